This is an optimization exercise on Yosys and OpenROAD, whose aim is small area, a short achievable clock period and few clock cycles, not a production implementation.
At most, simulation tests tie the RTL to the original design; equivalence was not proved.
Order is by start time. A run may have started before the one above it ended, and the first run may already hold edits.
Some runs may be left out. An edit can pass the tests and still lose a function that they never use.
No functional check of the RTL was part of runs 7 to 10, 14, 19, 20, 24, 31 to 33, 39, 43, 56, 57, 61, 62, 64, 65, 73 and 76 to 78.

--- flow/design.v ---
module qrcode_decoder(
    input clk,
    input srst_n,             
    input start,                         
    input sram_rdata,       
    output reg [11:0] sram_raddr,
    output reg [5:0] loc_y,
    output reg [5:0] loc_x,
    output reg [7:0] decode_text,
    output reg valid,
    output reg finish         
);
reg [11:0] n_sram_raddr;
reg [7:0] n_decode_text;
reg [5:0] n_loc_y;
reg [5:0] n_loc_x;
reg n_finish;
reg n_valid;
localparam IDLE = 3'b000, LOC = 3'b001, ROTAT = 3'b010, MASK = 3'b011, READ = 3'b100, WRITE = 3'b101;
reg [2:0]state, n_state;
reg [8:0]cnt, n_cnt;
reg [2:0]rot, n_rot;
reg rot_done, n_rot_done;
reg rot_pause, n_rot_pause;
reg [2:0] mask_ID, n_mask_ID;
reg [152-1:0] codeword;
reg [152-1:0] n_codeword;
reg [8-1:0] length;
reg [5:0] i_index, n_i_index; 
reg [5:0] j_index, n_j_index;
integer i, j;
always @* begin
    case (state)  
        IDLE: begin
            n_state = IDLE;
            n_sram_raddr = 0;
            n_rot = rot;
            n_loc_x = 0;
            n_loc_y = 0;
            n_i_index = 0;
            n_j_index = 0;
            n_rot_done = 0;
            n_rot_pause = 0; 
            if(start) begin
                n_state = LOC;
            end
        end 
        LOC : begin
            n_state = LOC;
            n_sram_raddr = sram_raddr + 1;
            n_rot = rot;
            n_loc_x = loc_x;
            n_loc_y = loc_y;
            n_i_index = 0;
            n_j_index = 0;
            n_rot_done = 0;
            n_rot_pause = 0;     
            if(sram_rdata) begin
                n_state = ROTAT;
                n_loc_x = sram_raddr%64;
                n_loc_y = sram_raddr/64;
                n_sram_raddr = sram_raddr;
            end
        end
        ROTAT: begin
            n_state = ROTAT;
            n_sram_raddr = sram_raddr + 1;
            n_rot = rot;
            n_loc_x = loc_x;
            n_loc_y = loc_y;
            n_i_index = i_index;
            n_j_index = j_index;
            n_rot_done = rot_done;
            n_rot_pause = rot_pause;
            if(rot_done) begin
                n_state = MASK;
                n_rot_done = 0;
                n_i_index = 2;
                n_j_index = 8;
                case (rot)
                    3'b111: begin  
                        n_loc_x = loc_x;
                        n_loc_y = loc_y;
                        n_sram_raddr = loc_x + 64*loc_y + 514;
                    end
                    3'b101: begin  
                        n_loc_x = loc_x;
                        n_loc_y = loc_y + 20;
                        n_sram_raddr = loc_x + 64*loc_y + 1160;
                    end
                    3'b110: begin  
                        n_loc_x = loc_x + 20;
                        n_loc_y = loc_y + 20;
                        n_sram_raddr = loc_x + 64*loc_y + 786; 
                    end
                    3'b011: begin  
                        n_loc_x = loc_x + 20;
                        n_loc_y = loc_y;
                        n_sram_raddr = loc_x + 64*loc_y + 140; 
                    end
                    3'b000: begin  
                        n_loc_x = loc_x + 20; 
                        n_loc_y = loc_y + 20;
                        n_sram_raddr = loc_x + 64*loc_y + 786; 
                    end
                    default: begin
                        n_loc_x = loc_x;
                        n_loc_y = loc_y;
                        n_sram_raddr = loc_x + 64*loc_y + 514;
                    end
                endcase
            end
            else if(sram_raddr/64 == loc_y) begin
                n_rot_done = 0;
                n_rot_pause = 0;
                if(sram_raddr%64 < loc_x+7) begin
                    if(~sram_rdata) begin
                        n_rot[0] = 0;
                        n_sram_raddr = loc_x+(64*loc_y)+14;
                        n_rot_pause = 1;
                    end
                    else if(sram_raddr%64 == loc_x+6) begin
                        n_rot[0] = 1;
                        n_sram_raddr = loc_x+(64*loc_y)+14;
                    end
                end
                else if(rot_pause & (sram_raddr == loc_x+(64*loc_y)+14)) begin
                    n_rot = rot;
                    n_rot_pause = 0;
                    n_sram_raddr = sram_raddr;
                end
                else begin
                    if(~sram_rdata) begin
                        n_rot[1] = 0;
                        n_sram_raddr = loc_x+64*(loc_y+14);
                        if(~n_rot[0]) begin
                            n_loc_x = ((sram_raddr- 21)%64);
                        end 
                    end
                    else if(sram_raddr%64 == loc_x+20) begin
                        n_rot[1] = 1;
                        n_sram_raddr = loc_x+64*(loc_y+14);
                    end      
                end
            end
            else begin
                n_rot_done = 0;
                n_sram_raddr = sram_raddr + 64;
                if(~sram_rdata) begin
                    n_rot[2] = 0;
                    n_rot_done = 1;
                end
                else if(sram_raddr/64 == loc_y+20)begin
                    n_rot[2] = 1;
                    n_rot_done = 1;
                end
            end
        end
        MASK: begin
            n_state = MASK;
            n_rot = rot;
            n_loc_x = loc_x;
            n_loc_y = loc_y;
            n_i_index = i_index + 1;
            n_j_index = 8;
            n_rot_done = rot_done;
            n_rot_pause = rot_pause;
            n_sram_raddr = (loc_x + n_i_index) + 64*(loc_y + n_j_index);
            case (rot)
                3'b111: begin  
                    n_sram_raddr = (loc_x + n_i_index) + 64*(loc_y + n_j_index);
                end
                3'b101: begin  
                    n_sram_raddr = (loc_x + n_j_index) + 64*(loc_y - n_i_index);
                end
                3'b110: begin  
                    n_sram_raddr = (loc_x - n_i_index) + 64*(loc_y - n_j_index);
                end
                3'b011: begin  
                    n_sram_raddr = (loc_x - n_j_index) + 64*(loc_y + n_i_index);
                end
                3'b000: begin  
                    n_sram_raddr = (loc_x - n_i_index) + 64*(loc_y - n_j_index);
                end
                default: begin
                    n_sram_raddr = (loc_x + n_i_index) + 64*(loc_y + n_j_index);
                end
            endcase
            if(i_index == 4) begin
                n_state = READ;
                n_i_index = 20;
                n_j_index = 20;
            end
        end
        READ: begin
            n_state = READ;
            n_rot = rot;
            n_loc_x = loc_x;
            n_loc_y = loc_y;
            n_rot_done = rot_done;
            n_rot_pause = rot_pause;
            n_i_index = i_index - 1;
            n_j_index = j_index;
            if(j_index > 8) begin
                if(i_index == 11) begin
                    n_j_index = j_index - 1;
                    if(j_index == 9)
                        n_i_index = 12;
                    else
                        n_i_index = 20;
                end
            end
            else begin
                if(i_index == 9) begin
                    n_i_index = 12;
                    if(j_index == 7)
                        n_j_index = j_index - 2;
                    else if(j_index == 0) begin
                        n_i_index = 0;
                        n_j_index = 0;
                        n_state = WRITE;
                    end
                    else
                        n_j_index = j_index - 1;
                end
            end
            n_sram_raddr = (loc_x + n_i_index) + 64*(loc_y + n_j_index);
            case (rot)
                3'b111: begin  
                    n_sram_raddr = (loc_x + n_i_index) + 64*(loc_y + n_j_index);
                end
                3'b101: begin  
                    n_sram_raddr = (loc_x + n_j_index) + 64*(loc_y - n_i_index);
                end
                3'b110: begin  
                    n_sram_raddr = (loc_x - n_i_index) + 64*(loc_y - n_j_index);
                end
                3'b011: begin  
                    n_sram_raddr = (loc_x - n_j_index) + 64*(loc_y + n_i_index);
                end
                3'b000: begin  
                    n_sram_raddr = (loc_x - n_i_index) + 64*(loc_y - n_j_index);
                end
                default: begin
                    n_sram_raddr = (loc_x + n_i_index) + 64*(loc_y + n_j_index);
                end
            endcase
        end
        WRITE: begin
            n_state = WRITE;
            n_sram_raddr = sram_raddr;
            n_rot = rot;
            n_loc_x = loc_x;
            n_loc_y = loc_y;
            n_i_index = i_index;
            n_j_index = j_index;
            n_rot_done = rot_done;
            n_rot_pause = rot_pause;
            if(n_finish) n_state = IDLE;
        end
        default: begin
            n_state = IDLE;
            n_sram_raddr = sram_raddr;
            n_rot = rot;
            n_loc_x = loc_x;
            n_loc_y = loc_y;
            n_i_index = i_index;
            n_j_index = j_index;
            n_rot_done = rot_done;
            n_rot_pause = rot_pause;
        end 
    endcase
end
always @* begin
    n_mask_ID = mask_ID;
    if(state == MASK) begin
    case (i_index)  
        2: n_mask_ID[2] = sram_rdata^1'b1;
        3: n_mask_ID[1] = sram_rdata^1'b0;
        4: n_mask_ID[0] = sram_rdata^1'b1;
        default: n_mask_ID = 3'b0;
    endcase
    end
end
reg [31:0] cw_idx;
reg cw_we;
reg cw_bit;
always @* begin
    for(i=0; i<152; i=i+1)
        n_codeword[i] = codeword[i];
    case (mask_ID) 
    3'b000: cw_bit = sram_rdata^(((j_index)+(i_index))%2 == 0)?1:0;
    3'b001: cw_bit = sram_rdata^((j_index)%2 == 0)?1:0;
    3'b010: cw_bit = sram_rdata^((i_index)%3 == 0)?1:0;
    3'b011: cw_bit = sram_rdata^(((j_index)+(i_index))%3 == 0)?1:0;
    3'b100: cw_bit = sram_rdata^((((j_index)/2)+((i_index)/3))%2 == 0)?1:0;
    3'b101: cw_bit = sram_rdata^((((j_index)*(i_index))%2)+(((j_index)*(i_index))%3) == 0)?1:0;
    3'b110: cw_bit = sram_rdata^(((((j_index)*(i_index))%2)+(((j_index)*(i_index))%3))%2 == 0)?1:0;
    default: cw_bit = sram_rdata^(((((j_index)*(i_index))%3)+(((j_index)+(i_index))%2))%2 == 0)?1:0;
    endcase
    cw_we = 0;
    cw_idx = 0;
    if(state == READ) begin
        if(j_index > 8) begin
            if((i_index-1)%4 > 1) begin
                if((i_index-1)/4 == 4) begin
                    cw_we = 1;
                    cw_idx = 23-2*(j_index-9)-(i_index-19);
                end
                else if((i_index-1)/4 == 3) begin
                    cw_we = 1;
                    cw_idx = 71-2*(j_index-9)-(i_index-15);
                end
                else if((i_index-1)/4 == 2) begin
                    cw_we = 1;
                    cw_idx = 119-2*(j_index-9)-(i_index-11);
                end
            end
            else begin
                if((i_index-1)/4 == 4) begin
                    cw_we = 1;
                    cw_idx = 25+2*(j_index-9)-(i_index-17);
                end
                else if((i_index-1)/4 == 3) begin
                    cw_we = 1;
                    cw_idx = 73+2*(j_index-9)-(i_index-13);
                end
            end 
        end
        else begin
            if((i_index-1)%4 > 1) begin
                if((j_index) > 6) begin
                    cw_we = 1;
                    cw_idx = 123-2*(j_index-7)-(i_index-11);
                end
                else begin
                    cw_we = 1;
                    cw_idx = 135-2*(j_index)-(i_index-11);
                end
            end
            else begin
                if((j_index) > 6) begin
                    cw_we = 1;
                    cw_idx = 149+2*(j_index-7)-(i_index-9);
                end
                else begin
                    cw_we = 1;
                    cw_idx = 137+2*(j_index)-(i_index-9);
                end
            end
        end
        if(cw_we) n_codeword[cw_idx] = cw_bit;
    end
end
always @* begin
    for(i=0; i<8; i=i+1)
        length[i] = codeword[11-i];
end
always @* begin
    n_cnt = cnt;
    n_valid = 0;
    n_finish = 0;
    n_decode_text = decode_text;
    if(state == WRITE) begin
        n_cnt = cnt + 1;
        n_valid = 1;
        n_finish = 0;
        n_decode_text[0] = codeword[19+cnt*8];
        n_decode_text[1] = codeword[18+cnt*8];
        n_decode_text[2] = codeword[17+cnt*8];
        n_decode_text[3] = codeword[16+cnt*8];
        n_decode_text[4] = codeword[15+cnt*8];
        n_decode_text[5] = codeword[14+cnt*8];
        n_decode_text[6] = codeword[13+cnt*8];
        n_decode_text[7] = codeword[12+cnt*8];
        if(cnt == length-1) begin
            n_finish = 1;
        end
    end
end
always @(posedge clk) begin
    if(!srst_n) begin
        sram_raddr <= 0;
        decode_text <= 0;
        mask_ID <= 0;
        loc_y <= 0;
        loc_x <= 0;
        finish <= 0;
        valid <= 0;
        state <= 0;
        cnt <= 0;
        rot <= 0;
        rot_done <= 0;
        rot_pause <= 0;
        for(i=0; i<152; i=i+1)
            codeword[i] <= 0;
        i_index <= 0;
        j_index <= 0;
    end
    else begin
        sram_raddr <= n_sram_raddr;
        decode_text <= n_decode_text;
        mask_ID <= n_mask_ID;
        loc_y <= n_loc_y;
        loc_x <= n_loc_x;
        finish <= n_finish;
        valid <= n_valid;
        state <= n_state;
        cnt <= n_cnt;
        rot <= n_rot;
        rot_done <= n_rot_done;
        rot_pause <= n_rot_pause;
        for(i=0; i<152; i=i+1)
            codeword[i] <= n_codeword[i];
        i_index <= n_i_index;
        j_index <= n_j_index;
    end
end
endmodule
--- flow/run.sh ---
#!/bin/bash
# synth_recipe.tcl (not shown) runs the flow's synth.tcl, then flattens the netlist and writes it again
# the make line also repeats each setting of config.mk as NAME=value (left out here)
make -C /OpenROAD-flow-scripts/flow DESIGN_CONFIG=/design/flow/config.mk WORK_HOME=/design/flow/orfs CLKGATE_MAP_FILE= SYNTH_SCRIPT=/design/flow/synth_recipe.tcl finish
--- flow/config.mk ---
export PLATFORM = sky130hd
export DESIGN_NAME = qrcode_decoder
export DESIGN_NICKNAME = qrcode_decoder
export VERILOG_FILES = /design/flow/design.v
export SDC_FILE = /design/flow/constraint.sdc
export NUM_CORES = 8
export LEC_CHECK = 0
export CAP_MARGIN = 20
export CORE_MARGIN = 2
export CORE_UTILIZATION = 40
export SLEW_MARGIN = 20
--- flow/constraint.sdc ---
create_clock -name core_clock -period 16.0 [get_ports {clk}]
set_input_delay 3.2000 -clock core_clock [delete_from_list [all_inputs] [get_ports {clk}]]
set_output_delay 3.2000 -clock core_clock [all_outputs]
set_load 0.01 [all_outputs]
==> results of run 1 <==
-- through the flow --
stage / hold slack [ps] / area (um2)
finish: 508 / 31200
global route: 542 / 31200
CTS: 520 / 31200
detailed placement: 504 / 30300
global placement: 499 / 30300
floorplan: 471 / 29300
-- layout make-up --
type	count	area (um2)	share of cell area, %
multi-input cells	3041	23200	74.3
flip-flops and latches	214	4290	13.8
well taps	959	1200	3.85
inverters	242	916	2.94
repair buffers	88	753	2.42
clock buffers	34	709	2.28
clock inverters	9	139	0.445
-- cell usage after synthesis, drive strengths merged (12+ instances only) --
cell type,n
a31oi,46
o21ai,173
and3,23
nand2b,34
a22o,12
a21oi,208
mux4,41
or3,22
nor3,70
buf,39
nor3b,13
o211ai,30
nor4,33
o221ai,23
xor2,96
a22oi,33
o22ai,36
o21bai,25
ha,326
clkbuf,189
nor2b,34
a21o,58
nand4,32
o21a,12
nor2,463
nand2,265
a211oi,210
o31ai,19
mux2i,168
and2,45
inv,238
xnor2,183
nand3,61
a221oi,16
fa,42
dfxtp,214
-- cells by family (layout without fill, tap and decap cells) --
group | after synthesis | count (layout) | share of synthesized area [%]
AND/OR/NAND/NOR | 1144 | 1144 | 18.2
buffers and inverters | 470 | 373 | 6.43
XOR/XNOR | 279 | 279 | 8.39
multiplexers | 215 | 215 | 9.13
flip-flops | 214 | 214 | 14.6
adder cells (fa/ha/maj) | 368 | 368 | 16.8
AO/OA/AOI/OAI | 1035 | 1035 | 26.4
-- cell usage in the layout (no fill, tap or decap), types with 69 or more instances in the layout --
cell	n
nor2_1	461
a21oi_1	206
ha_1	326
mux2i_1	168
nand2_1	264
inv_1	237
a211oi_1	87
xor2_1	95
dfxtp_1	211
a211oi_2	123
o21ai_0	166
xnor2_1	182
nor3_1	69
-- tightest hold or removal path, cell delays in order, from the launching register on --
cell and delay [ps]:
dfxtp_1 320, a22oi_1 80, nor2_1 80
-- worst max path at each step --
stage / endpoint / slack [ps] / cells after the start
CTS: codeword[32]$_SDFFE_PN0P_ / 2400 / 40
global placement: codeword[110]$_SDFFE_PN0P_ / 2710 / 41
global route: codeword[128]$_SDFFE_PN0P_ / 1270 / 41
finish: codeword[126]$_SDFFE_PN0P_ / 2330 / 42
detailed placement: codeword[126]$_SDFFE_PN0P_ / 2460 / 41
floorplan: codeword[48]$_SDFFE_PN0P_ / 4730 / 47
-- state kept, by name, indices dropped and copies added, names as in the netlist, 3 cells and up --
signal / cells
cnt: 9
codeword: 148
decode_text: 8
i_index: 6
j_index: 6
loc_x: 6
loc_y: 6
mask_ID: 3
rot: 3
sram_raddr: 12
state: 3
-- per-layer routing --
layer	up-vias	GRT usage (%)	wire, um
li1	13300	-	-
met2	992	36.5	39600
met3	129	2.85	6490
met1	13200	34.4	43400
met4	0	5.42	2000
met5	-	0	0
==> flow_metrics.env, run 1 <==
export IMPL_die_w_um=275
export IMPL_maxSlewHeadroom_pct=24.3
export IMPL_holdPathStages=2
export IMPL_r2r_cells=42
export IMPL_worstMarginPinSlew_ps=1130
export IMPL_netlist_area_mm2=0.0293
export IMPL_syn_area_per_cell_um2=7.87
export IMPL_cp_arrival_ps=14100
export IMPL_dr_total_vias=27600
export IMPL_whs_endpoint="decode_text[7]$_SDFFE_PN0P_"
export IMPL_portBuffers=37
export IMPL_routed_via_density=6.02
export IMPL_critical_path_most_common_cell="ha_1"
export IMPL_holdCritPathClass="reg2reg"
export IMPL_reg2reg_slack_ps=2330
export IMPL_status="timing/DRC/antenna clean"
export IMPL_critPathMaxFanout=121
export IMPL_synth_seq_cells=214
export IMPL_cts_max_level=1
export IMPL_hold_start="decode_text[7]$_SDFFE_PN0P_"
export IMPL_drtPass1Iterations=6
export IMPL_fin_nets=3984
export IMPL_antennaDiodeCount=0
export IMPL_setup_viol=0
export IMPL_period_needed_ps=13670
export IMPL_grt_pass1_vias=25400
export IMPL_reg2reg_from="i_index[0]$_SDFFE_PN0P_"
export IMPL_seq_area_frac_synth_pct=14.6
export IMPL_die_y_um=275
export IMPL_postCtsSetupBuffers=0
export IMPL_fin_util_pct=42.9
export IMPL_cp_top_family="compound AO/OA/AOI/OAI gates"
export IMPL_grt_pass1_wl_um=144000
export IMPL_grtUsageTotal_pct=23.5
export IMPL_startpoint="i_index[0]$_SDFFE_PN0P_"
export IMPL_dpl_hpwl_um=66000
export IMPL_drtIter0Drc=2438
export IMPL_die_area_mm2=0.0755
export IMPL_syn_nets=4097
export IMPL_fin_worst_skew_ps=22.8
export IMPL_rows=99
export IMPL_routed_wirelength_um=91400
export IMPL_async_flop_share_pct=0
export IMPL_drv_slew=0
export IMPL_cts_path_max_buffers=3
export IMPL_cts_resized=0
export IMPL_yosysTopAreaCellShare_pct=14.6
export IMPL_slowest_delay_ps=920
export IMPL_post_synth_inst_count=3725
export IMPL_worst_path_buf_inv=6
export IMPL_grt_max_degree=122
export IMPL_min_period_over_period_pct=85.5
export IMPL_rsz0062_at_grt="false"
export IMPL_layout_drive_gt1_share_pct=8.71
export IMPL_tns_ps=0
export IMPL_overflow=0
export IMPL_maxCapViolCount=0
export IMPL_pre_cts_ws_ps=2460
export IMPL_crit_type="reg2reg"
export IMPL_remaining_drc_errors=0
export IMPL_postRouteAntennaNets=0
export IMPL_cts_sinks=214
export IMPL_end_kind="flop"
export IMPL_cts_inserted_buffers=25
export IMPL_core_area_mm2=0.0727
export IMPL_wire_per_inst_um=19.9
export IMPL_synth_area_leader_cell="dfxtp_1"
export IMPL_cts_root_buffer="clkbuf_16"
export IMPL_reg2reg_to="codeword[126]$_SDFFE_PN0P_"
export IMPL_max_freq_ghz=0.0731
export IMPL_synth_edf_count=0
export IMPL_worst_ep_required_time_ps=16430
export IMPL_dp_cells=4544
export IMPL_globalplace_congestion=0.933
export IMPL_hold_buffers=0
export IMPL_fin_cells=4587
export IMPL_clk_transition_reported_paths_ps=60
export IMPL_synth_ff_type="dfxtp_1"
export IMPL_hold_violations=0
export IMPL_area_delta_synth_final_pct=6.36
export IMPL_critPathSlowestCell="mux2_8"
export IMPL_layout_setup_ws_ps=2330
export IMPL_fillerInstances=7319
export IMPL_start_kind="flop"
export IMPL_pin_count=38
export IMPL_clk_latency_ps=580
export IMPL_antenna_found_initial=0
export IMPL_start_util_pct=40.3
export IMPL_ys_warn_count=1
export IMPL_yosysUniqueCellTypes=108
export IMPL_cts_tree="done"
export IMPL_synth_area_leaders="dfxtp_1 (15%), ha_1 (14%), nor2_1 (5.9%)"
Testbench counts, summed over its fixed seeds: cycles 309,800.
Power of run 1 is not shown: the default activity estimate is doubtful for this run.
==> inputs of run 2 (changes only) <==
==> flow/design.v (replaced) <==
module qrcode_decoder(
    input clk,
    input srst_n,
    input start,
    input sram_rdata,
    output [11:0] sram_raddr,
    output reg [5:0] loc_y,
    output reg [5:0] loc_x,
    output reg [7:0] decode_text,
    output reg valid,
    output reg finish
);
localparam S_A = 3'd0, S_P = 3'd1, S_Y = 3'd2, S_X = 3'd3, S_V = 3'd4,
           S_M = 3'd5, S_D = 3'd6, S_E = 3'd7;
reg [2:0] st;
reg [5:0] y, x;           
reg       pv;             
reg       started;
assign sram_raddr = {y, x};
wire dark = sram_rdata & pv;
reg [4:0] t;              
reg [3:0] k;              
reg [4:0] o;              
reg [5:0] ylo, yhi, xlo, xhi;
reg       grp;            
reg [1:0] cidx;           
reg [1:0] rot;
reg [2:0] mask;
reg [4:0] i, j;
reg       up;
reg [2:0] bc;
reg       inlen;
reg [4:0] rem;
function [11:0] rotd;     
    input [1:0] r;
    input [5:0] di, dj;
    begin
        case (r)
            2'd0: rotd = {di, dj};
            2'd1: rotd = {dj, -di};
            2'd2: rotd = {-di, -dj};
            default: rotd = {-dj, di};
        endcase
    end
endfunction
function maskbit;
    input [2:0] m;
    input [4:0] a, b;     
    reg [9:0] p;
    begin
        p = a * b;
        case (m)
            3'd0: maskbit = ((a + b) % 2) == 0;
            3'd1: maskbit = (a % 2) == 0;
            3'd2: maskbit = (b % 3) == 0;
            3'd3: maskbit = ((a + b) % 3) == 0;
            3'd4: maskbit = ((a / 2 + b / 3) % 2) == 0;
            3'd5: maskbit = ((p % 2) + (p % 3)) == 0;
            3'd6: maskbit = (((p % 2) + (p % 3)) % 2) == 0;
            default: maskbit = ((((a + b) % 2) + (p % 3)) % 2) == 0;
        endcase
    end
endfunction
function [11:0] apoint;   
    input [4:0] tt;
    input [3:0] kk;
    reg [5:0] c, h, l;
    begin
        c = {1'b0, tt} + 6'd20; h = {1'b0, tt} + 6'd41; l = {1'b0, tt} + 6'd63;
        case (kk)
            4'd0: apoint = {c, c};
            4'd1: apoint = {c, h};
            4'd2: apoint = {h, c};
            4'd3: apoint = {h, h};
            4'd4: apoint = {c, l};
            4'd5: apoint = {h, l};
            4'd6: apoint = {l, c};
            4'd7: apoint = {l, h};
            default: apoint = {l, l};
        endcase
    end
endfunction
function [11:0] poff;     
    input [4:0] oo;
    begin
        case (oo)
            5'd0:  poff = {6'd0,  6'd14};
            5'd1:  poff = {6'd0,  6'd50};
            5'd2:  poff = {6'd14, 6'd0};
            5'd3:  poff = {6'd50, 6'd0};
            5'd4:  poff = {6'd14, 6'd14};
            5'd5:  poff = {6'd50, 6'd50};
            5'd6:  poff = {6'd14, 6'd50};
            5'd7:  poff = {6'd50, 6'd14};
            5'd8:  poff = {6'd0,  6'd7};
            5'd9:  poff = {6'd0,  6'd57};
            5'd10: poff = {6'd7,  6'd0};
            5'd11: poff = {6'd57, 6'd0};
            5'd12: poff = {6'd7,  6'd7};
            5'd13: poff = {6'd57, 6'd57};
            5'd14: poff = {6'd7,  6'd57};
            5'd15: poff = {6'd57, 6'd7};
            5'd16: poff = {6'd0,  6'd17};
            5'd17: poff = {6'd0,  6'd47};
            5'd18: poff = {6'd17, 6'd0};
            5'd19: poff = {6'd47, 6'd0};
            5'd20: poff = {6'd0,  6'd10};
            5'd21: poff = {6'd0,  6'd54};
            5'd22: poff = {6'd10, 6'd0};
            5'd23: poff = {6'd54, 6'd0};
            5'd24: poff = {6'd3,  6'd14};
            5'd25: poff = {6'd61, 6'd50};
            5'd26: poff = {6'd14, 6'd3};
            default: poff = {6'd50, 6'd61};
        endcase
    end
endfunction
localparam [4:0] P_LAST = 5'd27;
function [6:0] ring;      
    input [3:0] kk;
    begin
        case (kk)
            4'd0: ring = {3'd3, 3'd3, 1'b1};
            4'd1: ring = {3'd1, 3'd1, 1'b0};
            4'd2: ring = {3'd2, 3'd2, 1'b1};
            4'd3: ring = {3'd1, 3'd3, 1'b0};
            4'd4: ring = {3'd3, 3'd1, 1'b0};
            4'd5: ring = {3'd1, 3'd5, 1'b0};
            4'd6: ring = {3'd5, 3'd1, 1'b0};
            4'd7: ring = {3'd4, 3'd4, 1'b1};
            4'd8: ring = {3'd1, 3'd2, 1'b0};
            4'd9: ring = {3'd2, 3'd1, 1'b0};
            4'd10: ring = {3'd5, 3'd5, 1'b0};
            4'd11: ring = {3'd2, 3'd4, 1'b1};
            4'd12: ring = {3'd4, 3'd2, 1'b1};
            4'd13: ring = {3'd1, 3'd4, 1'b0};
            4'd14: ring = {3'd4, 3'd1, 1'b0};
            default: ring = {3'd3, 3'd2, 1'b1};
        endcase
    end
endfunction
wire [4:0] o1 = o + 5'd1;
wire [11:0] po = poff(o1);
wire [6:0] pny = {1'b0, loc_y} + {po[11], po[11:6]};
wire [6:0] pnx = {1'b0, loc_x} + {po[5], po[5:0]};
wire [5:0] ym20 = y - 6'd20, xm20 = x - 6'd20;
wire [5:0] u_ylo = (y >= 6'd20 && ym20 > ylo) ? ym20 : ylo;
wire [5:0] u_yhi = (y < yhi) ? y : yhi;
wire [5:0] u_xlo = (x >= 6'd20 && xm20 > xlo) ? xm20 : xlo;
wire [5:0] u_xhi = (x < xhi) ? x : xhi;
wire [5:0] c_ylo = dark ? u_ylo : ylo;
wire [5:0] c_yhi = dark ? u_yhi : yhi;
wire [5:0] c_xlo = dark ? u_xlo : xlo;
wire [5:0] c_xhi = dark ? u_xhi : xhi;
wire c_small = ((c_yhi - c_ylo) <= 6'd6) && ((c_xhi - c_xlo) <= 6'd6);
wire [4:0] top = (j >= 5'd13) ? 5'd9 : 5'd0;
wire lowj = (j <= 5'd12);
reg [5:0] w_di, w_dj;
reg [4:0] w_i, w_j;
reg       w_up;
always @* begin
    w_up = up;
    if (!j[0]) begin
        w_di = 0; w_dj = 6'h3f; w_i = i; w_j = j - 5'd1;
    end else if (up) begin
        if (i == top) begin
            w_di = 0; w_dj = 6'h3f; w_i = i; w_j = j - 5'd1; w_up = 1'b0;
        end else if (lowj && i == 5'd7) begin
            w_di = 6'h3e; w_dj = 6'd1; w_i = 5'd5; w_j = j + 5'd1;
        end else begin
            w_di = 6'h3f; w_dj = 6'd1; w_i = i - 5'd1; w_j = j + 5'd1;
        end
    end else begin
        if (i == 5'd20) begin
            w_di = 0; w_dj = 6'h3f; w_i = i; w_j = j - 5'd1; w_up = 1'b1;
        end else if (lowj && i == 5'd5) begin
            w_di = 6'd2; w_dj = 6'd1; w_i = 5'd7; w_j = j + 5'd1;
        end else begin
            w_di = 6'd1; w_dj = 6'd1; w_i = i + 5'd1; w_j = j + 5'd1;
        end
    end
end
wire [11:0] w_d = rotd(rot, w_di, w_dj);
wire dbit = sram_rdata ^ maskbit(mask, i, j);
reg [1:0] m_rot;
reg [5:0] m_oy, m_ox;
always @* begin
    case (cidx)
        2'd0: begin m_rot = 2'd2; m_oy = ylo + 6'd20; m_ox = xlo + 6'd20; end
        2'd1: begin m_rot = 2'd3; m_oy = ylo + 6'd20; m_ox = xlo; end
        2'd2: begin m_rot = 2'd1; m_oy = ylo; m_ox = xlo + 6'd20; end
        default: begin m_rot = 2'd0; m_oy = ylo; m_ox = xlo; end
    endcase
end
wire [11:0] m_d0 = rotd(m_rot, 6'd8, 6'd2);
wire [11:0] m_dn = rotd(rot, 6'd0, 6'd1);
wire [11:0] m_dd = rotd(rot, 6'd9, 6'd15);    
wire [1:0] cn = cidx + 2'd1;
wire [5:0] cy0 = ylo, cy1 = ylo + 6'd20, cx0 = xlo, cx1 = xlo + 6'd20;
wire [6:0] rg = ring(k);
wire [6:0] rgn = ring(k + 4'd1);
wire [6:0] rg0 = ring(4'd0);
function [11:0] raddr;    
    input [1:0] c;
    input [2:0] a, b;
    input [5:0] yl, xl;
    begin
        raddr = {c[1] ? yl + 6'd20 - a : yl + a, c[0] ? xl + 6'd20 - b : xl + b};
    end
endfunction
always @(posedge clk) begin
    if (!srst_n) begin
        st <= S_A; y <= 6'd20; x <= 6'd20; pv <= 1'b1; started <= 1'b0;
        t <= 0; k <= 0; o <= 0; ylo <= 0; yhi <= 0; xlo <= 0; xhi <= 0;
        grp <= 0; cidx <= 0; rot <= 0; mask <= 0; i <= 0; j <= 0; up <= 0;
        bc <= 0; inlen <= 0; rem <= 0;
        loc_y <= 0; loc_x <= 0; decode_text <= 0; valid <= 0; finish <= 0;
    end else begin
        if (start) started <= 1'b1;
        valid <= 1'b0;
        finish <= 1'b0;
        case (st)
        S_A: begin
            if (dark) begin
                loc_y <= y; loc_x <= x;
                ylo <= (y >= 6'd20) ? y - 6'd20 : 6'd0;
                yhi <= (y > 6'd43) ? 6'd43 : y;
                xlo <= (x >= 6'd20) ? x - 6'd20 : 6'd0;
                xhi <= (x > 6'd43) ? 6'd43 : x;
                o <= 5'd0;
                st <= S_P;
                y <= y; x <= x + 6'd14; pv <= (x <= 6'd49);
            end else begin
                if (k == 4'd8) begin
                    k <= 4'd0;
                    t <= (t == 5'd20) ? 5'd0 : t + 5'd1;
                    {y, x} <= apoint((t == 5'd20) ? 5'd0 : t + 5'd1, 4'd0);
                end else begin
                    k <= k + 4'd1;
                    {y, x} <= apoint(t, k + 4'd1);
                end
                pv <= 1'b1;
            end
        end
        S_P: begin
            ylo <= c_ylo; yhi <= c_yhi; xlo <= c_xlo; xhi <= c_xhi;
            if (c_small || o == P_LAST) begin
                st <= S_Y; grp <= 1'b0;
                y <= c_ylo; x <= c_xhi; pv <= 1'b1;
            end else begin
                o <= o1;
                y <= pny[5:0]; x <= pnx[5:0];
                pv <= (pny[6] == 1'b0) && (pnx[6] == 1'b0);
            end
        end
        S_Y: begin
            pv <= 1'b1;
            if (dark) begin
                ylo <= y;
                st <= S_X; grp <= 1'b0;
                y <= y; x <= xlo;
            end else if (!grp) begin
                if (x >= xlo + 6'd7) x <= x - 6'd7;
                else begin grp <= 1'b1; x <= xlo + 6'd20; end
            end else begin
                if (x + 6'd7 <= xhi + 6'd20 && x <= 6'd56) x <= x + 6'd7;
                else begin grp <= 1'b0; y <= y + 6'd1; x <= xhi; end
            end
        end
        S_X: begin
            pv <= 1'b1;
            if (dark) begin
                xlo <= x;
                st <= S_V;
                if (grp) begin
                    cidx <= 2'd0; st <= S_M;
                    rot <= 2'd2; loc_y <= ylo + 6'd20; loc_x <= x + 6'd20;
                    {y, x} <= {ylo + 6'd20 - 6'd8, x + 6'd20 - 6'd2};
                    k <= 4'd0;
                end else begin
                    cidx <= 2'd1; grp <= 1'b0;
                    y <= ylo; x <= x + 6'd20;
                end
            end else if (!grp) begin
                grp <= 1'b1; y <= ylo + 6'd20;
            end else begin
                grp <= 1'b0; y <= ylo; x <= x + 6'd1;
            end
        end
        S_V: begin
            if ((!grp && !dark) || (grp && (dark != rg[0]))) begin
                st <= S_M; rot <= m_rot; loc_y <= m_oy; loc_x <= m_ox;
                y <= m_oy + m_d0[11:6]; x <= m_ox + m_d0[5:0];
                k <= 4'd0;
            end else if (!grp) begin
                if (cidx == 2'd3) begin
                    grp <= 1'b1; cidx <= 2'd0; k <= 4'd0;
                    {y, x} <= raddr(2'd0, rg0[6:4], rg0[3:1], ylo, xlo);
                end else begin
                    cidx <= cn;
                    y <= cn[1] ? cy1 : cy0; x <= cn[0] ? cx1 : cx0;
                end
            end else begin
                cidx <= cn;
                if (cidx == 2'd3 && k == 4'd15) begin
                    st <= S_M; rot <= m_rot; loc_y <= m_oy; loc_x <= m_ox;
                    y <= m_oy + m_d0[11:6]; x <= m_ox + m_d0[5:0];
                    k <= 4'd0;
                end else if (cidx == 2'd3) begin
                    k <= k + 4'd1;
                    {y, x} <= raddr(2'd0, rgn[6:4], rgn[3:1], ylo, xlo);
                end else begin
                    {y, x} <= raddr(cn, rg[6:4], rg[3:1], ylo, xlo);
                end
            end
        end
        S_M: begin
            if (k == 4'd0 && !started) begin
            end else begin
                mask <= {mask[1:0], sram_rdata ^ ~k[0]};
                if (k == 4'd2) begin
                    st <= S_D; i <= 5'd17; j <= 5'd19; up <= 1'b1;
                    inlen <= 1'b1; bc <= 3'd0; rem <= 5'd0;
                    y <= y + m_dd[11:6]; x <= x + m_dd[5:0];
                end else begin
                    k <= k + 4'd1;
                    y <= y + m_dn[11:6]; x <= x + m_dn[5:0];
                end
            end
        end
        S_D: begin
            i <= w_i; j <= w_j; up <= w_up;
            y <= y + w_d[11:6]; x <= x + w_d[5:0];
            if (inlen) begin
                rem <= {rem[3:0], dbit};
                bc <= (bc == 3'd4) ? 3'd0 : bc + 3'd1;
                if (bc == 3'd4) inlen <= 1'b0;
            end else begin
                decode_text <= {decode_text[6:0], dbit};
                bc <= bc + 3'd1;
                if (bc == 3'd7) begin
                    valid <= 1'b1;
                    rem <= rem - 5'd1;
                    if (rem == 5'd1) begin
                        finish <= 1'b1;
                        st <= S_E;
                    end
                end
            end
        end
        default: ;
        endcase
    end
end
endmodule
==> flow_metrics.env, run 2 <==
export IMPL_status="timing/DRC/antenna clean"
export IMPL_top_layer="met4"
export IMPL_routed_wirelength_um=59400
export IMPL_postRouteAntennaNets=0
export IMPL_layout_drive_gt1_share_pct=4.34
export IMPL_yosys_area_share_simple_pct=21.6
export IMPL_reg2reg_slack_ps=4960
export IMPL_antenna_found_initial=0
export IMPL_placed_area_mm2=0.0182
export IMPL_cts_resized=0
export IMPL_synth_seq_cells=112
export IMPL_clk_latency_ps=400
export IMPL_area_delta_synth_final_pct=6.61
export IMPL_largest_register_ff_count=8
export IMPL_ys_warn_count=1
export IMPL_holdCritPathClass="reg2reg"
export IMPL_cts_inserted_buffers=9
export IMPL_busiest_layer="met2"
export IMPL_end_kind="flop"
export IMPL_met1_usage_pct=34.4
export IMPL_die_y_um=212
export IMPL_grtUsageMet2_pct=42.6
export IMPL_post_synth_inst_count=2499
export IMPL_nonClockBufferCount=79
export IMPL_worst_ep_required_time_ps=16270
export IMPL_portBuffers=37
export IMPL_period_needed_ps=11040
export IMPL_dpl_hpwl_um=44800
export IMPL_syn_area_per_cell_um2=6.95
export IMPL_r2r_cells=42
export IMPL_fin_worst_skew_ps=18.4
export IMPL_pin_count=38
export IMPL_holdPathStages=2
export IMPL_yosysUniqueCellTypes=96
export IMPL_fin_util_pct=43.1
export IMPL_cp_arrival_ps=11310
export IMPL_grt_pass1_wl_um=94600
export IMPL_critPathMaxFanout=18
export IMPL_cts_tree="done"
export IMPL_reg2reg_to="rem[0]$_SDFFE_PN0P_"
export IMPL_dp_cells=3014
export IMPL_synth_fa_ha_area_share_pct=17.9
export IMPL_worstMarginPinSlew_ps=1070
export IMPL_core_area_mm2=0.0430
export IMPL_dr_wl_met2_um=27000
export IMPL_fin_cells=3030
export IMPL_seq_area_frac_synth_pct=12.9
export IMPL_tns_ps=0
export IMPL_synth_area_leaders="ha_1 (15%), dfxtp_1 (13%), a21oi_1 (7.4%)"
-- run 2: changes by cell type after synthesis, moves of 23 or more --
cell	previous run	this run
a211oi_1	87	40
a211oi_2	123	2
a21oi_1	207	257
clkbuf_1	189	137
dfxtp_1	214	112
ha_1	326	208
inv_1	237	158
mux2i_1	168	45
mux4_2	41	2
nor2_1	461	278
nor4_1	33	10
xnor2_1	182	111
xor2_1	95	40
-- run 2: worst max path at each step --
stage | startpoint | end | slack (ps) | cells past startpoint
finish | j[2]$_SDFFE_PN0P_ | rem[0]$_SDFFE_PN0P_ | 4960 | 42
CTS | j[2]$_SDFFE_PN0P_ | rem[0]$_SDFFE_PN0P_ | 5000 | 42
global route | j[2]$_SDFFE_PN0P_ | rem[0]$_SDFFE_PN0P_ | 4070 | 42
global placement | j[2]$_SDFFE_PN0P_ | rem[0]$_SDFFE_PN0P_ | 5270 | 42
floorplan | j[3]$_SDFFE_PN0P_ | rem[0]$_SDFFE_PN0P_ | 6590 | 42
detailed placement | j[2]$_SDFFE_PN0P_ | rem[0]$_SDFFE_PN0P_ | 5090 | 42
Testbench counts for the RTL of run 2, summed over its fixed seeds: cycles 22,667.
Power of run 2 is not shown: the default activity estimate is doubtful for this run.
==> inputs of run 3 (changes only) <==
==> flow/design.v (replaced) <==
module qrcode_decoder(
    input clk,
    input srst_n,
    input start,
    input sram_rdata,
    output [11:0] sram_raddr,
    output reg [5:0] loc_y,
    output reg [5:0] loc_x,
    output reg [7:0] decode_text,
    output reg valid,
    output reg finish
);
localparam S_A = 3'd0, S_P = 3'd1, S_Y = 3'd2, S_X = 3'd3, S_V = 3'd4,
           S_M = 3'd5, S_D = 3'd6, S_E = 3'd7;
reg [2:0] st, pst;        
reg [5:0] y, x;           
reg       pv;             
reg [5:0] py, px;         
reg       pix;            
reg       started;
assign sram_raddr = {y, x};
reg [5:0] k;              
reg [5:0] ya, yb, xa, xb; 
reg       tight, wide;    
reg       grp;            
reg [1:0] cidx, pcidx;    
reg       pf;             
reg [1:0] rot;
reg [2:0] mask;
reg [1:0] pk;             
reg [4:0] i, j;           
reg       up;
reg [2:0] mv;             
reg [1:0] i3, j3;         
reg       jq;             
reg       mbit;           
reg [2:0] bc;
reg       inlen;
reg [4:0] rem;
function [11:0] rotd;     
    input [1:0] r;
    input [5:0] di, dj;
    begin
        case (r)
            2'd0: rotd = {di, dj};
            2'd1: rotd = {dj, -di};
            2'd2: rotd = {-di, -dj};
            default: rotd = {-dj, di};
        endcase
    end
endfunction
function maskbit;        
    input [2:0] m;
    input a0, a1, b0;     
    input [1:0] a3, b3;   
    input q;              
    reg [1:0] p3, s3;
    reg p2, s2;
    begin
        p3 = (a3 == 2'd0 || b3 == 2'd0) ? 2'd0 : (a3 == b3) ? 2'd1 : 2'd2;
        s3 = (a3 == 2'd0) ? b3 : (b3 == 2'd0) ? a3 : (a3 != b3) ? 2'd0 : (a3 == 2'd1) ? 2'd2 : 2'd1;
        p2 = a0 & b0;
        s2 = a0 ^ b0;
        case (m)
            3'd0: maskbit = ~s2;
            3'd1: maskbit = ~a0;
            3'd2: maskbit = (b3 == 2'd0);
            3'd3: maskbit = (s3 == 2'd0);
            3'd4: maskbit = ~(a1 ^ q);
            3'd5: maskbit = ~p2 & (p3 == 2'd0);
            3'd6: maskbit = ~(p2 ^ p3[0]);
            default: maskbit = ~(s2 ^ p3[0]);
        endcase
    end
endfunction
function [11:0] astep;    
    input [3:0] kk;
    begin
        astep =
    (kk == 4'd0) ? {6'd0, 6'd21} :
    (kk == 4'd1) ? {6'd21, 6'd43} :
    (kk == 4'd2) ? {6'd0, 6'd21} :
    (kk == 4'd3) ? {6'd43, 6'd22} :
    (kk == 4'd4) ? {6'd21, 6'd0} :
    (kk == 4'd5) ? {6'd22, 6'd21} :
    (kk == 4'd6) ? {6'd0, 6'd21} :
    (kk == 4'd7) ? {6'd0, 6'd22} :
    {6'd22, 6'd22};
    end
endfunction
function [11:0] poff;     
    input [4:0] kk;
    begin
        poff =
    (kk == 5'd0) ? {6'd0, 6'd14} :
    (kk == 5'd1) ? {6'd0, 6'd50} :
    (kk == 5'd2) ? {6'd14, 6'd0} :
    (kk == 5'd3) ? {6'd50, 6'd0} :
    (kk == 5'd4) ? {6'd14, 6'd14} :
    (kk == 5'd5) ? {6'd50, 6'd50} :
    (kk == 5'd6) ? {6'd14, 6'd50} :
    (kk == 5'd7) ? {6'd50, 6'd14} :
    (kk == 5'd8) ? {6'd0, 6'd7} :
    (kk == 5'd9) ? {6'd0, 6'd57} :
    (kk == 5'd10) ? {6'd7, 6'd0} :
    (kk == 5'd11) ? {6'd57, 6'd0} :
    (kk == 5'd12) ? {6'd7, 6'd7} :
    (kk == 5'd13) ? {6'd57, 6'd57} :
    (kk == 5'd14) ? {6'd7, 6'd57} :
    (kk == 5'd15) ? {6'd57, 6'd7} :
    (kk == 5'd16) ? {6'd0, 6'd17} :
    (kk == 5'd17) ? {6'd0, 6'd47} :
    (kk == 5'd18) ? {6'd17, 6'd0} :
    (kk == 5'd19) ? {6'd47, 6'd0} :
    (kk == 5'd20) ? {6'd0, 6'd10} :
    (kk == 5'd21) ? {6'd0, 6'd54} :
    (kk == 5'd22) ? {6'd10, 6'd0} :
    (kk == 5'd23) ? {6'd54, 6'd0} :
    (kk == 5'd24) ? {6'd3, 6'd14} :
    (kk == 5'd25) ? {6'd61, 6'd50} :
    (kk == 5'd26) ? {6'd14, 6'd3} :
    {6'd50, 6'd61};
    end
endfunction
localparam [5:0] P_N = 6'd28;
function [5:0] roff;      
    input s;
    input [2:0] a;
    begin
        roff = s ? 6'd20 - {3'd0, a} : {3'd0, a};
    end
endfunction
function [2:0] wmove;     
    input [4:0] a, b;
    input u;
    begin
        if (!b[0]) wmove = 3'd0;                                    
        else if (u) begin
            if (a == ((b >= 5'd13) ? 5'd9 : 5'd0)) wmove = 3'd0;    
            else if (b <= 5'd12 && a == 5'd7) wmove = 3'd2;         
            else wmove = 3'd1;
        end else begin
            if (a == 5'd20) wmove = 3'd0;
            else if (b <= 5'd12 && a == 5'd5) wmove = 3'd4;
            else wmove = 3'd3;
        end
    end
endfunction
wire [1:0] cn = cidx + 2'd1;
wire [5:0] kn = (cidx == 2'd3) ? k + 6'd1 : k;
wire ring_f = (k[5:3] != 3'd7) && (k[2:0] != 3'd7) &&
              !(((k[5:3] == 3'd1) || (k[5:3] == 3'd5)) && (k[2:0] >= 3'd1) && (k[2:0] <= 3'd5)) &&
              !(((k[2:0] == 3'd1) || (k[2:0] == 3'd5)) && (k[5:3] >= 3'd1) && (k[5:3] <= 3'd5));
wire v_miss = (pst == S_V) && (pix != pf);
wire v_end = v_miss || (cidx == 2'd3 && k == 6'd63);
wire [1:0] mc = (st == S_X) ? 2'd0 : v_miss ? pcidx : 2'd3;
reg [1:0] m_rot;
reg [5:0] m_my, m_mx;     
always @* begin
    case (mc)
        2'd0: begin m_rot = 2'd2; m_my = 6'd12; m_mx = 6'd18; end
        2'd1: begin m_rot = 2'd3; m_my = 6'd18; m_mx = 6'd8;  end
        2'd2: begin m_rot = 2'd1; m_my = 6'd2;  m_mx = 6'd12; end
        default: begin m_rot = 2'd0; m_my = 6'd8; m_mx = 6'd2; end
    endcase
end
reg [2:0] n_mask;
always @* begin
    n_mask = mask;
    if (pst == S_M) begin
        case (pk)
            2'd0: n_mask[2] = ~pix;
            2'd1: n_mask[1] = pix;
            default: n_mask[0] = ~pix;
        endcase
    end
end
wire dbit = pix ^ mbit;
reg [5:0] mdi, mdj;
always @* begin
    case (mv)
        3'd0: begin mdi = 6'd0;  mdj = 6'h3f; end
        3'd1: begin mdi = 6'h3f; mdj = 6'd1; end
        3'd2: begin mdi = 6'h3e; mdj = 6'd1; end
        3'd3: begin mdi = 6'd1;  mdj = 6'd1; end
        default: begin mdi = 6'd2; mdj = 6'd1; end
    endcase
end
wire [4:0] ni = i + mdi[4:0];
wire [4:0] nj = j + mdj[4:0];
wire nup = (mv == 3'd0 && j[0]) ? ~up : up;
reg [1:0] ni3, nj3;
reg nq;
always @* begin
    case (mv)
        3'd1: ni3 = (i3 == 2'd0) ? 2'd2 : i3 - 2'd1;
        3'd2: ni3 = (i3 == 2'd2) ? 2'd0 : i3 + 2'd1;
        3'd3: ni3 = (i3 == 2'd2) ? 2'd0 : i3 + 2'd1;
        3'd4: ni3 = (i3 == 2'd0) ? 2'd2 : i3 - 2'd1;
        default: ni3 = i3;
    endcase
    if (mv == 3'd0) begin
        nj3 = (j3 == 2'd0) ? 2'd2 : j3 - 2'd1;
        nq = (j3 == 2'd0) ? ~jq : jq;
    end else begin
        nj3 = (j3 == 2'd2) ? 2'd0 : j3 + 2'd1;
        nq = (j3 == 2'd2) ? ~jq : jq;
    end
end
wire [11:0] a_st = astep(k[3:0]);
wire [11:0] p_of = poff(k[4:0]);
wire [11:0] r_dd = rotd(rot, 6'd9, 6'd15);    
wire [11:0] r_dn = rotd(rot, 6'd0, 6'd1);     
wire [11:0] r_dw = rotd(rot, mdi, mdj);       
reg [5:0] ay, by, ax, bx;
wire [6:0] sy = {1'b0, ay} + {by[5], by};
wire [6:0] sx = {1'b0, ax} + {bx[5], bx};
wire hit = pix && (pst == st);
always @* begin
    ay = y; by = 6'd0; ax = x; bx = 6'd0;
    case (st)
        S_A: if (hit) begin ay = py; ax = px; bx = 6'd14; end
             else begin by = a_st[11:6]; bx = a_st[5:0]; end
        S_P: if (tight || k == P_N) begin ay = yb; by = 6'd44; ax = xa; end
             else begin ay = loc_y; by = p_of[11:6]; ax = loc_x; bx = p_of[5:0]; end
        S_Y: if (hit) begin ay = py; ax = xb; bx = 6'd44; end
             else case (k[2:0])
                 3'd0, 3'd2, 3'd4: bx = 6'd14;
                 3'd1, 3'd3: if (wide) bx = 6'd43; else begin by = 6'd1; bx = 6'd50; end
                 default: by = 6'd1;
             endcase
        S_X: if (hit) begin
                 ay = ya; ax = px;
                 if (py != ya) begin by = m_my; bx = m_mx; end
                 else bx = 6'd20;
             end else if (!grp) by = 6'd20;
             else begin by = 6'd44; bx = 6'd1; end
        S_V: if (v_end) begin ay = ya; by = m_my; ax = xb; bx = m_mx; end
             else begin ay = ya; by = roff(cn[1], kn[5:3]); ax = xb; bx = roff(cn[0], kn[2:0]); end
        S_M: if (k == 6'd2) begin by = r_dd[11:6]; bx = r_dd[5:0]; end
             else if (k != 6'd0 || started) begin by = r_dn[11:6]; bx = r_dn[5:0]; end
        S_D: begin by = r_dw[11:6]; bx = r_dw[5:0]; end
        default: ;
    endcase
end
always @(posedge clk) begin
    begin
        if (start) started <= 1'b1;
        py <= y; px <= x; pix <= sram_rdata & pv; pst <= st;
        pcidx <= cidx; pf <= ring_f; pk <= k[1:0];
        mask <= n_mask;
        mbit <= maskbit(n_mask, i[0], i[1], j[0], i3, j3, jq);
        y <= sy[5:0]; x <= sx[5:0]; pv <= 1'b1;
        valid <= 1'b0;
        finish <= 1'b0;
        case (st)
        S_A: begin
            if (hit) begin
                loc_y <= py; loc_x <= px;
                ya <= py; yb <= py;
                xa <= (px > 6'd43) ? 6'd43 : px; xb <= px;
                tight <= 1'b0;
                st <= S_P; k <= 6'd1;
                pv <= !sx[6];
            end else begin
                k <= (k == 6'd8) ? 6'd0 : k + 6'd1;
            end
        end
        S_P: begin
            if (hit) begin
                if (py < ya) ya <= py;
                if (py > yb) yb <= py;
                if (px < xa) xa <= px;
                if (px > xb) xb <= px;
            end
            tight <= ((yb - ya >= 6'd14) || (ya <= 6'd6) || (yb >= 6'd57)) &&
                     ((xb - xa >= 6'd14) || (xa <= 6'd6) || (xb >= 6'd57));
            wide <= !((xb - xa >= 6'd14) || (xa <= 6'd6) || (xb >= 6'd57));
            if (tight || k == P_N) begin
                st <= S_Y; k <= 6'd0;
                if (sy[6]) y <= 6'd0;
            end else begin
                k <= k + 6'd1;
                pv <= !sy[6] && !sx[6];
            end
        end
        S_Y: begin
            if (hit) begin
                ya <= py;                       
                st <= S_X; grp <= 1'b0;
                if (sx[6]) x <= 6'd0;           
            end else begin
                if (k[2:0] == (wide ? 3'd5 : 3'd1)) k <= 6'd0;
                else k <= k + 6'd1;
            end
        end
        S_X: begin
            if (hit) begin
                xb <= px;                       
                if (py != ya) begin
                    rot <= 2'd2; loc_y <= ya + 6'd20; loc_x <= px + 6'd20;
                    st <= S_M; k <= 6'd0;
                end else begin
                    st <= S_V; cidx <= 2'd1; k <= 6'd0;
                end
            end else grp <= ~grp;
        end
        S_V: begin
            if (v_end) begin
                rot <= m_rot;
                loc_y <= mc[1] ? ya : ya + 6'd20;
                loc_x <= mc[0] ? xb : xb + 6'd20;
                st <= S_M; k <= 6'd0;
            end else begin
                cidx <= cn; k <= kn;
            end
        end
        S_M: begin
            if (k == 6'd2) begin
                st <= S_D; i <= 5'd17; j <= 5'd19; up <= 1'b1; mv <= 3'd1;
                i3 <= 2'd2; j3 <= 2'd1; jq <= 1'b0;
                inlen <= 1'b1; bc <= 3'd0; rem <= 5'd0;
            end else if (k != 6'd0 || started) k <= k + 6'd1;
        end
        S_D: begin
            i <= ni; j <= nj; up <= nup; mv <= wmove(ni, nj, nup);
            i3 <= ni3; j3 <= nj3; jq <= nq;
            if (pst == S_D) begin
                if (inlen) begin
                    rem <= {rem[3:0], dbit};
                    bc <= (bc == 3'd4) ? 3'd0 : bc + 3'd1;
                    if (bc == 3'd4) inlen <= 1'b0;
                end else begin
                    decode_text <= {decode_text[6:0], dbit};
                    bc <= bc + 3'd1;
                    if (bc == 3'd7) begin
                        valid <= 1'b1;
                        rem <= rem - 5'd1;
                        if (rem == 5'd1) begin
                            finish <= 1'b1;
                            st <= S_E;
                        end
                    end
                end
            end
        end
        default: ;
        endcase
    end
    if (!srst_n) begin
        st <= S_A; pst <= S_E; y <= 6'd20; x <= 6'd20; pv <= 1'b1;
        started <= 1'b0; k <= 6'd0; valid <= 1'b0; finish <= 1'b0;
    end
end
endmodule
--- a/flow/config.mk
+++ b/flow/config.mk
@@ -7,2 +7,3 @@
 export LEC_CHECK = 0
+export ABC_AREA = 1
 export CAP_MARGIN = 20
==> flow_metrics.env, run 3 <==
export IMPL_status="timing/DRC/antenna clean"
export IMPL_fin_util_pct=45.8
export IMPL_multi_input_cells=967
export IMPL_layout_drive_gt1_share_pct=6.91
export IMPL_final_clk_cell_share_pct=5.10
export IMPL_hold_buffers=0
export IMPL_maxCapViolCount=0
export IMPL_largest_register_ff_count=8
export IMPL_syn_area_per_cell_um2=7.49
export IMPL_largest_cell_class="multi-input combinational cells"
export IMPL_yosysTopAreaCellShare_pct=23.5
export IMPL_cts_inserted_buffers=17
export IMPL_die_w_um=163
export IMPL_busiest_layer="met2"
export IMPL_synth_area_leader_cell="edfxtp_1"
export IMPL_synth_seq_cells=129
export IMPL_routed_via_density=5.40
export IMPL_reg2reg_to="y[2]$_SDFF_PN1_"
export IMPL_dr_total_vias=9350
export IMPL_slowest_delay_ps=1030
export IMPL_grt_pass1_wl_um=47000
export IMPL_synth_ff_type="edfxtp_1"
export IMPL_regMostFlops="decode_text"
export IMPL_start_kind="primary input"
export IMPL_worst_ep_required_time_ps=16310
export IMPL_seq_area_frac_synth_pct=33.4
export IMPL_drtIter0Drc=767
export IMPL_layout_commonest_cell="nand2_1"
export IMPL_tns_ps=0
export IMPL_clk_latency_ps=430
export IMPL_cts_path_max_buffers=2
export IMPL_fin_cells=1733
export IMPL_synth_area_leaders="edfxtp_1 (23%), ha_1 (12%), dfxtp_1 (9.9%)"
export IMPL_routed_wirelength_um=29100
export IMPL_r2r_cells=21
export IMPL_wl_met3_um=1800
export IMPL_sh_seq_area_pct=29.5
export IMPL_area_delta_synth_final_pct=13.0
export IMPL_cp_arrival_ps=5180
export IMPL_cp_top_family="buffers and inverters"
export IMPL_nonClockBufferCount=45
export IMPL_antennaDiodeCount=0
export IMPL_grtUsageMet2_pct=36.1
export IMPL_wl_met1_um=13600
export IMPL_taps=330
export IMPL_critPathMaxFanout=17
export IMPL_grt_max_degree=22
export IMPL_async_flop_share_pct=0
export IMPL_globalplace_congestion=0.952
run 3: cell types whose count changed after synthesis, sizes merged, moves of 79 or more:
cell    delta
nor2     -107
ha       -112
clkbuf   -128
edfxtp    +79
xnor2    -101
a21oi    -174
run 3: per-stage QoR:
step	area, um2	setup WS, ps
floorplan	10100	12160
global placement	10800	10810
detailed placement	10800	10740
CTS	11400	11160
global route	11400	10650
finish	11400	11130
run 3: kinds of logic after synthesis:
| logic type | count (synthesis) | share of synthesized area, % |
|---|---|---|
| compound gates | 304 | 18.3 |
| buf+inv | 253 | 9.73 |
| fa+ha+maj | 102 | 13.1 |
| xor+xnor | 32 | 2.77 |
| simple gates | 528 | 22.7 |
| mux | 1 | 0.0990 |
| flops | 129 | 33.4 |
run 3: worst max path at each step:
| stage | startpoint | end | depth (start not counted) |
|---|---|---|---|
| floorplan | srst_n | y[3]$_SDFF_PN0_ | 4 |
| global placement | srst_n | k[3]$_SDFFE_PN0P_ | 3 |
| detailed placement | srst_n | k[3]$_SDFFE_PN0P_ | 3 |
| CTS | srst_n | k[5]$_SDFFE_PN0P_ | 3 |
| global route | k[0]$_SDFFE_PN0P_ | y[2]$_SDFF_PN1_ | 21 |
| finish | srst_n | k[3]$_SDFFE_PN0P_ | 3 |
Testbench counts for the RTL of run 3, summed over its fixed seeds: cycles 23,910.
Power of run 3 is not shown: the default activity estimate is doubtful for this run.
==> inputs of run 4 (changes only) <==
==> flow/flow/run.sh (new file) <==
#!/bin/bash
# The standard layout, with one change: the buffers that the flow puts on every
# input and output port are sky130_fd_sc_hd__buf_4 cells instead of the delay
# buffers buffer_ports picks by default. Each tool's output is in standard.log.
export BUFFER_PORTS_ARGS="-buffer_cell sky130_fd_sc_hd__buf_4"
bash standard.sh > standard.log 2>&1
==> flow/standard.sh (new file) <==
#!/bin/bash
# synth_recipe.tcl (not shown) runs the flow's synth.tcl, then flattens the netlist and writes it again
# the make line also repeats each setting of config.mk as NAME=value (left out here)
make -C /OpenROAD-flow-scripts/flow DESIGN_CONFIG=/design/flow/config.mk WORK_HOME=/design/flow/orfs CLKGATE_MAP_FILE= SYNTH_SCRIPT=/design/flow/synth_recipe.tcl "${@:-finish}"
removed: flow/run.sh
==> flow_metrics.env, run 4 <==
export IMPL_dp_cells=1698
export IMPL_antennaDiodeCount=0
export IMPL_busiest_layer="met2"
export IMPL_cp_top_family="compound AO/OA/AOI/OAI gates"
export IMPL_synth_area_leaders="edfxtp_1 (23%), ha_1 (12%), dfxtp_1 (9.9%)"
export IMPL_portBuffers=37
export IMPL_synth_top_family_by_area="simple AND/OR/NAND/NOR gates"
export IMPL_yosysMostFrequentCell="nand2_1"
export IMPL_synthTopCellsByCount="nand2_1 (239), inv_1 (209), nor2_1 (155), ha_1 (96), o21ai_0 (92)"
export IMPL_worst_path_buf_inv=2
export IMPL_critPathSlowestCell="fa_1"
export IMPL_cts_max_level=4
export IMPL_hold_buffers=0
export IMPL_cts_resized=0
export IMPL_fin_util_pct=45.2
export IMPL_critPathMaxFanout=15
export IMPL_drtIter0Drc=783
export IMPL_wl_met3_um=1690
export IMPL_grt_pass1_wl_um=47800
export IMPL_rsz0062_at_grt="false"
export IMPL_drtPass1Iterations=5
export IMPL_synth_area_leader_cell="edfxtp_1"
export IMPL_status="timing/DRC/antenna clean"
export IMPL_netlist_area_mm2=0.0101
export IMPL_met3_usage_pct=3.62
export IMPL_cts_tree="done"
export IMPL_syn_nets=1455
export IMPL_mostFrequentLayoutCells="nand2_1 (239), inv_1 (209), nor2_1 (155), ha_1 (96), o21ai_0 (92)"
export IMPL_async_flop_share_pct=0
export IMPL_grt_max_degree=23
export IMPL_whs_ps=381
export IMPL_synth_edf_count=79
export IMPL_remaining_drc_errors=0
export IMPL_synthMuxAreaShare_pct=0.0990
export IMPL_hold_violations=0
export IMPL_fin_nets=1493
export IMPL_fin_cells=1730
export IMPL_worstMarginPinSlew_ps=1060
export IMPL_area_delta_synth_final_pct=11.7
export IMPL_yosysUniqueCellTypes=60
export IMPL_drv_slew=0
export IMPL_largest_cell_class="multi-input combinational cells"
export IMPL_synth_compound_area_share_pct=18.3
export IMPL_layout_setup_ws_ps=11100
export IMPL_yosysTopAreaCellShare_pct=23.5
export IMPL_grt_pass1_vias=9082
export IMPL_layout_drive_gt1_share_pct=9.29
export IMPL_dpl_hpwl_um=23300
export IMPL_stdcell_area_mm2=0.0113
-- run 4: cell counts after synthesis --
Identical to the previous run, type by type.
-- run 4: final timing paths --
path	from	endpoint	slack, ps	cells past startpoint
setup / recovery	st[0]$_SDFFE_PN0P_	y[4]$_SDFF_PN1_	11100	18
hold reg to reg	x[0]$_SDFF_PN0_	px[0]$_DFF_P_	380	0
setup reg to reg	st[0]$_SDFFE_PN0P_	y[4]$_SDFF_PN1_	11100	18
hold / removal	x[0]$_SDFF_PN0_	px[0]$_DFF_P_	380	0
-- run 4: worst reg2reg max path: stages, from the launching register on --
cell,delay [ps]
dfxtp_1,520
nand2_1,180
nor2_1,210
inv_1,290
o21ai_1,520
ha_1,390
inv_1,140
a21oi_1,110
a221oi_1,400
o311ai_0,440
fa_1,560
a21oi_1,140
o21ai_0,140
a21oi_1,170
nor2_1,70
o21ai_1,190
nand3_2,150
nand2_1,100
nand2_1,50
-- run 4: cells by family (layout without fill, tap and decap cells) --
logic type | Yosys count | in the layout
xor gates and xnor gates | 32 | 32
DFF | 129 | 129
buffers and inverters | 253 | 304
and+or+nand+nor | 528 | 528
muxes | 1 | 1
adders and majority gates | 102 | 102
AOI/OAI and AO/OA | 304 | 304
Power of run 4 is not shown: the default activity estimate is doubtful for this run.
==> inputs of run 5 (changes only) <==
==> flow/flow/run.sh (replaced) <==
#!/bin/bash
# The standard layout (standard.sh, unchanged), with two changes made through
# its environment:
#  - the buffers that the flow puts on every input and output port are
#    sky130_fd_sc_hd__buf_4 cells instead of the slow delay cells that
#    buffer_ports picks by default;
#  - repair_timing aims for a setup slack of 12 ns, i.e. it sizes the cells of
#    paths slower than about 4 ns. The clock, its period and the I/O
#    constraints are the design's, unchanged.
# Each tool's full output is in standard.log in this folder.
export BUFFER_PORTS_ARGS="-buffer_cell sky130_fd_sc_hd__buf_4"
export SETUP_SLACK_MARGIN=12
bash standard.sh > standard.log 2>&1
==> flow_metrics.env, run 5 <==
export IMPL_synth_ff_type="edfxtp_1"
export IMPL_period_needed_ps=4180
export IMPL_whs_endpoint="py[0]$_DFF_P_"
export IMPL_antenna_found_initial=0
export IMPL_cp_top_family="flip-flops"
export IMPL_cts_resized=74
export IMPL_dr_wl_met2_um=14200
export IMPL_cts_root_buffer="clkbuf_16"
export IMPL_reg2reg_slack_ps=12170
export IMPL_worst_ep_required_time_ps=12800
export IMPL_path_depth=1
export IMPL_worst_path_buf_inv=1
export IMPL_post_synth_inst_count=1349
export IMPL_ys_warn_count=1
export IMPL_die_area_mm2=0.0266
export IMPL_maxCapViolCount=0
export IMPL_async_flop_share_pct=0
export IMPL_postRouteAntennaNets=0
export IMPL_end_kind="output pin"
export IMPL_yosysUniqueCellTypes=60
export IMPL_slowest_delay_ps=420
export IMPL_setup_viol=0
export IMPL_cts_path_max_buffers=2
export IMPL_critical_path_endpoint="loc_y[5]"
export IMPL_overflow=0
export IMPL_pin_count=38
export IMPL_die_y_um=163
export IMPL_dpl_hpwl_um=23300
export IMPL_start_util_pct=40.5
export IMPL_portBuffers=37
export IMPL_worstMarginPinSlew_ps=1050
export IMPL_drv_slew=0
export IMPL_min_period_over_period_pct=26.1
export IMPL_tns_ps=0
export IMPL_globalplace_congestion=0.984
export IMPL_holdPathStages=0
export IMPL_maxSlewHeadroom_pct=27.9
export IMPL_holdCritPathClass="reg2reg"
export IMPL_drtIter0Drc=825
export IMPL_met1_usage_pct=31.8
export IMPL_routed_wirelength_um=31100
export IMPL_grtUsageTotal_pct=23.6
export IMPL_fillerInstances=2442
export IMPL_status="timing/DRC/antenna clean"
export IMPL_synth_area_leader_cell="edfxtp_1"
export IMPL_grt_pass1_wl_um=48700
export IMPL_fin_worst_skew_ps=12.3
export IMPL_antennaDiodeCount=0
export IMPL_clk_latency_ps=430
## run 5: cell counts after synthesis
Identical to the previous run, type by type.
## run 5: kinds of logic after synthesis
family	share of synthesized area, %
flip-flops	33.4
multiplexers	0.0990
buffers and inverters	9.73
AO/OA/AOI/OAI	18.3
AND/OR/NAND/NOR	22.7
XOR/XNOR	2.77
adder cells (fa/ha/maj)	13.1
## run 5: per-stage QoR
step                      worst slack (ps)  hold WS (ps)  utilization [%]  area (um2)  cells
final                                11820           397             48.8       12200   1787
after global routing                 11770           405             48.8       12200   1787
after CTS                            11800           400             47.0       11700   1755
after detailed placement             11260           372             43.0       10700   1698
after global placement               11420           379             43.0       10700   1698
after floorplan                      12160           352                -       10100   1349
## run 5: final cells by class
type | instances | area, um2 | area share (%)
multi-input combinational | 967 | 6030 | 49.4
timing repair buffer | 99 | 867 | 7.11
tap | 330 | 413 | 3.39
clock inverter | 13 | 125 | 1.03
inverter | 230 | 887 | 7.28
sequential | 129 | 3430 | 28.1
clock buffer | 19 | 443 | 3.63
Power of run 5 is not shown: the default activity estimate is doubtful for this run.
==> inputs of run 6 (changes only) <==
--- a/flow/design.v
+++ b/flow/design.v
@@ -14,3 +14,4 @@
            S_M = 3'd5, S_D = 3'd6, S_E = 3'd7;
-reg [2:0] st, pst;        
+reg [2:0] st;             
+reg       cont;           
 reg [5:0] y, x;           
@@ -29,3 +30,2 @@
 reg [2:0] mask;
-reg [1:0] pk;             
 reg [4:0] i, j;           
@@ -35,3 +35,2 @@
 reg       jq;             
-reg       mbit;           
 reg [2:0] bc;
@@ -153,3 +152,3 @@
               !(((k[2:0] == 3'd1) || (k[2:0] == 3'd5)) && (k[5:3] >= 3'd1) && (k[5:3] <= 3'd5));
-wire v_miss = (pst == S_V) && (pix != pf);
+wire v_miss = cont && (pix != pf);
 wire v_end = v_miss || (cidx == 2'd3 && k == 6'd63);
@@ -166,14 +165,3 @@
 end
-reg [2:0] n_mask;
-always @* begin
-    n_mask = mask;
-    if (pst == S_M) begin
-        case (pk)
-            2'd0: n_mask[2] = ~pix;
-            2'd1: n_mask[1] = pix;
-            default: n_mask[0] = ~pix;
-        endcase
-    end
-end
-wire dbit = pix ^ mbit;
+wire dbit = sram_rdata ^ maskbit(mask, i[0], i[1], j[0], i3, j3, jq);
 reg [5:0] mdi, mdj;
@@ -217,3 +205,3 @@
 wire [6:0] sx = {1'b0, ax} + {bx[5], bx};
-wire hit = pix && (pst == st);
+wire hit = pix && cont;
 always @* begin
@@ -248,6 +236,4 @@
         if (start) started <= 1'b1;
-        py <= y; px <= x; pix <= sram_rdata & pv; pst <= st;
-        pcidx <= cidx; pf <= ring_f; pk <= k[1:0];
-        mask <= n_mask;
-        mbit <= maskbit(n_mask, i[0], i[1], j[0], i3, j3, jq);
+        py <= y; px <= x; pix <= sram_rdata & pv; cont <= 1'b1;
+        pcidx <= cidx; pf <= ring_f;
         y <= sy[5:0]; x <= sx[5:0]; pv <= 1'b1;
@@ -262,3 +248,3 @@
                 tight <= 1'b0;
-                st <= S_P; k <= 6'd1;
+                st <= S_P; cont <= 1'b0; k <= 6'd1;
                 pv <= !sx[6];
@@ -279,3 +265,3 @@
             if (tight || k == P_N) begin
-                st <= S_Y; k <= 6'd0;
+                st <= S_Y; cont <= 1'b0; k <= 6'd0;
                 if (sy[6]) y <= 6'd0;
@@ -289,3 +275,3 @@
                 ya <= py;                       
-                st <= S_X; grp <= 1'b0;
+                st <= S_X; cont <= 1'b0; grp <= 1'b0;
                 if (sx[6]) x <= 6'd0;           
@@ -301,5 +287,5 @@
                     rot <= 2'd2; loc_y <= ya + 6'd20; loc_x <= px + 6'd20;
-                    st <= S_M; k <= 6'd0;
+                    st <= S_M; cont <= 1'b0; k <= 6'd0;
                 end else begin
-                    st <= S_V; cidx <= 2'd1; k <= 6'd0;
+                    st <= S_V; cont <= 1'b0; cidx <= 2'd1; k <= 6'd0;
                 end
@@ -312,3 +298,3 @@
                 loc_x <= mc[0] ? xb : xb + 6'd20;
-                st <= S_M; k <= 6'd0;
+                st <= S_M; cont <= 1'b0; k <= 6'd0;
             end else begin
@@ -318,4 +304,9 @@
         S_M: begin
+            case (k[1:0])
+                2'd0: mask[2] <= ~sram_rdata;
+                2'd1: mask[1] <= sram_rdata;
+                default: mask[0] <= ~sram_rdata;
+            endcase
             if (k == 6'd2) begin
-                st <= S_D; i <= 5'd17; j <= 5'd19; up <= 1'b1; mv <= 3'd1;
+                st <= S_D; cont <= 1'b0; i <= 5'd17; j <= 5'd19; up <= 1'b1; mv <= 3'd1;
                 i3 <= 2'd2; j3 <= 2'd1; jq <= 1'b0;
@@ -327,3 +318,3 @@
             i3 <= ni3; j3 <= nj3; jq <= nq;
-            if (pst == S_D) begin
+            begin
                 if (inlen) begin
@@ -340,3 +331,3 @@
                             finish <= 1'b1;
-                            st <= S_E;
+                            st <= S_E; cont <= 1'b0;
                         end
@@ -350,3 +341,3 @@
     if (!srst_n) begin
-        st <= S_A; pst <= S_E; y <= 6'd20; x <= 6'd20; pv <= 1'b1;
+        st <= S_A; cont <= 1'b0; y <= 6'd20; x <= 6'd20; pv <= 1'b1;
         started <= 1'b0; k <= 6'd0; valid <= 1'b0; finish <= 1'b0;
==> flow_metrics.env, run 6 <==
export IMPL_status="timing/DRC/antenna clean"
export IMPL_drtPass1Iterations=6
export IMPL_end_kind="output pin"
export IMPL_multi_input_comb_area_mm2=0.00600
export IMPL_reg2reg_from="k[0]$_SDFFE_PN0P_"
export IMPL_reg2reg_to="y[5]$_SDFF_PN0_"
export IMPL_cts_path_max_buffers=2
export IMPL_cts_resized=79
export IMPL_portBuffers=37
export IMPL_dr_wl_met2_um=14800
export IMPL_synth_area_leaders="edfxtp_1 (25%), ha_1 (12%), dfxtp_1 (8.4%)"
export IMPL_largest_register_ff_count=8
export IMPL_post_synth_inst_count=1334
export IMPL_clk_latency_ps=430
export IMPL_regMostFlops="decode_text"
export IMPL_r2r_cells=22
export IMPL_synth_ff_type="edfxtp_1"
export IMPL_synthTopCellsByCount="inv_1 (220), nand2_1 (220), nor2_1 (162), ha_1 (96), o21ai_0 (88)"
export IMPL_synth_seq_cells=124
export IMPL_min_period_over_period_pct=26.5
export IMPL_met1_usage_pct=33.4
export IMPL_cts_tree="done"
export IMPL_antenna_found_initial=0
export IMPL_postRouteAntennaNets=0
export IMPL_seq_area_frac_synth_pct=33.0
export IMPL_tns_ps=0
export IMPL_hold_buffers=0
export IMPL_taps=324
export IMPL_n_all_inverters=237
export IMPL_routed_via_density=5.47
export IMPL_grt_pass1_vias=9159
export IMPL_start_kind="flop"
export IMPL_fillerInstances=2372
export IMPL_met3_usage_pct=4.16
export IMPL_maxCapViolCount=0
export IMPL_area_delta_synth_final_pct=23.3
export IMPL_grtUsageMet2_pct=38.4
export IMPL_fin_nets=1553
export IMPL_die_area_mm2=0.0263
export IMPL_synth_edf_count=82
export IMPL_clock_buffers=18
export IMPL_dpl_hpwl_um=23800
export IMPL_startpoint="loc_x[2]$_DFFE_PP_"
export IMPL_crit_type="reg2out"
export IMPL_antennaDiodeCount=0
export IMPL_routed_wirelength_um=31900
export IMPL_die_w_um=162
export IMPL_postCtsSetupBuffers=31
export IMPL_layout_drive_gt1_share_pct=19.2
-- run 6: cell types whose count changed in the layout (fill, tap and decap cells not counted), sizes merged, moves of 8 or more --
cell	previous run	this run
nor2	172	181
buf	99	115
nand3	50	65
a211oi	17	8
nand2	248	231
o21ai	104	94
dfxtp	50	42
-- run 6: per-stage QoR --
stage               area [um2]  hold WS, ps  util, %  setup WS, ps  cells
finish                   12300          405     50.4         11760   1784
global route             12300          408     50.4         11740   1784
detailed placement       10600          384     43.5         11370   1680
floorplan                10000          352        -         12120   1334
CTS                      11700          399     48.0         11760   1743
global placement         10600          383     43.4         11460   1680
-- run 6: worst min-delay path by stage --
stage	startpoint	endpoint	slack, ps	cells after the start
CTS	y[5]$_SDFF_PN0_	py[5]$_DFF_P_	400	0
global placement	x[0]$_SDFF_PN0_	px[0]$_DFF_P_	380	0
floorplan	cidx[1]$_SDFFCE_PN0P_	pcidx[1]$_DFF_P_	350	0
detailed placement	x[0]$_SDFF_PN0_	px[0]$_DFF_P_	380	0
global route	x[2]$_SDFF_PN1_	px[2]$_DFF_P_	410	0
finish	x[2]$_SDFF_PN1_	px[2]$_DFF_P_	410	0
Testbench counts for the RTL of run 6, summed over its fixed seeds: cycles 23,718.
Power of run 6 is not shown: the default activity estimate is doubtful for this run.
==> inputs of run 7 (changes only) <==
==> flow/design.v (replaced) <==
module qrcode_decoder(
    input clk,
    input srst_n,
    input start,
    input sram_rdata,
    output [11:0] sram_raddr,
    output reg [5:0] loc_y,
    output reg [5:0] loc_x,
    output reg [7:0] decode_text,    
    output reg valid,
    output reg finish
);
localparam S_A = 3'd0, S_P = 3'd1, S_Y = 3'd2, S_X = 3'd3, S_V = 3'd4,
           S_M = 3'd5, S_D = 3'd6, S_E = 3'd7;
reg [2:0] st;             
reg       cont;           
reg [5:0] y, x;           
reg       pv;             
reg [5:0] py, px;         
reg       pix;            
reg       started;
assign sram_raddr = {y, x};
reg [5:0] k;              
reg [5:0] s0;             
reg [5:0] s1;             
reg [5:0] s2;             
reg [5:0] s3;             
reg [1:0] cidx, pcidx;    
reg [1:0] rot;
reg [2:0] mask;
wire signed [2:0] cy_lo = s0[5:3], cy_hi = s0[2:0];
wire signed [2:0] cx_lo = s1[5:3], cx_hi = s1[2:0];
wire signed [2:0] pcy = s2[5:3], pcx = s2[2:0];
wire tight = s3[5], wide = s3[4], grp = s3[0];
wire [4:0] i = s0[4:0];   
wire       up = s0[5];
wire [4:0] j = s1[4:0];
wire       inlen = s1[5]; 
wire [4:0] rem = s2[4:0]; 
wire       jq = s2[5];    
wire [2:0] mv = s3[2:0];  
wire [2:0] bc = s3[5:3];  
wire [1:0] i3 = cidx, j3 = pcidx;
always @* decode_text = {px[1:0], py};
function [11:0] rotd;     
    input [1:0] r;
    input [5:0] di, dj;
    begin
        case (r)
            2'd0: rotd = {di, dj};
            2'd1: rotd = {dj, -di};
            2'd2: rotd = {-di, -dj};
            default: rotd = {-dj, di};
        endcase
    end
endfunction
function maskbit;         
    input [2:0] m;
    input a0, a1, b0;     
    input [1:0] a3, b3;   
    input q;              
    reg [1:0] p3, s3;
    reg p2, s2;
    begin
        p3 = (a3 == 2'd0 || b3 == 2'd0) ? 2'd0 : (a3 == b3) ? 2'd1 : 2'd2;
        s3 = (a3 == 2'd0) ? b3 : (b3 == 2'd0) ? a3 : (a3 != b3) ? 2'd0 : (a3 == 2'd1) ? 2'd2 : 2'd1;
        p2 = a0 & b0;
        s2 = a0 ^ b0;
        case (m)
            3'd0: maskbit = ~s2;
            3'd1: maskbit = ~a0;
            3'd2: maskbit = (b3 == 2'd0);
            3'd3: maskbit = (s3 == 2'd0);
            3'd4: maskbit = ~(a1 ^ q);
            3'd5: maskbit = ~p2 & (p3 == 2'd0);
            3'd6: maskbit = ~(p2 ^ p3[0]);
            default: maskbit = ~(s2 ^ p3[0]);
        endcase
    end
endfunction
function [3:0] astep;     
    input [3:0] kk;       
    begin
        astep =
            (kk == 4'd0) ? {2'd0, 2'd1} :
            (kk == 4'd1) ? {2'd1, 2'd3} :
            (kk == 4'd2) ? {2'd0, 2'd1} :
            (kk == 4'd3) ? {2'd3, 2'd2} :
            (kk == 4'd4) ? {2'd1, 2'd0} :
            (kk == 4'd5) ? {2'd2, 2'd1} :
            (kk == 4'd6) ? {2'd0, 2'd1} :
            (kk == 4'd7) ? {2'd0, 2'd2} :
                           {2'd2, 2'd2};
    end
endfunction
function [5:0] astepv;    
    input [1:0] c;
    begin
        case (c)
            2'd0: astepv = 6'd0;
            2'd1: astepv = 6'd21;
            2'd2: astepv = 6'd22;
            default: astepv = 6'd43;
        endcase
    end
endfunction
function [5:0] poff;      
    input [3:0] kk;
    begin
        poff =
            (kk == 4'd0) ? {3'sd0, 3'sd2} :
            (kk == 4'd1) ? {3'sd0, -3'sd2} :
            (kk == 4'd2) ? {3'sd2, 3'sd0} :
            (kk == 4'd3) ? {-3'sd2, 3'sd0} :
            (kk == 4'd4) ? {3'sd2, 3'sd2} :
            (kk == 4'd5) ? {-3'sd2, -3'sd2} :
            (kk == 4'd6) ? {3'sd2, -3'sd2} :
            (kk == 4'd7) ? {-3'sd2, 3'sd2} :
            (kk == 4'd8) ? {3'sd0, 3'sd1} :
            (kk == 4'd9) ? {3'sd0, -3'sd1} :
            (kk == 4'd10) ? {3'sd1, 3'sd0} :
            (kk == 4'd11) ? {-3'sd1, 3'sd0} :
            (kk == 4'd12) ? {3'sd1, 3'sd1} :
            (kk == 4'd13) ? {-3'sd1, -3'sd1} :
            (kk == 4'd14) ? {3'sd1, -3'sd1} :
                           {-3'sd1, 3'sd1};
    end
endfunction
localparam [5:0] P_N = 6'd16;     
function [5:0] x7;        
    input [2:0] c;
    begin
        case (c)
            3'b001: x7 = 6'd7;
            3'b010: x7 = 6'd14;
            3'b111: x7 = 6'd57;
            3'b110: x7 = 6'd50;
            default: x7 = 6'd0;
        endcase
    end
endfunction
function [5:0] x7m20;     
    input [2:0] c;
    begin
        case (c)
            3'b001: x7m20 = 6'd51;
            3'b010: x7m20 = 6'd58;
            3'b111: x7m20 = 6'd37;
            3'b110: x7m20 = 6'd30;
            default: x7m20 = 6'd44;
        endcase
    end
endfunction
function span2;           
    input signed [2:0] lo, hi;
    begin
        span2 = (hi - lo) >= 2;
    end
endfunction
function [5:0] roff;      
    input s;
    input [2:0] c;
    begin
        case (c)
            3'd0: roff = s ? 6'd17 : 6'd3;
            3'd1: roff = s ? 6'd18 : 6'd2;
            3'd2: roff = s ? 6'd16 : 6'd4;
            3'd3: roff = s ? 6'd20 : 6'd0;
            default: roff = s ? 6'd14 : 6'd6;
        endcase
    end
endfunction
function [2:0] wmove;     
    input [4:0] a, b;
    input u;
    begin
        if (!b[0]) wmove = 3'd0;                                    
        else if (u) begin
            if (a == ((b >= 5'd13) ? 5'd9 : 5'd0)) wmove = 3'd0;    
            else if (b <= 5'd12 && a == 5'd7) wmove = 3'd2;         
            else wmove = 3'd1;
        end else begin
            if (a == 5'd20) wmove = 3'd0;
            else if (b <= 5'd12 && a == 5'd5) wmove = 3'd4;
            else wmove = 3'd3;
        end
    end
endfunction
wire [5:0] p_c = poff(k[3:0]);           
wire [5:0] p_n = poff(k[3:0] + 4'd1);     
wire y_ok = span2(cy_lo, cy_hi), x_ok = span2(cx_lo, cx_hi);
wire [5:0] xhi_c = 6'd43;
wire [1:0] cn = cidx + 2'd1;
wire [5:0] kn = (cidx != 2'd3) ? k : (k[2:0] == 3'd4) ? {k[5:3] + 3'd1, 3'd0} : k + 6'd1;
wire v_miss = cont && !pix;
wire v_end = v_miss || (cidx == 2'd3 && k == 6'o44);
wire [1:0] mc = (st == S_X) ? 2'd0 : v_miss ? pcidx : 2'd3;
reg [1:0] m_rot;
reg [5:0] m_my, m_mx;     
always @* begin
    case (mc)
        2'd0: begin m_rot = 2'd2; m_my = 6'd12; m_mx = 6'd18; end
        2'd1: begin m_rot = 2'd3; m_my = 6'd18; m_mx = 6'd8;  end
        2'd2: begin m_rot = 2'd1; m_my = 6'd2;  m_mx = 6'd12; end
        default: begin m_rot = 2'd0; m_my = 6'd8; m_mx = 6'd2; end
    endcase
end
wire dbit = sram_rdata ^ maskbit(mask, i[0], i[1], j[0], i3, j3, jq);
reg [2:0] mdi, mdj;       
always @* begin
    case (mv)
        3'd0: begin mdi = 3'd0; mdj = 3'd7; end
        3'd1: begin mdi = 3'd7; mdj = 3'd1; end
        3'd2: begin mdi = 3'd6; mdj = 3'd1; end
        3'd3: begin mdi = 3'd1; mdj = 3'd1; end
        default: begin mdi = 3'd2; mdj = 3'd1; end
    endcase
end
reg [2:0] wdy, wdx;       
always @* begin
    case (rot)
        2'd0: begin wdy = mdi; wdx = mdj; end
        2'd1: begin wdy = mdj; wdx = -mdi; end
        2'd2: begin wdy = -mdi; wdx = -mdj; end
        default: begin wdy = -mdj; wdx = mdi; end
    endcase
end
wire [4:0] ni = i + {{2{mdi[2]}}, mdi};
wire [4:0] nj = j + {{2{mdj[2]}}, mdj};
wire nup = (mv == 3'd0 && j[0]) ? ~up : up;
reg [1:0] ni3, nj3;
reg nq;
always @* begin
    case (mv)
        3'd1: ni3 = (i3 == 2'd0) ? 2'd2 : i3 - 2'd1;
        3'd2: ni3 = (i3 == 2'd2) ? 2'd0 : i3 + 2'd1;
        3'd3: ni3 = (i3 == 2'd2) ? 2'd0 : i3 + 2'd1;
        3'd4: ni3 = (i3 == 2'd0) ? 2'd2 : i3 - 2'd1;
        default: ni3 = i3;
    endcase
    if (mv == 3'd0) begin
        nj3 = (j3 == 2'd0) ? 2'd2 : j3 - 2'd1;
        nq = (j3 == 2'd0) ? ~jq : jq;
    end else begin
        nj3 = (j3 == 2'd2) ? 2'd0 : j3 + 2'd1;
        nq = (j3 == 2'd2) ? ~jq : jq;
    end
end
wire [3:0] a_st = astep(k[3:0]);
wire [11:0] r_dd = rotd(rot, 6'd9, 6'd15);    
wire [11:0] r_dn = rotd(rot, 6'd0, 6'd1);     
wire p_end = tight || k == P_N;
reg [5:0] ay, by, ax, bx;
wire [6:0] sy = {1'b0, ay} + {by[5], by};
wire [6:0] sx = {1'b0, ax} + {bx[5], bx};
wire hit = pix && cont;
always @* begin
    ay = y; by = 6'd0; ax = x; bx = 6'd0;
    case (st)
        S_A: if (hit) begin ay = py; ax = px; bx = 6'd14; end
             else begin by = astepv(a_st[3:2]); bx = astepv(a_st[1:0]); end
        S_P: begin
                 ay = loc_y; ax = loc_x;
                 if (p_end) begin by = x7m20(cy_hi); bx = x7(cx_lo); end
                 else begin by = x7(p_n[5:3]); bx = x7(p_n[2:0]); end
             end
        S_Y: if (hit) begin ay = py; ax = loc_x; bx = x7m20(cx_hi); end
             else case (k[2:0])
                 3'd0, 3'd2, 3'd4: bx = 6'd14;
                 3'd1, 3'd3: if (wide) bx = 6'd43; else begin by = 6'd1; bx = 6'd50; end
                 default: by = 6'd1;
             endcase
        S_X: if (hit) begin
                 ay = loc_y; ax = px;
                 if (py != loc_y) begin by = m_my; bx = m_mx; end
                 else bx = 6'd20;
             end else if (!grp) by = 6'd20;
             else begin by = 6'd44; bx = 6'd1; end
        S_V: if (v_end) begin ay = loc_y; by = m_my; ax = loc_x; bx = m_mx; end
             else begin ay = loc_y; by = roff(cn[1], kn[5:3]); ax = loc_x; bx = roff(cn[0], kn[2:0]); end
        S_M: if (k == 6'd2) begin by = r_dd[11:6]; bx = r_dd[5:0]; end
             else if (k != 6'd0 || started) begin by = r_dn[11:6]; bx = r_dn[5:0]; end
        S_D: begin by = {{3{wdy[2]}}, wdy}; bx = {{3{wdx[2]}}, wdx}; end
        default: ;
    endcase
end
always @(posedge clk) begin
    if (start) started <= 1'b1;
    if (st != S_D) begin py <= y; px <= x; pcidx <= cidx; end
    pix <= sram_rdata & pv; cont <= 1'b1;
    y <= sy[5:0]; x <= sx[5:0]; pv <= 1'b1;
    valid <= 1'b0;
    finish <= 1'b0;
    case (st)
    S_A: begin
        if (hit) begin
            loc_y <= py; loc_x <= px;
            s0 <= 6'd0; s1 <= 6'd0; s3 <= 6'd0;
            st <= S_P; cont <= 1'b0; k <= 6'd0;
            pv <= !sx[6];
        end else begin
            k <= (k == 6'd8) ? 6'd0 : k + 6'd1;
        end
    end
    S_P: begin
        if (hit) begin
            if (pcy < cy_lo) s0[5:3] <= pcy;
            if (pcy > cy_hi) s0[2:0] <= pcy;
            if (pcx < cx_lo) s1[5:3] <= pcx;
            if (pcx > cx_hi) s1[2:0] <= pcx;
        end
        s3[5] <= y_ok && x_ok;
        s3[4] <= !x_ok;
        if (p_end) begin
            st <= S_Y; cont <= 1'b0; k <= 6'd0;
            if (sy[6]) y <= 6'd0;
            if (sx[5:0] > 6'd43) x <= xhi_c;
        end else begin
            k <= k + 6'd1;
            pv <= !sy[6] && !sx[6] && (k != P_N - 6'd1);
        end
        s2 <= p_c;                          
    end
    S_Y: begin
        if (hit) begin
            loc_y <= py;                        
            st <= S_X; cont <= 1'b0; s3[0] <= 1'b0;
            if (sx[6]) x <= 6'd0;               
        end else begin
            if (k[2:0] == (wide ? 3'd5 : 3'd1)) k <= 6'd0;
            else k <= k + 6'd1;
        end
    end
    S_X: begin
        if (hit) begin
            loc_x <= px;                        
            if (py != loc_y) begin
                rot <= 2'd2; loc_y <= loc_y + 6'd20; loc_x <= px + 6'd20;
                st <= S_M; cont <= 1'b0; k <= 6'd0;
            end else begin
                st <= S_V; cont <= 1'b0; cidx <= 2'd1; k <= 6'd0;
            end
        end else s3[0] <= ~grp;
    end
    S_V: begin
        if (v_end) begin
            rot <= m_rot;
            if (!mc[1]) loc_y <= loc_y + 6'd20;
            if (!mc[0]) loc_x <= loc_x + 6'd20;
            st <= S_M; cont <= 1'b0; k <= 6'd0;
        end else begin
            cidx <= cn; k <= kn;
        end
    end
    S_M: begin
        case (k[1:0])
            2'd0: mask[2] <= ~sram_rdata;
            2'd1: mask[1] <= sram_rdata;
            default: mask[0] <= ~sram_rdata;
        endcase
        if (k == 6'd2) begin
            st <= S_D; cont <= 1'b0;
            s0 <= {1'b1, 5'd17};            
            s1 <= {1'b1, 5'd19};            
            s2 <= {1'b0, 5'd0};             
            s3 <= {3'd0, 3'd1};             
            cidx <= 2'd2; pcidx <= 2'd1;    
        end else if (k != 6'd0 || started) k <= k + 6'd1;
    end
    S_D: begin
        s0 <= {nup, ni}; s1[4:0] <= nj; s3[2:0] <= wmove(ni, nj, nup);
        cidx <= ni3; pcidx <= nj3; s2[5] <= nq;
        if (inlen) begin
            s2[4:0] <= {rem[3:0], dbit};
            s3[5:3] <= (bc == 3'd4) ? 3'd0 : bc + 3'd1;
            if (bc == 3'd4) s1[5] <= 1'b0;
        end else begin
            {px[1:0], py} <= {px[0], py, dbit};
            s3[5:3] <= bc + 3'd1;
            if (bc == 3'd7) begin
                valid <= 1'b1;
                s2[4:0] <= rem - 5'd1;
                if (rem == 5'd1) begin
                    finish <= 1'b1;
                    st <= S_E; cont <= 1'b0;
                end
            end
        end
    end
    default: ;
    endcase
    if (!srst_n) begin
        st <= S_A; cont <= 1'b0; y <= 6'd20; x <= 6'd20; pv <= 1'b1;
        started <= 1'b0; k <= 6'd0; valid <= 1'b0; finish <= 1'b0;
    end
end
endmodule
--- a/flow/flow/run.sh
+++ b/flow/flow/run.sh
@@ -11,3 +11,3 @@
 export BUFFER_PORTS_ARGS="-buffer_cell sky130_fd_sc_hd__buf_4"
-export SETUP_SLACK_MARGIN=12
+export SETUP_SLACK_MARGIN=11.5
 bash standard.sh > standard.log 2>&1
==> flow_metrics.env, run 7 <==
export IMPL_status="timing/DRC/antenna clean"
export IMPL_clock_buffers=10
export IMPL_worst_path_buf_inv=4
export IMPL_grt_max_degree=28
export IMPL_setup_viol=0
export IMPL_synthMuxAreaShare_pct=0
export IMPL_whs_endpoint="pix$_DFF_P_"
export IMPL_wire_per_inst_um=19.3
export IMPL_post_synth_inst_count=1176
export IMPL_overflow=0
export IMPL_cts_sinks=84
export IMPL_synth_area_leader_cell="edfxtp_1"
export IMPL_holdPathStages=2
export IMPL_routed_via_density=5.67
export IMPL_n_all_inverters=190
export IMPL_cp_top_family="simple AND/OR/NAND/NOR gates"
export IMPL_fillerInstances=2154
export IMPL_synth_top_family_by_area="simple AND/OR/NAND/NOR gates"
export IMPL_rsz0062_at_grt="true"
export IMPL_drtPass1Iterations=7
export IMPL_die_w_um=149
export IMPL_fin_util_pct=46.5
export IMPL_pin_count=38
export IMPL_synth_edf_count=47
export IMPL_netlist_area_mm2=0.00844
export IMPL_dpl_hpwl_um=23000
export IMPL_remaining_drc_errors=0
export IMPL_synth_area_leaders="edfxtp_1 (17%), ha_1 (12%), nand2_1 (9.7%)"
export IMPL_top_layer="met4"
export IMPL_final_seq_area_mm2=0.00217
export IMPL_layout_setup_ws_ps=11680
export IMPL_cts_resized=19
export IMPL_reg2reg_slack_ps=11680
export IMPL_critical_path_most_common_cell="nand2_1"
export IMPL_drtIter0Drc=839
export IMPL_whs_ps=449
export IMPL_sh_seq_area_pct=22.3
export IMPL_period_needed_ps=4320
export IMPL_ys_warn_count=1
export IMPL_clk_transition_reported_paths_ps=70
export IMPL_nFlopsAndLatches=84
export IMPL_taps=275
export IMPL_start_util_pct=40.4
export IMPL_yosysTopAreaCellShare_pct=16.7
export IMPL_maxCapViolCount=0
export IMPL_min_period_over_period_pct=27.0
export IMPL_multi_input_cells=882
export IMPL_antenna_found_initial=0
export IMPL_seq_area_frac_synth_pct=25.5
[run 7: changes by cell type in the layout (fill, tap and decap cells not counted), sizes merged, moves of 12 or more]
cell	before	now
o21ai	94	118
a21oi	87	58
ha	96	84
buf	115	65
edfxtp	82	47
inv	233	187
nor2	181	137
[run 7: how the worst max path moves through the flow]
stage / startpoint / end / slack, ps
2_1_floorplan: k[0]$_SDFFE_PN0P_ / x[2]$_SDFF_PN1_ / 11770
3_3_place_gp: k[1]$_SDFFE_PN0P_ / x[4]$_SDFF_PN1_ / 11210
3_5_place_dp: k[1]$_SDFFE_PN0P_ / x[2]$_SDFF_PN1_ / 11150
4_1_cts: k[0]$_SDFFE_PN0P_ / x[2]$_SDFF_PN1_ / 11520
5_1_grt: k[0]$_SDFFE_PN0P_ / x[2]$_SDFF_PN1_ / 11460
6_report: k[0]$_SDFFE_PN0P_ / y[2]$_SDFF_PN1_ / 11680
[run 7: logic make-up after synthesis]
kind of cell	after synthesis
buffers and inverters	210
AO/OA/AOI/OAI	274
adder cells (fa/ha/maj)	90
AND/OR/NAND/NOR	489
flip-flops	84
XOR/XNOR	29
[run 7: worst min-delay path, cell delays in order, from the launching register on]
cell	delay (ps)
dfxtp_1	320
nand2_1	60
inv_1	30
Power of run 7 is not shown: the default activity estimate is doubtful for this run.
==> inputs of run 8 (changes only) <==
--- a/flow/flow/run.sh
+++ b/flow/flow/run.sh
@@ -11,3 +11,3 @@
 export BUFFER_PORTS_ARGS="-buffer_cell sky130_fd_sc_hd__buf_4"
-export SETUP_SLACK_MARGIN=11.5
+export SETUP_SLACK_MARGIN=12.5
 bash standard.sh > standard.log 2>&1
==> flow_metrics.env, run 8 <==
export IMPL_fin_util_pct=54.3
export IMPL_stdcell_area_mm2=0.0113
export IMPL_layout_drive_gt1_share_pct=31.5
export IMPL_routed_wirelength_um=31700
export IMPL_fin_cells=1617
export IMPL_hold_buffers=0
export IMPL_placed_area_mm2=0.00917
export IMPL_status="timing/DRC/antenna clean"
export IMPL_cp_arrival_ps=950
export IMPL_largest_cell_class="multi-input combinational cells"
export IMPL_antennaDiodeCount=1
export IMPL_dp_cells=1473
export IMPL_portBuffers=37
export IMPL_synth_xor_area_share_pct=3.01
export IMPL_fillerInstances=1975
export IMPL_dr_total_vias=9166
export IMPL_multi_input_comb_area_mm2=0.00624
export IMPL_final_seq_area_mm2=0.00222
export IMPL_overflow=0
export IMPL_layout_setup_ws_ps=11850
export IMPL_synth_compound_area_share_pct=19.7
export IMPL_remaining_drc_errors=0
export IMPL_critPathMaxFanout=2
export IMPL_clk_latency_ps=360
export IMPL_critPathSlowestCell="edfxtp_1"
export IMPL_yosysUniqueCellTypes=55
export IMPL_sh_seq_area_pct=19.6
export IMPL_grtUsageTotal_pct=28.3
export IMPL_synth_ff_type="edfxtp_1"
export IMPL_synthTopCellsByCount="nand2_1 (217), inv_1 (167), nor2_1 (121), o21ai_0 (114), ha_1 (84)"
export IMPL_cts_path_max_buffers=2
export IMPL_holdCritPathClass="reg2reg"
export IMPL_multi_input_area_share_pct=55.1
export IMPL_taps=275
export IMPL_routed_via_density=5.67
export IMPL_pin_count=38
export IMPL_grt_pass1_vias=8655
export IMPL_crit_type="reg2out"
export IMPL_nonClockBufferCount=168
export IMPL_synth_seq_cells=84
export IMPL_rows=53
export IMPL_fin_worst_skew_ps=11.0
export IMPL_n_all_inverters=190
export IMPL_worst_path_buf_inv=1
export IMPL_pre_cts_ws_ps=11450
export IMPL_maxSlewHeadroom_pct=48.8
export IMPL_yosys_area_share_simple_pct=28.1
export IMPL_drtIter0Drc=907
export IMPL_antenna_found_initial=1
## run 8: cell counts after synthesis
No cell type changed its count.
## run 8: how the worst min path moves through the flow
stage / start / endpoint / slack (ps) / cells past startpoint
2_1_floorplan: pv$_SDFF_PN1_ / pix$_DFF_P_ / 390 / 2
3_3_place_gp: x[5]$_SDFF_PN0_ / px[5]$_DFFE_PN_ / 440 / 0
3_5_place_dp: x[3]$_SDFF_PN0_ / px[3]$_DFFE_PN_ / 440 / 0
4_1_cts: pv$_SDFF_PN1_ / pix$_DFF_P_ / 440 / 2
5_1_grt: pv$_SDFF_PN1_ / pix$_DFF_P_ / 470 / 2
6_report: pv$_SDFF_PN1_ / pix$_DFF_P_ / 450 / 2
## run 8: timing repair
action	CTS	global route
resized for setup	196	36
endpoints found under the setup margin	51	50
buffers inserted	107	19
pin swaps	67	41
gates cloned	1	0
## run 8: metal layers
metal	vias up	GRT usage, %	routed length (um)	share of wire, %
met1	4314	38.4	13500	43
met5	-	0.227	0	0
met3	86	6.39	3050	9.6
met2	434	41.9	13500	43
met4	0	14.6	1600	5.0
li1	4332	-	-	-
Power of run 8 is not shown: the default activity estimate is doubtful for this run.
==> inputs of run 9 (changes only) <==
--- a/flow/design.v
+++ b/flow/design.v
@@ -190,3 +190,7 @@
 wire [5:0] p_n = poff(k[3:0] + 4'd1);     
-wire y_ok = span2(cy_lo, cy_hi), x_ok = span2(cx_lo, cx_hi);
+wire signed [2:0] u_ylo = (hit && pcy < cy_lo) ? pcy : cy_lo;
+wire signed [2:0] u_yhi = (hit && pcy > cy_hi) ? pcy : cy_hi;
+wire signed [2:0] u_xlo = (hit && pcx < cx_lo) ? pcx : cx_lo;
+wire signed [2:0] u_xhi = (hit && pcx > cx_hi) ? pcx : cx_hi;
+wire y_ok = span2(u_ylo, u_yhi), x_ok = span2(u_xlo, u_xhi);
 wire [5:0] xhi_c = 6'd43;
@@ -305,8 +309,3 @@
     S_P: begin
-        if (hit) begin
-            if (pcy < cy_lo) s0[5:3] <= pcy;
-            if (pcy > cy_hi) s0[2:0] <= pcy;
-            if (pcx < cx_lo) s1[5:3] <= pcx;
-            if (pcx > cx_hi) s1[2:0] <= pcx;
-        end
+        s0 <= {u_ylo, u_yhi}; s1 <= {u_xlo, u_xhi};
         s3[5] <= y_ok && x_ok;
--- a/flow/flow/run.sh
+++ b/flow/flow/run.sh
@@ -11,3 +11,3 @@
 export BUFFER_PORTS_ARGS="-buffer_cell sky130_fd_sc_hd__buf_4"
-export SETUP_SLACK_MARGIN=12.5
+export SETUP_SLACK_MARGIN=11.0
 bash standard.sh > standard.log 2>&1
==> flow_metrics.env, run 9 <==
export IMPL_status="timing/DRC/antenna clean"
export IMPL_synth_area_leader_cell="edfxtp_1"
export IMPL_cts_tree="done"
export IMPL_syn_area_per_cell_um2=7.05
export IMPL_r2r_cells=21
export IMPL_clk_latency_ps=360
export IMPL_multi_input_cells=863
export IMPL_period_needed_ps=4620
export IMPL_maxSlewHeadroom_pct=42.8
export IMPL_yosys_area_share_simple_pct=25.5
export IMPL_cp_arrival_ps=4870
export IMPL_crit_type="reg2reg"
export IMPL_rsz0062_at_grt="false"
export IMPL_synth_xor_area_share_pct=2.88
export IMPL_pre_cts_ws_ps=11200
export IMPL_wire_per_inst_um=19.6
export IMPL_taps=270
export IMPL_multi_input_area_share_pct=57.5
export IMPL_synth_area_leaders="edfxtp_1 (17%), ha_1 (12%), nand2_1 (10%)"
export IMPL_fin_worst_skew_ps=8.74
export IMPL_stdcell_area_mm2=0.00909
export IMPL_end_kind="flop"
export IMPL_portBuffers=37
export IMPL_yosysMostFrequentCell="nand2_1"
export IMPL_hold_buffers=0
export IMPL_rows=52
export IMPL_cts_path_max_buffers=2
export IMPL_start_util_pct=40.6
export IMPL_worst_ep_required_time_ps=16250
export IMPL_fillerInstances=2122
export IMPL_dpl_hpwl_um=23000
export IMPL_startpoint="st[2]$_SDFFE_PN0P_"
export IMPL_netlist_area_mm2=0.00820
export IMPL_whs_ps=439
export IMPL_critPathMaxFanout=12
export IMPL_seq_area_frac_synth_pct=26.3
export IMPL_globalplace_congestion=1.03
export IMPL_grtUsageTotal_pct=26.5
export IMPL_reg2reg_from="st[2]$_SDFFE_PN0P_"
export IMPL_start_kind="flop"
export IMPL_synth_top_family_by_area="simple AND/OR/NAND/NOR gates"
export IMPL_layout_commonest_cell="nand2_1"
export IMPL_nonClockBufferCount=41
export IMPL_drtIter0Drc=888
export IMPL_drv_slew=0
export IMPL_yosysTopAreaCellShare_pct=17.2
export IMPL_fin_nets=1284
export IMPL_sh_seq_area_pct=23.7
export IMPL_die_y_um=147
-- run 9: cell count changes after synthesis, moves of 5 or more --
| cell | change |
|---|---|
| a22oi_1 | -6 |
| o21ai_1 | +5 |
| nand3_2 | -6 |
| inv_2 | -11 |
| o21ai_0 | -13 |
| nor2_4 | -6 |
| nor2_1 | -11 |
| o211ai_1 | +5 |
| nand2_4 | -8 |
| inv_1 | +14 |
| nand2_1 | +8 |
| a21oi_1 | +9 |
| o221ai_1 | +10 |
| nand2_2 | -10 |
-- run 9: metal layers --
metal / GRT usage, % / wire length (um) / up-vias
li1: - / - / 4032
met1: 39.7 / 13400 / 3821
met2: 38.6 / 12000 / 395
met3: 4.97 / 2600 / 47
met4: 7.98 / 742 / 0
met5: 0 / 0 / -
-- run 9: worst max-delay path: stages, from the launching register on --
cell and delay [ps]:
dfxtp_1 730, inv_1 300, nor2_2 550, inv_1 360, nor2_2 400, nand4_1 190, nand2_1 110, nor4_1 50
nand2_1 110, ha_1 180, inv_1 60, fa_1 390, o21ai_0 280, nand2_1 90, nand2_1 70, a21oi_1 70
nand4_1 140, nand3_2 130, nand2_1 120, nand2_1 60, nand2_1 50, nand2_1 50
Power of run 9 is not shown: the default activity estimate is doubtful for this run.
==> inputs of run 10 (changes only) <==
--- a/flow/flow/run.sh
+++ b/flow/flow/run.sh
@@ -11,3 +11,3 @@
 export BUFFER_PORTS_ARGS="-buffer_cell sky130_fd_sc_hd__buf_4"
-export SETUP_SLACK_MARGIN=11.0
+export SETUP_SLACK_MARGIN=10.5
 bash standard.sh > standard.log 2>&1
==> flow_metrics.env, run 10 <==
export IMPL_pre_cts_ws_ps=11200
export IMPL_start_kind="flop"
export IMPL_seq_area_frac_synth_pct=26.3
export IMPL_drtPass1Iterations=5
export IMPL_area_delta_synth_final_pct=10.6
export IMPL_fin_nets=1284
export IMPL_die_w_um=147
export IMPL_globalplace_congestion=1.03
export IMPL_synth_seq_cells=84
export IMPL_sh_seq_area_pct=23.7
export IMPL_dp_cells=1452
export IMPL_holdPathStages=2
export IMPL_path_cells="inv_1 -> nor2_1 -> inv_1 -> nor2_2 -> nand4_1 -> nand2_1 -> nor4_1 -> nand2_1 -> ha_1 -> inv_1 -> fa_1 -> o21ai_0 -> nand2_1 -> nand2_1 -> a21oi_1 -> nand4_1 -> nand3_2 -> nand2_1 -> nand2_1 -> nand2_1 -> nand2_1"
export IMPL_layout_drive_gt1_share_pct=8.68
export IMPL_post_synth_inst_count=1163
export IMPL_fin_worst_skew_ps=9.17
export IMPL_drv_slew=0
export IMPL_start_util_pct=40.6
export IMPL_crit_type="reg2reg"
export IMPL_cts_inserted_buffers=9
export IMPL_r2r_cells=21
export IMPL_syn_area_per_cell_um2=7.05
export IMPL_dpl_hpwl_um=23000
export IMPL_clk_transition_reported_paths_ps=70
export IMPL_multi_input_cells=863
export IMPL_synth_edf_count=47
export IMPL_maxCapViolCount=0
export IMPL_postRouteAntennaNets=0
export IMPL_cts_root_buffer="clkbuf_16"
export IMPL_hold_buffers=0
export IMPL_die_y_um=147
export IMPL_synth_ff_type="edfxtp_1"
export IMPL_postCtsSetupBuffers=0
export IMPL_worstMarginPinSlew_ps=905
export IMPL_cts_tree="done"
export IMPL_max_freq_ghz=0.203
export IMPL_async_flop_share_pct=0
export IMPL_fillerInstances=2126
export IMPL_critPathMaxFanout=12
export IMPL_dr_total_vias=8341
export IMPL_netlist_area_mm2=0.00820
export IMPL_cts_resized=0
export IMPL_hold_violations=0
export IMPL_status="timing/DRC/antenna clean"
export IMPL_yosysUniqueCellTypes=60
export IMPL_path_depth=21
export IMPL_mostFrequentLayoutCells="nand2_1 (225), inv_1 (181), nor2_1 (110), o21ai_0 (101), ha_1 (81)"
export IMPL_rows=52
export IMPL_reg2reg_to="x[2]$_SDFF_PN1_"
[run 10: cell counts after synthesis]
Identical to the previous run, type by type.
[run 10: cell families (layout without fill, tap and decap cells)]
group	Yosys count	after routing	share of synthesized area, %
buffers and inverters	216	251	10.2
adder cells (fa/ha/maj)	87	87	13.8
flip-flops	84	84	26.3
AO/OA/AOI/OAI	285	285	21.3
XOR/XNOR	27	27	2.88
AND/OR/NAND/NOR	464	464	25.5
[run 10: worst max path at each step]
stage / start / to / slack (ps)
after floorplan: k[0]$_SDFFE_PN0P_ / x[2]$_SDFF_PN1_ / 12090
after global placement: k[0]$_SDFFE_PN0P_ / x[3]$_SDFF_PN0_ / 11150
after detailed placement: st[2]$_SDFFE_PN0P_ / x[2]$_SDFF_PN1_ / 11200
after CTS: st[2]$_SDFFE_PN0P_ / x[2]$_SDFF_PN1_ / 11190
after global routing: k[0]$_SDFFE_PN0P_ / x[5]$_SDFF_PN0_ / 10560
final: st[2]$_SDFFE_PN0P_ / x[2]$_SDFF_PN1_ / 11080
[run 10: layer usage]
metal	global-route usage (%)	vias to the layer above	wire length [um]
met1	39.7	3854	13500
met4	7.98	0	715
li1	-	4029	-
met3	4.97	46	2630
met2	38.6	412	12000
met5	0	-	0
Power of run 10 is not shown: the default activity estimate is doubtful for this run.
==> inputs of run 11 (changes only) <==
--- a/flow/design.v
+++ b/flow/design.v
@@ -61,9 +61,9 @@
     input q;              
-    reg [1:0] p3, s3;
-    reg p2, s2;
+    reg s2, p2, p1, p0, s0;
     begin
-        p3 = (a3 == 2'd0 || b3 == 2'd0) ? 2'd0 : (a3 == b3) ? 2'd1 : 2'd2;
-        s3 = (a3 == 2'd0) ? b3 : (b3 == 2'd0) ? a3 : (a3 != b3) ? 2'd0 : (a3 == 2'd1) ? 2'd2 : 2'd1;
-        p2 = a0 & b0;
-        s2 = a0 ^ b0;
+        s2 = a0 ^ b0;                                   
+        p2 = a0 & b0;                                   
+        p1 = (a3 == b3) && (a3 != 2'd0);                
+        p0 = (a3 == 2'd0) || (b3 == 2'd0);              
+        s0 = (a3 == 2'd0) ? (b3 == 2'd0) : (a3 == 2'd1) ? (b3 == 2'd2) : (b3 == 2'd1);  
         case (m)
@@ -72,7 +72,7 @@
             3'd2: maskbit = (b3 == 2'd0);
-            3'd3: maskbit = (s3 == 2'd0);
+            3'd3: maskbit = s0;
             3'd4: maskbit = ~(a1 ^ q);
-            3'd5: maskbit = ~p2 & (p3 == 2'd0);
-            3'd6: maskbit = ~(p2 ^ p3[0]);
-            default: maskbit = ~(s2 ^ p3[0]);
+            3'd5: maskbit = ~p2 & p0;
+            3'd6: maskbit = ~(p2 ^ p1);
+            default: maskbit = ~(s2 ^ p1);
         endcase
@@ -222,11 +222,6 @@
 end
-reg [2:0] wdy, wdx;       
-always @* begin
-    case (rot)
-        2'd0: begin wdy = mdi; wdx = mdj; end
-        2'd1: begin wdy = mdj; wdx = -mdi; end
-        2'd2: begin wdy = -mdi; wdx = -mdj; end
-        default: begin wdy = -mdj; wdx = mdi; end
-    endcase
-end
+wire [2:0] ei = (rot[0] == rot[1]) ? mdi : -mdi;
+wire [2:0] ej = rot[1] ? -mdj : mdj;
+wire [2:0] wdy = rot[0] ? ej : ei;
+wire [2:0] wdx = rot[0] ? ei : ej;
 wire [4:0] ni = i + {{2{mdi[2]}}, mdi};
--- a/flow/flow/run.sh
+++ b/flow/flow/run.sh
@@ -11,3 +11,3 @@
 export BUFFER_PORTS_ARGS="-buffer_cell sky130_fd_sc_hd__buf_4"
-export SETUP_SLACK_MARGIN=10.5
+export SETUP_SLACK_MARGIN=11.5
 bash standard.sh > standard.log 2>&1
==> flow_metrics.env, run 11 <==
export IMPL_antennaDiodeCount=0
export IMPL_post_synth_inst_count=1174
export IMPL_rows=52
export IMPL_maxCapViolCount=0
export IMPL_setup_viol=0
export IMPL_clk_transition_reported_paths_ps=80
export IMPL_cp_arrival_ps=1050
export IMPL_cts_root_buffer="clkbuf_16"
export IMPL_hold_buffers=0
export IMPL_critical_path_endpoint="loc_y[2]"
export IMPL_synth_area_leaders="edfxtp_1 (17%), ha_1 (12%), nand2_1 (10%)"
export IMPL_synth_edf_count=47
export IMPL_period_needed_ps=4250
export IMPL_drv_slew=0
export IMPL_synthTopCellsByCount="nand2_1 (230), inv_1 (179), nor2_1 (110), o21ai_0 (100), a21oi_1 (80)"
export IMPL_mostFrequentLayoutCells="nand2_1 (229), inv_1 (177), nor2_1 (106), o21ai_0 (99)"
export IMPL_seq_area_frac_synth_pct=26.1
export IMPL_r2r_cells=18
export IMPL_n_all_inverters=198
export IMPL_min_period_over_period_pct=26.6
export IMPL_synth_ff_type="edfxtp_1"
export IMPL_postRouteAntennaNets=0
export IMPL_area_delta_synth_final_pct=11.0
export IMPL_drtIter0Drc=824
export IMPL_reg2reg_to="pv$_SDFF_PN1_"
export IMPL_yosysUniqueCellTypes=57
export IMPL_routed_via_density=5.66
export IMPL_final_seq_area_mm2=0.00216
export IMPL_globalplace_congestion=1.05
export IMPL_start_kind="flop"
export IMPL_sh_seq_area_pct=23.5
export IMPL_worstMarginPinSlew_ps=1060
export IMPL_multi_input_area_share_pct=57.5
export IMPL_netlist_area_mm2=0.00826
export IMPL_status="timing/DRC/antenna clean"
export IMPL_cts_max_level=3
export IMPL_yosysMostFrequentCell="nand2_1"
export IMPL_holdCritPathClass="reg2reg"
export IMPL_largest_cell_class="multi-input combinational cells"
export IMPL_grtUsageTotal_pct=27.1
export IMPL_reg2reg_slack_ps=11860
export IMPL_synth_seq_cells=84
export IMPL_multi_input_cells=872
export IMPL_hold_start="pv$_SDFF_PN1_"
export IMPL_crit_type="reg2out"
export IMPL_clk_latency_ps=370
export IMPL_pre_cts_ws_ps=11630
export IMPL_die_y_um=148
export IMPL_nonClockBufferCount=47
[run 11: cell types whose count changed after synthesis, moves of 5 or more]
cell      previous run  this run
nand3_1             51        58
a31oi_1             12         5
inv_2                9        15
nand2_1            225       230
a21oi_1             65        80
o221ai_1            21        15
o22ai_1             14         9
o21ai_1              8         0
[run 11: what timing repair did]
item,4_1_cts,5_1_grt
setup endpoints to repair,0,13
resized for setup,0,15
buffers inserted,0,4
[run 11: layer usage]
layer	GRT usage (%)	wire length, um	vias up
li1	-	-	4064
met1	40.0	13500	3954
met2	41.0	12800	358
met3	3.89	2350	42
met4	8.32	745	0
met5	0	0	-
[run 11: cells by family (layout without fill, tap and decap cells)]
group	Yosys count	in the layout	share of synthesized area, %
xor+xnor	25	25	2.65
compound gates	283	283	21.2
fa+ha+maj	85	85	13.4
flops	84	84	26.1
simple gates	479	479	26.3
buf+inv	218	261	10.3
[run 11: stage by stage]
step	area, um2	instances
floorplan	8260	1174
global placement	8810	1467
detailed placement	8810	1467
CTS	9100	1483
global route	9170	1487
finish	9170	1487
Testbench counts for the RTL of run 11, summed over its fixed seeds: cycles 24,384.
Power of run 11 is not shown: the default activity estimate is doubtful for this run.
==> inputs of run 12 (changes only) <==
--- a/flow/flow/run.sh
+++ b/flow/flow/run.sh
@@ -11,3 +11,3 @@
 export BUFFER_PORTS_ARGS="-buffer_cell sky130_fd_sc_hd__buf_4"
-export SETUP_SLACK_MARGIN=11.5
+export SETUP_SLACK_MARGIN=12.0
 bash standard.sh > standard.log 2>&1
==> flow_metrics.env, run 12 <==
export IMPL_cp_arrival_ps=950
export IMPL_crit_type="reg2out"
export IMPL_yosysTopAreaCellShare_pct=17.1
export IMPL_hold_violations=0
export IMPL_final_seq_area_mm2=0.00220
export IMPL_wl_met3_um=2170
export IMPL_tns_ps=0
export IMPL_drv_slew=0
export IMPL_start_kind="flop"
export IMPL_placed_area_mm2=0.00881
export IMPL_reg2reg_slack_ps=12100
export IMPL_drtPass1Iterations=5
export IMPL_die_w_um=148
export IMPL_whs_endpoint="pix$_DFF_P_"
export IMPL_min_period_over_period_pct=26.0
export IMPL_worst_ep_required_time_ps=12800
export IMPL_multi_input_comb_area_mm2=0.00554
export IMPL_period_needed_ps=4150
export IMPL_critical_path_endpoint="loc_y[5]"
export IMPL_overflow=0
export IMPL_wire_per_inst_um=19.7
export IMPL_startpoint="loc_y[5]$_DFFE_PP_"
export IMPL_cts_root_buffer="clkbuf_16"
export IMPL_holdCritPathClass="reg2reg"
export IMPL_synth_ff_type="edfxtp_1"
export IMPL_fillerInstances=2048
export IMPL_cp_top_family="flip-flops"
export IMPL_layout_commonest_cell="nand2_1"
export IMPL_top_layer="met4"
export IMPL_clk_latency_ps=370
export IMPL_cts_max_level=3
export IMPL_hold_start="pv$_SDFF_PN1_"
export IMPL_reg2reg_from="k[1]$_SDFFE_PN0P_"
export IMPL_rows=52
export IMPL_path_cells="buf_6"
export IMPL_seq_area_frac_synth_pct=26.1
export IMPL_hold_buffers=0
export IMPL_maxSlewHeadroom_pct=47.4
export IMPL_yosys_area_share_simple_pct=26.3
export IMPL_max_freq_ghz=0.241
export IMPL_synthMuxAreaShare_pct=0
export IMPL_layout_drive_gt1_share_pct=21.2
export IMPL_worstMarginPinSlew_ps=784
export IMPL_grt_pass1_vias=8023
export IMPL_globalplace_congestion=1.05
export IMPL_fin_nets=1355
export IMPL_fin_worst_skew_ps=10.1
export IMPL_grt_pass1_wl_um=45800
export IMPL_status="timing/DRC/antenna clean"
==> run 12: cell counts after synthesis <==
No cell type changed its count.
==> run 12: logic make-up after synthesis <==
kind of cell / Yosys count
buf+inv: 218
xor+xnor: 25
fa+ha+maj: 85
compound gates: 283
simple gates: 479
flops: 84
==> run 12: routing by layer <==
layer	up-vias	track usage (%)
li1	4189	-
met1	4123	40.1
met2	361	41.9
met3	44	4.35
met4	0	8.80
met5	-	0
==> run 12: final cells by class <==
type / count / area share (%)
Tap cell: 270 / 3.37
Inverter: 198 / 7.64
Clock inverter: 7 / 0.711
Clock buffer: 9 / 2.25
Multi-Input combinational cell: 872 / 55.2
Antenna cell: 1 / 0.0250
Sequential cell: 84 / 22.0
Timing Repair Buffer: 101 / 8.80
==> run 12: timing repair <==
action,4_1_cts,5_1_grt
pin swaps,2,28
setup buffers,30,28
endpoints found under the setup margin,47,47
gates resized for setup,78,77
==> run 12: per-stage QoR <==
stage	setup slack, ps	cells	hold WS (ps)
3_5_place_dp	11630	1467	436
5_1_grt	11830	1541	454
3_3_place_gp	11750	1467	438
6_report	11850	1542	452
4_1_cts	11840	1513	448
2_1_floorplan	12240	1174	390
Power of run 12 is not shown: the default activity estimate is doubtful for this run.
==> inputs of run 13 (changes only) <==
--- a/flow/flow/run.sh
+++ b/flow/flow/run.sh
@@ -7,3 +7,3 @@
 #  - repair_timing aims for a setup slack of 12 ns, i.e. it sizes the cells of
-#    paths slower than about 4 ns. The clock, its period and the I/O
+#    paths slower than about 4.5 ns. The clock, its period and the I/O
 #    constraints are the design's, unchanged.
@@ -11,3 +11,3 @@
 export BUFFER_PORTS_ARGS="-buffer_cell sky130_fd_sc_hd__buf_4"
-export SETUP_SLACK_MARGIN=12.0
+export SETUP_SLACK_MARGIN=11.5
 bash standard.sh > standard.log 2>&1
==> flow_metrics.env, run 13 <==
export IMPL_layout_commonest_cell="nand2_1"
export IMPL_clk_transition_reported_paths_ps=80
export IMPL_layout_setup_ws_ps=11750
export IMPL_met3_usage_pct=3.89
export IMPL_grt_max_degree=22
export IMPL_largest_cell_class="multi-input combinational cells"
export IMPL_cp_top_family="flip-flops"
export IMPL_setup_viol=0
export IMPL_nFlopsAndLatches=84
export IMPL_cts_max_level=3
export IMPL_worstMarginPinSlew_ps=1060
export IMPL_crit_type="reg2out"
export IMPL_synth_area_leaders="edfxtp_1 (17%), ha_1 (12%), nand2_1 (10%)"
export IMPL_drtIter0Drc=824
export IMPL_grtUsageMet2_pct=41.0
export IMPL_fin_nets=1301
export IMPL_portBuffers=37
export IMPL_die_area_mm2=0.0218
export IMPL_clk_latency_ps=370
export IMPL_die_w_um=148
export IMPL_globalplace_congestion=1.05
export IMPL_dr_wl_met2_um=12800
export IMPL_final_seq_area_mm2=0.00216
export IMPL_met1_usage_pct=40.0
export IMPL_rows=52
export IMPL_taps=270
export IMPL_synth_edf_count=47
export IMPL_hold_violations=0
export IMPL_yosysMostFrequentCell="nand2_1"
export IMPL_postCtsSetupBuffers=0
export IMPL_path_cells="buf_4"
export IMPL_die_y_um=148
export IMPL_end_kind="output pin"
export IMPL_grt_pass1_vias=7805
export IMPL_syn_area_per_cell_um2=7.03
export IMPL_synth_ff_type="edfxtp_1"
export IMPL_yosysUniqueCellTypes=57
export IMPL_antennaDiodeCount=0
export IMPL_yosysTopAreaCellShare_pct=17.1
export IMPL_cp_arrival_ps=1050
export IMPL_start_kind="flop"
export IMPL_worst_ep_required_time_ps=12800
export IMPL_async_flop_share_pct=0
export IMPL_layout_nonclk_buf_share_pct=3.85
export IMPL_cts_inserted_buffers=9
export IMPL_status="timing/DRC/antenna clean"
export IMPL_maxCapViolCount=0
export IMPL_pre_cts_ws_ps=11630
export IMPL_cts_resized=0
[run 13: kinds of logic after synthesis]
family / Yosys count / share of synthesized area, %
AOI/OAI and AO/OA: 283 / 21.2
xor gates and xnor gates: 25 / 2.65
adders and majority gates: 85 / 13.4
buffers and inverters: 218 / 10.3
DFF: 84 / 26.1
and+or+nand+nor: 479 / 26.3
[run 13: final timing paths]
check / from / end / slack (ps) / cells past startpoint
worst max-delay path: loc_y[2]$_DFFE_PP_ / loc_y[2] / 11750 / 1
worst min-delay path: pv$_SDFF_PN1_ / pix$_DFF_P_ / 450 / 2
worst max register to register: st[0]$_SDFFE_PN0P_ / pv$_SDFF_PN1_ / 11860 / 18
worst min register to register: pv$_SDFF_PN1_ / pix$_DFF_P_ / 450 / 2
[run 13: stage by stage]
| stage | hold WS, ps | instance area [um2] | util [%] |
|---|---|---|---|
| floorplan | 390 | 8260 | - |
| global placement | 438 | 8810 | 43.5 |
| detailed placement | 436 | 8810 | 43.5 |
| CTS | 448 | 9100 | 45.0 |
| global route | 452 | 9170 | 45.3 |
| finish | 452 | 9170 | 45.3 |
Power of run 13 is not shown: the default activity estimate is doubtful for this run.
==> inputs of run 14 (changes only) <==
--- a/flow/design.v
+++ b/flow/design.v
@@ -12,5 +12,6 @@
 );
-localparam S_A = 3'd0, S_P = 3'd1, S_Y = 3'd2, S_X = 3'd3, S_V = 3'd4,
-           S_M = 3'd5, S_D = 3'd6, S_E = 3'd7;
-reg [2:0] st;             
+localparam S_A = 8'h01, S_P = 8'h02, S_Y = 8'h04, S_X = 8'h08, S_V = 8'h10,
+           S_M = 8'h20, S_D = 8'h40, S_E = 8'h80;
+localparam A = 0, P = 1, Y = 2, X = 3, V = 4, M = 5, D = 6;
+reg [7:0] st;             
 reg       cont;           
@@ -22,2 +23,3 @@
 assign sram_raddr = {y, x};
+wire hit = pix && cont;   
 reg [5:0] k;              
@@ -200,3 +202,3 @@
 wire v_end = v_miss || (cidx == 2'd3 && k == 6'o44);
-wire [1:0] mc = (st == S_X) ? 2'd0 : v_miss ? pcidx : 2'd3;
+wire [1:0] mc = st[X] ? 2'd0 : v_miss ? pcidx : 2'd3;
 reg [1:0] m_rot;
@@ -251,39 +253,46 @@
 wire p_end = tight || k == P_N;
-reg [5:0] ay, by, ax, bx;
-wire [6:0] sy = {1'b0, ay} + {by[5], by};
-wire [6:0] sx = {1'b0, ax} + {bx[5], bx};
-wire hit = pix && cont;
+reg [5:0] ayA, byA, axA, bxA, ayP, byP, axP, bxP, ayY, byY, axY, bxY;
+reg [5:0] ayX, byX, axX, bxX, ayV, byV, axV, bxV, byM, bxM, byD, bxD;
 always @* begin
-    ay = y; by = 6'd0; ax = x; bx = 6'd0;
-    case (st)
-        S_A: if (hit) begin ay = py; ax = px; bx = 6'd14; end
-             else begin by = astepv(a_st[3:2]); bx = astepv(a_st[1:0]); end
-        S_P: begin
-                 ay = loc_y; ax = loc_x;
-                 if (p_end) begin by = x7m20(cy_hi); bx = x7(cx_lo); end
-                 else begin by = x7(p_n[5:3]); bx = x7(p_n[2:0]); end
-             end
-        S_Y: if (hit) begin ay = py; ax = loc_x; bx = x7m20(cx_hi); end
-             else case (k[2:0])
-                 3'd0, 3'd2, 3'd4: bx = 6'd14;
-                 3'd1, 3'd3: if (wide) bx = 6'd43; else begin by = 6'd1; bx = 6'd50; end
-                 default: by = 6'd1;
-             endcase
-        S_X: if (hit) begin
-                 ay = loc_y; ax = px;
-                 if (py != loc_y) begin by = m_my; bx = m_mx; end
-                 else bx = 6'd20;
-             end else if (!grp) by = 6'd20;
-             else begin by = 6'd44; bx = 6'd1; end
-        S_V: if (v_end) begin ay = loc_y; by = m_my; ax = loc_x; bx = m_mx; end
-             else begin ay = loc_y; by = roff(cn[1], kn[5:3]); ax = loc_x; bx = roff(cn[0], kn[2:0]); end
-        S_M: if (k == 6'd2) begin by = r_dd[11:6]; bx = r_dd[5:0]; end
-             else if (k != 6'd0 || started) begin by = r_dn[11:6]; bx = r_dn[5:0]; end
-        S_D: begin by = {{3{wdy[2]}}, wdy}; bx = {{3{wdx[2]}}, wdx}; end
-        default: ;
+    ayA = hit ? py : y;  byA = hit ? 6'd0 : astepv(a_st[3:2]);
+    axA = hit ? px : x;  bxA = hit ? 6'd14 : astepv(a_st[1:0]);
+    ayP = loc_y; byP = p_end ? x7m20(cy_hi) : x7(p_n[5:3]);
+    axP = loc_x; bxP = p_end ? x7(cx_lo) : x7(p_n[2:0]);
+    ayY = hit ? py : y;
+    axY = hit ? loc_x : x;
+    byY = 6'd0; bxY = 6'd0;
+    if (hit) bxY = x7m20(cx_hi);
+    else case (k[2:0])
+        3'd0, 3'd2, 3'd4: bxY = 6'd14;
+        3'd1, 3'd3: if (wide) bxY = 6'd43; else begin byY = 6'd1; bxY = 6'd50; end
+        default: byY = 6'd1;
     endcase
+    ayX = hit ? loc_y : y;
+    axX = hit ? px : x;
+    if (hit) begin
+        if (py != loc_y) begin byX = m_my; bxX = m_mx; end
+        else begin byX = 6'd0; bxX = 6'd20; end
+    end else if (!grp) begin byX = 6'd20; bxX = 6'd0; end
+    else begin byX = 6'd44; bxX = 6'd1; end
+    ayV = loc_y; axV = loc_x;
+    byV = v_end ? m_my : roff(cn[1], kn[5:3]);
+    bxV = v_end ? m_mx : roff(cn[0], kn[2:0]);
+    if (k == 6'd2) begin byM = r_dd[11:6]; bxM = r_dd[5:0]; end
+    else if (k != 6'd0 || started) begin byM = r_dn[11:6]; bxM = r_dn[5:0]; end
+    else begin byM = 6'd0; bxM = 6'd0; end
+    byD = {{3{wdy[2]}}, wdy}; bxD = {{3{wdx[2]}}, wdx};
 end
+wire [5:0] ay = ({6{st[A]}} & ayA) | ({6{st[P]}} & ayP) | ({6{st[Y]}} & ayY) |
+                ({6{st[X]}} & ayX) | ({6{st[V]}} & ayV) | ({6{st[M] | st[D] | st[7]}} & y);
+wire [5:0] ax = ({6{st[A]}} & axA) | ({6{st[P]}} & axP) | ({6{st[Y]}} & axY) |
+                ({6{st[X]}} & axX) | ({6{st[V]}} & axV) | ({6{st[M] | st[D] | st[7]}} & x);
+wire [5:0] by = ({6{st[A]}} & byA) | ({6{st[P]}} & byP) | ({6{st[Y]}} & byY) |
+                ({6{st[X]}} & byX) | ({6{st[V]}} & byV) | ({6{st[M]}} & byM) | ({6{st[D]}} & byD);
+wire [5:0] bx = ({6{st[A]}} & bxA) | ({6{st[P]}} & bxP) | ({6{st[Y]}} & bxY) |
+                ({6{st[X]}} & bxX) | ({6{st[V]}} & bxV) | ({6{st[M]}} & bxM) | ({6{st[D]}} & bxD);
+wire [6:0] sy = {1'b0, ay} + {by[5], by};
+wire [6:0] sx = {1'b0, ax} + {bx[5], bx};
 always @(posedge clk) begin
     if (start) started <= 1'b1;
-    if (st != S_D) begin py <= y; px <= x; pcidx <= cidx; end
+    if (!st[D]) begin py <= y; px <= x; pcidx <= cidx; end
     pix <= sram_rdata & pv; cont <= 1'b1;
@@ -292,4 +301,3 @@
     finish <= 1'b0;
-    case (st)
-    S_A: begin
+    if (st[A]) begin
         if (hit) begin
@@ -303,3 +311,3 @@
     end
-    S_P: begin
+    if (st[P]) begin
         s0 <= {u_ylo, u_yhi}; s1 <= {u_xlo, u_xhi};
@@ -317,3 +325,3 @@
     end
-    S_Y: begin
+    if (st[Y]) begin
         if (hit) begin
@@ -327,3 +335,3 @@
     end
-    S_X: begin
+    if (st[X]) begin
         if (hit) begin
@@ -338,3 +346,3 @@
     end
-    S_V: begin
+    if (st[V]) begin
         if (v_end) begin
@@ -348,3 +356,3 @@
     end
-    S_M: begin
+    if (st[M]) begin
         case (k[1:0])
@@ -363,3 +371,3 @@
     end
-    S_D: begin
+    if (st[D]) begin
         s0 <= {nup, ni}; s1[4:0] <= nj; s3[2:0] <= wmove(ni, nj, nup);
@@ -383,4 +391,2 @@
     end
-    default: ;
-    endcase
     if (!srst_n) begin
--- a/flow/flow/run.sh
+++ b/flow/flow/run.sh
@@ -7,3 +7,3 @@
 #  - repair_timing aims for a setup slack of 12 ns, i.e. it sizes the cells of
-#    paths slower than about 4.5 ns. The clock, its period and the I/O
+#    paths slower than about 4 ns. The clock, its period and the I/O
 #    constraints are the design's, unchanged.
==> flow_metrics.env, run 14 <==
export IMPL_hold_start="pv$_SDFF_PN1_"
export IMPL_critPathMaxFanout=8
export IMPL_area_delta_synth_final_pct=10.9
export IMPL_die_area_mm2=0.0221
export IMPL_overflow=0
export IMPL_clk_transition_reported_paths_ps=70
export IMPL_grtUsageMet2_pct=42.1
export IMPL_rows=52
export IMPL_met1_usage_pct=40.7
export IMPL_critPathSlowestCell="dfxtp_2"
export IMPL_reg2reg_from="k[0]$_SDFF_PN0_"
export IMPL_synthTopCellsByCount="nand2_1 (228), inv_1 (193), nor2_1 (106), o21ai_0 (92), a21oi_1 (81)"
export IMPL_routed_wirelength_um=30700
export IMPL_core_area_mm2=0.0204
export IMPL_die_y_um=149
export IMPL_yosysTopAreaCellShare_pct=17.9
export IMPL_top_layer="met4"
export IMPL_fin_nets=1370
export IMPL_busiest_layer="met2"
export IMPL_portBuffers=37
export IMPL_layout_setup_ws_ps=11760
export IMPL_mostFrequentLayoutCells="nand2_1 (228), inv_1 (192), nor2_1 (106), o21ai_0 (90), a21oi_1 (80)"
export IMPL_cts_max_level=3
export IMPL_die_w_um=149
export IMPL_yosysUniqueCellTypes=62
export IMPL_regMostFlops="st"
export IMPL_post_synth_inst_count=1256
export IMPL_layout_drive_gt1_share_pct=12.6
export IMPL_largest_register_ff_count=8
export IMPL_ys_warn_count=1
export IMPL_placed_area_mm2=0.00895
export IMPL_antennaDiodeCount=0
export IMPL_cts_tree="done"
export IMPL_cp_arrival_ps=4500
export IMPL_r2r_cells=22
export IMPL_syn_area_per_cell_um2=6.68
export IMPL_cts_inserted_buffers=9
export IMPL_dpl_hpwl_um=24400
export IMPL_whs_ps=472
export IMPL_fin_worst_skew_ps=7.73
export IMPL_synth_ff_type="dfxtp_1"
export IMPL_min_period_over_period_pct=26.5
export IMPL_drv_slew=0
export IMPL_crit_type="reg2reg"
export IMPL_status="timing/DRC/antenna clean"
export IMPL_remaining_drc_errors=0
export IMPL_grtUsageTotal_pct=27.9
export IMPL_dr_wl_met2_um=13100
export IMPL_maxSlewHeadroom_pct=44.8
## run 14: changes by cell type after synthesis, moves of 8 or more
cell / delta
edfxtp_1: -33
o21ai_1: +11
nor2_2: +12
nand2_2: +11
o21ai_0: -8
nand3_1: +9
inv_1: +14
dfxtp_1: +38
o22ai_1: +11
## run 14: what timing repair did
action,4_1_cts,5_1_grt
cloned,0,0
buffers inserted,0,1
pin swaps,0,1
setup endpoints to repair,10,13
resized for setup,2,17
hold buffers,0,0
## run 14: final cells by class
cell class	instances	share of cell area [%]
clock buffer	10	2.46
clock inverter	6	0.578
inverter	218	8.86
multi-input combinational	921	59.9
sequential	89	20.7
tap	270	3.63
timing repair buffer	48	3.87
## run 14: cells by family after synthesis
logic type	count (synthesis)	share of synthesized area (%)
AOI/OAI and AO/OA	308	22.6
xor gates and xnor gates	30	3.31
adders and majority gates	79	12.3
buffers and inverters	246	11.4
DFF	89	22.9
muxes	1	0.134
and+or+nand+nor	503	27.3
## run 14: critical path, delay by kind of cell, from the launching register on
family	cells	cell delay (ps)
XOR/XNOR	1	150
AND/OR/NAND/NOR	8	1140
AO/OA/AOI/OAI	5	940
flip-flops	1	360
adder cells (fa/ha/maj)	3	750
buffers and inverters	5	810
Power of run 14 is not shown: the default activity estimate is doubtful for this run.
==> inputs of run 15 (changes only) <==
==> flow/design.v: back to that of run 11 <==
--- a/flow/config.mk
+++ b/flow/config.mk
@@ -10,3 +10,3 @@
 export CORE_MARGIN = 2
-export CORE_UTILIZATION = 40
+export CORE_UTILIZATION = 55
 export SLEW_MARGIN = 20
==> flow_metrics.env, run 15 <==
export IMPL_wire_per_inst_um=19.9
export IMPL_syn_area_per_cell_um2=7.03
export IMPL_synthMuxAreaShare_pct=0
export IMPL_sh_seq_area_pct=23.9
export IMPL_grt_pass1_vias=7862
export IMPL_pre_cts_ws_ps=11720
export IMPL_mostFrequentLayoutCells="nand2_1 (230), inv_1 (177), nor2_1 (108), o21ai_0 (99)"
export IMPL_portBuffers=37
export IMPL_globalplace_congestion=1.06
export IMPL_cts_path_max_buffers=2
export IMPL_remaining_drc_errors=0
export IMPL_reg2reg_from="cont$_SDFF_PN0_"
export IMPL_ys_warn_count=1
export IMPL_status="timing/DRC/antenna clean"
export IMPL_slowest_delay_ps=500
export IMPL_holdPathStages=0
export IMPL_nFlopsAndLatches=84
export IMPL_grtUsageTotal_pct=35.2
export IMPL_maxCapViolCount=0
export IMPL_fin_worst_skew_ps=13.2
export IMPL_drv_slew=0
export IMPL_end_kind="output pin"
export IMPL_pin_count=38
export IMPL_tns_ps=0
export IMPL_die_y_um=127
export IMPL_worst_path_buf_inv=1
export IMPL_placed_area_mm2=0.00870
export IMPL_max_freq_ghz=0.235
export IMPL_drtPass1Iterations=5
export IMPL_multi_input_comb_area_mm2=0.00527
export IMPL_netlist_area_mm2=0.00826
export IMPL_synth_xor_area_share_pct=2.65
export IMPL_grt_max_degree=28
export IMPL_synth_seq_cells=84
export IMPL_fin_cells=1398
export IMPL_die_w_um=127
export IMPL_overflow=0
export IMPL_synth_ff_type="edfxtp_1"
export IMPL_multi_input_area_share_pct=58.4
export IMPL_start_util_pct=56.6
export IMPL_yosysTopAreaCellShare_pct=17.1
export IMPL_start_kind="flop"
export IMPL_cp_arrival_ps=1050
export IMPL_area_delta_synth_final_pct=9.33
export IMPL_largest_cell_class="multi-input combinational cells"
export IMPL_routed_wirelength_um=27800
export IMPL_cts_max_level=3
export IMPL_die_area_mm2=0.0160
export IMPL_cts_sinks=84
## run 15: cell count changes after synthesis, sizes merged, moves of 8 or more
cell    before  now
dfxtp       75   37
inv        215  194
edfxtp      14   47
nand2      248  240
o22ai       20    9
## run 15: routing by layer
metal	share of wire (%)	global-route usage [%]	wire length (um)	up-vias
met2	43	52.5	11900	441
met3	12	10.1	3300	65
li1	-	-	-	4062
met5	0	0	0	-
met1	42	48.0	11600	3845
met4	3.7	14.5	1020	0
## run 15: logic make-up after synthesis
family | Yosys count
flops | 84
compound gates | 283
fa+ha+maj | 85
buf+inv | 218
xor+xnor | 25
simple gates | 479
## run 15: how the worst max path moves through the flow
stage | end | from | cells after the start
after floorplan | x[0]$_SDFF_PN0_ | k[0]$_SDFFE_PN0P_ | 27
after CTS | x[3]$_SDFF_PN0_ | k[0]$_SDFFE_PN0P_ | 26
after detailed placement | x[3]$_SDFF_PN0_ | k[0]$_SDFFE_PN0P_ | 26
after global placement | x[3]$_SDFF_PN0_ | k[0]$_SDFFE_PN0P_ | 25
final | loc_y[4] | loc_y[4]$_DFFE_PP_ | 1
after global routing | x[3]$_SDFF_PN0_ | k[1]$_SDFFE_PN0P_ | 24
Testbench counts for the RTL of run 15, summed over its fixed seeds: cycles 24,384.
Power of run 15 is not shown: the default activity estimate is doubtful for this run.
==> inputs of run 16 (changes only) <==
--- a/flow/flow/run.sh
+++ b/flow/flow/run.sh
@@ -11,3 +11,3 @@
 export BUFFER_PORTS_ARGS="-buffer_cell sky130_fd_sc_hd__buf_4"
-export SETUP_SLACK_MARGIN=11.5
+export SETUP_SLACK_MARGIN=11.75
 bash standard.sh > standard.log 2>&1
--- a/flow/config.mk
+++ b/flow/config.mk
@@ -10,3 +10,3 @@
 export CORE_MARGIN = 2
-export CORE_UTILIZATION = 55
+export CORE_UTILIZATION = 40
 export SLEW_MARGIN = 20
==> flow_metrics.env, run 16 <==
export IMPL_cp_arrival_ps=1020
export IMPL_seq_area_frac_synth_pct=26.1
export IMPL_cts_max_level=3
export IMPL_end_kind="output pin"
export IMPL_layout_drive_gt1_share_pct=14.4
export IMPL_dr_total_vias=8462
export IMPL_wl_met3_um=1990
export IMPL_busiest_layer="met2"
export IMPL_clk_latency_ps=370
export IMPL_dp_cells=1467
export IMPL_reg2reg_slack_ps=11970
export IMPL_synth_ff_type="edfxtp_1"
export IMPL_layout_nonclk_buf_share_pct=4.65
export IMPL_max_freq_ghz=0.237
export IMPL_synth_top_family_by_area="simple AND/OR/NAND/NOR gates"
export IMPL_synth_seq_cells=84
export IMPL_yosysTopAreaCellShare_pct=17.1
export IMPL_maxCapViolCount=0
export IMPL_reg2reg_to="x[0]$_SDFF_PN0_"
export IMPL_pin_count=38
export IMPL_cts_inserted_buffers=9
export IMPL_taps=270
export IMPL_tns_ps=0
export IMPL_antennaDiodeCount=0
export IMPL_drtPass1Iterations=6
export IMPL_hold_violations=0
export IMPL_clock_buffers=9
export IMPL_layout_commonest_cell="nand2_1"
export IMPL_synth_compound_area_share_pct=21.2
export IMPL_drtIter0Drc=839
export IMPL_grt_pass1_vias=7807
export IMPL_status="timing/DRC/antenna clean"
export IMPL_clk_transition_reported_paths_ps=80
export IMPL_multi_input_area_share_pct=57.5
export IMPL_met1_usage_pct=40.0
export IMPL_ys_warn_count=1
export IMPL_critPathMaxFanout=5
export IMPL_synth_area_leader_cell="edfxtp_1"
export IMPL_rsz0062_at_grt="true"
export IMPL_min_period_over_period_pct=26.4
export IMPL_cp_top_family="flip-flops"
export IMPL_synthTopCellsByCount="nand2_1 (230), inv_1 (179), nor2_1 (110), o21ai_0 (100), a21oi_1 (80)"
export IMPL_worstMarginPinSlew_ps=1050
export IMPL_antenna_found_initial=0
export IMPL_fillerInstances=2122
export IMPL_globalplace_congestion=1.05
export IMPL_async_flop_share_pct=0
export IMPL_start_kind="flop"
export IMPL_grt_max_degree=22
[run 16: worst max-delay path by stage]
stage	to	slack, ps	cells past startpoint	from
after detailed placement	x[0]$_SDFF_PN0_	11630	26	k[0]$_SDFFE_PN0P_
after global routing	x[0]$_SDFF_PN0_	11720	26	k[0]$_SDFFE_PN0P_
final	loc_x[2]	11780	1	loc_x[2]$_DFFE_PP_
after global placement	x[0]$_SDFF_PN0_	11750	26	k[0]$_SDFFE_PN0P_
after floorplan	x[0]$_SDFF_PN0_	12240	27	k[0]$_SDFFE_PN0P_
after CTS	x[0]$_SDFF_PN0_	11750	24	k[2]$_SDFFE_PN0P_
[run 16: what timing repair did]
action / in CTS / in global routing
setup buffers: 1 / 14
resized for setup: 3 / 46
endpoints found under the hold margin: 0 / 0
pin swaps: 0 / 9
endpoints found under the setup margin: 7 / 14
[run 16: worst register-to-register path, delay by kind of cell, from the launching register on]
kind / cells / cell delay [ps]
simple gates: 12 / 1240
compound gates: 8 / 1110
fa+ha+maj: 3 / 840
flops: 1 / 400
buf+inv: 3 / 300
Power of run 16 is not shown: the default activity estimate is doubtful for this run.
==> inputs of run 17 (changes only) <==
==> flow/design.v (replaced) <==
module qrcode_decoder(
    input clk,
    input srst_n,
    input start,
    input sram_rdata,
    output [11:0] sram_raddr,
    output reg [5:0] loc_y,
    output reg [5:0] loc_x,
    output reg [7:0] decode_text,    
    output reg valid,
    output reg finish
);
localparam S_A = 3'd0, S_P = 3'd1, S_Y = 3'd2, S_X = 3'd3, S_V = 3'd4,
           S_M = 3'd5, S_D = 3'd6, S_E = 3'd7;
reg [2:0] st;             
reg       cont;           
reg [5:0] y, x;           
reg       pv;             
reg       pix;            
reg       started;
assign sram_raddr = {y, x};
wire hit = pix && cont;   
reg [5:0] k;              
reg       lx6;            
reg [5:0] s0;             
reg [5:0] s1;             
reg [5:0] s2;             
reg [5:0] s3;             
reg [1:0] cidx, pcidx;    
reg [1:0] rot;
reg [2:0] mask;
wire signed [2:0] cy_lo = s0[5:3], cy_hi = s0[2:0];
wire signed [2:0] cx_lo = s1[5:3], cx_hi = s1[2:0];
wire signed [2:0] pcy = s2[5:3], pcx = s2[2:0];
wire tight = s3[5], wide = s3[4], tlm = s3[1], grp = s3[0];
wire [4:0] i = s0[4:0];   
wire [4:0] j = s1[4:0];
wire       inlen = s1[5]; 
wire [4:0] rem = s2[4:0]; 
wire [2:0] mv = s3[2:0];  
wire [2:0] bc = s3[5:3];  
always @* decode_text = {cidx, k};
wire [7:0] sa = 8'd1 << st;    
function maskbit;         
    input [2:0] m;
    input a0, a1, b0;     
    input [1:0] a3, b3;   
    input q;              
    reg s2, p2, p1, p0, s0;
    begin
        s2 = a0 ^ b0;                                   
        p2 = a0 & b0;                                   
        p1 = (a3 == b3) && (a3 != 2'd0);                
        p0 = (a3 == 2'd0) || (b3 == 2'd0);              
        s0 = (a3 == 2'd0) ? (b3 == 2'd0) : (a3 == 2'd1) ? (b3 == 2'd2) : (b3 == 2'd1);  
        case (m)
            3'd0: maskbit = ~s2;
            3'd1: maskbit = ~a0;
            3'd2: maskbit = (b3 == 2'd0);
            3'd3: maskbit = s0;
            3'd4: maskbit = ~(a1 ^ q);
            3'd5: maskbit = ~p2 & p0;
            3'd6: maskbit = ~(p2 ^ p1);
            default: maskbit = ~(s2 ^ p1);
        endcase
    end
endfunction
function [1:0] mod3;
    input [4:0] v;
    begin
        mod3 = v % 3;
    end
endfunction
function [3:0] astep;     
    input [3:0] kk;       
    begin
        astep =
            (kk == 4'd0) ? {2'd0, 2'd1} :
            (kk == 4'd1) ? {2'd1, 2'd3} :
            (kk == 4'd2) ? {2'd0, 2'd1} :
            (kk == 4'd3) ? {2'd3, 2'd2} :
            (kk == 4'd4) ? {2'd1, 2'd0} :
            (kk == 4'd5) ? {2'd2, 2'd1} :
            (kk == 4'd6) ? {2'd0, 2'd1} :
            (kk == 4'd7) ? {2'd0, 2'd2} :
                           {2'd2, 2'd2};
    end
endfunction
function [5:0] astepv;    
    input [1:0] c;
    begin
        case (c)
            2'd0: astepv = 6'd0;
            2'd1: astepv = 6'd21;
            2'd2: astepv = 6'd22;
            default: astepv = 6'd43;
        endcase
    end
endfunction
function [3:0] bstep;     
    input [3:0] kk;       
    begin
        bstep =
            (kk == 4'd1) ? {2'd0, 2'd1} :
            (kk == 4'd2) ? {2'd1, 2'd3} :
            (kk == 4'd3) ? {2'd0, 2'd1} :
            (kk == 4'd4) ? {2'd3, 2'd2} :
            (kk == 4'd5) ? {2'd1, 2'd0} :
            (kk == 4'd6) ? {2'd2, 2'd1} :
            (kk == 4'd7) ? {2'd0, 2'd1} :
            (kk == 4'd8) ? {2'd0, 2'd2} :
                           {2'd2, 2'd2};
    end
endfunction
function [5:0] bstepy;    
    input [1:0] c;
    begin
        case (c)
            2'd0: bstepy = 6'd0;
            2'd1: bstepy = 6'd43;
            2'd2: bstepy = 6'd42;
            default: bstepy = 6'd21;
        endcase
    end
endfunction
function [6:0] bstepx14;  
    input [1:0] c;
    begin
        case (c)
            2'd0: bstepx14 = 7'd14;
            2'd1: bstepx14 = 7'd121;      
            2'd2: bstepx14 = 7'd120;      
            default: bstepx14 = 7'd99;    
        endcase
    end
endfunction
function [5:0] poff;      
    input [3:0] kk;
    begin
        poff =
            (kk == 4'd0)  ? {3'sd0, 3'sd2} :
            (kk == 4'd1)  ? {3'sd0, -3'sd2} :
            (kk == 4'd2)  ? {3'sd2, 3'sd0} :
            (kk == 4'd3)  ? {-3'sd2, 3'sd0} :
            (kk == 4'd4)  ? {3'sd2, 3'sd2} :
            (kk == 4'd5)  ? {-3'sd2, -3'sd2} :
            (kk == 4'd6)  ? {3'sd2, -3'sd2} :
            (kk == 4'd7)  ? {-3'sd2, 3'sd2} :
            (kk == 4'd8)  ? {3'sd0, 3'sd1} :
            (kk == 4'd9)  ? {3'sd0, -3'sd1} :
            (kk == 4'd10) ? {3'sd1, 3'sd0} :
            (kk == 4'd11) ? {-3'sd1, 3'sd0} :
            (kk == 4'd12) ? {3'sd1, 3'sd1} :
            (kk == 4'd13) ? {-3'sd1, -3'sd1} :
            (kk == 4'd14) ? {3'sd1, -3'sd1} :
                            {-3'sd1, 3'sd1};
    end
endfunction
localparam [5:0] P_N = 6'd16;     
function [5:0] x7;        
    input [2:0] c;
    begin
        case (c)
            3'b001: x7 = 6'd7;
            3'b010: x7 = 6'd14;
            3'b111: x7 = 6'd57;
            3'b110: x7 = 6'd50;
            default: x7 = 6'd0;
        endcase
    end
endfunction
function [6:0] x7m14;     
    input [2:0] c;
    begin
        case (c)
            3'b001: x7m14 = 7'd121;
            3'b010: x7m14 = 7'd0;
            3'b111: x7m14 = 7'd107;
            3'b110: x7m14 = 7'd100;
            default: x7m14 = 7'd114;
        endcase
    end
endfunction
function [5:0] x7m20;     
    input [2:0] c;
    begin
        case (c)
            3'b001: x7m20 = 6'd51;
            3'b010: x7m20 = 6'd58;
            3'b111: x7m20 = 6'd37;
            3'b110: x7m20 = 6'd30;
            default: x7m20 = 6'd44;
        endcase
    end
endfunction
function [6:0] x7m34;     
    input [2:0] c;
    begin
        case (c)
            3'b001: x7m34 = 7'd101;
            3'b010: x7m34 = 7'd108;
            3'b111: x7m34 = 7'd87;
            3'b110: x7m34 = 7'd80;
            default: x7m34 = 7'd94;
        endcase
    end
endfunction
function span2;           
    input signed [2:0] lo, hi;
    begin
        span2 = (hi - lo) >= 2;
    end
endfunction
function [5:0] roffy;     
    input s;
    input [2:0] c;
    begin
        case (c)
            3'd0: roffy = s ? 6'd17 : 6'd3;
            3'd1: roffy = s ? 6'd18 : 6'd2;
            3'd2: roffy = s ? 6'd16 : 6'd4;
            3'd3: roffy = s ? 6'd20 : 6'd0;
            default: roffy = s ? 6'd14 : 6'd6;
        endcase
    end
endfunction
function [5:0] roffx;     
    input s;
    input [2:0] c;
    begin
        case (c)
            3'd0: roffx = s ? 6'd61 : 6'd47;
            3'd1: roffx = s ? 6'd62 : 6'd46;
            3'd2: roffx = s ? 6'd60 : 6'd48;
            3'd3: roffx = s ? 6'd0 : 6'd44;
            default: roffx = s ? 6'd58 : 6'd50;
        endcase
    end
endfunction
function [2:0] wmove;     
    input [4:0] a, b;
    reg u;
    begin
        u = (b == 5'd20) || (b == 5'd19) || (b == 5'd16) || (b == 5'd15) ||
            (b == 5'd12) || (b == 5'd11);
        if (!b[0]) wmove = 3'd0;                                    
        else if (u) begin
            if (a == ((b >= 5'd13) ? 5'd9 : 5'd0)) wmove = 3'd0;    
            else if (b <= 5'd12 && a == 5'd7) wmove = 3'd2;         
            else wmove = 3'd1;
        end else begin
            if (a == 5'd20) wmove = 3'd0;
            else if (b <= 5'd12 && a == 5'd5) wmove = 3'd4;
            else wmove = 3'd3;
        end
    end
endfunction
wire [5:0] p_c = poff(k[3:0]);           
wire [5:0] p_n = poff(k[3:0] + 4'd1);    
wire signed [2:0] u_ylo = (hit && pcy < cy_lo) ? pcy : cy_lo;
wire signed [2:0] u_yhi = (hit && pcy > cy_hi) ? pcy : cy_hi;
wire signed [2:0] u_xlo = (hit && pcx < cx_lo) ? pcx : cx_lo;
wire signed [2:0] u_xhi = (hit && pcx > cx_hi) ? pcx : cx_hi;
wire y_ok = span2(u_ylo, u_yhi), x_ok = span2(u_xlo, u_xhi);
wire p_end = tight || k == P_N;
wire [1:0] cn = cidx + 2'd1;
wire [5:0] kn = (cidx != 2'd3) ? k : (k[2:0] == 3'd4) ? {k[5:3] + 3'd1, 3'd0} : k + 6'd1;
wire v_miss = cont && !pix;
wire v_end = tlm || v_miss || (cidx == 2'd3 && k == 6'o44);
wire [1:0] mc = tlm ? 2'd0 : v_miss ? pcidx : 2'd3;    
reg [1:0] m_rot;
reg [5:0] m_my, m_mx;     
always @* begin
    case (mc)
        2'd0: begin m_rot = 2'd2; m_my = 6'd12; m_mx = 6'd62; end
        2'd1: begin m_rot = 2'd3; m_my = 6'd18; m_mx = 6'd52; end
        2'd2: begin m_rot = 2'd1; m_my = 6'd2;  m_mx = 6'd56; end
        default: begin m_rot = 2'd0; m_my = 6'd8; m_mx = 6'd46; end
    endcase
end
wire [1:0] i3 = mod3(i), j3 = mod3(j);
wire jq = ((j / 3) % 2) == 1;
wire dbit = sram_rdata ^ maskbit(mask, i[0], i[1], j[0], i3, j3, jq);
reg [2:0] mdi, mdj;       
always @* begin
    case (mv)
        3'd0: begin mdi = 3'd0; mdj = 3'd7; end
        3'd1: begin mdi = 3'd7; mdj = 3'd1; end
        3'd2: begin mdi = 3'd6; mdj = 3'd1; end
        3'd3: begin mdi = 3'd1; mdj = 3'd1; end
        default: begin mdi = 3'd2; mdj = 3'd1; end
    endcase
end
wire [2:0] ei = (rot[0] == rot[1]) ? mdi : -mdi;
wire [2:0] ej = rot[1] ? -mdj : mdj;
wire [2:0] wdy = rot[0] ? ej : ei;
wire [2:0] wdx = rot[0] ? ei : ej;
wire [4:0] ni = i + {{2{mdi[2]}}, mdi};
wire [4:0] nj = j + {{2{mdj[2]}}, mdj};
reg [5:0] r_ddy, r_ddx, r_dny, r_dnx;    
always @* begin
    case (rot)
        2'd0: begin r_ddy = 6'd9;  r_ddx = 6'd15; r_dny = 6'd0;  r_dnx = 6'd1;  end
        2'd1: begin r_ddy = 6'd15; r_ddx = 6'd55; r_dny = 6'd1;  r_dnx = 6'd0;  end
        2'd2: begin r_ddy = 6'd55; r_ddx = 6'd49; r_dny = 6'd0;  r_dnx = 6'd63; end
        default: begin r_ddy = 6'd49; r_ddx = 6'd9; r_dny = 6'd63; r_dnx = 6'd0; end
    endcase
end
wire [3:0] a_st = astep(k[3:0]);
wire [3:0] b_st = bstep(k[3:0]);
reg [5:0] ayA, byA, ayP, byP, ayY, byY, ayX, byX, ayV, byV, byM, byD;
reg [6:0] axA, bxA, axP, bxP, axY, bxY, axX, bxX, axV, bxV, bxM, bxD;
always @* begin
    ayA = y; byA = hit ? bstepy(b_st[3:2]) : astepv(a_st[3:2]);
    axA = {1'b0, x};
    bxA = hit ? bstepx14(b_st[1:0]) : {1'b0, astepv(a_st[1:0])};
    ayP = loc_y; byP = p_end ? x7m20(cy_hi) : x7(p_n[5:3]);
    axP = {lx6, loc_x}; bxP = x7m14(p_end ? cx_lo : p_n[2:0]);
    ayY = y; axY = hit ? {lx6, loc_x} : {1'b0, x};
    byY = 6'd0; bxY = 7'd0;
    if (hit) begin
        byY = (k[2:0] == 3'd0) ? 6'd63 : 6'd0;
        bxY = x7m34(cx_hi);
    end else case (k[2:0])
        3'd0, 3'd2, 3'd4: bxY = 7'd14;
        3'd1, 3'd3: if (wide) bxY = 7'd107; else begin byY = 6'd1; bxY = 7'd114; end
        default: byY = 6'd1;
    endcase
    ayX = y; axX = {1'b0, x};
    if (hit) begin
        byX = grp ? 6'd44 : 6'd0; bxX = grp ? 7'd20 : 7'd19;
    end else if (!grp) begin byX = 6'd20; bxX = 7'd0; end
    else begin byX = 6'd44; bxX = 7'd1; end
    ayV = loc_y; axV = {1'b0, loc_x};
    byV = v_end ? m_my : roffy(cn[1], kn[5:3]);
    bxV = {1'b0, v_end ? m_mx : roffx(cn[0], kn[2:0])};
    if (k == 6'd2) begin byM = r_ddy; bxM = {1'b0, r_ddx}; end
    else if (k != 6'd0 || started) begin byM = r_dny; bxM = {1'b0, r_dnx}; end
    else begin byM = 6'd0; bxM = 7'd0; end
    byD = {{3{wdy[2]}}, wdy}; bxD = {1'b0, {3{wdx[2]}}, wdx};
end
wire [5:0] ay = ({6{sa[0]}} & ayA) | ({6{sa[1]}} & ayP) | ({6{sa[2]}} & ayY) |
                ({6{sa[3]}} & ayX) | ({6{sa[4]}} & ayV) | ({6{sa[5] | sa[6] | sa[7]}} & y);
wire [6:0] ax = ({7{sa[0]}} & axA) | ({7{sa[1]}} & axP) | ({7{sa[2]}} & axY) |
                ({7{sa[3]}} & axX) | ({7{sa[4]}} & axV) | ({7{sa[5] | sa[6] | sa[7]}} & {1'b0, x});
wire [5:0] by = ({6{sa[0]}} & byA) | ({6{sa[1]}} & byP) | ({6{sa[2]}} & byY) |
                ({6{sa[3]}} & byX) | ({6{sa[4]}} & byV) | ({6{sa[5]}} & byM) | ({6{sa[6]}} & byD);
wire [6:0] bx = ({7{sa[0]}} & bxA) | ({7{sa[1]}} & bxP) | ({7{sa[2]}} & bxY) |
                ({7{sa[3]}} & bxX) | ({7{sa[4]}} & bxV) | ({7{sa[5]}} & bxM) | ({7{sa[6]}} & bxD);
wire [6:0] sy = {1'b0, ay} + {by[5], by};
wire [6:0] sx = ax + bx;
always @(posedge clk) begin
    if (start) started <= 1'b1;
    if (!sa[6]) pcidx <= cidx;
    pix <= sram_rdata & pv; cont <= 1'b1;
    y <= sy[5:0]; x <= sx[5:0]; pv <= 1'b1;
    valid <= 1'b0;
    finish <= 1'b0;
    if (sa[0]) begin
        if (hit) begin
            loc_y <= sy[5:0]; loc_x <= sx[5:0]; lx6 <= (sx[5:0] < 6'd14);
            s0 <= 6'd0; s1 <= 6'd0; s3 <= 6'd0;
            st <= S_P; cont <= 1'b0; k <= 6'd0;
            pv <= (sx[5:0] >= 6'd14);
        end else begin
            k <= (k == 6'd8) ? 6'd0 : k + 6'd1;
        end
    end
    if (sa[1]) begin
        s0 <= {u_ylo, u_yhi}; s1 <= {u_xlo, u_xhi};
        s3[5] <= y_ok && x_ok;
        s3[4] <= !x_ok;
        if (p_end) begin
            st <= S_Y; cont <= 1'b0; k <= 6'd0;
            if (sy[6]) y <= 6'd0;
            if (sx[5:0] > 6'd43) x <= 6'd43;
        end else begin
            k <= k + 6'd1;
            pv <= !sy[6] && !sx[6] && (k != P_N - 6'd1);
        end
        s2 <= p_c;                          
    end
    if (sa[2]) begin
        if (hit) begin
            loc_y <= sy[5:0];                   
            st <= S_X; cont <= 1'b0; s3[1:0] <= 2'b00;
            if (sx[6]) x <= 6'd0;               
        end else begin
            if (k[2:0] == (wide ? 3'd5 : 3'd1)) k <= 6'd0;
            else k <= k + 6'd1;
        end
    end
    if (sa[3]) begin
        if (hit) begin
            loc_x <= sx[5:0];                   
            s3[1] <= !grp;
            st <= S_V; cont <= 1'b0; cidx <= 2'd1; k <= 6'd0;
        end else s3[0] <= ~grp;
    end
    if (sa[4]) begin
        if (v_end) begin
            rot <= m_rot;
            if (!mc[1]) loc_y <= loc_y + 6'd20;
            if (mc[0]) loc_x <= loc_x - 6'd20;
            st <= S_M; cont <= 1'b0; k <= 6'd0;
        end else begin
            cidx <= cn; k <= kn;
        end
    end
    if (sa[5]) begin
        case (k[1:0])
            2'd0: mask[2] <= ~sram_rdata;
            2'd1: mask[1] <= sram_rdata;
            default: mask[0] <= ~sram_rdata;
        endcase
        if (k == 6'd2) begin
            st <= S_D; cont <= 1'b0;
            s0 <= {1'b0, 5'd17};            
            s1 <= {1'b1, 5'd19};            
            s2 <= {1'b0, 5'd0};             
            s3 <= {3'd0, 3'd1};             
        end else if (k != 6'd0 || started) k <= k + 6'd1;
    end
    if (sa[6]) begin
        s0[4:0] <= ni; s1[4:0] <= nj; s3[2:0] <= wmove(ni, nj);
        if (inlen) begin
            s2[4:0] <= {rem[3:0], dbit};
            s3[5:3] <= (bc == 3'd4) ? 3'd0 : bc + 3'd1;
            if (bc == 3'd4) s1[5] <= 1'b0;
        end else begin
            {cidx, k} <= {cidx[0], k, dbit};
            s3[5:3] <= bc + 3'd1;
            if (bc == 3'd7) begin
                valid <= 1'b1;
                s2[4:0] <= rem - 5'd1;
                if (rem == 5'd1) begin
                    finish <= 1'b1;
                    st <= S_E; cont <= 1'b0;
                end
            end
        end
    end
    if (!srst_n) begin
        st <= S_A; cont <= 1'b0; y <= 6'd20; x <= 6'd20; pv <= 1'b1;
        started <= 1'b0; k <= 6'd0; valid <= 1'b0; finish <= 1'b0;
    end
end
endmodule
==> flow/flow/run.sh (replaced) <==
#!/bin/bash
export BUFFER_PORTS_ARGS="-buffer_cell sky130_fd_sc_hd__buf_2"
export SETUP_SLACK_MARGIN=11.5

bash standard.sh > standard.log 2>&1
==> flow_metrics.env, run 17 <==
export IMPL_fin_worst_skew_ps=17.0
export IMPL_placed_area_mm2=0.00847
export IMPL_cts_inserted_buffers=9
export IMPL_netlist_area_mm2=0.00803
export IMPL_pin_count=38
export IMPL_dr_total_vias=8522
export IMPL_worst_path_buf_inv=1
export IMPL_synth_area_leaders="dfxtp_1 (15%), ha_1 (13%), nand2_1 (11%)"
export IMPL_wire_per_inst_um=17.8
export IMPL_die_y_um=146
export IMPL_end_kind="output pin"
export IMPL_ys_warn_count=1
export IMPL_dpl_hpwl_um=21800
export IMPL_rows=51
export IMPL_max_freq_ghz=0.228
export IMPL_wl_met3_um=1560
export IMPL_cts_root_buffer="clkbuf_16"
export IMPL_die_w_um=146
export IMPL_async_flop_share_pct=0
export IMPL_final_seq_area_mm2=0.00159
export IMPL_cp_arrival_ps=1190
export IMPL_clk_transition_reported_paths_ps=70
export IMPL_layout_drive_gt1_share_pct=12.2
export IMPL_clk_latency_ps=360
export IMPL_routed_via_density=5.51
export IMPL_hold_start="pv$_SDFF_PN1_"
export IMPL_synth_seq_cells=73
export IMPL_cts_sinks=73
export IMPL_synthTopCellsByCount="nand2_1 (240), inv_1 (181), nor2_1 (145), o21ai_0 (98), ha_1 (84)"
export IMPL_synth_edf_count=12
export IMPL_status="timing/DRC/antenna clean"
export IMPL_startpoint="k[4]$_SDFF_PN0_"
export IMPL_globalplace_congestion=0.999
export IMPL_area_delta_synth_final_pct=11.4
export IMPL_drv_slew=0
export IMPL_fin_util_pct=45.7
export IMPL_reg2reg_from="k[1]$_SDFF_PN0_"
export IMPL_drtIter0Drc=741
export IMPL_hold_buffers=0
export IMPL_synth_ff_type="dfxtp_1"
export IMPL_dp_cells=1530
export IMPL_worst_ep_required_time_ps=12800
export IMPL_fin_cells=1548
export IMPL_grt_max_degree=33
export IMPL_overflow=0
export IMPL_grtUsageTotal_pct=25.6
export IMPL_reg2reg_slack_ps=11810
export IMPL_path_cells="buf_2"
export IMPL_antennaDiodeCount=0
## run 17: cell types whose count changed after synthesis, sizes merged, moves of 12 or more
cell / change
o211ai: -14
nor2: +33
nor3: +13
dfxtp: +24
edfxtp: -35
o221ai: -12
## run 17: layer usage
layer | global-route usage (%) | vias up
li1 | - | 4248
met1 | 35.4 | 3985
met2 | 42.3 | 252
met3 | 3.29 | 37
met4 | 6.18 | 0
met5 | 0 | -
## run 17: cell type report
class | instances | area share, %
Clock buffer | 10 | 2.80
Clock inverter | 6 | 0.574
Inverter | 205 | 8.67
Multi-Input combinational cell | 945 | 63.8
Sequential cell | 73 | 17.8
Tap cell | 265 | 3.71
Timing Repair Buffer | 44 | 2.66
## run 17: timing repair
action | in CTS | in global routing
gates cloned | 0 | 0
endpoints found under the hold margin | 0 | 0
buffers inserted | 1 | 1
gates resized for setup | 11 | 38
pin swaps | 1 | 3
endpoints found under the setup margin | 19 | 16
## run 17: cell families (layout without fill, tap and decap cells)
logic type      after synthesis  count (layout)  share of synthesized area (%)
simple gates                544             544                           29.5
compound gates              275             275                           20.7
buf+inv                     230             265                           11.1
fa+ha+maj                    90              90                           14.6
flops                        73              73                           19.7
xor+xnor                     30              30                           3.60
mux                           6               6                          0.841
Testbench counts for the RTL of run 17, summed over its fixed seeds: cycles 24,414.
Power of run 17 is not shown: the default activity estimate is doubtful for this run.
==> inputs of run 18 (changes only) <==
--- a/flow/flow/run.sh
+++ b/flow/flow/run.sh
@@ -3,3 +3,3 @@
 export SETUP_SLACK_MARGIN=11.5
-
+export CTS_ARGS="-sink_clustering_enable -repair_clock_nets -dont_use_dummy_load"
 bash standard.sh > standard.log 2>&1
==> flow_metrics.env, run 18 <==
export IMPL_grtUsageMet2_pct=42.1
export IMPL_die_area_mm2=0.0212
export IMPL_cp_arrival_ps=1170
export IMPL_grt_pass1_vias=7845
export IMPL_antenna_found_initial=0
export IMPL_async_flop_share_pct=0
export IMPL_grt_max_degree=33
export IMPL_whs_endpoint="pix$_DFF_P_"
export IMPL_rows=51
export IMPL_postRouteAntennaNets=0
export IMPL_stdcell_area_mm2=0.00886
export IMPL_post_synth_inst_count=1248
export IMPL_period_needed_ps=4370
export IMPL_layout_setup_ws_ps=11630
export IMPL_holdCritPathClass="reg2reg"
export IMPL_drtPass1Iterations=6
export IMPL_synth_top_family_by_area="simple AND/OR/NAND/NOR gates"
export IMPL_pin_count=38
export IMPL_clk_latency_ps=350
export IMPL_placed_area_mm2=0.00847
export IMPL_status="timing/DRC/antenna clean"
export IMPL_seq_area_frac_synth_pct=19.7
export IMPL_syn_area_per_cell_um2=6.43
export IMPL_dr_wl_met2_um=12700
export IMPL_die_w_um=146
export IMPL_globalplace_congestion=0.999
export IMPL_crit_type="reg2out"
export IMPL_worst_path_buf_inv=1
export IMPL_synth_ff_type="dfxtp_1"
export IMPL_startpoint="k[4]$_SDFF_PN0_"
export IMPL_die_y_um=146
export IMPL_worstMarginPinSlew_ps=730
export IMPL_worst_ep_required_time_ps=12800
export IMPL_pre_cts_ws_ps=10990
export IMPL_clk_transition_reported_paths_ps=60
export IMPL_portBuffers=37
export IMPL_routed_wirelength_um=27500
export IMPL_synth_xor_area_share_pct=3.60
export IMPL_hold_start="pv$_SDFF_PN1_"
export IMPL_hold_violations=0
export IMPL_synthMuxAreaShare_pct=0.842
export IMPL_dpl_hpwl_um=21800
export IMPL_fin_nets=1376
export IMPL_top_layer="met4"
export IMPL_mostFrequentLayoutCells="nand2_1 (239), inv_1 (179), nor2_1 (137), o21ai_0 (95), ha_1 (80)"
export IMPL_tns_ps=0
export IMPL_fin_worst_skew_ps=20.6
export IMPL_cts_path_max_buffers=2
export IMPL_reg2reg_to="x[5]$_SDFF_PN0_"
-- run 18: layout make-up --
cell class	instances	area, um2
Inverter	205	772
Sequential cell	73	1590
Tap cell	265	332
Fill cell	2147	10700
Timing Repair Buffer	48	268
Clock buffer	9	225
Multi-Input combinational cell	945	5670
-- run 18: cell families after synthesis --
family                     Yosys count
buffers and inverters              230
and+or+nand+nor                    544
muxes                                6
DFF                                 73
adders and majority gates           90
xor gates and xnor gates            30
AOI/OAI and AO/OA                  275
-- run 18: repair_timing --
| action | in CTS | in global routing |
|---|---|---|
| cloned | 0 | 0 |
| hold buffers | 0 | 0 |
| pin swaps | 1 | 3 |
| endpoints found under the hold margin | 0 | 0 |
| resized for setup | 10 | 32 |
| endpoints found under the setup margin | 19 | 16 |
| buffers inserted | 1 | 5 |
-- run 18: worst reg2reg max path, delay by kind of cell (launching register included) --
kind	cells	cell delay, ps
compound gates	5	1180
xor+xnor	1	170
fa+ha+maj	1	390
buf+inv	2	520
flops	1	630
simple gates	10	1200
-- run 18: metrics by stage --
step           utilization [%]  hold slack, ps
2_1_floorplan                -             390
6_report                  45.2             437
3_5_place_dp              43.2             427
3_3_place_gp              43.2             417
4_1_cts                   44.5             446
5_1_grt                   45.2             463
Power of run 18 is not shown: the default activity estimate is doubtful for this run.
==> inputs of run 19 (changes only) <==
--- a/flow/design.v
+++ b/flow/design.v
@@ -38,6 +38,6 @@
 wire       inlen = s1[5]; 
-wire [4:0] rem = s2[4:0]; 
+wire [4:0] rem = k[4:0];  
 wire [2:0] mv = s3[2:0];  
 wire [2:0] bc = s3[5:3];  
-always @* decode_text = {cidx, k};
+always @* decode_text = {pcidx, s2};
 wire [7:0] sa = 8'd1 << st;    
@@ -419,3 +419,3 @@
             s1 <= {1'b1, 5'd19};            
-            s2 <= {1'b0, 5'd0};             
+            k <= 6'd0;                      
             s3 <= {3'd0, 3'd1};             
@@ -426,3 +426,3 @@
         if (inlen) begin
-            s2[4:0] <= {rem[3:0], dbit};
+            k[4:0] <= {rem[3:0], dbit};
             s3[5:3] <= (bc == 3'd4) ? 3'd0 : bc + 3'd1;
@@ -430,3 +430,3 @@
         end else begin
-            {cidx, k} <= {cidx[0], k, dbit};
+            {pcidx, s2} <= {pcidx[0], s2, dbit};
             s3[5:3] <= bc + 3'd1;
@@ -434,3 +434,3 @@
                 valid <= 1'b1;
-                s2[4:0] <= rem - 5'd1;
+                k[4:0] <= rem - 5'd1;
                 if (rem == 5'd1) begin
==> flow/flow/run.sh (replaced) <==
#!/bin/bash
export BUFFER_PORTS_ARGS="-buffer_cell sky130_fd_sc_hd__buf_4"
export SETUP_SLACK_MARGIN=11.5
export CTS_ARGS="-sink_clustering_enable -repair_clock_nets -dont_use_dummy_load"
bash standard.sh > standard.log 2>&1
==> flow_metrics.env, run 19 <==
export IMPL_cts_max_level=3
export IMPL_status="timing/DRC/antenna clean"
export IMPL_setup_viol=0
export IMPL_layout_nonclk_buf_share_pct=4.30
export IMPL_postRouteAntennaNets=0
export IMPL_critPathMaxFanout=7
export IMPL_drv_slew=0
export IMPL_hold_buffers=0
export IMPL_max_freq_ghz=0.234
export IMPL_cts_sinks=73
export IMPL_dp_cells=1535
export IMPL_holdCritPathClass="reg2reg"
export IMPL_ys_warn_count=1
export IMPL_dr_wl_met2_um=12600
export IMPL_slowest_delay_ps=530
export IMPL_n_all_inverters=204
export IMPL_postCtsSetupBuffers=2
export IMPL_fin_util_pct=45.8
export IMPL_whs_ps=478
export IMPL_rows=52
export IMPL_mostFrequentLayoutCells="nand2_1 (235), inv_1 (170), nor2_1 (121), o21ai_0 (103), ha_1 (82)"
export IMPL_met3_usage_pct=4.13
export IMPL_routed_wirelength_um=28000
export IMPL_die_y_um=147
export IMPL_synth_fa_ha_area_share_pct=14.6
export IMPL_synth_ff_type="dfxtp_1"
export IMPL_overflow=0
export IMPL_fin_cells=1556
export IMPL_routed_via_density=5.61
export IMPL_synth_area_leader_cell="dfxtp_1"
export IMPL_busiest_layer="met2"
export IMPL_rsz0062_at_grt="false"
export IMPL_grt_max_degree=31
export IMPL_die_w_um=147
export IMPL_cp_top_family="flip-flops"
export IMPL_core_area_mm2=0.0202
export IMPL_async_flop_share_pct=0
export IMPL_synthMuxAreaShare_pct=0.827
export IMPL_clk_latency_ps=350
export IMPL_synth_seq_cells=73
export IMPL_remaining_drc_errors=0
export IMPL_netlist_area_mm2=0.00817
export IMPL_cp_arrival_ps=1070
export IMPL_synth_xor_area_share_pct=3.23
export IMPL_largest_cell_class="multi-input combinational cells"
export IMPL_die_area_mm2=0.0216
export IMPL_synth_area_leaders="dfxtp_1 (15%), ha_1 (13%), nand2_1 (11%)"
export IMPL_dr_total_vias=8727
export IMPL_multi_input_comb_area_mm2=0.00591
==> run 19: changes by cell type after synthesis, moves of 6 or more <==
cell,change
o21ai_1,-6
o21ai_0,+10
o211ai_1,+6
nor2_1,-16
==> run 19: cell families (layout without fill, tap and decap cells) <==
logic type / count (synthesis) / count (layout)
AND/OR/NAND/NOR: 519 / 519
AO/OA/AOI/OAI: 302 / 302
buffers and inverters: 226 / 266
adder cells (fa/ha/maj): 92 / 92
flip-flops: 73 / 73
XOR/XNOR: 28 / 28
multiplexers: 6 / 6
==> run 19: worst paths after layout <==
path,start,end,slack (ps),depth (start not counted)
worst max register to register,k[1]$_SDFF_PN0_,x[2]$_SDFF_PN1_,11740,24
worst max-delay path,s2[4]$_DFF_P_,decode_text[4],11730,1
worst min-delay path,pv$_SDFF_PN1_,pix$_DFF_P_,480,2
worst min register to register,pv$_SDFF_PN1_,pix$_DFF_P_,480,2
==> run 19: metrics by stage <==
| step | instance area, um2 | worst slack (ps) |
|---|---|---|
| finish | 9240 | 11730 |
| global route | 9240 | 11480 |
| CTS | 9000 | 11500 |
| detailed placement | 8710 | 10580 |
| global placement | 8710 | 10770 |
| floorplan | 8170 | 11670 |
Power of run 19 is not shown: the default activity estimate is doubtful for this run.
==> inputs of run 20 (changes only) <==
==> flow/flow/run.sh (replaced) <==
#!/bin/bash
export BUFFER_PORTS_ARGS="-buffer_cell sky130_fd_sc_hd__buf_2"
export SETUP_SLACK_MARGIN=11.5
export CTS_ARGS="-sink_clustering_enable -repair_clock_nets -dont_use_dummy_load"
bash standard.sh > standard.log 2>&1
==> flow_metrics.env, run 20 <==
export IMPL_status="timing/DRC/antenna clean"
export IMPL_yosysTopAreaCellShare_pct=15.4
export IMPL_synth_xor_area_share_pct=3.23
export IMPL_synth_fa_ha_area_share_pct=14.6
export IMPL_syn_area_per_cell_um2=6.56
export IMPL_path_cells="buf_2"
export IMPL_grt_pass1_wl_um=43700
export IMPL_period_needed_ps=4300
export IMPL_rows=52
export IMPL_layout_commonest_cell="nand2_1"
export IMPL_cts_max_level=3
export IMPL_worstMarginPinSlew_ps=906
export IMPL_cts_root_buffer="clkbuf_16"
export IMPL_maxSlewHeadroom_pct=38.9
export IMPL_cp_arrival_ps=1100
export IMPL_remaining_drc_errors=0
export IMPL_overflow=0
export IMPL_critPathMaxFanout=7
export IMPL_holdCritPathClass="reg2reg"
export IMPL_yosys_area_share_simple_pct=28.6
export IMPL_dr_total_vias=8699
export IMPL_slowest_delay_ps=540
export IMPL_hold_buffers=0
export IMPL_synth_seq_cells=73
export IMPL_portBuffers=37
export IMPL_synth_top_family_by_area="simple AND/OR/NAND/NOR gates"
export IMPL_dpl_hpwl_um=22300
export IMPL_die_y_um=147
export IMPL_core_area_mm2=0.0202
export IMPL_synth_compound_area_share_pct=22.8
export IMPL_hold_violations=0
export IMPL_netlist_area_mm2=0.00817
export IMPL_drtIter0Drc=953
export IMPL_tns_ps=0
export IMPL_routed_via_density=5.60
export IMPL_reg2reg_from="k[1]$_SDFF_PN0_"
export IMPL_critPathSlowestCell="dfxtp_1"
export IMPL_wire_per_inst_um=18.3
export IMPL_cts_tree="done"
export IMPL_die_area_mm2=0.0216
export IMPL_grtUsageMet2_pct=39.9
export IMPL_worst_path_buf_inv=1
export IMPL_synth_edf_count=10
export IMPL_syn_nets=1342
export IMPL_startpoint="s2[4]$_DFF_P_"
export IMPL_async_flop_share_pct=0
export IMPL_postRouteAntennaNets=0
export IMPL_crit_type="reg2out"
export IMPL_cts_path_max_buffers=2
-- run 20: cell counts after synthesis --
Identical to the previous run, type by type.
-- run 20: metrics by stage --
stage / std cells / hold slack, ps / cell area (um2) / worst slack, ps / util, %
detailed placement: 1535 / 460 / 8610 / 10740 / 42.7
CTS: 1548 / 467 / 8920 / 11500 / 44.2
global placement: 1535 / 455 / 8610 / 10880 / 42.7
floorplan: 1246 / 390 / 8170 / 11670 / -
finish: 1553 / 476 / 9120 / 11700 / 45.2
global route: 1553 / 492 / 9120 / 11510 / 45.2
-- run 20: what timing repair did --
item                                    4_1_cts  5_1_grt
endpoints found under the setup margin       17       17
pin swaps                                     3        6
buffers inserted                              4        5
resized for setup                            18       50
-- run 20: path summary, 6_finish.rpt --
kind,endpoint,slack (ps),cells past startpoint
max,decode_text[4],11700,1
min reg2reg,pix$_DFF_P_,480,2
max reg2reg,x[4]$_SDFF_PN1_,11720,25
min,pix$_DFF_P_,480,2
-- run 20: cell type report --
class                           count  area, um2
Fill cell                        2150      11000
Multi-Input combinational cell    947       5900
Sequential cell                    73       1580
Inverter                          204        797
Tap cell                          270        338
Timing Repair Buffer               50        283
Clock buffer                        9        225
Power of run 20 is not shown: the default activity estimate is doubtful for this run.
==> inputs of run 21 (changes only) <==
--- a/flow/design.v
+++ b/flow/design.v
@@ -38,6 +38,6 @@
 wire       inlen = s1[5]; 
-wire [4:0] rem = k[4:0];  
+wire [4:0] rem = s2[4:0]; 
 wire [2:0] mv = s3[2:0];  
 wire [2:0] bc = s3[5:3];  
-always @* decode_text = {pcidx, s2};
+always @* decode_text = {cidx, k};
 wire [7:0] sa = 8'd1 << st;    
@@ -419,3 +419,3 @@
             s1 <= {1'b1, 5'd19};            
-            k <= 6'd0;                      
+            s2 <= {1'b0, 5'd0};             
             s3 <= {3'd0, 3'd1};             
@@ -426,3 +426,3 @@
         if (inlen) begin
-            k[4:0] <= {rem[3:0], dbit};
+            s2[4:0] <= {rem[3:0], dbit};
             s3[5:3] <= (bc == 3'd4) ? 3'd0 : bc + 3'd1;
@@ -430,3 +430,3 @@
         end else begin
-            {pcidx, s2} <= {pcidx[0], s2, dbit};
+            {cidx, k} <= {cidx[0], k, dbit};
             s3[5:3] <= bc + 3'd1;
@@ -434,3 +434,3 @@
                 valid <= 1'b1;
-                k[4:0] <= rem - 5'd1;
+                s2[4:0] <= rem - 5'd1;
                 if (rem == 5'd1) begin
--- a/flow/flow/run.sh
+++ b/flow/flow/run.sh
@@ -1,2 +1,12 @@
 #!/bin/bash
+# The standard layout (standard.sh, unchanged), with three changes made through
+# its environment:
+#  - the buffers that the flow puts on every input and output port are
+#    sky130_fd_sc_hd__buf_2 cells instead of the slower delay cells that
+#    buffer_ports picks by default;
+#  - repair_timing aims for a setup slack of 11.5 ns, i.e. it sizes the cells
+#    of paths slower than about 4.5 ns;
+#  - clock tree synthesis runs without dummy loads.
+# The clock, its period and the I/O constraints are the design's, unchanged.
+# Each tool's full output is in standard.log in this folder.
 export BUFFER_PORTS_ARGS="-buffer_cell sky130_fd_sc_hd__buf_2"
==> flow_metrics.env, run 21 <==
export IMPL_grtUsageTotal_pct=25.5
export IMPL_synth_top_family_by_area="simple AND/OR/NAND/NOR gates"
export IMPL_clk_latency_ps=350
export IMPL_seq_area_frac_synth_pct=19.7
export IMPL_synth_edf_count=12
export IMPL_whs_ps=437
export IMPL_dr_total_vias=8556
export IMPL_fin_cells=1545
export IMPL_synthMuxAreaShare_pct=0.842
export IMPL_globalplace_congestion=0.999
export IMPL_max_freq_ghz=0.229
export IMPL_routed_wirelength_um=27500
export IMPL_synth_ff_type="dfxtp_1"
export IMPL_synth_area_leaders="dfxtp_1 (15%), ha_1 (13%), nand2_1 (11%)"
export IMPL_postRouteAntennaNets=0
export IMPL_antennaDiodeCount=0
export IMPL_top_layer="met4"
export IMPL_die_y_um=146
export IMPL_layout_setup_ws_ps=11630
export IMPL_cts_path_max_buffers=2
export IMPL_area_delta_synth_final_pct=10.4
export IMPL_met1_usage_pct=35.2
export IMPL_post_synth_inst_count=1248
export IMPL_yosysMostFrequentCell="nand2_1"
export IMPL_yosysUniqueCellTypes=61
export IMPL_layout_drive_gt1_share_pct=11.7
export IMPL_layout_commonest_cell="nand2_1"
export IMPL_dr_wl_met2_um=12700
export IMPL_cts_max_level=3
export IMPL_cts_inserted_buffers=9
export IMPL_drtIter0Drc=777
export IMPL_pin_count=38
export IMPL_wl_met1_um=12400
export IMPL_period_needed_ps=4370
export IMPL_end_kind="output pin"
export IMPL_status="timing/DRC/antenna clean"
export IMPL_dp_cells=1530
export IMPL_crit_type="reg2out"
export IMPL_clk_transition_reported_paths_ps=60
export IMPL_synth_area_leader_cell="dfxtp_1"
export IMPL_fin_util_pct=45.2
export IMPL_mostFrequentLayoutCells="nand2_1 (239), inv_1 (179), nor2_1 (137), o21ai_0 (95), ha_1 (80)"
export IMPL_setup_viol=0
export IMPL_yosysTopAreaCellShare_pct=15.2
export IMPL_async_flop_share_pct=0
export IMPL_cts_tree="done"
export IMPL_cp_arrival_ps=1170
export IMPL_rows=51
export IMPL_grt_pass1_vias=7845
-- run 21: repair_timing --
action	4_1_cts	5_1_grt
buffers inserted	1	5
hold buffers	0	0
setup endpoints to repair	19	16
gates resized for setup	10	32
pin swaps	1	3
-- run 21: logic make-up (layout without fill, tap and decap cells) --
family | count (synthesis) | after routing
xor gates and xnor gates | 30 | 30
adders and majority gates | 90 | 90
muxes | 6 | 6
DFF | 73 | 73
and+or+nand+nor | 544 | 544
buffers and inverters | 230 | 262
AOI/OAI and AO/OA | 275 | 275
-- run 21: worst paths after layout --
check                  startpoint         endpoint  slack [ps]  cells after the start
setup / recovery  k[4]$_SDFF_PN0_   decode_text[4]       11630                      1
hold / removal      pv$_SDFF_PN1_      pix$_DFF_P_         440                      2
setup reg to reg    s1[0]$_DFF_P_  x[5]$_SDFF_PN0_       11810                     19
hold reg to reg     pv$_SDFF_PN1_      pix$_DFF_P_         440                      2
-- run 21: cell type report --
class / count / area, um2 / share of cell area [%]
flip-flops and latches: 73 / 1590 / 18.0
repair buffers: 48 / 268 / 3.02
clock buffers: 9 / 225 / 2.54
well taps: 265 / 332 / 3.74
multi-input cells: 945 / 5670 / 64.0
inverters: 205 / 772 / 8.71
Testbench counts for the RTL of run 21, summed over its fixed seeds: cycles 24,414.
Power of run 21 is not shown: the default activity estimate is doubtful for this run.
==> inputs of run 22 (changes only) <==
--- a/flow/flow/run.sh
+++ b/flow/flow/run.sh
@@ -13,3 +13,3 @@
 export SETUP_SLACK_MARGIN=11.5
-export CTS_ARGS="-sink_clustering_enable -repair_clock_nets -dont_use_dummy_load"
+export CTS_ARGS="-sink_clustering_enable -repair_clock_nets -dont_use_dummy_load -buf_list sky130_fd_sc_hd__clkbuf_8"
 bash standard.sh > standard.log 2>&1
==> flow_metrics.env, run 22 <==
export IMPL_reg2reg_from="k[1]$_SDFF_PN0_"
export IMPL_antenna_found_initial=0
export IMPL_cp_top_family="flip-flops"
export IMPL_die_area_mm2=0.0212
export IMPL_wire_per_inst_um=17.8
export IMPL_cts_max_level=3
export IMPL_dpl_hpwl_um=21800
export IMPL_fin_worst_skew_ps=29.3
export IMPL_cts_resized=10
export IMPL_yosysMostFrequentCell="nand2_1"
export IMPL_layout_setup_ws_ps=11600
export IMPL_synth_edf_count=12
export IMPL_dr_total_vias=8526
export IMPL_cts_sinks=73
export IMPL_mostFrequentLayoutCells="nand2_1 (239), inv_1 (179), nor2_1 (137), o21ai_0 (95), ha_1 (80)"
export IMPL_syn_area_per_cell_um2=6.43
export IMPL_syn_nets=1342
export IMPL_r2r_cells=26
export IMPL_status="timing/DRC/antenna clean"
export IMPL_synth_top_family_by_area="simple AND/OR/NAND/NOR gates"
export IMPL_drtIter0Drc=810
export IMPL_die_y_um=146
export IMPL_worst_ep_required_time_ps=12800
export IMPL_fin_util_pct=44.5
export IMPL_synthTopCellsByCount="nand2_1 (240), inv_1 (181), nor2_1 (145), o21ai_0 (98), ha_1 (84)"
export IMPL_maxSlewHeadroom_pct=48.8
export IMPL_min_period_over_period_pct=27.5
export IMPL_hold_start="pv$_SDFF_PN1_"
export IMPL_tns_ps=0
export IMPL_fin_nets=1371
export IMPL_path_depth=1
export IMPL_end_kind="output pin"
export IMPL_yosys_area_share_simple_pct=29.5
export IMPL_routed_via_density=5.54
export IMPL_globalplace_congestion=0.999
export IMPL_layout_commonest_cell="nand2_1"
export IMPL_synth_area_leader_cell="dfxtp_1"
export IMPL_drtPass1Iterations=6
export IMPL_die_w_um=146
export IMPL_maxCapViolCount=0
export IMPL_synth_seq_cells=73
export IMPL_yosysUniqueCellTypes=61
export IMPL_post_synth_inst_count=1248
export IMPL_path_cells="buf_2"
export IMPL_overflow=0
export IMPL_area_delta_synth_final_pct=8.54
export IMPL_grt_pass1_wl_um=43200
export IMPL_ys_warn_count=1
export IMPL_postRouteAntennaNets=0
[run 22: cell counts after synthesis]
No cell type changed its count.
[run 22: layer usage]
metal / vias to the layer above / GRT usage, % / share of wire [%]
met3: 45 / 3.39 / 6.0
met5: - / 0 / 0
met4: 0 / 6.08 / 2.0
met1: 3951 / 35.5 / 46
met2: 298 / 42.1 / 46
li1: 4232 / - / -
[run 22: final timing paths]
| path | slack, ps | endpoint |
|---|---|---|
| setup / recovery | 11600 | decode_text[4] |
| hold / removal | 440 | pix$_DFF_P_ |
| setup reg to reg | 11740 | x[5]$_SDFF_PN0_ |
| hold reg to reg | 440 | pix$_DFF_P_ |
[run 22: per-stage QoR]
| step | std cells | instance area (um2) |
|---|---|---|
| detailed placement | 1530 | 8470 |
| finish | 1540 | 8710 |
| global placement | 1530 | 8470 |
| floorplan | 1248 | 8030 |
| global route | 1540 | 8710 |
| CTS | 1540 | 8620 |
[run 22: cell type report]
class	count	area, um2
fill	2165	10900
multi-input combinational	945	5660
sequential	73	1590
inverter	205	772
tap	265	332
timing repair buffer	43	230
clock buffer	9	124
Power of run 22 is not shown: the default activity estimate is doubtful for this run.
==> inputs of run 23 (changes only) <==
--- a/flow/config.mk
+++ b/flow/config.mk
@@ -10,3 +10,3 @@
 export CORE_MARGIN = 2
-export CORE_UTILIZATION = 40
+export CORE_UTILIZATION = 60
 export SLEW_MARGIN = 20
==> flow_metrics.env, run 23 <==
export IMPL_fin_nets=1374
export IMPL_core_area_mm2=0.0131
export IMPL_yosys_area_share_simple_pct=29.5
export IMPL_routed_via_density=6.03
export IMPL_reg2reg_slack_ps=11730
export IMPL_synth_compound_area_share_pct=20.7
export IMPL_synth_edf_count=12
export IMPL_synth_ff_type="dfxtp_1"
export IMPL_path_depth=1
export IMPL_rsz0062_at_grt="false"
export IMPL_cts_tree="done"
export IMPL_post_synth_inst_count=1248
export IMPL_mostFrequentLayoutCells="nand2_1 (239), inv_1 (180), nor2_1 (141), o21ai_0 (96), ha_1 (81)"
export IMPL_grtUsageTotal_pct=37.0
export IMPL_cts_sinks=73
export IMPL_maxSlewHeadroom_pct=46.6
export IMPL_rows=42
export IMPL_cp_top_family="flip-flops"
export IMPL_cts_max_level=3
export IMPL_cts_path_max_buffers=2
export IMPL_path_cells="buf_2"
export IMPL_crit_type="reg2out"
export IMPL_setup_viol=0
export IMPL_cts_resized=8
export IMPL_async_flop_share_pct=0
export IMPL_start_util_pct=61.1
export IMPL_die_area_mm2=0.0143
export IMPL_status="timing/DRC/antenna clean"
export IMPL_dr_total_vias=8765
export IMPL_overflow=0
export IMPL_dpl_hpwl_um=20500
export IMPL_remaining_drc_errors=0
export IMPL_period_needed_ps=4370
export IMPL_worst_ep_required_time_ps=12800
export IMPL_grt_max_degree=32
export IMPL_reg2reg_from="k[1]$_SDFF_PN0_"
export IMPL_start_kind="flop"
export IMPL_yosysUniqueCellTypes=61
export IMPL_worstMarginPinSlew_ps=798
export IMPL_portBuffers=37
export IMPL_syn_area_per_cell_um2=6.43
export IMPL_die_y_um=120
export IMPL_fin_cells=1454
export IMPL_clk_latency_ps=390
export IMPL_synthMuxAreaShare_pct=0.842
export IMPL_wire_per_inst_um=18.0
export IMPL_synthTopCellsByCount="nand2_1 (240), inv_1 (181), nor2_1 (145), o21ai_0 (98), ha_1 (84)"
export IMPL_yosysTopAreaCellShare_pct=15.2
export IMPL_yosysMostFrequentCell="nand2_1"
## run 23: cell counts after synthesis
Identical to the previous run, type by type.
## run 23: through the flow
stage	setup slack (ps)	instance area, um2
4_1_cts	11560	8510
2_1_floorplan	11780	8030
6_report	11630	8630
5_1_grt	11460	8630
3_5_place_dp	11040	8370
3_3_place_gp	11270	8370
## run 23: layer usage
layer / routed length [um] / track usage [%] / up-vias
met5: 0 / 0 / -
met3: 2200 / 6.04 / 69
met1: 11200 / 49.5 / 4028
li1: - / - / 4251
met2: 11700 / 59.3 / 417
met4: 1040 / 15.0 / 0
## run 23: cell type report
class                   instances  area, um2  share of cell area, %
well taps                     176        220                   2.55
multi-input cells             945       5660                   65.6
repair buffers                 46        253                   2.93
clock buffers                   9        124                   1.44
inverters                     205        776                   8.99
flip-flops and latches         73       1600                   18.5
## run 23: cells by family after synthesis
family,Yosys count
adder cells (fa/ha/maj),90
multiplexers,6
AND/OR/NAND/NOR,544
flip-flops,73
AO/OA/AOI/OAI,275
buffers and inverters,230
XOR/XNOR,30
Power of run 23 is not shown: the default activity estimate is doubtful for this run.
==> inputs of run 24 (changes only) <==
--- a/flow/design.v
+++ b/flow/design.v
@@ -140,18 +140,18 @@
         poff =
-            (kk == 4'd0)  ? {3'sd0, 3'sd2} :
-            (kk == 4'd1)  ? {3'sd0, -3'sd2} :
-            (kk == 4'd2)  ? {3'sd2, 3'sd0} :
-            (kk == 4'd3)  ? {-3'sd2, 3'sd0} :
-            (kk == 4'd4)  ? {3'sd2, 3'sd2} :
-            (kk == 4'd5)  ? {-3'sd2, -3'sd2} :
-            (kk == 4'd6)  ? {3'sd2, -3'sd2} :
-            (kk == 4'd7)  ? {-3'sd2, 3'sd2} :
-            (kk == 4'd8)  ? {3'sd0, 3'sd1} :
-            (kk == 4'd9)  ? {3'sd0, -3'sd1} :
-            (kk == 4'd10) ? {3'sd1, 3'sd0} :
-            (kk == 4'd11) ? {-3'sd1, 3'sd0} :
-            (kk == 4'd12) ? {3'sd1, 3'sd1} :
-            (kk == 4'd13) ? {-3'sd1, -3'sd1} :
-            (kk == 4'd14) ? {3'sd1, -3'sd1} :
-                            {-3'sd1, 3'sd1};
+            (kk == 4'd0) ? {3'sd0, 3'sd2} :
+            (kk == 4'd1) ? {3'sd2, 3'sd2} :
+            (kk == 4'd2) ? {-3'sd2, -3'sd2} :
+            (kk == 4'd3) ? {3'sd2, -3'sd2} :
+            (kk == 4'd4) ? {-3'sd2, 3'sd2} :
+            (kk == 4'd5) ? {3'sd0, -3'sd2} :
+            (kk == 4'd6) ? {3'sd2, 3'sd0} :
+            (kk == 4'd7) ? {-3'sd2, 3'sd0} :
+            (kk == 4'd8) ? {3'sd1, 3'sd1} :
+            (kk == 4'd9) ? {-3'sd1, -3'sd1} :
+            (kk == 4'd10) ? {3'sd1, -3'sd1} :
+            (kk == 4'd11) ? {-3'sd1, 3'sd1} :
+            (kk == 4'd12) ? {3'sd0, 3'sd1} :
+            (kk == 4'd13) ? {3'sd0, -3'sd1} :
+            (kk == 4'd14) ? {3'sd1, 3'sd0} :
+                            {-3'sd1, 3'sd0};
     end
@@ -219,5 +219,5 @@
             3'd0: roffy = s ? 6'd17 : 6'd3;
-            3'd1: roffy = s ? 6'd18 : 6'd2;
-            3'd2: roffy = s ? 6'd16 : 6'd4;
-            3'd3: roffy = s ? 6'd20 : 6'd0;
+            3'd1: roffy = s ? 6'd20 : 6'd0;
+            3'd2: roffy = s ? 6'd18 : 6'd2;
+            3'd3: roffy = s ? 6'd16 : 6'd4;
             default: roffy = s ? 6'd14 : 6'd6;
@@ -232,5 +232,5 @@
             3'd0: roffx = s ? 6'd61 : 6'd47;
-            3'd1: roffx = s ? 6'd62 : 6'd46;
-            3'd2: roffx = s ? 6'd60 : 6'd48;
-            3'd3: roffx = s ? 6'd0 : 6'd44;
+            3'd1: roffx = s ? 6'd0 : 6'd44;
+            3'd2: roffx = s ? 6'd62 : 6'd46;
+            3'd3: roffx = s ? 6'd60 : 6'd48;
             default: roffx = s ? 6'd58 : 6'd50;
@@ -264,3 +264,3 @@
 wire y_ok = span2(u_ylo, u_yhi), x_ok = span2(u_xlo, u_xhi);
-wire p_end = tight || k == P_N;
+wire p_end = (y_ok && x_ok) || k == P_N;    
 wire [1:0] cn = cidx + 2'd1;
@@ -316,4 +316,4 @@
     bxA = hit ? bstepx14(b_st[1:0]) : {1'b0, astepv(a_st[1:0])};
-    ayP = loc_y; byP = p_end ? x7m20(cy_hi) : x7(p_n[5:3]);
-    axP = {lx6, loc_x}; bxP = x7m14(p_end ? cx_lo : p_n[2:0]);
+    ayP = loc_y; byP = p_end ? x7m20(u_yhi) : x7(p_n[5:3]);
+    axP = {lx6, loc_x}; bxP = x7m14(p_end ? u_xlo : p_n[2:0]);
     ayY = y; axY = hit ? {lx6, loc_x} : {1'b0, x};
--- a/flow/config.mk
+++ b/flow/config.mk
@@ -10,3 +10,3 @@
 export CORE_MARGIN = 2
-export CORE_UTILIZATION = 60
+export CORE_UTILIZATION = 40
 export SLEW_MARGIN = 20
==> flow_metrics.env, run 24 <==
export IMPL_status="timing/DRC/antenna clean"
export IMPL_remaining_drc_errors=0
export IMPL_synth_ff_type="dfxtp_1"
export IMPL_path_depth=37
export IMPL_ys_warn_count=1
export IMPL_drtIter0Drc=698
export IMPL_portBuffers=37
export IMPL_grt_pass1_vias=8691
export IMPL_cts_inserted_buffers=9
export IMPL_cp_arrival_ps=5120
export IMPL_holdPathStages=2
export IMPL_tns_ps=0
export IMPL_critical_path_most_common_cell="nand2_4"
export IMPL_critPathSlowestCell="dfxtp_2"
export IMPL_hold_violations=0
export IMPL_fin_nets=1519
export IMPL_synthMuxAreaShare_pct=1.03
export IMPL_netlist_area_mm2=0.00854
export IMPL_multi_input_comb_area_mm2=0.00650
export IMPL_crit_type="reg2reg"
export IMPL_sh_seq_area_pct=16.2
export IMPL_cts_sinks=73
export IMPL_n_all_inverters=235
export IMPL_yosysUniqueCellTypes=64
export IMPL_syn_area_per_cell_um2=6.26
export IMPL_worst_path_buf_inv=3
export IMPL_hold_buffers=0
export IMPL_wl_met1_um=13000
export IMPL_rows=53
export IMPL_cts_max_level=3
export IMPL_multi_input_cells=1030
export IMPL_final_clk_cell_share_pct=1.24
export IMPL_multi_input_area_share_pct=64.9
export IMPL_r2r_cells=37
export IMPL_nonClockBufferCount=79
export IMPL_fillerInstances=2193
export IMPL_yosysTopAreaCellShare_pct=14.3
export IMPL_grt_max_degree=30
export IMPL_yosys_area_share_simple_pct=30.5
export IMPL_worstMarginPinSlew_ps=1060
export IMPL_cts_tree="done"
export IMPL_antennaDiodeCount=0
export IMPL_synth_xor_area_share_pct=3.16
export IMPL_grtUsageMet2_pct=42.3
export IMPL_final_seq_area_mm2=0.00163
export IMPL_dpl_hpwl_um=21900
export IMPL_routed_via_density=5.48
export IMPL_critPathMaxFanout=7
export IMPL_rsz0062_at_grt="true"
run 24: cell types whose count changed after synthesis, sizes merged, moves of 5 or more:
cell	before	now
a21oi	74	110
a211oi	11	5
o211ai	8	14
o21ai	107	132
clkbuf	13	18
inv	198	229
o31ai	8	3
o32ai	10	4
nor2	160	152
nand2	249	298
nand3	75	67
run 24: path summary, 6_finish.rpt:
| check | startpoint | to | slack, ps |
|---|---|---|---|
| setup / recovery | s1[5]$_DFF_P_ | x[5]$_SDFF_PN0_ | 11170 |
| hold / removal | pv$_SDFF_PN1_ | pix$_DFF_P_ | 450 |
| setup reg to reg | s1[5]$_DFF_P_ | x[5]$_SDFF_PN0_ | 11170 |
| hold reg to reg | pv$_SDFF_PN1_ | pix$_DFF_P_ | 450 |
run 24: stage by stage:
step           util, %  instances  hold WS (ps)  setup slack, ps
2_1_floorplan        -       1365           390            11510
3_3_place_gp      43.0       1654           437            10760
3_5_place_dp      43.0       1654           436            10660
4_1_cts           45.5       1685           467            11240
5_1_grt           47.7       1701           480            10880
6_report          47.7       1701           453            11170
run 24: timing repair:
item                       CTS  global route
pin swaps                   25            35
setup buffers               22            16
resized for setup           74            81
hold endpoints to repair     0             0
setup endpoints to repair   23            26
Power of run 24 is left out: the tool's default activity adds up to more than one toggle a clock period on the data nets, which glitch-free logic cannot reach.
==> inputs of run 25 (changes only) <==
--- a/flow/design.v
+++ b/flow/design.v
@@ -264,3 +264,3 @@
 wire y_ok = span2(u_ylo, u_yhi), x_ok = span2(u_xlo, u_xhi);
-wire p_end = (y_ok && x_ok) || k == P_N;    
+wire p_end = tight || k == P_N;
 wire [1:0] cn = cidx + 2'd1;
@@ -316,4 +316,4 @@
     bxA = hit ? bstepx14(b_st[1:0]) : {1'b0, astepv(a_st[1:0])};
-    ayP = loc_y; byP = p_end ? x7m20(u_yhi) : x7(p_n[5:3]);
-    axP = {lx6, loc_x}; bxP = x7m14(p_end ? u_xlo : p_n[2:0]);
+    ayP = loc_y; byP = p_end ? x7m20(cy_hi) : x7(p_n[5:3]);
+    axP = {lx6, loc_x}; bxP = x7m14(p_end ? cx_lo : p_n[2:0]);
     ayY = y; axY = hit ? {lx6, loc_x} : {1'b0, x};
==> flow_metrics.env, run 25 <==
export IMPL_status="timing/DRC/antenna clean"
export IMPL_fin_cells=1547
export IMPL_maxCapViolCount=0
export IMPL_yosysMostFrequentCell="nand2_1"
export IMPL_start_util_pct=40.7
export IMPL_synth_seq_cells=73
export IMPL_whs_endpoint="pix$_DFF_P_"
export IMPL_grt_max_degree=28
export IMPL_area_delta_synth_final_pct=10.7
export IMPL_cts_inserted_buffers=9
export IMPL_r2r_cells=22
export IMPL_startpoint="s3[0]$_DFF_P_"
export IMPL_clk_latency_ps=380
export IMPL_crit_type="reg2reg"
export IMPL_cts_tree="done"
export IMPL_stdcell_area_mm2=0.00878
export IMPL_reg2reg_to="pv$_SDFF_PN1_"
export IMPL_drtPass1Iterations=5
export IMPL_maxSlewHeadroom_pct=44.8
export IMPL_tns_ps=0
export IMPL_worstMarginPinSlew_ps=825
export IMPL_reg2reg_slack_ps=11730
export IMPL_pin_count=38
export IMPL_synth_edf_count=12
export IMPL_cp_arrival_ps=4530
export IMPL_synth_area_leaders="dfxtp_1 (15%), ha_1 (13%), nand2_1 (11%)"
export IMPL_dpl_hpwl_um=21300
export IMPL_fin_worst_skew_ps=28.6
export IMPL_dp_cells=1527
export IMPL_holdCritPathClass="reg2reg"
export IMPL_die_area_mm2=0.0210
export IMPL_hold_buffers=0
export IMPL_yosysTopAreaCellShare_pct=15.4
export IMPL_rows=51
export IMPL_synthTopCellsByCount="nand2_1 (232), inv_1 (200), nor2_1 (141), o21ai_0 (114), ha_1 (83)"
export IMPL_cts_resized=21
export IMPL_fillerInstances=2113
export IMPL_layout_commonest_cell="nand2_1"
export IMPL_ys_warn_count=1
export IMPL_cts_path_max_buffers=2
export IMPL_overflow=0
export IMPL_clk_transition_reported_paths_ps=70
export IMPL_reg2reg_from="s3[0]$_DFF_P_"
export IMPL_fin_util_pct=45.1
export IMPL_wire_per_inst_um=17.6
export IMPL_multi_input_comb_area_mm2=0.00560
export IMPL_final_seq_area_mm2=0.00160
export IMPL_syn_nets=1334
export IMPL_placed_area_mm2=0.00839
[run 25: cell type report]
class                   count  area share, %
inverters                 218           9.45
well taps                 265           3.78
multi-input cells         929           63.7
repair buffers             53           3.48
flip-flops and latches     73           18.2
clock buffers               9           1.41
[run 25: worst max-delay path: stages, from the launching register on]
cell and delay, ps:
dfxtp_2 410, inv_1 170, nand2_1 100, nand3_1 200, nand2_1 150, inv_1 100
ha_1 210, nor2_1 140, xor2_1 230, a21oi_1 200, nor4_2 420, o311ai_2 170
ha_1 390, a21oi_1 160, nand2_1 100, a21oi_1 140, o21ai_0 120, xor2_1 200
buf_4 150, nor2_1 140, nand2_1 80, a21oi_1 130, nand2_1 70
[run 25: kinds of logic after synthesis]
logic type                 synth area share [%]
AOI/OAI and AO/OA                          21.8
xor gates and xnor gates                   3.19
adders and majority gates                  14.6
buffers and inverters                      11.6
DFF                                        19.9
muxes                                     0.978
and+or+nand+nor                            27.8
[run 25: layer usage]
layer | routed length, um | track usage [%]
met5 | 0 | 0
met4 | 822 | 9.50
met3 | 1950 | 3.65
met2 | 12100 | 41.8
met1 | 12300 | 35.7
Testbench counts for the RTL of run 25, summed over its fixed seeds: cycles 24,336.
Power of run 25 is not shown: the default activity estimate is doubtful for this run.
==> inputs of run 26 (changes only) <==
--- a/flow/flow/run.sh
+++ b/flow/flow/run.sh
@@ -8,3 +8,4 @@
 #    of paths slower than about 4.5 ns;
-#  - clock tree synthesis runs without dummy loads.
+#  - clock tree synthesis uses sky130_fd_sc_hd__clkbuf_8 buffers and no dummy
+#    loads.
 # The clock, its period and the I/O constraints are the design's, unchanged.
==> flow_metrics.env, run 26 <==
export IMPL_syn_nets=1334
export IMPL_antennaDiodeCount=0
export IMPL_remaining_drc_errors=0
export IMPL_clk_transition_reported_paths_ps=70
export IMPL_cp_top_family="simple AND/OR/NAND/NOR gates"
export IMPL_end_kind="flop"
export IMPL_grtUsageTotal_pct=26.1
export IMPL_worst_path_buf_inv=3
export IMPL_rsz0062_at_grt="false"
export IMPL_die_y_um=145
export IMPL_cts_path_max_buffers=2
export IMPL_fin_worst_skew_ps=28.6
export IMPL_synth_area_leaders="dfxtp_1 (15%), ha_1 (13%), nand2_1 (11%)"
export IMPL_grt_max_degree=28
export IMPL_holdCritPathClass="reg2reg"
export IMPL_path_cells="inv_1 -> nand2_1 -> nand3_1 -> nand2_1 -> inv_1 -> ha_1 -> nor2_1 -> xor2_1 -> a21oi_1 -> nor4_2 -> o311ai_2 -> ha_1 -> a21oi_1 -> nand2_1 -> a21oi_1 -> o21ai_0 -> xor2_1 -> buf_4 -> nor2_1 -> nand2_1 -> a21oi_1 -> nand2_1"
export IMPL_die_area_mm2=0.0210
export IMPL_cts_max_level=3
export IMPL_worstMarginPinSlew_ps=825
export IMPL_grtUsageMet2_pct=41.8
export IMPL_maxSlewHeadroom_pct=44.8
export IMPL_drtIter0Drc=804
export IMPL_syn_area_per_cell_um2=6.39
export IMPL_async_flop_share_pct=0
export IMPL_synth_ff_type="dfxtp_1"
export IMPL_max_freq_ghz=0.234
export IMPL_yosysTopAreaCellShare_pct=15.4
export IMPL_status="timing/DRC/antenna clean"
export IMPL_grt_pass1_vias=7896
export IMPL_busiest_layer="met2"
export IMPL_critical_path_most_common_cell="nand2_1"
export IMPL_dr_wl_met2_um=12100
export IMPL_tns_ps=0
export IMPL_layout_drive_gt1_share_pct=11.2
export IMPL_post_synth_inst_count=1241
export IMPL_routed_via_density=5.57
export IMPL_synth_compound_area_share_pct=21.8
export IMPL_crit_type="reg2reg"
export IMPL_start_kind="flop"
export IMPL_slowest_delay_ps=420
export IMPL_dr_total_vias=8620
export IMPL_synthTopCellsByCount="nand2_1 (232), inv_1 (200), nor2_1 (141), o21ai_0 (114), ha_1 (83)"
export IMPL_dpl_hpwl_um=21300
export IMPL_ys_warn_count=1
export IMPL_top_layer="met4"
export IMPL_hold_buffers=0
export IMPL_synth_top_family_by_area="simple AND/OR/NAND/NOR gates"
export IMPL_synth_xor_area_share_pct=3.19
export IMPL_synth_edf_count=12
## run 26: cell counts in the layout (fill, tap and decap cells not counted)
No cell type changed its count.
## run 26: layout make-up
type                       instances  area [um2]
clock buffer                       9         124
fill                            2113       10700
tap                              265         332
inverter                         218         830
multi-input combinational        929        5600
timing repair buffer              53         305
sequential                        73        1600
## run 26: final timing paths
kind | startpoint | to | cells after the start
setup / recovery | s3[0]$_DFF_P_ | pv$_SDFF_PN1_ | 22
hold / removal | pv$_SDFF_PN1_ | pix$_DFF_P_ | 2
setup reg to reg | s3[0]$_DFF_P_ | pv$_SDFF_PN1_ | 22
hold reg to reg | pv$_SDFF_PN1_ | pix$_DFF_P_ | 2
## run 26: per-stage QoR
step	setup slack [ps]	hold slack [ps]	util, %	instances	instance area [um2]
final	11730	422	45.1	1547	8780
after global routing	11510	445	45.1	1547	8780
after CTS	11500	428	44.2	1539	8600
after detailed placement	10700	413	43.1	1527	8390
after global placement	10840	397	43.1	1527	8390
after floorplan	11910	390	-	1241	7930
## run 26: what timing repair did
item                                    in CTS  in global routing
buffers inserted                             3                  8
gates cloned                                 0                  0
resized for setup                           21                 40
pin swaps                                    4                  8
endpoints found under the setup margin      20                 16
Power of run 26 is not shown: the default activity estimate is doubtful for this run.
==> inputs of run 27 (changes only) <==
--- a/flow/flow/run.sh
+++ b/flow/flow/run.sh
@@ -13,3 +13,3 @@
 export BUFFER_PORTS_ARGS="-buffer_cell sky130_fd_sc_hd__buf_2"
-export SETUP_SLACK_MARGIN=11.5
+export SETUP_SLACK_MARGIN=11.3
 export CTS_ARGS="-sink_clustering_enable -repair_clock_nets -dont_use_dummy_load -buf_list sky130_fd_sc_hd__clkbuf_8"
==> flow_metrics.env, run 27 <==
export IMPL_drtPass1Iterations=6
export IMPL_maxSlewHeadroom_pct=42.3
export IMPL_startpoint="k[1]$_SDFF_PN0_"
export IMPL_r2r_cells=24
export IMPL_layout_drive_gt1_share_pct=9.74
export IMPL_busiest_layer="met2"
export IMPL_synth_compound_area_share_pct=21.8
export IMPL_antennaDiodeCount=0
export IMPL_hold_start="pv$_SDFF_PN1_"
export IMPL_yosysMostFrequentCell="nand2_1"
export IMPL_netlist_area_mm2=0.00793
export IMPL_critPathMaxFanout=9
export IMPL_syn_nets=1334
export IMPL_cts_inserted_buffers=9
export IMPL_layout_commonest_cell="nand2_1"
export IMPL_synth_ff_type="dfxtp_1"
export IMPL_hold_buffers=0
export IMPL_seq_area_frac_synth_pct=19.9
export IMPL_synth_top_family_by_area="simple AND/OR/NAND/NOR gates"
export IMPL_routed_via_density=5.61
export IMPL_die_w_um=145
export IMPL_synthMuxAreaShare_pct=0.978
export IMPL_end_kind="flop"
export IMPL_clk_latency_ps=380
export IMPL_holdPathStages=2
export IMPL_grtUsageMet2_pct=41.6
export IMPL_area_delta_synth_final_pct=9.32
export IMPL_reg2reg_from="k[1]$_SDFF_PN0_"
export IMPL_maxCapViolCount=0
export IMPL_start_kind="flop"
export IMPL_drtIter0Drc=758
export IMPL_portBuffers=37
export IMPL_grt_pass1_wl_um=42200
export IMPL_max_freq_ghz=0.224
export IMPL_worst_ep_required_time_ps=16260
export IMPL_status="timing/DRC/antenna clean"
export IMPL_cp_arrival_ps=4720
export IMPL_synthTopCellsByCount="nand2_1 (232), inv_1 (200), nor2_1 (141), o21ai_0 (114), ha_1 (83)"
export IMPL_rsz0062_at_grt="false"
export IMPL_ys_warn_count=1
export IMPL_dr_wl_met2_um=12100
export IMPL_yosysTopAreaCellShare_pct=15.4
export IMPL_postRouteAntennaNets=0
export IMPL_placed_area_mm2=0.00839
export IMPL_met1_usage_pct=35.7
export IMPL_cts_path_max_buffers=2
export IMPL_dpl_hpwl_um=21300
export IMPL_grt_max_degree=28
export IMPL_crit_type="reg2reg"
==> run 27: cell counts after synthesis <==
No cell type changed its count.
==> run 27: cell type report <==
cell class / count / area, um2
repair buffers: 44 / 238
well taps: 265 / 332
multi-input cells: 929 / 5560
inverters: 218 / 830
fillers: 2120 / 10800
flip-flops and latches: 73 / 1590
clock buffers: 9 / 124
==> run 27: worst max-delay path: stages, from the launching register on <==
cell and delay [ps]:
dfxtp_2 410, inv_1 130, ha_1 270, inv_4 150
nor2_2 80, nor2_1 190, inv_1 90, a21oi_2 190
inv_1 70, ha_1 290, o21ai_0 240, o2bb2ai_1 90
nor4_1 290, o311ai_1 190, ha_1 420, a21oi_1 160
nand2_1 100, a21oi_1 140, o21ai_0 100, xor2_1 180
buf_4 150, nor2_1 140, nand2_1 80, a21oi_1 130
nand2_1 70
==> run 27: through the flow <==
step                      worst slack [ps]  instances  hold WS, ps
after detailed placement             10700       1527          413
after CTS                            11310       1537          428
after global routing                 11290       1538          445
final                                11540       1538          422
after global placement               10840       1527          397
after floorplan                      11910       1241          390
==> run 27: what timing repair did <==
action,CTS,global route
gates resized for setup,13,32
setup buffers,1,1
pin swaps,3,2
gates cloned,0,0
endpoints found under the setup margin,16,16
hold endpoints to repair,0,0
Power of run 27 is not shown: the default activity estimate is doubtful for this run.
==> inputs of run 28 (changes only) <==
--- a/flow/flow/run.sh
+++ b/flow/flow/run.sh
@@ -13,3 +13,3 @@
 export BUFFER_PORTS_ARGS="-buffer_cell sky130_fd_sc_hd__buf_2"
-export SETUP_SLACK_MARGIN=11.3
+export SETUP_SLACK_MARGIN=11.7
 export CTS_ARGS="-sink_clustering_enable -repair_clock_nets -dont_use_dummy_load -buf_list sky130_fd_sc_hd__clkbuf_8"
==> flow_metrics.env, run 28 <==
export IMPL_end_kind="output pin"
export IMPL_setup_viol=0
export IMPL_yosysMostFrequentCell="nand2_1"
export IMPL_wire_per_inst_um=17.6
export IMPL_overflow=0
export IMPL_reg2reg_slack_ps=11870
export IMPL_remaining_drc_errors=0
export IMPL_grt_pass1_vias=7920
export IMPL_startpoint="k[0]$_SDFF_PN0_"
export IMPL_worstMarginPinSlew_ps=822
export IMPL_die_area_mm2=0.0210
export IMPL_die_w_um=145
export IMPL_syn_area_per_cell_um2=6.39
export IMPL_fin_worst_skew_ps=27.9
export IMPL_hold_buffers=0
export IMPL_status="timing/DRC/antenna clean"
export IMPL_fin_nets=1388
export IMPL_routed_via_density=5.60
export IMPL_netlist_area_mm2=0.00793
export IMPL_whs_endpoint="pix$_DFF_P_"
export IMPL_worst_ep_required_time_ps=12800
export IMPL_hold_start="pv$_SDFF_PN1_"
export IMPL_cts_resized=43
export IMPL_rsz0062_at_grt="true"
export IMPL_async_flop_share_pct=0
export IMPL_reg2reg_from="s3[0]$_DFF_P_"
export IMPL_cts_inserted_buffers=9
export IMPL_maxSlewHeadroom_pct=44.7
export IMPL_layout_drive_gt1_share_pct=14.4
export IMPL_synth_area_leaders="dfxtp_1 (15%), ha_1 (13%), nand2_1 (11%)"
export IMPL_synthTopCellsByCount="nand2_1 (232), inv_1 (200), nor2_1 (141), o21ai_0 (114), ha_1 (83)"
export IMPL_cp_top_family="flip-flops"
export IMPL_holdCritPathClass="reg2reg"
export IMPL_drtIter0Drc=792
export IMPL_drv_slew=0
export IMPL_min_period_over_period_pct=26.4
export IMPL_postRouteAntennaNets=0
export IMPL_final_seq_area_mm2=0.00160
export IMPL_synth_seq_cells=73
export IMPL_cts_root_buffer="clkbuf_8"
export IMPL_die_y_um=145
export IMPL_cts_tree="done"
export IMPL_multi_input_comb_area_mm2=0.00574
export IMPL_dpl_hpwl_um=21300
export IMPL_yosysTopAreaCellShare_pct=15.4
export IMPL_holdPathStages=2
export IMPL_tns_ps=0
export IMPL_grt_max_degree=28
export IMPL_clk_transition_reported_paths_ps=70
-- run 28: cell counts after synthesis --
Identical to the previous run, type by type.
-- run 28: stage by stage --
| step | hold WS (ps) | cells |
|---|---|---|
| 2_1_floorplan | 390 | 1241 |
| 3_3_place_gp | 397 | 1527 |
| 3_5_place_dp | 413 | 1527 |
| 4_1_cts | 428 | 1539 |
| 5_1_grt | 445 | 1558 |
| 6_report | 422 | 1558 |
-- run 28: final cells by class --
| cell class | instances | area share (%) |
|---|---|---|
| clock buffers | 9 | 1.37 |
| flip-flops and latches | 73 | 17.7 |
| repair buffers | 64 | 4.42 |
| inverters | 218 | 9.35 |
| multi-input cells | 929 | 63.5 |
| well taps | 265 | 3.66 |
-- run 28: layer usage --
layer | track usage [%] | wire, um | vias up
met5 | 0 | 0 | -
met4 | 9.91 | 898 | 0
met3 | 3.92 | 1980 | 64
met2 | 41.7 | 12300 | 373
met1 | 35.7 | 12300 | 4020
li1 | - | - | 4265
-- run 28: cells by family after synthesis --
kind of cell | synth area share, %
flops | 19.9
compound gates | 21.8
mux | 0.978
buf+inv | 11.6
fa+ha+maj | 14.6
xor+xnor | 3.19
simple gates | 27.8
Power of run 28 is not shown: the default activity estimate is doubtful for this run.
==> inputs of run 29 (changes only) <==
--- a/flow/flow/run.sh
+++ b/flow/flow/run.sh
@@ -13,3 +13,3 @@
 export BUFFER_PORTS_ARGS="-buffer_cell sky130_fd_sc_hd__buf_2"
-export SETUP_SLACK_MARGIN=11.7
+export SETUP_SLACK_MARGIN=11.9
 export CTS_ARGS="-sink_clustering_enable -repair_clock_nets -dont_use_dummy_load -buf_list sky130_fd_sc_hd__clkbuf_8"
==> flow_metrics.env, run 29 <==
export IMPL_status="timing/DRC/antenna clean"
export IMPL_sh_seq_area_pct=17.0
export IMPL_core_area_mm2=0.0195
export IMPL_cts_path_max_buffers=2
export IMPL_synth_edf_count=12
export IMPL_end_kind="output pin"
export IMPL_postRouteAntennaNets=0
export IMPL_yosysTopAreaCellShare_pct=15.4
export IMPL_cp_arrival_ps=990
export IMPL_grt_pass1_vias=8107
export IMPL_layout_nonclk_buf_share_pct=7.22
export IMPL_wire_per_inst_um=17.8
export IMPL_overflow=0
export IMPL_period_needed_ps=4190
export IMPL_fillerInstances=2012
export IMPL_ys_warn_count=1
export IMPL_worstMarginPinSlew_ps=1010
export IMPL_layout_setup_ws_ps=11810
export IMPL_path_cells="buf_6 -> buf_6"
export IMPL_remaining_drc_errors=0
export IMPL_antenna_found_initial=0
export IMPL_critical_path_endpoint="decode_text[0]"
export IMPL_final_seq_area_mm2=0.00165
export IMPL_async_flop_share_pct=0
export IMPL_synth_fa_ha_area_share_pct=14.6
export IMPL_synthMuxAreaShare_pct=0.978
export IMPL_r2r_cells=24
export IMPL_cts_root_buffer="clkbuf_8"
export IMPL_drtPass1Iterations=6
export IMPL_clk_latency_ps=380
export IMPL_startpoint="k[0]$_SDFF_PN0_"
export IMPL_grt_pass1_wl_um=43100
export IMPL_reg2reg_to="y[1]$_SDFF_PN0_"
export IMPL_layout_drive_gt1_share_pct=22.9
export IMPL_yosysUniqueCellTypes=62
export IMPL_hold_violations=0
export IMPL_die_area_mm2=0.0210
export IMPL_post_synth_inst_count=1241
export IMPL_slowest_delay_ps=420
export IMPL_holdPathStages=2
export IMPL_cts_sinks=73
export IMPL_path_depth=2
export IMPL_setup_viol=0
export IMPL_yosysMostFrequentCell="nand2_1"
export IMPL_maxCapViolCount=0
export IMPL_synth_xor_area_share_pct=3.19
export IMPL_hold_buffers=0
export IMPL_multi_input_comb_area_mm2=0.00605
export IMPL_grtUsageTotal_pct=26.5
==> run 29: changes by cell type in the layout (fill, tap and decap cells not counted), moves of 6 or more <==
cell,delta
dfxtp_2,+12
dfxtp_4,+9
nand2_1,-11
inv_2,+6
dfxtp_1,-21
nor2_1,-12
nor2_4,+9
buf_4,+34
inv_1,-11
nand2_2,+7
a21oi_2,+9
a21oi_1,-9
buf_6,+6
==> run 29: worst register-to-register path, stage by stage, from the launching register on <==
cell	delay, ps
dfxtp_4	420
buf_6	120
ha_4	190
inv_2	60
nor2_4	140
inv_2	80
a21oi_2	150
o21a_1	200
ha_4	220
o21ai_4	130
nor2_2	50
a2111o_1	410
a311oi_2	270
o31ai_2	130
ha_1	340
a21oi_2	160
o21ai_2	80
a21oi_1	170
inv_1	70
a21oi_2	170
inv_1	70
nand2_2	80
nand3_4	110
nand2_4	110
nor2_1	50
==> run 29: metal layers <==
metal	track usage, %	wire (um)	vias up
met2	42.9	13000	424
met1	35.9	12400	4140
met5	0	0	-
met4	9.91	919	0
li1	-	-	4330
met3	3.72	2090	68
==> run 29: timing repair <==
item                       4_1_cts  5_1_grt
pin swaps                       13       49
buffers inserted                27       31
resized for setup               87      148
setup endpoints to repair       48       37
Power of run 29 is not shown: the default activity estimate is doubtful for this run.
==> inputs of run 30 (changes only) <==
--- a/flow/flow/run.sh
+++ b/flow/flow/run.sh
@@ -13,3 +13,3 @@
 export BUFFER_PORTS_ARGS="-buffer_cell sky130_fd_sc_hd__buf_2"
-export SETUP_SLACK_MARGIN=11.9
+export SETUP_SLACK_MARGIN=11.8
 export CTS_ARGS="-sink_clustering_enable -repair_clock_nets -dont_use_dummy_load -buf_list sky130_fd_sc_hd__clkbuf_8"
==> flow_metrics.env, run 30 <==
export IMPL_status="timing/DRC/antenna clean"
export IMPL_area_delta_synth_final_pct=18.1
export IMPL_cts_inserted_buffers=9
export IMPL_tns_ps=0
export IMPL_post_synth_inst_count=1241
export IMPL_clk_latency_ps=380
export IMPL_cts_path_max_buffers=2
export IMPL_hold_violations=0
export IMPL_die_y_um=145
export IMPL_start_util_pct=40.7
export IMPL_holdCritPathClass="reg2reg"
export IMPL_antenna_found_initial=0
export IMPL_placed_area_mm2=0.00839
export IMPL_grt_pass1_wl_um=42500
export IMPL_hold_buffers=0
export IMPL_path_cells="buf_6 -> buf_6"
export IMPL_busiest_layer="met2"
export IMPL_grt_pass1_vias=7941
export IMPL_start_kind="flop"
export IMPL_cp_arrival_ps=1010
export IMPL_top_layer="met4"
export IMPL_async_flop_share_pct=0
export IMPL_clk_transition_reported_paths_ps=70
export IMPL_overflow=0
export IMPL_rsz0062_at_grt="true"
export IMPL_ys_warn_count=1
export IMPL_fin_cells=1570
export IMPL_postCtsSetupBuffers=7
export IMPL_wl_met3_um=1900
export IMPL_min_period_over_period_pct=26.3
export IMPL_synth_ff_type="dfxtp_1"
export IMPL_crit_type="reg2out"
export IMPL_cts_max_level=3
export IMPL_whs_ps=422
export IMPL_dp_cells=1527
export IMPL_cts_resized=55
export IMPL_syn_area_per_cell_um2=6.39
export IMPL_slowest_delay_ps=440
export IMPL_critical_path_most_common_cell="buf_6"
export IMPL_antennaDiodeCount=0
export IMPL_synth_area_leaders="dfxtp_1 (15%), ha_1 (13%), nand2_1 (11%)"
export IMPL_core_area_mm2=0.0195
export IMPL_syn_nets=1334
export IMPL_drtIter0Drc=798
export IMPL_maxSlewHeadroom_pct=44.5
export IMPL_met3_usage_pct=3.88
export IMPL_max_freq_ghz=0.237
export IMPL_maxCapViolCount=0
export IMPL_fin_worst_skew_ps=28.9
run 30: cell counts after synthesis:
No cell type changed its count.
run 30: worst max-delay path, delay by kind of cell (launching register included):
family | cells | cell delay (ps)
buf+inv | 2 | 220
flops | 1 | 440
run 30: cells by family (layout without fill, tap and decap cells):
logic type / count (synthesis) / after routing / share of synthesized area, %
AND/OR/NAND/NOR: 517 / 517 / 27.8
adder cells (fa/ha/maj): 89 / 89 / 14.6
AO/OA/AOI/OAI: 288 / 288 / 21.8
buffers and inverters: 239 / 303 / 11.6
multiplexers: 7 / 7 / 0.978
flip-flops: 73 / 73 / 19.9
XOR/XNOR: 28 / 28 / 3.19
run 30: area by class of cell:
cell class                      instances  area [um2]  share of cell area, %
Clock buffer                            9         124                   1.32
Inverter                              218         862                   9.21
Multi-Input combinational cell        929        5920                   63.2
Sequential cell                        73        1620                   17.3
Tap cell                              265         332                   3.54
Timing Repair Buffer                   76         508                   5.42
run 30: path summary, 6_finish.rpt:
path | to | slack [ps] | cells after the start
worst max register to register | y[1]$_SDFF_PN0_ | 11930 | 25
worst max-delay path | decode_text[0] | 11790 | 2
worst min register to register | pix$_DFF_P_ | 420 | 2
worst min-delay path | pix$_DFF_P_ | 420 | 2
Power of run 30 is not shown: the default activity estimate is doubtful for this run.
==> inputs of run 31 (changes only) <==
--- a/flow/design.v
+++ b/flow/design.v
@@ -34,3 +34,3 @@
 wire signed [2:0] pcy = s2[5:3], pcx = s2[2:0];
-wire tight = s3[5], wide = s3[4], tlm = s3[1], grp = s3[0];
+wire tight = s3[5], wide = s3[4], mid = s3[3], tlm = s3[1], grp = s3[0];
 wire [4:0] i = s0[4:0];   
@@ -325,3 +325,4 @@
         3'd0, 3'd2, 3'd4: bxY = 7'd14;
-        3'd1, 3'd3: if (wide) bxY = 7'd107; else begin byY = 6'd1; bxY = 7'd114; end
+        3'd1: if (wide || mid) bxY = 7'd107; else begin byY = 6'd1; bxY = 7'd114; end
+        3'd3: if (wide) bxY = 7'd107; else begin byY = 6'd1; bxY = 7'd121; end
         default: byY = 6'd1;
@@ -371,3 +372,4 @@
         s3[5] <= y_ok && x_ok;
-        s3[4] <= !x_ok;
+        s3[4] <= !x_ok && !(u_xhi != u_xlo);
+        s3[3] <= !x_ok && (u_xhi != u_xlo);
         if (p_end) begin
@@ -388,3 +390,3 @@
         end else begin
-            if (k[2:0] == (wide ? 3'd5 : 3'd1)) k <= 6'd0;
+            if (k[2:0] == (wide ? 3'd5 : mid ? 3'd3 : 3'd1)) k <= 6'd0;
             else k <= k + 6'd1;
--- a/flow/flow/run.sh
+++ b/flow/flow/run.sh
@@ -13,3 +13,3 @@
 export BUFFER_PORTS_ARGS="-buffer_cell sky130_fd_sc_hd__buf_2"
-export SETUP_SLACK_MARGIN=11.8
+export SETUP_SLACK_MARGIN=11.5
 export CTS_ARGS="-sink_clustering_enable -repair_clock_nets -dont_use_dummy_load -buf_list sky130_fd_sc_hd__clkbuf_8"
==> flow_metrics.env, run 31 <==
export IMPL_status="timing/DRC/antenna clean"
export IMPL_layout_commonest_cell="nand2_1"
export IMPL_reg2reg_from="k[0]$_SDFF_PN0_"
export IMPL_drtIter0Drc=833
export IMPL_hold_start="pv$_SDFF_PN1_"
export IMPL_synth_edf_count=12
export IMPL_critPathSlowestCell="dfxtp_1"
export IMPL_yosysMostFrequentCell="nand2_1"
export IMPL_post_synth_inst_count=1263
export IMPL_die_area_mm2=0.0219
export IMPL_cp_arrival_ps=1170
export IMPL_async_flop_share_pct=0
export IMPL_placed_area_mm2=0.00875
export IMPL_fillerInstances=2151
export IMPL_drtPass1Iterations=6
export IMPL_seq_area_frac_synth_pct=19.0
export IMPL_rsz0062_at_grt="false"
export IMPL_fin_nets=1396
export IMPL_die_y_um=148
export IMPL_rows=52
export IMPL_die_w_um=148
export IMPL_cts_max_level=3
export IMPL_syn_area_per_cell_um2=6.58
export IMPL_portBuffers=37
export IMPL_synth_area_leaders="dfxtp_1 (15%), ha_1 (13%), nand2_1 (9.8%)"
export IMPL_critical_path_endpoint="decode_text[4]"
export IMPL_multi_input_comb_area_mm2=0.00593
export IMPL_fin_worst_skew_ps=39.1
export IMPL_yosysUniqueCellTypes=66
export IMPL_dpl_hpwl_um=22300
export IMPL_postRouteAntennaNets=0
export IMPL_cts_tree="done"
export IMPL_path_depth=1
export IMPL_clk_latency_ps=390
export IMPL_worst_path_buf_inv=1
export IMPL_pin_count=38
export IMPL_area_delta_synth_final_pct=8.96
export IMPL_critPathMaxFanout=8
export IMPL_syn_nets=1360
export IMPL_min_period_over_period_pct=27.3
export IMPL_antenna_found_initial=0
export IMPL_worst_ep_required_time_ps=12800
export IMPL_start_kind="flop"
export IMPL_grt_pass1_wl_um=44600
export IMPL_grt_pass1_vias=8125
export IMPL_reg2reg_to="y[1]$_SDFF_PN0_"
export IMPL_routed_wirelength_um=28300
export IMPL_crit_type="reg2out"
export IMPL_startpoint="k[4]$_SDFF_PN0_"
## run 31: final cells by class
cell class | count | share of cell area (%)
repair buffers | 47 | 2.88
flip-flops and latches | 73 | 17.7
inverters | 211 | 8.81
clock buffers | 9 | 1.37
well taps | 270 | 3.73
multi-input cells | 957 | 65.5
## run 31: per-layer routing
layer  routed length [um]  global-route usage, %
met2                12600                   41.4
met3                 2040                   3.59
met1                12900                   36.8
met5                    0                      0
met4                  654                   7.33
## run 31: through the flow
stage	instances	util, %	setup WS, ps
floorplan	1263	-	11760
global placement	1553	43.1	11230
detailed placement	1553	43.1	11090
CTS	1563	43.8	11520
global route	1567	44.6	11500
finish	1567	44.6	11630
## run 31: what timing repair did
action	in CTS	in global routing
pin swaps	1	4
gates resized for setup	11	38
buffers inserted	1	4
setup endpoints to repair	15	19
cloned	0	0
## run 31: cell families after synthesis
group	synth area share (%)
and+or+nand+nor	29.0
AOI/OAI and AO/OA	22.3
buffers and inverters	11.0
adders and majority gates	14.6
DFF	19.0
xor gates and xnor gates	3.25
muxes	0.934
## run 31: tightest hold or removal path: stages, from the launching register on
cell and delay [ps]:
dfxtp_1 320, nand2_1 50, inv_1 40
Power of run 31 is not shown: the default activity estimate is doubtful for this run.
==> inputs of run 32 (changes only) <==
--- a/flow/flow/run.sh
+++ b/flow/flow/run.sh
@@ -13,3 +13,3 @@
 export BUFFER_PORTS_ARGS="-buffer_cell sky130_fd_sc_hd__buf_2"
-export SETUP_SLACK_MARGIN=11.5
+export SETUP_SLACK_MARGIN=11.3
 export CTS_ARGS="-sink_clustering_enable -repair_clock_nets -dont_use_dummy_load -buf_list sky130_fd_sc_hd__clkbuf_8"
==> flow_metrics.env, run 32 <==
export IMPL_critical_path_most_common_cell="nand2_1"
export IMPL_start_util_pct=40.9
export IMPL_cp_top_family="simple AND/OR/NAND/NOR gates"
export IMPL_top_layer="met4"
export IMPL_synth_seq_cells=73
export IMPL_antennaDiodeCount=0
export IMPL_pre_cts_ws_ps=11090
export IMPL_drv_slew=0
export IMPL_wl_met1_um=13100
export IMPL_status="timing/DRC/antenna clean"
export IMPL_cts_tree="done"
export IMPL_layout_drive_gt1_share_pct=13.4
export IMPL_r2r_cells=27
export IMPL_cts_path_max_buffers=2
export IMPL_fin_worst_skew_ps=39.3
export IMPL_remaining_drc_errors=0
export IMPL_cp_arrival_ps=4680
export IMPL_cts_root_buffer="clkbuf_8"
export IMPL_setup_viol=0
export IMPL_drtIter0Drc=928
export IMPL_grt_pass1_wl_um=44600
export IMPL_cts_sinks=73
export IMPL_hold_violations=0
export IMPL_mostFrequentLayoutCells="nand2_1 (215), inv_1 (174), nor2_1 (142), o21ai_0 (109), ha_1 (85)"
export IMPL_synthTopCellsByCount="nand2_1 (216), inv_1 (177), nor2_1 (143), o21ai_0 (111), ha_1 (87)"
export IMPL_globalplace_congestion=1.06
export IMPL_async_flop_share_pct=0
export IMPL_crit_type="reg2reg"
export IMPL_slowest_delay_ps=430
export IMPL_critPathSlowestCell="nor2_1"
export IMPL_rsz0062_at_grt="true"
export IMPL_clk_transition_reported_paths_ps=90
export IMPL_dr_total_vias=8822
export IMPL_whs_endpoint="pix$_DFF_P_"
export IMPL_holdPathStages=2
export IMPL_end_kind="flop"
export IMPL_tns_ps=0
export IMPL_synth_edf_count=12
export IMPL_antenna_found_initial=0
export IMPL_worst_ep_required_time_ps=16260
export IMPL_grt_pass1_vias=8128
export IMPL_overflow=0
export IMPL_netlist_area_mm2=0.00831
export IMPL_layout_setup_ws_ps=11580
export IMPL_dpl_hpwl_um=22300
export IMPL_busiest_layer="met2"
export IMPL_synth_area_leaders="dfxtp_1 (15%), ha_1 (13%), nand2_1 (9.8%)"
export IMPL_grt_max_degree=30
export IMPL_yosysUniqueCellTypes=66
-- run 32: changes by cell type in the layout (fill, tap and decap cells not counted), moves of 3 or more --
cell / delta
buf_4: -3
nor2_2: -6
nor2_1: +6
ha_1: +4
-- run 32: layout make-up --
| type | instances | area (um2) |
|---|---|---|
| Clock buffer | 9 | 124 |
| Fill cell | 2159 | 11300 |
| Inverter | 211 | 797 |
| Multi-Input combinational cell | 957 | 5870 |
| Sequential cell | 73 | 1590 |
| Tap cell | 270 | 338 |
| Timing Repair Buffer | 44 | 238 |
-- run 32: cells by family after synthesis --
kind of cell	count (synthesis)	synth area share, %
adder cells (fa/ha/maj)	93	14.6
multiplexers	7	0.934
XOR/XNOR	30	3.25
flip-flops	73	19.0
AO/OA/AOI/OAI	304	22.3
buffers and inverters	233	11.0
AND/OR/NAND/NOR	523	29.0
-- run 32: per-stage QoR --
step                      utilization (%)  hold slack (ps)  std cells  area [um2]
after CTS                            43.8              426       1563        8880
after global routing                 44.1              444       1564        8960
after detailed placement             43.1              403       1553        8750
after floorplan                         -              390       1263        8310
final                                44.1              421       1564        8960
after global placement               43.1              401       1553        8750
Power of run 32 is not shown: the default activity estimate is doubtful for this run.
==> inputs of run 33 (changes only) <==
--- a/flow/flow/run.sh
+++ b/flow/flow/run.sh
@@ -13,3 +13,3 @@
 export BUFFER_PORTS_ARGS="-buffer_cell sky130_fd_sc_hd__buf_2"
-export SETUP_SLACK_MARGIN=11.3
+export SETUP_SLACK_MARGIN=11.7
 export CTS_ARGS="-sink_clustering_enable -repair_clock_nets -dont_use_dummy_load -buf_list sky130_fd_sc_hd__clkbuf_8"
==> flow_metrics.env, run 33 <==
export IMPL_synth_ff_type="dfxtp_1"
export IMPL_antenna_found_initial=0
export IMPL_cp_top_family="flip-flops"
export IMPL_reg2reg_to="pv$_SDFF_PN1_"
export IMPL_ys_warn_count=1
export IMPL_clk_latency_ps=390
export IMPL_status="timing/DRC/antenna clean"
export IMPL_yosysMostFrequentCell="nand2_1"
export IMPL_pin_count=38
export IMPL_worstMarginPinSlew_ps=745
export IMPL_maxCapViolCount=0
export IMPL_drtIter0Drc=833
export IMPL_mostFrequentLayoutCells="nand2_1 (208), inv_1 (170), nor2_1 (132), o21ai_0 (105), ha_1 (79)"
export IMPL_cts_tree="done"
export IMPL_min_period_over_period_pct=26.6
export IMPL_synth_fa_ha_area_share_pct=14.6
export IMPL_start_kind="flop"
export IMPL_slowest_delay_ps=420
export IMPL_post_synth_inst_count=1263
export IMPL_cts_sinks=73
export IMPL_crit_type="reg2out"
export IMPL_hold_violations=0
export IMPL_postRouteAntennaNets=0
export IMPL_startpoint="k[1]$_SDFF_PN0_"
export IMPL_syn_nets=1360
export IMPL_fin_nets=1411
export IMPL_end_kind="output pin"
export IMPL_die_w_um=148
export IMPL_antennaDiodeCount=0
export IMPL_rows=52
export IMPL_dpl_hpwl_um=22300
export IMPL_remaining_drc_errors=0
export IMPL_globalplace_congestion=1.06
export IMPL_maxSlewHeadroom_pct=50.0
export IMPL_routed_wirelength_um=28700
export IMPL_cts_inserted_buffers=9
export IMPL_reg2reg_slack_ps=11950
export IMPL_hold_buffers=0
export IMPL_cts_root_buffer="clkbuf_8"
export IMPL_synth_xor_area_share_pct=3.25
export IMPL_path_cells="buf_4 -> buf_2"
export IMPL_grt_pass1_wl_um=44700
export IMPL_holdCritPathClass="reg2reg"
export IMPL_synth_top_family_by_area="simple AND/OR/NAND/NOR gates"
export IMPL_grtUsageTotal_pct=26.0
export IMPL_fin_util_pct=46.0
export IMPL_area_delta_synth_final_pct=12.4
export IMPL_cts_path_max_buffers=2
export IMPL_async_flop_share_pct=0
[run 33: worst register-to-register path, delay by kind of cell, from the launching register on]
family	cells	cell delay, ps
DFF	1	390
buffers and inverters	4	370
adders and majority gates	3	800
AOI/OAI and AO/OA	5	650
and+or+nand+nor	16	1590
xor gates and xnor gates	1	150
[run 33: cell type report]
type,instances,area [um2]
clock buffers,9,124
fillers,2120,11000
inverters,211,817
multi-input cells,957,6070
flip-flops and latches,73,1600
well taps,270,338
repair buffers,62,385
[run 33: through the flow]
step,hold WS (ps),instances
after floorplan,390,1263
after global placement,401,1553
after detailed placement,403,1553
after CTS,426,1564
after global routing,444,1582
final,421,1582
[run 33: per-layer routing]
| layer | global-route usage (%) | vias up | share of wire [%] |
|---|---|---|---|
| met5 | 0 | - | 0 |
| met4 | 7.81 | 0 | 2.7 |
| met3 | 3.37 | 65 | 7.6 |
| met2 | 41.4 | 369 | 44 |
| met1 | 36.8 | 4076 | 45 |
| li1 | - | 4364 | - |
[run 33: repair_timing]
action,in CTS,in global routing
buffers inserted,2,18
cloned,0,0
resized for setup,26,65
endpoints found under the hold margin,0,0
setup endpoints to repair,22,19
pin swaps,1,18
Power of run 33 is not shown: the default activity estimate is doubtful for this run.
==> inputs of run 34 (changes only) <==
--- a/flow/design.v
+++ b/flow/design.v
@@ -34,3 +34,3 @@
 wire signed [2:0] pcy = s2[5:3], pcx = s2[2:0];
-wire tight = s3[5], wide = s3[4], mid = s3[3], tlm = s3[1], grp = s3[0];
+wire tight = s3[5], wide = s3[4], tlm = s3[1], grp = s3[0];
 wire [4:0] i = s0[4:0];   
@@ -325,4 +325,3 @@
         3'd0, 3'd2, 3'd4: bxY = 7'd14;
-        3'd1: if (wide || mid) bxY = 7'd107; else begin byY = 6'd1; bxY = 7'd114; end
-        3'd3: if (wide) bxY = 7'd107; else begin byY = 6'd1; bxY = 7'd121; end
+        3'd1, 3'd3: if (wide) bxY = 7'd107; else begin byY = 6'd1; bxY = 7'd114; end
         default: byY = 6'd1;
@@ -372,4 +371,3 @@
         s3[5] <= y_ok && x_ok;
-        s3[4] <= !x_ok && !(u_xhi != u_xlo);
-        s3[3] <= !x_ok && (u_xhi != u_xlo);
+        s3[4] <= !x_ok;
         if (p_end) begin
@@ -390,3 +388,3 @@
         end else begin
-            if (k[2:0] == (wide ? 3'd5 : mid ? 3'd3 : 3'd1)) k <= 6'd0;
+            if (k[2:0] == (wide ? 3'd5 : 3'd1)) k <= 6'd0;
             else k <= k + 6'd1;
--- a/flow/flow/run.sh
+++ b/flow/flow/run.sh
@@ -13,3 +13,3 @@
 export BUFFER_PORTS_ARGS="-buffer_cell sky130_fd_sc_hd__buf_2"
-export SETUP_SLACK_MARGIN=11.7
+export SETUP_SLACK_MARGIN=11.5
 export CTS_ARGS="-sink_clustering_enable -repair_clock_nets -dont_use_dummy_load -buf_list sky130_fd_sc_hd__clkbuf_8"
--- a/flow/config.mk
+++ b/flow/config.mk
@@ -7,3 +7,3 @@
 export LEC_CHECK = 0
-export ABC_AREA = 1
+export ABC_AREA = 0
 export CAP_MARGIN = 20
==> flow_metrics.env, run 34 <==
export IMPL_cp_top_family="flip-flops"
export IMPL_drv_slew=0
export IMPL_grtUsageTotal_pct=25.1
export IMPL_synth_area_leader_cell="dfxtp_1"
export IMPL_top_layer="met4"
export IMPL_seq_area_frac_synth_pct=19.3
export IMPL_fin_nets=1230
export IMPL_routed_via_density=6.09
export IMPL_grt_max_degree=39
export IMPL_layout_setup_ws_ps=11550
export IMPL_syn_nets=1214
export IMPL_worst_ep_required_time_ps=12800
export IMPL_maxCapViolCount=0
export IMPL_syn_area_per_cell_um2=7.30
export IMPL_fin_cells=1405
export IMPL_cts_root_buffer="clkbuf_8"
export IMPL_path_cells="buf_2"
export IMPL_hold_start="pv$_SDFF_PN1_"
export IMPL_hold_violations=0
export IMPL_placed_area_mm2=0.00851
export IMPL_rows=52
export IMPL_async_flop_share_pct=0
export IMPL_synth_seq_cells=73
export IMPL_clk_latency_ps=390
export IMPL_drtIter0Drc=788
export IMPL_pre_cts_ws_ps=10990
export IMPL_reg2reg_from="k[1]$_SDFF_PN0_"
export IMPL_grtUsageMet2_pct=41.1
export IMPL_cp_arrival_ps=1250
export IMPL_yosysUniqueCellTypes=84
export IMPL_holdCritPathClass="reg2reg"
export IMPL_cts_max_level=3
export IMPL_antennaDiodeCount=0
export IMPL_synth_edf_count=12
export IMPL_routed_wirelength_um=27500
export IMPL_globalplace_congestion=1.00
export IMPL_fin_worst_skew_ps=37.3
export IMPL_synth_ff_type="dfxtp_1"
export IMPL_dp_cells=1375
export IMPL_dpl_hpwl_um=20700
export IMPL_netlist_area_mm2=0.00818
export IMPL_remaining_drc_errors=0
export IMPL_start_kind="flop"
export IMPL_max_freq_ghz=0.225
export IMPL_critPathSlowestCell="dfxtp_1"
export IMPL_whs_ps=477
export IMPL_status="timing/DRC/antenna clean"
export IMPL_post_synth_inst_count=1121
export IMPL_cts_sinks=73
==> run 34: path summary, 6_finish.rpt <==
path | endpoint | slack, ps | depth (start not counted)
setup reg to reg | pv$_SDFF_PN1_ | 11710 | 21
hold / removal | pix$_DFF_P_ | 480 | 1
setup / recovery | decode_text[4] | 11550 | 1
hold reg to reg | pix$_DFF_P_ | 480 | 1
==> run 34: cells by family (layout without fill, tap and decap cells) <==
group	count (synthesis)	after routing	synth area share, %
muxes	25	25	3.49
AOI/OAI and AO/OA	358	358	28.1
buffers and inverters	131	145	6.47
and+or+nand+nor	402	402	23.7
adders and majority gates	89	89	14.2
DFF	73	73	19.3
xor gates and xnor gates	43	43	4.69
==> run 34: final cells by class <==
class | instances | area, um2
Timing Repair Buffer | 67 | 427
Fill cell | 2109 | 11100
Clock buffer | 9 | 124
Tap cell | 270 | 338
Multi-Input combinational cell | 917 | 6350
Sequential cell | 73 | 1610
Inverter | 69 | 263
==> run 34: repair_timing <==
action | in CTS | in global routing
buffers inserted | 0 | 21
setup endpoints to repair | 18 | 18
hold endpoints to repair | 0 | 0
gates resized for setup | 20 | 57
pin swaps | 0 | 10
gates cloned | 0 | 0
Testbench counts for the RTL of run 34, summed over its fixed seeds: cycles 24,336.
Power of run 34 is not shown: the default activity estimate is doubtful for this run.
==> inputs of run 35 (changes only) <==
--- a/flow/flow/run.sh
+++ b/flow/flow/run.sh
@@ -15,2 +15,3 @@
 export CTS_ARGS="-sink_clustering_enable -repair_clock_nets -dont_use_dummy_load -buf_list sky130_fd_sc_hd__clkbuf_8"
+export ADDER_MAP_FILE=
 bash standard.sh > standard.log 2>&1
--- a/flow/config.mk
+++ b/flow/config.mk
@@ -7,3 +7,3 @@
 export LEC_CHECK = 0
-export ABC_AREA = 0
+export ABC_AREA = 1
 export CAP_MARGIN = 20
==> flow_metrics.env, run 35 <==
export IMPL_status="timing/DRC/antenna clean"
export IMPL_hold_buffers=0
export IMPL_wl_met1_um=12100
export IMPL_critical_path_endpoint="decode_text[0]"
export IMPL_critPathMaxFanout=17
export IMPL_end_kind="output pin"
export IMPL_die_area_mm2=0.0194
export IMPL_dp_cells=1535
export IMPL_whs_ps=477
export IMPL_sh_seq_area_pct=20.4
export IMPL_pre_cts_ws_ps=11780
export IMPL_portBuffers=37
export IMPL_reg2reg_from="st[1]$_SDFF_PN0_"
export IMPL_core_area_mm2=0.0180
export IMPL_remaining_drc_errors=0
export IMPL_die_y_um=139
export IMPL_area_delta_synth_final_pct=6.07
export IMPL_layout_commonest_cell="nand2_1"
export IMPL_start_kind="flop"
export IMPL_nFlopsAndLatches=73
export IMPL_cts_path_max_buffers=2
export IMPL_antennaDiodeCount=0
export IMPL_grt_max_degree=30
export IMPL_synth_ff_type="dfxtp_1"
export IMPL_reg2reg_to="x[2]$_SDFF_PN1_"
export IMPL_drtIter0Drc=1123
export IMPL_cts_tree="done"
export IMPL_mostFrequentLayoutCells="nand2_1 (407), inv_1 (160), nor2_1 (142), nand3_1 (125), o21ai_0 (86)"
export IMPL_startpoint="k[0]$_SDFF_PN0_"
export IMPL_layout_nonclk_buf_share_pct=2.87
export IMPL_layout_drive_gt1_share_pct=8.82
export IMPL_postCtsSetupBuffers=0
export IMPL_grt_pass1_vias=7626
export IMPL_slowest_delay_ps=570
export IMPL_cts_root_buffer="clkbuf_8"
export IMPL_ys_warn_count=1
export IMPL_stdcell_area_mm2=0.00777
export IMPL_antenna_found_initial=1
export IMPL_worst_ep_required_time_ps=12800
export IMPL_r2r_cells=18
export IMPL_fin_util_pct=43.2
export IMPL_tns_ps=0
export IMPL_cp_arrival_ps=1140
export IMPL_placed_area_mm2=0.00764
export IMPL_rows=49
export IMPL_syn_nets=1301
export IMPL_drtPass1Iterations=8
export IMPL_synth_seq_cells=73
export IMPL_drv_slew=0
## run 35: changes by cell type after synthesis, moves of 16 or more
| cell | delta |
|---|---|
| xnor2_1 | -22 |
| ha_1 | -83 |
| nand2_1 | +318 |
| clkbuf_1 | -29 |
| a21oi_1 | -52 |
| nand4_1 | +16 |
| a211oi_1 | -17 |
| nand2b_1 | -19 |
| nor3_1 | -27 |
| nand3_1 | +97 |
| inv_1 | +95 |
## run 35: logic make-up after synthesis
family                 after synthesis  share of synthesized area (%)
AND/OR/NAND/NOR                    755                           44.6
AO/OA/AOI/OAI                      233                           19.0
buffers and inverters              211                           11.8
flip-flops                          73                           21.6
XOR/XNOR                            24                           2.87
multiplexers                         1                          0.137
## run 35: worst reg2reg max path, cell delays in order (launching register included)
cell     delay (ps)
dfxtp_1         370
inv_2           110
nand2_2          90
nor2_4          580
inv_4           310
nand2_4         240
inv_2            80
nand2_1         290
nand2_1          90
o21ai_1         210
nor2_1          110
o21ai_1         270
nand2_1          90
nand2_1         120
nand3_1         120
nand2_1         120
nand3_2         140
nand3_1         110
nand2_1          50
Power of run 35 is not shown: the default activity estimate is doubtful for this run.
==> inputs of run 36 (changes only) <==
--- a/flow/flow/run.sh
+++ b/flow/flow/run.sh
@@ -1,4 +1,9 @@
 #!/bin/bash
-# The standard layout (standard.sh, unchanged), with three changes made through
+# The standard layout (standard.sh, unchanged), with four changes made through
 # its environment:
+#  - synthesis leaves the adders to ABC instead of mapping them to the
+#    library's half- and full-adder cells (ADDER_MAP_FILE empty); the rest of
+#    the synthesis is standard.sh's own (synth_recipe.tcl: no fsm or share
+#    passes, flattened, function nets renamed), so the registers are the
+#    standard synthesis's;
 #  - the buffers that the flow puts on every input and output port are
@@ -12,2 +17,3 @@
 # Each tool's full output is in standard.log in this folder.
+export ADDER_MAP_FILE=
 export BUFFER_PORTS_ARGS="-buffer_cell sky130_fd_sc_hd__buf_2"
@@ -15,3 +21,2 @@
 export CTS_ARGS="-sink_clustering_enable -repair_clock_nets -dont_use_dummy_load -buf_list sky130_fd_sc_hd__clkbuf_8"
-export ADDER_MAP_FILE=
 bash standard.sh > standard.log 2>&1
==> flow_metrics.env, run 36 <==
export IMPL_status="timing/DRC/antenna clean"
export IMPL_drtIter0Drc=1123
export IMPL_ys_warn_count=1
export IMPL_start_util_pct=40.8
export IMPL_synth_edf_count=12
export IMPL_cp_arrival_ps=1140
export IMPL_hold_violations=0
export IMPL_met3_usage_pct=5.88
export IMPL_routed_via_density=5.65
export IMPL_drtPass1Iterations=8
export IMPL_tns_ps=0
export IMPL_async_flop_share_pct=0
export IMPL_cts_inserted_buffers=9
export IMPL_grtUsageTotal_pct=26.7
export IMPL_grtUsageMet2_pct=39.3
export IMPL_met1_usage_pct=37.9
export IMPL_layout_drive_gt1_share_pct=8.82
export IMPL_cts_root_buffer="clkbuf_8"
export IMPL_fin_util_pct=43.2
export IMPL_stdcell_area_mm2=0.00777
export IMPL_synthTopCellsByCount="nand2_1 (407), inv_1 (160), nor2_1 (142), nand3_1 (125), o21ai_0 (86)"
export IMPL_synth_ff_type="dfxtp_1"
export IMPL_seq_area_frac_synth_pct=21.6
export IMPL_reg2reg_from="st[1]$_SDFF_PN0_"
export IMPL_post_synth_inst_count=1297
export IMPL_clk_latency_ps=380
export IMPL_synth_area_leaders="nand2_1 (21%), dfxtp_1 (17%), nand3_1 (8.5%)"
export IMPL_maxCapViolCount=0
export IMPL_synth_seq_cells=73
export IMPL_dp_cells=1535
export IMPL_cp_top_family="flip-flops"
export IMPL_hold_buffers=0
export IMPL_die_y_um=139
export IMPL_pin_count=38
export IMPL_postCtsSetupBuffers=0
export IMPL_grt_pass1_vias=7626
export IMPL_antenna_found_initial=1
export IMPL_whs_ps=477
export IMPL_yosysTopAreaCellShare_pct=20.9
export IMPL_yosysUniqueCellTypes=55
export IMPL_layout_setup_ws_ps=11660
export IMPL_worst_path_buf_inv=1
export IMPL_portBuffers=37
export IMPL_syn_nets=1301
export IMPL_netlist_area_mm2=0.00732
export IMPL_maxSlewHeadroom_pct=41.1
export IMPL_fin_cells=1544
export IMPL_critPathMaxFanout=17
export IMPL_rsz0062_at_grt="false"
## run 36: cell counts after synthesis
No cell type changed its count.
## run 36: worst paths after layout
check                          to  slack [ps]  depth (start not counted)
max                decode_text[0]       11660                          1
max reg2reg       x[2]$_SDFF_PN1_       12380                         18
min          started$_SDFFE_PN0P_         480                          2
min reg2reg  started$_SDFFE_PN0P_         480                          2
## run 36: area by class of cell
class,instances,area [um2]
clock buffers,9,124
fillers,1964,10200
inverters,178,671
multi-input cells,1013,4880
flip-flops and latches,73,1590
well taps,229,287
repair buffers,42,223
## run 36: what timing repair did
| item | CTS | global route |
|---|---|---|
| gates cloned | 0 | 0 |
| endpoints found under the setup margin | 1 | 3 |
| gates resized for setup | 1 | 3 |
## run 36: kinds of logic (layout without fill, tap and decap cells)
logic type,after synthesis,in the layout,synth area share (%)
AOI/OAI and AO/OA,233,233,19.0
and+or+nand+nor,755,755,44.6
buffers and inverters,211,229,11.8
DFF,73,73,21.6
xor gates and xnor gates,24,24,2.87
muxes,1,1,0.137
## run 36: metal layers
layer	vias up	wire length, um	part of all wire, %
met3	64	2370	9.0
li1	4288	-	-
met1	3954	12100	46
met4	0	969	3.7
met5	-	0	0
met2	417	10900	42
Power of run 36 is not shown: the default activity estimate is doubtful for this run.
==> inputs of run 37 (changes only) <==
--- a/flow/flow/run.sh
+++ b/flow/flow/run.sh
@@ -19,3 +19,3 @@
 export BUFFER_PORTS_ARGS="-buffer_cell sky130_fd_sc_hd__buf_2"
-export SETUP_SLACK_MARGIN=11.5
+export SETUP_SLACK_MARGIN=11.8
 export CTS_ARGS="-sink_clustering_enable -repair_clock_nets -dont_use_dummy_load -buf_list sky130_fd_sc_hd__clkbuf_8"
==> flow_metrics.env, run 37 <==
export IMPL_grtUsageMet2_pct=39.3
export IMPL_largest_cell_class="multi-input combinational cells"
export IMPL_routed_via_density=5.67
export IMPL_die_w_um=139
export IMPL_reg2reg_from="st[1]$_SDFF_PN0_"
export IMPL_cp_arrival_ps=950
export IMPL_remaining_drc_errors=0
export IMPL_start_util_pct=40.8
export IMPL_fin_nets=1330
export IMPL_max_freq_ghz=0.241
export IMPL_synth_ff_type="dfxtp_1"
export IMPL_start_kind="flop"
export IMPL_critPathMaxFanout=3
export IMPL_grt_pass1_vias=7626
export IMPL_period_needed_ps=4150
export IMPL_drtIter0Drc=1130
export IMPL_rows=49
export IMPL_cp_top_family="flip-flops"
export IMPL_hold_buffers=0
export IMPL_rsz0062_at_grt="false"
export IMPL_wire_per_inst_um=17.1
export IMPL_postRouteAntennaNets=0
export IMPL_grt_max_degree=30
export IMPL_status="timing/DRC/antenna clean"
export IMPL_multi_input_cells=1013
export IMPL_dpl_hpwl_um=20700
export IMPL_syn_area_per_cell_um2=5.65
export IMPL_postCtsSetupBuffers=0
export IMPL_clk_transition_reported_paths_ps=100
export IMPL_maxSlewHeadroom_pct=38.6
export IMPL_cts_root_buffer="clkbuf_8"
export IMPL_whs_ps=477
export IMPL_clock_buffers=9
export IMPL_clk_latency_ps=380
export IMPL_crit_type="reg2out"
export IMPL_die_y_um=139
export IMPL_routed_wirelength_um=26500
export IMPL_layout_commonest_cell="nand2_1"
export IMPL_final_seq_area_mm2=0.00160
export IMPL_top_layer="met4"
export IMPL_pin_count=38
export IMPL_end_kind="output pin"
export IMPL_r2r_cells=18
export IMPL_multi_input_comb_area_mm2=0.00488
export IMPL_path_cells="buf_2"
export IMPL_busiest_layer="met2"
export IMPL_n_all_inverters=178
export IMPL_synthTopCellsByCount="nand2_1 (407), inv_1 (160), nor2_1 (142), nand3_1 (125), o21ai_0 (86)"
export IMPL_holdPathStages=2
[run 37: cell types whose count changed in the layout (fill, tap and decap cells not counted)]
cell     change
buf_4        +9
dfxtp_1      -4
dfxtp_4      +4
[run 37: stage by stage]
| step | std cells | cell area (um2) | utilization, % | setup WS [ps] |
|---|---|---|---|---|
| after floorplan | 1297 | 7320 | - | 12160 |
| after global placement | 1535 | 7640 | 42.5 | 11810 |
| after detailed placement | 1535 | 7640 | 42.5 | 11780 |
| after CTS | 1544 | 7780 | 43.3 | 11770 |
| after global routing | 1553 | 7850 | 43.7 | 11800 |
| final | 1553 | 7850 | 43.7 | 11850 |
[run 37: cells by family after synthesis]
kind of cell / Yosys count / share of synthesized area, %
compound gates: 233 / 19.0
buf+inv: 211 / 11.8
flops: 73 / 21.6
xor+xnor: 24 / 2.87
simple gates: 755 / 44.6
mux: 1 / 0.137
[run 37: how the worst max path moves through the flow]
stage / endpoint / slack, ps
floorplan: k[1]$_SDFF_PN0_ / 12160
global placement: decode_text[0] / 11810
detailed placement: decode_text[0] / 11780
CTS: decode_text[0] / 11770
global route: loc_x[2] / 11800
finish: loc_y[1] / 11850
Power of run 37 is not shown: the default activity estimate is doubtful for this run.
==> inputs of run 38 (changes only) <==
--- a/flow/flow/run.sh
+++ b/flow/flow/run.sh
@@ -19,3 +19,3 @@
 export BUFFER_PORTS_ARGS="-buffer_cell sky130_fd_sc_hd__buf_2"
-export SETUP_SLACK_MARGIN=11.8
+export SETUP_SLACK_MARGIN=12.0
 export CTS_ARGS="-sink_clustering_enable -repair_clock_nets -dont_use_dummy_load -buf_list sky130_fd_sc_hd__clkbuf_8"
==> flow_metrics.env, run 38 <==
export IMPL_status="timing/DRC/antenna clean"
export IMPL_cts_path_max_buffers=2
export IMPL_antennaDiodeCount=0
export IMPL_cts_tree="done"
export IMPL_remaining_drc_errors=0
export IMPL_die_w_um=139
export IMPL_seq_area_frac_synth_pct=21.6
export IMPL_globalplace_congestion=1.05
export IMPL_netlist_area_mm2=0.00732
export IMPL_postCtsSetupBuffers=19
export IMPL_synth_area_leader_cell="nand2_1"
export IMPL_yosys_area_share_simple_pct=44.6
export IMPL_period_needed_ps=4140
export IMPL_tns_ps=0
export IMPL_layout_drive_gt1_share_pct=12.3
export IMPL_cts_sinks=73
export IMPL_worst_ep_required_time_ps=12800
export IMPL_r2r_cells=18
export IMPL_hold_violations=0
export IMPL_grt_max_degree=30
export IMPL_synth_compound_area_share_pct=19.0
export IMPL_worst_path_buf_inv=1
export IMPL_start_util_pct=40.8
export IMPL_synth_fa_ha_area_share_pct=0
export IMPL_dr_total_vias=8808
export IMPL_overflow=0
export IMPL_min_period_over_period_pct=25.9
export IMPL_clk_latency_ps=380
export IMPL_whs_endpoint="started$_SDFFE_PN0P_"
export IMPL_post_synth_inst_count=1297
export IMPL_routed_via_density=5.62
export IMPL_fin_worst_skew_ps=32.1
export IMPL_antenna_found_initial=1
export IMPL_final_seq_area_mm2=0.00164
export IMPL_fillerInstances=1928
export IMPL_worstMarginPinSlew_ps=895
export IMPL_hold_buffers=0
export IMPL_cts_max_level=3
export IMPL_reg2reg_from="st[1]$_SDFF_PN0_"
export IMPL_die_area_mm2=0.0194
export IMPL_async_flop_share_pct=0
export IMPL_synth_ff_type="dfxtp_1"
export IMPL_cp_top_family="flip-flops"
export IMPL_critical_path_endpoint="loc_x[0]"
export IMPL_portBuffers=37
export IMPL_layout_commonest_cell="nand2_1"
export IMPL_routed_wirelength_um=26800
export IMPL_cts_resized=67
export IMPL_setup_viol=0
-- run 38: changes by cell type in the layout (fill, tap and decap cells not counted) --
cell and change:
buf_2 -30, buf_4 +14, buf_6 +30, dfxtp_1 -22, dfxtp_2 +18, dfxtp_4 +4
-- run 38: layer usage --
layer	wire, um	track usage [%]
met4	949	9.52
met5	0	0
met3	2530	6.19
met1	12000	38.1
met2	11300	40.6
-- run 38: metrics by stage --
| stage | util, % | area (um2) | std cells | hold slack [ps] | setup WS (ps) |
|---|---|---|---|---|---|
| finish | 45.5 | 8180 | 1567 | 477 | 11860 |
| global route | 45.5 | 8180 | 1567 | 511 | 11800 |
| CTS | 45.3 | 8140 | 1563 | 481 | 11840 |
| detailed placement | 42.5 | 7640 | 1535 | 466 | 11780 |
| global placement | 42.5 | 7640 | 1535 | 460 | 11810 |
| floorplan | - | 7320 | 1297 | 390 | 12160 |
-- run 38: final cells by class --
type,count,share of cell area [%]
Clock buffer,9,1.51
Timing Repair Buffer,65,7.13
Tap cell,229,3.50
Inverter,178,8.20
Sequential cell,73,20.0
Multi-Input combinational cell,1013,59.6
Power of run 38 is not shown: the default activity estimate is doubtful for this run.
==> inputs of run 39 (changes only) <==
--- a/flow/design.v
+++ b/flow/design.v
@@ -34,3 +34,3 @@
 wire signed [2:0] pcy = s2[5:3], pcx = s2[2:0];
-wire tight = s3[5], wide = s3[4], tlm = s3[1], grp = s3[0];
+wire tight = s3[5], wide = s3[4], mid = s3[3], tlm = s3[1], grp = s3[0];
 wire [4:0] i = s0[4:0];   
@@ -325,3 +325,4 @@
         3'd0, 3'd2, 3'd4: bxY = 7'd14;
-        3'd1, 3'd3: if (wide) bxY = 7'd107; else begin byY = 6'd1; bxY = 7'd114; end
+        3'd1: if (wide || mid) bxY = 7'd107; else begin byY = 6'd1; bxY = 7'd114; end
+        3'd3: if (wide) bxY = 7'd107; else begin byY = 6'd1; bxY = 7'd121; end
         default: byY = 6'd1;
@@ -371,3 +372,4 @@
         s3[5] <= y_ok && x_ok;
-        s3[4] <= !x_ok;
+        s3[4] <= !x_ok && !(u_xhi != u_xlo);
+        s3[3] <= !x_ok && (u_xhi != u_xlo);
         if (p_end) begin
@@ -388,3 +390,3 @@
         end else begin
-            if (k[2:0] == (wide ? 3'd5 : 3'd1)) k <= 6'd0;
+            if (k[2:0] == (wide ? 3'd5 : mid ? 3'd3 : 3'd1)) k <= 6'd0;
             else k <= k + 6'd1;
--- a/flow/flow/run.sh
+++ b/flow/flow/run.sh
@@ -19,3 +19,3 @@
 export BUFFER_PORTS_ARGS="-buffer_cell sky130_fd_sc_hd__buf_2"
-export SETUP_SLACK_MARGIN=12.0
+export SETUP_SLACK_MARGIN=11.8
 export CTS_ARGS="-sink_clustering_enable -repair_clock_nets -dont_use_dummy_load -buf_list sky130_fd_sc_hd__clkbuf_8"
==> flow_metrics.env, run 39 <==
export IMPL_fin_worst_skew_ps=24.8
export IMPL_overflow=0
export IMPL_final_clk_cell_share_pct=1.58
export IMPL_critPathMaxFanout=3
export IMPL_yosysMostFrequentCell="nand2_1"
export IMPL_sh_seq_area_pct=20.5
export IMPL_synth_area_leader_cell="nand2_1"
export IMPL_holdCritPathClass="reg2reg"
export IMPL_seq_area_frac_synth_pct=21.7
export IMPL_drtIter0Drc=862
export IMPL_dp_cells=1516
export IMPL_maxCapViolCount=0
export IMPL_cp_arrival_ps=970
export IMPL_setup_viol=0
export IMPL_area_delta_synth_final_pct=7.53
export IMPL_synthTopCellsByCount="nand2_1 (369), inv_1 (164), nor2_1 (150), nand3_1 (106), o21ai_0 (85)"
export IMPL_ys_warn_count=1
export IMPL_mostFrequentLayoutCells="nand2_1 (369), inv_1 (164), nor2_1 (150), nand3_1 (106), o21ai_0 (85)"
export IMPL_clk_transition_reported_paths_ps=80
export IMPL_grt_max_degree=31
export IMPL_max_freq_ghz=0.240
export IMPL_layout_drive_gt1_share_pct=11.2
export IMPL_core_area_mm2=0.0179
export IMPL_cts_tree="done"
export IMPL_dr_wl_met2_um=11300
export IMPL_final_seq_area_mm2=0.00160
export IMPL_antenna_found_initial=0
export IMPL_clock_buffers=9
export IMPL_crit_type="reg2out"
export IMPL_drtPass1Iterations=6
export IMPL_hold_buffers=0
export IMPL_grt_pass1_wl_um=41300
export IMPL_status="timing/DRC/antenna clean"
export IMPL_r2r_cells=19
export IMPL_slowest_delay_ps=420
export IMPL_die_y_um=139
export IMPL_cts_max_level=3
export IMPL_cp_top_family="flip-flops"
export IMPL_end_kind="output pin"
export IMPL_critPathSlowestCell="edfxtp_1"
export IMPL_hold_violations=0
export IMPL_worstMarginPinSlew_ps=925
export IMPL_cts_inserted_buffers=9
export IMPL_cts_root_buffer="clkbuf_8"
export IMPL_async_flop_share_pct=0
export IMPL_n_all_inverters=180
export IMPL_layout_setup_ws_ps=11830
export IMPL_rows=49
export IMPL_drv_slew=0
[run 39: path summary, 6_finish.rpt]
kind	startpoint	endpoint	slack (ps)
hold reg to reg	started$_SDFFE_PN0P_	started$_SDFFE_PN0P_	480
setup / recovery	loc_x[1]$_DFFE_PP_	loc_x[1]	11830
hold / removal	started$_SDFFE_PN0P_	started$_SDFFE_PN0P_	480
setup reg to reg	st[2]$_SDFF_PN0_	y[3]$_SDFF_PN0_	12540
[run 39: through the flow]
stage | hold WS, ps | cell area [um2] | util [%]
floorplan | 390 | 7280 | -
global placement | 449 | 7620 | 42.5
detailed placement | 460 | 7620 | 42.5
CTS | 477 | 7760 | 43.4
global route | 495 | 7830 | 43.7
finish | 477 | 7830 | 43.7
[run 39: metal layers]
layer,track usage (%),vias to the layer above
li1,-,4249
met1,39.2,3978
met2,40.7,362
met3,3.73,46
met4,8.35,0
met5,0,-
[run 39: kinds of logic (layout without fill, tap and decap cells)]
group	count (synthesis)	in the layout	synth area share, %
xor gates and xnor gates	21	21	2.53
AOI/OAI and AO/OA	247	247	20.1
DFF	73	73	21.7
buffers and inverters	210	239	11.6
muxes	1	1	0.137
and+or+nand+nor	724	724	43.9
Power of run 39 is not shown: the default activity estimate is doubtful for this run.
==> inputs of run 40 (changes only) <==
--- a/flow/design.v
+++ b/flow/design.v
@@ -48,5 +48,5 @@
     input q;              
-    reg s2, p2, p1, p0, s0;
+    reg t2, p2, p1, p0, t0;
     begin
-        s2 = a0 ^ b0;                                   
+        t2 = a0 ^ b0;                                   
         p2 = a0 & b0;                                   
@@ -54,8 +54,8 @@
         p0 = (a3 == 2'd0) || (b3 == 2'd0);              
-        s0 = (a3 == 2'd0) ? (b3 == 2'd0) : (a3 == 2'd1) ? (b3 == 2'd2) : (b3 == 2'd1);  
+        t0 = (a3 == 2'd0) ? (b3 == 2'd0) : (a3 == 2'd1) ? (b3 == 2'd2) : (b3 == 2'd1);  
         case (m)
-            3'd0: maskbit = ~s2;
+            3'd0: maskbit = ~t2;
             3'd1: maskbit = ~a0;
             3'd2: maskbit = (b3 == 2'd0);
-            3'd3: maskbit = s0;
+            3'd3: maskbit = t0;
             3'd4: maskbit = ~(a1 ^ q);
@@ -63,3 +63,3 @@
             3'd6: maskbit = ~(p2 ^ p1);
-            default: maskbit = ~(s2 ^ p1);
+            default: maskbit = ~(t2 ^ p1);
         endcase
@@ -140,18 +140,18 @@
         poff =
-            (kk == 4'd0) ? {3'sd0, 3'sd2} :
-            (kk == 4'd1) ? {3'sd2, 3'sd2} :
-            (kk == 4'd2) ? {-3'sd2, -3'sd2} :
-            (kk == 4'd3) ? {3'sd2, -3'sd2} :
-            (kk == 4'd4) ? {-3'sd2, 3'sd2} :
-            (kk == 4'd5) ? {3'sd0, -3'sd2} :
-            (kk == 4'd6) ? {3'sd2, 3'sd0} :
-            (kk == 4'd7) ? {-3'sd2, 3'sd0} :
-            (kk == 4'd8) ? {3'sd1, 3'sd1} :
-            (kk == 4'd9) ? {-3'sd1, -3'sd1} :
-            (kk == 4'd10) ? {3'sd1, -3'sd1} :
-            (kk == 4'd11) ? {-3'sd1, 3'sd1} :
-            (kk == 4'd12) ? {3'sd0, 3'sd1} :
-            (kk == 4'd13) ? {3'sd0, -3'sd1} :
-            (kk == 4'd14) ? {3'sd1, 3'sd0} :
-                            {-3'sd1, 3'sd0};
+            (kk == 4'd0)  ? {3'sd0, 3'sd2} :
+            (kk == 4'd1)  ? {3'sd0, -3'sd2} :
+            (kk == 4'd2)  ? {3'sd2, 3'sd0} :
+            (kk == 4'd3)  ? {-3'sd2, 3'sd0} :
+            (kk == 4'd4)  ? {3'sd2, 3'sd2} :
+            (kk == 4'd5)  ? {-3'sd2, -3'sd2} :
+            (kk == 4'd6)  ? {3'sd2, -3'sd2} :
+            (kk == 4'd7)  ? {-3'sd2, 3'sd2} :
+            (kk == 4'd8)  ? {3'sd0, 3'sd1} :
+            (kk == 4'd9)  ? {3'sd0, -3'sd1} :
+            (kk == 4'd10) ? {3'sd1, 3'sd0} :
+            (kk == 4'd11) ? {-3'sd1, 3'sd0} :
+            (kk == 4'd12) ? {3'sd1, 3'sd1} :
+            (kk == 4'd13) ? {-3'sd1, -3'sd1} :
+            (kk == 4'd14) ? {3'sd1, -3'sd1} :
+                            {-3'sd1, 3'sd1};
     end
@@ -219,5 +219,5 @@
             3'd0: roffy = s ? 6'd17 : 6'd3;
-            3'd1: roffy = s ? 6'd20 : 6'd0;
-            3'd2: roffy = s ? 6'd18 : 6'd2;
-            3'd3: roffy = s ? 6'd16 : 6'd4;
+            3'd1: roffy = s ? 6'd18 : 6'd2;
+            3'd2: roffy = s ? 6'd16 : 6'd4;
+            3'd3: roffy = s ? 6'd20 : 6'd0;
             default: roffy = s ? 6'd14 : 6'd6;
@@ -232,5 +232,5 @@
             3'd0: roffx = s ? 6'd61 : 6'd47;
-            3'd1: roffx = s ? 6'd0 : 6'd44;
-            3'd2: roffx = s ? 6'd62 : 6'd46;
-            3'd3: roffx = s ? 6'd60 : 6'd48;
+            3'd1: roffx = s ? 6'd62 : 6'd46;
+            3'd2: roffx = s ? 6'd60 : 6'd48;
+            3'd3: roffx = s ? 6'd0 : 6'd44;
             default: roffx = s ? 6'd58 : 6'd50;
@@ -299,2 +299,3 @@
 wire [4:0] nj = j + {{2{mdj[2]}}, mdj};
+wire [2:0] nmv = wmove(ni, nj);         
 reg [5:0] r_ddy, r_ddx, r_dny, r_dnx;    
@@ -426,3 +427,3 @@
     if (sa[6]) begin
-        s0[4:0] <= ni; s1[4:0] <= nj; s3[2:0] <= wmove(ni, nj);
+        s0[4:0] <= ni; s1[4:0] <= nj; s3[2:0] <= nmv;
         if (inlen) begin
==> flow_metrics.env, run 40 <==
export IMPL_dr_total_vias=8485
export IMPL_n_all_inverters=179
export IMPL_setup_viol=0
export IMPL_postCtsSetupBuffers=0
export IMPL_yosysMostFrequentCell="nand2_1"
export IMPL_async_flop_share_pct=0
export IMPL_dp_cells=1514
export IMPL_dpl_hpwl_um=19400
export IMPL_cp_arrival_ps=960
export IMPL_wl_met3_um=1600
export IMPL_syn_nets=1281
export IMPL_remaining_drc_errors=0
export IMPL_postRouteAntennaNets=0
export IMPL_fillerInstances=1993
export IMPL_area_delta_synth_final_pct=7.17
export IMPL_post_synth_inst_count=1277
export IMPL_grtUsageTotal_pct=25.9
export IMPL_clk_latency_ps=380
export IMPL_maxCapViolCount=0
export IMPL_crit_type="reg2out"
export IMPL_routed_via_density=5.56
export IMPL_wl_met1_um=11700
export IMPL_worst_ep_required_time_ps=12800
export IMPL_critPathSlowestCell="edfxtp_1"
export IMPL_holdCritPathClass="reg2reg"
export IMPL_critPathMaxFanout=3
export IMPL_die_y_um=138
export IMPL_overflow=0
export IMPL_layout_drive_gt1_share_pct=9.94
export IMPL_ys_warn_count=1
export IMPL_largest_cell_class="multi-input combinational cells"
export IMPL_start_util_pct=40.5
export IMPL_top_layer="met4"
export IMPL_wire_per_inst_um=16.4
export IMPL_status="timing/DRC/antenna clean"
export IMPL_grtUsageMet2_pct=40.4
export IMPL_synth_edf_count=12
export IMPL_synth_area_leader_cell="nand2_1"
export IMPL_path_cells="buf_2"
export IMPL_core_area_mm2=0.0178
export IMPL_min_period_over_period_pct=26.0
export IMPL_drtIter0Drc=970
export IMPL_layout_nonclk_buf_share_pct=3.27
export IMPL_cts_sinks=73
export IMPL_mostFrequentLayoutCells="nand2_1 (380), inv_1 (160), nor2_1 (138), nand3_1 (122), o21ai_0 (92)"
export IMPL_synth_ff_type="dfxtp_1"
export IMPL_final_clk_cell_share_pct=1.60
export IMPL_netlist_area_mm2=0.00722
export IMPL_synthTopCellsByCount="nand2_1 (380), inv_1 (160), nor2_1 (138), nand3_1 (122), o21ai_0 (92)"
==> run 40: cell types whose count changed in the layout (fill, tap and decap cells not counted), sizes merged, moves of 6 or more <==
cell | before | now
a21oi | 62 | 56
nand3 | 113 | 127
nand4 | 21 | 27
nor2 | 167 | 149
nor3 | 13 | 19
==> run 40: path summary, 6_finish.rpt <==
check / startpoint / to / slack [ps] / cells after the start
max: loc_x[0]$_DFFE_PP_ / loc_x[0] / 11840 / 1
min: pv$_SDFF_PN1_ / pix$_DFF_P_ / 460 / 2
max reg2reg: st[0]$_SDFF_PN0_ / y[3]$_SDFF_PN0_ / 12510 / 19
min reg2reg: pv$_SDFF_PN1_ / pix$_DFF_P_ / 460 / 2
==> run 40: kinds of logic after synthesis <==
| group | after synthesis | share of synthesized area [%] |
|---|---|---|
| AOI/OAI and AO/OA | 230 | 19.0 |
| and+or+nand+nor | 739 | 44.8 |
| buffers and inverters | 213 | 11.6 |
| xor gates and xnor gates | 22 | 2.67 |
| DFF | 73 | 21.9 |
==> run 40: through the flow <==
stage	cell area, um2	util (%)	setup WS (ps)
after floorplan	7220	-	12320
after global placement	7560	42.4	11890
after detailed placement	7560	42.4	11870
after CTS	7710	43.2	11800
after global routing	7740	43.4	11800
final	7740	43.4	11840
Testbench counts for the RTL of run 40, summed over its fixed seeds: cycles 24,098.
Power of run 40 is not shown: the default activity estimate is doubtful for this run.
==> inputs of run 41 (changes only) <==
--- a/flow/design.v
+++ b/flow/design.v
@@ -34,3 +34,3 @@
 wire signed [2:0] pcy = s2[5:3], pcx = s2[2:0];
-wire tight = s3[5], wide = s3[4], mid = s3[3], tlm = s3[1], grp = s3[0];
+wire tight = s3[5], wide = s3[4], tlm = s3[1], grp = s3[0];
 wire [4:0] i = s0[4:0];   
@@ -48,5 +48,5 @@
     input q;              
-    reg t2, p2, p1, p0, t0;
+    reg s2, p2, p1, p0, s0;
     begin
-        t2 = a0 ^ b0;                                   
+        s2 = a0 ^ b0;                                   
         p2 = a0 & b0;                                   
@@ -54,8 +54,8 @@
         p0 = (a3 == 2'd0) || (b3 == 2'd0);              
-        t0 = (a3 == 2'd0) ? (b3 == 2'd0) : (a3 == 2'd1) ? (b3 == 2'd2) : (b3 == 2'd1);  
+        s0 = (a3 == 2'd0) ? (b3 == 2'd0) : (a3 == 2'd1) ? (b3 == 2'd2) : (b3 == 2'd1);  
         case (m)
-            3'd0: maskbit = ~t2;
+            3'd0: maskbit = ~s2;
             3'd1: maskbit = ~a0;
             3'd2: maskbit = (b3 == 2'd0);
-            3'd3: maskbit = t0;
+            3'd3: maskbit = s0;
             3'd4: maskbit = ~(a1 ^ q);
@@ -63,3 +63,3 @@
             3'd6: maskbit = ~(p2 ^ p1);
-            default: maskbit = ~(t2 ^ p1);
+            default: maskbit = ~(s2 ^ p1);
         endcase
@@ -299,3 +299,2 @@
 wire [4:0] nj = j + {{2{mdj[2]}}, mdj};
-wire [2:0] nmv = wmove(ni, nj);         
 reg [5:0] r_ddy, r_ddx, r_dny, r_dnx;    
@@ -326,4 +325,3 @@
         3'd0, 3'd2, 3'd4: bxY = 7'd14;
-        3'd1: if (wide || mid) bxY = 7'd107; else begin byY = 6'd1; bxY = 7'd114; end
-        3'd3: if (wide) bxY = 7'd107; else begin byY = 6'd1; bxY = 7'd121; end
+        3'd1, 3'd3: if (wide) bxY = 7'd107; else begin byY = 6'd1; bxY = 7'd114; end
         default: byY = 6'd1;
@@ -373,4 +371,3 @@
         s3[5] <= y_ok && x_ok;
-        s3[4] <= !x_ok && !(u_xhi != u_xlo);
-        s3[3] <= !x_ok && (u_xhi != u_xlo);
+        s3[4] <= !x_ok;
         if (p_end) begin
@@ -391,3 +388,3 @@
         end else begin
-            if (k[2:0] == (wide ? 3'd5 : mid ? 3'd3 : 3'd1)) k <= 6'd0;
+            if (k[2:0] == (wide ? 3'd5 : 3'd1)) k <= 6'd0;
             else k <= k + 6'd1;
@@ -427,3 +424,3 @@
     if (sa[6]) begin
-        s0[4:0] <= ni; s1[4:0] <= nj; s3[2:0] <= nmv;
+        s0[4:0] <= ni; s1[4:0] <= nj; s3[2:0] <= wmove(ni, nj);
         if (inlen) begin
==> flow_metrics.env, run 41 <==
export IMPL_drv_slew=0
export IMPL_seq_area_frac_synth_pct=22.2
export IMPL_wire_per_inst_um=16.5
export IMPL_worst_ep_required_time_ps=12800
export IMPL_start_util_pct=41.0
export IMPL_ys_warn_count=1
export IMPL_drtIter0Drc=831
export IMPL_cts_tree="done"
export IMPL_critPathSlowestCell="dfxtp_4"
export IMPL_nFlopsAndLatches=73
export IMPL_cp_top_family="flip-flops"
export IMPL_status="timing/DRC/antenna clean"
export IMPL_min_period_over_period_pct=26.1
export IMPL_syn_nets=1277
export IMPL_clk_transition_reported_paths_ps=80
export IMPL_end_kind="output pin"
export IMPL_cp_arrival_ps=970
export IMPL_dr_total_vias=8457
export IMPL_postCtsSetupBuffers=1
export IMPL_dp_cells=1510
export IMPL_whs_ps=433
export IMPL_grt_pass1_vias=7414
export IMPL_slowest_delay_ps=450
export IMPL_dpl_hpwl_um=19900
export IMPL_portBuffers=37
export IMPL_final_seq_area_mm2=0.00160
export IMPL_maxCapViolCount=0
export IMPL_final_clk_cell_share_pct=1.62
export IMPL_worstMarginPinSlew_ps=1010
export IMPL_cts_max_level=3
export IMPL_met3_usage_pct=5.52
export IMPL_period_needed_ps=4170
export IMPL_core_area_mm2=0.0174
export IMPL_layout_drive_gt1_share_pct=10.3
export IMPL_overflow=0
export IMPL_drtPass1Iterations=6
export IMPL_synth_area_leader_cell="nand2_1"
export IMPL_synth_edf_count=12
export IMPL_fin_worst_skew_ps=30.7
export IMPL_grtUsageMet2_pct=40.7
export IMPL_start_kind="flop"
export IMPL_pin_count=38
export IMPL_hold_violations=0
export IMPL_path_cells="buf_2"
export IMPL_sh_seq_area_pct=20.9
export IMPL_top_layer="met4"
export IMPL_max_freq_ghz=0.240
export IMPL_antenna_found_initial=0
export IMPL_multi_input_comb_area_mm2=0.00475
## run 41: cell count changes after synthesis, moves of 4 or more
cell	before	now
nor2_1	138	153
a221o_1	4	0
inv_1	160	137
a21oi_1	50	59
clkinv_1	3	9
o31ai_1	6	2
nand3_1	122	115
nand2_1	380	394
inv_2	16	25
o21ai_1	9	13
nand4_1	27	23
o21ai_0	92	86
## run 41: logic make-up (layout without fill, tap and decap cells)
group	count (synthesis)	in the layout	synth area share [%]
buffers and inverters	201	228	11.1
multiplexers	1	1	0.141
AO/OA/AOI/OAI	232	232	19.1
XOR/XNOR	22	22	2.81
flip-flops	73	73	22.2
AND/OR/NAND/NOR	744	744	44.6
## run 41: worst min-delay path, delay by kind of cell, from the launching register on
kind	cells	cell delay (ps)
flops	1	310
simple gates	1	60
buf+inv	1	30
## run 41: worst paths after layout
| path | startpoint | to | cells after the start |
|---|---|---|---|
| worst min-delay path | pv$_SDFF_PN1_ | pix$_DFF_P_ | 2 |
| worst max-delay path | k[3]$_SDFF_PN0_ | decode_text[3] | 1 |
| worst max register to register | pix$_DFF_P_ | y[5]$_SDFF_PN0_ | 16 |
| worst min register to register | pv$_SDFF_PN1_ | pix$_DFF_P_ | 2 |
Testbench counts for the RTL of run 41, summed over its fixed seeds: cycles 24,414.
Power of run 41 is not shown: the default activity estimate is doubtful for this run.
==> inputs of run 42 (changes only) <==
--- a/flow/design.v
+++ b/flow/design.v
@@ -34,3 +34,3 @@
 wire signed [2:0] pcy = s2[5:3], pcx = s2[2:0];
-wire tight = s3[5], wide = s3[4], tlm = s3[1], grp = s3[0];
+wire tight = s3[5], wide = s3[4], mid = s3[3], tlm = s3[1], grp = s3[0];
 wire [4:0] i = s0[4:0];   
@@ -48,5 +48,5 @@
     input q;              
-    reg s2, p2, p1, p0, s0;
+    reg t2, p2, p1, p0, t0;
     begin
-        s2 = a0 ^ b0;                                   
+        t2 = a0 ^ b0;                                   
         p2 = a0 & b0;                                   
@@ -54,8 +54,8 @@
         p0 = (a3 == 2'd0) || (b3 == 2'd0);              
-        s0 = (a3 == 2'd0) ? (b3 == 2'd0) : (a3 == 2'd1) ? (b3 == 2'd2) : (b3 == 2'd1);  
+        t0 = (a3 == 2'd0) ? (b3 == 2'd0) : (a3 == 2'd1) ? (b3 == 2'd2) : (b3 == 2'd1);  
         case (m)
-            3'd0: maskbit = ~s2;
+            3'd0: maskbit = ~t2;
             3'd1: maskbit = ~a0;
             3'd2: maskbit = (b3 == 2'd0);
-            3'd3: maskbit = s0;
+            3'd3: maskbit = t0;
             3'd4: maskbit = ~(a1 ^ q);
@@ -63,3 +63,3 @@
             3'd6: maskbit = ~(p2 ^ p1);
-            default: maskbit = ~(s2 ^ p1);
+            default: maskbit = ~(t2 ^ p1);
         endcase
@@ -299,2 +299,3 @@
 wire [4:0] nj = j + {{2{mdj[2]}}, mdj};
+wire [2:0] nmv = wmove(ni, nj);         
 reg [5:0] r_ddy, r_ddx, r_dny, r_dnx;    
@@ -325,3 +326,4 @@
         3'd0, 3'd2, 3'd4: bxY = 7'd14;
-        3'd1, 3'd3: if (wide) bxY = 7'd107; else begin byY = 6'd1; bxY = 7'd114; end
+        3'd1: if (wide || mid) bxY = 7'd107; else begin byY = 6'd1; bxY = 7'd114; end
+        3'd3: if (wide) bxY = 7'd107; else begin byY = 6'd1; bxY = 7'd121; end
         default: byY = 6'd1;
@@ -371,3 +373,4 @@
         s3[5] <= y_ok && x_ok;
-        s3[4] <= !x_ok;
+        s3[4] <= !x_ok && !(u_xhi != u_xlo);
+        s3[3] <= !x_ok && (u_xhi != u_xlo);
         if (p_end) begin
@@ -388,3 +391,3 @@
         end else begin
-            if (k[2:0] == (wide ? 3'd5 : 3'd1)) k <= 6'd0;
+            if (k[2:0] == (wide ? 3'd5 : mid ? 3'd3 : 3'd1)) k <= 6'd0;
             else k <= k + 6'd1;
@@ -424,3 +427,3 @@
     if (sa[6]) begin
-        s0[4:0] <= ni; s1[4:0] <= nj; s3[2:0] <= wmove(ni, nj);
+        s0[4:0] <= ni; s1[4:0] <= nj; s3[2:0] <= nmv;
         if (inlen) begin
--- a/flow/flow/run.sh
+++ b/flow/flow/run.sh
@@ -11,4 +11,4 @@
 #    buffer_ports picks by default;
-#  - repair_timing aims for a setup slack of 11.5 ns, i.e. it sizes the cells
-#    of paths slower than about 4.5 ns;
+#  - repair_timing aims for a setup slack of 11.8 ns, i.e. it sizes the cells
+#    of paths slower than about 4.2 ns;
 #  - clock tree synthesis uses sky130_fd_sc_hd__clkbuf_8 buffers and no dummy
==> flow_metrics.env, run 42 <==
export IMPL_routed_via_density=5.56
export IMPL_top_layer="met4"
export IMPL_fillerInstances=1993
export IMPL_die_area_mm2=0.0191
export IMPL_die_y_um=138
export IMPL_synth_edf_count=12
export IMPL_antenna_found_initial=0
export IMPL_setup_viol=0
export IMPL_synth_xor_area_share_pct=2.67
export IMPL_worst_path_buf_inv=1
export IMPL_mostFrequentLayoutCells="nand2_1 (380), inv_1 (160), nor2_1 (138), nand3_1 (122), o21ai_0 (92)"
export IMPL_crit_type="reg2out"
export IMPL_cts_tree="done"
export IMPL_holdCritPathClass="reg2reg"
export IMPL_synth_top_family_by_area="simple AND/OR/NAND/NOR gates"
export IMPL_holdPathStages=2
export IMPL_cp_top_family="flip-flops"
export IMPL_fin_cells=1527
export IMPL_synth_area_leaders="nand2_1 (20%), dfxtp_1 (17%), nand3_1 (8.5%)"
export IMPL_cts_path_max_buffers=2
export IMPL_drv_slew=0
export IMPL_met1_usage_pct=36.0
export IMPL_synth_ff_type="dfxtp_1"
export IMPL_max_freq_ghz=0.240
export IMPL_grtUsageMet2_pct=40.4
export IMPL_worstMarginPinSlew_ps=677
export IMPL_grt_max_degree=38
export IMPL_syn_nets=1281
export IMPL_cts_resized=12
export IMPL_netlist_area_mm2=0.00722
export IMPL_hold_violations=0
export IMPL_globalplace_congestion=0.958
export IMPL_syn_area_per_cell_um2=5.65
export IMPL_dr_total_vias=8485
export IMPL_status="timing/DRC/antenna clean"
export IMPL_fin_worst_skew_ps=20.4
export IMPL_layout_drive_gt1_share_pct=9.94
export IMPL_clk_latency_ps=380
export IMPL_yosysMostFrequentCell="nand2_1"
export IMPL_start_util_pct=40.5
export IMPL_ys_warn_count=1
export IMPL_maxCapViolCount=0
export IMPL_grtUsageTotal_pct=25.9
export IMPL_remaining_drc_errors=0
export IMPL_dpl_hpwl_um=19400
export IMPL_critPathSlowestCell="edfxtp_1"
export IMPL_hold_buffers=0
export IMPL_reg2reg_from="st[0]$_SDFF_PN0_"
export IMPL_pin_count=38
==> run 42: cell types whose count changed after synthesis, sizes merged, moves of 4 or more <==
cell | previous run | this run
nor2 | 165 | 149
a21oi | 61 | 56
nand4 | 23 | 27
buf | 11 | 16
nand2 | 412 | 399
nor3 | 14 | 19
inv | 162 | 176
clkinv | 9 | 3
o31ai | 2 | 6
nand3 | 121 | 127
a221o | 0 | 4
==> run 42: worst paths after layout <==
path,to,slack [ps]
max,loc_x[0],11840
min,pix$_DFF_P_,460
max reg2reg,y[3]$_SDFF_PN0_,12510
min reg2reg,pix$_DFF_P_,460
==> run 42: worst reg2reg max path, delay by kind of cell (launching register included) <==
family                 cells  cell delay (ps)
buffers and inverters      3              980
AND/OR/NAND/NOR           15             1770
flip-flops                 1              590
AO/OA/AOI/OAI              1               80
==> run 42: cells by family after synthesis <==
family,count (synthesis)
simple gates,739
compound gates,230
buf+inv,213
flops,73
xor+xnor,22
==> run 42: area by class of cell <==
class / instances / area, um2 / area share, %
multi-input combinational: 991 / 4800 / 62.0
timing repair buffer: 46 / 253 / 3.27
tap: 229 / 287 / 3.70
sequential: 73 / 1600 / 20.7
inverter: 179 / 672 / 8.68
clock buffer: 9 / 124 / 1.60
Testbench counts for the RTL of run 42, summed over its fixed seeds: cycles 24,098.
Power of run 42 is not shown: the default activity estimate is doubtful for this run.
==> inputs of run 43 (changes only) <==
--- a/flow/design.v
+++ b/flow/design.v
@@ -264,3 +264,3 @@
 wire y_ok = span2(u_ylo, u_yhi), x_ok = span2(u_xlo, u_xhi);
-wire p_end = tight || k == P_N;
+wire p_end = (y_ok && x_ok) || k == P_N;    
 wire [1:0] cn = cidx + 2'd1;
@@ -317,4 +317,4 @@
     bxA = hit ? bstepx14(b_st[1:0]) : {1'b0, astepv(a_st[1:0])};
-    ayP = loc_y; byP = p_end ? x7m20(cy_hi) : x7(p_n[5:3]);
-    axP = {lx6, loc_x}; bxP = x7m14(p_end ? cx_lo : p_n[2:0]);
+    ayP = loc_y; byP = p_end ? x7m20(u_yhi) : x7(p_n[5:3]);
+    axP = {lx6, loc_x}; bxP = x7m14(p_end ? u_xlo : p_n[2:0]);
     ayY = y; axY = hit ? {lx6, loc_x} : {1'b0, x};
--- a/flow/flow/run.sh
+++ b/flow/flow/run.sh
@@ -11,4 +11,4 @@
 #    buffer_ports picks by default;
-#  - repair_timing aims for a setup slack of 11.8 ns, i.e. it sizes the cells
-#    of paths slower than about 4.2 ns;
+#  - repair_timing aims for a setup slack of 11.5 ns, i.e. it sizes the cells
+#    of paths slower than about 4.5 ns;
 #  - clock tree synthesis uses sky130_fd_sc_hd__clkbuf_8 buffers and no dummy
==> flow_metrics.env, run 43 <==
export IMPL_maxSlewHeadroom_pct=42.0
export IMPL_hold_buffers=0
export IMPL_yosysMostFrequentCell="nand2_1"
export IMPL_synth_fa_ha_area_share_pct=0.136
export IMPL_synth_seq_cells=73
export IMPL_start_util_pct=40.8
export IMPL_ys_warn_count=1
export IMPL_whs_ps=485
export IMPL_fin_util_pct=43.7
export IMPL_whs_endpoint="s0[5]$_DFF_P_"
export IMPL_fin_cells=1495
export IMPL_cp_top_family="flip-flops"
export IMPL_synthMuxAreaShare_pct=0.443
export IMPL_fin_worst_skew_ps=31.7
export IMPL_layout_drive_gt1_share_pct=14.6
export IMPL_synth_top_family_by_area="simple AND/OR/NAND/NOR gates"
export IMPL_remaining_drc_errors=0
export IMPL_drtPass1Iterations=6
export IMPL_die_area_mm2=0.0195
export IMPL_netlist_area_mm2=0.00735
export IMPL_post_synth_inst_count=1243
export IMPL_area_delta_synth_final_pct=7.15
export IMPL_antenna_found_initial=0
export IMPL_status="timing/DRC/antenna clean"
export IMPL_dpl_hpwl_um=19900
export IMPL_grt_pass1_vias=7565
export IMPL_yosys_area_share_simple_pct=39.9
export IMPL_layout_setup_ws_ps=11840
export IMPL_fillerInstances=1983
export IMPL_placed_area_mm2=0.00766
export IMPL_die_w_um=140
export IMPL_cts_tree="done"
export IMPL_mostFrequentLayoutCells="nand2_1 (281), inv_1 (165), nor2_1 (138), nand3_1 (93), o21ai_0 (78)"
export IMPL_path_cells="buf_2"
export IMPL_cts_inserted_buffers=9
export IMPL_syn_nets=1247
export IMPL_setup_viol=0
export IMPL_holdPathStages=2
export IMPL_end_kind="output pin"
export IMPL_hold_violations=0
export IMPL_overflow=0
export IMPL_syn_area_per_cell_um2=5.91
export IMPL_stdcell_area_mm2=0.00788
export IMPL_grt_max_degree=33
export IMPL_antennaDiodeCount=0
export IMPL_cts_root_buffer="clkbuf_8"
export IMPL_synth_ff_type="dfxtp_1"
export IMPL_yosysUniqueCellTypes=65
export IMPL_synth_area_leader_cell="dfxtp_1"
[run 43: routing by layer]
metal	GRT usage [%]	wire length [um]	up-vias	part of all wire [%]
li1	-	-	4181	-
met5	0	0	-	0
met4	8.68	763	0	3.0
met2	40.5	11200	366	44
met3	4.82	2050	51	8.0
met1	36.5	11700	3878	45
[run 43: layout make-up]
cell class              instances  area, um2  area share [%]
well taps                     229        287            3.64
clock buffers                   9        124            1.57
repair buffers                 51        290            3.69
multi-input cells             940       4840            61.4
inverters                     193        729            9.26
flip-flops and latches         73       1610            20.4
[run 43: worst min-delay path, cell delays in order, from the launching register on]
cell     delay [ps]
dfxtp_1         320
nand2_1          70
a21oi_1          50
[run 43: cell families (layout without fill, tap and decap cells)]
| kind of cell | count (synthesis) | in the layout |
|---|---|---|
| compound gates | 266 | 266 |
| xor+xnor | 26 | 26 |
| fa+ha+maj | 1 | 1 |
| buf+inv | 230 | 253 |
| flops | 73 | 73 |
| mux | 3 | 3 |
| simple gates | 644 | 644 |
[run 43: timing repair]
item / 4_1_cts / 5_1_grt
resized for setup: 10 / 5
setup endpoints to repair: 7 / 9
buffers inserted: 1 / 7
Power of run 43 is not shown: the default activity estimate is doubtful for this run.
==> inputs of run 44 (changes only) <==
--- a/flow/design.v
+++ b/flow/design.v
@@ -264,3 +264,3 @@
 wire y_ok = span2(u_ylo, u_yhi), x_ok = span2(u_xlo, u_xhi);
-wire p_end = (y_ok && x_ok) || k == P_N;    
+wire p_end = tight || k == P_N;
 wire [1:0] cn = cidx + 2'd1;
@@ -317,4 +317,4 @@
     bxA = hit ? bstepx14(b_st[1:0]) : {1'b0, astepv(a_st[1:0])};
-    ayP = loc_y; byP = p_end ? x7m20(u_yhi) : x7(p_n[5:3]);
-    axP = {lx6, loc_x}; bxP = x7m14(p_end ? u_xlo : p_n[2:0]);
+    ayP = loc_y; byP = p_end ? x7m20(cy_hi) : x7(p_n[5:3]);
+    axP = {lx6, loc_x}; bxP = x7m14(p_end ? cx_lo : p_n[2:0]);
     ayY = y; axY = hit ? {lx6, loc_x} : {1'b0, x};
--- a/flow/flow/run.sh
+++ b/flow/flow/run.sh
@@ -19,3 +19,3 @@
 export BUFFER_PORTS_ARGS="-buffer_cell sky130_fd_sc_hd__buf_2"
-export SETUP_SLACK_MARGIN=11.8
+export SETUP_SLACK_MARGIN=11.7
 export CTS_ARGS="-sink_clustering_enable -repair_clock_nets -dont_use_dummy_load -buf_list sky130_fd_sc_hd__clkbuf_8"
==> flow_metrics.env, run 44 <==
export IMPL_layout_commonest_cell="nand2_1"
export IMPL_yosysMostFrequentCell="nand2_1"
export IMPL_met1_usage_pct=36.0
export IMPL_synth_ff_type="dfxtp_1"
export IMPL_overflow=0
export IMPL_maxSlewHeadroom_pct=54.5
export IMPL_dr_total_vias=8493
export IMPL_end_kind="output pin"
export IMPL_portBuffers=37
export IMPL_cp_top_family="flip-flops"
export IMPL_layout_setup_ws_ps=11750
export IMPL_start_kind="flop"
export IMPL_synth_edf_count=12
export IMPL_max_freq_ghz=0.236
export IMPL_grt_pass1_wl_um=40000
export IMPL_postCtsSetupBuffers=0
export IMPL_worstMarginPinSlew_ps=682
export IMPL_worst_path_buf_inv=1
export IMPL_crit_type="reg2out"
export IMPL_grtUsageTotal_pct=25.9
export IMPL_synthMuxAreaShare_pct=0
export IMPL_synth_area_leader_cell="nand2_1"
export IMPL_drv_slew=0
export IMPL_synth_top_family_by_area="simple AND/OR/NAND/NOR gates"
export IMPL_fin_cells=1523
export IMPL_cp_arrival_ps=1050
export IMPL_dr_wl_met2_um=11000
export IMPL_die_area_mm2=0.0191
export IMPL_cts_path_max_buffers=2
export IMPL_rsz0062_at_grt="false"
export IMPL_netlist_area_mm2=0.00722
export IMPL_wire_per_inst_um=16.5
export IMPL_tns_ps=0
export IMPL_mostFrequentLayoutCells="nand2_1 (380), inv_1 (160), nor2_1 (138), nand3_1 (122), o21ai_0 (92)"
export IMPL_area_delta_synth_final_pct=6.60
export IMPL_yosys_area_share_simple_pct=44.8
export IMPL_clk_latency_ps=380
export IMPL_path_cells="buf_2"
export IMPL_cts_max_level=3
export IMPL_status="timing/DRC/antenna clean"
export IMPL_critPathSlowestCell="dfxtp_2"
export IMPL_wl_met3_um=1700
export IMPL_seq_area_frac_synth_pct=21.9
export IMPL_setup_viol=0
export IMPL_drtIter0Drc=924
export IMPL_antennaDiodeCount=0
export IMPL_cts_root_buffer="clkbuf_8"
export IMPL_dp_cells=1514
export IMPL_fin_nets=1300
==> run 44: cell types whose count changed in the layout (fill, tap and decap cells not counted), moves of 7 or more <==
cell	delta
o22ai_1	-7
buf_4	-9
nand2_1	+99
xor2_1	-7
nand3_1	+29
nand4_1	+8
inv_2	-8
a21oi_1	-15
nor3_1	-12
o21ai_0	+14
nand2_2	-26
==> run 44: worst paths after layout <==
path              slack, ps             start              end  cells past startpoint
hold reg to reg         450     pv$_SDFF_PN1_      pix$_DFF_P_                      2
setup / recovery      11750   k[2]$_SDFF_PN0_   decode_text[2]                      1
setup reg to reg      12530  st[0]$_SDFF_PN0_  y[3]$_SDFF_PN0_                     19
hold / removal          450     pv$_SDFF_PN1_      pix$_DFF_P_                      2
==> run 44: cell type report <==
cell class,instances,area [um2]
inverters,179,672
multi-input cells,991,4800
flip-flops and latches,73,1590
fillers,1994,10100
well taps,229,287
repair buffers,42,223
clock buffers,9,124
==> run 44: cell families (layout without fill, tap and decap cells) <==
logic type / count (synthesis) / count (layout)
and+or+nand+nor: 739 / 739
AOI/OAI and AO/OA: 230 / 230
DFF: 73 / 73
buffers and inverters: 213 / 230
xor gates and xnor gates: 22 / 22
Testbench counts for the RTL of run 44, summed over its fixed seeds: cycles 24,098.
Power of run 44 is not shown: the default activity estimate is doubtful for this run.
==> inputs of run 45 (changes only) <==
--- a/flow/flow/run.sh
+++ b/flow/flow/run.sh
@@ -19,3 +19,3 @@
 export BUFFER_PORTS_ARGS="-buffer_cell sky130_fd_sc_hd__buf_2"
-export SETUP_SLACK_MARGIN=11.7
+export SETUP_SLACK_MARGIN=11.9
 export CTS_ARGS="-sink_clustering_enable -repair_clock_nets -dont_use_dummy_load -buf_list sky130_fd_sc_hd__clkbuf_8"
==> flow_metrics.env, run 45 <==
export IMPL_portBuffers=37
export IMPL_clk_transition_reported_paths_ps=90
export IMPL_period_needed_ps=4130
export IMPL_layout_commonest_cell="nand2_1"
export IMPL_globalplace_congestion=0.958
export IMPL_synth_ff_type="dfxtp_1"
export IMPL_cts_inserted_buffers=9
export IMPL_grtUsageMet2_pct=40.8
export IMPL_dr_total_vias=8562
export IMPL_grtUsageTotal_pct=26.0
export IMPL_drtIter0Drc=884
export IMPL_status="timing/DRC/antenna clean"
export IMPL_wl_met1_um=11500
export IMPL_yosysTopAreaCellShare_pct=19.8
export IMPL_hold_violations=0
export IMPL_synth_area_leaders="nand2_1 (20%), dfxtp_1 (17%), nand3_1 (8.5%)"
export IMPL_netlist_area_mm2=0.00722
export IMPL_stdcell_area_mm2=0.00786
export IMPL_maxCapViolCount=0
export IMPL_critPathSlowestCell="edfxtp_1"
export IMPL_path_depth=1
export IMPL_routed_wirelength_um=25300
export IMPL_cts_sinks=73
export IMPL_layout_drive_gt1_share_pct=11.1
export IMPL_area_delta_synth_final_pct=8.87
export IMPL_whs_ps=450
export IMPL_pre_cts_ws_ps=11870
export IMPL_wire_per_inst_um=16.4
export IMPL_reg2reg_slack_ps=12520
export IMPL_worstMarginPinSlew_ps=687
export IMPL_crit_type="reg2out"
export IMPL_reg2reg_to="y[1]$_SDFF_PN0_"
export IMPL_yosysMostFrequentCell="nand2_1"
export IMPL_seq_area_frac_synth_pct=21.9
export IMPL_holdCritPathClass="reg2reg"
export IMPL_dp_cells=1514
export IMPL_cts_path_max_buffers=2
export IMPL_min_period_over_period_pct=25.8
export IMPL_worst_path_buf_inv=1
export IMPL_rows=49
export IMPL_dr_wl_met2_um=11000
export IMPL_rsz0062_at_grt="true"
export IMPL_busiest_layer="met2"
export IMPL_critical_path_endpoint="loc_x[0]"
export IMPL_synth_edf_count=12
export IMPL_synth_area_leader_cell="nand2_1"
export IMPL_clk_latency_ps=380
export IMPL_syn_nets=1281
export IMPL_end_kind="output pin"
-- run 45: cell counts after synthesis --
Identical to the previous run, type by type.
-- run 45: area by class of cell --
class,count,area (um2),area share (%)
well taps,229,287,3.64
clock buffers,9,124,1.58
multi-input cells,991,4800,61.1
inverters,179,672,8.55
repair buffers,58,355,4.52
flip-flops and latches,73,1620,20.7
-- run 45: what timing repair did --
action | CTS | global route
buffers inserted | 10 | 6
gates resized for setup | 22 | 4
endpoints found under the setup margin | 17 | 9
-- run 45: cell families after synthesis --
kind of cell | synth area share (%)
AND/OR/NAND/NOR | 44.8
AO/OA/AOI/OAI | 19.0
buffers and inverters | 11.6
flip-flops | 21.9
XOR/XNOR | 2.67
-- run 45: worst min path at each step --
| stage | from | to | cells after the start |
|---|---|---|---|
| after floorplan | pv$_SDFF_PN1_ | pix$_DFF_P_ | 2 |
| after global placement | started$_SDFFE_PN0P_ | started$_SDFFE_PN0P_ | 2 |
| after detailed placement | started$_SDFFE_PN0P_ | started$_SDFFE_PN0P_ | 2 |
| after CTS | pv$_SDFF_PN1_ | pix$_DFF_P_ | 2 |
| after global routing | pv$_SDFF_PN1_ | pix$_DFF_P_ | 2 |
| final | pv$_SDFF_PN1_ | pix$_DFF_P_ | 2 |
Power of run 45 is not shown: the default activity estimate is doubtful for this run.
==> inputs of run 46 (changes only) <==
==> flow/flow/run.sh (replaced) <==
#!/bin/bash
cp -r "$FLOW_HOME/scripts" orfs_scripts
printf '%s\n' 'strash' 'dch' 'amap' 'topo' 'stime -c'  > orfs_scripts/abc_area.script
export SCRIPTS_DIR="$PWD/orfs_scripts"
export ADDER_MAP_FILE=
export BUFFER_PORTS_ARGS="-buffer_cell sky130_fd_sc_hd__buf_2"
export SETUP_SLACK_MARGIN=11.8
export CTS_ARGS="-sink_clustering_enable -repair_clock_nets -dont_use_dummy_load -buf_list sky130_fd_sc_hd__clkbuf_8"
bash standard.sh > standard.log 2>&1
==> flow_metrics.env, run 46 <==
export IMPL_busiest_layer="met2"
export IMPL_seq_area_frac_synth_pct=26.4
export IMPL_grtUsageMet2_pct=45.0
export IMPL_cts_max_level=3
export IMPL_async_flop_share_pct=0
export IMPL_met3_usage_pct=7.43
export IMPL_tns_ps=0
export IMPL_yosysUniqueCellTypes=43
export IMPL_slowest_delay_ps=410
export IMPL_routed_via_density=6.35
export IMPL_critical_path_most_common_cell="buf_6"
export IMPL_whs_endpoint="loc_y[2]$_DFF_P_"
export IMPL_grt_pass1_vias=6949
export IMPL_cts_inserted_buffers=9
export IMPL_ys_warn_count=1
export IMPL_worstMarginPinSlew_ps=876
export IMPL_setup_viol=0
export IMPL_remaining_drc_errors=0
export IMPL_fin_nets=1072
export IMPL_rsz0062_at_grt="true"
export IMPL_drv_slew=0
export IMPL_startpoint="k[0]$_SDFF_PN0_"
export IMPL_layout_commonest_cell="nor2_1"
export IMPL_holdCritPathClass="reg2reg"
export IMPL_period_needed_ps=4300
export IMPL_clk_transition_reported_paths_ps=90
export IMPL_antenna_found_initial=0
export IMPL_placed_area_mm2=0.00647
export IMPL_syn_nets=944
export IMPL_cts_sinks=73
export IMPL_max_freq_ghz=0.233
export IMPL_cts_tree="done"
export IMPL_routed_wirelength_um=25600
export IMPL_die_w_um=126
export IMPL_synth_compound_area_share_pct=39.0
export IMPL_postCtsSetupBuffers=33
export IMPL_cp_arrival_ps=4410
export IMPL_grt_max_degree=36
export IMPL_layout_drive_gt1_share_pct=26.0
export IMPL_yosysTopAreaCellShare_pct=20.4
export IMPL_wire_per_inst_um=20.5
export IMPL_pin_count=38
export IMPL_status="timing/DRC/antenna clean"
export IMPL_hold_violations=0
export IMPL_critPathSlowestCell="dfxtp_4"
export IMPL_die_y_um=126
export IMPL_start_util_pct=41.0
export IMPL_antennaDiodeCount=0
export IMPL_synthTopCellsByCount="nor2_1 (215), clkinv_1 (127), o21ai_0 (100), a21oi_1 (76), nand2_1 (71)"
-- run 46: cell count changes after synthesis, moves of 18 or more --
| cell | change |
|---|---|
| o22ai_1 | +29 |
| nand2_1 | -309 |
| nand4_1 | -25 |
| nand3_1 | -109 |
| a21oi_1 | +26 |
| nor2_1 | +77 |
| clkinv_1 | +124 |
| clkbuf_1 | -18 |
| inv_1 | -160 |
| nor3_1 | +23 |
-- run 46: area by class of cell --
| cell class | instances | area, um2 | area share, % |
|---|---|---|---|
| Tap cell | 184 | 230 | 2.89 |
| Sequential cell | 73 | 1620 | 20.3 |
| Clock buffer | 9 | 124 | 1.55 |
| Timing Repair Buffer | 117 | 841 | 10.5 |
| Multi-Input combinational cell | 740 | 4570 | 57.3 |
| Inverter | 127 | 589 | 7.39 |
-- run 46: metrics by stage --
step	worst slack, ps	utilization (%)	hold WS (ps)	std cells
after global routing	11580	54.6	550	1250
final	11700	54.6	512	1250
after CTS	11750	49.5	517	1210
after detailed placement	10240	44.4	481	1168
after global placement	10180	44.4	481	1168
after floorplan	11830	-	414	940
-- run 46: worst max-delay path: cells and delay by family (launching register included) --
kind                   cells  cell delay (ps)
buffers and inverters     18             1560
and+or+nand+nor            7             1050
DFF                        1              410
AOI/OAI and AO/OA          7             1030
Power of run 46 is not shown: the default activity estimate is doubtful for this run.
==> inputs of run 47 (changes only) <==
--- a/flow/flow/run.sh
+++ b/flow/flow/run.sh
@@ -2,3 +2,3 @@
 cp -r "$FLOW_HOME/scripts" orfs_scripts
-printf '%s\n' 'strash' 'dch' 'amap' 'topo' 'stime -c'  > orfs_scripts/abc_area.script
+printf '%s\n' 'strash' 'dch' 'amap' 'topo' 'stime -c' 'buffer -c' 'upsize -c' 'dnsize -c'  > orfs_scripts/abc_area.script
 export SCRIPTS_DIR="$PWD/orfs_scripts"
==> flow_metrics.env, run 47 <==
export IMPL_status="timing/DRC/antenna clean"
export IMPL_antenna_found_initial=0
export IMPL_synthTopCellsByCount="nor2_1 (203), inv_1 (103), o21ai_0 (79), a21oi_1 (75), nand2_1 (70)"
export IMPL_reg2reg_to="pv$_SDFF_PN1_"
export IMPL_period_needed_ps=4180
export IMPL_drtPass1Iterations=7
export IMPL_setup_viol=0
export IMPL_rsz0062_at_grt="true"
export IMPL_pin_count=38
export IMPL_drtIter0Drc=909
export IMPL_routed_wirelength_um=24500
export IMPL_layout_drive_gt1_share_pct=20.7
export IMPL_mostFrequentLayoutCells="nor2_1 (193), inv_1 (99), o21ai_0 (74), a21oi_1 (71), nand2_1 (69)"
export IMPL_grt_max_degree=36
export IMPL_cts_path_max_buffers=2
export IMPL_worstMarginPinSlew_ps=952
export IMPL_seq_area_frac_synth_pct=25.0
export IMPL_drv_slew=0
export IMPL_tns_ps=0
export IMPL_start_kind="flop"
export IMPL_die_area_mm2=0.0168
export IMPL_cts_root_buffer="clkbuf_8"
export IMPL_grt_pass1_wl_um=37000
export IMPL_remaining_drc_errors=0
export IMPL_crit_type="reg2out"
export IMPL_antennaDiodeCount=0
export IMPL_fin_util_pct=49.2
export IMPL_cp_arrival_ps=980
export IMPL_grt_pass1_vias=6732
export IMPL_cts_sinks=73
export IMPL_cts_max_level=3
export IMPL_postRouteAntennaNets=0
export IMPL_max_freq_ghz=0.239
export IMPL_whs_ps=437
export IMPL_portBuffers=37
export IMPL_ys_warn_count=1
export IMPL_r2r_cells=25
export IMPL_dr_wl_met2_um=10600
export IMPL_syn_area_per_cell_um2=6.46
export IMPL_grtUsageTotal_pct=28.5
export IMPL_stdcell_area_mm2=0.00754
export IMPL_clk_transition_reported_paths_ps=90
export IMPL_synth_edf_count=12
export IMPL_rows=45
export IMPL_cp_top_family="flip-flops"
export IMPL_maxCapViolCount=0
export IMPL_synth_area_leader_cell="dfxtp_1"
export IMPL_routed_via_density=6.18
export IMPL_wl_met3_um=2130
==> run 47: layout make-up <==
cell class | instances | area [um2] | share of cell area [%]
Multi-Input combinational cell | 740 | 4420 | 58.6
Sequential cell | 73 | 1610 | 21.4
Timing Repair Buffer | 90 | 599 | 7.95
Inverter | 127 | 520 | 6.91
Tap cell | 211 | 264 | 3.50
Clock buffer | 9 | 124 | 1.64
==> run 47: kinds of logic after synthesis <==
group                  Yosys count  share of synthesized area (%)
AOI/OAI and AO/OA              362                           38.1
DFF                             73                           25.0
buffers and inverters          164                           10.0
and+or+nand+nor                378                           26.8
==> run 47: per-layer routing <==
| layer | track usage (%) | up-vias |
|---|---|---|
| li1 | - | 3679 |
| met4 | 9.30 | 0 |
| met3 | 6.23 | 55 |
| met2 | 44.0 | 380 |
| met5 | 0 | - |
| met1 | 39.6 | 3611 |
==> run 47: metrics by stage <==
stage,setup WS (ps),instances
after detailed placement,11140,1197
after global placement,11130,1197
after CTS,11720,1223
after global routing,11640,1250
after floorplan,11920,977
final,11820,1250
==> run 47: repair_timing <==
action | CTS | global route
setup endpoints to repair | 28 | 29
buffers inserted | 17 | 27
resized for setup | 25 | 80
pin swaps | 2 | 14
endpoints found under the hold margin | 0 | 0
gates cloned | 0 | 0
Power of run 47 is not shown: the default activity estimate is doubtful for this run.
==> inputs of run 48 (changes only) <==
--- a/flow/flow/run.sh
+++ b/flow/flow/run.sh
@@ -2,3 +2,3 @@
 cp -r "$FLOW_HOME/scripts" orfs_scripts
-printf '%s\n' 'strash' 'dch' 'amap' 'topo' 'stime -c' 'buffer -c' 'upsize -c' 'dnsize -c'  > orfs_scripts/abc_area.script
+printf '%s\n' 'strash' 'dch' 'map -a' 'topo' 'stime -c' 'buffer -c' 'upsize -c' 'dnsize -c'  > orfs_scripts/abc_area.script
 export SCRIPTS_DIR="$PWD/orfs_scripts"
==> flow_metrics.env, run 48 <==
export IMPL_synth_compound_area_share_pct=27.7
export IMPL_synth_seq_cells=73
export IMPL_min_period_over_period_pct=26.1
export IMPL_ys_warn_count=1
export IMPL_layout_commonest_cell="nor2_1"
export IMPL_holdCritPathClass="reg2reg"
export IMPL_portBuffers=37
export IMPL_synth_top_family_by_area="simple AND/OR/NAND/NOR gates"
export IMPL_grtUsageTotal_pct=27.5
export IMPL_globalplace_congestion=1.05
export IMPL_reg2reg_slack_ps=12030
export IMPL_worstMarginPinSlew_ps=1060
export IMPL_clk_latency_ps=380
export IMPL_syn_nets=1092
export IMPL_yosys_area_share_simple_pct=31.6
export IMPL_routed_via_density=5.78
export IMPL_seq_area_frac_synth_pct=23.2
export IMPL_slowest_delay_ps=430
export IMPL_cts_inserted_buffers=9
export IMPL_fin_nets=1128
export IMPL_worst_path_buf_inv=1
export IMPL_critPathSlowestCell="edfxtp_1"
export IMPL_status="timing/DRC/antenna clean"
export IMPL_grt_pass1_vias=7177
export IMPL_multi_input_comb_area_mm2=0.00445
export IMPL_synth_area_leaders="dfxtp_1 (18%), nor2_1 (11%), inv_1 (8.0%)"
export IMPL_met1_usage_pct=38.3
export IMPL_antennaDiodeCount=0
export IMPL_drtPass1Iterations=6
export IMPL_yosysTopAreaCellShare_pct=17.9
export IMPL_syn_area_per_cell_um2=6.28
export IMPL_cts_max_level=3
export IMPL_hold_buffers=0
export IMPL_area_delta_synth_final_pct=9.07
export IMPL_start_util_pct=41.0
export IMPL_layout_drive_gt1_share_pct=15.5
export IMPL_routed_wirelength_um=24700
export IMPL_mostFrequentLayoutCells="nor2_1 (202), inv_1 (142), nand2_1 (128), a21oi_1 (87), o21ai_0 (82)"
export IMPL_netlist_area_mm2=0.00683
export IMPL_clk_transition_reported_paths_ps=90
export IMPL_drv_slew=0
export IMPL_postRouteAntennaNets=0
export IMPL_path_cells="buf_2"
export IMPL_cts_tree="done"
export IMPL_max_freq_ghz=0.240
export IMPL_fin_worst_skew_ps=17.2
export IMPL_antenna_found_initial=0
export IMPL_cts_root_buffer="clkbuf_8"
export IMPL_synth_xor_area_share_pct=4.23
## run 48: stage by stage
step,worst slack [ps],cell area (um2),cells,hold slack (ps)
global placement,11930,7190,1322,431
detailed placement,11890,7190,1322,417
floorplan,12210,6830,1088,388
finish,11830,7450,1342,426
global route,11790,7450,1342,454
CTS,11730,7330,1331,426
## run 48: layout make-up
class | instances | share of cell area [%]
Multi-Input combinational cell | 811 | 59.7
Sequential cell | 73 | 21.6
Inverter | 174 | 9.07
Timing Repair Buffer | 54 | 4.20
Tap cell | 220 | 3.69
Clock buffer | 9 | 1.66
Timing Repair inverter | 1 | 0.0672
## run 48: worst paths after layout
| path | end | start | cells past startpoint |
|---|---|---|---|
| max | loc_y[0] | loc_y[0]$_DFFE_PP_ | 1 |
| max reg2reg | x[2]$_SDFF_PN1_ | cont$_SDFF_PN0_ | 16 |
| min reg2reg | pix$_DFF_P_ | pv$_SDFF_PN1_ | 2 |
| min | pix$_DFF_P_ | pv$_SDFF_PN1_ | 2 |
## run 48: per-layer routing
metal  vias to the layer above  share of wire (%)
li1                       3762                  -
met1                      3551                 45
met2                       374                 43
met3                        75                8.7
met4                         0                3.7
met5                         -                  0
Power of run 48 is not shown: the default activity estimate is doubtful for this run.
==> inputs of run 49 (changes only) <==
--- a/flow/flow/run.sh
+++ b/flow/flow/run.sh
@@ -2,3 +2,3 @@
 cp -r "$FLOW_HOME/scripts" orfs_scripts
-printf '%s\n' 'strash' 'dch' 'map -a' 'topo' 'stime -c' 'buffer -c' 'upsize -c' 'dnsize -c'  > orfs_scripts/abc_area.script
+printf '%s\n' 'strash' 'dch' 'map -a' 'topo' 'stime -c' 'buffer -c' 'dnsize -c'  > orfs_scripts/abc_area.script
 export SCRIPTS_DIR="$PWD/orfs_scripts"
==> flow_metrics.env, run 49 <==
export IMPL_rsz0062_at_grt="false"
export IMPL_die_area_mm2=0.0172
export IMPL_setup_viol=0
export IMPL_met3_usage_pct=6.43
export IMPL_hold_violations=0
export IMPL_critPathSlowestCell="edfxtp_1"
export IMPL_clk_transition_reported_paths_ps=80
export IMPL_final_seq_area_mm2=0.00161
export IMPL_cp_top_family="flip-flops"
export IMPL_start_util_pct=40.8
export IMPL_multi_input_area_share_pct=57.8
export IMPL_netlist_area_mm2=0.00646
export IMPL_die_y_um=131
export IMPL_layout_commonest_cell="nor2_1"
export IMPL_status="timing/DRC/antenna clean"
export IMPL_synth_ff_type="dfxtp_1"
export IMPL_routed_wirelength_um=24800
export IMPL_dpl_hpwl_um=18600
export IMPL_maxSlewHeadroom_pct=34.0
export IMPL_ys_warn_count=1
export IMPL_cts_inserted_buffers=9
export IMPL_clk_latency_ps=390
export IMPL_dr_wl_met2_um=10300
export IMPL_synth_seq_cells=73
export IMPL_rows=46
export IMPL_fin_nets=1144
export IMPL_remaining_drc_errors=0
export IMPL_cts_tree="done"
export IMPL_synth_area_leaders="dfxtp_1 (19%), nor2_1 (13%), inv_1 (9.8%)"
export IMPL_cts_sinks=73
export IMPL_syn_nets=1092
export IMPL_holdCritPathClass="reg2reg"
export IMPL_slowest_delay_ps=420
export IMPL_worstMarginPinSlew_ps=986
export IMPL_tns_ps=0
export IMPL_synth_area_leader_cell="dfxtp_1"
export IMPL_dr_total_vias=7910
export IMPL_yosysMostFrequentCell="nor2_1"
export IMPL_top_layer="met4"
export IMPL_core_area_mm2=0.0158
export IMPL_min_period_over_period_pct=26.1
export IMPL_cts_root_buffer="clkbuf_8"
export IMPL_largest_cell_class="multi-input combinational cells"
export IMPL_taps=216
export IMPL_fillerInstances=1715
export IMPL_yosysUniqueCellTypes=48
export IMPL_post_synth_inst_count=1088
export IMPL_clock_buffers=9
export IMPL_postRouteAntennaNets=0
run 49: timing repair:
action / in CTS / in global routing
gates resized for setup: 23 / 52
endpoints found under the hold margin: 0 / 0
setup buffers: 2 / 21
hold buffers: 0 / 0
pin swaps: 0 / 7
endpoints found under the setup margin: 30 / 25
run 49: metrics by stage:
step / utilization (%) / cell area [um2] / instances / hold slack [ps] / worst slack [ps]
after floorplan: - / 6460 / 1088 / 388 / 12250
after global placement: 43.5 / 6890 / 1322 / 422 / 11040
after detailed placement: 43.5 / 6890 / 1322 / 420 / 11150
after CTS: 44.8 / 7090 / 1333 / 430 / 11760
after global routing: 46.7 / 7390 / 1354 / 446 / 11770
final: 46.7 / 7390 / 1354 / 428 / 11830
run 49: final timing paths:
kind                            from               to  slack (ps)  cells after the start
setup / recovery  loc_y[0]$_DFFE_PP_         loc_y[0]       11830                      1
hold / removal         pv$_SDFF_PN1_      pix$_DFF_P_         430                      2
setup reg to reg     k[3]$_SDFF_PN0_  y[5]$_SDFF_PN0_       11970                     25
hold reg to reg        pv$_SDFF_PN1_      pix$_DFF_P_         430                      2
Power of run 49 is not shown: the default activity estimate is doubtful for this run.
==> inputs of run 50 (changes only) <==
--- a/flow/flow/run.sh
+++ b/flow/flow/run.sh
@@ -2,3 +2,3 @@
 cp -r "$FLOW_HOME/scripts" orfs_scripts
-printf '%s\n' 'strash' 'dch' 'map -a' 'topo' 'stime -c' 'buffer -c' 'dnsize -c'  > orfs_scripts/abc_area.script
+printf '%s\n' 'strash' 'balance' 'rewrite' 'refactor' 'balance' 'rewrite' 'rewrite -z' 'balance' 'refactor -z' 'rewrite -z' 'balance' 'dch' 'map -a' 'topo' 'stime -c' 'buffer -c' 'upsize -c' 'dnsize -c'  > orfs_scripts/abc_area.script
 export SCRIPTS_DIR="$PWD/orfs_scripts"
==> flow_metrics.env, run 50 <==
export IMPL_yosysUniqueCellTypes=69
export IMPL_path_cells="buf_2"
export IMPL_synth_area_leader_cell="dfxtp_1"
export IMPL_slowest_delay_ps=420
export IMPL_remaining_drc_errors=0
export IMPL_grt_pass1_vias=6758
export IMPL_fin_worst_skew_ps=18.8
export IMPL_max_freq_ghz=0.240
export IMPL_netlist_area_mm2=0.00654
export IMPL_pin_count=38
export IMPL_synth_xor_area_share_pct=4.13
export IMPL_rsz0062_at_grt="false"
export IMPL_routed_wirelength_um=23400
export IMPL_grtUsageTotal_pct=26.7
export IMPL_cp_arrival_ps=970
export IMPL_synth_seq_cells=73
export IMPL_overflow=0
export IMPL_maxCapViolCount=0
export IMPL_pre_cts_ws_ps=11730
export IMPL_die_w_um=132
export IMPL_worst_ep_required_time_ps=12800
export IMPL_dp_cells=1286
export IMPL_synth_ff_type="dfxtp_1"
export IMPL_start_util_pct=41.0
export IMPL_start_kind="flop"
export IMPL_wire_per_inst_um=18.0
export IMPL_synthTopCellsByCount="nor2_1 (177), nand2_1 (166), inv_1 (140), a21oi_1 (83), o21ai_0 (82)"
export IMPL_cts_root_buffer="clkbuf_8"
export IMPL_die_y_um=132
export IMPL_die_area_mm2=0.0174
export IMPL_tns_ps=0
export IMPL_grt_pass1_wl_um=36800
export IMPL_synth_compound_area_share_pct=28.9
export IMPL_yosys_area_share_simple_pct=31.2
export IMPL_cts_inserted_buffers=9
export IMPL_holdCritPathClass="reg2reg"
export IMPL_status="timing/DRC/antenna clean"
export IMPL_area_delta_synth_final_pct=8.88
export IMPL_fin_nets=1092
export IMPL_fin_cells=1302
export IMPL_multi_input_comb_area_mm2=0.00422
export IMPL_layout_drive_gt1_share_pct=13.0
export IMPL_synthMuxAreaShare_pct=0.306
export IMPL_async_flop_share_pct=0
export IMPL_crit_type="reg2out"
export IMPL_drv_slew=0
export IMPL_min_period_over_period_pct=26.1
export IMPL_maxSlewHeadroom_pct=42.1
export IMPL_critPathMaxFanout=6
run 50: changes by cell type in the layout (fill, tap and decap cells not counted), moves of 13 or more:
cell	previous run	this run
inv_2	3	16
nand3_1	45	28
nor2_1	208	177
inv_1	164	139
nand2_1	134	166
buf_4	34	13
run 50: repair_timing:
action | in CTS | in global routing
pin swaps | 0 | 0
gates resized for setup | 10 | 2
hold buffers | 0 | 0
setup endpoints to repair | 6 | 8
buffers inserted | 2 | 5
run 50: layout make-up:
type,instances,share of cell area [%]
inverters,163,8.72
flip-flops and latches,73,22.5
multi-input cells,791,59.3
repair buffers,50,3.97
clock buffers,9,1.74
well taps,216,3.80
run 50: path summary, 6_finish.rpt:
check	start	endpoint	slack, ps	cells past startpoint
min	pv$_SDFF_PN1_	pix$_DFF_P_	450	2
max	loc_y[2]$_DFF_P_	loc_y[2]	11830	1
max reg2reg	st[1]$_SDFF_PN0_	pv$_SDFF_PN1_	12080	20
min reg2reg	pv$_SDFF_PN1_	pix$_DFF_P_	450	2
run 50: per-layer routing:
metal  global-route usage [%]  routed length (um)
met2                     40.6               10100
met3                     6.38                2060
met1                     36.4               10500
met5                        0                   0
met4                     10.7                 756
Power of run 50 is not shown: the default activity estimate is doubtful for this run.
==> inputs of run 51 (changes only) <==
==> flow/flow/run.sh (replaced) <==
#!/bin/bash
cp -r "$FLOW_HOME/scripts" orfs_scripts
printf '%s\n' 'strash' 'balance' 'rewrite' 'refactor' 'balance' 'rewrite' 'rewrite -z' 'balance' 'refactor -z' 'rewrite -z' 'balance' 'dch' 'map -a' 'topo' 'stime -c' 'buffer -c' 'dnsize -c'  > orfs_scripts/abc_area.script
export SCRIPTS_DIR="$PWD/orfs_scripts"
export ADDER_MAP_FILE=
export BUFFER_PORTS_ARGS="-buffer_cell sky130_fd_sc_hd__buf_2"
export SETUP_SLACK_MARGIN=11.8
export CTS_ARGS="-sink_clustering_enable -repair_clock_nets -dont_use_dummy_load -buf_list sky130_fd_sc_hd__clkbuf_8"
bash standard.sh > standard.log 2>&1
==> flow_metrics.env, run 51 <==
export IMPL_critical_path_endpoint="decode_text[0]"
export IMPL_synth_fa_ha_area_share_pct=0
export IMPL_fin_worst_skew_ps=28.9
export IMPL_syn_area_per_cell_um2=5.94
export IMPL_die_w_um=129
export IMPL_period_needed_ps=4220
export IMPL_min_period_over_period_pct=26.4
export IMPL_fin_nets=1106
export IMPL_antennaDiodeCount=0
export IMPL_worstMarginPinSlew_ps=927
export IMPL_worst_ep_required_time_ps=12800
export IMPL_dpl_hpwl_um=17600
export IMPL_syn_nets=1057
export IMPL_yosysTopAreaCellShare_pct=19.5
export IMPL_rsz0062_at_grt="true"
export IMPL_seq_area_frac_synth_pct=25.3
export IMPL_synth_seq_cells=73
export IMPL_reg2reg_slack_ps=12040
export IMPL_crit_type="reg2out"
export IMPL_end_kind="output pin"
export IMPL_synth_area_leader_cell="dfxtp_1"
export IMPL_yosysUniqueCellTypes=44
export IMPL_wire_per_inst_um=17.7
export IMPL_hold_start="pv$_SDFF_PN1_"
export IMPL_reg2reg_from="k[1]$_SDFF_PN0_"
export IMPL_cts_root_buffer="clkbuf_8"
export IMPL_path_cells="buf_4 -> buf_2"
export IMPL_startpoint="k[0]$_SDFF_PN0_"
export IMPL_worst_path_buf_inv=2
export IMPL_postRouteAntennaNets=0
export IMPL_drtPass1Iterations=6
export IMPL_synth_compound_area_share_pct=28.8
export IMPL_cp_top_family="flip-flops"
export IMPL_remaining_drc_errors=0
export IMPL_grt_max_degree=26
export IMPL_setup_viol=0
export IMPL_area_delta_synth_final_pct=14.3
export IMPL_slowest_delay_ps=410
export IMPL_overflow=0
export IMPL_layout_drive_gt1_share_pct=11.8
export IMPL_status="timing/DRC/antenna clean"
export IMPL_fin_util_pct=46.9
export IMPL_clk_transition_reported_paths_ps=60
export IMPL_holdPathStages=2
export IMPL_dr_total_vias=7464
export IMPL_synth_xor_area_share_pct=4.20
export IMPL_reg2reg_to="x[3]$_SDFF_PN0_"
export IMPL_cts_path_max_buffers=2
export IMPL_synth_top_family_by_area="simple AND/OR/NAND/NOR gates"
[run 51: metrics by stage]
stage / worst slack, ps / area [um2] / instances
after floorplan: 11980 / 6260 / 1053
after detailed placement: 11030 / 6670 / 1283
final: 11780 / 7150 / 1311
after global routing: 11720 / 7150 / 1311
after CTS: 11790 / 6840 / 1293
after global placement: 11270 / 6670 / 1283
[run 51: final cells by class]
cell class | instances | area, um2
Multi-Input combinational cell | 791 | 4130
Clock buffer | 9 | 124
Tap cell | 211 | 264
Fill cell | 1642 | 8110
Sequential cell | 73 | 1600
Inverter | 163 | 634
Timing Repair Buffer | 64 | 400
[run 51: routing by layer]
layer	vias to the layer above	share of wire (%)	track usage [%]
met1	3391	45	39.2
met2	332	42	41.7
met3	72	8.7	5.08
li1	3669	-	-
met5	-	0	0
met4	0	3.6	11.0
[run 51: worst reg2reg max path, delay by kind of cell (launching register included)]
kind	cells	cell delay, ps
AOI/OAI and AO/OA	6	930
buffers and inverters	4	350
and+or+nand+nor	17	1990
DFF	1	380
xor gates and xnor gates	1	200
[run 51: timing repair]
action / CTS / global route
setup buffers: 1 / 18
setup endpoints to repair: 24 / 24
hold buffers: 0 / 0
pin swaps: 0 / 3
gates resized for setup: 19 / 49
Power of run 51 is not shown: the default activity estimate is doubtful for this run.
==> inputs of run 52 (changes only) <==
==> flow/flow/run.sh (replaced) <==
#!/bin/bash
cp -r "$FLOW_HOME/scripts" orfs_scripts
printf '%s\n' 'strash' 'balance' 'rewrite' 'refactor' 'balance' 'rewrite' 'rewrite -z' 'balance' 'refactor -z' 'rewrite -z' 'balance' 'balance' 'rewrite' 'refactor' 'balance' 'rewrite' 'rewrite -z' 'balance' 'refactor -z' 'rewrite -z' 'balance' 'dch' 'map -a' 'topo' 'stime -c' 'buffer -c' 'upsize -c' 'dnsize -c'  > orfs_scripts/abc_area.script
export SCRIPTS_DIR="$PWD/orfs_scripts"
export ADDER_MAP_FILE=
export BUFFER_PORTS_ARGS="-buffer_cell sky130_fd_sc_hd__buf_2"
export SETUP_SLACK_MARGIN=11.8
export CTS_ARGS="-sink_clustering_enable -repair_clock_nets -dont_use_dummy_load -buf_list sky130_fd_sc_hd__clkbuf_8"
bash standard.sh > standard.log 2>&1
==> flow_metrics.env, run 52 <==
export IMPL_status="timing/DRC/antenna clean"
export IMPL_async_flop_share_pct=0
export IMPL_grt_max_degree=29
export IMPL_mostFrequentLayoutCells="nor2_1 (185), inv_1 (143), nand2_1 (139), a21oi_1 (88), o21ai_0 (80)"
export IMPL_syn_nets=1041
export IMPL_critPathMaxFanout=13
export IMPL_remaining_drc_errors=0
export IMPL_synth_area_leaders="dfxtp_1 (19%), nor2_1 (11%), inv_1 (8.4%)"
export IMPL_multi_input_comb_area_mm2=0.00428
export IMPL_synth_area_leader_cell="dfxtp_1"
export IMPL_wl_met1_um=10900
export IMPL_area_delta_synth_final_pct=11.2
export IMPL_reg2reg_slack_ps=12040
export IMPL_end_kind="output pin"
export IMPL_pin_count=38
export IMPL_worst_ep_required_time_ps=12800
export IMPL_grtUsageMet2_pct=38.1
export IMPL_wl_met3_um=2200
export IMPL_setup_viol=0
export IMPL_grtUsageTotal_pct=26.7
export IMPL_post_synth_inst_count=1037
export IMPL_rows=46
export IMPL_clk_latency_ps=390
export IMPL_synthTopCellsByCount="nor2_1 (190), inv_1 (145), nand2_1 (140), a21oi_1 (88), o21ai_0 (80)"
export IMPL_synth_seq_cells=73
export IMPL_clock_buffers=9
export IMPL_cts_path_max_buffers=2
export IMPL_multi_input_area_share_pct=59.5
export IMPL_slowest_delay_ps=450
export IMPL_cts_root_buffer="clkbuf_8"
export IMPL_dr_wl_met2_um=9570
export IMPL_netlist_area_mm2=0.00647
export IMPL_placed_area_mm2=0.00686
export IMPL_dpl_hpwl_um=18300
export IMPL_syn_area_per_cell_um2=6.24
export IMPL_sh_seq_area_pct=22.3
export IMPL_die_y_um=131
export IMPL_cp_arrival_ps=980
export IMPL_dr_total_vias=7387
export IMPL_synth_ff_type="dfxtp_1"
export IMPL_start_util_pct=40.9
export IMPL_multi_input_cells=778
export IMPL_fin_worst_skew_ps=19.9
export IMPL_drtIter0Drc=708
export IMPL_nFlopsAndLatches=73
export IMPL_cts_sinks=73
export IMPL_met3_usage_pct=7.29
export IMPL_portBuffers=37
export IMPL_cp_top_family="flip-flops"
[run 52: cells by family after synthesis]
kind of cell           after synthesis  share of synthesized area, %
multiplexers                         9                          1.39
AO/OA/AOI/OAI                      289                          28.0
flip-flops                          73                          24.4
buffers and inverters              186                          11.0
XOR/XNOR                            30                          4.06
AND/OR/NAND/NOR                    450                          31.1
[run 52: worst register-to-register path, delay by kind of cell, from the launching register on]
kind,cells,cell delay [ps]
and+or+nand+nor,18,2490
buffers and inverters,5,670
DFF,1,380
xor gates and xnor gates,1,180
AOI/OAI and AO/OA,2,120
[run 52: repair_timing]
action	4_1_cts	5_1_grt
endpoints found under the setup margin	20	24
pin swaps	0	1
resized for setup	16	26
hold buffers	0	0
setup buffers	0	9
[run 52: worst paths after layout]
check                   start  depth (start not counted)               to
min reg2reg     pv$_SDFF_PN1_                          2      pix$_DFF_P_
min             pv$_SDFF_PN1_                          2      pix$_DFF_P_
max           k[3]$_SDFF_PN0_                          1   decode_text[3]
max reg2reg  st[1]$_SDFF_PN0_                         26  x[1]$_SDFF_PN0_
Power of run 52 is not shown: the default activity estimate is doubtful for this run.
==> inputs of run 53 (changes only) <==
==> flow/flow/run.sh (replaced) <==
#!/bin/bash
cp -r "$FLOW_HOME/scripts" orfs_scripts
printf '%s\n' 'strash' 'dc2' 'dch' 'map -a' 'topo' 'stime -c' 'buffer -c' 'upsize -c' 'dnsize -c'  > orfs_scripts/abc_area.script
export SCRIPTS_DIR="$PWD/orfs_scripts"
export ADDER_MAP_FILE=
export BUFFER_PORTS_ARGS="-buffer_cell sky130_fd_sc_hd__buf_2"
export SETUP_SLACK_MARGIN=11.8
export CTS_ARGS="-sink_clustering_enable -repair_clock_nets -dont_use_dummy_load -buf_list sky130_fd_sc_hd__clkbuf_8"
bash standard.sh > standard.log 2>&1
==> flow_metrics.env, run 53 <==
export IMPL_cts_sinks=73
export IMPL_whs_ps=432
export IMPL_period_needed_ps=4190
export IMPL_top_layer="met4"
export IMPL_async_flop_share_pct=0
export IMPL_yosys_area_share_simple_pct=29.0
export IMPL_worst_ep_required_time_ps=12800
export IMPL_layout_commonest_cell="nor2_1"
export IMPL_critPathSlowestCell="dfxtp_4"
export IMPL_rsz0062_at_grt="true"
export IMPL_dpl_hpwl_um=18600
export IMPL_drtIter0Drc=914
export IMPL_cts_inserted_buffers=9
export IMPL_dr_wl_met2_um=10300
export IMPL_postRouteAntennaNets=0
export IMPL_r2r_cells=25
export IMPL_busiest_layer="met2"
export IMPL_die_area_mm2=0.0173
export IMPL_cts_path_max_buffers=2
export IMPL_synth_area_leader_cell="dfxtp_1"
export IMPL_drv_slew=0
export IMPL_cts_root_buffer="clkbuf_8"
export IMPL_synth_ff_type="dfxtp_1"
export IMPL_critical_path_endpoint="decode_text[2]"
export IMPL_crit_type="reg2out"
export IMPL_syn_area_per_cell_um2=6.24
export IMPL_drtPass1Iterations=5
export IMPL_start_kind="flop"
export IMPL_reg2reg_slack_ps=12040
export IMPL_postCtsSetupBuffers=0
export IMPL_portBuffers=37
export IMPL_pin_count=38
export IMPL_wl_met1_um=11100
export IMPL_status="timing/DRC/antenna clean"
export IMPL_path_depth=1
export IMPL_hold_violations=0
export IMPL_synth_area_leaders="dfxtp_1 (19%), nor2_1 (9.9%), nand2_1 (8.4%)"
export IMPL_cp_arrival_ps=990
export IMPL_synth_top_family_by_area="simple AND/OR/NAND/NOR gates"
export IMPL_antennaDiodeCount=0
export IMPL_clk_transition_reported_paths_ps=80
export IMPL_worstMarginPinSlew_ps=739
export IMPL_holdPathStages=2
export IMPL_yosysTopAreaCellShare_pct=18.8
export IMPL_mostFrequentLayoutCells="nor2_1 (170), nand2_1 (143), inv_1 (134), o21ai_0 (89), a21oi_1 (75)"
export IMPL_seq_area_frac_synth_pct=24.3
export IMPL_met3_usage_pct=4.48
export IMPL_globalplace_congestion=1.02
export IMPL_die_w_um=132
## run 53: stage by stage
stage	cells	util [%]	worst slack, ps	instance area (um2)
floorplan	1044	-	12260	6510
global placement	1275	43.3	11730	6890
detailed placement	1275	43.3	11730	6890
CTS	1285	44.3	11740	7040
global route	1294	45.1	11760	7160
finish	1294	45.1	11810	7160
## run 53: worst register-to-register path, cell delays in order (launching register included)
cell and delay, ps:
dfxtp_2 370, inv_2 270, nand2_2 140, nor2_1 180, nor2_1 90, nand2_1 60
o21ai_1 110, inv_1 130, nor2_2 50, nand2_1 80, o211ai_1 190, a221oi_2 290
nand3_1 190, xnor2_1 230, nor3_1 90, a21oi_2 180, o21ai_2 90, a21oi_2 170
nor2_1 70, or3_1 330, nand2_2 100, inv_2 40, nor2_1 150, nand2_1 90
a21oi_1 120, nand2_1 70
## run 53: layout make-up
| type | instances | share of cell area, % |
|---|---|---|
| clock buffer | 9 | 1.73 |
| timing repair inverter | 2 | 0.140 |
| multi-input combinational | 777 | 59.1 |
| timing repair buffer | 50 | 3.96 |
| sequential | 73 | 22.4 |
| tap | 216 | 3.77 |
| inverter | 167 | 8.92 |
Power of run 53 is not shown: the default activity estimate is doubtful for this run.
==> inputs of run 54 (changes only) <==
==> flow/flow/run.sh (replaced) <==
#!/bin/bash
cp -r "$FLOW_HOME/scripts" orfs_scripts
printf '%s\n' 'strash' 'balance' 'rewrite' 'refactor' 'balance' 'rewrite' 'rewrite -z' 'balance' 'refactor -z' 'rewrite -z' 'balance' 'dch' 'map -a' 'topo' 'stime -c' 'buffer -c' 'upsize -c' 'dnsize -c'  > orfs_scripts/abc_area.script
export SCRIPTS_DIR="$PWD/orfs_scripts"
export ADDER_MAP_FILE=
export BUFFER_PORTS_ARGS="-buffer_cell sky130_fd_sc_hd__buf_2"
export SETUP_SLACK_MARGIN=11.9
export CTS_ARGS="-sink_clustering_enable -repair_clock_nets -dont_use_dummy_load -buf_list sky130_fd_sc_hd__clkbuf_8"
bash standard.sh > standard.log 2>&1
==> flow_metrics.env, run 54 <==
export IMPL_status="timing/DRC/antenna clean"
export IMPL_synth_area_leader_cell="dfxtp_1"
export IMPL_synth_top_family_by_area="simple AND/OR/NAND/NOR gates"
export IMPL_syn_area_per_cell_um2=6.21
export IMPL_synthMuxAreaShare_pct=0.306
export IMPL_period_needed_ps=4140
export IMPL_wire_per_inst_um=18.0
export IMPL_min_period_over_period_pct=25.9
export IMPL_cts_max_level=3
export IMPL_area_delta_synth_final_pct=10.7
export IMPL_worstMarginPinSlew_ps=852
export IMPL_critPathMaxFanout=2
export IMPL_drtPass1Iterations=8
export IMPL_holdPathStages=2
export IMPL_antenna_found_initial=0
export IMPL_tns_ps=0
export IMPL_end_kind="output pin"
export IMPL_grt_pass1_vias=6800
export IMPL_cts_inserted_buffers=9
export IMPL_reg2reg_to="x[1]$_SDFF_PN0_"
export IMPL_dp_cells=1286
export IMPL_reg2reg_from="k[0]$_SDFF_PN0_"
export IMPL_start_kind="flop"
export IMPL_dr_total_vias=7439
export IMPL_drtIter0Drc=723
export IMPL_yosysTopAreaCellShare_pct=18.7
export IMPL_clk_transition_reported_paths_ps=80
export IMPL_drv_slew=0
export IMPL_hold_violations=0
export IMPL_mostFrequentLayoutCells="nor2_1 (176), nand2_1 (166), inv_1 (138), a21oi_1 (82), o21ai_0 (82)"
export IMPL_max_freq_ghz=0.241
export IMPL_synthTopCellsByCount="nor2_1 (177), nand2_1 (166), inv_1 (140), a21oi_1 (83), o21ai_0 (82)"
export IMPL_whs_ps=451
export IMPL_postRouteAntennaNets=0
export IMPL_cts_path_max_buffers=2
export IMPL_synth_edf_count=12
export IMPL_cp_arrival_ps=940
export IMPL_hold_start="pv$_SDFF_PN1_"
export IMPL_core_area_mm2=0.0159
export IMPL_cts_root_buffer="clkbuf_8"
export IMPL_routed_wirelength_um=23600
export IMPL_yosys_area_share_simple_pct=31.2
export IMPL_antennaDiodeCount=0
export IMPL_synth_fa_ha_area_share_pct=0
export IMPL_r2r_cells=28
export IMPL_clk_latency_ps=380
export IMPL_stdcell_area_mm2=0.00724
export IMPL_path_cells="buf_2"
export IMPL_die_y_um=132
==> run 54: timing repair <==
action                     4_1_cts  5_1_grt
gates cloned                     0        0
setup endpoints to repair       21       22
resized for setup               24       16
setup buffers                   11        2
==> run 54: worst max path at each step <==
| stage | depth (start not counted) | from | end | slack [ps] |
|---|---|---|---|---|
| after global routing | 1 | loc_y[0]$_DFFE_PP_ | loc_y[0] | 11820 |
| after floorplan | 3 | srst_n | cont$_SDFF_PN0_ | 12130 |
| after detailed placement | 3 | srst_n | k[1]$_SDFF_PN0_ | 11730 |
| final | 1 | loc_y[0]$_DFFE_PP_ | loc_y[0] | 11860 |
| after global placement | 3 | srst_n | k[3]$_SDFF_PN0_ | 11810 |
| after CTS | 1 | loc_y[1]$_DFFE_PP_ | loc_y[1] | 11840 |
==> run 54: per-layer routing <==
metal / vias up / wire [um] / GRT usage (%)
li1: 3652 / - / -
met1: 3401 / 10700 / 37.6
met2: 329 / 10100 / 41.1
met3: 57 / 2000 / 5.04
met4: 0 / 721 / 10.3
met5: - / 0 / 0
==> run 54: final cells by class <==
type,instances,area (um2)
sequential,73,1620
inverter,163,627
tap,216,270
fill,1746,8700
timing repair buffer,56,334
multi-input combinational,791,4260
clock buffer,9,124
Power of run 54 is not shown: the default activity estimate is doubtful for this run.
==> inputs of run 55 (changes only) <==
==> flow/flow/run.sh (replaced) <==
#!/bin/bash
# The standard layout (standard.sh, unchanged), run with a copy of the ORFS
# scripts in which only abc_area.script (the logic optimisation recipe that
# synthesis hands to ABC) differs, and with these settings in its environment:
#  - ABC's recipe: resyn2-style AIG rewriting, dch, then area-oriented
#    mapping (map -a) and ABC's usual buffering and sizing, instead of
#    dch and delay-oriented mapping (map -B 0.9);
#  - synthesis leaves the adders to ABC instead of mapping them to the
#    library's half- and full-adder cells (ADDER_MAP_FILE empty);
#    the rest of synthesis is standard.sh's own (synth_recipe.tcl: no fsm or
#    share passes, flattened, function nets renamed), so the registers are the
#    standard synthesis's;
#  - the buffers that the flow puts on every input and output port are
#    sky130_fd_sc_hd__buf_2 cells instead of the slower delay cells that
#    buffer_ports picks by default;
#  - repair_timing aims for a setup slack of 11.8 ns, i.e. it sizes the cells
#    of paths slower than about 4.2 ns;
#  - clock tree synthesis uses sky130_fd_sc_hd__clkbuf_8 buffers and no dummy
#    loads.
# The clock, its period and the I/O constraints are the design's, unchanged.
# Each tool's full output is in standard.log in this folder (and ORFS's own
# per-step logs under orfs/logs).
cp -r "$FLOW_HOME/scripts" orfs_scripts
cat > orfs_scripts/abc_area.script <<'ABC'
strash
balance
rewrite
refactor
balance
rewrite
rewrite -z
balance
refactor -z
rewrite -z
balance
dch
map -a
topo
stime -c
buffer -c
upsize -c
dnsize -c
ABC
export SCRIPTS_DIR="$PWD/orfs_scripts"
export ADDER_MAP_FILE=
export BUFFER_PORTS_ARGS="-buffer_cell sky130_fd_sc_hd__buf_2"
export SETUP_SLACK_MARGIN=11.8
export CTS_ARGS="-sink_clustering_enable -repair_clock_nets -dont_use_dummy_load -buf_list sky130_fd_sc_hd__clkbuf_8"
bash standard.sh > standard.log 2>&1
==> flow_metrics.env, run 55 <==
export IMPL_status="timing/DRC/antenna clean"
export IMPL_placed_area_mm2=0.00692
export IMPL_holdCritPathClass="reg2reg"
export IMPL_multi_input_cells=791
export IMPL_synth_xor_area_share_pct=4.13
export IMPL_worstMarginPinSlew_ps=866
export IMPL_layout_drive_gt1_share_pct=13.0
export IMPL_post_synth_inst_count=1053
export IMPL_fillerInstances=1744
export IMPL_die_y_um=132
export IMPL_min_period_over_period_pct=26.1
export IMPL_fin_util_pct=44.7
export IMPL_wl_met3_um=2060
export IMPL_area_delta_synth_final_pct=8.88
export IMPL_antennaDiodeCount=0
export IMPL_synth_top_family_by_area="simple AND/OR/NAND/NOR gates"
export IMPL_syn_area_per_cell_um2=6.21
export IMPL_sh_seq_area_pct=22.5
export IMPL_reg2reg_from="st[1]$_SDFF_PN0_"
export IMPL_multi_input_comb_area_mm2=0.00422
export IMPL_async_flop_share_pct=0
export IMPL_r2r_cells=20
export IMPL_start_kind="flop"
export IMPL_multi_input_area_share_pct=59.3
export IMPL_pre_cts_ws_ps=11730
export IMPL_drtPass1Iterations=5
export IMPL_worst_path_buf_inv=1
export IMPL_synth_compound_area_share_pct=28.9
export IMPL_fin_worst_skew_ps=18.8
export IMPL_rows=46
export IMPL_wire_per_inst_um=18.0
export IMPL_path_cells="buf_2"
export IMPL_layout_setup_ws_ps=11830
export IMPL_grt_pass1_wl_um=36800
export IMPL_die_area_mm2=0.0174
export IMPL_synthMuxAreaShare_pct=0.306
export IMPL_cts_root_buffer="clkbuf_8"
export IMPL_dr_wl_met2_um=10100
export IMPL_routed_via_density=5.72
export IMPL_critPathSlowestCell="dfxtp_1"
export IMPL_die_w_um=132
export IMPL_layout_commonest_cell="nor2_1"
export IMPL_max_freq_ghz=0.240
export IMPL_grtUsageMet2_pct=40.6
export IMPL_overflow=0
export IMPL_portBuffers=37
export IMPL_hold_start="pv$_SDFF_PN1_"
export IMPL_period_needed_ps=4170
export IMPL_wl_met1_um=10500
run 55: cell counts after synthesis:
Identical to the previous run, type by type.
run 55: cell families (layout without fill, tap and decap cells):
group / after synthesis / after routing
compound gates: 297 / 297
buf+inv: 189 / 222
mux: 2 / 2
flops: 73 / 73
simple gates: 462 / 462
xor+xnor: 30 / 30
run 55: worst max-delay path by stage:
stage                      from              end  slack (ps)  cells past startpoint
3_5_place_dp             srst_n  k[1]$_SDFF_PN0_       11730                      3
3_3_place_gp             srst_n  k[3]$_SDFF_PN0_       11810                      3
5_1_grt        loc_y[2]$_DFF_P_         loc_y[2]       11790                      1
6_report       loc_y[2]$_DFF_P_         loc_y[2]       11830                      1
2_1_floorplan            srst_n  cont$_SDFF_PN0_       12130                      3
4_1_cts         k[0]$_SDFF_PN0_   decode_text[0]       11770                      1
run 55: timing repair:
item | in CTS | in global routing
setup endpoints to repair | 6 | 8
hold buffers | 0 | 0
resized for setup | 10 | 2
pin swaps | 0 | 0
setup buffers | 2 | 5
run 55: stage by stage:
stage | hold slack [ps] | std cells
after CTS | 464 | 1297
after detailed placement | 440 | 1286
after floorplan | 388 | 1053
after global routing | 483 | 1302
final | 449 | 1302
after global placement | 438 | 1286
Power of run 55 is not shown: the default activity estimate is doubtful for this run.
==> inputs of run 56 (changes only) <==
--- a/flow/design.v
+++ b/flow/design.v
@@ -264,3 +264,3 @@
 wire y_ok = span2(u_ylo, u_yhi), x_ok = span2(u_xlo, u_xhi);
-wire p_end = tight || k == P_N;
+wire p_end = (y_ok && x_ok) || k == P_N;    
 wire [1:0] cn = cidx + 2'd1;
@@ -317,4 +317,4 @@
     bxA = hit ? bstepx14(b_st[1:0]) : {1'b0, astepv(a_st[1:0])};
-    ayP = loc_y; byP = p_end ? x7m20(cy_hi) : x7(p_n[5:3]);
-    axP = {lx6, loc_x}; bxP = x7m14(p_end ? cx_lo : p_n[2:0]);
+    ayP = loc_y; byP = p_end ? x7m20(u_yhi) : x7(p_n[5:3]);
+    axP = {lx6, loc_x}; bxP = x7m14(p_end ? u_xlo : p_n[2:0]);
     ayY = y; axY = hit ? {lx6, loc_x} : {1'b0, x};
==> flow_metrics.env, run 56 <==
export IMPL_dp_cells=1293
export IMPL_wl_met3_um=2160
export IMPL_async_flop_share_pct=0
export IMPL_cts_root_buffer="clkbuf_8"
export IMPL_wl_met1_um=11100
export IMPL_cts_sinks=73
export IMPL_hold_violations=0
export IMPL_nonClockBufferCount=76
export IMPL_met1_usage_pct=40.3
export IMPL_holdCritPathClass="reg2reg"
export IMPL_status="timing/DRC/antenna clean"
export IMPL_nFlopsAndLatches=73
export IMPL_drtPass1Iterations=6
export IMPL_end_kind="flop"
export IMPL_postRouteAntennaNets=0
export IMPL_drtIter0Drc=847
export IMPL_synth_edf_count=12
export IMPL_portBuffers=37
export IMPL_yosysMostFrequentCell="nor2_1"
export IMPL_fin_cells=1334
export IMPL_setup_viol=0
export IMPL_pre_cts_ws_ps=11000
export IMPL_grtUsageMet2_pct=41.9
export IMPL_synth_seq_cells=73
export IMPL_clk_latency_ps=380
export IMPL_placed_area_mm2=0.00691
export IMPL_wire_per_inst_um=18.6
export IMPL_max_freq_ghz=0.235
export IMPL_syn_area_per_cell_um2=6.14
export IMPL_dr_wl_met2_um=10700
export IMPL_synth_area_leader_cell="dfxtp_1"
export IMPL_maxCapViolCount=0
export IMPL_die_y_um=131
export IMPL_layout_commonest_cell="nor2_1"
export IMPL_netlist_area_mm2=0.00650
export IMPL_yosysTopAreaCellShare_pct=18.8
export IMPL_multi_input_area_share_pct=58.4
export IMPL_crit_type="reg2reg"
export IMPL_layout_setup_ws_ps=11740
export IMPL_min_period_over_period_pct=26.6
export IMPL_multi_input_cells=791
export IMPL_synth_area_leaders="dfxtp_1 (19%), nor2_1 (12%), nand2_1 (8.8%)"
export IMPL_clk_transition_reported_paths_ps=60
export IMPL_clock_buffers=9
export IMPL_worst_ep_required_time_ps=16240
export IMPL_start_util_pct=40.9
export IMPL_rsz0062_at_grt="true"
export IMPL_start_kind="flop"
export IMPL_n_all_inverters=169
==> run 56: cell count changes in the layout (fill, tap and decap cells not counted), sizes merged, moves of 6 or more <==
cell | previous run | this run
o21ai | 92 | 76
buf | 50 | 76
nand4 | 4 | 10
xor2 | 18 | 27
a21oi | 84 | 108
o211ai | 12 | 5
nor2 | 198 | 207
nand2 | 173 | 157
nor3 | 40 | 29
xnor2 | 12 | 5
==> run 56: cell families (layout without fill, tap and decap cells) <==
group | Yosys count | in the layout | synth area share [%]
AOI/OAI and AO/OA | 301 | 301 | 29.3
xor gates and xnor gates | 32 | 32 | 4.66
buffers and inverters | 194 | 254 | 11.5
DFF | 73 | 73 | 24.3
muxes | 5 | 5 | 0.789
and+or+nand+nor | 453 | 453 | 29.4
==> run 56: final timing paths <==
path,start,end,slack [ps],cells past startpoint
worst min-delay path,started$_SDFFE_PN0P_,started$_SDFFE_PN0P_,470,2
worst min register to register,started$_SDFFE_PN0P_,started$_SDFFE_PN0P_,470,2
worst max-delay path,s0[0]$_DFF_P_,x[2]$_SDFF_PN1_,11740,28
worst max register to register,s0[0]$_DFF_P_,x[2]$_SDFF_PN1_,11740,28
Power of run 56 is not shown: the default activity estimate is doubtful for this run.
==> inputs of run 57 (changes only) <==
==> flow/design.v: back to that of run 31 <==
==> flow_metrics.env, run 57 <==
export IMPL_status="timing/DRC/antenna clean"
export IMPL_multi_input_area_share_pct=59.2
export IMPL_fin_worst_skew_ps=20.6
export IMPL_maxSlewHeadroom_pct=44.1
export IMPL_yosysUniqueCellTypes=69
export IMPL_synth_area_leader_cell="dfxtp_1"
export IMPL_die_w_um=132
export IMPL_synth_seq_cells=73
export IMPL_dpl_hpwl_um=18500
export IMPL_postCtsSetupBuffers=2
export IMPL_cts_max_level=3
export IMPL_holdPathStages=2
export IMPL_cts_path_max_buffers=2
export IMPL_die_y_um=132
export IMPL_netlist_area_mm2=0.00652
export IMPL_dp_cells=1279
export IMPL_synth_fa_ha_area_share_pct=0
export IMPL_worstMarginPinSlew_ps=817
export IMPL_layout_nonclk_buf_share_pct=4.14
export IMPL_die_area_mm2=0.0173
export IMPL_syn_nets=1055
export IMPL_yosysMostFrequentCell="nor2_1"
export IMPL_synth_top_family_by_area="simple AND/OR/NAND/NOR gates"
export IMPL_grtUsageTotal_pct=27.4
export IMPL_pre_cts_ws_ps=11480
export IMPL_min_period_over_period_pct=26.1
export IMPL_postRouteAntennaNets=0
export IMPL_tns_ps=0
export IMPL_synth_compound_area_share_pct=28.7
export IMPL_start_kind="flop"
export IMPL_layout_commonest_cell="nor2_1"
export IMPL_synth_area_leaders="dfxtp_1 (19%), nor2_1 (9.9%), nand2_1 (8.4%)"
export IMPL_clk_latency_ps=390
export IMPL_crit_type="reg2out"
export IMPL_cts_resized=14
export IMPL_holdCritPathClass="reg2reg"
export IMPL_antennaDiodeCount=0
export IMPL_seq_area_frac_synth_pct=24.2
export IMPL_remaining_drc_errors=0
export IMPL_slowest_delay_ps=440
export IMPL_cts_tree="done"
export IMPL_end_kind="output pin"
export IMPL_cts_root_buffer="clkbuf_8"
export IMPL_worst_ep_required_time_ps=12800
export IMPL_globalplace_congestion=1.03
export IMPL_layout_drive_gt1_share_pct=15.1
export IMPL_start_util_pct=41.1
export IMPL_wire_per_inst_um=18.5
export IMPL_async_flop_share_pct=0
## run 57: changes by cell type after synthesis, moves of 7 or more
cell	change
nor3_1	+9
inv_2	+22
o21ai_0	+22
inv_1	-28
a21oi_1	-15
nor2_1	-30
nand2_1	-7
nand3_1	+8
o21ai_1	+7
## run 57: routing by layer
layer  GRT usage, %  part of all wire (%)  up-vias
li1               -                     -     3650
met2           39.1                    41      399
met1           37.8                    44     3399
met4           12.9                   4.1        0
met5              0                     0        -
met3           8.22                    11       78
## run 57: worst max path at each step
stage	start	endpoint	slack, ps	cells past startpoint
2_1_floorplan	srst_n	k[2]$_SDFF_PN0_	12000	4
3_3_place_gp	st[1]$_SDFF_PN0_	x[4]$_SDFF_PN1_	11600	19
3_5_place_dp	st[1]$_SDFF_PN0_	x[2]$_SDFF_PN1_	11480	19
4_1_cts	k[3]$_SDFF_PN0_	decode_text[3]	11770	1
5_1_grt	loc_x[1]$_DFFE_PP_	loc_x[1]	11790	1
6_report	k[2]$_SDFF_PN0_	decode_text[2]	11820	1
## run 57: stage by stage
step           hold slack (ps)  utilization (%)
5_1_grt                    525             45.3
4_1_cts                    493             44.3
6_report                   510             45.3
2_1_floorplan              388                -
3_5_place_dp               473             43.3
3_3_place_gp               493             43.3
Power of run 57 is not shown: the default activity estimate is doubtful for this run.
==> inputs of run 58 (changes only) <==
==> flow/design.v: back to that of run 40 <==
--- a/flow/flow/run.sh
+++ b/flow/flow/run.sh
@@ -26,9 +26,17 @@
 balance
+resub -K 6
 rewrite
+resub -K 6 -N 2
 refactor
+resub -K 8
 balance
+resub -K 8 -N 2
 rewrite
+resub -K 10
 rewrite -z
+resub -K 10 -N 2
 balance
+resub -K 12
 refactor -z
+resub -K 12 -N 2
 rewrite -z
==> flow_metrics.env, run 58 <==
export IMPL_end_kind="output pin"
export IMPL_cts_max_level=3
export IMPL_status="timing/DRC/antenna clean"
export IMPL_dr_wl_met2_um=9670
export IMPL_netlist_area_mm2=0.00640
export IMPL_clk_latency_ps=380
export IMPL_path_cells="buf_2"
export IMPL_maxSlewHeadroom_pct=37.5
export IMPL_synth_area_leader_cell="dfxtp_1"
export IMPL_fin_worst_skew_ps=19.7
export IMPL_synth_compound_area_share_pct=29.0
export IMPL_hold_violations=0
export IMPL_cts_root_buffer="clkbuf_8"
export IMPL_holdCritPathClass="reg2reg"
export IMPL_area_delta_synth_final_pct=10.6
export IMPL_die_y_um=131
export IMPL_synth_fa_ha_area_share_pct=0
export IMPL_setup_viol=0
export IMPL_cts_sinks=73
export IMPL_pin_count=38
export IMPL_layout_commonest_cell="nor2_1"
export IMPL_die_area_mm2=0.0170
export IMPL_yosysTopAreaCellShare_pct=19.1
export IMPL_synthTopCellsByCount="nor2_1 (171), inv_1 (139), nand2_1 (135), a21oi_1 (91), o21ai_0 (89)"
export IMPL_synth_edf_count=12
export IMPL_critPathMaxFanout=10
export IMPL_worst_path_buf_inv=1
export IMPL_antenna_found_initial=0
export IMPL_die_w_um=131
export IMPL_placed_area_mm2=0.00679
export IMPL_overflow=0
export IMPL_synth_ff_type="dfxtp_1"
export IMPL_layout_drive_gt1_share_pct=14.9
export IMPL_syn_nets=1028
export IMPL_globalplace_congestion=1.01
export IMPL_grt_max_degree=21
export IMPL_fin_util_pct=44.9
export IMPL_antennaDiodeCount=0
export IMPL_yosys_area_share_simple_pct=29.0
export IMPL_cts_tree="done"
export IMPL_grt_pass1_wl_um=35300
export IMPL_worstMarginPinSlew_ps=934
export IMPL_reg2reg_slack_ps=12090
export IMPL_routed_via_density=5.69
export IMPL_core_area_mm2=0.0158
export IMPL_post_synth_inst_count=1024
export IMPL_min_period_over_period_pct=26.3
export IMPL_synth_xor_area_share_pct=5.30
export IMPL_start_kind="flop"
## run 58: cell types whose count changed in the layout (fill, tap and decap cells not counted), sizes merged, moves of 5 or more
| cell | previous run | this run |
|---|---|---|
| inv | 159 | 165 |
| nand2 | 149 | 141 |
| nor2 | 190 | 185 |
| nor3 | 44 | 33 |
| o21ai | 99 | 104 |
| o22ai | 25 | 13 |
| xnor2 | 11 | 16 |
## run 58: path summary, 6_finish.rpt
kind / from / end / cells after the start
setup / recovery: k[3]$_SDFF_PN0_ / decode_text[3] / 1
hold reg to reg: pv$_SDFF_PN1_ / pix$_DFF_P_ / 2
hold / removal: pv$_SDFF_PN1_ / pix$_DFF_P_ / 2
setup reg to reg: s3[1]$_DFF_P_ / x[0]$_SDFF_PN0_ / 21
## run 58: layer usage
metal  vias up  track usage [%]
li1       3535                -
met1      3312             37.6
met2       352             41.1
met3        58             5.82
met4         0             10.9
met5         -                0
## run 58: area by class of cell
type	count	area, um2	area share (%)
inverters	168	639	9.03
clock buffers	9	124	1.75
flip-flops and latches	73	1600	22.6
repair buffers	51	290	4.10
multi-input cells	759	4160	58.7
well taps	216	270	3.82
## run 58: tightest hold or removal path, cell delays in order, from the launching register on
cell and delay, ps:
dfxtp_1 310, inv_1 80, nor2_1 40
Testbench counts for the RTL of run 58, summed over its fixed seeds: cycles 24,098.
Power of run 58 is not shown: the default activity estimate is doubtful for this run.
==> inputs of run 59 (changes only) <==
--- a/flow/flow/run.sh
+++ b/flow/flow/run.sh
@@ -26,20 +26,12 @@
 balance
-resub -K 6
 rewrite
-resub -K 6 -N 2
 refactor
-resub -K 8
 balance
-resub -K 8 -N 2
 rewrite
-resub -K 10
-rewrite -z
-resub -K 10 -N 2
-balance
-resub -K 12
-refactor -z
-resub -K 12 -N 2
 rewrite -z
 balance
-dch
+refactor -z
+rewrite -z
+balance
+dch -f
 map -a
==> flow_metrics.env, run 59 <==
export IMPL_status="timing/DRC/antenna clean"
export IMPL_whs_endpoint="pix$_DFF_P_"
export IMPL_top_layer="met4"
export IMPL_clk_latency_ps=400
export IMPL_grt_pass1_wl_um=36600
export IMPL_worstMarginPinSlew_ps=871
export IMPL_r2r_cells=16
export IMPL_holdCritPathClass="reg2reg"
export IMPL_end_kind="output pin"
export IMPL_drtIter0Drc=1160
export IMPL_critical_path_endpoint="decode_text[6]"
export IMPL_remaining_drc_errors=0
export IMPL_ys_warn_count=1
export IMPL_hold_violations=0
export IMPL_fin_nets=1092
export IMPL_yosysUniqueCellTypes=68
export IMPL_fin_worst_skew_ps=33.2
export IMPL_mostFrequentLayoutCells="nor2_1 (172), nand2_1 (151), inv_1 (145), a21oi_1 (101), o21ai_0 (92)"
export IMPL_yosysMostFrequentCell="nor2_1"
export IMPL_wire_per_inst_um=17.9
export IMPL_placed_area_mm2=0.00688
export IMPL_pin_count=38
export IMPL_cts_resized=10
export IMPL_routed_wirelength_um=23400
export IMPL_stdcell_area_mm2=0.00714
export IMPL_dr_total_vias=7593
export IMPL_yosysTopAreaCellShare_pct=18.8
export IMPL_min_period_over_period_pct=26.1
export IMPL_holdPathStages=2
export IMPL_reg2reg_to="y[5]$_SDFF_PN0_"
export IMPL_syn_area_per_cell_um2=6.18
export IMPL_cts_sinks=73
export IMPL_grtUsageMet2_pct=40.0
export IMPL_rows=46
export IMPL_path_depth=1
export IMPL_critPathMaxFanout=9
export IMPL_reg2reg_slack_ps=12020
export IMPL_path_cells="buf_2"
export IMPL_antennaDiodeCount=0
export IMPL_worst_path_buf_inv=1
export IMPL_antenna_found_initial=0
export IMPL_cts_tree="done"
export IMPL_start_util_pct=40.9
export IMPL_period_needed_ps=4170
export IMPL_hold_start="pv$_SDFF_PN1_"
export IMPL_grt_pass1_vias=6690
export IMPL_cts_inserted_buffers=9
export IMPL_tns_ps=0
export IMPL_cts_root_buffer="clkbuf_8"
==> run 59: cell types whose count changed in the layout (fill, tap and decap cells not counted), moves of 6 or more <==
cell	previous run	this run
inv_2	25	9
nor3_1	28	35
inv_1	138	145
nand3_1	27	35
a21oi_1	90	101
o22ai_1	13	22
nand2_1	134	151
xnor2_1	15	9
==> run 59: worst min-delay path, delay by kind of cell (launching register included) <==
kind | cells | cell delay (ps)
buffers and inverters | 1 | 40
DFF | 1 | 300
and+or+nand+nor | 1 | 60
==> run 59: cell type report <==
class                           count  area, um2  area share, %
Clock buffer                        9        124           1.74
Inverter                          164        632           8.85
Multi-Input combinational cell    790       4220           59.2
Sequential cell                    73       1610           22.5
Tap cell                          216        270           3.79
Timing Repair Buffer               50        283           3.96
==> run 59: metrics by stage <==
stage / util (%) / hold WS (ps) / instances
floorplan: - / 388 / 1050
global placement: 43.3 / 430 / 1285
detailed placement: 43.3 / 429 / 1285
CTS: 44.3 / 439 / 1295
global route: 44.9 / 493 / 1302
finish: 44.9 / 447 / 1302
==> run 59: logic make-up after synthesis <==
group	share of synthesized area, %
simple gates	30.1
compound gates	30.2
buf+inv	11.2
flops	24.4
xor+xnor	3.78
mux	0.308
Power of run 59 is not shown: the default activity estimate is doubtful for this run.
==> inputs of run 60 (changes only) <==
--- a/flow/flow/run.sh
+++ b/flow/flow/run.sh
@@ -26,9 +26,17 @@
 balance
+resub -K 6
 rewrite
+resub -K 6 -N 2
 refactor
+resub -K 8
 balance
+resub -K 8 -N 2
 rewrite
+resub -K 10
 rewrite -z
+resub -K 10 -N 2
 balance
+resub -K 12
 refactor -z
+resub -K 12 -N 2
 rewrite -z
==> flow_metrics.env, run 60 <==
export IMPL_grt_pass1_vias=6430
export IMPL_fin_nets=1063
export IMPL_maxCapViolCount=0
export IMPL_slowest_delay_ps=460
export IMPL_status="timing/DRC/antenna clean"
export IMPL_yosysTopAreaCellShare_pct=19.1
export IMPL_fin_cells=1273
export IMPL_fin_worst_skew_ps=24.3
export IMPL_area_delta_synth_final_pct=10.0
export IMPL_die_w_um=130
export IMPL_setup_viol=0
export IMPL_synth_ff_type="dfxtp_1"
export IMPL_antenna_found_initial=0
export IMPL_drtPass1Iterations=6
export IMPL_fillerInstances=1716
export IMPL_placed_area_mm2=0.00674
export IMPL_rows=46
export IMPL_die_y_um=130
export IMPL_top_layer="met4"
export IMPL_reg2reg_to="x[2]$_SDFF_PN1_"
export IMPL_start_util_pct=40.6
export IMPL_dr_wl_met2_um=9690
export IMPL_synthTopCellsByCount="nor2_1 (173), nand2_1 (158), inv_1 (134), a21oi_1 (84), o21ai_0 (72)"
export IMPL_postRouteAntennaNets=0
export IMPL_cts_sinks=73
export IMPL_syn_nets=1029
export IMPL_routed_via_density=5.70
export IMPL_antennaDiodeCount=0
export IMPL_layout_drive_gt1_share_pct=14.3
export IMPL_rsz0062_at_grt="true"
export IMPL_layout_setup_ws_ps=11810
export IMPL_min_period_over_period_pct=26.2
export IMPL_netlist_area_mm2=0.00638
export IMPL_hold_start="pv$_SDFF_PN1_"
export IMPL_dr_total_vias=7258
export IMPL_remaining_drc_errors=0
export IMPL_yosysMostFrequentCell="nor2_1"
export IMPL_grt_max_degree=21
export IMPL_maxSlewHeadroom_pct=43.5
export IMPL_holdPathStages=2
export IMPL_reg2reg_from="st[1]$_SDFF_PN0_"
export IMPL_cts_path_max_buffers=2
export IMPL_drtIter0Drc=763
export IMPL_critPathSlowestCell="dfxtp_4"
export IMPL_dpl_hpwl_um=17700
export IMPL_r2r_cells=21
export IMPL_path_cells="buf_2"
export IMPL_post_synth_inst_count=1025
export IMPL_whs_endpoint="pix$_DFF_P_"
run 60: changes by cell type after synthesis, moves of 9 or more:
cell	change
nor2_2	+9
inv_1	-12
xor2_1	+9
a21oi_1	-17
o21ai_0	-20
nor3_1	-12
run 60: area by class of cell:
type | instances | share of cell area, %
sequential | 73 | 22.9
clock buffer | 9 | 1.76
multi-input combinational | 770 | 58.7
inverter | 152 | 8.48
tap | 216 | 3.85
timing repair buffer | 53 | 4.35
run 60: cell families (layout without fill, tap and decap cells):
kind of cell / after synthesis / in the layout / share of synthesized area [%]
XOR/XNOR: 42 / 42 / 5.88
flip-flops: 73 / 73 / 24.8
buffers and inverters: 182 / 214 / 11.1
AND/OR/NAND/NOR: 440 / 440 / 30.3
multiplexers: 4 / 4 / 0.706
adder cells (fa/ha/maj): 3 / 3 / 0.510
AO/OA/AOI/OAI: 281 / 281 / 26.8
run 60: repair_timing:
action / in CTS / in global routing
endpoints found under the setup margin: 24 / 23
hold endpoints to repair: 0 / 0
buffers inserted: 1 / 10
pin swaps: 0 / 2
resized for setup: 11 / 19
run 60: metal layers:
metal / GRT usage, % / vias up
met5: 0 / -
met4: 11.0 / 0
met3: 5.62 / 53
met2: 40.5 / 339
met1: 38.1 / 3335
li1: - / 3531
Power of run 60 is not shown: the default activity estimate is doubtful for this run.
==> inputs of run 61 (changes only) <==
--- a/flow/design.v
+++ b/flow/design.v
@@ -73,65 +73,2 @@
 endfunction
-function [3:0] astep;     
-    input [3:0] kk;       
-    begin
-        astep =
-            (kk == 4'd0) ? {2'd0, 2'd1} :
-            (kk == 4'd1) ? {2'd1, 2'd3} :
-            (kk == 4'd2) ? {2'd0, 2'd1} :
-            (kk == 4'd3) ? {2'd3, 2'd2} :
-            (kk == 4'd4) ? {2'd1, 2'd0} :
-            (kk == 4'd5) ? {2'd2, 2'd1} :
-            (kk == 4'd6) ? {2'd0, 2'd1} :
-            (kk == 4'd7) ? {2'd0, 2'd2} :
-                           {2'd2, 2'd2};
-    end
-endfunction
-function [5:0] astepv;    
-    input [1:0] c;
-    begin
-        case (c)
-            2'd0: astepv = 6'd0;
-            2'd1: astepv = 6'd21;
-            2'd2: astepv = 6'd22;
-            default: astepv = 6'd43;
-        endcase
-    end
-endfunction
-function [3:0] bstep;     
-    input [3:0] kk;       
-    begin
-        bstep =
-            (kk == 4'd1) ? {2'd0, 2'd1} :
-            (kk == 4'd2) ? {2'd1, 2'd3} :
-            (kk == 4'd3) ? {2'd0, 2'd1} :
-            (kk == 4'd4) ? {2'd3, 2'd2} :
-            (kk == 4'd5) ? {2'd1, 2'd0} :
-            (kk == 4'd6) ? {2'd2, 2'd1} :
-            (kk == 4'd7) ? {2'd0, 2'd1} :
-            (kk == 4'd8) ? {2'd0, 2'd2} :
-                           {2'd2, 2'd2};
-    end
-endfunction
-function [5:0] bstepy;    
-    input [1:0] c;
-    begin
-        case (c)
-            2'd0: bstepy = 6'd0;
-            2'd1: bstepy = 6'd43;
-            2'd2: bstepy = 6'd42;
-            default: bstepy = 6'd21;
-        endcase
-    end
-endfunction
-function [6:0] bstepx14;  
-    input [1:0] c;
-    begin
-        case (c)
-            2'd0: bstepx14 = 7'd14;
-            2'd1: bstepx14 = 7'd121;      
-            2'd2: bstepx14 = 7'd120;      
-            default: bstepx14 = 7'd99;    
-        endcase
-    end
-endfunction
 function [5:0] poff;      
@@ -309,4 +246,7 @@
 end
-wire [3:0] a_st = astep(k[3:0]);
-wire [3:0] b_st = bstep(k[3:0]);
+wire [1:0] a_row = k[3:2], a_col = k[1:0];
+wire [5:0] a_dy = (a_col != 2'd2) ? 6'd0 : (a_row == 2'd0) ? 6'd21 : 6'd22;
+wire [5:0] a_dx = (a_col == 2'd1 || (a_col == 2'd2 && a_row == 2'd2)) ? 6'd22 : 6'd21;
+wire [5:0] b_dy = (a_col != 2'd0) ? 6'd0 : (a_row == 2'd1) ? 6'd43 : 6'd42;
+wire [6:0] b_dx14 = (a_col == 2'd2 || (a_col == 2'd0 && a_row == 2'd0)) ? 7'd120 : 7'd121;
 reg [5:0] ayA, byA, ayP, byP, ayY, byY, ayX, byX, ayV, byV, byM, byD;
@@ -314,5 +254,5 @@
 always @* begin
-    ayA = y; byA = hit ? bstepy(b_st[3:2]) : astepv(a_st[3:2]);
+    ayA = y; byA = hit ? b_dy : a_dy;
     axA = {1'b0, x};
-    bxA = hit ? bstepx14(b_st[1:0]) : {1'b0, astepv(a_st[1:0])};
+    bxA = hit ? b_dx14 : {1'b0, a_dx};
     ayP = loc_y; byP = p_end ? x7m20(cy_hi) : x7(p_n[5:3]);
@@ -367,3 +307,3 @@
         end else begin
-            k <= (k == 6'd8) ? 6'd0 : k + 6'd1;
+            k <= (a_col != 2'd2) ? k + 6'd1 : (a_row == 2'd2) ? 6'd0 : {2'd0, a_row + 2'd1, 2'd0};
         end
--- a/flow/flow/run.sh
+++ b/flow/flow/run.sh
@@ -26,20 +26,12 @@
 balance
-resub -K 6
 rewrite
-resub -K 6 -N 2
 refactor
-resub -K 8
 balance
-resub -K 8 -N 2
 rewrite
-resub -K 10
-rewrite -z
-resub -K 10 -N 2
-balance
-resub -K 12
-refactor -z
-resub -K 12 -N 2
 rewrite -z
 balance
-dch -f
+refactor -z
+rewrite -z
+balance
+dch
 map -a
==> flow_metrics.env, run 61 <==
export IMPL_pre_cts_ws_ps=11590
export IMPL_synth_fa_ha_area_share_pct=0
export IMPL_wl_met3_um=1990
export IMPL_postCtsSetupBuffers=0
export IMPL_crit_type="reg2out"
export IMPL_status="timing/DRC/antenna clean"
export IMPL_cts_max_level=3
export IMPL_placed_area_mm2=0.00693
export IMPL_yosys_area_share_simple_pct=30.4
export IMPL_clk_transition_reported_paths_ps=90
export IMPL_area_delta_synth_final_pct=9.71
export IMPL_path_cells="buf_2"
export IMPL_grt_max_degree=26
export IMPL_yosysUniqueCellTypes=74
export IMPL_fin_cells=1295
export IMPL_cts_root_buffer="clkbuf_8"
export IMPL_pin_count=38
export IMPL_synth_area_leaders="dfxtp_1 (19%), nor2_1 (11%), nand2_1 (8.1%)"
export IMPL_r2r_cells=21
export IMPL_die_y_um=132
export IMPL_whs_endpoint="pix$_DFF_P_"
export IMPL_grtUsageMet2_pct=39.3
export IMPL_synth_seq_cells=73
export IMPL_yosysMostFrequentCell="nor2_1"
export IMPL_layout_drive_gt1_share_pct=14.9
export IMPL_drtPass1Iterations=5
export IMPL_yosysTopAreaCellShare_pct=18.7
export IMPL_portBuffers=37
export IMPL_synth_area_leader_cell="dfxtp_1"
export IMPL_whs_ps=455
export IMPL_syn_area_per_cell_um2=6.29
export IMPL_grt_pass1_vias=6481
export IMPL_busiest_layer="met2"
export IMPL_synth_ff_type="dfxtp_1"
export IMPL_holdPathStages=2
export IMPL_synth_compound_area_share_pct=29.5
export IMPL_maxSlewHeadroom_pct=47.3
export IMPL_antenna_found_initial=0
export IMPL_multi_input_comb_area_mm2=0.00421
export IMPL_dp_cells=1275
export IMPL_setup_viol=0
export IMPL_synth_top_family_by_area="simple AND/OR/NAND/NOR gates"
export IMPL_layout_setup_ws_ps=11820
export IMPL_drv_slew=0
export IMPL_antennaDiodeCount=0
export IMPL_synthTopCellsByCount="nor2_1 (192), nand2_1 (141), inv_1 (139), a21oi_1 (89), o21ai_0 (78)"
export IMPL_ys_warn_count=1
export IMPL_reg2reg_slack_ps=12060
export IMPL_hold_violations=0
run 61: cell types whose count changed after synthesis, sizes merged, moves of 6 or more:
| cell | delta |
|---|---|
| a31oi | -6 |
| inv | +17 |
| xor2 | -8 |
| nand4 | -6 |
| nand2 | -18 |
| nor2 | +27 |
| nor3 | +6 |
| clkbuf | -7 |
run 61: cell families (layout without fill, tap and decap cells):
logic type,count (synthesis),after routing
simple gates,444,444
compound gates,297,297
buf+inv,196,234
flops,73,73
xor+xnor,29,29
mux,2,2
run 61: worst max path at each step:
stage                            start               end  slack [ps]
finish                 k[1]$_SDFF_PN0_    decode_text[1]       11820
global route        loc_y[0]$_DFFE_PP_          loc_y[0]       11790
CTS                    k[0]$_SDFF_PN0_    decode_text[0]       11770
detailed placement              srst_n  st[0]$_SDFF_PN0_       11590
global placement                srst_n  st[0]$_SDFF_PN0_       11660
floorplan                       srst_n  st[0]$_SDFF_PN0_       12230
run 61: final cells by class:
type | count | area share [%]
Inverter | 172 | 9.22
Clock buffer | 9 | 1.73
Tap cell | 216 | 3.76
Multi-Input combinational cell | 772 | 58.7
Timing Repair Buffer | 53 | 4.25
Sequential cell | 73 | 22.4
Power of run 61 is not shown: the default activity estimate is doubtful for this run.
==> inputs of run 62 (changes only) <==
--- a/flow/flow/run.sh
+++ b/flow/flow/run.sh
@@ -26,12 +26,20 @@
 balance
+resub -K 6
 rewrite
+resub -K 6 -N 2
 refactor
+resub -K 8
 balance
+resub -K 8 -N 2
 rewrite
+resub -K 10
+rewrite -z
+resub -K 10 -N 2
+balance
+resub -K 12
+refactor -z
+resub -K 12 -N 2
 rewrite -z
 balance
-refactor -z
-rewrite -z
-balance
-dch
+dch -f
 map -a
==> flow_metrics.env, run 62 <==
export IMPL_status="timing/DRC/antenna clean"
export IMPL_die_w_um=130
export IMPL_synth_ff_type="dfxtp_1"
export IMPL_cts_sinks=73
export IMPL_tns_ps=0
export IMPL_routed_wirelength_um=22800
export IMPL_remaining_drc_errors=0
export IMPL_synth_top_family_by_area="compound AO/OA/AOI/OAI gates"
export IMPL_cts_root_buffer="clkbuf_8"
export IMPL_synth_fa_ha_area_share_pct=0.356
export IMPL_max_freq_ghz=0.240
export IMPL_cp_top_family="flip-flops"
export IMPL_die_area_mm2=0.0168
export IMPL_hold_start="pv$_SDFF_PN1_"
export IMPL_grt_max_degree=27
export IMPL_yosysTopAreaCellShare_pct=19.3
export IMPL_hold_buffers=0
export IMPL_core_area_mm2=0.0153
export IMPL_seq_area_frac_synth_pct=25.0
export IMPL_layout_commonest_cell="nor2_1"
export IMPL_worst_ep_required_time_ps=12800
export IMPL_drv_slew=0
export IMPL_placed_area_mm2=0.00670
export IMPL_rows=45
export IMPL_pre_cts_ws_ps=11390
export IMPL_reg2reg_to="y[1]$_SDFF_PN0_"
export IMPL_fin_util_pct=46.0
export IMPL_syn_nets=1026
export IMPL_slowest_delay_ps=430
export IMPL_worstMarginPinSlew_ps=906
export IMPL_fin_worst_skew_ps=29.9
export IMPL_netlist_area_mm2=0.00633
export IMPL_mostFrequentLayoutCells="nor2_1 (155), nand2_1 (154), inv_1 (153), a21oi_1 (93), o21ai_0 (90)"
export IMPL_maxCapViolCount=0
export IMPL_ys_warn_count=1
export IMPL_rsz0062_at_grt="true"
export IMPL_crit_type="reg2out"
export IMPL_routed_via_density=5.71
export IMPL_holdCritPathClass="reg2reg"
export IMPL_dpl_hpwl_um=17700
export IMPL_synth_compound_area_share_pct=29.0
export IMPL_async_flop_share_pct=0
export IMPL_synthMuxAreaShare_pct=0.415
export IMPL_cts_max_level=3
export IMPL_portBuffers=37
export IMPL_wl_met1_um=10200
export IMPL_start_util_pct=41.3
export IMPL_globalplace_congestion=1.05
export IMPL_r2r_cells=23
run 62: changes by cell type in the layout (fill, tap and decap cells not counted), moves of 12 or more:
cell / before / now
nor2_1: 191 / 155
inv_2: 24 / 11
inv_1: 138 / 153
nand2_1: 141 / 154
o21ai_0: 78 / 90
run 62: cell families after synthesis:
group,after synthesis
AND/OR/NAND/NOR,415
adder cells (fa/ha/maj),2
AO/OA/AOI/OAI,302
flip-flops,73
XOR/XNOR,36
multiplexers,2
buffers and inverters,192
run 62: through the flow:
| step | std cells | hold WS (ps) |
|---|---|---|
| after floorplan | 1022 | 388 |
| after global placement | 1249 | 433 |
| after detailed placement | 1249 | 421 |
| after CTS | 1259 | 448 |
| after global routing | 1275 | 451 |
| final | 1275 | 443 |
run 62: cell type report:
type	count	area, um2
clock buffer	9	124
tap	211	264
sequential	73	1610
fill	1678	8270
multi-input combinational	757	4080
inverter	169	644
timing repair buffer	56	328
run 62: tightest hold or removal path: stages (launching register included):
cell and delay, ps:
dfxtp_1 300, inv_1 40, nor2_1 50
run 62: layer usage:
metal | up-vias | GRT usage, %
li1 | 3555 | -
met1 | 3320 | 38.8
met2 | 349 | 40.6
met3 | 60 | 5.62
met4 | 0 | 13.1
met5 | - | 0
Power of run 62 is not shown: the default activity estimate is doubtful for this run.
==> inputs of run 63 (changes only) <==
==> flow/design.v: back to that of run 40 <==
--- a/flow/flow/run.sh
+++ b/flow/flow/run.sh
@@ -54,3 +54,3 @@
 export BUFFER_PORTS_ARGS="-buffer_cell sky130_fd_sc_hd__buf_2"
-export SETUP_SLACK_MARGIN=11.8
+export SETUP_SLACK_MARGIN=11.7
 export CTS_ARGS="-sink_clustering_enable -repair_clock_nets -dont_use_dummy_load -buf_list sky130_fd_sc_hd__clkbuf_8"
==> flow_metrics.env, run 63 <==
export IMPL_status="timing/DRC/antenna clean"
export IMPL_r2r_cells=20
export IMPL_seq_area_frac_synth_pct=24.8
export IMPL_whs_ps=461
export IMPL_async_flop_share_pct=0
export IMPL_cp_top_family="flip-flops"
export IMPL_worstMarginPinSlew_ps=838
export IMPL_post_synth_inst_count=1025
export IMPL_worst_path_buf_inv=1
export IMPL_syn_nets=1029
export IMPL_rsz0062_at_grt="true"
export IMPL_drtIter0Drc=711
export IMPL_core_area_mm2=0.0157
export IMPL_placed_area_mm2=0.00674
export IMPL_grt_max_degree=21
export IMPL_holdPathStages=2
export IMPL_die_area_mm2=0.0170
export IMPL_fin_worst_skew_ps=23.0
export IMPL_period_needed_ps=4260
export IMPL_min_period_over_period_pct=26.6
export IMPL_drv_slew=0
export IMPL_globalplace_congestion=0.996
export IMPL_layout_commonest_cell="nor2_1"
export IMPL_pin_count=38
export IMPL_drtPass1Iterations=5
export IMPL_grt_pass1_wl_um=35200
export IMPL_yosysUniqueCellTypes=62
export IMPL_fin_nets=1061
export IMPL_synthTopCellsByCount="nor2_1 (173), nand2_1 (158), inv_1 (134), a21oi_1 (84), o21ai_0 (72)"
export IMPL_fin_util_pct=44.4
export IMPL_critPathMaxFanout=12
export IMPL_synth_ff_type="dfxtp_1"
export IMPL_ys_warn_count=1
export IMPL_hold_violations=0
export IMPL_cts_sinks=73
export IMPL_hold_start="pv$_SDFF_PN1_"
export IMPL_area_delta_synth_final_pct=9.19
export IMPL_remaining_drc_errors=0
export IMPL_yosysMostFrequentCell="nor2_1"
export IMPL_path_cells="buf_2"
export IMPL_overflow=0
export IMPL_pre_cts_ws_ps=11470
export IMPL_holdCritPathClass="reg2reg"
export IMPL_max_freq_ghz=0.235
export IMPL_antenna_found_initial=0
export IMPL_critPathSlowestCell="dfxtp_2"
export IMPL_maxCapViolCount=0
export IMPL_grt_pass1_vias=6447
export IMPL_routed_via_density=5.70
-- run 63: kinds of logic (layout without fill, tap and decap cells) --
logic type	Yosys count	in the layout	share of synthesized area, %
buffers and inverters	182	212	11.1
AO/OA/AOI/OAI	281	281	26.8
flip-flops	73	73	24.8
XOR/XNOR	42	42	5.88
multiplexers	4	4	0.706
adder cells (fa/ha/maj)	3	3	0.510
AND/OR/NAND/NOR	440	440	30.3
-- run 63: area by class of cell --
type / count / area share (%)
clock buffer: 9 / 1.78
inverter: 152 / 8.40
multi-input combinational: 770 / 59.0
sequential: 73 / 22.8
tap: 216 / 3.88
timing repair buffer: 51 / 4.16
-- run 63: timing repair --
action / 4_1_cts / 5_1_grt
buffers inserted: 0 / 9
endpoints found under the setup margin: 20 / 17
gates resized for setup: 6 / 8
pin swaps: 0 / 2
-- run 63: layer usage --
layer | global-route usage [%] | vias up | wire length, um
li1 | - | 3528 | -
met1 | 37.7 | 3330 | 10300
met2 | 40.8 | 338 | 9740
met3 | 5.82 | 51 | 2000
met4 | 11.0 | 0 | 697
met5 | 0 | - | 0
Testbench counts for the RTL of run 63, summed over its fixed seeds: cycles 24,098.
Power of run 63 is not shown: the default activity estimate is doubtful for this run.
==> inputs of run 64 (changes only) <==
--- a/flow/design.v
+++ b/flow/design.v
@@ -35,4 +35,4 @@
 wire tight = s3[5], wide = s3[4], mid = s3[3], tlm = s3[1], grp = s3[0];
-wire [4:0] i = s0[4:0];   
-wire [4:0] j = s1[4:0];
+wire [2:0] iq = s0[4:2], jq3 = s1[4:2];
+wire [1:0] ir = s0[1:0], jr = s1[1:0];
 wire       inlen = s1[5]; 
@@ -67,8 +67,2 @@
 endfunction
-function [1:0] mod3;
-    input [4:0] v;
-    begin
-        mod3 = v % 3;
-    end
-endfunction
 function [3:0] astep;     
@@ -240,15 +234,18 @@
 function [2:0] wmove;     
-    input [4:0] a, b;
-    reg u;
-    begin
-        u = (b == 5'd20) || (b == 5'd19) || (b == 5'd16) || (b == 5'd15) ||
-            (b == 5'd12) || (b == 5'd11);
-        if (!b[0]) wmove = 3'd0;                                    
+    input [2:0] aq, bq;
+    input [1:0] ar, br;
+    reg u, lowb;
+    begin
+        u = ({bq, br} == {3'd6, 2'd2}) || ({bq, br} == {3'd6, 2'd1}) ||
+            ({bq, br} == {3'd5, 2'd1}) || ({bq, br} == {3'd5, 2'd0}) ||
+            ({bq, br} == {3'd4, 2'd0}) || ({bq, br} == {3'd3, 2'd2});
+        lowb = (bq < 3'd4) || ({bq, br} == {3'd4, 2'd0});                
+        if (bq[0] == br[0]) wmove = 3'd0;                                  
         else if (u) begin
-            if (a == ((b >= 5'd13) ? 5'd9 : 5'd0)) wmove = 3'd0;    
-            else if (b <= 5'd12 && a == 5'd7) wmove = 3'd2;         
+            if ({aq, ar} == (lowb ? {3'd0, 2'd0} : {3'd3, 2'd0})) wmove = 3'd0;    
+            else if (lowb && {aq, ar} == {3'd2, 2'd1}) wmove = 3'd2;      
             else wmove = 3'd1;
         end else begin
-            if (a == 5'd20) wmove = 3'd0;
-            else if (b <= 5'd12 && a == 5'd5) wmove = 3'd4;
+            if ({aq, ar} == {3'd6, 2'd2}) wmove = 3'd0;                    
+            else if (lowb && {aq, ar} == {3'd1, 2'd2}) wmove = 3'd4;       
             else wmove = 3'd3;
@@ -257,2 +254,18 @@
 endfunction
+function [4:0] add3;      
+    input [2:0] q;
+    input [1:0] r;
+    input [2:0] d;
+    reg [2:0] t;
+    begin
+        t = {1'b0, r} + d;                  
+        case (t)
+            3'd3: add3 = {q + 3'd1, 2'd0};
+            3'd4: add3 = {q + 3'd1, 2'd1};
+            3'd7: add3 = {q - 3'd1, 2'd2};
+            3'd6: add3 = {q - 3'd1, 2'd1};
+            default: add3 = {q, t[1:0]};
+        endcase
+    end
+endfunction
 wire [5:0] p_c = poff(k[3:0]);           
@@ -280,5 +293,7 @@
 end
-wire [1:0] i3 = mod3(i), j3 = mod3(j);
-wire jq = ((j / 3) % 2) == 1;
-wire dbit = sram_rdata ^ maskbit(mask, i[0], i[1], j[0], i3, j3, jq);
+wire [1:0] i3 = ir, j3 = jr;
+wire jq = jq3[0];                        
+wire i0 = iq[0] ^ ir[0], j0 = jq3[0] ^ jr[0];
+wire [1:0] i4 = ir - iq[1:0];            
+wire dbit = sram_rdata ^ maskbit(mask, i0, i4[1], j0, i3, j3, jq);
 reg [2:0] mdi, mdj;       
@@ -297,5 +312,5 @@
 wire [2:0] wdx = rot[0] ? ei : ej;
-wire [4:0] ni = i + {{2{mdi[2]}}, mdi};
-wire [4:0] nj = j + {{2{mdj[2]}}, mdj};
-wire [2:0] nmv = wmove(ni, nj);         
+wire [4:0] ni = add3(iq, ir, mdi);
+wire [4:0] nj = add3(jq3, jr, mdj);
+wire [2:0] nmv = wmove(ni[4:2], nj[4:2], ni[1:0], nj[1:0]);    
 reg [5:0] r_ddy, r_ddx, r_dny, r_dnx;    
@@ -420,4 +435,4 @@
             st <= S_D; cont <= 1'b0;
-            s0 <= {1'b0, 5'd17};            
-            s1 <= {1'b1, 5'd19};            
+            s0 <= {1'b0, 3'd5, 2'd2};       
+            s1 <= {1'b1, 3'd6, 2'd1};       
             s2 <= {1'b0, 5'd0};             
--- a/flow/flow/run.sh
+++ b/flow/flow/run.sh
@@ -26,20 +26,12 @@
 balance
-resub -K 6
 rewrite
-resub -K 6 -N 2
 refactor
-resub -K 8
 balance
-resub -K 8 -N 2
 rewrite
-resub -K 10
-rewrite -z
-resub -K 10 -N 2
-balance
-resub -K 12
-refactor -z
-resub -K 12 -N 2
 rewrite -z
 balance
-dch -f
+refactor -z
+rewrite -z
+balance
+dch
 map -a
@@ -54,3 +46,3 @@
 export BUFFER_PORTS_ARGS="-buffer_cell sky130_fd_sc_hd__buf_2"
-export SETUP_SLACK_MARGIN=11.7
+export SETUP_SLACK_MARGIN=11.8
 export CTS_ARGS="-sink_clustering_enable -repair_clock_nets -dont_use_dummy_load -buf_list sky130_fd_sc_hd__clkbuf_8"
==> flow_metrics.env, run 64 <==
export IMPL_die_y_um=130
export IMPL_mostFrequentLayoutCells="nor2_1 (167), nand2_1 (135), inv_1 (125), a21oi_1 (89), o21ai_0 (78)"
export IMPL_clk_latency_ps=400
export IMPL_antennaDiodeCount=0
export IMPL_dr_wl_met2_um=9570
export IMPL_synth_area_leader_cell="dfxtp_1"
export IMPL_met3_usage_pct=3.81
export IMPL_min_period_over_period_pct=26.2
export IMPL_busiest_layer="met2"
export IMPL_async_flop_share_pct=0
export IMPL_cp_top_family="flip-flops"
export IMPL_worst_ep_required_time_ps=12800
export IMPL_cts_root_buffer="clkbuf_8"
export IMPL_yosys_area_share_simple_pct=27.7
export IMPL_wl_met3_um=1490
export IMPL_worst_path_buf_inv=1
export IMPL_netlist_area_mm2=0.00635
export IMPL_cts_path_max_buffers=2
export IMPL_wl_met1_um=10300
export IMPL_maxSlewHeadroom_pct=32.8
export IMPL_synth_area_leaders="dfxtp_1 (19%), nor2_1 (9.9%), nand2_1 (8.0%)"
export IMPL_die_w_um=130
export IMPL_met1_usage_pct=36.4
export IMPL_status="timing/DRC/antenna clean"
export IMPL_drtIter0Drc=679
export IMPL_slowest_delay_ps=450
export IMPL_top_layer="met4"
export IMPL_synth_ff_type="dfxtp_1"
export IMPL_synth_xor_area_share_pct=5.22
export IMPL_period_needed_ps=4200
export IMPL_tns_ps=0
export IMPL_rsz0062_at_grt="false"
export IMPL_fin_nets=1034
export IMPL_end_kind="output pin"
export IMPL_portBuffers=37
export IMPL_core_area_mm2=0.0157
export IMPL_antenna_found_initial=0
export IMPL_path_cells="buf_2"
export IMPL_ys_warn_count=1
export IMPL_synth_seq_cells=73
export IMPL_drv_slew=0
export IMPL_yosysTopAreaCellShare_pct=19.2
export IMPL_grtUsageTotal_pct=26.2
export IMPL_pin_count=38
export IMPL_postRouteAntennaNets=0
export IMPL_maxCapViolCount=0
export IMPL_grtUsageMet2_pct=39.9
export IMPL_synth_compound_area_share_pct=30.9
export IMPL_reg2reg_slack_ps=12040
==> run 64: cell count changes after synthesis, sizes merged, moves of 5 or more <==
cell and change:
a32oi +6, nand2 -22, nand4 -11, a22oi +5
a211oi +5, clkbuf -5, xor2 -9
==> run 64: path summary, 6_finish.rpt <==
check | depth (start not counted) | start | end
hold / removal | 2 | pv$_SDFF_PN1_ | pix$_DFF_P_
hold reg to reg | 2 | pv$_SDFF_PN1_ | pix$_DFF_P_
setup / recovery | 1 | k[4]$_SDFF_PN0_ | decode_text[4]
setup reg to reg | 19 | st[0]$_SDFF_PN0_ | y[1]$_SDFF_PN0_
==> run 64: through the flow <==
step	setup slack [ps]	cells	hold WS, ps
floorplan	12220	994	388
global placement	11840	1226	400
detailed placement	11820	1226	411
CTS	11770	1236	427
global route	11800	1244	448
finish	11800	1244	419
==> run 64: area by class of cell <==
cell class,count,area [um2],share of cell area [%]
multi-input cells,745,4100,59.0
flip-flops and latches,73,1600,23.0
inverters,151,576,8.27
repair buffers,50,283,4.06
well taps,216,270,3.88
clock buffers,9,124,1.78
==> run 64: repair_timing <==
item / in CTS / in global routing
gates resized for setup: 10 / 8
buffers inserted: 1 / 8
pin swaps: 0 / 1
setup endpoints to repair: 6 / 21
Power of run 64 is not shown: the default activity estimate is doubtful for this run.
==> inputs of run 65 (changes only) <==
--- a/flow/flow/run.sh
+++ b/flow/flow/run.sh
@@ -26,12 +26,20 @@
 balance
+resub -K 6
 rewrite
+resub -K 6 -N 2
 refactor
+resub -K 8
 balance
+resub -K 8 -N 2
 rewrite
+resub -K 10
+rewrite -z
+resub -K 10 -N 2
+balance
+resub -K 12
+refactor -z
+resub -K 12 -N 2
 rewrite -z
 balance
-refactor -z
-rewrite -z
-balance
-dch
+dch -f
 map -a
==> flow_metrics.env, run 65 <==
export IMPL_fin_util_pct=44.5
export IMPL_syn_nets=1014
export IMPL_maxSlewHeadroom_pct=36.6
export IMPL_synth_ff_type="dfxtp_1"
export IMPL_core_area_mm2=0.0157
export IMPL_cts_path_max_buffers=2
export IMPL_grt_pass1_wl_um=35200
export IMPL_synth_edf_count=12
export IMPL_pre_cts_ws_ps=11780
export IMPL_min_period_over_period_pct=26.0
export IMPL_die_y_um=130
export IMPL_dp_cells=1239
export IMPL_synthMuxAreaShare_pct=0.335
export IMPL_grt_max_degree=24
export IMPL_globalplace_congestion=1.05
export IMPL_syn_area_per_cell_um2=6.29
export IMPL_synth_area_leaders="dfxtp_1 (19%), nor2_1 (11%), inv_1 (8.6%)"
export IMPL_drtIter0Drc=832
export IMPL_fin_worst_skew_ps=24.3
export IMPL_synth_fa_ha_area_share_pct=0.355
export IMPL_wire_per_inst_um=17.8
export IMPL_die_w_um=130
export IMPL_hold_violations=0
export IMPL_yosysUniqueCellTypes=72
export IMPL_hold_buffers=0
export IMPL_yosysMostFrequentCell="nor2_1"
export IMPL_status="timing/DRC/antenna clean"
export IMPL_clk_latency_ps=390
export IMPL_stdcell_area_mm2=0.00699
export IMPL_max_freq_ghz=0.240
export IMPL_setup_viol=0
export IMPL_layout_setup_ws_ps=11840
export IMPL_critPathSlowestCell="edfxtp_1"
export IMPL_crit_type="reg2out"
export IMPL_async_flop_share_pct=0
export IMPL_layout_commonest_cell="nor2_1"
export IMPL_whs_ps=495
export IMPL_start_kind="flop"
export IMPL_maxCapViolCount=0
export IMPL_worst_ep_required_time_ps=12800
export IMPL_die_area_mm2=0.0169
export IMPL_fin_nets=1053
export IMPL_cts_max_level=3
export IMPL_placed_area_mm2=0.00671
export IMPL_overflow=0
export IMPL_routed_via_density=5.67
export IMPL_synth_seq_cells=73
export IMPL_remaining_drc_errors=0
export IMPL_cts_inserted_buffers=9
[run 65: cell count changes after synthesis, sizes merged, moves of 5 or more]
cell	before	now
clkbuf	16	22
inv	148	161
nor3	28	22
a32oi	8	3
nor2	184	202
o21ai	87	81
a211oi	16	10
[run 65: timing repair]
| action | CTS | global route |
|---|---|---|
| hold endpoints to repair | 0 | 0 |
| setup endpoints to repair | 8 | 23 |
| buffers inserted | 0 | 15 |
| resized for setup | 12 | 8 |
[run 65: layout make-up]
cell class              count  area [um2]
flip-flops and latches     73        1610
multi-input cells         743        4020
repair buffers             58         343
clock buffers               9         124
fillers                  1727        8730
well taps                 216         270
inverters                 164         624
[run 65: path summary, 6_finish.rpt]
check                           cells after the start               to               start
worst max register to register                     19  y[3]$_SDFF_PN0_    st[0]$_SDFF_PN0_
worst max-delay path                                1         loc_y[1]  loc_y[1]$_DFFE_PP_
worst min register to register                      2      pix$_DFF_P_       pv$_SDFF_PN1_
worst min-delay path                                2      pix$_DFF_P_       pv$_SDFF_PN1_
[run 65: routing by layer]
layer,share of wire [%],global-route usage (%),up-vias
met2,42,39.5,368
met4,3.2,9.11,0
li1,-,-,3487
met1,45,38.7,3256
met3,9.3,6.81,54
met5,0,0,-
Power of run 65 is not shown: the default activity estimate is doubtful for this run.
==> inputs of run 66 (changes only) <==
--- a/flow/design.v
+++ b/flow/design.v
@@ -67,65 +67,2 @@
 endfunction
-function [3:0] astep;     
-    input [3:0] kk;       
-    begin
-        astep =
-            (kk == 4'd0) ? {2'd0, 2'd1} :
-            (kk == 4'd1) ? {2'd1, 2'd3} :
-            (kk == 4'd2) ? {2'd0, 2'd1} :
-            (kk == 4'd3) ? {2'd3, 2'd2} :
-            (kk == 4'd4) ? {2'd1, 2'd0} :
-            (kk == 4'd5) ? {2'd2, 2'd1} :
-            (kk == 4'd6) ? {2'd0, 2'd1} :
-            (kk == 4'd7) ? {2'd0, 2'd2} :
-                           {2'd2, 2'd2};
-    end
-endfunction
-function [5:0] astepv;    
-    input [1:0] c;
-    begin
-        case (c)
-            2'd0: astepv = 6'd0;
-            2'd1: astepv = 6'd21;
-            2'd2: astepv = 6'd22;
-            default: astepv = 6'd43;
-        endcase
-    end
-endfunction
-function [3:0] bstep;     
-    input [3:0] kk;       
-    begin
-        bstep =
-            (kk == 4'd1) ? {2'd0, 2'd1} :
-            (kk == 4'd2) ? {2'd1, 2'd3} :
-            (kk == 4'd3) ? {2'd0, 2'd1} :
-            (kk == 4'd4) ? {2'd3, 2'd2} :
-            (kk == 4'd5) ? {2'd1, 2'd0} :
-            (kk == 4'd6) ? {2'd2, 2'd1} :
-            (kk == 4'd7) ? {2'd0, 2'd1} :
-            (kk == 4'd8) ? {2'd0, 2'd2} :
-                           {2'd2, 2'd2};
-    end
-endfunction
-function [5:0] bstepy;    
-    input [1:0] c;
-    begin
-        case (c)
-            2'd0: bstepy = 6'd0;
-            2'd1: bstepy = 6'd43;
-            2'd2: bstepy = 6'd42;
-            default: bstepy = 6'd21;
-        endcase
-    end
-endfunction
-function [6:0] bstepx14;  
-    input [1:0] c;
-    begin
-        case (c)
-            2'd0: bstepx14 = 7'd14;
-            2'd1: bstepx14 = 7'd121;      
-            2'd2: bstepx14 = 7'd120;      
-            default: bstepx14 = 7'd99;    
-        endcase
-    end
-endfunction
 function [5:0] poff;      
@@ -324,4 +261,7 @@
 end
-wire [3:0] a_st = astep(k[3:0]);
-wire [3:0] b_st = bstep(k[3:0]);
+wire [1:0] a_row = k[3:2], a_col = k[1:0];
+wire [5:0] a_dy = (a_col != 2'd2) ? 6'd0 : (a_row == 2'd0) ? 6'd21 : 6'd22;
+wire [5:0] a_dx = (a_col == 2'd1 || (a_col == 2'd2 && a_row == 2'd2)) ? 6'd22 : 6'd21;
+wire [5:0] b_dy = (a_col != 2'd0) ? 6'd0 : (a_row == 2'd1) ? 6'd43 : 6'd42;
+wire [6:0] b_dx14 = (a_col == 2'd2 || (a_col == 2'd0 && a_row == 2'd0)) ? 7'd120 : 7'd121;
 reg [5:0] ayA, byA, ayP, byP, ayY, byY, ayX, byX, ayV, byV, byM, byD;
@@ -329,5 +269,5 @@
 always @* begin
-    ayA = y; byA = hit ? bstepy(b_st[3:2]) : astepv(a_st[3:2]);
+    ayA = y; byA = hit ? b_dy : a_dy;
     axA = {1'b0, x};
-    bxA = hit ? bstepx14(b_st[1:0]) : {1'b0, astepv(a_st[1:0])};
+    bxA = hit ? b_dx14 : {1'b0, a_dx};
     ayP = loc_y; byP = p_end ? x7m20(cy_hi) : x7(p_n[5:3]);
@@ -382,3 +322,3 @@
         end else begin
-            k <= (k == 6'd8) ? 6'd0 : k + 6'd1;
+            k <= (a_col != 2'd2) ? k + 6'd1 : (a_row == 2'd2) ? 6'd0 : {2'd0, a_row + 2'd1, 2'd0};
         end
==> flow_metrics.env, run 66 <==
export IMPL_status="timing/DRC/antenna clean"
export IMPL_critical_path_endpoint="decode_text[4]"
export IMPL_critPathSlowestCell="dfxtp_2"
export IMPL_multi_input_cells=749
export IMPL_antenna_found_initial=0
export IMPL_synth_edf_count=12
export IMPL_overflow=0
export IMPL_globalplace_congestion=1.02
export IMPL_grtUsageTotal_pct=27.5
export IMPL_end_kind="output pin"
export IMPL_synthTopCellsByCount="nor2_1 (177), nand2_1 (141), inv_1 (122), a21oi_1 (90), o21ai_0 (73)"
export IMPL_area_delta_synth_final_pct=10.0
export IMPL_taps=216
export IMPL_layout_nonclk_buf_share_pct=4.56
export IMPL_cts_path_max_buffers=2
export IMPL_slowest_delay_ps=430
export IMPL_path_cells="buf_2"
export IMPL_netlist_area_mm2=0.00634
export IMPL_multi_input_comb_area_mm2=0.00411
export IMPL_drtIter0Drc=634
export IMPL_period_needed_ps=4160
export IMPL_holdPathStages=2
export IMPL_worstMarginPinSlew_ps=941
export IMPL_grt_pass1_wl_um=35500
export IMPL_largest_cell_class="multi-input combinational cells"
export IMPL_worst_path_buf_inv=1
export IMPL_synth_area_leaders="dfxtp_1 (19%), nor2_1 (10%), nand2_1 (8.4%)"
export IMPL_grt_max_degree=24
export IMPL_tns_ps=0
export IMPL_holdCritPathClass="reg2reg"
export IMPL_routed_wirelength_um=22900
export IMPL_max_freq_ghz=0.240
export IMPL_final_clk_cell_share_pct=1.78
export IMPL_rsz0062_at_grt="true"
export IMPL_portBuffers=37
export IMPL_reg2reg_slack_ps=12030
export IMPL_yosysUniqueCellTypes=75
export IMPL_die_y_um=130
export IMPL_drv_slew=0
export IMPL_synth_seq_cells=73
export IMPL_maxCapViolCount=0
export IMPL_dpl_hpwl_um=17800
export IMPL_yosysTopAreaCellShare_pct=19.3
export IMPL_ys_warn_count=1
export IMPL_hold_buffers=0
export IMPL_hold_violations=0
export IMPL_seq_area_frac_synth_pct=25.0
export IMPL_startpoint="k[4]$_SDFF_PN0_"
export IMPL_nFlopsAndLatches=73
-- run 66: cell count changes in the layout (fill, tap and decap cells not counted), sizes merged, moves of 4 or more --
| cell | change |
|---|---|
| a211oi | -4 |
| a221oi | +6 |
| a22oi | +5 |
| a31oi | -5 |
| buf | -5 |
| inv | -20 |
| nand2 | +5 |
| nand3 | +4 |
| nand4 | -5 |
| nor2 | -5 |
| nor4 | +4 |
| o2111ai | -5 |
| xor2 | +5 |
-- run 66: layer usage --
layer | routed length (um) | part of all wire, % | GRT usage (%)
met3 | 1650 | 7.2 | 5.66
met4 | 695 | 3.0 | 9.87
met1 | 10800 | 47 | 39.4
met2 | 9680 | 42 | 40.7
met5 | 0 | 0 | 0
-- run 66: metrics by stage --
step,instances,util [%],setup WS (ps)
final,1242,44.5,11840
after global routing,1242,44.5,11780
after CTS,1231,43.8,11790
after detailed placement,1220,42.7,11810
after global placement,1220,42.7,11820
after floorplan,990,-,12040
-- run 66: cell families (layout without fill, tap and decap cells) --
kind of cell	Yosys count	after routing	share of synthesized area, %
AND/OR/NAND/NOR	420	420	29.0
AO/OA/AOI/OAI	287	287	29.2
buffers and inverters	168	204	10.6
flip-flops	73	73	25.0
XOR/XNOR	38	38	5.61
multiplexers	4	4	0.750
Testbench counts for the RTL of run 66, summed over its fixed seeds: cycles 24,170.
Power of run 66 is not shown: the default activity estimate is doubtful for this run.
==> inputs of run 67 (changes only) <==
--- a/flow/flow/run.sh
+++ b/flow/flow/run.sh
@@ -26,20 +26,12 @@
 balance
-resub -K 6
 rewrite
-resub -K 6 -N 2
 refactor
-resub -K 8
 balance
-resub -K 8 -N 2
 rewrite
-resub -K 10
-rewrite -z
-resub -K 10 -N 2
-balance
-resub -K 12
-refactor -z
-resub -K 12 -N 2
 rewrite -z
 balance
-dch -f
+refactor -z
+rewrite -z
+balance
+dch
 map -a
==> flow_metrics.env, run 67 <==
export IMPL_synthTopCellsByCount="nor2_1 (182), nand2_1 (144), inv_1 (137), a21oi_1 (85), o21ai_0 (80)"
export IMPL_synth_area_leader_cell="dfxtp_1"
export IMPL_wl_met3_um=1860
export IMPL_cts_resized=13
export IMPL_die_y_um=128
export IMPL_antennaDiodeCount=0
export IMPL_multi_input_comb_area_mm2=0.00403
export IMPL_yosysUniqueCellTypes=60
export IMPL_dr_total_vias=7092
export IMPL_drtPass1Iterations=5
export IMPL_yosysMostFrequentCell="nor2_1"
export IMPL_status="timing/DRC/antenna clean"
export IMPL_routed_wirelength_um=22700
export IMPL_sh_seq_area_pct=23.1
export IMPL_critPathMaxFanout=3
export IMPL_die_w_um=128
export IMPL_antenna_found_initial=0
export IMPL_post_synth_inst_count=1001
export IMPL_die_area_mm2=0.0164
export IMPL_maxSlewHeadroom_pct=48.2
export IMPL_met3_usage_pct=6.09
export IMPL_drtIter0Drc=836
export IMPL_wl_met1_um=10400
export IMPL_clk_transition_reported_paths_ps=90
export IMPL_grt_max_degree=23
export IMPL_setup_viol=0
export IMPL_seq_area_frac_synth_pct=25.7
export IMPL_nonClockBufferCount=59
export IMPL_fin_worst_skew_ps=32.0
export IMPL_critPathSlowestCell="edfxtp_1"
export IMPL_period_needed_ps=4170
export IMPL_wire_per_inst_um=18.3
export IMPL_stdcell_area_mm2=0.00695
export IMPL_cts_inserted_buffers=9
export IMPL_hold_violations=0
export IMPL_synth_area_leaders="dfxtp_1 (20%), nor2_1 (11%), nand2_1 (8.8%)"
export IMPL_grtUsageTotal_pct=28.0
export IMPL_async_flop_share_pct=0
export IMPL_dp_cells=1207
export IMPL_busiest_layer="met2"
export IMPL_cts_max_level=3
export IMPL_final_seq_area_mm2=0.00161
export IMPL_met1_usage_pct=39.3
export IMPL_mostFrequentLayoutCells="nor2_1 (179), nand2_1 (143), inv_1 (135), a21oi_1 (85), o21ai_0 (79)"
export IMPL_end_kind="output pin"
export IMPL_postCtsSetupBuffers=3
export IMPL_cts_path_max_buffers=2
export IMPL_layout_drive_gt1_share_pct=13.1
export IMPL_yosysTopAreaCellShare_pct=19.8
## run 67: cell count changes in the layout (fill, tap and decap cells not counted), sizes merged, moves of 5 or more
cell / change
nor3: +9
a21oi: -7
buf: +6
nand4: +6
a211oi: +5
a221oi: -5
inv: +5
o21ai: +5
## run 67: path summary, 6_finish.rpt
| check | slack, ps | depth (start not counted) | end | from |
|---|---|---|---|---|
| min | 450 | 2 | pix$_DFF_P_ | pv$_SDFF_PN1_ |
| max | 11830 | 1 | loc_x[0] | loc_x[0]$_DFFE_PP_ |
| max reg2reg | 12070 | 23 | x[3]$_SDFF_PN0_ | k[0]$_SDFF_PN0_ |
| min reg2reg | 450 | 2 | pix$_DFF_P_ | pv$_SDFF_PN1_ |
## run 67: logic make-up (layout without fill, tap and decap cells)
logic type / Yosys count / in the layout / share of synthesized area, %
multiplexers: 2 / 2 / 0.325
XOR/XNOR: 36 / 36 / 5.24
AO/OA/AOI/OAI: 284 / 284 / 28.0
flip-flops: 73 / 73 / 25.7
buffers and inverters: 175 / 221 / 10.8
adder cells (fa/ha/maj): 1 / 1 / 0.183
AND/OR/NAND/NOR: 430 / 430 / 29.8
Power of run 67 is not shown: the default activity estimate is doubtful for this run.
==> inputs of run 68 (changes only) <==
--- a/flow/flow/run.sh
+++ b/flow/flow/run.sh
@@ -4,5 +4,5 @@
 # synthesis hands to ABC) differs, and with these settings in its environment:
-#  - ABC's recipe: resyn2-style AIG rewriting, dch, then area-oriented
-#    mapping (map -a) and ABC's usual buffering and sizing, instead of
-#    dch and delay-oriented mapping (map -B 0.9);
+#  - ABC's recipe: resyn2rs-style AIG rewriting and resubstitution, dch -f,
+#    then area-oriented mapping (map -a) and ABC's usual buffering and
+#    sizing, instead of dch and delay-oriented mapping (map -B 0.9);
 #  - synthesis leaves the adders to ABC instead of mapping them to the
@@ -26,12 +26,20 @@
 balance
+resub -K 6
 rewrite
+resub -K 6 -N 2
 refactor
+resub -K 8
 balance
+resub -K 8 -N 2
 rewrite
+resub -K 10
+rewrite -z
+resub -K 10 -N 2
+balance
+resub -K 12
+refactor -z
+resub -K 12 -N 2
 rewrite -z
 balance
-refactor -z
-rewrite -z
-balance
-dch
+dch -f
 map -a
==> flow_metrics.env, run 68 <==
export IMPL_placed_area_mm2=0.00669
export IMPL_wl_met1_um=10800
export IMPL_dp_cells=1220
export IMPL_fillerInstances=1742
export IMPL_die_w_um=130
export IMPL_synth_area_leaders="dfxtp_1 (19%), nor2_1 (10%), nand2_1 (8.4%)"
export IMPL_critPathSlowestCell="dfxtp_2"
export IMPL_cts_tree="done"
export IMPL_stdcell_area_mm2=0.00697
export IMPL_yosysMostFrequentCell="nor2_1"
export IMPL_status="timing/DRC/antenna clean"
export IMPL_period_needed_ps=4160
export IMPL_holdCritPathClass="reg2reg"
export IMPL_grtUsageMet2_pct=40.7
export IMPL_synth_area_leader_cell="dfxtp_1"
export IMPL_rsz0062_at_grt="true"
export IMPL_synth_edf_count=12
export IMPL_syn_nets=994
export IMPL_syn_area_per_cell_um2=6.40
export IMPL_met3_usage_pct=5.66
export IMPL_cts_max_level=3
export IMPL_worstMarginPinSlew_ps=941
export IMPL_min_period_over_period_pct=26.0
export IMPL_die_y_um=130
export IMPL_worst_ep_required_time_ps=12800
export IMPL_grt_pass1_vias=6376
export IMPL_fin_worst_skew_ps=26.5
export IMPL_end_kind="output pin"
export IMPL_cp_top_family="flip-flops"
export IMPL_whs_ps=463
export IMPL_maxSlewHeadroom_pct=36.5
export IMPL_ys_warn_count=1
export IMPL_rows=46
export IMPL_grt_pass1_wl_um=35500
export IMPL_yosysTopAreaCellShare_pct=19.3
export IMPL_seq_area_frac_synth_pct=25.0
export IMPL_wl_met3_um=1650
export IMPL_layout_commonest_cell="nor2_1"
export IMPL_globalplace_congestion=1.02
export IMPL_clk_latency_ps=380
export IMPL_pin_count=38
export IMPL_antennaDiodeCount=0
export IMPL_portBuffers=37
export IMPL_area_delta_synth_final_pct=10.0
export IMPL_yosysUniqueCellTypes=75
export IMPL_fin_util_pct=44.5
export IMPL_cts_sinks=73
export IMPL_die_area_mm2=0.0169
export IMPL_multi_input_comb_area_mm2=0.00411
run 68: what timing repair did:
action / in CTS / in global routing
gates resized for setup: 15 / 7
setup buffers: 2 / 11
hold buffers: 0 / 0
setup endpoints to repair: 12 / 21
pin swaps: 0 / 1
gates cloned: 0 / 0
run 68: path summary, 6_finish.rpt:
kind                            slack [ps]       startpoint        endpoint  cells past startpoint
worst max-delay path                 11840  k[4]$_SDFF_PN0_  decode_text[4]                      1
worst min-delay path                   460    pv$_SDFF_PN1_     pix$_DFF_P_                      2
worst max register to register       12030      pix$_DFF_P_   pv$_SDFF_PN1_                     21
worst min register to register         460    pv$_SDFF_PN1_     pix$_DFF_P_                      2
run 68: cell families (layout without fill, tap and decap cells):
family	Yosys count	count (layout)	share of synthesized area, %
simple gates	420	420	29.0
compound gates	287	287	29.2
xor+xnor	38	38	5.61
buf+inv	168	204	10.6
mux	4	4	0.750
flops	73	73	25.0
run 68: layout make-up:
class	instances	area share, %
Multi-Input combinational cell	749	58.9
Sequential cell	73	23.1
Inverter	142	7.84
Timing Repair Buffer	53	4.56
Tap cell	216	3.88
Clock buffer	9	1.78
Power of run 68 is not shown: the default activity estimate is doubtful for this run.
==> inputs of run 69 (changes only) <==
--- a/flow/config.mk
+++ b/flow/config.mk
@@ -8,5 +8,5 @@
 export ABC_AREA = 1
-export CAP_MARGIN = 20
+export CAP_MARGIN = 10
 export CORE_MARGIN = 2
 export CORE_UTILIZATION = 40
-export SLEW_MARGIN = 20
+export SLEW_MARGIN = 10
==> flow_metrics.env, run 69 <==
export IMPL_area_delta_synth_final_pct=9.58
export IMPL_maxCapViolCount=0
export IMPL_core_area_mm2=0.0157
export IMPL_antennaDiodeCount=0
export IMPL_multi_input_area_share_pct=59.1
export IMPL_cts_inserted_buffers=9
export IMPL_reg2reg_from="k[0]$_SDFF_PN0_"
export IMPL_max_freq_ghz=0.240
export IMPL_synthTopCellsByCount="nor2_1 (177), nand2_1 (141), inv_1 (122), a21oi_1 (90), o21ai_0 (73)"
export IMPL_overflow=0
export IMPL_dpl_hpwl_um=17700
export IMPL_reg2reg_to="pv$_SDFF_PN1_"
export IMPL_clk_latency_ps=380
export IMPL_worst_path_buf_inv=1
export IMPL_mostFrequentLayoutCells="nor2_1 (174), nand2_1 (141), inv_1 (121), a21oi_1 (90), o21ai_0 (73)"
export IMPL_cp_arrival_ps=960
export IMPL_layout_setup_ws_ps=11840
export IMPL_cts_root_buffer="clkbuf_8"
export IMPL_largest_cell_class="multi-input combinational cells"
export IMPL_drtPass1Iterations=5
export IMPL_ys_warn_count=1
export IMPL_synth_seq_cells=73
export IMPL_sh_seq_area_pct=23.2
export IMPL_path_cells="buf_2"
export IMPL_cts_path_max_buffers=2
export IMPL_clock_buffers=9
export IMPL_synth_ff_type="dfxtp_1"
export IMPL_synth_edf_count=12
export IMPL_stdcell_area_mm2=0.00694
export IMPL_fin_cells=1240
export IMPL_maxSlewHeadroom_pct=14.8
export IMPL_multi_input_cells=749
export IMPL_yosysMostFrequentCell="nor2_1"
export IMPL_tns_ps=0
export IMPL_hold_violations=0
export IMPL_end_kind="output pin"
export IMPL_reg2reg_slack_ps=11960
export IMPL_syn_area_per_cell_um2=6.40
export IMPL_cts_tree="done"
export IMPL_status="timing/DRC/antenna clean"
export IMPL_crit_type="reg2out"
export IMPL_routed_via_density=5.68
export IMPL_multi_input_comb_area_mm2=0.00411
export IMPL_portBuffers=37
export IMPL_globalplace_congestion=1.02
export IMPL_placed_area_mm2=0.00669
export IMPL_async_flop_share_pct=0
export IMPL_fin_nets=1030
export IMPL_cp_top_family="flip-flops"
==> run 69: cell counts after synthesis <==
Identical to the previous run, type by type.
==> run 69: how the worst max path moves through the flow <==
stage                             startpoint  slack, ps  cells after the start                to
after floorplan                       srst_n      12040                      4  st[0]$_SDFF_PN0_
after global placement                srst_n      11820                      3   k[0]$_SDFF_PN0_
after detailed placement              srst_n      11830                      3  valid$_SDFF_PP0_
after CTS                    k[3]$_SDFF_PN0_      11770                      1    decode_text[3]
after global routing      loc_y[0]$_DFFE_PP_      11790                      1          loc_y[0]
final                        k[4]$_SDFF_PN0_      11840                      1    decode_text[4]
==> run 69: what timing repair did <==
| item | CTS | global route |
|---|---|---|
| buffers inserted | 3 | 8 |
| pin swaps | 0 | 0 |
| setup endpoints to repair | 12 | 20 |
| gates resized for setup | 15 | 7 |
==> run 69: logic make-up after synthesis <==
kind of cell    count (synthesis)  share of synthesized area [%]
xor+xnor                       38                           5.61
mux                             4                          0.750
buf+inv                       168                           10.6
compound gates                287                           29.2
flops                          73                           25.0
simple gates                  420                           29.0
==> run 69: routing by layer <==
layer	global-route usage [%]	wire length, um	part of all wire (%)
met5	0	0	0
met4	9.87	596	2.6
met3	6.48	1980	8.7
met2	41.2	9840	43
met1	38.8	10300	45
Power of run 69 is not shown: the default activity estimate is doubtful for this run.
==> inputs of run 70 (changes only) <==
--- a/flow/design.v
+++ b/flow/design.v
@@ -28,3 +28,3 @@
 reg [5:0] s3;             
-reg [1:0] cidx, pcidx;    
+reg [1:0] cidx;           
 reg [1:0] rot;
@@ -219,3 +219,3 @@
 wire v_end = tlm || v_miss || (cidx == 2'd3 && k == 6'o44);
-wire [1:0] mc = tlm ? 2'd0 : v_miss ? pcidx : 2'd3;    
+wire [1:0] mc = tlm ? 2'd0 : v_miss ? cidx - 2'd1 : 2'd3;    
 reg [1:0] m_rot;
@@ -310,3 +310,2 @@
     if (start) started <= 1'b1;
-    if (!sa[6]) pcidx <= cidx;
     pix <= sram_rdata & pv; cont <= 1'b1;
--- a/flow/flow/run.sh
+++ b/flow/flow/run.sh
@@ -55,3 +55,3 @@
 export SETUP_SLACK_MARGIN=11.8
-export CTS_ARGS="-sink_clustering_enable -repair_clock_nets -dont_use_dummy_load -buf_list sky130_fd_sc_hd__clkbuf_8"
+export CTS_ARGS="-sink_clustering_enable -repair_clock_nets -dont_use_dummy_load -buf_list sky130_fd_sc_hd__clkbuf_16"
 bash standard.sh > standard.log 2>&1
--- a/flow/config.mk
+++ b/flow/config.mk
@@ -8,5 +8,5 @@
 export ABC_AREA = 1
-export CAP_MARGIN = 10
+export CAP_MARGIN = 20
 export CORE_MARGIN = 2
 export CORE_UTILIZATION = 40
-export SLEW_MARGIN = 10
+export SLEW_MARGIN = 20
==> flow_metrics.env, run 70 <==
export IMPL_status="timing/DRC/antenna clean"
export IMPL_core_area_mm2=0.0152
export IMPL_pre_cts_ws_ps=11620
export IMPL_clock_buffers=9
export IMPL_worst_path_buf_inv=1
export IMPL_layout_drive_gt1_share_pct=14.2
export IMPL_grt_pass1_vias=6374
export IMPL_drv_slew=0
export IMPL_rows=45
export IMPL_pin_count=38
export IMPL_dpl_hpwl_um=17400
export IMPL_synth_ff_type="dfxtp_1"
export IMPL_met3_usage_pct=5.57
export IMPL_final_seq_area_mm2=0.00154
export IMPL_routed_wirelength_um=22500
export IMPL_rsz0062_at_grt="true"
export IMPL_start_util_pct=41.1
export IMPL_synth_fa_ha_area_share_pct=0.361
export IMPL_synth_top_family_by_area="simple AND/OR/NAND/NOR gates"
export IMPL_clk_transition_reported_paths_ps=60
export IMPL_synth_edf_count=10
export IMPL_dp_cells=1202
export IMPL_cp_top_family="flip-flops"
export IMPL_maxSlewHeadroom_pct=33.8
export IMPL_placed_area_mm2=0.00658
export IMPL_crit_type="reg2out"
export IMPL_stdcell_area_mm2=0.00688
export IMPL_dr_total_vias=7227
export IMPL_yosysTopAreaCellShare_pct=19.6
export IMPL_grtUsageTotal_pct=27.3
export IMPL_die_w_um=129
export IMPL_start_kind="flop"
export IMPL_netlist_area_mm2=0.00624
export IMPL_wire_per_inst_um=18.5
export IMPL_cts_sinks=71
export IMPL_hold_violations=0
export IMPL_fin_nets=1032
export IMPL_remaining_drc_errors=0
export IMPL_grt_pass1_wl_um=35300
export IMPL_nFlopsAndLatches=71
export IMPL_n_all_inverters=152
export IMPL_layout_commonest_cell="nor2_1"
export IMPL_period_needed_ps=4160
export IMPL_syn_nets=1003
export IMPL_area_delta_synth_final_pct=10.2
export IMPL_critPathSlowestCell="edfxtp_1"
export IMPL_whs_ps=408
export IMPL_synth_compound_area_share_pct=27.8
export IMPL_maxCapViolCount=0
-- run 70: changes by cell type in the layout (fill, tap and decap cells not counted), moves of 5 or more --
cell       delta
clkbuf_8      -9
nand2_1       +6
buf_4         -6
o22ai_1       -6
nor2_4        -5
nor2_2        +6
inv_1         +7
inv_2         +5
clkbuf_16     +9
-- run 70: worst reg2reg max path: stages (launching register included) --
cell and delay (ps):
dfxtp_2 360, nor2_1 360, inv_1 210, nor3_4 350
nor2_1 120, a21oi_2 180, nor2_1 90, clkinv_1 70
nand4_1 120, a31oi_1 330, nand4_2 220, xor2_2 210
a21oi_4 170, o21ai_2 80, maj3_2 340, a21oi_4 160
inv_1 50, nand2_1 70, nand3_1 120, nand2_1 190
nor2_1 60
-- run 70: path summary, 6_finish.rpt --
kind	startpoint	endpoint	slack, ps	cells after the start
max	loc_x[0]$_DFFE_PP_	loc_x[0]	11840	1
min	pv$_SDFF_PN1_	pix$_DFF_P_	410	2
max reg2reg	k[4]$_SDFF_PN0_	y[3]$_SDFF_PN0_	12010	20
min reg2reg	pv$_SDFF_PN1_	pix$_DFF_P_	410	2
-- run 70: repair_timing --
action	4_1_cts	5_1_grt
setup buffers	0	3
setup endpoints to repair	12	14
resized for setup	9	13
Testbench counts for the RTL of run 70, summed over its fixed seeds: cycles 24,170.
Power of run 70 is not shown: the default activity estimate is doubtful for this run.
==> inputs of run 71 (changes only) <==
--- a/flow/flow/run.sh
+++ b/flow/flow/run.sh
@@ -55,3 +55,3 @@
 export SETUP_SLACK_MARGIN=11.8
-export CTS_ARGS="-sink_clustering_enable -repair_clock_nets -dont_use_dummy_load -buf_list sky130_fd_sc_hd__clkbuf_16"
+export CTS_ARGS="-sink_clustering_enable -repair_clock_nets -dont_use_dummy_load -buf_list sky130_fd_sc_hd__clkbuf_8"
 bash standard.sh > standard.log 2>&1
==> flow_metrics.env, run 71 <==
export IMPL_multi_input_area_share_pct=59.7
export IMPL_path_depth=1
export IMPL_layout_drive_gt1_share_pct=14.1
export IMPL_period_needed_ps=4170
export IMPL_tns_ps=0
export IMPL_drv_slew=0
export IMPL_postCtsSetupBuffers=1
export IMPL_rsz0062_at_grt="true"
export IMPL_maxSlewHeadroom_pct=33.8
export IMPL_syn_area_per_cell_um2=6.25
export IMPL_overflow=0
export IMPL_pin_count=38
export IMPL_n_all_inverters=152
export IMPL_synth_area_leaders="dfxtp_1 (20%), nor2_1 (11%), nand2_1 (8.8%)"
export IMPL_cts_max_level=3
export IMPL_yosysUniqueCellTypes=66
export IMPL_synthTopCellsByCount="nor2_1 (180), nand2_1 (147), inv_1 (128), a21oi_1 (87), o21ai_0 (73)"
export IMPL_final_clk_cell_share_pct=1.83
export IMPL_cts_root_buffer="clkbuf_8"
export IMPL_fin_worst_skew_ps=19.1
export IMPL_layout_nonclk_buf_share_pct=3.73
export IMPL_synth_area_leader_cell="dfxtp_1"
export IMPL_hold_violations=0
export IMPL_r2r_cells=20
export IMPL_end_kind="output pin"
export IMPL_cts_resized=11
export IMPL_start_util_pct=41.1
export IMPL_synth_ff_type="dfxtp_1"
export IMPL_fin_nets=1033
export IMPL_die_area_mm2=0.0166
export IMPL_grt_pass1_wl_um=35300
export IMPL_cp_arrival_ps=970
export IMPL_start_kind="flop"
export IMPL_status="timing/DRC/antenna clean"
export IMPL_stdcell_area_mm2=0.00677
export IMPL_synth_seq_cells=71
export IMPL_holdPathStages=2
export IMPL_grtUsageTotal_pct=27.3
export IMPL_ys_warn_count=1
export IMPL_clk_transition_reported_paths_ps=80
export IMPL_cts_inserted_buffers=9
export IMPL_clk_latency_ps=380
export IMPL_worst_ep_required_time_ps=12800
export IMPL_hold_buffers=0
export IMPL_antenna_found_initial=0
export IMPL_fillerInstances=1633
export IMPL_nonClockBufferCount=46
export IMPL_final_seq_area_mm2=0.00154
export IMPL_dpl_hpwl_um=17400
-- run 71: cell types whose count changed in the layout (fill, tap and decap cells not counted), sizes merged --
cell  delta
buf      +1
-- run 71: through the flow --
step	cells	hold slack (ps)	setup WS, ps
finish	1215	412	11830
global route	1215	423	11790
CTS	1212	415	11690
floorplan	999	388	12090
detailed placement	1202	412	11620
global placement	1202	410	11610
-- run 71: kinds of logic (layout without fill, tap and decap cells) --
| group | count (synthesis) | in the layout | share of synthesized area [%] |
|---|---|---|---|
| compound gates | 276 | 276 | 27.8 |
| xor+xnor | 36 | 36 | 5.29 |
| fa+ha+maj | 2 | 2 | 0.361 |
| buf+inv | 179 | 207 | 11.2 |
| flops | 71 | 71 | 24.4 |
| mux | 2 | 2 | 0.341 |
| simple gates | 433 | 433 | 30.6 |
-- run 71: layer usage --
layer / global-route usage [%] / vias up / share of wire [%]
met5: 0 / - / 0
met4: 8.70 / 0 / 2.7
met2: 42.5 / 360 / 44
met3: 6.20 / 58 / 8.5
li1: - / 3428 / -
met1: 37.7 / 3276 / 44
-- run 71: worst min-delay path: stages, from the launching register on --
cell     delay [ps]
dfxtp_1         310
inv_1            40
nor2_1           30
Power of run 71 is not shown: the default activity estimate is doubtful for this run.
==> inputs of run 72 (changes only) <==
--- a/flow/flow/run.sh
+++ b/flow/flow/run.sh
@@ -44,2 +44,3 @@
 dch -f
+dch -f
 map -a
==> flow_metrics.env, run 72 <==
export IMPL_status="timing/DRC/antenna clean"
export IMPL_whs_ps=412
export IMPL_grt_pass1_wl_um=34700
export IMPL_synthTopCellsByCount="nor2_1 (163), inv_1 (145), nand2_1 (133), a21oi_1 (96), o21ai_0 (79)"
export IMPL_cp_arrival_ps=980
export IMPL_grtUsageMet2_pct=40.5
export IMPL_netlist_area_mm2=0.00617
export IMPL_rsz0062_at_grt="true"
export IMPL_fin_cells=1205
export IMPL_hold_violations=0
export IMPL_routed_wirelength_um=22200
export IMPL_routed_via_density=5.78
export IMPL_layout_drive_gt1_share_pct=13.7
export IMPL_cp_top_family="flip-flops"
export IMPL_busiest_layer="met2"
export IMPL_synth_area_leaders="dfxtp_1 (20%), nor2_1 (9.9%), inv_1 (8.8%)"
export IMPL_antenna_found_initial=0
export IMPL_dp_cells=1185
export IMPL_yosysMostFrequentCell="nor2_1"
export IMPL_multi_input_comb_area_mm2=0.00399
export IMPL_drtIter0Drc=624
export IMPL_met1_usage_pct=39.6
export IMPL_setup_viol=0
export IMPL_globalplace_congestion=1.01
export IMPL_holdCritPathClass="reg2reg"
export IMPL_antennaDiodeCount=0
export IMPL_hold_buffers=0
export IMPL_drtPass1Iterations=6
export IMPL_die_w_um=128
export IMPL_cts_root_buffer="clkbuf_8"
export IMPL_grt_pass1_vias=6458
export IMPL_clk_transition_reported_paths_ps=90
export IMPL_maxSlewHeadroom_pct=42.8
export IMPL_fillerInstances=1630
export IMPL_synth_area_leader_cell="dfxtp_1"
export IMPL_cts_tree="done"
export IMPL_async_flop_share_pct=0
export IMPL_area_delta_synth_final_pct=10.2
export IMPL_layout_setup_ws_ps=11820
export IMPL_rows=45
export IMPL_tns_ps=0
export IMPL_worst_path_buf_inv=1
export IMPL_wl_met1_um=10600
export IMPL_grtUsageTotal_pct=27.2
export IMPL_syn_nets=986
export IMPL_maxCapViolCount=0
export IMPL_wl_met3_um=1590
export IMPL_top_layer="met4"
export IMPL_synth_ff_type="dfxtp_1"
## run 72: timing repair
action	4_1_cts	5_1_grt
pin swaps	0	4
gates cloned	0	0
endpoints found under the setup margin	14	17
endpoints found under the hold margin	0	0
setup buffers	0	11
gates resized for setup	14	22
## run 72: layout make-up
| cell class | count | share of cell area [%] |
|---|---|---|
| repair buffers | 51 | 4.27 |
| flip-flops and latches | 71 | 22.7 |
| clock buffers | 9 | 1.82 |
| well taps | 188 | 3.46 |
| inverters | 160 | 9.13 |
| multi-input cells | 726 | 58.6 |
## run 72: cells by family after synthesis
| group | share of synthesized area [%] |
|---|---|
| buffers and inverters | 11.9 |
| AND/OR/NAND/NOR | 27.7 |
| AO/OA/AOI/OAI | 29.3 |
| XOR/XNOR | 5.52 |
| multiplexers | 0.892 |
| flip-flops | 24.7 |
## run 72: worst paths after layout
check	cells after the start	to	startpoint	slack [ps]
setup / recovery	1	decode_text[1]	k[1]$_SDFF_PN0_	11820
hold / removal	2	pix$_DFF_P_	pv$_SDFF_PN1_	410
hold reg to reg	2	pix$_DFF_P_	pv$_SDFF_PN1_	410
setup reg to reg	21	y[5]$_SDFF_PN0_	s3[1]$_DFF_P_	11960
Power of run 72 is not shown: the default activity estimate is doubtful for this run.
==> inputs of run 73 (changes only) <==
--- a/flow/design.v
+++ b/flow/design.v
@@ -15,3 +15,2 @@
 reg [2:0] st;             
-reg       cont;           
 reg [5:0] y, x;           
@@ -21,3 +20,3 @@
 assign sram_raddr = {y, x};
-wire hit = pix && cont;   
+wire hit = pix;           
 reg [5:0] k;              
@@ -217,3 +216,3 @@
 wire [5:0] kn = (cidx != 2'd3) ? k : (k[2:0] == 3'd4) ? {k[5:3] + 3'd1, 3'd0} : k + 6'd1;
-wire v_miss = cont && !pix;
+wire v_miss = !pix;
 wire v_end = tlm || v_miss || (cidx == 2'd3 && k == 6'o44);
@@ -310,3 +309,3 @@
     if (start) started <= 1'b1;
-    pix <= sram_rdata & pv; cont <= 1'b1;
+    pix <= sram_rdata & pv;
     y <= sy[5:0]; x <= sx[5:0]; pv <= 1'b1;
@@ -318,3 +317,3 @@
             s0 <= 6'd0; s1 <= 6'd0; s3 <= 6'd0;
-            st <= S_P; cont <= 1'b0; k <= 6'd0;
+            st <= S_P; pix <= 1'b0; k <= 6'd0;
             pv <= (sx[5:0] >= 6'd14);
@@ -330,3 +329,3 @@
         if (p_end) begin
-            st <= S_Y; cont <= 1'b0; k <= 6'd0;
+            st <= S_Y; pix <= 1'b0; k <= 6'd0;
             if (sy[6]) y <= 6'd0;
@@ -342,3 +341,3 @@
             loc_y <= sy[5:0];                   
-            st <= S_X; cont <= 1'b0; s3[1:0] <= 2'b00;
+            st <= S_X; pix <= 1'b0; s3[1:0] <= 2'b00;
             if (sx[6]) x <= 6'd0;               
@@ -353,3 +352,3 @@
             s3[1] <= !grp;
-            st <= S_V; cont <= 1'b0; cidx <= 2'd1; k <= 6'd0;
+            st <= S_V; pix <= 1'b1; cidx <= 2'd1; k <= 6'd0;
         end else s3[0] <= ~grp;
@@ -361,3 +360,3 @@
             if (mc[0]) loc_x <= loc_x - 6'd20;
-            st <= S_M; cont <= 1'b0; k <= 6'd0;
+            st <= S_M; pix <= 1'b0; k <= 6'd0;
         end else begin
@@ -373,3 +372,3 @@
         if (k == 6'd2) begin
-            st <= S_D; cont <= 1'b0;
+            st <= S_D; pix <= 1'b0;
             s0 <= {1'b0, 3'd5, 2'd2};       
@@ -394,3 +393,3 @@
                     finish <= 1'b1;
-                    st <= S_E; cont <= 1'b0;
+                    st <= S_E; pix <= 1'b0;
                 end
@@ -400,3 +399,3 @@
     if (!srst_n) begin
-        st <= S_A; cont <= 1'b0; y <= 6'd20; x <= 6'd20; pv <= 1'b1;
+        st <= S_A; pix <= 1'b0; y <= 6'd20; x <= 6'd20; pv <= 1'b1;
         started <= 1'b0; k <= 6'd0; valid <= 1'b0; finish <= 1'b0;
--- a/flow/flow/run.sh
+++ b/flow/flow/run.sh
@@ -44,3 +44,2 @@
 dch -f
-dch -f
 map -a
==> flow_metrics.env, run 73 <==
export IMPL_postRouteAntennaNets=0
export IMPL_cts_tree="done"
export IMPL_cts_max_level=3
export IMPL_hold_start="loc_y[2]$_DFF_P_"
export IMPL_async_flop_share_pct=0
export IMPL_fin_nets=1029
export IMPL_area_delta_synth_final_pct=10.6
export IMPL_yosys_area_share_simple_pct=28.1
export IMPL_synth_edf_count=10
export IMPL_cts_inserted_buffers=9
export IMPL_hold_buffers=0
export IMPL_critPathMaxFanout=12
export IMPL_die_area_mm2=0.0163
export IMPL_synth_area_leader_cell="dfxtp_1"
export IMPL_start_kind="flop"
export IMPL_path_depth=1
export IMPL_synth_compound_area_share_pct=29.5
export IMPL_layout_setup_ws_ps=11810
export IMPL_dp_cells=1193
export IMPL_cts_root_buffer="clkbuf_8"
export IMPL_portBuffers=37
export IMPL_overflow=0
export IMPL_synth_area_leaders="dfxtp_1 (20%), nor2_1 (10%), nand2_1 (8.5%)"
export IMPL_syn_area_per_cell_um2=6.20
export IMPL_grt_pass1_vias=6284
export IMPL_reg2reg_from="k[1]$_SDFF_PN0_"
export IMPL_final_seq_area_mm2=0.00153
export IMPL_synth_xor_area_share_pct=5.71
export IMPL_slowest_delay_ps=440
export IMPL_clk_latency_ps=390
export IMPL_multi_input_comb_area_mm2=0.00400
export IMPL_globalplace_congestion=1.01
export IMPL_start_util_pct=40.5
export IMPL_cp_arrival_ps=990
export IMPL_critPathSlowestCell="dfxtp_4"
export IMPL_rsz0062_at_grt="true"
export IMPL_rows=45
export IMPL_yosysTopAreaCellShare_pct=19.6
export IMPL_synth_seq_cells=70
export IMPL_synth_top_family_by_area="compound AO/OA/AOI/OAI gates"
export IMPL_mostFrequentLayoutCells="nor2_1 (168), nand2_1 (139), inv_1 (133), a21oi_1 (97), o21ai_0 (86)"
export IMPL_hold_violations=0
export IMPL_dr_total_vias=7097
export IMPL_drv_slew=0
export IMPL_stdcell_area_mm2=0.00676
export IMPL_layout_drive_gt1_share_pct=15.0
export IMPL_grtUsageTotal_pct=27.0
export IMPL_cts_sinks=70
export IMPL_status="timing/DRC/antenna clean"
run 73: cell types whose count changed after synthesis, moves of 6 or more:
cell,delta
o21ai_1,+7
o21ai_0,+7
xor2_1,-12
o22ai_1,-9
nand2_1,+6
inv_2,+8
nor2_1,+8
inv_1,-10
xnor2_1,+8
run 73: routing by layer:
layer  part of all wire, %  GRT usage (%)  wire [um]  vias to the layer above
met5                     0              0          0                        -
met4                   2.8           10.6        630                        0
met3                   8.3           4.94       1850                       44
met2                    43           40.7       9470                      366
met1                    46           38.1      10200                     3277
li1                      -              -          -                     3410
run 73: worst max-delay path by stage:
stage	end	slack, ps
floorplan	s2[0]$_DFF_P_	12180
detailed placement	pv$_SDFF_PN1_	11730
CTS	decode_text[2]	11700
finish	decode_text[3]	11810
global route	x[4]$_SDFF_PN1_	11790
global placement	pv$_SDFF_PN1_	11740
run 73: layout make-up:
type                            count  area share (%)
Sequential cell                    70            22.6
Timing Repair Buffer               50            4.18
Inverter                          154            8.66
Tap cell                          188            3.48
Multi-Input combinational cell    739            59.2
Clock buffer                        9            1.83
Timing Repair inverter              1          0.0740
run 73: timing repair:
item                                    CTS  global route
gates resized for setup                   9            22
cloned                                    0             1
setup buffers                             1             7
endpoints found under the setup margin   10            23
Power of run 73 is not shown: the default activity estimate is doubtful for this run.
==> inputs of run 74 (changes only) <==
--- a/flow/design.v
+++ b/flow/design.v
@@ -15,2 +15,3 @@
 reg [2:0] st;             
+reg       cont;           
 reg [5:0] y, x;           
@@ -20,3 +21,3 @@
 assign sram_raddr = {y, x};
-wire hit = pix;           
+wire hit = pix && cont;   
 reg [5:0] k;              
@@ -216,3 +217,3 @@
 wire [5:0] kn = (cidx != 2'd3) ? k : (k[2:0] == 3'd4) ? {k[5:3] + 3'd1, 3'd0} : k + 6'd1;
-wire v_miss = !pix;
+wire v_miss = cont && !pix;
 wire v_end = tlm || v_miss || (cidx == 2'd3 && k == 6'o44);
@@ -309,3 +310,3 @@
     if (start) started <= 1'b1;
-    pix <= sram_rdata & pv;
+    pix <= sram_rdata & pv; cont <= 1'b1;
     y <= sy[5:0]; x <= sx[5:0]; pv <= 1'b1;
@@ -317,3 +318,3 @@
             s0 <= 6'd0; s1 <= 6'd0; s3 <= 6'd0;
-            st <= S_P; pix <= 1'b0; k <= 6'd0;
+            st <= S_P; cont <= 1'b0; k <= 6'd0;
             pv <= (sx[5:0] >= 6'd14);
@@ -329,3 +330,3 @@
         if (p_end) begin
-            st <= S_Y; pix <= 1'b0; k <= 6'd0;
+            st <= S_Y; cont <= 1'b0; k <= 6'd0;
             if (sy[6]) y <= 6'd0;
@@ -341,3 +342,3 @@
             loc_y <= sy[5:0];                   
-            st <= S_X; pix <= 1'b0; s3[1:0] <= 2'b00;
+            st <= S_X; cont <= 1'b0; s3[1:0] <= 2'b00;
             if (sx[6]) x <= 6'd0;               
@@ -352,3 +353,3 @@
             s3[1] <= !grp;
-            st <= S_V; pix <= 1'b1; cidx <= 2'd1; k <= 6'd0;
+            st <= S_V; cont <= 1'b0; cidx <= 2'd1; k <= 6'd0;
         end else s3[0] <= ~grp;
@@ -360,3 +361,3 @@
             if (mc[0]) loc_x <= loc_x - 6'd20;
-            st <= S_M; pix <= 1'b0; k <= 6'd0;
+            st <= S_M; cont <= 1'b0; k <= 6'd0;
         end else begin
@@ -372,3 +373,3 @@
         if (k == 6'd2) begin
-            st <= S_D; pix <= 1'b0;
+            st <= S_D; cont <= 1'b0;
             s0 <= {1'b0, 3'd5, 2'd2};       
@@ -393,3 +394,3 @@
                     finish <= 1'b1;
-                    st <= S_E; pix <= 1'b0;
+                    st <= S_E; cont <= 1'b0;
                 end
@@ -399,3 +400,3 @@
     if (!srst_n) begin
-        st <= S_A; pix <= 1'b0; y <= 6'd20; x <= 6'd20; pv <= 1'b1;
+        st <= S_A; cont <= 1'b0; y <= 6'd20; x <= 6'd20; pv <= 1'b1;
         started <= 1'b0; k <= 6'd0; valid <= 1'b0; finish <= 1'b0;
--- a/flow/config.mk
+++ b/flow/config.mk
@@ -10,3 +10,3 @@
 export CORE_MARGIN = 2
-export CORE_UTILIZATION = 40
+export CORE_UTILIZATION = 25
 export SLEW_MARGIN = 20
==> flow_metrics.env, run 74 <==
export IMPL_postRouteAntennaNets=0
export IMPL_hold_violations=0
export IMPL_routed_wirelength_um=23900
export IMPL_drtIter0Drc=772
export IMPL_drtPass1Iterations=5
export IMPL_yosysTopAreaCellShare_pct=19.6
export IMPL_whs_endpoint="pix$_DFF_P_"
export IMPL_start_kind="flop"
export IMPL_critical_path_endpoint="loc_x[1]"
export IMPL_remaining_drc_errors=0
export IMPL_worst_path_buf_inv=1
export IMPL_reg2reg_slack_ps=11940
export IMPL_layout_commonest_cell="nor2_1"
export IMPL_clk_latency_ps=380
export IMPL_ys_warn_count=1
export IMPL_max_freq_ghz=0.241
export IMPL_holdPathStages=2
export IMPL_synth_area_leaders="dfxtp_1 (20%), nor2_1 (11%), nand2_1 (8.8%)"
export IMPL_cp_arrival_ps=940
export IMPL_cp_top_family="flip-flops"
export IMPL_die_y_um=162
export IMPL_holdCritPathClass="reg2reg"
export IMPL_period_needed_ps=4140
export IMPL_portBuffers=37
export IMPL_maxCapViolCount=0
export IMPL_stdcell_area_mm2=0.00703
export IMPL_path_cells="buf_2"
export IMPL_synth_ff_type="dfxtp_1"
export IMPL_post_synth_inst_count=999
export IMPL_die_w_um=162
export IMPL_fin_util_pct=28.8
export IMPL_mostFrequentLayoutCells="nor2_1 (173), nand2_1 (147), inv_1 (128), a21oi_1 (87), o21ai_0 (73)"
export IMPL_crit_type="reg2out"
export IMPL_core_area_mm2=0.0244
export IMPL_startpoint="loc_x[1]$_DFFE_PP_"
export IMPL_tns_ps=0
export IMPL_grtUsageTotal_pct=18.4
export IMPL_rows=57
export IMPL_rsz0062_at_grt="true"
export IMPL_dr_total_vias=7021
export IMPL_layout_setup_ws_ps=11860
export IMPL_slowest_delay_ps=420
export IMPL_status="timing/DRC/antenna clean"
export IMPL_die_area_mm2=0.0263
export IMPL_pin_count=38
export IMPL_syn_nets=1003
export IMPL_cts_path_max_buffers=2
export IMPL_worstMarginPinSlew_ps=971
export IMPL_drv_slew=0
## run 74: layer usage
metal | wire length, um | global-route usage, % | up-vias
met1 | 11100 | 26.0 | 3255
met4 | 634 | 6.07 | 0
met5 | 0 | 0 | -
li1 | - | - | 3429
met2 | 10500 | 27.9 | 294
met3 | 1680 | 3.65 | 43
## run 74: cell families after synthesis
| family | synth area share [%] |
|---|---|
| DFF | 24.4 |
| buffers and inverters | 11.2 |
| and+or+nand+nor | 30.6 |
| xor gates and xnor gates | 5.29 |
| AOI/OAI and AO/OA | 27.8 |
| adders and majority gates | 0.361 |
| muxes | 0.341 |
## run 74: area by class of cell
class / count / area, um2
clock buffer: 9 / 124
fill: 2752 / 17400
inverter: 152 / 578
multi-input combinational: 749 / 4070
sequential: 71 / 1550
tap: 324 / 405
timing repair buffer: 53 / 303
## run 74: repair_timing
action | in CTS | in global routing
buffers inserted | 1 | 10
endpoints found under the setup margin | 19 | 26
gates resized for setup | 12 | 17
hold buffers | 0 | 0
pin swaps | 0 | 1
Testbench counts for the RTL of run 74, summed over its fixed seeds: cycles 24,170.
Power of run 74 is not shown: the default activity estimate is doubtful for this run.
==> inputs of run 75 (changes only) <==
--- a/flow/config.mk
+++ b/flow/config.mk
@@ -10,3 +10,3 @@
 export CORE_MARGIN = 2
-export CORE_UTILIZATION = 25
+export CORE_UTILIZATION = 60
 export SLEW_MARGIN = 20
==> flow_metrics.env, run 75 <==
export IMPL_holdCritPathClass="reg2reg"
export IMPL_grt_max_degree=29
export IMPL_yosysTopAreaCellShare_pct=19.6
export IMPL_syn_nets=1003
export IMPL_yosysMostFrequentCell="nor2_1"
export IMPL_postRouteAntennaNets=0
export IMPL_worstMarginPinSlew_ps=1000
export IMPL_grt_pass1_vias=6443
export IMPL_holdPathStages=2
export IMPL_seq_area_frac_synth_pct=24.4
export IMPL_tns_ps=0
export IMPL_drv_slew=0
export IMPL_status="timing/DRC/antenna clean"
export IMPL_final_seq_area_mm2=0.00154
export IMPL_core_area_mm2=0.0102
export IMPL_n_all_inverters=152
export IMPL_pre_cts_ws_ps=11820
export IMPL_end_kind="output pin"
export IMPL_r2r_cells=21
export IMPL_cts_tree="done"
export IMPL_grtUsageTotal_pct=38.7
export IMPL_path_depth=1
export IMPL_wire_per_inst_um=18.5
export IMPL_multi_input_cells=749
export IMPL_overflow=0
export IMPL_post_synth_inst_count=999
export IMPL_critPathMaxFanout=15
export IMPL_rsz0062_at_grt="true"
export IMPL_fin_nets=1030
export IMPL_rows=37
export IMPL_synth_area_leader_cell="dfxtp_1"
export IMPL_pin_count=38
export IMPL_nFlopsAndLatches=71
export IMPL_taps=136
export IMPL_synth_area_leaders="dfxtp_1 (20%), nor2_1 (11%), nand2_1 (8.8%)"
export IMPL_maxSlewHeadroom_pct=33.1
export IMPL_dpl_hpwl_um=16500
export IMPL_multi_input_comb_area_mm2=0.00403
export IMPL_cts_root_buffer="clkbuf_8"
export IMPL_max_freq_ghz=0.239
export IMPL_setup_viol=0
export IMPL_yosysUniqueCellTypes=66
export IMPL_reg2reg_from="pix$_DFF_P_"
export IMPL_synth_seq_cells=71
export IMPL_ys_warn_count=1
export IMPL_cts_sinks=71
export IMPL_met3_usage_pct=9.99
export IMPL_grt_pass1_wl_um=34000
export IMPL_routed_wirelength_um=21400
==> run 75: cell counts after synthesis <==
Identical to the previous run, type by type.
==> run 75: metrics by stage <==
step / instance area (um2) / cells
3_3_place_gp: 6510 / 1150
5_1_grt: 6680 / 1160
2_1_floorplan: 6240 / 999
3_5_place_dp: 6510 / 1150
6_report: 6680 / 1160
4_1_cts: 6650 / 1159
==> run 75: what timing repair did <==
action,4_1_cts,5_1_grt
setup endpoints to repair,8,16
gates resized for setup,9,5
setup buffers,0,1
gates cloned,0,0
endpoints found under the hold margin,0,0
==> run 75: cells by family after synthesis <==
kind of cell | Yosys count | share of synthesized area [%]
DFF | 71 | 24.4
AOI/OAI and AO/OA | 276 | 27.8
muxes | 2 | 0.341
xor gates and xnor gates | 36 | 5.29
and+or+nand+nor | 433 | 30.6
buffers and inverters | 179 | 11.2
adders and majority gates | 2 | 0.361
==> run 75: tightest hold or removal path, cell delays in order, from the launching register on <==
cell     delay, ps
dfxtp_1        300
inv_1           40
nor2_1          30
Power of run 75 is not shown: the default activity estimate is doubtful for this run.
==> inputs of run 76 (changes only) <==
--- a/flow/design.v
+++ b/flow/design.v
@@ -15,3 +15,2 @@
 reg [2:0] st;             
-reg       cont;           
 reg [5:0] y, x;           
@@ -21,3 +20,3 @@
 assign sram_raddr = {y, x};
-wire hit = pix && cont;   
+wire hit = pix;           
 reg [5:0] k;              
@@ -71,18 +70,18 @@
         poff =
-            (kk == 4'd0)  ? {3'sd0, 3'sd2} :
-            (kk == 4'd1)  ? {3'sd0, -3'sd2} :
-            (kk == 4'd2)  ? {3'sd2, 3'sd0} :
-            (kk == 4'd3)  ? {-3'sd2, 3'sd0} :
-            (kk == 4'd4)  ? {3'sd2, 3'sd2} :
-            (kk == 4'd5)  ? {-3'sd2, -3'sd2} :
-            (kk == 4'd6)  ? {3'sd2, -3'sd2} :
-            (kk == 4'd7)  ? {-3'sd2, 3'sd2} :
-            (kk == 4'd8)  ? {3'sd0, 3'sd1} :
-            (kk == 4'd9)  ? {3'sd0, -3'sd1} :
-            (kk == 4'd10) ? {3'sd1, 3'sd0} :
-            (kk == 4'd11) ? {-3'sd1, 3'sd0} :
-            (kk == 4'd12) ? {3'sd1, 3'sd1} :
-            (kk == 4'd13) ? {-3'sd1, -3'sd1} :
-            (kk == 4'd14) ? {3'sd1, -3'sd1} :
-                            {-3'sd1, 3'sd1};
+            (kk == 4'd0) ? {3'sd0, 3'sd2} :
+            (kk == 4'd1) ? {3'sd2, 3'sd2} :
+            (kk == 4'd2) ? {-3'sd2, -3'sd2} :
+            (kk == 4'd3) ? {3'sd2, -3'sd2} :
+            (kk == 4'd4) ? {-3'sd2, 3'sd2} :
+            (kk == 4'd5) ? {3'sd0, -3'sd2} :
+            (kk == 4'd6) ? {3'sd2, 3'sd0} :
+            (kk == 4'd7) ? {-3'sd2, 3'sd0} :
+            (kk == 4'd8) ? {3'sd1, 3'sd1} :
+            (kk == 4'd9) ? {-3'sd1, -3'sd1} :
+            (kk == 4'd10) ? {3'sd1, -3'sd1} :
+            (kk == 4'd11) ? {-3'sd1, 3'sd1} :
+            (kk == 4'd12) ? {3'sd0, 3'sd1} :
+            (kk == 4'd13) ? {3'sd0, -3'sd1} :
+            (kk == 4'd14) ? {3'sd1, 3'sd0} :
+                            {-3'sd1, 3'sd0};
     end
@@ -150,5 +149,5 @@
             3'd0: roffy = s ? 6'd17 : 6'd3;
-            3'd1: roffy = s ? 6'd18 : 6'd2;
-            3'd2: roffy = s ? 6'd16 : 6'd4;
-            3'd3: roffy = s ? 6'd20 : 6'd0;
+            3'd1: roffy = s ? 6'd20 : 6'd0;
+            3'd2: roffy = s ? 6'd18 : 6'd2;
+            3'd3: roffy = s ? 6'd16 : 6'd4;
             default: roffy = s ? 6'd14 : 6'd6;
@@ -163,5 +162,5 @@
             3'd0: roffx = s ? 6'd61 : 6'd47;
-            3'd1: roffx = s ? 6'd62 : 6'd46;
-            3'd2: roffx = s ? 6'd60 : 6'd48;
-            3'd3: roffx = s ? 6'd0 : 6'd44;
+            3'd1: roffx = s ? 6'd0 : 6'd44;
+            3'd2: roffx = s ? 6'd62 : 6'd46;
+            3'd3: roffx = s ? 6'd60 : 6'd48;
             default: roffx = s ? 6'd58 : 6'd50;
@@ -217,3 +216,3 @@
 wire [5:0] kn = (cidx != 2'd3) ? k : (k[2:0] == 3'd4) ? {k[5:3] + 3'd1, 3'd0} : k + 6'd1;
-wire v_miss = cont && !pix;
+wire v_miss = !pix;
 wire v_end = tlm || v_miss || (cidx == 2'd3 && k == 6'o44);
@@ -310,3 +309,3 @@
     if (start) started <= 1'b1;
-    pix <= sram_rdata & pv; cont <= 1'b1;
+    pix <= sram_rdata & pv;
     y <= sy[5:0]; x <= sx[5:0]; pv <= 1'b1;
@@ -318,3 +317,3 @@
             s0 <= 6'd0; s1 <= 6'd0; s3 <= 6'd0;
-            st <= S_P; cont <= 1'b0; k <= 6'd0;
+            st <= S_P; pix <= 1'b0; k <= 6'd0;
             pv <= (sx[5:0] >= 6'd14);
@@ -330,3 +329,3 @@
         if (p_end) begin
-            st <= S_Y; cont <= 1'b0; k <= 6'd0;
+            st <= S_Y; pix <= 1'b0; k <= 6'd0;
             if (sy[6]) y <= 6'd0;
@@ -342,3 +341,3 @@
             loc_y <= sy[5:0];                   
-            st <= S_X; cont <= 1'b0; s3[1:0] <= 2'b00;
+            st <= S_X; pix <= 1'b0; s3[1:0] <= 2'b00;
             if (sx[6]) x <= 6'd0;               
@@ -353,3 +352,3 @@
             s3[1] <= !grp;
-            st <= S_V; cont <= 1'b0; cidx <= 2'd1; k <= 6'd0;
+            st <= S_V; pix <= 1'b1; cidx <= 2'd1; k <= 6'd0;
         end else s3[0] <= ~grp;
@@ -361,3 +360,3 @@
             if (mc[0]) loc_x <= loc_x - 6'd20;
-            st <= S_M; cont <= 1'b0; k <= 6'd0;
+            st <= S_M; pix <= 1'b0; k <= 6'd0;
         end else begin
@@ -373,3 +372,3 @@
         if (k == 6'd2) begin
-            st <= S_D; cont <= 1'b0;
+            st <= S_D; pix <= 1'b0;
             s0 <= {1'b0, 3'd5, 2'd2};       
@@ -394,3 +393,3 @@
                     finish <= 1'b1;
-                    st <= S_E; cont <= 1'b0;
+                    st <= S_E; pix <= 1'b0;
                 end
@@ -400,3 +399,3 @@
     if (!srst_n) begin
-        st <= S_A; cont <= 1'b0; y <= 6'd20; x <= 6'd20; pv <= 1'b1;
+        st <= S_A; pix <= 1'b0; y <= 6'd20; x <= 6'd20; pv <= 1'b1;
         started <= 1'b0; k <= 6'd0; valid <= 1'b0; finish <= 1'b0;
--- a/flow/config.mk
+++ b/flow/config.mk
@@ -10,3 +10,3 @@
 export CORE_MARGIN = 2
-export CORE_UTILIZATION = 60
+export CORE_UTILIZATION = 40
 export SLEW_MARGIN = 20
==> flow_metrics.env, run 76 <==
export IMPL_placed_area_mm2=0.00651
export IMPL_reg2reg_slack_ps=11930
export IMPL_holdPathStages=1
export IMPL_synth_edf_count=10
export IMPL_layout_drive_gt1_share_pct=16.9
export IMPL_fin_worst_skew_ps=38.5
export IMPL_worstMarginPinSlew_ps=817
export IMPL_cp_top_family="flip-flops"
export IMPL_pin_count=38
export IMPL_grtUsageTotal_pct=27.2
export IMPL_syn_nets=1009
export IMPL_routed_via_density=5.80
export IMPL_synthMuxAreaShare_pct=0.366
export IMPL_yosysMostFrequentCell="nor2_1"
export IMPL_worst_ep_required_time_ps=12800
export IMPL_fin_cells=1249
export IMPL_die_w_um=128
export IMPL_dp_cells=1213
export IMPL_clock_buffers=9
export IMPL_mostFrequentLayoutCells="nor2_1 (175), nand2_1 (148), inv_1 (123), a21oi_1 (99), o21ai_0 (77)"
export IMPL_rows=45
export IMPL_status="timing/DRC/antenna clean"
export IMPL_antenna_found_initial=0
export IMPL_seq_area_frac_synth_pct=24.4
export IMPL_core_area_mm2=0.0151
export IMPL_grt_max_degree=32
export IMPL_grt_pass1_vias=6415
export IMPL_globalplace_congestion=1.02
export IMPL_clk_transition_reported_paths_ps=90
export IMPL_dr_total_vias=7240
export IMPL_multi_input_comb_area_mm2=0.00415
export IMPL_drtIter0Drc=862
export IMPL_crit_type="reg2out"
export IMPL_rsz0062_at_grt="true"
export IMPL_overflow=0
export IMPL_wire_per_inst_um=18.0
export IMPL_taps=188
export IMPL_portBuffers=37
export IMPL_post_synth_inst_count=1005
export IMPL_clk_latency_ps=390
export IMPL_synth_compound_area_share_pct=28.9
export IMPL_cts_sinks=70
export IMPL_whs_endpoint="loc_y[2]$_DFF_P_"
export IMPL_sh_seq_area_pct=21.6
export IMPL_stdcell_area_mm2=0.00707
export IMPL_cts_max_level=3
export IMPL_final_seq_area_mm2=0.00153
export IMPL_layout_setup_ws_ps=11820
export IMPL_holdCritPathClass="reg2reg"
run 76: cell types whose count changed in the layout (fill, tap and decap cells not counted), moves of 5 or more:
cell,change
o22ai_1,+6
dfxtp_1,-7
a21oi_1,+12
inv_1,-5
nand3_1,-6
nor2_4,+7
buf_4,+26
run 76: what timing repair did:
action	4_1_cts	5_1_grt
setup buffers	0	27
pin swaps	0	17
setup endpoints to repair	23	27
resized for setup	16	54
run 76: worst max-delay path by stage:
stage	from	to	slack, ps	depth (start not counted)
floorplan	srst_n	pv$_SDFF_PN1_	12110	5
global placement	k[1]$_SDFF_PN0_	y[3]$_SDFF_PN0_	11200	25
detailed placement	k[1]$_SDFF_PN0_	y[3]$_SDFF_PN0_	11160	25
CTS	k[2]$_SDFF_PN0_	y[3]$_SDFF_PN0_	11770	27
global route	k[1]$_SDFF_PN0_	x[3]$_SDFF_PN0_	11750	25
finish	k[5]$_SDFF_PN0_	decode_text[5]	11820	1
run 76: per-layer routing:
metal	global-route usage, %	vias up	wire, um
met5	0	-	0
met4	11.2	0	697
met3	5.84	57	2170
met2	39.3	380	9460
met1	39.2	3294	10100
li1	-	3509	-
Power of run 76 is not shown: the default activity estimate is doubtful for this run.
==> inputs of run 77 (changes only) <==
--- a/flow/design.v
+++ b/flow/design.v
@@ -70,18 +70,18 @@
         poff =
-            (kk == 4'd0) ? {3'sd0, 3'sd2} :
-            (kk == 4'd1) ? {3'sd2, 3'sd2} :
-            (kk == 4'd2) ? {-3'sd2, -3'sd2} :
-            (kk == 4'd3) ? {3'sd2, -3'sd2} :
-            (kk == 4'd4) ? {-3'sd2, 3'sd2} :
-            (kk == 4'd5) ? {3'sd0, -3'sd2} :
-            (kk == 4'd6) ? {3'sd2, 3'sd0} :
-            (kk == 4'd7) ? {-3'sd2, 3'sd0} :
-            (kk == 4'd8) ? {3'sd1, 3'sd1} :
-            (kk == 4'd9) ? {-3'sd1, -3'sd1} :
-            (kk == 4'd10) ? {3'sd1, -3'sd1} :
-            (kk == 4'd11) ? {-3'sd1, 3'sd1} :
-            (kk == 4'd12) ? {3'sd0, 3'sd1} :
-            (kk == 4'd13) ? {3'sd0, -3'sd1} :
-            (kk == 4'd14) ? {3'sd1, 3'sd0} :
-                            {-3'sd1, 3'sd0};
+            (kk == 4'd0)  ? {3'sd0, 3'sd2} :
+            (kk == 4'd1)  ? {3'sd0, -3'sd2} :
+            (kk == 4'd2)  ? {3'sd2, 3'sd0} :
+            (kk == 4'd3)  ? {-3'sd2, 3'sd0} :
+            (kk == 4'd4)  ? {3'sd2, 3'sd2} :
+            (kk == 4'd5)  ? {-3'sd2, -3'sd2} :
+            (kk == 4'd6)  ? {3'sd2, -3'sd2} :
+            (kk == 4'd7)  ? {-3'sd2, 3'sd2} :
+            (kk == 4'd8)  ? {3'sd0, 3'sd1} :
+            (kk == 4'd9)  ? {3'sd0, -3'sd1} :
+            (kk == 4'd10) ? {3'sd1, 3'sd0} :
+            (kk == 4'd11) ? {-3'sd1, 3'sd0} :
+            (kk == 4'd12) ? {3'sd1, 3'sd1} :
+            (kk == 4'd13) ? {-3'sd1, -3'sd1} :
+            (kk == 4'd14) ? {3'sd1, -3'sd1} :
+                            {-3'sd1, 3'sd1};
     end
@@ -149,5 +149,5 @@
             3'd0: roffy = s ? 6'd17 : 6'd3;
-            3'd1: roffy = s ? 6'd20 : 6'd0;
-            3'd2: roffy = s ? 6'd18 : 6'd2;
-            3'd3: roffy = s ? 6'd16 : 6'd4;
+            3'd1: roffy = s ? 6'd18 : 6'd2;
+            3'd2: roffy = s ? 6'd16 : 6'd4;
+            3'd3: roffy = s ? 6'd20 : 6'd0;
             default: roffy = s ? 6'd14 : 6'd6;
@@ -162,5 +162,5 @@
             3'd0: roffx = s ? 6'd61 : 6'd47;
-            3'd1: roffx = s ? 6'd0 : 6'd44;
-            3'd2: roffx = s ? 6'd62 : 6'd46;
-            3'd3: roffx = s ? 6'd60 : 6'd48;
+            3'd1: roffx = s ? 6'd62 : 6'd46;
+            3'd2: roffx = s ? 6'd60 : 6'd48;
+            3'd3: roffx = s ? 6'd0 : 6'd44;
             default: roffx = s ? 6'd58 : 6'd50;
--- a/flow/flow/run.sh
+++ b/flow/flow/run.sh
@@ -26,20 +26,12 @@
 balance
-resub -K 6
 rewrite
-resub -K 6 -N 2
 refactor
-resub -K 8
 balance
-resub -K 8 -N 2
 rewrite
-resub -K 10
-rewrite -z
-resub -K 10 -N 2
-balance
-resub -K 12
-refactor -z
-resub -K 12 -N 2
 rewrite -z
 balance
-dch -f
+refactor -z
+rewrite -z
+balance
+dch
 map -a
==> flow_metrics.env, run 77 <==
export IMPL_grtUsageTotal_pct=27.5
export IMPL_period_needed_ps=4210
export IMPL_cts_root_buffer="clkbuf_8"
export IMPL_area_delta_synth_final_pct=10.2
export IMPL_cts_max_level=3
export IMPL_whs_endpoint="started$_SDFFE_PN0P_"
export IMPL_async_flop_share_pct=0
export IMPL_synth_seq_cells=70
export IMPL_fin_cells=1197
export IMPL_grt_max_degree=25
export IMPL_syn_area_per_cell_um2=6.39
export IMPL_layout_drive_gt1_share_pct=16.1
export IMPL_crit_type="reg2out"
export IMPL_cts_sinks=70
export IMPL_synth_edf_count=10
export IMPL_wl_met1_um=10200
export IMPL_start_kind="flop"
export IMPL_portBuffers=37
export IMPL_slowest_delay_ps=470
export IMPL_max_freq_ghz=0.238
export IMPL_reg2reg_to="x[5]$_SDFF_PN0_"
export IMPL_synth_area_leaders="dfxtp_1 (19%), nor2_1 (10%), nand2_1 (7.5%)"
export IMPL_grt_pass1_vias=6378
export IMPL_status="timing/DRC/antenna clean"
export IMPL_cts_inserted_buffers=9
export IMPL_hold_start="started$_SDFFE_PN0P_"
export IMPL_cp_top_family="flip-flops"
export IMPL_fin_worst_skew_ps=24.5
export IMPL_start_util_pct=40.9
export IMPL_dr_total_vias=7091
export IMPL_pin_count=38
export IMPL_wl_met3_um=1970
export IMPL_dpl_hpwl_um=17300
export IMPL_worst_ep_required_time_ps=12800
export IMPL_cts_path_max_buffers=2
export IMPL_stdcell_area_mm2=0.00685
export IMPL_antennaDiodeCount=0
export IMPL_top_layer="met4"
export IMPL_dr_wl_met2_um=9530
export IMPL_cts_tree="done"
export IMPL_fillerInstances=1621
export IMPL_yosysMostFrequentCell="nor2_1"
export IMPL_routed_wirelength_um=22400
export IMPL_synth_ff_type="dfxtp_1"
export IMPL_end_kind="output pin"
export IMPL_holdPathStages=2
export IMPL_grt_pass1_wl_um=35300
export IMPL_synth_area_leader_cell="dfxtp_1"
export IMPL_whs_ps=505
## run 77: kinds of logic after synthesis
kind of cell	count (synthesis)	share of synthesized area [%]
simple gates	398	28.5
compound gates	292	30.1
buf+inv	172	11.0
flops	70	24.2
xor+xnor	36	5.44
mux	5	0.806
## run 77: worst max path at each step
stage                    start         endpoint  slack, ps  depth (start not counted)
2_1_floorplan           srst_n  x[0]$_SDFF_PN0_      12190                          3
3_3_place_gp            srst_n    pv$_SDFF_PN1_      11630                          4
3_5_place_dp            srst_n    pv$_SDFF_PN1_      11620                          4
4_1_cts        k[0]$_SDFF_PN0_   decode_text[0]      11680                          1
5_1_grt        k[2]$_SDFF_PN0_    pv$_SDFF_PN1_      11780                         24
6_report       k[3]$_SDFF_PN0_   decode_text[3]      11790                          1
## run 77: final cells by class
type | instances | share of cell area [%]
clock buffers | 9 | 1.81
inverters | 146 | 8.26
multi-input cells | 731 | 59.4
flip-flops and latches | 70 | 22.3
well taps | 188 | 3.44
repair buffers | 53 | 4.82
## run 77: repair_timing
item                                    CTS  global route
gates resized for setup                  10            17
endpoints found under the setup margin    7            25
buffers inserted                          1             9
pin swaps                                 0             1
Power of run 77 is not shown: the default activity estimate is doubtful for this run.
==> inputs of run 78 (changes only) <==
--- a/flow/design.v
+++ b/flow/design.v
@@ -70,18 +70,18 @@
         poff =
-            (kk == 4'd0)  ? {3'sd0, 3'sd2} :
-            (kk == 4'd1)  ? {3'sd0, -3'sd2} :
-            (kk == 4'd2)  ? {3'sd2, 3'sd0} :
-            (kk == 4'd3)  ? {-3'sd2, 3'sd0} :
-            (kk == 4'd4)  ? {3'sd2, 3'sd2} :
-            (kk == 4'd5)  ? {-3'sd2, -3'sd2} :
-            (kk == 4'd6)  ? {3'sd2, -3'sd2} :
-            (kk == 4'd7)  ? {-3'sd2, 3'sd2} :
-            (kk == 4'd8)  ? {3'sd0, 3'sd1} :
-            (kk == 4'd9)  ? {3'sd0, -3'sd1} :
-            (kk == 4'd10) ? {3'sd1, 3'sd0} :
-            (kk == 4'd11) ? {-3'sd1, 3'sd0} :
-            (kk == 4'd12) ? {3'sd1, 3'sd1} :
-            (kk == 4'd13) ? {-3'sd1, -3'sd1} :
-            (kk == 4'd14) ? {3'sd1, -3'sd1} :
-                            {-3'sd1, 3'sd1};
+            (kk == 4'd0) ? {3'sd0, 3'sd2} :
+            (kk == 4'd1) ? {3'sd2, 3'sd2} :
+            (kk == 4'd2) ? {-3'sd2, -3'sd2} :
+            (kk == 4'd3) ? {3'sd2, -3'sd2} :
+            (kk == 4'd4) ? {-3'sd2, 3'sd2} :
+            (kk == 4'd5) ? {3'sd0, -3'sd2} :
+            (kk == 4'd6) ? {3'sd2, 3'sd0} :
+            (kk == 4'd7) ? {-3'sd2, 3'sd0} :
+            (kk == 4'd8) ? {3'sd1, 3'sd1} :
+            (kk == 4'd9) ? {-3'sd1, -3'sd1} :
+            (kk == 4'd10) ? {3'sd1, -3'sd1} :
+            (kk == 4'd11) ? {-3'sd1, 3'sd1} :
+            (kk == 4'd12) ? {3'sd0, 3'sd1} :
+            (kk == 4'd13) ? {3'sd0, -3'sd1} :
+            (kk == 4'd14) ? {3'sd1, 3'sd0} :
+                            {-3'sd1, 3'sd0};
     end
@@ -149,5 +149,5 @@
             3'd0: roffy = s ? 6'd17 : 6'd3;
-            3'd1: roffy = s ? 6'd18 : 6'd2;
-            3'd2: roffy = s ? 6'd16 : 6'd4;
-            3'd3: roffy = s ? 6'd20 : 6'd0;
+            3'd1: roffy = s ? 6'd20 : 6'd0;
+            3'd2: roffy = s ? 6'd18 : 6'd2;
+            3'd3: roffy = s ? 6'd16 : 6'd4;
             default: roffy = s ? 6'd14 : 6'd6;
@@ -162,5 +162,5 @@
             3'd0: roffx = s ? 6'd61 : 6'd47;
-            3'd1: roffx = s ? 6'd62 : 6'd46;
-            3'd2: roffx = s ? 6'd60 : 6'd48;
-            3'd3: roffx = s ? 6'd0 : 6'd44;
+            3'd1: roffx = s ? 6'd0 : 6'd44;
+            3'd2: roffx = s ? 6'd62 : 6'd46;
+            3'd3: roffx = s ? 6'd60 : 6'd48;
             default: roffx = s ? 6'd58 : 6'd50;
==> flow_metrics.env, run 78 <==
export IMPL_layout_commonest_cell="nor2_1"
export IMPL_critPathSlowestCell="dfxtp_4"
export IMPL_grt_pass1_vias=6440
export IMPL_start_kind="flop"
export IMPL_routed_via_density=5.83
export IMPL_nonClockBufferCount=48
export IMPL_grtUsageTotal_pct=27.2
export IMPL_yosysUniqueCellTypes=66
export IMPL_routed_wirelength_um=22700
export IMPL_largest_cell_class="multi-input combinational cells"
export IMPL_die_area_mm2=0.0167
export IMPL_layout_drive_gt1_share_pct=13.3
export IMPL_hold_buffers=0
export IMPL_seq_area_frac_synth_pct=24.0
export IMPL_core_area_mm2=0.0153
export IMPL_syn_area_per_cell_um2=6.32
export IMPL_overflow=0
export IMPL_path_depth=1
export IMPL_remaining_drc_errors=0
export IMPL_final_clk_cell_share_pct=1.81
export IMPL_pin_count=38
export IMPL_end_kind="output pin"
export IMPL_maxSlewHeadroom_pct=29.7
export IMPL_start_util_pct=41.0
export IMPL_clk_transition_reported_paths_ps=80
export IMPL_portBuffers=37
export IMPL_clock_buffers=9
export IMPL_fin_nets=1029
export IMPL_area_delta_synth_final_pct=9.13
export IMPL_whs_endpoint="loc_y[2]$_DFF_P_"
export IMPL_die_w_um=129
export IMPL_critical_path_endpoint="decode_text[3]"
export IMPL_wl_met1_um=10500
export IMPL_cts_path_max_buffers=2
export IMPL_worstMarginPinSlew_ps=1050
export IMPL_r2r_cells=16
export IMPL_rows=45
export IMPL_fillerInstances=1682
export IMPL_min_period_over_period_pct=26.1
export IMPL_period_needed_ps=4180
export IMPL_postCtsSetupBuffers=4
export IMPL_status="timing/DRC/antenna clean"
export IMPL_synth_seq_cells=70
export IMPL_startpoint="k[3]$_SDFF_PN0_"
export IMPL_n_all_inverters=144
export IMPL_wire_per_inst_um=18.4
export IMPL_synth_area_leader_cell="dfxtp_1"
export IMPL_synth_area_leaders="dfxtp_1 (19%), nor2_1 (10%), nand2_1 (9.3%)"
export IMPL_cts_resized=10
[run 78: cell count changes after synthesis, moves of 6 or more]
| cell | before | now |
|---|---|---|
| a21oi_1 | 71 | 79 |
| o21ai_0 | 77 | 84 |
| nor3_1 | 25 | 18 |
| nand3_1 | 21 | 30 |
| nor2_2 | 13 | 4 |
| o21ai_1 | 12 | 6 |
| nand2_1 | 124 | 155 |
[run 78: per-stage QoR]
stage | util, % | hold slack (ps) | instance area, um2 | setup slack, ps | std cells
CTS | 44.4 | 514 | 6780 | 11760 | 1230
global placement | 43.3 | 506 | 6600 | 11660 | 1217
floorplan | - | 439 | 6260 | 12160 | 991
detailed placement | 43.3 | 501 | 6600 | 11580 | 1217
global route | 44.8 | 540 | 6830 | 11790 | 1234
finish | 44.8 | 513 | 6830 | 11820 | 1234
[run 78: cell families (layout without fill, tap and decap cells)]
logic type,count (synthesis),after routing,share of synthesized area [%]
AND/OR/NAND/NOR,423,423,30.3
multiplexers,7,7,1.14
buffers and inverters,169,201,10.9
AO/OA/AOI/OAI,290,290,29.0
flip-flops,70,70,24.0
XOR/XNOR,32,32,4.72
Power of run 78 is not shown: the default activity estimate is doubtful for this run.
==> inputs of run 79 (changes only) <==
==> flow/design.v: back to that of run 70 <==
--- a/flow/flow/run.sh
+++ b/flow/flow/run.sh
@@ -26,12 +26,20 @@
 balance
+resub -K 6
 rewrite
+resub -K 6 -N 2
 refactor
+resub -K 8
 balance
+resub -K 8 -N 2
 rewrite
+resub -K 10
+rewrite -z
+resub -K 10 -N 2
+balance
+resub -K 12
+refactor -z
+resub -K 12 -N 2
 rewrite -z
 balance
-refactor -z
-rewrite -z
-balance
-dch
+dch -f
 map -a
@@ -46,3 +54,3 @@
 export BUFFER_PORTS_ARGS="-buffer_cell sky130_fd_sc_hd__buf_2"
-export SETUP_SLACK_MARGIN=11.8
+export SETUP_SLACK_MARGIN=11.7
 export CTS_ARGS="-sink_clustering_enable -repair_clock_nets -dont_use_dummy_load -buf_list sky130_fd_sc_hd__clkbuf_8"
==> flow_metrics.env, run 79 <==
export IMPL_status="timing/DRC/antenna clean"
export IMPL_grtUsageTotal_pct=27.4
export IMPL_hold_violations=0
export IMPL_postCtsSetupBuffers=0
export IMPL_fin_util_pct=44.3
export IMPL_remaining_drc_errors=0
export IMPL_yosysUniqueCellTypes=66
export IMPL_postRouteAntennaNets=0
export IMPL_die_y_um=129
export IMPL_pre_cts_ws_ps=11620
export IMPL_synth_edf_count=10
export IMPL_r2r_cells=20
export IMPL_rsz0062_at_grt="true"
export IMPL_wire_per_inst_um=18.5
export IMPL_maxCapViolCount=0
export IMPL_hold_start="pv$_SDFF_PN1_"
export IMPL_reg2reg_to="y[3]$_SDFF_PN0_"
export IMPL_fillerInstances=1642
export IMPL_antenna_found_initial=0
export IMPL_async_flop_share_pct=0
export IMPL_yosys_area_share_simple_pct=30.6
export IMPL_synth_top_family_by_area="simple AND/OR/NAND/NOR gates"
export IMPL_globalplace_congestion=1.04
export IMPL_cts_max_level=3
export IMPL_yosysMostFrequentCell="nor2_1"
export IMPL_cts_tree="done"
export IMPL_end_kind="output pin"
export IMPL_grt_pass1_wl_um=35300
export IMPL_holdCritPathClass="reg2reg"
export IMPL_synth_compound_area_share_pct=27.8
export IMPL_fin_worst_skew_ps=19.0
export IMPL_slowest_delay_ps=510
export IMPL_final_seq_area_mm2=0.00153
export IMPL_portBuffers=37
export IMPL_path_cells="buf_2"
export IMPL_whs_endpoint="pix$_DFF_P_"
export IMPL_seq_area_frac_synth_pct=24.4
export IMPL_drtIter0Drc=902
export IMPL_min_period_over_period_pct=26.7
export IMPL_placed_area_mm2=0.00658
export IMPL_critPathSlowestCell="dfxtp_2"
export IMPL_syn_nets=1003
export IMPL_dp_cells=1202
export IMPL_period_needed_ps=4260
export IMPL_synthMuxAreaShare_pct=0.341
export IMPL_critPathMaxFanout=12
export IMPL_cp_top_family="flip-flops"
export IMPL_syn_area_per_cell_um2=6.25
export IMPL_clk_latency_ps=380
==> run 79: cell count changes after synthesis, sizes merged, moves of 5 or more <==
| cell | before | now |
|---|---|---|
| mux2i | 6 | 1 |
| o21ai | 94 | 81 |
| nor2 | 187 | 197 |
| clkinv | 8 | 3 |
| a21oi | 81 | 94 |
| nand2 | 160 | 151 |
| inv | 136 | 149 |
| nor3 | 22 | 32 |
| a31oi | 17 | 11 |
==> run 79: timing repair <==
action	4_1_cts	5_1_grt
hold buffers	0	0
setup endpoints to repair	11	15
endpoints found under the hold margin	0	0
resized for setup	5	7
==> run 79: metal layers <==
metal	up-vias	wire length, um	part of all wire [%]	GRT usage (%)
li1	3427	-	-	-
met1	3255	10100	45	37.7
met2	347	9850	44	42.6
met3	61	1850	8.2	6.15
met4	0	632	2.8	8.70
met5	-	0	0	0
==> run 79: cell type report <==
cell class	count	area share [%]
Multi-Input combinational cell	749	60.1
Sequential cell	71	22.7
Inverter	152	8.62
Tap cell	188	3.49
Timing Repair Buffer	42	3.31
Clock buffer	9	1.84
==> run 79: cell families after synthesis <==
kind of cell               Yosys count
DFF                                 71
AOI/OAI and AO/OA                  276
adders and majority gates            2
buffers and inverters              179
and+or+nand+nor                    433
muxes                                2
xor gates and xnor gates            36
Testbench counts for the RTL of run 79, summed over its fixed seeds: cycles 24,170.
Power of run 79 is not shown: the default activity estimate is doubtful for this run.
==> inputs of run 80 (changes only) <==
--- a/flow/flow/run.sh
+++ b/flow/flow/run.sh
@@ -54,3 +54,3 @@
 export BUFFER_PORTS_ARGS="-buffer_cell sky130_fd_sc_hd__buf_2"
-export SETUP_SLACK_MARGIN=11.7
+export SETUP_SLACK_MARGIN=11.9
 export CTS_ARGS="-sink_clustering_enable -repair_clock_nets -dont_use_dummy_load -buf_list sky130_fd_sc_hd__clkbuf_8"
==> flow_metrics.env, run 80 <==
export IMPL_crit_type="reg2out"
export IMPL_busiest_layer="met2"
export IMPL_path_cells="buf_2"
export IMPL_cts_root_buffer="clkbuf_8"
export IMPL_post_synth_inst_count=999
export IMPL_synth_edf_count=10
export IMPL_met1_usage_pct=37.8
export IMPL_rows=45
export IMPL_hold_violations=0
export IMPL_overflow=0
export IMPL_die_y_um=129
export IMPL_postRouteAntennaNets=0
export IMPL_maxCapViolCount=0
export IMPL_maxSlewHeadroom_pct=35.0
export IMPL_hold_buffers=0
export IMPL_pre_cts_ws_ps=11620
export IMPL_fin_nets=1045
export IMPL_wire_per_inst_um=18.6
export IMPL_die_w_um=129
export IMPL_fin_cells=1227
export IMPL_placed_area_mm2=0.00658
export IMPL_max_freq_ghz=0.242
export IMPL_layout_drive_gt1_share_pct=17.1
export IMPL_clk_latency_ps=380
export IMPL_critPathMaxFanout=2
export IMPL_clk_transition_reported_paths_ps=80
export IMPL_dpl_hpwl_um=17400
export IMPL_worst_ep_required_time_ps=12800
export IMPL_layout_commonest_cell="nor2_1"
export IMPL_rsz0062_at_grt="true"
export IMPL_critPathSlowestCell="edfxtp_1"
export IMPL_fin_worst_skew_ps=20.4
export IMPL_stdcell_area_mm2=0.00696
export IMPL_status="timing/DRC/antenna clean"
export IMPL_top_layer="met4"
export IMPL_drtIter0Drc=871
export IMPL_antenna_found_initial=0
export IMPL_grtUsageMet2_pct=43.0
export IMPL_globalplace_congestion=1.04
export IMPL_grt_pass1_wl_um=35600
export IMPL_cts_path_max_buffers=2
export IMPL_syn_area_per_cell_um2=6.25
export IMPL_whs_ps=410
export IMPL_worst_path_buf_inv=1
export IMPL_grt_max_degree=30
export IMPL_cp_arrival_ps=940
export IMPL_end_kind="output pin"
export IMPL_area_delta_synth_final_pct=11.4
export IMPL_fillerInstances=1616
-- run 80: cell counts after synthesis --
Identical to the previous run, type by type.
-- run 80: cell type report --
| type | instances | area (um2) | share of cell area, % |
|---|---|---|---|
| multi-input cells | 749 | 4090 | 58.8 |
| clock buffers | 9 | 124 | 1.78 |
| inverters | 152 | 581 | 8.34 |
| flip-flops and latches | 71 | 1570 | 22.5 |
| well taps | 188 | 235 | 3.38 |
| repair buffers | 58 | 355 | 5.11 |
-- run 80: kinds of logic (layout without fill, tap and decap cells) --
logic type,count (synthesis),in the layout,synth area share [%]
xor gates and xnor gates,36,36,5.29
buffers and inverters,179,219,11.2
AOI/OAI and AO/OA,276,276,27.8
muxes,2,2,0.341
adders and majority gates,2,2,0.361
and+or+nand+nor,433,433,30.6
DFF,71,71,24.4
-- run 80: worst paths after layout --
kind	slack (ps)	endpoint	from	depth (start not counted)
max reg2reg	12050	x[0]$_SDFF_PN0_	k[0]$_SDFF_PN0_	22
min reg2reg	410	pix$_DFF_P_	pv$_SDFF_PN1_	2
max	11860	loc_x[1]	loc_x[1]$_DFFE_PP_	1
min	410	pix$_DFF_P_	pv$_SDFF_PN1_	2
Power of run 80 is not shown: the default activity estimate is doubtful for this run.
==> inputs of run 81 (changes only) <==
--- a/flow/flow/run.sh
+++ b/flow/flow/run.sh
@@ -48,3 +48,2 @@
 buffer -c
-upsize -c
 dnsize -c
@@ -54,3 +53,3 @@
 export BUFFER_PORTS_ARGS="-buffer_cell sky130_fd_sc_hd__buf_2"
-export SETUP_SLACK_MARGIN=11.9
+export SETUP_SLACK_MARGIN=11.8
 export CTS_ARGS="-sink_clustering_enable -repair_clock_nets -dont_use_dummy_load -buf_list sky130_fd_sc_hd__clkbuf_8"
==> flow_metrics.env, run 81 <==
export IMPL_critPathSlowestCell="dfxtp_2"
export IMPL_async_flop_share_pct=0
export IMPL_status="timing/DRC/antenna clean"
export IMPL_post_synth_inst_count=999
export IMPL_wire_per_inst_um=18.7
export IMPL_final_seq_area_mm2=0.00154
export IMPL_layout_setup_ws_ps=11810
export IMPL_layout_commonest_cell="nor2_1"
export IMPL_cp_top_family="flip-flops"
export IMPL_synth_edf_count=10
export IMPL_holdCritPathClass="reg2reg"
export IMPL_yosys_area_share_simple_pct=29.5
export IMPL_die_area_mm2=0.0159
export IMPL_fillerInstances=1612
export IMPL_setup_viol=0
export IMPL_cts_inserted_buffers=9
export IMPL_synthTopCellsByCount="nor2_1 (197), nand2_1 (151), inv_1 (148), a21oi_1 (94), o21ai_0 (81)"
export IMPL_ys_warn_count=1
export IMPL_synth_top_family_by_area="simple AND/OR/NAND/NOR gates"
export IMPL_dr_wl_met2_um=10000
export IMPL_drtPass1Iterations=6
export IMPL_synth_xor_area_share_pct=5.29
export IMPL_die_y_um=126
export IMPL_portBuffers=37
export IMPL_mostFrequentLayoutCells="nor2_1 (179), nand2_1 (149), inv_1 (141), a21oi_1 (89), o21ai_0 (78)"
export IMPL_rsz0062_at_grt="true"
export IMPL_antenna_found_initial=0
export IMPL_cts_tree="done"
export IMPL_cts_sinks=71
export IMPL_worst_ep_required_time_ps=12800
export IMPL_top_layer="met4"
export IMPL_yosysTopAreaCellShare_pct=20.5
export IMPL_clk_transition_reported_paths_ps=90
export IMPL_cts_root_buffer="clkbuf_8"
export IMPL_met3_usage_pct=6.20
export IMPL_routed_wirelength_um=22900
export IMPL_fin_nets=1049
export IMPL_fin_worst_skew_ps=25.6
export IMPL_wl_met3_um=2050
export IMPL_synth_area_leaders="dfxtp_1 (20%), nor2_1 (12%), nand2_1 (9.5%)"
export IMPL_core_area_mm2=0.0145
export IMPL_worst_path_buf_inv=1
export IMPL_dr_total_vias=7200
export IMPL_slowest_delay_ps=440
export IMPL_maxCapViolCount=0
export IMPL_dpl_hpwl_um=17500
export IMPL_synth_fa_ha_area_share_pct=0.336
export IMPL_netlist_area_mm2=0.00596
export IMPL_synthMuxAreaShare_pct=0.357
run 81: cell types whose count changed after synthesis, moves of 6 or more:
cell     before  now
inv_1       128  148
inv_2        20    1
a21oi_1      87   94
nor2_2       14    0
o21ai_0      73   81
o21ai_1       6    0
nor3_1       26   32
nor2_1      180  197
run 81: stage by stage:
step	cell area, um2	hold WS (ps)	utilization (%)	instances
after floorplan	5960	388	-	999
after global placement	6310	421	43.4	1198
after detailed placement	6310	414	43.4	1198
after CTS	6560	435	45.1	1211
after global routing	6830	465	47.0	1227
final	6830	433	47.0	1227
run 81: worst paths after layout:
check	from	to	slack, ps	depth (start not counted)
setup / recovery	k[4]$_SDFF_PN0_	decode_text[4]	11810	1
hold / removal	pv$_SDFF_PN1_	pix$_DFF_P_	430	2
setup reg to reg	st[2]$_SDFF_PN0_	pv$_SDFF_PN1_	11910	23
hold reg to reg	pv$_SDFF_PN1_	pix$_DFF_P_	430	2
run 81: layout make-up:
type	instances	share of cell area, %
multi-input cells	749	58.2
flip-flops and latches	71	22.6
inverters	152	8.58
repair buffers	62	5.46
well taps	184	3.37
clock buffers	9	1.81
run 81: timing repair:
action,in CTS,in global routing
resized for setup,32,47
setup endpoints to repair,26,24
buffers inserted,4,16
pin swaps,1,6
Power of run 81 is not shown: the default activity estimate is doubtful for this run.
==> inputs of run 82 (changes only) <==
--- a/flow/flow/run.sh
+++ b/flow/flow/run.sh
@@ -43,2 +43,3 @@
 balance
+dc2
 dch -f
@@ -48,2 +49,3 @@
 buffer -c
+upsize -c
 dnsize -c
==> flow_metrics.env, run 82 <==
export IMPL_die_y_um=128
export IMPL_grtUsageMet2_pct=40.1
export IMPL_fin_cells=1212
export IMPL_critPathMaxFanout=7
export IMPL_pre_cts_ws_ps=11710
export IMPL_holdCritPathClass="reg2reg"
export IMPL_layout_drive_gt1_share_pct=14.3
export IMPL_placed_area_mm2=0.00648
export IMPL_synth_area_leader_cell="dfxtp_1"
export IMPL_cts_path_max_buffers=2
export IMPL_antennaDiodeCount=0
export IMPL_wl_met3_um=2020
export IMPL_die_area_mm2=0.0164
export IMPL_drtPass1Iterations=6
export IMPL_met3_usage_pct=5.84
export IMPL_synth_ff_type="dfxtp_1"
export IMPL_dr_total_vias=7092
export IMPL_whs_ps=410
export IMPL_globalplace_congestion=1.04
export IMPL_top_layer="met4"
export IMPL_min_period_over_period_pct=26.3
export IMPL_path_cells="buf_2"
export IMPL_remaining_drc_errors=0
export IMPL_antenna_found_initial=0
export IMPL_stdcell_area_mm2=0.00687
export IMPL_routed_via_density=5.85
export IMPL_synth_edf_count=10
export IMPL_clk_transition_reported_paths_ps=90
export IMPL_hold_violations=0
export IMPL_dp_cells=1186
export IMPL_tns_ps=0
export IMPL_post_synth_inst_count=981
export IMPL_clk_latency_ps=390
export IMPL_maxSlewHeadroom_pct=34.4
export IMPL_setup_viol=0
export IMPL_postCtsSetupBuffers=2
export IMPL_rows=45
export IMPL_cts_tree="done"
export IMPL_pin_count=38
export IMPL_cts_sinks=71
export IMPL_netlist_area_mm2=0.00615
export IMPL_routed_wirelength_um=22500
export IMPL_start_util_pct=40.7
export IMPL_status="timing/DRC/antenna clean"
export IMPL_busiest_layer="met1"
export IMPL_end_kind="output pin"
export IMPL_fin_nets=1030
export IMPL_core_area_mm2=0.0151
export IMPL_cp_top_family="flip-flops"
==> run 82: cells by family (layout without fill, tap and decap cells) <==
group                     count (synthesis)  in the layout  share of synthesized area (%)
and+or+nand+nor                         407            407                           29.5
buffers and inverters                   177            219                           11.3
muxes                                     4              4                          0.651
xor gates and xnor gates                 36             36                           5.25
AOI/OAI and AO/OA                       286            287                           28.6
DFF                                      71             71                           24.8
==> run 82: final timing paths <==
| check | cells after the start | start | endpoint | slack, ps |
|---|---|---|---|---|
| worst max-delay path | 1 | k[4]$_SDFF_PN0_ | decode_text[4] | 11790 |
| worst min-delay path | 2 | pv$_SDFF_PN1_ | pix$_DFF_P_ | 410 |
| worst max register to register | 23 | st[0]$_SDFF_PN0_ | loc_y[5]$_DFF_P_ | 11970 |
| worst min register to register | 2 | pv$_SDFF_PN1_ | pix$_DFF_P_ | 410 |
==> run 82: cell type report <==
class	instances	area, um2	area share, %
Clock buffer	9	124	1.80
Inverter	153	589	8.58
Multi-Input combinational cell	734	4040	58.8
Sequential cell	71	1540	22.5
Tap cell	188	235	3.43
Timing Repair Buffer	57	339	4.94
Power of run 82 is not shown: the default activity estimate is doubtful for this run.
==> inputs of run 83 (changes only) <==
--- a/flow/flow/run.sh
+++ b/flow/flow/run.sh
@@ -43,3 +43,2 @@
 balance
-dc2
 dch -f
--- a/flow/config.mk
+++ b/flow/config.mk
@@ -11,2 +11,3 @@
 export CORE_UTILIZATION = 40
+export GPL_TIMING_DRIVEN = 1
 export SLEW_MARGIN = 20
==> flow_metrics.env, run 83 <==
export IMPL_status="timing/DRC/antenna clean"
export IMPL_antenna_found_initial=0
export IMPL_fin_nets=1033
export IMPL_critPathMaxFanout=12
export IMPL_fillerInstances=1633
export IMPL_yosysUniqueCellTypes=66
export IMPL_cts_root_buffer="clkbuf_8"
export IMPL_grtUsageMet2_pct=42.5
export IMPL_routed_wirelength_um=22600
export IMPL_fin_worst_skew_ps=19.1
export IMPL_setup_viol=0
export IMPL_yosysMostFrequentCell="nor2_1"
export IMPL_period_needed_ps=4170
export IMPL_hold_violations=0
export IMPL_drv_slew=0
export IMPL_antennaDiodeCount=0
export IMPL_end_kind="output pin"
export IMPL_synthTopCellsByCount="nor2_1 (180), nand2_1 (147), inv_1 (128), a21oi_1 (87), o21ai_0 (73)"
export IMPL_cts_sinks=71
export IMPL_core_area_mm2=0.0152
export IMPL_die_area_mm2=0.0166
export IMPL_remaining_drc_errors=0
export IMPL_syn_nets=1003
export IMPL_grt_pass1_wl_um=35300
export IMPL_drtIter0Drc=946
export IMPL_start_kind="flop"
export IMPL_worst_ep_required_time_ps=12800
export IMPL_dp_cells=1202
export IMPL_postRouteAntennaNets=0
export IMPL_layout_commonest_cell="nor2_1"
export IMPL_mostFrequentLayoutCells="nor2_1 (174), nand2_1 (147), inv_1 (128), a21oi_1 (87), o21ai_0 (73)"
export IMPL_holdCritPathClass="reg2reg"
export IMPL_synth_edf_count=10
export IMPL_rows=45
export IMPL_tns_ps=0
export IMPL_async_flop_share_pct=0
export IMPL_cts_max_level=3
export IMPL_syn_area_per_cell_um2=6.25
export IMPL_cts_tree="done"
export IMPL_synth_area_leaders="dfxtp_1 (20%), nor2_1 (11%), nand2_1 (8.8%)"
export IMPL_met3_usage_pct=6.20
export IMPL_slowest_delay_ps=440
export IMPL_grtUsageTotal_pct=27.3
export IMPL_worstMarginPinSlew_ps=989
export IMPL_final_seq_area_mm2=0.00154
export IMPL_cts_inserted_buffers=9
export IMPL_synth_area_leader_cell="dfxtp_1"
export IMPL_wire_per_inst_um=18.6
export IMPL_layout_drive_gt1_share_pct=14.1
==> run 83: final timing paths <==
path,end,slack (ps),depth (start not counted),from
hold / removal,pix$_DFF_P_,410,2,pv$_SDFF_PN1_
hold reg to reg,pix$_DFF_P_,410,2,pv$_SDFF_PN1_
setup reg to reg,y[3]$_SDFF_PN0_,12010,20,k[4]$_SDFF_PN0_
setup / recovery,decode_text[3],11830,1,k[3]$_SDFF_PN0_
==> run 83: cell type report <==
cell class / instances / share of cell area (%)
clock buffers: 9 / 1.83
inverters: 152 / 8.53
multi-input cells: 749 / 59.7
flip-flops and latches: 71 / 22.8
well taps: 188 / 3.47
repair buffers: 46 / 3.73
==> run 83: logic make-up after synthesis <==
logic type,synth area share (%)
AOI/OAI and AO/OA,27.8
xor gates and xnor gates,5.29
adders and majority gates,0.361
buffers and inverters,11.2
DFF,24.4
muxes,0.341
and+or+nand+nor,30.6
==> run 83: per-layer routing <==
layer	share of wire, %	wire length [um]	up-vias
met2	44	10000	360
met4	2.7	605	0
met3	8.5	1930	58
met5	0	0	-
li1	-	-	3428
met1	44	10000	3276
==> run 83: repair_timing <==
action | in CTS | in global routing
buffers inserted | 1 | 3
setup endpoints to repair | 15 | 14
gates resized for setup | 11 | 9
hold buffers | 0 | 0
Power of run 83 is not shown: the default activity estimate is doubtful for this run.
==> inputs of run 84 (changes only) <==
--- a/flow/config.mk
+++ b/flow/config.mk
@@ -11,3 +11,4 @@
 export CORE_UTILIZATION = 40
-export GPL_TIMING_DRIVEN = 1
+export GPL_ROUTABILITY_DRIVEN = 0
+export GPL_TIMING_DRIVEN = 0
 export SLEW_MARGIN = 20
==> flow_metrics.env, run 84 <==
export IMPL_fillerInstances=1670
export IMPL_synth_fa_ha_area_share_pct=0.361
export IMPL_synth_xor_area_share_pct=5.29
export IMPL_synth_seq_cells=71
export IMPL_slowest_delay_ps=420
export IMPL_post_synth_inst_count=999
export IMPL_yosysTopAreaCellShare_pct=19.6
export IMPL_clk_transition_reported_paths_ps=70
export IMPL_max_freq_ghz=0.241
export IMPL_end_kind="output pin"
export IMPL_worst_path_buf_inv=1
export IMPL_synthMuxAreaShare_pct=0.341
export IMPL_setup_viol=0
export IMPL_critPathMaxFanout=3
export IMPL_clk_latency_ps=380
export IMPL_core_area_mm2=0.0152
export IMPL_met1_usage_pct=37.6
export IMPL_met3_usage_pct=4.16
export IMPL_overflow=0
export IMPL_drtPass1Iterations=6
export IMPL_async_flop_share_pct=0
export IMPL_worst_ep_required_time_ps=12800
export IMPL_holdPathStages=2
export IMPL_dr_total_vias=7145
export IMPL_drtIter0Drc=862
export IMPL_yosysMostFrequentCell="nor2_1"
export IMPL_maxCapViolCount=0
export IMPL_dp_cells=1223
export IMPL_status="timing/DRC/antenna clean"
export IMPL_syn_area_per_cell_um2=6.25
export IMPL_period_needed_ps=4150
export IMPL_grt_max_degree=13
export IMPL_netlist_area_mm2=0.00624
export IMPL_routed_wirelength_um=22000
export IMPL_start_util_pct=41.1
export IMPL_yosys_area_share_simple_pct=30.6
export IMPL_grtUsageTotal_pct=26.9
export IMPL_synthTopCellsByCount="nor2_1 (180), nand2_1 (147), inv_1 (128), a21oi_1 (87), o21ai_0 (73)"
export IMPL_remaining_drc_errors=0
export IMPL_layout_commonest_cell="nor2_1"
export IMPL_hold_violations=0
export IMPL_die_w_um=129
export IMPL_wire_per_inst_um=17.8
export IMPL_hold_buffers=0
export IMPL_synth_area_leaders="dfxtp_1 (20%), nor2_1 (11%), nand2_1 (8.8%)"
export IMPL_syn_nets=1003
export IMPL_routed_via_density=5.79
export IMPL_worstMarginPinSlew_ps=779
export IMPL_fin_nets=1051
-- run 84: cell type report --
cell class / instances / area, um2 / share of cell area [%]
Buffer: 27 / 129 / 1.89
Clock buffer: 9 / 124 / 1.82
Inverter: 152 / 573 / 8.42
Multi-Input combinational cell: 749 / 4030 / 59.2
Sequential cell: 71 / 1530 / 22.5
Tap cell: 188 / 235 / 3.46
Timing Repair Buffer: 37 / 188 / 2.76
-- run 84: stage by stage --
step | setup WS [ps] | hold slack, ps | util [%]
3_3_place_gp | 11600 | 395 | 43.8
3_5_place_dp | 11640 | 398 | 43.8
4_1_cts | 11800 | 407 | 44.7
2_1_floorplan | 12090 | 388 | -
6_report | 11850 | 408 | 44.8
5_1_grt | 11730 | 448 | 44.8
-- run 84: per-layer routing --
metal	vias up	share of wire (%)
li1	3466	-
met1	3248	44
met2	362	43
met3	69	8.8
met4	0	3.9
met5	-	0
-- run 84: worst paths after layout --
check	slack, ps	from	endpoint
worst min register to register	410	pv$_SDFF_PN1_	pix$_DFF_P_
worst min-delay path	410	pv$_SDFF_PN1_	pix$_DFF_P_
worst max register to register	11970	k[4]$_SDFF_PN0_	pv$_SDFF_PN1_
worst max-delay path	11850	loc_y[1]$_DFFE_PP_	loc_y[1]
Power of run 84 is not shown: the default activity estimate is doubtful for this run.
==> inputs of run 85 (changes only) <==
--- a/flow/flow/run.sh
+++ b/flow/flow/run.sh
@@ -55,3 +55,3 @@
 export SETUP_SLACK_MARGIN=11.8
-export CTS_ARGS="-sink_clustering_enable -repair_clock_nets -dont_use_dummy_load -buf_list sky130_fd_sc_hd__clkbuf_8"
+export CTS_ARGS="-sink_clustering_enable -sink_clustering_size 100 -sink_clustering_max_diameter 500 -repair_clock_nets -dont_use_dummy_load -buf_list sky130_fd_sc_hd__clkbuf_16"
 bash standard.sh > standard.log 2>&1
--- a/flow/config.mk
+++ b/flow/config.mk
@@ -11,4 +11,2 @@
 export CORE_UTILIZATION = 40
-export GPL_ROUTABILITY_DRIVEN = 0
-export GPL_TIMING_DRIVEN = 0
 export SLEW_MARGIN = 20
==> flow_metrics.env, run 85 <==
export IMPL_status="timing/DRC/antenna clean"
export IMPL_crit_type="reg2out"
export IMPL_fin_worst_skew_ps=14.0
export IMPL_placed_area_mm2=0.00658
export IMPL_path_cells="buf_2"
export IMPL_dr_total_vias=7227
export IMPL_min_period_over_period_pct=26.0
export IMPL_die_y_um=129
export IMPL_cts_tree="done"
export IMPL_hold_violations=0
export IMPL_mostFrequentLayoutCells="nor2_1 (173), nand2_1 (147), inv_1 (128), a21oi_1 (87), o21ai_0 (73)"
export IMPL_antenna_found_initial=0
export IMPL_dp_cells=1202
export IMPL_die_area_mm2=0.0166
export IMPL_ys_warn_count=1
export IMPL_wl_met1_um=9790
export IMPL_worstMarginPinSlew_ps=989
export IMPL_rsz0062_at_grt="true"
export IMPL_fin_cells=1214
export IMPL_fin_util_pct=45.3
export IMPL_synthTopCellsByCount="nor2_1 (180), nand2_1 (147), inv_1 (128), a21oi_1 (87), o21ai_0 (73)"
export IMPL_wl_met3_um=2120
export IMPL_maxSlewHeadroom_pct=33.8
export IMPL_end_kind="output pin"
export IMPL_area_delta_synth_final_pct=10.2
export IMPL_top_layer="met4"
export IMPL_slowest_delay_ps=440
export IMPL_drv_slew=0
export IMPL_setup_viol=0
export IMPL_maxCapViolCount=0
export IMPL_whs_ps=408
export IMPL_syn_nets=1003
export IMPL_period_needed_ps=4160
export IMPL_globalplace_congestion=1.04
export IMPL_grt_max_degree=30
export IMPL_cp_top_family="flip-flops"
export IMPL_fin_nets=1032
export IMPL_grtUsageTotal_pct=27.3
export IMPL_busiest_layer="met2"
export IMPL_yosysTopAreaCellShare_pct=19.6
export IMPL_layout_drive_gt1_share_pct=14.2
export IMPL_seq_area_frac_synth_pct=24.4
export IMPL_syn_area_per_cell_um2=6.25
export IMPL_holdCritPathClass="reg2reg"
export IMPL_pin_count=38
export IMPL_routed_via_density=5.95
export IMPL_antennaDiodeCount=0
export IMPL_dr_wl_met2_um=9910
export IMPL_critPathMaxFanout=4
## run 85: cell families (layout without fill, tap and decap cells)
group / after synthesis / after routing / synth area share [%]
simple gates: 433 / 433 / 30.6
buf+inv: 179 / 206 / 11.2
fa+ha+maj: 2 / 2 / 0.361
flops: 71 / 71 / 24.4
xor+xnor: 36 / 36 / 5.29
mux: 2 / 2 / 0.341
compound gates: 276 / 276 / 27.8
## run 85: layout make-up
| cell class | count | share of cell area [%] |
|---|---|---|
| Clock buffer | 9 | 3.27 |
| Inverter | 152 | 8.40 |
| Multi-Input combinational cell | 749 | 59.0 |
| Sequential cell | 71 | 22.3 |
| Tap cell | 188 | 3.42 |
| Timing Repair Buffer | 45 | 3.56 |
## run 85: path summary, 6_finish.rpt
kind	from	to	slack, ps	depth (start not counted)
max	loc_x[0]$_DFFE_PP_	loc_x[0]	11840	1
min reg2reg	pv$_SDFF_PN1_	pix$_DFF_P_	410	2
min	pv$_SDFF_PN1_	pix$_DFF_P_	410	2
max reg2reg	k[4]$_SDFF_PN0_	y[3]$_SDFF_PN0_	12010	20
## run 85: timing repair
action | CTS | global route
setup buffers | 0 | 3
setup endpoints to repair | 12 | 14
hold buffers | 0 | 0
gates resized for setup | 9 | 13
Power of run 85 is not shown: the default activity estimate is doubtful for this run.
==> inputs of run 86 (changes only) <==
--- a/flow/flow/run.sh
+++ b/flow/flow/run.sh
@@ -54,3 +54,3 @@
 export BUFFER_PORTS_ARGS="-buffer_cell sky130_fd_sc_hd__buf_2"
-export SETUP_SLACK_MARGIN=11.8
+export SETUP_SLACK_MARGIN=12.0
 export CTS_ARGS="-sink_clustering_enable -sink_clustering_size 100 -sink_clustering_max_diameter 500 -repair_clock_nets -dont_use_dummy_load -buf_list sky130_fd_sc_hd__clkbuf_16"
==> flow_metrics.env, run 86 <==
export IMPL_status="timing/DRC/antenna clean"
export IMPL_maxSlewHeadroom_pct=34.3
export IMPL_yosysUniqueCellTypes=66
export IMPL_critical_path_endpoint="loc_x[0]"
export IMPL_portBuffers=37
export IMPL_pre_cts_ws_ps=11620
export IMPL_seq_area_frac_synth_pct=24.4
export IMPL_reg2reg_to="x[0]$_SDFF_PN0_"
export IMPL_hold_buffers=0
export IMPL_grt_pass1_wl_um=35900
export IMPL_period_needed_ps=4100
export IMPL_antenna_found_initial=0
export IMPL_grtUsageTotal_pct=27.7
export IMPL_rsz0062_at_grt="true"
export IMPL_drv_slew=0
export IMPL_holdCritPathClass="reg2reg"
export IMPL_antennaDiodeCount=0
export IMPL_layout_drive_gt1_share_pct=21.5
export IMPL_synthMuxAreaShare_pct=0.341
export IMPL_max_freq_ghz=0.244
export IMPL_clk_transition_reported_paths_ps=60
export IMPL_cp_arrival_ps=900
export IMPL_netlist_area_mm2=0.00624
export IMPL_core_area_mm2=0.0152
export IMPL_end_kind="output pin"
export IMPL_clk_latency_ps=350
export IMPL_routed_wirelength_um=23100
export IMPL_yosysTopAreaCellShare_pct=19.6
export IMPL_busiest_layer="met2"
export IMPL_pin_count=38
export IMPL_r2r_cells=21
export IMPL_whs_ps=410
export IMPL_grt_max_degree=30
export IMPL_setup_viol=0
export IMPL_remaining_drc_errors=0
export IMPL_dp_cells=1202
export IMPL_wire_per_inst_um=18.6
export IMPL_syn_area_per_cell_um2=6.25
export IMPL_fin_nets=1060
export IMPL_placed_area_mm2=0.00658
export IMPL_yosys_area_share_simple_pct=30.6
export IMPL_ys_warn_count=1
export IMPL_worst_path_buf_inv=1
export IMPL_critPathMaxFanout=2
export IMPL_die_y_um=129
export IMPL_routed_via_density=5.85
export IMPL_crit_type="reg2out"
export IMPL_hold_start="pv$_SDFF_PN1_"
export IMPL_whs_endpoint="pix$_DFF_P_"
## run 86: final cells by class
| type | count | area, um2 | share of cell area, % |
|---|---|---|---|
| multi-input cells | 749 | 4210 | 56.4 |
| flip-flops and latches | 71 | 1580 | 21.1 |
| repair buffers | 73 | 636 | 8.51 |
| inverters | 152 | 587 | 7.86 |
| well taps | 188 | 235 | 3.15 |
| clock buffers | 9 | 225 | 3.02 |
## run 86: cells by family (layout without fill, tap and decap cells)
| group | after synthesis | count (layout) |
|---|---|---|
| mux | 2 | 2 |
| buf+inv | 179 | 234 |
| compound gates | 276 | 276 |
| simple gates | 433 | 433 |
| fa+ha+maj | 2 | 2 |
| flops | 71 | 71 |
| xor+xnor | 36 | 36 |
## run 86: what timing repair did
action                     in CTS  in global routing
pin swaps                       0                 14
gates resized for setup        59                 62
buffers inserted               24                  7
cloned                          0                  0
setup endpoints to repair      48                 41
## run 86: routing by layer
layer / vias to the layer above / part of all wire, %
li1: 3494 / -
met1: 3364 / 44
met2: 336 / 44
met3: 67 / 8.5
met4: 0 / 3.2
met5: - / 0
Power of run 86 is not shown: the default activity estimate is doubtful for this run.

-- what the ideal ports hide --
No port has a modelled driver above. Below, the same layouts with a new extraction and two added sets of constraints.
Step 1: set_driving_cell puts a clkbuf_16 on clk and a buf_2 on each other input, an assumption about the parent block.
Step 2 times the ports against the registers' clock, not the clock port: input delays grow and output delays shrink by t, the midpoint of the rising clock arrivals with the driver on.
Three values: ideal, step 1, step 2; two values: the first two.
run | t (ns) | slack for setup (ns) | pins driven straight from the clock port
run 1 | 0.616 | 2.326 / 2.326 / 2.326 | 1
run 2 | 0.447 | 4.960 / 4.960 / 4.960 | 1
run 3 | 0.475 | 11.131 / 11.156 / 10.682 | 1
run 4 | 0.472 | 11.096 / 11.096 / 11.096 | 1
run 5 | 0.470 | 11.818 / 11.768 / 11.668 | 1
run 6 | 0.472 | 11.762 / 11.713 / 11.704 | 1
run 7 | 0.406 | 11.676 / 11.676 / 11.676 | 1
run 8 | 0.406 | 11.851 / 11.804 / 11.986 | 1
run 9 | 0.403 | 11.384 / 11.384 / 11.384 | 1
run 10 | 0.408 | 11.080 / 11.080 / 11.080 | 1
run 11 | 0.406 | 11.747 / 11.703 / 11.823 | 1
run 12 | 0.405 | 11.847 / 11.802 / 11.813 | 1
run 13 | 0.406 | 11.747 / 11.703 / 11.823 | 1
run 14 | 0.405 | 11.759 / 11.725 / 11.628 | 1
run 15 | 0.398 | 11.753 / 11.711 / 11.769 | 1
run 16 | 0.405 | 11.777 / 11.734 / 11.817 | 1
run 17 | 0.397 | 11.614 / 11.569 / 11.567 | 1
run 18 | 0.390 | 11.634 / 11.588 / 11.559 | 1
run 19 | 0.386 | 11.735 / 11.691 / 11.623 | 1
run 20 | 0.388 | 11.697 / 11.657 / 11.567 | 1
run 21 | 0.390 | 11.634 / 11.588 / 11.559 | 1
run 22 | 0.414 | 11.597 / 11.556 / 11.576 | 1
run 23 | 0.419 | 11.629 / 11.589 / 11.571 | 1
run 24 | 0.412 | 11.167 / 11.167 / 11.167 | 1
run 25 | 0.407 | 11.730 / 11.688 / 11.539 | 1
run 26 | 0.407 | 11.730 / 11.688 / 11.539 | 1
run 27 | 0.411 | 11.538 / 11.538 / 11.532 | 1
run 28 | 0.407 | 11.771 / 11.730 / 11.510 | 1
run 29 | 0.411 | 11.815 / 11.771 / 11.661 | 1
run 30 | 0.412 | 11.789 / 11.746 / 11.532 | 1
run 31 | 0.403 | 11.634 / 11.597 / 11.628 | 1
run 32 | 0.404 | 11.578 / 11.578 / 11.578 | 1
run 33 | 0.410 | 11.738 / 11.700 / 11.626 | 1
run 34 | 0.407 | 11.549 / 11.513 / 11.387 | 1
run 35 | 0.406 | 11.662 / 11.621 / 11.823 | 1
run 36 | 0.406 | 11.662 / 11.621 / 11.823 | 1
run 37 | 0.409 | 11.853 / 11.812 / 11.816 | 1
run 38 | 0.410 | 11.861 / 11.819 / 11.807 | 1
run 39 | 0.414 | 11.831 / 11.791 / 11.805 | 1
run 40 | 0.413 | 11.840 / 11.800 / 11.920 | 1
run 41 | 0.407 | 11.827 / 11.786 / 11.642 | 1
run 42 | 0.413 | 11.840 / 11.800 / 11.920 | 1
run 43 | 0.405 | 11.840 / 11.802 / 11.648 | 1
run 44 | 0.414 | 11.755 / 11.713 / 11.921 | 1
run 45 | 0.414 | 11.873 / 11.833 / 11.920 | 1
run 46 | 0.400 | 11.704 / 11.704 / 11.381 | 1
run 47 | 0.412 | 11.821 / 11.779 / 11.557 | 1
run 48 | 0.410 | 11.826 / 11.784 / 11.863 | 1
run 49 | 0.416 | 11.830 / 11.789 / 11.672 | 1
run 50 | 0.408 | 11.829 / 11.790 / 11.718 | 1
run 51 | 0.411 | 11.779 / 11.740 / 11.565 | 1
run 52 | 0.418 | 11.817 / 11.776 / 11.607 | 1
run 53 | 0.417 | 11.815 / 11.775 / 11.644 | 1
run 54 | 0.413 | 11.858 / 11.818 / 11.723 | 1
run 55 | 0.408 | 11.829 / 11.790 / 11.718 | 1
run 56 | 0.412 | 11.736 / 11.736 / 11.613 | 1
run 57 | 0.416 | 11.824 / 11.785 / 11.570 | 1
run 58 | 0.414 | 11.797 / 11.756 / 11.657 | 1
run 59 | 0.420 | 11.827 / 11.786 / 11.862 | 1
run 60 | 0.411 | 11.806 / 11.768 / 11.727 | 1
run 61 | 0.401 | 11.822 / 11.781 / 11.576 | 1
run 62 | 0.412 | 11.831 / 11.793 / 11.765 | 1
run 63 | 0.408 | 11.743 / 11.704 / 11.735 | 1
run 64 | 0.422 | 11.801 / 11.761 / 11.847 | 1
run 65 | 0.416 | 11.841 / 11.802 / 11.779 | 1
run 66 | 0.406 | 11.840 / 11.801 / 11.866 | 1
run 67 | 0.415 | 11.830 / 11.789 / 11.712 | 1
run 68 | 0.406 | 11.840 / 11.801 / 11.866 | 1
run 69 | 0.411 | 11.837 / 11.797 / 11.826 | 1
run 70 | 0.385 | 11.842 / 11.800 / 11.805 | 1
run 71 | 0.406 | 11.827 / 11.792 / 11.799 | 1
run 72 | 0.406 | 11.817 / 11.778 / 11.588 | 1
run 73 | 0.414 | 11.811 / 11.770 / 11.667 | 1
run 74 | 0.412 | 11.858 / 11.816 / 11.823 | 1
run 75 | 0.402 | 11.814 / 11.775 / 11.856 | 1
run 76 | 0.410 | 11.820 / 11.781 / 11.688 | 1
run 77 | 0.406 | 11.791 / 11.750 / 11.556 | 1
run 78 | 0.410 | 11.822 / 11.781 / 11.667 | 1
run 79 | 0.404 | 11.735 / 11.700 / 11.798 | 1
run 80 | 0.401 | 11.860 / 11.826 / 11.819 | 1
run 81 | 0.420 | 11.813 / 11.774 / 11.675 | 1
run 82 | 0.416 | 11.792 / 11.752 / 11.687 | 1
run 83 | 0.406 | 11.827 / 11.792 / 11.799 | 1
run 84 | 0.406 | 11.847 / 11.807 / 11.584 | 1
run 85 | 0.385 | 11.842 / 11.800 / 11.805 | 1
run 86 | 0.384 | 11.898 / 11.856 / 11.761 | 1
After both steps setup and hold are still met in every run listed. For run 3, which loses most, drivers alone change the setup slack by +0.025 ns; drivers and shift together by -0.449 ns.
